What follows belongs to an exercise in optimizing a design on an open flow for small area; a production flow would make more cautious choices. Only simulation tests tie the RTL to the original design; equivalence was not proved. Runs are listed by start time; runs that overlapped did not see each other's results, and the first one shown may already differ from the original design. Some runs may be left out. An edit can pass the tests and still lose a function that they never use. Power figures rest on the tool's default switching activity, not on a simulated workload.

===== run.sh =====
#!/bin/bash
# synth_recipe.tcl (not shown) runs the flow's synth.tcl, then flattens the netlist and writes it again
# the make line also repeats each setting of config.mk as NAME=value (left out here)
make -C /OpenROAD-flow-scripts/flow DESIGN_CONFIG=/design/flow/config.mk WORK_HOME=/design/flow/orfs CLKGATE_MAP_FILE= SYNTH_SCRIPT=/design/flow/synth_recipe.tcl finish

===== config.mk =====
export PLATFORM = sky130hd
export DESIGN_NAME = ES_top
export DESIGN_NICKNAME = ES_top
export VERILOG_FILES = /design/flow/design.v
export SDC_FILE = /design/flow/constraint.sdc
export NUM_CORES = 8
export LEC_CHECK = 0
export ABC_AREA = 1
export CAP_MARGIN = 20
export CORE_MARGIN = 2
export CORE_UTILIZATION = 40
export SLEW_MARGIN = 20

===== constraint.sdc =====
create_clock -name core_clock -period 300.0 [get_ports {clk_t}]
set_input_delay 60.0000 -clock core_clock [delete_from_list [all_inputs] [get_ports {clk_t}]]
set_output_delay 60.0000 -clock core_clock [all_outputs]
set_load 0.01 [all_outputs]

===== design.v =====
`timescale 1ns / 1ps
module ES_top(
    input wire clk_t,
    input wire clr_t,
    input wire [7:0] sw_t,
    input wire [1:0] dip_t,
    input wire [9:0] ad_data_t,
    output wire clk_1kHz_t,
    output wire [7:0] seg_left_t,
    output wire [7:0] seg_right_t,
    output wire [3:0] an_left_t,
    output wire [3:0] an_right_t,
    output wire [13:0] dac_sum_t,
    input wire btn_up_t,
    input wire btn_down_t,
    input wire [1:0] waveform_sel_t,
    input wire mode_sel_t
    );
    wire clk_1hz_t;
    wire en_1k_t;
    wire [31:0] frequency_t;
    wire freq_valid_t;
    wire [15:0] duty_cycle_t;
    wire duty_valid_t;
    wire [2:0] fine_step_t;
    wire [31:0] current_freq_t;
    wire [3:0] waveform_type_t;
    wire [13:0] dac_waveform_t;
    wire [13:0] dac_dds_t;
    freq_division u_freq_division(
        .clk(clk_t),
        .clr(clr_t),
        .clk_1kHz(clk_1kHz_t),
        .en_1k(en_1k_t),
        .clk_1hz(clk_1hz_t)
    );
    number u_number(
        .clk(clk_t),
        .en_1k(en_1k_t),
        .rst(clr_t),
        .sw(sw_t),
        .dip(dip_t),
        .seg_left(seg_left_t),
        .seg_right(seg_right_t),
        .an_left(an_left_t),
        .an_right(an_right_t),
        .freq_data(frequency_t),
        .freq_valid(freq_valid_t),
        .duty_data(duty_cycle_t),
        .duty_valid(duty_valid_t),
        .high_res_freq(current_freq_t),
        .fine_step(fine_step_t),
        .waveform_type(waveform_type_t),
        .mode_sel(mode_sel_t)
    );
    freq_meter u_freq_meter(
        .clk_10m(clk_t),
        .rst(clr_t),
        .adc_data(ad_data_t),
        .gate_clk(clk_1hz_t),
        .frequency(frequency_t),
        .freq_valid(freq_valid_t)
    );
    duty_cycle_meter u_duty_cycle_meter(
        .clk_10m(clk_t),
        .rst(clr_t),
        .adc_data(ad_data_t),
        .duty_cycle(duty_cycle_t),
        .duty_valid(duty_valid_t)
    );
    dds_high_res u_dds_high_res(
    .clk(clk_t),
    .rst_n(clr_t),
    .freq_word(sw_t),
    .btn_up(btn_up_t),
    .btn_down(btn_down_t),
    .dac_sum(dac_dds_t),
    .fine_step(fine_step_t),
    .current_freq(current_freq_t)
    );
    waveform_generator u_waveform_gen(
    .clk(clk_t),
    .rst_n(clr_t),
    .freq_word(sw_t),
    .waveform_sel(waveform_sel_t),
    .dac_out(dac_waveform_t),
    .waveform_type(waveform_type_t)
    );
    assign dac_sum_t = mode_sel_t ? dac_waveform_t : dac_dds_t;
endmodule
`timescale 1ns / 1ps
module freq_division(
    input wire clk,
    input wire clr,
    output reg clk_1kHz,
    output wire en_1k,
    output reg clk_1hz
    );
    parameter CNT_1kHz=8;
    parameter CNT_1Hz=2048;
    reg [16:0] cnt_1khz;
    always @(posedge clk or posedge clr) begin
        if (clr) begin
            cnt_1khz <= 17'd0;
            clk_1kHz <= 1'b0;
        end
        else begin
            if(cnt_1khz == CNT_1kHz-1) begin
                cnt_1khz <=17'd0;
                clk_1kHz <= ~clk_1kHz;
            end
            else begin
                cnt_1khz <= cnt_1khz + 1'b1;
            end
        end
    end
    assign en_1k = (cnt_1khz == CNT_1kHz-1) && !clk_1kHz;
    reg [26:0] cnt_1hz;
    always @(posedge clk or posedge clr) begin
        if (clr) begin
            cnt_1hz <= 27'd0;
            clk_1hz <= 1'b0;
        end else begin
            if (cnt_1hz == CNT_1Hz-1) begin
                cnt_1hz <= 27'd0;
                clk_1hz <= ~clk_1hz;
            end else begin
                cnt_1hz <= cnt_1hz + 1'b1;
            end
        end
    end
endmodule
`timescale 1ns / 1ps
module number(
    input clk,                  
    input en_1k,                
    input rst,
    input wire [7:0] sw,
    input wire [1:0] dip,
    input wire [31:0] freq_data,
    input wire freq_valid,
    input wire [15:0] duty_data,
    input wire duty_valid,
    input wire [31:0] high_res_freq,
    input wire [2:0] fine_step,
    input wire [3:0] waveform_type,
    input wire mode_sel,
    output reg [7:0] seg_left,
    output reg [7:0] seg_right,
    output reg [3:0] an_left,
    output reg [3:0] an_right
    );
    reg [1:0] scan_counter;
    reg [3:0] current_digit;
    reg current_dp;
    reg [6:0] seg_pattern;
    reg group_sel;
    always @(posedge clk or posedge rst) begin
        if (rst) begin
            scan_counter <= 2'd0;
            group_sel <=1'b0;
        end else if (en_1k) begin
            if (scan_counter == 2'd3)begin
                scan_counter <= 2'd0;
                group_sel <= ~group_sel;
            end
            else
                scan_counter <= scan_counter + 1'b1;
        end
    end
    reg [31:0] high_res_freq_hz;
    reg [3:0] high_res_digits[7:0];
    always @(*) begin
        high_res_freq_hz = high_res_freq;    
    end
    integer i;
    reg [31:0] temp_high_res;
    always @(*) begin
        temp_high_res = high_res_freq_hz;
        for (i = 0; i < 8; i = i + 1) begin
            high_res_digits[i] = temp_high_res % 10;
            temp_high_res = temp_high_res / 10;
        end
    end
    reg [3:0] bcd[7:0];
    reg [31:0] freq_display;
    always @(posedge clk or posedge rst) begin
        if (rst) begin
            freq_display <= 32'd0;
        end else if (en_1k && freq_valid) begin
            freq_display <= freq_data;
        end
    end
    integer j;
    reg [31:0] temp_meter;
    always @(*) begin
        temp_meter = freq_display;
        for (j = 0; j < 8; j = j + 1) begin
            bcd[j] = temp_meter % 10;
            temp_meter = temp_meter / 10;
        end
    end
    reg [3:0] duty_bcd[3:0];
    reg [15:0] duty_display;
    always @(posedge clk or posedge rst) begin
        if (rst) begin
            duty_display <= 16'd0;
        end else if (en_1k && duty_valid) begin
            duty_display <= duty_data;
        end
    end
    integer k;
    reg [15:0] temp_duty;
    always @(*) begin
        temp_duty = duty_display;
        for (k = 0; k < 4; k = k + 1) begin
            duty_bcd[k] = temp_duty % 10;
            temp_duty = temp_duty / 10;
        end
    end
    always @(*) begin
        case (current_digit)
            4'd0: seg_pattern = 7'b0111111;   
            4'd1: seg_pattern = 7'b0000110;   
            4'd2: seg_pattern = 7'b1011011;   
            4'd3: seg_pattern = 7'b1001111;   
            4'd4: seg_pattern = 7'b1100110;   
            4'd5: seg_pattern = 7'b1101101;   
            4'd6: seg_pattern = 7'b1111101;   
            4'd7: seg_pattern = 7'b0000111;   
            4'd8: seg_pattern = 7'b1111111;   
            4'd9: seg_pattern = 7'b1101111;   
            default: seg_pattern = 7'b0000000;
        endcase
    end
    always @(*) begin
        if (group_sel == 1'b0) begin
            case (scan_counter)
                2'd0: an_left = 4'b0001;
                2'd1: an_left = 4'b0010;
                2'd2: an_left = 4'b0100;
                2'd3: an_left = 4'b1000;
                default: an_left = 4'b0000;
            endcase
            an_right = 4'b0000;
        end else begin
            an_left = 4'b0000;
            case (scan_counter)
                2'd0: an_right = 4'b0001;
                2'd1: an_right = 4'b0010;
                2'd2: an_right = 4'b0100;
                2'd3: an_right = 4'b1000;
                default: an_right = 4'b0000;
            endcase
        end
    end
    reg [3:0] display_left [3:0];
    reg [3:0] display_right [3:0];
    reg [3:0] dp_left;
    reg [3:0] dp_right;
    always @(*) begin
        if (dip == 2'b00) begin
            display_left[3] = 4'd2;
            display_left[2] = 4'd0;   
            display_left[1] = 4'd2;   
            display_left[0] = 4'd5;
            display_right[3] = 4'd0;
            display_right[2] = 4'd2;  
            display_right[1] = 4'd1;  
            display_right[0] = 4'd1;
            dp_left = 4'b0001;
            dp_right = 4'b0000;
        end else if (dip == 2'b01) begin
            display_left[3] = high_res_digits[7];
            display_left[2] = high_res_digits[6];
            display_left[1] = high_res_digits[5];
            display_left[0] = high_res_digits[4];
            display_right[3] = high_res_digits[3];
            display_right[2] = high_res_digits[2];
            display_right[1] = high_res_digits[1];
            display_right[0] = high_res_digits[0];
            dp_left = 4'b0000;
            dp_right = 4'b1000;
        end else if (dip == 2'b10) begin
            display_left[3] = bcd[7];
            display_left[2] = bcd[6];
            display_left[1] = bcd[5];
            display_left[0] = bcd[4];
            display_right[3] = bcd[3];
            display_right[2] = bcd[2];
            display_right[1] = bcd[1];
            display_right[0] = bcd[0];
            dp_left = 4'b0000;
            dp_right = 4'b1000;
        end else begin  
            if (mode_sel == 1'b0) begin
                display_left[3] = 4'd0;
                display_left[2] = 4'd0;
                display_left[1] = 4'd0;
                display_left[0] = 4'd0;
                display_right[3] = 4'd0;
                display_right[2] = 4'd0;
                display_right[1] = duty_bcd[3];
                display_right[0] = duty_bcd[2];
                dp_left = 4'b0000;
                dp_right = 4'b0100;
            end else begin
                display_left[3] = 4'd0;
                display_left[2] = 4'd0;
                display_left[1] = 4'd0;
                display_left[0] = 4'd0;
                display_right[3] = waveform_type;
                display_right[2] = 4'd0;
                display_right[1] = 4'd0;
                display_right[0] = 4'd0;
                dp_left = 4'b0001;
                dp_right = 4'b0000;
            end
        end
    end
    always @(*) begin
        if (group_sel == 1'b0) begin
            current_digit = display_left[scan_counter];
            current_dp = dp_left[scan_counter];
        end else begin
            current_digit = display_right[scan_counter];
            current_dp = dp_right[scan_counter];
        end
    end
    always @(*) begin
        if (group_sel == 1'b0) begin
            seg_left = {current_dp, seg_pattern};   
            seg_right = 8'b00000000;
        end
        else begin
            seg_right = {current_dp, seg_pattern};
            seg_left = 8'b00000000;
        end
    end
endmodule
`timescale 1ns/1ps
module freq_meter(
    input wire clk_10m,            
    input wire rst,                
    input wire [9:0] adc_data,     
    input wire gate_clk,           
    output reg [31:0] frequency,   
    output reg freq_valid          
);
    parameter THRESHOLD_HIGH = 10'd522;
    parameter THRESHOLD_LOW = 10'd502;
    parameter VALID_WIDTH = 16'd32;       
    localparam IDLE = 2'd0;
    localparam COUNTING = 2'd1;
    localparam DONE = 2'd2;
    reg [9:0] adc_data_d1;
    reg signal_level;
    reg signal_level_d1;
    wire rising_edge;
    reg gate_clk_d1, gate_clk_d2;
    wire gate_posedge;
    reg [31:0] pulse_counter;
    reg [1:0] state;
    reg counting_enable;
    reg [31:0] frequency_internal;
    reg freq_valid_pulse;
    reg [15:0] valid_counter;
    reg data_locked;
    always @(posedge clk_10m or posedge rst) begin
        if (rst) begin
            adc_data_d1 <= 10'd512;
            signal_level <= 1'b0;
            signal_level_d1 <= 1'b0;
        end else begin
            adc_data_d1 <= adc_data;
            signal_level_d1 <= signal_level;
            if (adc_data_d1 >= THRESHOLD_HIGH) begin
                signal_level <= 1'b1;
            end else if (adc_data_d1 <= THRESHOLD_LOW) begin
                signal_level <= 1'b0;
            end
        end
    end
    assign rising_edge = signal_level && !signal_level_d1;
    always @(posedge clk_10m or posedge rst) begin
        if (rst) begin
            gate_clk_d1 <= 1'b0;
            gate_clk_d2 <= 1'b0;
        end else begin
            gate_clk_d1 <= gate_clk;
            gate_clk_d2 <= gate_clk_d1;
        end
    end
    assign gate_posedge = gate_clk_d1 && !gate_clk_d2;
    always @(posedge clk_10m or posedge rst) begin
        if (rst) begin
            state <= IDLE;
            pulse_counter <= 32'd0;
            frequency_internal <= 32'd0;
            freq_valid_pulse <= 1'b0;
            counting_enable <= 1'b0;
        end else begin
            freq_valid_pulse <= 1'b0;
            case (state)
                IDLE: begin
                    if (gate_posedge && !data_locked) begin
                        pulse_counter <= 32'd0;
                        counting_enable <= 1'b1;
                        state <= COUNTING;
                    end
                end
                COUNTING: begin
                    if (rising_edge && counting_enable) begin
                        pulse_counter <= pulse_counter + 1'b1;
                    end
                    if (gate_posedge) begin
                        frequency_internal <= pulse_counter;
                        freq_valid_pulse <= 1'b1;
                        counting_enable <= 1'b0;
                        state <= DONE;
                    end
                end
                DONE: begin
                    if (!data_locked) begin
                        state <= IDLE;
                    end
                end
                default: begin
                    state <= IDLE;
                end
            endcase
        end
    end
    always @(posedge clk_10m or posedge rst) begin
        if (rst) begin
            freq_valid <= 1'b0;
            frequency <= 32'd0;
            valid_counter <= 16'd0;
            data_locked <= 1'b0;
        end else begin
            if (freq_valid_pulse) begin
                freq_valid <= 1'b1;
                frequency <= frequency_internal;
                valid_counter <= VALID_WIDTH;
                data_locked <= 1'b1;
            end else if (valid_counter > 16'd0) begin
                valid_counter <= valid_counter - 1'b1;
                freq_valid <= 1'b1;
                data_locked <= 1'b1;
            end else begin
                freq_valid <= 1'b0;
                data_locked <= 1'b0;
            end
        end
    end
endmodule
`timescale 1ns / 1ps
module duty_cycle_meter(
    input wire clk_10m,
    input wire rst,
    input wire [9:0] adc_data,
    output reg [15:0] duty_cycle,
    output reg duty_valid
);
    parameter THRESHOLD_HIGH = 10'd520;
    parameter THRESHOLD_LOW  = 10'd504;
    localparam IDLE         = 3'd0;
    localparam WAIT_LOW     = 3'd1;
    localparam WAIT_RISING  = 3'd2;
    localparam COUNT_HIGH   = 3'd3;
    localparam COUNT_LOW    = 3'd4;
    localparam CALCULATE    = 3'd5;
    localparam DATA_LOCKED  = 3'd6;
    reg [2:0] state;
    reg [31:0] high_counter;
    reg [31:0] period_counter;
    reg [15:0] duty_cycle_internal;
    reg duty_valid_pulse;
    reg [15:0] valid_counter;
    parameter VALID_WIDTH = 16'd32;      
    reg data_locked;
    reg [9:0] adc_d1;
    wire is_high, is_low;
    assign is_high = (adc_d1 >= THRESHOLD_HIGH);
    assign is_low  = (adc_d1 <= THRESHOLD_LOW);
    reg prev_is_high;
    wire rising_edge, falling_edge;
    always @(posedge clk_10m or posedge rst) begin
        if (rst) begin
            adc_d1 <= 10'd512;
            prev_is_high <= 1'b0;
        end else begin
            adc_d1 <= adc_data;
            prev_is_high <= is_high;
        end
    end
    assign rising_edge  = is_high && !prev_is_high;
    assign falling_edge = !is_high && prev_is_high;
    reg [27:0] timeout_counter;
    parameter TIMEOUT_MAX = 28'd4000;    
    always @(posedge clk_10m or posedge rst) begin
        if (rst) begin
            state <= IDLE;
            high_counter <= 32'd0;
            period_counter <= 32'd0;
            duty_cycle_internal <= 16'd0;
            duty_valid_pulse <= 1'b0;
            timeout_counter <= 28'd0;
        end else begin
            duty_valid_pulse <= 1'b0;
            case (state)
                IDLE: begin
                    if (!data_locked) begin
                        high_counter <= 32'd0;
                        period_counter <= 32'd0;
                        timeout_counter <= 28'd0;
                        state <= WAIT_LOW;
                    end
                end
                WAIT_LOW: begin
                    timeout_counter <= timeout_counter + 1'b1;
                    if (is_low) begin
                        state <= WAIT_RISING;
                        timeout_counter <= 28'd0;
                    end else if (timeout_counter >= TIMEOUT_MAX) begin
                        state <= IDLE;
                    end
                end
                WAIT_RISING: begin
                    timeout_counter <= timeout_counter + 1'b1;
                    if (rising_edge) begin
                        high_counter <= 32'd0;
                        period_counter <= 32'd0;
                        state <= COUNT_HIGH;
                        timeout_counter <= 28'd0;
                    end else if (timeout_counter >= TIMEOUT_MAX) begin
                        state <= IDLE;
                    end
                end
                COUNT_HIGH: begin
                    timeout_counter <= timeout_counter + 1'b1;
                    high_counter <= high_counter + 1'b1;
                    period_counter <= period_counter + 1'b1;
                    if (falling_edge) begin
                        state <= COUNT_LOW;
                        timeout_counter <= 28'd0;
                    end else if (timeout_counter >= TIMEOUT_MAX) begin
                        state <= IDLE;
                    end
                end
                COUNT_LOW: begin
                    timeout_counter <= timeout_counter + 1'b1;
                    period_counter <= period_counter + 1'b1;
                    if (rising_edge) begin
                        state <= CALCULATE;
                        timeout_counter <= 28'd0;
                    end else if (timeout_counter >= TIMEOUT_MAX) begin
                        state <= IDLE;
                    end
                end
                CALCULATE: begin
                    if (period_counter > 32'd100) begin
                        duty_cycle_internal <= (high_counter * 64'd10000) / period_counter;
                        duty_valid_pulse <= 1'b1;
                    end else begin
                        duty_cycle_internal <= 16'd0;
                    end
                    state <= DATA_LOCKED;
                end
                DATA_LOCKED: begin
                    if (!data_locked) begin
                        state <= IDLE;
                    end
                end
                default: begin
                    state <= IDLE;
                end
            endcase
        end
    end
    always @(posedge clk_10m or posedge rst) begin
        if (rst) begin
            duty_valid <= 1'b0;
            duty_cycle <= 16'd0;
            valid_counter <= 16'd0;
            data_locked <= 1'b0;
        end else begin
            if (duty_valid_pulse) begin
                duty_valid <= 1'b1;
                duty_cycle <= duty_cycle_internal;
                valid_counter <= VALID_WIDTH;
                data_locked <= 1'b1;
            end else if (valid_counter > 16'd0) begin
                valid_counter <= valid_counter - 1'b1;
                duty_valid <= 1'b1;
                data_locked <= 1'b1;
            end else begin
                duty_valid <= 1'b0;
                data_locked <= 1'b0;
            end
        end
    end
endmodule
`timescale 1ns / 1ps
module dds_high_res(
    input wire clk,
    input wire rst_n,
    input wire [7:0] freq_word,
    input wire btn_up,
    input wire btn_down,
    output reg [13:0] dac_sum,
    output reg [2:0] fine_step,
    output reg [31:0] current_freq
    );
    reg [10:0] phase_acc;
    wire [10:0] freq_word_full;
    assign freq_word_full = {freq_word, fine_step};
    function [7:0] sine_rom;
        input [7:0] addr;
        begin
          case (addr)
            8'd0: sine_rom = 8'd128;
            8'd1: sine_rom = 8'd131;
            8'd2: sine_rom = 8'd134;
            8'd3: sine_rom = 8'd137;
            8'd4: sine_rom = 8'd140;
            8'd5: sine_rom = 8'd144;
            8'd6: sine_rom = 8'd147;
            8'd7: sine_rom = 8'd150;
            8'd8: sine_rom = 8'd153;
            8'd9: sine_rom = 8'd156;
            8'd10: sine_rom = 8'd159;
            8'd11: sine_rom = 8'd162;
            8'd12: sine_rom = 8'd165;
            8'd13: sine_rom = 8'd168;
            8'd14: sine_rom = 8'd171;
            8'd15: sine_rom = 8'd174;
            8'd16: sine_rom = 8'd177;
            8'd17: sine_rom = 8'd179;
            8'd18: sine_rom = 8'd182;
            8'd19: sine_rom = 8'd185;
            8'd20: sine_rom = 8'd188;
            8'd21: sine_rom = 8'd191;
            8'd22: sine_rom = 8'd193;
            8'd23: sine_rom = 8'd196;
            8'd24: sine_rom = 8'd199;
            8'd25: sine_rom = 8'd201;
            8'd26: sine_rom = 8'd204;
            8'd27: sine_rom = 8'd206;
            8'd28: sine_rom = 8'd209;
            8'd29: sine_rom = 8'd211;
            8'd30: sine_rom = 8'd213;
            8'd31: sine_rom = 8'd216;
            8'd32: sine_rom = 8'd218;
            8'd33: sine_rom = 8'd220;
            8'd34: sine_rom = 8'd222;
            8'd35: sine_rom = 8'd224;
            8'd36: sine_rom = 8'd226;
            8'd37: sine_rom = 8'd228;
            8'd38: sine_rom = 8'd230;
            8'd39: sine_rom = 8'd232;
            8'd40: sine_rom = 8'd234;
            8'd41: sine_rom = 8'd235;
            8'd42: sine_rom = 8'd237;
            8'd43: sine_rom = 8'd239;
            8'd44: sine_rom = 8'd240;
            8'd45: sine_rom = 8'd241;
            8'd46: sine_rom = 8'd243;
            8'd47: sine_rom = 8'd244;
            8'd48: sine_rom = 8'd245;
            8'd49: sine_rom = 8'd246;
            8'd50: sine_rom = 8'd248;
            8'd51: sine_rom = 8'd249;
            8'd52: sine_rom = 8'd250;
            8'd53: sine_rom = 8'd250;
            8'd54: sine_rom = 8'd251;
            8'd55: sine_rom = 8'd252;
            8'd56: sine_rom = 8'd253;
            8'd57: sine_rom = 8'd253;
            8'd58: sine_rom = 8'd254;
            8'd59: sine_rom = 8'd254;
            8'd60: sine_rom = 8'd254;
            8'd61: sine_rom = 8'd255;
            8'd62: sine_rom = 8'd255;
            8'd63: sine_rom = 8'd255;
            8'd64: sine_rom = 8'd255;
            8'd65: sine_rom = 8'd255;
            8'd66: sine_rom = 8'd255;
            8'd67: sine_rom = 8'd255;
            8'd68: sine_rom = 8'd254;
            8'd69: sine_rom = 8'd254;
            8'd70: sine_rom = 8'd254;
            8'd71: sine_rom = 8'd253;
            8'd72: sine_rom = 8'd253;
            8'd73: sine_rom = 8'd252;
            8'd74: sine_rom = 8'd251;
            8'd75: sine_rom = 8'd250;
            8'd76: sine_rom = 8'd250;
            8'd77: sine_rom = 8'd249;
            8'd78: sine_rom = 8'd248;
            8'd79: sine_rom = 8'd246;
            8'd80: sine_rom = 8'd245;
            8'd81: sine_rom = 8'd244;
            8'd82: sine_rom = 8'd243;
            8'd83: sine_rom = 8'd241;
            8'd84: sine_rom = 8'd240;
            8'd85: sine_rom = 8'd239;
            8'd86: sine_rom = 8'd237;
            8'd87: sine_rom = 8'd235;
            8'd88: sine_rom = 8'd234;
            8'd89: sine_rom = 8'd232;
            8'd90: sine_rom = 8'd230;
            8'd91: sine_rom = 8'd228;
            8'd92: sine_rom = 8'd226;
            8'd93: sine_rom = 8'd224;
            8'd94: sine_rom = 8'd222;
            8'd95: sine_rom = 8'd220;
            8'd96: sine_rom = 8'd218;
            8'd97: sine_rom = 8'd216;
            8'd98: sine_rom = 8'd213;
            8'd99: sine_rom = 8'd211;
            8'd100: sine_rom = 8'd209;
            8'd101: sine_rom = 8'd206;
            8'd102: sine_rom = 8'd204;
            8'd103: sine_rom = 8'd201;
            8'd104: sine_rom = 8'd199;
            8'd105: sine_rom = 8'd196;
            8'd106: sine_rom = 8'd193;
            8'd107: sine_rom = 8'd191;
            8'd108: sine_rom = 8'd188;
            8'd109: sine_rom = 8'd185;
            8'd110: sine_rom = 8'd182;
            8'd111: sine_rom = 8'd179;
            8'd112: sine_rom = 8'd177;
            8'd113: sine_rom = 8'd174;
            8'd114: sine_rom = 8'd171;
            8'd115: sine_rom = 8'd168;
            8'd116: sine_rom = 8'd165;
            8'd117: sine_rom = 8'd162;
            8'd118: sine_rom = 8'd159;
            8'd119: sine_rom = 8'd156;
            8'd120: sine_rom = 8'd153;
            8'd121: sine_rom = 8'd150;
            8'd122: sine_rom = 8'd147;
            8'd123: sine_rom = 8'd144;
            8'd124: sine_rom = 8'd140;
            8'd125: sine_rom = 8'd137;
            8'd126: sine_rom = 8'd134;
            8'd127: sine_rom = 8'd131;
            8'd128: sine_rom = 8'd128;
            8'd129: sine_rom = 8'd125;
            8'd130: sine_rom = 8'd122;
            8'd131: sine_rom = 8'd119;
            8'd132: sine_rom = 8'd116;
            8'd133: sine_rom = 8'd112;
            8'd134: sine_rom = 8'd109;
            8'd135: sine_rom = 8'd106;
            8'd136: sine_rom = 8'd103;
            8'd137: sine_rom = 8'd100;
            8'd138: sine_rom = 8'd97;
            8'd139: sine_rom = 8'd94;
            8'd140: sine_rom = 8'd91;
            8'd141: sine_rom = 8'd88;
            8'd142: sine_rom = 8'd85;
            8'd143: sine_rom = 8'd82;
            8'd144: sine_rom = 8'd79;
            8'd145: sine_rom = 8'd77;
            8'd146: sine_rom = 8'd74;
            8'd147: sine_rom = 8'd71;
            8'd148: sine_rom = 8'd68;
            8'd149: sine_rom = 8'd65;
            8'd150: sine_rom = 8'd63;
            8'd151: sine_rom = 8'd60;
            8'd152: sine_rom = 8'd57;
            8'd153: sine_rom = 8'd55;
            8'd154: sine_rom = 8'd52;
            8'd155: sine_rom = 8'd50;
            8'd156: sine_rom = 8'd47;
            8'd157: sine_rom = 8'd45;
            8'd158: sine_rom = 8'd43;
            8'd159: sine_rom = 8'd40;
            8'd160: sine_rom = 8'd38;
            8'd161: sine_rom = 8'd36;
            8'd162: sine_rom = 8'd34;
            8'd163: sine_rom = 8'd32;
            8'd164: sine_rom = 8'd30;
            8'd165: sine_rom = 8'd28;
            8'd166: sine_rom = 8'd26;
            8'd167: sine_rom = 8'd24;
            8'd168: sine_rom = 8'd22;
            8'd169: sine_rom = 8'd21;
            8'd170: sine_rom = 8'd19;
            8'd171: sine_rom = 8'd17;
            8'd172: sine_rom = 8'd16;
            8'd173: sine_rom = 8'd15;
            8'd174: sine_rom = 8'd13;
            8'd175: sine_rom = 8'd12;
            8'd176: sine_rom = 8'd11;
            8'd177: sine_rom = 8'd10;
            8'd178: sine_rom = 8'd8;
            8'd179: sine_rom = 8'd7;
            8'd180: sine_rom = 8'd6;
            8'd181: sine_rom = 8'd6;
            8'd182: sine_rom = 8'd5;
            8'd183: sine_rom = 8'd4;
            8'd184: sine_rom = 8'd3;
            8'd185: sine_rom = 8'd3;
            8'd186: sine_rom = 8'd2;
            8'd187: sine_rom = 8'd2;
            8'd188: sine_rom = 8'd2;
            8'd189: sine_rom = 8'd1;
            8'd190: sine_rom = 8'd1;
            8'd191: sine_rom = 8'd1;
            8'd192: sine_rom = 8'd1;
            8'd193: sine_rom = 8'd1;
            8'd194: sine_rom = 8'd1;
            8'd195: sine_rom = 8'd1;
            8'd196: sine_rom = 8'd2;
            8'd197: sine_rom = 8'd2;
            8'd198: sine_rom = 8'd2;
            8'd199: sine_rom = 8'd3;
            8'd200: sine_rom = 8'd3;
            8'd201: sine_rom = 8'd4;
            8'd202: sine_rom = 8'd5;
            8'd203: sine_rom = 8'd6;
            8'd204: sine_rom = 8'd6;
            8'd205: sine_rom = 8'd7;
            8'd206: sine_rom = 8'd8;
            8'd207: sine_rom = 8'd10;
            8'd208: sine_rom = 8'd11;
            8'd209: sine_rom = 8'd12;
            8'd210: sine_rom = 8'd13;
            8'd211: sine_rom = 8'd15;
            8'd212: sine_rom = 8'd16;
            8'd213: sine_rom = 8'd17;
            8'd214: sine_rom = 8'd19;
            8'd215: sine_rom = 8'd21;
            8'd216: sine_rom = 8'd22;
            8'd217: sine_rom = 8'd24;
            8'd218: sine_rom = 8'd26;
            8'd219: sine_rom = 8'd28;
            8'd220: sine_rom = 8'd30;
            8'd221: sine_rom = 8'd32;
            8'd222: sine_rom = 8'd34;
            8'd223: sine_rom = 8'd36;
            8'd224: sine_rom = 8'd38;
            8'd225: sine_rom = 8'd40;
            8'd226: sine_rom = 8'd43;
            8'd227: sine_rom = 8'd45;
            8'd228: sine_rom = 8'd47;
            8'd229: sine_rom = 8'd50;
            8'd230: sine_rom = 8'd52;
            8'd231: sine_rom = 8'd55;
            8'd232: sine_rom = 8'd57;
            8'd233: sine_rom = 8'd60;
            8'd234: sine_rom = 8'd63;
            8'd235: sine_rom = 8'd65;
            8'd236: sine_rom = 8'd68;
            8'd237: sine_rom = 8'd71;
            8'd238: sine_rom = 8'd74;
            8'd239: sine_rom = 8'd77;
            8'd240: sine_rom = 8'd79;
            8'd241: sine_rom = 8'd82;
            8'd242: sine_rom = 8'd85;
            8'd243: sine_rom = 8'd88;
            8'd244: sine_rom = 8'd91;
            8'd245: sine_rom = 8'd94;
            8'd246: sine_rom = 8'd97;
            8'd247: sine_rom = 8'd100;
            8'd248: sine_rom = 8'd103;
            8'd249: sine_rom = 8'd106;
            8'd250: sine_rom = 8'd109;
            8'd251: sine_rom = 8'd112;
            8'd252: sine_rom = 8'd116;
            8'd253: sine_rom = 8'd119;
            8'd254: sine_rom = 8'd122;
            8'd255: sine_rom = 8'd125;
            default: sine_rom = 8'd0;
          endcase
        end
    endfunction
    reg [7:0] dac_data;
    reg [19:0] btn_up_cnt;
    reg [19:0] btn_down_cnt;
    reg btn_up_stable;
    reg btn_down_stable;
    reg btn_up_prev;
    reg btn_down_prev;
    wire btn_up_posedge;
    wire btn_down_posedge;
    parameter DEBOUNCE_TIME = 20'd50;    
    always @(posedge clk or posedge rst_n) begin
        if (rst_n) begin
            btn_up_cnt <= 20'd0;
            btn_up_stable <= 1'b0;
        end else begin
            if (btn_up == btn_up_stable) begin
                btn_up_cnt <= 20'd0;
            end else begin
                btn_up_cnt <= btn_up_cnt + 1'b1;
                if (btn_up_cnt >= DEBOUNCE_TIME) begin
                    btn_up_stable <= btn_up;
                    btn_up_cnt <= 20'd0;
                end
            end
        end
    end
    always @(posedge clk or posedge rst_n) begin
        if (rst_n) begin
            btn_down_cnt <= 20'd0;
            btn_down_stable <= 1'b0;
        end else begin
            if (btn_down == btn_down_stable) begin
                btn_down_cnt <= 20'd0;
            end else begin
                btn_down_cnt <= btn_down_cnt + 1'b1;
                if (btn_down_cnt >= DEBOUNCE_TIME) begin
                    btn_down_stable <= btn_down;
                    btn_down_cnt <= 20'd0;
                end
            end
        end
    end
    always @(posedge clk or posedge rst_n) begin
        if (rst_n) begin
            btn_up_prev <= 1'b0;
            btn_down_prev <= 1'b0;
        end else begin
            btn_up_prev <= btn_up_stable;
            btn_down_prev <= btn_down_stable;
        end
    end
    assign btn_up_posedge = btn_up_stable && !btn_up_prev;
    assign btn_down_posedge = btn_down_stable && !btn_down_prev;
    always @(posedge clk or posedge rst_n) begin
        if (rst_n) begin
            fine_step <= 3'd0;
        end else begin
            if (btn_up_posedge) begin
                if (fine_step == 3'd7)
                    fine_step <= 3'd0;
                else
                    fine_step <= fine_step + 1'b1;
            end else if (btn_down_posedge) begin
                if (fine_step == 3'd0)
                    fine_step <= 3'd7;
                else
                    fine_step <= fine_step - 1'b1;
            end
        end
    end
    always @(*) begin
        current_freq = ({freq_word, fine_step} * 32'd4882813) / 32'd1000;
    end
    always @(posedge clk or posedge rst_n) begin
        if (rst_n) begin
            phase_acc <= 11'd0;
        end else begin
            phase_acc <= phase_acc + freq_word_full;
        end
    end
    always @(posedge clk or posedge rst_n) begin
        if (rst_n) begin
            dac_data <= 8'd128;
        end else begin
            dac_data <= sine_rom(phase_acc[10:3]);
        end
    end
    always @(posedge clk or posedge rst_n) begin
        if (rst_n) begin
            dac_sum <= 14'd0;
        end else begin
            dac_sum <= {dac_data, 6'b0};
        end
    end
endmodule
`timescale 1ns / 1ps
module waveform_generator(
    input wire clk,
    input wire rst_n,
    input wire [7:0] freq_word,
    input wire [1:0] waveform_sel,
    output reg [13:0] dac_out,
    output reg [3:0] waveform_type
    );
    reg [7:0] phase_acc;
    reg [7:0] waveform_data;
    parameter SQUARE_HIGH = 8'd255;
    parameter SQUARE_LOW = 8'd0;
    always @(posedge clk or posedge rst_n) begin
        if (rst_n) begin
            phase_acc <= 8'd0;
        end else begin
            phase_acc <= phase_acc + freq_word;
        end
    end
    always @(posedge clk or posedge rst_n) begin
        if (rst_n) begin
            waveform_data <= 8'd128;
            waveform_type <= 4'd0;
        end else begin
            case (waveform_sel)
                2'b00: begin
                    waveform_type <= 4'd0;
                    if (phase_acc < 8'd128)
                        waveform_data <= SQUARE_HIGH;
                    else
                        waveform_data <= SQUARE_LOW;
                end
                2'b01: begin
                    waveform_type <= 4'd1;
                    if (phase_acc < 8'd128)
                        waveform_data <= {phase_acc[6:0], 1'b0};
                    else
                        waveform_data <= {~phase_acc[6:0], 1'b0};
                end
                2'b10: begin
                    waveform_type <= 4'd2;
                    waveform_data <= phase_acc;
                end
                2'b11: begin
                    waveform_type <= 4'd3;
                    waveform_data <= ~phase_acc;
                end
                default: begin
                    waveform_type <= 4'd0;
                    waveform_data <= 8'd128;
                end
            endcase
        end
    end
    always @(posedge clk or posedge rst_n) begin
        if (rst_n) begin
            dac_out <= 14'd8192;
        end else begin
            dac_out <= {waveform_data, 6'b0};
        end
    end
endmodule

==> impl_metrics.sql, run 1 <==
INSERT INTO impl_metrics (metric_group, metric, value, unit) VALUES
('status', 'outcome', 'finished clean', ''),
('worst_hold_path', 'worst_hold_startpoint', 'u_waveform_gen.waveform_data[0]', ''),
('critical_path', 'worstSetupPathType', 'reg2reg', ''),
('synthesis', 'synthMuxAreaShare', '0.121', '%'),
('critical_path', 'slowest_stage_cell_cp', 'sky130_fd_sc_hd__clkinv_1', ''),
('critical_path', 'critical-path-top-cell-by-count', 'sky130_fd_sc_hd__nand2_1', ''),
('critical_path', 'endpoint', 'u_duty_cycle_meter.duty_cycle_internal[0]', ''),
('sta', 'worst-slew-pin-transition', '1.16', 'ns'),
('critical_path', 'timing.rr.end', 'u_duty_cycle_meter.duty_cycle_internal[0]', ''),
('sta', 'layout_min_cycle_time', '260.89', 'ns'),
('sta', 'final_hold_viol_count', '0', ''),
('synthesis', 'synth-seq-cells', '474', ''),
('worst_hold_path', 'whs_endpoint', 'u_waveform_gen.dac_out[6]', ''),
('cells_and_area', 'layout-area-overhead-vs-synth', '4.43', '%'),
('critical_path', 'worst_r2r_startpoint', 'u_duty_cycle_meter.high_counter[4]', ''),
('die', 'std_cell_rows', '242', ''),
('die', 'io-pin-count', '66', ''),
('sta', 'fmaxAchievable', '0.00383', 'GHz'),
('synthesis', 'synth_enable_flop_cells', '0', ''),
('detailed_routing', 'dr.pass1.iters', '6', ''),
('synthesis', 'syn-instance-count', '29000', ''),
('worst_hold_path', 'class_of_the_most_critical_hold_timing_path', 'reg2reg', ''),
('detailed_routing', 'drc_errors', '0', ''),
('sta', 'setup_total_negative_slack', '0', 'ns'),
('die', 'coreArea', '435000', 'um2'),
('sta', 'setup_failing_eps_final', '0', ''),
('synthesis', 'postSynthAreaPerCell', '6.01', 'um2'),
('synthesis', 'area_contributors_post_synth', 'sky130_fd_sc_hd__nand2_1 14%, sky130_fd_sc_hd__ha_1 14%, sky130_fd_sc_hd__inv_1 9.6%', ''),
('grt', 'grtUsageTotal', '25.5', '%'),
('grt', 'globalRouteOverflowTotal', '0', ''),
('detailed_routing', 'wl', '588000', 'um'),
('grt', 'vias_in_the_first_global_route', '169000', ''),
('cells_and_area', 'final_nets', '31000', ''),
('synthesis', 'synth.top_cells.by_count', '6622 x sky130_fd_sc_hd__nand2_1, 4479 x sky130_fd_sc_hd__inv_1, 2960 x sky130_fd_sc_hd__nor2_1, 2238 x sky130_fd_sc_hd__a21oi_1, 1916 x sky130_fd_sc_hd__ha_1', ''),
('sta', 'setup_repair_after_global_routing_missed_its_margin', 'no', ''),
('synthesis', 'post_synthesis_share_of_cell_area_spent_on_full_adders_half_adders_and_majority_gates', '15.3', '%'),
('critical_path', 'critical_path_required', '300.58', 'ns'),
('cells_and_area', 'finish.utilization', '41.9', '%'),
('critical_path', 'maximum_net_fanout_on_the_critical_path', '46', ''),
('critical_path', 'crit_family', 'compound AO/OA/AOI/OAI gates', ''),
('detailed_routing', 'detail-route-antenna-nets', '0', ''),
('grt', 'grt_pass1_wl', '924000', 'um'),
('placed_design', 'gp_congestion', '0.996', ''),
('critical_path', 'r2r_depth', '1590', ''),
('cts', 'postCtsResizedCells', '0', ''),
('cts', 'clock_tree.htree_level_count', '2', ''),
('die', 'overall_die_area', '442000', 'um2'),
('cells_and_area', 'total_area_of_multi_input_combinational_cells', '140000', 'um2'),
('synthesis', 'synth_flop_cell', 'sky130_fd_sc_hd__dfrtp_1', ''),
('cells_and_area', 'sequential_cell_area', '11900', 'um2'),
('grt', 'grt_start_max_net_pins', '141', ''),
('synthesis', 'synth_warnings', '11', ''),
('job', 'max_cap_violations', '0', ''),
('synthesis', 'most_used_standard_cell_by_instance_count_after_synthesis', 'sky130_fd_sc_hd__nand2_1', ''),
('cts', 'post_cts_hold_buffers', '0', ''),
('critical_path', 'setup.worst_path.start', 'u_duty_cycle_meter.high_counter[4]', ''),
('sta', 'slew-limit-headroom', '22.1', '%'),
('cts', 'cts_tree', 'yes', ''),
('synthesis', 'synth_xor_area_share', '9.26', '%'),
('sta', 'fin_crit_sh', '87.0', '%'),
('worst_hold_path', 'min_path_cells', '0', ''),
('cts', 'cts_made_buffers', '60', ''),
('synthesis', 'synth_top_area_share', '14.2', '%'),
('critical_path', 'worstSetupEndpointType', 'register', ''),
('cts', 'clk_path_buf_depth', '3', ''),
('detailed_routing', 'vias_per_cell', '5.30', ''),
('placed_design', 'hpwlAfterDp', '489000', 'um'),
('cts', 'clock_sinks', '474', ''),
('die', 'overall_die_height', '664', 'um'),
('cts', 'clk-insertion-delay-late', '0.73', 'ns'),
('synthesis', 'synth_compound_area_share', '17.3', '%');
-- flip-flops by register name, summed over array words and instances, names as in the netlist, 10 cells and up --
name,cells
u_duty_cycle_meter.duty_cycle_internal,16
u_freq_division.cnt_1khz,17
u_freq_meter.valid_counter,16
u_dds_high_res.phase_acc,11
u_duty_cycle_meter.valid_counter,16
u_duty_cycle_meter.period_counter,32
u_number.freq_display,32
u_number.duty_display,16
u_duty_cycle_meter.duty_cycle,16
u_freq_meter.frequency,32
u_freq_meter.pulse_counter,32
u_freq_meter.frequency_internal,32
u_duty_cycle_meter.timeout_counter,28
u_duty_cycle_meter.adc_d1,10
u_dds_high_res.btn_up_cnt,20
u_duty_cycle_meter.high_counter,32
u_dds_high_res.btn_down_cnt,20
u_freq_division.cnt_1hz,27
-- metrics by stage --
step                hold WS (ns)  cell area, um2  worst slack, ns  instances
global placement           0.334          180000            49.05      34500
detailed placement         0.335          180000            42.96      34500
global route               0.351          182000             7.93      34700
finish                     0.347          182000            39.11      34700
floorplan                  0.331          175000            72.38      29100
CTS                        0.349          182000            42.20      34700
-- routing by layer --
metal  up-vias  track usage [%]  routed length, um
li1      94400                -                  -
met1     83800             35.6             279000
met2      4738             42.1             262000
met3       740             2.34              31800
met4         4             6.42              15700
met5         -                0                 26
-- cell type report --
cell class,instances,area share [%]
Tap cell,5734,3.94
Multi-Input combinational cell,23300,76.9
Clock inverter,35,0.279
Clock buffer,79,0.913
Sequential cell,474,6.51
Antenna cell,4,0.00549
Inverter,4854,10.5
Timing Repair Buffer,202,0.946
-- kinds of logic (layout without fill, tap and decap cells) --
group           Yosys count  after routing
flops                   474            474
mux                      20             20
simple gates          14000          14000
xor+xnor               1830           1830
compound gates         5366           5366
buf+inv                5330           5170
other cells               1             47
fa+ha+maj              2055           2055
-- placed cells by master, fill, tap and decap left out, types with 363 or more instances in the layout --
master,count
sky130_fd_sc_hd__a21oi_1,2237
sky130_fd_sc_hd__inv_1,4449
sky130_fd_sc_hd__nand2_2,455
sky130_fd_sc_hd__ha_1,1916
sky130_fd_sc_hd__nor3_1,363
sky130_fd_sc_hd__xnor2_1,705
sky130_fd_sc_hd__nand4_1,542
sky130_fd_sc_hd__xor2_1,1109
sky130_fd_sc_hd__nor2_1,2956
sky130_fd_sc_hd__nand3_1,1334
sky130_fd_sc_hd__nand2_1,6621
sky130_fd_sc_hd__dfrtp_1,469
sky130_fd_sc_hd__o21ai_0,1904
Power of run 1 is not shown: the default activity estimate is doubtful for this run.
==> run 2: changes to the inputs <==
==> design.v (replaced) <==
module ES_top(
    input wire clk_t,
    input wire clr_t,
    input wire [7:0] sw_t,
    input wire [1:0] dip_t,
    input wire [9:0] ad_data_t,
    output wire clk_1kHz_t,
    output wire [7:0] seg_left_t,
    output wire [7:0] seg_right_t,
    output wire [3:0] an_left_t,
    output wire [3:0] an_right_t,
    output wire [13:0] dac_sum_t,
    input wire btn_up_t,
    input wire btn_down_t,
    input wire [1:0] waveform_sel_t,
    input wire mode_sel_t
    );
    wire [12:0] e;
    wire [13:0] freq_bcd;
    wire [6:0] qn;
    wire duty_valid;
    wire [2:0] fine_step;
    wire [1:0] waveform_type;
    wire [7:0] dac_dds, dac_wave;
    freq_division u_freq_division(.clk(clk_t), .clr(clr_t), .e(e));
    assign clk_1kHz_t = ~e[3];
    freq_meter u_freq_meter(.clk(clk_t), .rst(clr_t), .adc_data(ad_data_t),
        .e(e), .freq_bcd(freq_bcd));
    duty_cycle_meter u_duty_cycle_meter(.clk(clk_t), .rst(clr_t),
        .adc_data(ad_data_t), .qn(qn), .duty_valid(duty_valid));
    dds_high_res u_dds_high_res(.clk(clk_t), .rst(clr_t), .freq_word(sw_t),
        .btn_up(btn_up_t), .btn_down(btn_down_t), .dac_hi(dac_dds),
        .fine_step(fine_step));
    waveform_generator u_waveform_gen(.clk(clk_t), .rst(clr_t),
        .freq_word(sw_t), .waveform_sel(waveform_sel_t), .dac_hi(dac_wave),
        .waveform_type(waveform_type));
    number u_number(.clk(clk_t), .rst(clr_t), .e(e), .sw(sw_t), .dip(dip_t),
        .fine_step(fine_step), .freq_bcd(freq_bcd), .qn(qn),
        .duty_valid(duty_valid), .waveform_type(waveform_type),
        .mode_sel(mode_sel_t), .seg_left(seg_left_t), .seg_right(seg_right_t),
        .an_left(an_left_t), .an_right(an_right_t));
    assign dac_sum_t = {mode_sel_t ? dac_wave : dac_dds, 6'b000000};
endmodule
module freq_division(
    input wire clk,
    input wire clr,
    output reg [12:0] e
    );
    always @(posedge clk or posedge clr) begin
        if (clr) e <= 13'd8;
        else     e <= e + 1'b1;
    end
endmodule
module hr_digits(
    input wire [10:0] x,
    output wire [27:0] dig           
    );
    wire k1 = (x >= 11'd880) && (x < 11'd1760);
    wire k2 = (x >= 11'd1760);
    wire [10:0] m = x - (k2 ? 11'd1760 : k1 ? 11'd880 : 11'd0);
    wire [13:0] t1 = m * 3'd5;
    wire [9:0]  f1 = t1[9:0];
    wire [12:0] t2 = f1 * 3'd5;
    wire [8:0]  f2 = t2[8:0];
    wire [11:0] t3 = f2 * 3'd5;
    wire [7:0]  f3 = t3[7:0];
    wire [10:0] t4 = f3 * 3'd5;
    wire [6:0]  f4 = t4[6:0];
    wire [9:0]  t5 = f4 * 3'd5;
    wire [5:0]  f5 = t5[5:0];
    wire [8:0]  t6 = f5 * 3'd5;
    wire [4:0]  f6 = t6[4:0];
    wire [7:0]  t7 = f6 * 3'd5;
    wire [3:0]  f7 = t7[3:0];
    wire [3:0] i6 = t1[13:10], i5 = t2[12:9], i4 = t3[11:8], i3 = t4[10:7],
               i2 = t5[9:6], i1 = t6[8:5], i0 = t7[7:4];
    wire [14:0] fsum = f7 * 10'd1000 + {x, 3'b000};
    wire c = k2 ? (fsum >= 15'd25472) : k1 ? (fsum >= 15'd20736) : (fsum >= 15'd16000);
    wire [3:0] a0 = k2 ? 4'd6 : k1 ? 4'd8 : 4'd0;
    wire [3:0] a1 = k2 ? 4'd1 : 4'd0;
    wire [3:0] a2 = k2 ? 4'd8 : k1 ? 4'd9 : 4'd0;
    wire [3:0] a3 = k2 ? 4'd3 : k1 ? 4'd1 : 4'd0;
    wire [4:0] s0 = i0 + a0 + c;
    wire c0 = (s0 >= 5'd10);
    wire [3:0] o0 = c0 ? s0 - 5'd10 : s0[3:0];
    wire [4:0] s1 = i1 + a1 + c0;
    wire c1 = (s1 >= 5'd10);
    wire [3:0] o1 = c1 ? s1 - 5'd10 : s1[3:0];
    wire [4:0] s2 = i2 + a2 + c1;
    wire c2 = (s2 >= 5'd10);
    wire [3:0] o2 = c2 ? s2 - 5'd10 : s2[3:0];
    wire [4:0] s3 = i3 + a3 + c2;
    wire c3 = (s3 >= 5'd10);
    wire [3:0] o3 = c3 ? s3 - 5'd10 : s3[3:0];
    wire [4:0] s4 = i4 + c3;
    wire c4 = (s4 >= 5'd10);
    wire [3:0] o4 = c4 ? s4 - 5'd10 : s4[3:0];
    wire [4:0] s5 = i5 + c4;
    wire c5 = (s5 >= 5'd10);
    wire [3:0] o5 = c5 ? s5 - 5'd10 : s5[3:0];
    wire [3:0] o6 = i6 + c5;
    assign dig = {o6, o5, o4, o3, o2, o1, o0};
endmodule
module number(
    input wire clk,
    input wire rst,
    input wire [12:0] e,
    input wire [7:0] sw,
    input wire [1:0] dip,
    input wire [2:0] fine_step,
    input wire [13:0] freq_bcd,
    input wire [6:0] qn,                
    input wire duty_valid,
    input wire [1:0] waveform_type,
    input wire mode_sel,
    output wire [7:0] seg_left,
    output wire [7:0] seg_right,
    output wire [3:0] an_left,
    output wire [3:0] an_right
    );
    wire en_1k = (e[3:0] == 4'hf);
    wire [1:0] scan = e[5:4];
    wire group_sel = e[6];
    wire [2:0] j = {~e[6], e[5:4]};    
    reg [6:0] duty_display;            
    always @(posedge clk or posedge rst) begin
        if (rst) duty_display <= 7'd99;
        else if (en_1k && duty_valid) duty_display <= qn;
    end
    wire [3:0] duty_tens = 4'd9 - duty_display / 7'd10;
    wire [3:0] duty_ones = 4'd9 - duty_display % 7'd10;
    wire [27:0] hr;
    hr_digits u_hr(.x({sw, fine_step}), .dig(hr));
    reg [3:0] digit;
    reg dp;
    always @(*) begin
        digit = 4'd0;
        dp = 1'b0;
        case (dip)
            2'b00: begin
                case (j)
                    3'd7: digit = 4'd2;
                    3'd5: digit = 4'd2;
                    3'd4: digit = 4'd5;
                    3'd2: digit = 4'd2;
                    3'd1: digit = 4'd1;
                    3'd0: digit = 4'd1;
                    default: digit = 4'd0;
                endcase
                dp = (j == 3'd4);
            end
            2'b01: begin
                case (j)
                    3'd0: digit = hr[3:0];
                    3'd1: digit = hr[7:4];
                    3'd2: digit = hr[11:8];
                    3'd3: digit = hr[15:12];
                    3'd4: digit = hr[19:16];
                    3'd5: digit = hr[23:20];
                    3'd6: digit = hr[27:24];
                    default: digit = 4'd0;
                endcase
                dp = (j == 3'd3);
            end
            2'b10: begin
                case (j)
                    3'd0: digit = freq_bcd[3:0];
                    3'd1: digit = freq_bcd[7:4];
                    3'd2: digit = freq_bcd[11:8];
                    3'd3: digit = {2'b00, freq_bcd[13:12]};
                    default: digit = 4'd0;
                endcase
                dp = (j == 3'd3);
            end
            default: begin
                if (!mode_sel) begin
                    case (j)
                        3'd0: digit = duty_ones;
                        3'd1: digit = duty_tens;
                        default: digit = 4'd0;
                    endcase
                    dp = (j == 3'd2);
                end else begin
                    digit = (j == 3'd3) ? {2'b00, waveform_type} : 4'd0;
                    dp = (j == 3'd4);
                end
            end
        endcase
    end
    reg [6:0] seg;
    always @(*) begin
        case (digit)
            4'd0: seg = 7'b0111111;
            4'd1: seg = 7'b0000110;
            4'd2: seg = 7'b1011011;
            4'd3: seg = 7'b1001111;
            4'd4: seg = 7'b1100110;
            4'd5: seg = 7'b1101101;
            4'd6: seg = 7'b1111101;
            4'd7: seg = 7'b0000111;
            4'd8: seg = 7'b1111111;
            4'd9: seg = 7'b1101111;
            default: seg = 7'b0000000;
        endcase
    end
    wire [3:0] an = 4'b0001 << scan;
    assign seg_left  = group_sel ? 8'd0 : {dp, seg};
    assign seg_right = group_sel ? {dp, seg} : 8'd0;
    assign an_left   = group_sel ? 4'd0 : an;
    assign an_right  = group_sel ? an : 4'd0;
endmodule
module freq_meter(
    input wire clk,
    input wire rst,
    input wire [9:0] adc_data,
    input wire [12:0] e,
    output reg [13:0] freq_bcd      
);
    reg sl_n;     
    reg sl, sl_d1;
    always @(posedge clk or posedge rst) begin
        if (rst) sl_n <= 1'b0;
        else if (adc_data >= 10'd522) sl_n <= 1'b1;
        else if (adc_data <= 10'd502) sl_n <= 1'b0;
    end
    always @(posedge clk) begin
        sl <= sl_n;
        sl_d1 <= sl;
    end
    wire rising = sl & ~sl_d1;
    wire win = (e >= 13'd2058) && (e <= 13'd6152);
    wire clear = (e[12:11] == 2'b00);
    wire load = (e == 13'd6159);
    reg [3:0] d0, d1, d2;
    reg [1:0] d3;
    always @(posedge clk) begin
        if (clear) begin
            d0 <= 4'd0; d1 <= 4'd0; d2 <= 4'd0; d3 <= 2'd0;
        end else if (win && rising) begin
            if (d0 == 4'd9) begin
                d0 <= 4'd0;
                if (d1 == 4'd9) begin
                    d1 <= 4'd0;
                    if (d2 == 4'd9) begin
                        d2 <= 4'd0;
                        d3 <= d3 + 1'b1;
                    end else d2 <= d2 + 1'b1;
                end else d1 <= d1 + 1'b1;
            end else d0 <= d0 + 1'b1;
        end
    end
    always @(posedge clk or posedge rst) begin
        if (rst) freq_bcd <= 14'd0;
        else if (load) freq_bcd <= {d3, d2, d1, d0};
    end
endmodule
module duty_cycle_meter(
    input wire clk,
    input wire rst,
    input wire [9:0] adc_data,
    output wire [6:0] qn,           
    output wire duty_valid
);
    localparam IDLE = 3'd0, WAIT_LOW = 3'd1, WAIT_RISING = 3'd2,
               COUNT_HIGH = 3'd3, COUNT_LOW = 3'd4, DIV1 = 3'd5,
               DIV2 = 3'd6, WIN = 3'd7;
    reg is_high, is_low, prev_is_high;
    always @(posedge clk) begin
        is_high <= (adc_data >= 10'd520);
        is_low  <= (adc_data <= 10'd504);
        prev_is_high <= is_high;
    end
    wire rising_edge  = is_high & ~prev_is_high;
    wire falling_edge = ~is_high & prev_is_high;
    reg [2:0] state;
    reg [19:0] x;        
    reg [12:0] p;        
    wire [16:0] tq = x[18:2];
    wire tmo = (tq >= 17'd100024);             
    function [20:0] dstep;       
        input [19:0] xi;
        input [12:0] d;
        reg [13:0] r2, diff;
        reg ge, c;
        integer i;
        begin
            r2 = {xi[19:7], xi[6]};
            c = 1'b1;                        
            for (i = 0; i < 14; i = i + 1) begin
                diff[i] = r2[i] ^ ~(i < 13 ? d[i] : 1'b0) ^ c;
                c = (r2[i] & ~(i < 13 ? d[i] : 1'b0)) | (r2[i] & c) | (~(i < 13 ? d[i] : 1'b0) & c);
            end
            ge = ~diff[13];
            dstep = {ge, (ge ? diff[12:0] : r2[12:0]), xi[5:0], ge};
        end
    endfunction
    function [16:0] add25;       
        input [16:0] v;
        reg [16:0] k;
        reg c;
        integer i;
        begin
            k = 17'd25;
            c = 1'b0;
            for (i = 0; i < 17; i = i + 1) begin
                add25[i] = v[i] ^ k[i] ^ c;
                c = (v[i] & k[i]) | (v[i] & c) | (k[i] & c);
            end
        end
    endfunction
    function [12:0] inc13;
        input [12:0] v;
        reg c;
        integer i;
        begin
            c = 1'b1;
            for (i = 0; i < 13; i = i + 1) begin
                inc13[i] = v[i] ^ c;
                c = c & v[i];
            end
        end
    endfunction
    wire in_div = (state == COUNT_LOW) || (state == DIV1) || (state == DIV2);
    wire [19:0] xsrc = (state == COUNT_LOW) ? {1'b0, tq, 2'b11} : x;
    wire [20:0] s1 = dstep(xsrc, p);
    wire [20:0] s2 = dstep(s1[19:0], p);
    wire ge_last = s1[20];
    wire first = (p[12:6] != 7'd0);
    assign duty_valid = (state == WIN);
    assign qn = {x[5:0], first ? ge_last : x[6]};
    always @(posedge clk or posedge rst) begin
        if (rst) state <= IDLE;
        else case (state)
            IDLE: state <= WAIT_LOW;
            WAIT_LOW: begin
                if (is_low) state <= WAIT_RISING;
                else if (tmo) state <= IDLE;
            end
            WAIT_RISING: begin
                if (rising_edge) state <= COUNT_HIGH;
                else if (tmo) state <= IDLE;
            end
            COUNT_HIGH: begin
                if (falling_edge) state <= COUNT_LOW;
                else if (tmo) state <= IDLE;
            end
            COUNT_LOW: begin
                if (rising_edge) state <= DIV1;
                else if (tmo) state <= IDLE;
            end
            DIV1: state <= DIV2;
            DIV2: state <= (p > 13'd100) ? WIN : IDLE;
            default: if (!first && p[5]) state <= IDLE;
        endcase
    end
    wire restart = (state == IDLE) ||
                   (state == WAIT_LOW && is_low) ||
                   (state == WAIT_RISING && rising_edge) ||
                   (state == COUNT_HIGH && falling_edge);
    wire div_now = (state == DIV1) || (state == DIV2) ||
                   (state == COUNT_LOW && rising_edge);
    always @(posedge clk) begin
        if (div_now) x <= s2[19:0];
        else if (state == WIN) begin
            if (first) x[6] <= ge_last;
        end else if (restart) x[18:2] <= 17'd24;
        else x[18:2] <= add25(tq);
    end
    always @(posedge clk) begin
        if (state == WAIT_RISING || (state == WIN && first)) p <= 13'd1;
        else if (!div_now) p <= inc13(p);
    end
endmodule
module dds_high_res(
    input wire clk,
    input wire rst,
    input wire [7:0] freq_word,
    input wire btn_up,
    input wire btn_down,
    output wire [7:0] dac_hi,        
    output reg [2:0] fine_step
    );
    function [6:0] half_sine;
        input [6:0] a;
        reg [6:0] q;
        begin
          case (a)
            7'd0: q = 7'd0;
            7'd1: q = 7'd3;
            7'd2: q = 7'd6;
            7'd3: q = 7'd9;
            7'd4: q = 7'd12;
            7'd5: q = 7'd16;
            7'd6: q = 7'd19;
            7'd7: q = 7'd22;
            7'd8: q = 7'd25;
            7'd9: q = 7'd28;
            7'd10: q = 7'd31;
            7'd11: q = 7'd34;
            7'd12: q = 7'd37;
            7'd13: q = 7'd40;
            7'd14: q = 7'd43;
            7'd15: q = 7'd46;
            7'd16: q = 7'd49;
            7'd17: q = 7'd51;
            7'd18: q = 7'd54;
            7'd19: q = 7'd57;
            7'd20: q = 7'd60;
            7'd21: q = 7'd63;
            7'd22: q = 7'd65;
            7'd23: q = 7'd68;
            7'd24: q = 7'd71;
            7'd25: q = 7'd73;
            7'd26: q = 7'd76;
            7'd27: q = 7'd78;
            7'd28: q = 7'd81;
            7'd29: q = 7'd83;
            7'd30: q = 7'd85;
            7'd31: q = 7'd88;
            7'd32: q = 7'd90;
            7'd33: q = 7'd92;
            7'd34: q = 7'd94;
            7'd35: q = 7'd96;
            7'd36: q = 7'd98;
            7'd37: q = 7'd100;
            7'd38: q = 7'd102;
            7'd39: q = 7'd104;
            7'd40: q = 7'd106;
            7'd41: q = 7'd107;
            7'd42: q = 7'd109;
            7'd43: q = 7'd111;
            7'd44: q = 7'd112;
            7'd45: q = 7'd113;
            7'd46: q = 7'd115;
            7'd47: q = 7'd116;
            7'd48: q = 7'd117;
            7'd49: q = 7'd118;
            7'd50: q = 7'd120;
            7'd51: q = 7'd121;
            7'd52: q = 7'd122;
            7'd53: q = 7'd122;
            7'd54: q = 7'd123;
            7'd55: q = 7'd124;
            7'd56: q = 7'd125;
            7'd57: q = 7'd125;
            7'd58: q = 7'd126;
            7'd59: q = 7'd126;
            7'd60: q = 7'd126;
            7'd61: q = 7'd127;
            7'd62: q = 7'd127;
            7'd63: q = 7'd127;
            7'd64: q = 7'd127;
            7'd65: q = 7'd127;
            7'd66: q = 7'd127;
            7'd67: q = 7'd127;
            7'd68: q = 7'd126;
            7'd69: q = 7'd126;
            7'd70: q = 7'd126;
            7'd71: q = 7'd125;
            7'd72: q = 7'd125;
            7'd73: q = 7'd124;
            7'd74: q = 7'd123;
            7'd75: q = 7'd122;
            7'd76: q = 7'd122;
            7'd77: q = 7'd121;
            7'd78: q = 7'd120;
            7'd79: q = 7'd118;
            7'd80: q = 7'd117;
            7'd81: q = 7'd116;
            7'd82: q = 7'd115;
            7'd83: q = 7'd113;
            7'd84: q = 7'd112;
            7'd85: q = 7'd111;
            7'd86: q = 7'd109;
            7'd87: q = 7'd107;
            7'd88: q = 7'd106;
            7'd89: q = 7'd104;
            7'd90: q = 7'd102;
            7'd91: q = 7'd100;
            7'd92: q = 7'd98;
            7'd93: q = 7'd96;
            7'd94: q = 7'd94;
            7'd95: q = 7'd92;
            7'd96: q = 7'd90;
            7'd97: q = 7'd88;
            7'd98: q = 7'd85;
            7'd99: q = 7'd83;
            7'd100: q = 7'd81;
            7'd101: q = 7'd78;
            7'd102: q = 7'd76;
            7'd103: q = 7'd73;
            7'd104: q = 7'd71;
            7'd105: q = 7'd68;
            7'd106: q = 7'd65;
            7'd107: q = 7'd63;
            7'd108: q = 7'd60;
            7'd109: q = 7'd57;
            7'd110: q = 7'd54;
            7'd111: q = 7'd51;
            7'd112: q = 7'd49;
            7'd113: q = 7'd46;
            7'd114: q = 7'd43;
            7'd115: q = 7'd40;
            7'd116: q = 7'd37;
            7'd117: q = 7'd34;
            7'd118: q = 7'd31;
            7'd119: q = 7'd28;
            7'd120: q = 7'd25;
            7'd121: q = 7'd22;
            7'd122: q = 7'd19;
            7'd123: q = 7'd16;
            7'd124: q = 7'd12;
            7'd125: q = 7'd9;
            7'd126: q = 7'd6;
            7'd127: q = 7'd3;
            default: q = 7'd0;
          endcase
          half_sine = q;
        end
    endfunction
    reg [10:0] phase_acc;
    reg [7:0] dac_data;
    reg [7:0] dac_sum;
    assign dac_hi = dac_sum;
    reg [5:0] up_cnt, dn_cnt;
    reg up_stable, dn_stable, up_prev, dn_prev;
    always @(posedge clk or posedge rst) begin
        if (rst) begin
            up_cnt <= 6'd0;
            up_stable <= 1'b0;
        end else if (btn_up == up_stable) begin
            up_cnt <= 6'd0;
        end else if (up_cnt >= 6'd50) begin
            up_stable <= btn_up;
            up_cnt <= 6'd0;
        end else begin
            up_cnt <= up_cnt + 1'b1;
        end
    end
    always @(posedge clk or posedge rst) begin
        if (rst) begin
            dn_cnt <= 6'd0;
            dn_stable <= 1'b0;
        end else if (btn_down == dn_stable) begin
            dn_cnt <= 6'd0;
        end else if (dn_cnt >= 6'd50) begin
            dn_stable <= btn_down;
            dn_cnt <= 6'd0;
        end else begin
            dn_cnt <= dn_cnt + 1'b1;
        end
    end
    always @(posedge clk or posedge rst) begin
        if (rst) begin
            up_prev <= 1'b0;
            dn_prev <= 1'b0;
        end else begin
            up_prev <= up_stable;
            dn_prev <= dn_stable;
        end
    end
    always @(posedge clk or posedge rst) begin
        if (rst) fine_step <= 3'd0;
        else if (up_stable && !up_prev) fine_step <= fine_step + 1'b1;
        else if (dn_stable && !dn_prev) fine_step <= fine_step - 1'b1;
    end
    wire [6:0] hq = half_sine(phase_acc[9:3]);
    wire [7:0] sine = phase_acc[10] ? (8'd128 - {1'b0, hq}) : {1'b1, hq};
    always @(posedge clk or posedge rst) begin
        if (rst) begin
            phase_acc <= 11'd0;
            dac_data <= 8'd128;
            dac_sum <= 8'd0;
        end else begin
            phase_acc <= phase_acc + {freq_word, fine_step};
            dac_data <= sine;
            dac_sum <= dac_data;
        end
    end
endmodule
module waveform_generator(
    input wire clk,
    input wire rst,
    input wire [7:0] freq_word,
    input wire [1:0] waveform_sel,
    output reg [7:0] dac_hi,         
    output reg [1:0] waveform_type
    );
    reg [7:0] phase_acc;
    reg [7:0] wdata;
    always @(posedge clk or posedge rst) begin
        if (rst) begin
            phase_acc <= 8'd0;
            wdata <= 8'd128;
            waveform_type <= 2'd0;
            dac_hi <= 8'd128;
        end else begin
            phase_acc <= phase_acc + freq_word;
            waveform_type <= waveform_sel;
            case (waveform_sel)
                2'b00: wdata <= phase_acc[7] ? 8'd0 : 8'd255;
                2'b01: wdata <= phase_acc[7] ? {~phase_acc[6:0], 1'b0} : {phase_acc[6:0], 1'b0};
                2'b10: wdata <= phase_acc;
                default: wdata <= ~phase_acc;
            endcase
            dac_hi <= wdata;
        end
    end
endmodule
==> run 2 against run 1 <==
Net effect:
- synthesized cell count is 93% lower
- first-iteration DRC count down 96%
- via count fell by 93%
- clock-buffer cell count shrank 53
- largest cell class unchanged
- maximum frequency rose by 87%
- clock skew fell by 0.035 ns
- global-route usage fell by 6.4 points
- non-clock buffer count down 140
- highest routed layer unchanged
- hold slack lost 0.0086 ns
- sequential share of layout area increased by 17 points
- wire length shrank 94%
- register-to-register slack gained 250 ns
==> impl_metrics.sql, run 2 <==
INSERT INTO impl_metrics (metric_group, metric, value, unit) VALUES
('cells_and_area', 'largest_register_ffs', '20', ''),
('grt', 'globalRouteOverflowTotal', '0', ''),
('detailed_routing', 'routed_wire_length_per_instance', '13.8', 'um'),
('placed_design', 'detailedPlace.worstSlack', '160.70', 'ns'),
('cells_and_area', 'final_common_cell', 'sky130_fd_sc_hd__nand2_1', ''),
('cts', 'cts_made_buffers', '17', ''),
('synthesis', 'synth-seq-area-share', '26.4', '%'),
('sta', 'worst-slew-pin-transition', '1.05', 'ns'),
('critical_path', 'maximum_net_fanout_on_the_critical_path', '6', ''),
('cts', 'clock_sinks', '162', ''),
('status', 'outcome', 'finished clean', ''),
('grt', 'grt_antenna_before_repair', '1', ''),
('synthesis', 'synth_xor_area_share', '4.97', '%'),
('critical_path', 'worstSetupEndpointType', 'output pin', ''),
('worst_hold_path', 'class_of_the_most_critical_hold_timing_path', 'reg2reg', ''),
('critical_path', 'worst_setup_path_start_kind', 'input port', ''),
('detailed_routing', 'vias_per_cell', '5.03', ''),
('cts', 'postCtsSetupBuffers', '0', ''),
('critical_path', 'critical_path.n_buffers_inverters', '21', ''),
('synthesis', 'synth-simple-area-share', '24.0', '%'),
('sta', 'layout_min_cycle_time', '139.28', 'ns'),
('synthesis', 'synthMuxAreaShare', '0.149', '%'),
('synthesis', 'mappedNetlistArea', '15100', 'um2'),
('detailed_routing', 'wl', '36000', 'um'),
('cts', 'clk_path_buf_depth', '2', ''),
('critical_path', 'r2r_slack', '287.38', 'ns'),
('critical_path', 'critical_path_required', '240.00', 'ns'),
('synthesis', 'synth.distinct_cells', '60', ''),
('synthesis', 'synth_compound_area_share', '12.6', '%'),
('critical_path', 'cpPeakStageDelay', '0.65', 'ns'),
('grt', 'grt_busiest_layer', 'met2', ''),
('grt', 'met1_routing_resource_usage_after_global_routing', '25.6', '%'),
('cts', 'post_cts_hold_buffers', '0', ''),
('detailed_routing', 'detail_route.iter0.violations', '663', ''),
('synthesis', 'syn-instance-count', '2040', ''),
('cells_and_area', 'register_with_the_highest_flop_count', 'u_duty_cycle_meter.x', ''),
('critical_path', 'timing.rr.end', 'u_duty_cycle_meter.x[18]', ''),
('critical_path', 'critical-path-top-cell-by-count', 'sky130_fd_sc_hd__ha_1', ''),
('die', 'io-pin-count', '66', ''),
('grt', 'grt_use_met2', '32.0', '%'),
('die', 'overall_die_height', '199', 'um'),
('critical_path', 'crit_family', 'adder cells', ''),
('die', 'start_util', '40.4', '%'),
('cells_and_area', 'ratio_of_cells_with_drive_above_1_in_the_final_layout', '4.24', '%'),
('die', 'overall_die_area', '39400', 'um2'),
('cts', 'clkSlewWorstSetupHoldPaths', '0.07', 'ns'),
('critical_path', 'worst_r2r_startpoint', 'u_duty_cycle_meter.x[6]', ''),
('synthesis', 'post_synthesis_share_of_cell_area_spent_on_full_adders_half_adders_and_majority_gates', '22.6', '%'),
('critical_path', 'arrival_time_worst_endpoint', '79.28', 'ns'),
('job', 'max_cap_violations', '0', ''),
('cells_and_area', 'layout-area-overhead-vs-synth', '11.5', '%'),
('synthesis', 'synth-seq-cells', '162', ''),
('worst_hold_path', 'worst_hold_startpoint', 'u_waveform_gen.wdata[3]', ''),
('sta', 'setup_failing_eps_final', '0', ''),
('sta', 'fmaxAchievable', '0.00718', 'GHz'),
('cells_and_area', 'top_regs', 'u_duty_cycle_meter.x (20), u_freq_meter.freq_bcd (14)', ''),
('critical_path', 'slowest_stage_cell_cp', 'sky130_fd_sc_hd__clkdlybuf4s50_1', ''),
('detailed_routing', 'dr.pass1.iters', '5', ''),
('sta', 'fin_crit_sh', '46.4', '%'),
('grt', 'groute.layer.met3.usage', '2.88', '%'),
('cts', 'clock_tree.htree_level_count', '4', ''),
('sta', 'setup_repair_after_global_routing_missed_its_margin', 'no', ''),
('synthesis', 'synth_top_area_share', '16.8', '%'),
('die', 'coreArea', '37500', 'um2'),
('die', 'std_cell_rows', '71', ''),
('critical_path', 'r2r_depth', '38', ''),
('placed_design', 'hpwlAfterDp', '28600', 'um'),
('sta', 'slew_violations', '0', ''),
('cells_and_area', 'num_antenna_cells', '0', ''),
('grt', 'grt_start_max_net_pins', '63', ''),
('synthesis', 'yosysTopAreaCell', 'sky130_fd_sc_hd__dfrtp_1', ''),
('synthesis', 'area_contributors_post_synth', 'sky130_fd_sc_hd__dfrtp_1 17%, sky130_fd_sc_hd__ha_1 17%, sky130_fd_sc_hd__nand2_1 11%', ''),
('cts', 'cts_tree', 'yes', ''),
('placed_design', 'numPortBuffers', '59', ''),
('worst_hold_path', 'whs_endpoint', 'u_waveform_gen.dac_hi[3]', ''),
('sta', 'slew-limit-headroom', '29.5', '%'),
('cells_and_area', 'final_nets', '2361', ''),
('die', 'die_x', '199', 'um'),
('synthesis', 'synth.top_cells.by_count', '444 x sky130_fd_sc_hd__nand2_1, 322 x sky130_fd_sc_hd__inv_1, 200 x sky130_fd_sc_hd__ha_1, 156 x sky130_fd_sc_hd__nor2_1, 126 x sky130_fd_sc_hd__nand3_1', ''),
('synthesis', 'most_used_standard_cell_by_instance_count_after_synthesis', 'sky130_fd_sc_hd__nand2_1', ''),
('synthesis', 'synth-async-reset-ratio', '67.9', '%'),
('grt', 'vias_in_the_first_global_route', '12900', ''),
('placed_design', 'gp_congestion', '0.881', ''),
('synthesis', 'postSynthAreaPerCell', '7.43', 'um2'),
('cts', 'root_buffer_master', 'sky130_fd_sc_hd__clkbuf_16', ''),
('grt', 'grt_pass1_wl', '61500', 'um'),
('cts', 'clk-insertion-delay-late', '0.44', 'ns'),
('sta', 'least_setup_slack_across_all_paths_after_layout', '160.72', 'ns'),
('synthesis', 'synth_flop_cell', 'sky130_fd_sc_hd__dfrtp_1', ''),
('sta', 'setup_total_negative_slack', '0', 'ns'),
('cts', 'postCtsResizedCells', '0', ''),
('detailed_routing', 'vias', '13100', ''),
('critical_path', 'worstSetupPathType', 'in2out', ''),
('synthesis', 'synth_warnings', '6', ''),
('sta', 'final_hold_viol_count', '0', ''),
('synthesis', 'combinational_family_with_the_most_area_after_synthesis', 'simple AND/OR/NAND/NOR gates', ''),
('detailed_routing', 'drc_errors', '0', ''),
('sta', 'clock_skew', '0.0102', 'ns'),
('cells_and_area', 'layout.cells.most_common_list', '444 x sky130_fd_sc_hd__nand2_1, 321 x sky130_fd_sc_hd__inv_1, 200 x sky130_fd_sc_hd__ha_1', ''),
('detailed_routing', 'detail-route-antenna-nets', '0', ''),
('synthesis', 'synth_enable_flop_cells', '19', ''),
('worst_hold_path', 'min_path_cells', '0', ''),
('grt', 'grtUsageTotal', '19.2', '%');
-- run 2: changes by cell type after synthesis, moves of 327 or more --
| cell | delta |
|---|---|
| sky130_fd_sc_hd__ha_1 | -1716 |
| sky130_fd_sc_hd__o21ai_0 | -1787 |
| sky130_fd_sc_hd__nor3_1 | -327 |
| sky130_fd_sc_hd__nand3_1 | -1208 |
| sky130_fd_sc_hd__xor2_1 | -1059 |
| sky130_fd_sc_hd__nand2_1 | -6178 |
| sky130_fd_sc_hd__nand2_2 | -441 |
| sky130_fd_sc_hd__nor2_1 | -2804 |
| sky130_fd_sc_hd__inv_1 | -4157 |
| sky130_fd_sc_hd__dfrtp_1 | -368 |
| sky130_fd_sc_hd__xnor2_1 | -670 |
| sky130_fd_sc_hd__nand4_1 | -517 |
| sky130_fd_sc_hd__a21oi_1 | -2116 |
-- run 2: through the flow --
stage               std cells  hold WS (ns)  area [um2]  util, %
finish                   2612         0.339       16900     45.1
global placement         2580         0.333       16300     43.4
CTS                      2612         0.343       16900     45.0
floorplan                2045         0.331       15200        -
detailed placement       2580         0.335       16300     43.4
global route             2612         0.345       16900     45.1
-- run 2: cell type report --
class	count	area (um2)
clock buffer	26	574
clock inverter	6	50.0
fill	3779	20600
inverter	332	1250
multi-input combinational	1513	9770
sequential	162	3990
tap	511	639
timing repair buffer	62	613
-- run 2: per-layer routing --
layer	vias up	wire length (um)
met4	2	744
met2	225	16600
li1	6783	-
met3	46	1180
met1	6089	17500
met5	-	11
-- run 2: logic make-up (layout without fill, tap and decap cells) --
family                   Yosys count  after routing
AO/OA/AOI/OAI                    332            332
XOR/XNOR                          86             86
adder cells (fa/ha/maj)          246            246
buffers and inverters            370            426
flip-flops                       162            162
multiplexers                       2              2
other                              1              6
AND/OR/NAND/NOR                  841            841
-- run 2: worst max-delay path by stage --
stage / from / cells past startpoint / end / slack [ns]
after floorplan: sw_t[0] / 108 / seg_left_t[3] / 163.45
after global placement: sw_t[2] / 111 / seg_right_t[3] / 161.36
after detailed placement: sw_t[0] / 109 / seg_right_t[3] / 160.70
after CTS: sw_t[0] / 109 / seg_right_t[3] / 160.70
after global routing: sw_t[2] / 111 / seg_right_t[2] / 159.07
final: sw_t[0] / 109 / seg_right_t[3] / 160.72
Power of run 2 is not shown: default switching activity piles up to over one toggle a cycle in this logic, so the estimate is an artifact.
==> run 3: changes to the inputs <==
--- a/design.v
+++ b/design.v
@@ -44,63 +44,27 @@
 module freq_division(
     input wire clk,
     input wire clr,
-    output reg [12:0] e
+    output wire [12:0] e
     );
+    reg [12:0] r;
+    assign e = r ^ 13'h0008;
+    function [12:0] inc13;
+        input [12:0] v;
+        reg c;
+        integer i;
+        begin
+            c = 1'b1;
+            for (i = 0; i < 13; i = i + 1) begin
+                inc13[i] = v[i] ^ c;
+                c = c & v[i];
+            end
+        end
+    endfunction
     always @(posedge clk or posedge clr) begin
-        if (clr) e <= 13'd8;
-        else     e <= e + 1'b1;
+        if (clr) r <= 13'd0;
+        else     r <= inc13(e) ^ 13'h0008;
     end
 endmodule
-module hr_digits(
-    input wire [10:0] x,
-    output wire [27:0] dig           
-    );
-    wire k1 = (x >= 11'd880) && (x < 11'd1760);
-    wire k2 = (x >= 11'd1760);
-    wire [10:0] m = x - (k2 ? 11'd1760 : k1 ? 11'd880 : 11'd0);
-    wire [13:0] t1 = m * 3'd5;
-    wire [9:0]  f1 = t1[9:0];
-    wire [12:0] t2 = f1 * 3'd5;
-    wire [8:0]  f2 = t2[8:0];
-    wire [11:0] t3 = f2 * 3'd5;
-    wire [7:0]  f3 = t3[7:0];
-    wire [10:0] t4 = f3 * 3'd5;
-    wire [6:0]  f4 = t4[6:0];
-    wire [9:0]  t5 = f4 * 3'd5;
-    wire [5:0]  f5 = t5[5:0];
-    wire [8:0]  t6 = f5 * 3'd5;
-    wire [4:0]  f6 = t6[4:0];
-    wire [7:0]  t7 = f6 * 3'd5;
-    wire [3:0]  f7 = t7[3:0];
-    wire [3:0] i6 = t1[13:10], i5 = t2[12:9], i4 = t3[11:8], i3 = t4[10:7],
-               i2 = t5[9:6], i1 = t6[8:5], i0 = t7[7:4];
-    wire [14:0] fsum = f7 * 10'd1000 + {x, 3'b000};
-    wire c = k2 ? (fsum >= 15'd25472) : k1 ? (fsum >= 15'd20736) : (fsum >= 15'd16000);
-    wire [3:0] a0 = k2 ? 4'd6 : k1 ? 4'd8 : 4'd0;
-    wire [3:0] a1 = k2 ? 4'd1 : 4'd0;
-    wire [3:0] a2 = k2 ? 4'd8 : k1 ? 4'd9 : 4'd0;
-    wire [3:0] a3 = k2 ? 4'd3 : k1 ? 4'd1 : 4'd0;
-    wire [4:0] s0 = i0 + a0 + c;
-    wire c0 = (s0 >= 5'd10);
-    wire [3:0] o0 = c0 ? s0 - 5'd10 : s0[3:0];
-    wire [4:0] s1 = i1 + a1 + c0;
-    wire c1 = (s1 >= 5'd10);
-    wire [3:0] o1 = c1 ? s1 - 5'd10 : s1[3:0];
-    wire [4:0] s2 = i2 + a2 + c1;
-    wire c2 = (s2 >= 5'd10);
-    wire [3:0] o2 = c2 ? s2 - 5'd10 : s2[3:0];
-    wire [4:0] s3 = i3 + a3 + c2;
-    wire c3 = (s3 >= 5'd10);
-    wire [3:0] o3 = c3 ? s3 - 5'd10 : s3[3:0];
-    wire [4:0] s4 = i4 + c3;
-    wire c4 = (s4 >= 5'd10);
-    wire [3:0] o4 = c4 ? s4 - 5'd10 : s4[3:0];
-    wire [4:0] s5 = i5 + c4;
-    wire c5 = (s5 >= 5'd10);
-    wire [3:0] o5 = c5 ? s5 - 5'd10 : s5[3:0];
-    wire [3:0] o6 = i6 + c5;
-    assign dig = {o6, o5, o4, o3, o2, o1, o0};
-endmodule
 module number(
     input wire clk,
     input wire rst,
@@ -118,10 +82,63 @@
     output wire [3:0] an_left,
     output wire [3:0] an_right
     );
+    function [12:0] x5;          
+        input [9:0] f;
+        reg [12:0] a, b;
+        reg c;
+        integer i;
+        begin
+            a = {3'b000, f};
+            b = {1'b0, f, 2'b00};
+            c = 1'b0;
+            for (i = 0; i < 13; i = i + 1) begin
+                x5[i] = a[i] ^ b[i] ^ c;
+                c = (a[i] & b[i]) | (a[i] & c) | (b[i] & c);
+            end
+        end
+    endfunction
+    function [6:0] add7;
+        input [6:0] a;
+        input [6:0] b;
+        reg c;
+        integer i;
+        begin
+            c = 1'b0;
+            for (i = 0; i < 7; i = i + 1) begin
+                add7[i] = a[i] ^ b[i] ^ c;
+                c = (a[i] & b[i]) | (a[i] & c) | (b[i] & c);
+            end
+        end
+    endfunction
+    function [4:0] add4;         
+        input [3:0] a;
+        input [3:0] b;
+        input ci;
+        reg c;
+        integer i;
+        begin
+            c = ci;
+            for (i = 0; i < 4; i = i + 1) begin
+                add4[i] = a[i] ^ b[i] ^ c;
+                c = (a[i] & b[i]) | (a[i] & c) | (b[i] & c);
+            end
+            add4[4] = c;
+        end
+    endfunction
+    function bcdc;               
+        input [3:0] d;
+        input [3:0] a;
+        input ci;
+        reg [4:0] s;
+        begin
+            s = add4(d, a, ci);
+            bcdc = s[4] | (s[3] & (s[2] | s[1]));
+        end
+    endfunction
     wire en_1k = (e[3:0] == 4'hf);
     wire [1:0] scan = e[5:4];
     wire group_sel = e[6];
-    wire [2:0] j = {~e[6], e[5:4]};    
+    wire [2:0] j = {~e[6], e[5:4]};
     reg [6:0] duty_display;            
     always @(posedge clk or posedge rst) begin
         if (rst) duty_display <= 7'd99;
@@ -129,8 +146,64 @@
     end
     wire [3:0] duty_tens = 4'd9 - duty_display / 7'd10;
     wire [3:0] duty_ones = 4'd9 - duty_display % 7'd10;
-    wire [27:0] hr;
-    hr_digits u_hr(.x({sw, fine_step}), .dig(hr));
+    wire [6:0] xh = sw[7:1];
+    wire [3:0] ml = {sw[0], fine_step};
+    wire k2 = (xh >= 7'd110);
+    wire k1 = (xh >= 7'd55) & ~k2;
+    wire [6:0] msum = add7(xh, {k1, 1'b0, k2, k1, 1'b0, k2, k1});    
+    wire [5:0] mh = msum[5:0];
+    wire [12:0] t1 = x5({mh, ml});
+    wire [12:0] t2 = x5(t1[9:0]);
+    wire [12:0] t3 = x5({1'b0, t2[8:0]});
+    wire [12:0] t4 = x5({2'b0, t3[7:0]});
+    wire [12:0] t5 = x5({3'b0, t4[6:0]});
+    wire [12:0] t6 = x5({4'b0, t5[5:0]});
+    wire [12:0] t7 = x5({5'b0, t6[4:0]});
+    wire [3:0] i6 = {1'b0, t1[12:10]}, i5 = t2[12:9], i4 = t3[11:8],
+               i3 = t4[10:7], i2 = t5[9:6], i1 = t6[8:5], i0 = t7[7:4];
+    reg b;
+    always @(*) begin
+        case (ml)
+            4'd1:  b = (xh >= 7'd24 && xh < 7'd55) || xh >= 7'd61;
+            4'd2:  b = (xh >= 7'd47 && xh < 7'd55) || (xh >= 7'd84 && xh < 7'd110) || xh >= 7'd121;
+            4'd3:  b = (xh >= 7'd108 && xh < 7'd110);
+            4'd6:  b = xh >= 7'd16;
+            4'd7:  b = (xh >= 7'd39 && xh < 7'd55) || (xh >= 7'd76 && xh < 7'd110) || xh >= 7'd113;
+            4'd8:  b = (xh >= 7'd99 && xh < 7'd110);
+            4'd11: b = xh >= 7'd8;
+            4'd12: b = (xh >= 7'd31 && xh < 7'd55) || xh >= 7'd68;
+            4'd13: b = (xh == 7'd54) || (xh >= 7'd91 && xh < 7'd110);
+            default: b = 1'b0;
+        endcase
+    end
+    wire [3:0] a0 = k2 ? 4'd6 : k1 ? 4'd8 : 4'd0;
+    wire [3:0] a1 = k2 ? 4'd1 : 4'd0;
+    wire [3:0] a2 = k2 ? 4'd8 : k1 ? 4'd9 : 4'd0;
+    wire [3:0] a3 = k2 ? 4'd3 : k1 ? 4'd1 : 4'd0;
+    wire c1 = bcdc(i0, a0, b);
+    wire c2 = bcdc(i1, a1, c1);
+    wire c3 = bcdc(i2, a2, c2);
+    wire c4 = bcdc(i3, a3, c3);
+    wire c5 = c4 & i4[3] & i4[0];
+    wire c6 = c5 & i5[3] & i5[0];
+    reg [3:0] hi, ha;
+    reg hc;
+    always @(*) begin
+        case (j)
+            3'd0: begin hi = i0; ha = a0; hc = b;  end
+            3'd1: begin hi = i1; ha = a1; hc = c1; end
+            3'd2: begin hi = i2; ha = a2; hc = c2; end
+            3'd3: begin hi = i3; ha = a3; hc = c3; end
+            3'd4: begin hi = i4; ha = 4'd0; hc = c4; end
+            3'd5: begin hi = i5; ha = 4'd0; hc = c5; end
+            3'd6: begin hi = i6; ha = 4'd0; hc = c6; end
+            default: begin hi = 4'd0; ha = 4'd0; hc = 1'b0; end
+        endcase
+    end
+    wire [4:0] hs = add4(hi, ha, hc);
+    wire hco = hs[4] | (hs[3] & (hs[2] | hs[1]));
+    wire [4:0] hs6 = add4(hs[3:0], 4'd6, 1'b0);
+    wire [3:0] hr_digit = hco ? hs6[3:0] : hs[3:0];
     reg [3:0] digit;
     reg dp;
     always @(*) begin
@@ -150,16 +223,7 @@
                 dp = (j == 3'd4);
             end
             2'b01: begin
-                case (j)
-                    3'd0: digit = hr[3:0];
-                    3'd1: digit = hr[7:4];
-                    3'd2: digit = hr[11:8];
-                    3'd3: digit = hr[15:12];
-                    3'd4: digit = hr[19:16];
-                    3'd5: digit = hr[23:20];
-                    3'd6: digit = hr[27:24];
-                    default: digit = 4'd0;
-                endcase
+                digit = hr_digit;
                 dp = (j == 3'd3);
             end
             2'b10: begin
@@ -203,7 +267,7 @@
             default: seg = 7'b0000000;
         endcase
     end
-    wire [3:0] an = 4'b0001 << scan;
+    wire [3:0] an = {scan == 2'd3, scan == 2'd2, scan == 2'd1, scan == 2'd0};
     assign seg_left  = group_sel ? 8'd0 : {dp, seg};
     assign seg_right = group_sel ? {dp, seg} : 8'd0;
     assign an_left   = group_sel ? 4'd0 : an;
@@ -227,26 +291,34 @@
         sl <= sl_n;
         sl_d1 <= sl;
     end
-    wire rising = sl & ~sl_d1;
     wire win = (e >= 13'd2058) && (e <= 13'd6152);
     wire clear = (e[12:11] == 2'b00);
     wire load = (e == 13'd6159);
+    wire cnt = win & sl & ~sl_d1;
+    function [4:0] dinc;         
+        input [3:0] d;
+        input c;
+        reg co;
+        begin
+            co = c & d[3] & d[0];
+            dinc[0] = d[0] ^ c;
+            dinc[1] = (d[1] ^ (c & d[0])) & ~co;
+            dinc[2] = d[2] ^ (c & d[0] & d[1]);
+            dinc[3] = (d[3] ^ (c & d[0] & d[1] & d[2])) & ~co;
+            dinc[4] = co;
+        end
+    endfunction
     reg [3:0] d0, d1, d2;
     reg [1:0] d3;
+    wire [4:0] n0 = dinc(d0, cnt);
+    wire [4:0] n1 = dinc(d1, n0[4]);
+    wire [4:0] n2 = dinc(d2, n1[4]);
+    wire [1:0] n3 = {d3[1] ^ (n2[4] & d3[0]), d3[0] ^ n2[4]};
     always @(posedge clk) begin
         if (clear) begin
             d0 <= 4'd0; d1 <= 4'd0; d2 <= 4'd0; d3 <= 2'd0;
-        end else if (win && rising) begin
-            if (d0 == 4'd9) begin
-                d0 <= 4'd0;
-                if (d1 == 4'd9) begin
-                    d1 <= 4'd0;
-                    if (d2 == 4'd9) begin
-                        d2 <= 4'd0;
-                        d3 <= d3 + 1'b1;
-                    end else d2 <= d2 + 1'b1;
-                end else d1 <= d1 + 1'b1;
-            end else d0 <= d0 + 1'b1;
+        end else begin
+            d0 <= n0[3:0]; d1 <= n1[3:0]; d2 <= n2[3:0]; d3 <= n3;
         end
     end
     always @(posedge clk or posedge rst) begin
@@ -380,7 +452,7 @@
     output wire [7:0] dac_hi,        
     output reg [2:0] fine_step
     );
-    function [6:0] half_sine;
+    function [6:0] qsine;
         input [6:0] a;
         reg [6:0] q;
         begin
@@ -450,72 +522,46 @@
             7'd62: q = 7'd127;
             7'd63: q = 7'd127;
             7'd64: q = 7'd127;
-            7'd65: q = 7'd127;
-            7'd66: q = 7'd127;
-            7'd67: q = 7'd127;
-            7'd68: q = 7'd126;
-            7'd69: q = 7'd126;
-            7'd70: q = 7'd126;
-            7'd71: q = 7'd125;
-            7'd72: q = 7'd125;
-            7'd73: q = 7'd124;
-            7'd74: q = 7'd123;
-            7'd75: q = 7'd122;
-            7'd76: q = 7'd122;
-            7'd77: q = 7'd121;
-            7'd78: q = 7'd120;
-            7'd79: q = 7'd118;
-            7'd80: q = 7'd117;
-            7'd81: q = 7'd116;
-            7'd82: q = 7'd115;
-            7'd83: q = 7'd113;
-            7'd84: q = 7'd112;
-            7'd85: q = 7'd111;
-            7'd86: q = 7'd109;
-            7'd87: q = 7'd107;
-            7'd88: q = 7'd106;
-            7'd89: q = 7'd104;
-            7'd90: q = 7'd102;
-            7'd91: q = 7'd100;
-            7'd92: q = 7'd98;
-            7'd93: q = 7'd96;
-            7'd94: q = 7'd94;
-            7'd95: q = 7'd92;
-            7'd96: q = 7'd90;
-            7'd97: q = 7'd88;
-            7'd98: q = 7'd85;
-            7'd99: q = 7'd83;
-            7'd100: q = 7'd81;
-            7'd101: q = 7'd78;
-            7'd102: q = 7'd76;
-            7'd103: q = 7'd73;
-            7'd104: q = 7'd71;
-            7'd105: q = 7'd68;
-            7'd106: q = 7'd65;
-            7'd107: q = 7'd63;
-            7'd108: q = 7'd60;
-            7'd109: q = 7'd57;
-            7'd110: q = 7'd54;
-            7'd111: q = 7'd51;
-            7'd112: q = 7'd49;
-            7'd113: q = 7'd46;
-            7'd114: q = 7'd43;
-            7'd115: q = 7'd40;
-            7'd116: q = 7'd37;
-            7'd117: q = 7'd34;
-            7'd118: q = 7'd31;
-            7'd119: q = 7'd28;
-            7'd120: q = 7'd25;
-            7'd121: q = 7'd22;
-            7'd122: q = 7'd19;
-            7'd123: q = 7'd16;
-            7'd124: q = 7'd12;
-            7'd125: q = 7'd9;
-            7'd126: q = 7'd6;
-            7'd127: q = 7'd3;
             default: q = 7'd0;
           endcase
-          half_sine = q;
+          qsine = q;
+        end
+    endfunction
+    function [10:0] add11;
+        input [10:0] a;
+        input [10:0] b;
+        reg c;
+        integer i;
+        begin
+            c = 1'b0;
+            for (i = 0; i < 11; i = i + 1) begin
+                add11[i] = a[i] ^ b[i] ^ c;
+                c = (a[i] & b[i]) | (a[i] & c) | (b[i] & c);
+            end
+        end
+    endfunction
+    function [6:0] neg7;         
+        input [6:0] v;
+        reg c;
+        integer i;
+        begin
+            c = 1'b1;
+            for (i = 0; i < 7; i = i + 1) begin
+                neg7[i] = ~v[i] ^ c;
+                c = c & ~v[i];
+            end
+        end
+    endfunction
+    function [5:0] inc6;
+        input [5:0] v;
+        reg c;
+        integer i;
+        begin
+            c = 1'b1;
+            for (i = 0; i < 6; i = i + 1) begin
+                inc6[i] = v[i] ^ c;
+                c = c & v[i];
+            end
         end
     endfunction
     reg [10:0] phase_acc;
@@ -524,17 +570,19 @@
     assign dac_hi = dac_sum;
     reg [5:0] up_cnt, dn_cnt;
     reg up_stable, dn_stable, up_prev, dn_prev;
+    wire up_full = up_cnt[5] & up_cnt[4] & up_cnt[1];
+    wire dn_full = dn_cnt[5] & dn_cnt[4] & dn_cnt[1];
     always @(posedge clk or posedge rst) begin
         if (rst) begin
             up_cnt <= 6'd0;
             up_stable <= 1'b0;
         end else if (btn_up == up_stable) begin
             up_cnt <= 6'd0;
-        end else if (up_cnt >= 6'd50) begin
+        end else if (up_full) begin
             up_stable <= btn_up;
             up_cnt <= 6'd0;
         end else begin
-            up_cnt <= up_cnt + 1'b1;
+            up_cnt <= inc6(up_cnt);
         end
     end
     always @(posedge clk or posedge rst) begin
@@ -543,11 +591,11 @@
             dn_stable <= 1'b0;
         end else if (btn_down == dn_stable) begin
             dn_cnt <= 6'd0;
-        end else if (dn_cnt >= 6'd50) begin
+        end else if (dn_full) begin
             dn_stable <= btn_down;
             dn_cnt <= 6'd0;
         end else begin
-            dn_cnt <= dn_cnt + 1'b1;
+            dn_cnt <= inc6(dn_cnt);
         end
     end
     always @(posedge clk or posedge rst) begin
@@ -559,20 +607,24 @@
             dn_prev <= dn_stable;
         end
     end
+    wire up_ev = up_stable & ~up_prev;
+    wire dn_ev = dn_stable & ~dn_prev;
     always @(posedge clk or posedge rst) begin
         if (rst) fine_step <= 3'd0;
-        else if (up_stable && !up_prev) fine_step <= fine_step + 1'b1;
-        else if (dn_stable && !dn_prev) fine_step <= fine_step - 1'b1;
+        else if (up_ev) fine_step <= fine_step + 1'b1;
+        else if (dn_ev) fine_step <= fine_step - 1'b1;
     end
-    wire [6:0] hq = half_sine(phase_acc[9:3]);
-    wire [7:0] sine = phase_acc[10] ? (8'd128 - {1'b0, hq}) : {1'b1, hq};
+    wire [7:0] a = phase_acc[10:3];
+    wire [6:0] idx = a[6] ? (neg7({1'b0, a[5:0]}) ^ 7'h40) : {1'b0, a[5:0]};    
+    wire [6:0] hq = qsine(idx);
+    wire [7:0] sine = a[7] ? {hq == 7'd0, neg7(hq)} : {1'b1, hq};
     always @(posedge clk or posedge rst) begin
         if (rst) begin
             phase_acc <= 11'd0;
             dac_data <= 8'd128;
             dac_sum <= 8'd0;
         end else begin
-            phase_acc <= phase_acc + {freq_word, fine_step};
+            phase_acc <= add11(phase_acc, {freq_word, fine_step});
             dac_data <= sine;
             dac_sum <= dac_data;
         end
@@ -586,6 +638,19 @@
     output reg [7:0] dac_hi,         
     output reg [1:0] waveform_type
     );
+    function [7:0] add8;
+        input [7:0] a;
+        input [7:0] b;
+        reg c;
+        integer i;
+        begin
+            c = 1'b0;
+            for (i = 0; i < 8; i = i + 1) begin
+                add8[i] = a[i] ^ b[i] ^ c;
+                c = (a[i] & b[i]) | (a[i] & c) | (b[i] & c);
+            end
+        end
+    endfunction
     reg [7:0] phase_acc;
     reg [7:0] wdata;
     always @(posedge clk or posedge rst) begin
@@ -595,11 +660,11 @@
             waveform_type <= 2'd0;
             dac_hi <= 8'd128;
         end else begin
-            phase_acc <= phase_acc + freq_word;
+            phase_acc <= add8(phase_acc, freq_word);
             waveform_type <= waveform_sel;
             case (waveform_sel)
                 2'b00: wdata <= phase_acc[7] ? 8'd0 : 8'd255;
-                2'b01: wdata <= phase_acc[7] ? {~phase_acc[6:0], 1'b0} : {phase_acc[6:0], 1'b0};
+                2'b01: wdata <= {phase_acc[6:0] ^ {7{phase_acc[7]}}, 1'b0};
                 2'b10: wdata <= phase_acc;
                 default: wdata <= ~phase_acc;
             endcase
==> run 3 against run 2 <==
Net effect:
- sequential share of layout area increased by 5.6 points
- hold slack improved by 0.0020 ns
- clock skew increased by 0.0021 ns
- die area decreased by 20%
- final cell count decreased by 30%
- area after synthesis decreased by 20%
- via count decreased by 31%
- setup slack improved by 3.6 ns
- critical path depth decreased by 43
- maximum frequency increased by 2.6%
- global-route usage decreased by 2.0 points
- highest routed layer is now met4
==> impl_metrics.sql, run 3 <==
INSERT INTO impl_metrics (metric_group, metric, value, unit) VALUES
('placed_design', 'hpwlAfterDp', '19900', 'um'),
('critical_path', 'worstSetupEndpointType', 'output pin', ''),
('critical_path', 'maximum_net_fanout_on_the_critical_path', '11', ''),
('detailed_routing', 'dr.pass1.iters', '5', ''),
('cts', 'clk-insertion-delay-late', '0.43', 'ns'),
('critical_path', 'r2r_depth', '37', ''),
('synthesis', 'synth_flop_cell', 'sky130_fd_sc_hd__dfrtp_1', ''),
('grt', 'vias_in_the_first_global_route', '8891', ''),
('critical_path', 'critical_path_required', '240.00', 'ns'),
('cells_and_area', 'final_common_cell', 'sky130_fd_sc_hd__inv_1', ''),
('worst_hold_path', 'worst_hold_startpoint', 'u_waveform_gen.wdata[3]', ''),
('die', 'coreArea', '29700', 'um2'),
('synthesis', 'synth-seq-cells', '162', ''),
('critical_path', 'worstSetupPathType', 'in2out', ''),
('critical_path', 'critical_path.n_buffers_inverters', '16', ''),
('cells_and_area', 'ratio_of_cells_with_drive_above_1_in_the_final_layout', '7.36', '%'),
('synthesis', 'synth.distinct_cells', '59', ''),
('synthesis', 'synth_warnings', '6', ''),
('sta', 'fmaxAchievable', '0.00737', 'GHz'),
('sta', 'fin_crit_sh', '45.2', '%'),
('sta', 'setup_failing_eps_final', '0', ''),
('synthesis', 'synth-async-reset-ratio', '67.9', '%'),
('die', 'io-pin-count', '66', ''),
('critical_path', 'crit_family', 'adder cells', ''),
('detailed_routing', 'drc_errors', '0', ''),
('synthesis', 'yosysTopAreaCell', 'sky130_fd_sc_hd__dfrtp_1', ''),
('cells_and_area', 'register_with_the_highest_flop_count', 'u_duty_cycle_meter.x', ''),
('synthesis', 'postSynthAreaPerCell', '8.78', 'um2'),
('synthesis', 'mappedNetlistArea', '12100', 'um2'),
('synthesis', 'most_used_standard_cell_by_instance_count_after_synthesis', 'sky130_fd_sc_hd__inv_1', ''),
('die', 'overall_die_area', '31600', 'um2'),
('die', 'std_cell_rows', '63', ''),
('critical_path', 'arrival_time_worst_endpoint', '75.70', 'ns'),
('cts', 'postCtsResizedCells', '0', ''),
('critical_path', 'critical-path-top-cell-by-count', 'sky130_fd_sc_hd__fa_1', ''),
('grt', 'grt_antenna_before_repair', '0', ''),
('sta', 'slew-limit-headroom', '30.5', '%'),
('detailed_routing', 'detail-route-antenna-nets', '0', ''),
('sta', 'layout_min_cycle_time', '135.70', 'ns'),
('synthesis', 'synth-seq-area-share', '33.0', '%'),
('cells_and_area', 'layout-area-overhead-vs-synth', '12.9', '%'),
('detailed_routing', 'wl', '25400', 'um'),
('worst_hold_path', 'whs_endpoint', 'u_waveform_gen.dac_hi[3]', ''),
('placed_design', 'gp_congestion', '0.920', ''),
('synthesis', 'synth_enable_flop_cells', '19', ''),
('cts', 'clock_sinks', '162', ''),
('sta', 'setup_repair_after_global_routing_missed_its_margin', 'no', ''),
('grt', 'grt_start_max_net_pins', '71', ''),
('cts', 'post_cts_hold_buffers', '0', ''),
('cts', 'postCtsSetupBuffers', '0', ''),
('cts', 'clk_path_buf_depth', '2', ''),
('grt', 'grt_pass1_wl', '43300', 'um'),
('critical_path', 'worst_setup_path_start_kind', 'input port', ''),
('cells_and_area', 'finish.utilization', '46.0', '%'),
('worst_hold_path', 'min_path_cells', '0', ''),
('die', 'overall_die_height', '178', 'um'),
('cells_and_area', 'top_regs', 'u_duty_cycle_meter.x (20), u_freq_meter.freq_bcd (14)', ''),
('sta', 'slew_violations', '0', ''),
('critical_path', 'worst_r2r_startpoint', 'u_duty_cycle_meter.x[6]', ''),
('die', 'die_x', '178', 'um'),
('grt', 'grtUsageTotal', '17.1', '%'),
('critical_path', 'cpPeakStageDelay', '0.72', 'ns'),
('cts', 'cts_tree', 'yes', ''),
('worst_hold_path', 'class_of_the_most_critical_hold_timing_path', 'reg2reg', ''),
('job', 'max_cap_violations', '0', ''),
('cts', 'clkSlewWorstSetupHoldPaths', '0.07', 'ns'),
('detailed_routing', 'vias_per_cell', '4.97', ''),
('cells_and_area', 'largest_register_ffs', '20', ''),
('sta', 'clock_skew', '0.0122', 'ns'),
('cts', 'clock_tree.htree_level_count', '4', ''),
('synthesis', 'syn-instance-count', '1378', ''),
('synthesis', 'synth.top_cells.by_count', '231 x sky130_fd_sc_hd__inv_1, 219 x sky130_fd_sc_hd__nand2_1, 124 x sky130_fd_sc_hd__nor2_1, 117 x sky130_fd_sc_hd__ha_1, 103 x sky130_fd_sc_hd__dfrtp_1', ''),
('placed_design', 'numPortBuffers', '59', ''),
('sta', 'setup_total_negative_slack', '0', 'ns'),
('synthesis', 'synth_top_area_share', '21.3', '%'),
('critical_path', 'timing.rr.end', 'u_duty_cycle_meter.x[7]', ''),
('detailed_routing', 'detail_route.iter0.violations', '746', ''),
('cts', 'root_buffer_master', 'sky130_fd_sc_hd__clkbuf_16', ''),
('cts', 'cts_made_buffers', '17', ''),
('sta', 'worst-slew-pin-transition', '1.04', 'ns'),
('synthesis', 'area_contributors_post_synth', 'sky130_fd_sc_hd__dfrtp_1 21%, sky130_fd_sc_hd__fa_1 14%, sky130_fd_sc_hd__ha_1 12%', ''),
('status', 'outcome', 'finished clean', ''),
('detailed_routing', 'routed_wire_length_per_instance', '13.9', 'um'),
('detailed_routing', 'vias', '9100', ''),
('cells_and_area', 'num_antenna_cells', '0', ''),
('critical_path', 'r2r_slack', '288.16', 'ns'),
('critical_path', 'slowest_stage_cell_cp', 'sky130_fd_sc_hd__clkdlybuf4s50_1', ''),
('sta', 'final_hold_viol_count', '0', ''),
('grt', 'globalRouteOverflowTotal', '0', ''),
('die', 'start_util', '40.7', '%'),
('cells_and_area', 'layout.cells.most_common_list', '230 x sky130_fd_sc_hd__inv_1, 219 x sky130_fd_sc_hd__nand2_1, 124 x sky130_fd_sc_hd__nor2_1', ''),
('cells_and_area', 'final_nets', '1659', '');
## run 3: worst max-delay path by stage
stage            start        endpoint  slack, ns  cells past startpoint
2_1_floorplan  sw_t[4]   seg_left_t[3]     166.49                     67
3_5_place_dp   sw_t[4]   seg_left_t[1]     164.43                     66
5_1_grt        sw_t[4]  seg_right_t[3]     163.19                     69
4_1_cts        sw_t[4]   seg_left_t[1]     164.40                     66
3_3_place_gp   sw_t[4]   seg_left_t[3]     164.77                     68
6_report       sw_t[4]   seg_left_t[2]     164.30                     66
## run 3: logic make-up (layout without fill, tap and decap cells)
group,Yosys count,count (layout),synth area share (%)
AOI/OAI and AO/OA,228,228,11.1
xor gates and xnor gates,21,21,1.58
adders and majority gates,207,207,26.8
buffers and inverters,274,332,8.78
DFF,162,162,33.0
muxes,19,19,1.76
other,1,6,0.0310
and+or+nand+nor,466,466,17.0
## run 3: metrics by stage
stage	area, um2	hold slack (ns)	setup WS, ns	instances
2_1_floorplan	12100	0.331	166.49	1383
3_3_place_gp	13100	0.332	164.77	1799
3_5_place_dp	13100	0.336	164.43	1799
4_1_cts	13700	0.347	164.40	1831
5_1_grt	13700	0.346	163.19	1831
6_report	13700	0.341	164.30	1831
## run 3: area by class of cell
class / count / area (um2)
clock buffers: 21 / 493
repair buffers: 64 / 628
multi-input cells: 947 / 7060
flip-flops and latches: 162 / 3990
inverters: 236 / 888
fillers: 2864 / 16100
well taps: 390 / 488
clock inverters: 11 / 109
## run 3: layer usage
metal / vias to the layer above / GRT usage (%) / part of all wire, %
met4: 0 / 4.47 / 1.2
li1: 4571 / - / -
met2: 204 / 26.2 / 44
met5: - / 0 / 0
met3: 22 / 3.28 / 4.4
met1: 4303 / 24.9 / 50
Power of run 3 is left out for the same reason.
==> run 4: changes to the inputs <==
--- a/config.mk
+++ b/config.mk
@@ -8,5 +8,6 @@
 export ABC_AREA = 1
 export CAP_MARGIN = 20
 export CORE_MARGIN = 2
-export CORE_UTILIZATION = 40
+export CORE_UTILIZATION = 60
+export CTS_BUF_LIST = sky130_fd_sc_hd__clkbuf_8
 export SLEW_MARGIN = 20
==> run 4 against run 3 <==
Net effect:
- still clean
- final area fell by 2.8%
- die area fell by 33%
- setup slack got worse by 0.18 ns
- critical path depth unchanged
- first-iteration DRC count down 3.9%
- maximum frequency decreased by 0.13%
- sequential share of layout area is 0.83 points higher
- area after synthesis did not move
- via count is 1.7% higher
- non-clock buffer count is the same
- flip-flop and latch count is the same
- critical endpoint is now seg_left_t[1]
==> impl_metrics.sql, run 4 <==
INSERT INTO impl_metrics (metric_group, metric, value, unit) VALUES
('status', 'outcome', 'finished clean', ''),
('grt', 'grt_pass1_wl', '44800', 'um'),
('synthesis', 'synth_top_area_share', '21.3', '%'),
('cells_and_area', 'layout-area-overhead-vs-synth', '9.80', '%'),
('die', 'std_cell_rows', '51', ''),
('critical_path', 'slowest_stage_cell_cp', 'sky130_fd_sc_hd__clkdlybuf4s50_1', ''),
('detailed_routing', 'dr.pass1.iters', '5', ''),
('cells_and_area', 'final_nets', '1659', ''),
('detailed_routing', 'detail-route-antenna-nets', '0', ''),
('detailed_routing', 'wl', '25900', 'um'),
('cells_and_area', 'fill_cells', '1626', ''),
('cts', 'clk-insertion-delay-late', '0.48', 'ns'),
('sta', 'clock_skew', '0.0166', 'ns'),
('placed_design', 'hpwlAfterDp', '19900', 'um'),
('grt', 'globalRouteOverflowTotal', '0', ''),
('grt', 'grt_start_max_net_pins', '66', ''),
('grt', 'vias_in_the_first_global_route', '9086', ''),
('critical_path', 'worstSetupEndpointType', 'output pin', ''),
('cts', 'cts_made_buffers', '17', ''),
('cts', 'postCtsResizedCells', '0', ''),
('placed_design', 'numPortBuffers', '59', ''),
('sta', 'setup_failing_eps_final', '0', ''),
('cells_and_area', 'num_antenna_cells', '0', ''),
('sta', 'final_hold_viol_count', '0', ''),
('critical_path', 'arrival_time_worst_endpoint', '75.88', 'ns'),
('synthesis', 'area_contributors_post_synth', 'sky130_fd_sc_hd__dfrtp_1 21%, sky130_fd_sc_hd__fa_1 14%, sky130_fd_sc_hd__ha_1 12%', ''),
('cts', 'root_buffer_master', 'sky130_fd_sc_hd__clkbuf_8', ''),
('sta', 'slew_violations', '0', ''),
('synthesis', 'postSynthAreaPerCell', '8.78', 'um2'),
('cells_and_area', 'finish.utilization', '67.8', '%'),
('synthesis', 'mappedNetlistArea', '12100', 'um2'),
('placed_design', 'gp_congestion', '0.929', ''),
('cells_and_area', 'largest_register_ffs', '20', ''),
('cts', 'clk_path_buf_depth', '2', ''),
('synthesis', 'synth-seq-cells', '162', ''),
('synthesis', 'synth.distinct_cells', '59', ''),
('cts', 'clock_tree.htree_level_count', '4', ''),
('die', 'start_util', '61.7', '%'),
('detailed_routing', 'routed_wire_length_per_instance', '15.2', 'um'),
('critical_path', 'worst_setup_path_start_kind', 'input port', ''),
('sta', 'layout_min_cycle_time', '135.88', 'ns'),
('sta', 'setup_repair_after_global_routing_missed_its_margin', 'no', ''),
('die', 'coreArea', '19600', 'um2'),
('grt', 'grtUsageTotal', '25.9', '%'),
('critical_path', 'critical_path_required', '240.00', 'ns'),
('sta', 'fin_crit_sh', '45.3', '%'),
('synthesis', 'synth-seq-area-share', '33.0', '%'),
('sta', 'slew-limit-headroom', '23.0', '%'),
('detailed_routing', 'detail_route.iter0.violations', '717', ''),
('synthesis', 'synth.top_cells.by_count', '231 x sky130_fd_sc_hd__inv_1, 219 x sky130_fd_sc_hd__nand2_1, 124 x sky130_fd_sc_hd__nor2_1, 117 x sky130_fd_sc_hd__ha_1, 103 x sky130_fd_sc_hd__dfrtp_1', ''),
('detailed_routing', 'drc_errors', '0', ''),
('synthesis', 'syn-instance-count', '1378', ''),
('cells_and_area', 'final_cell_count_no_fill', '1706', ''),
('cells_and_area', 'top_regs', 'u_duty_cycle_meter.x (20), u_freq_meter.freq_bcd (14)', ''),
('synthesis', 'synth_flop_cell', 'sky130_fd_sc_hd__dfrtp_1', ''),
('critical_path', 'cpPeakStageDelay', '0.75', 'ns'),
('cts', 'post_cts_hold_buffers', '0', ''),
('cells_and_area', 'layout.cells.most_common_list', '230 x sky130_fd_sc_hd__inv_1, 219 x sky130_fd_sc_hd__nand2_1, 124 x sky130_fd_sc_hd__nor2_1', ''),
('synthesis', 'yosysTopAreaCell', 'sky130_fd_sc_hd__dfrtp_1', ''),
('synthesis', 'synth_enable_flop_cells', '19', ''),
('synthesis', 'most_used_standard_cell_by_instance_count_after_synthesis', 'sky130_fd_sc_hd__inv_1', ''),
('sta', 'fmaxAchievable', '0.00736', 'GHz'),
('die', 'overall_die_area', '21300', 'um2'),
('critical_path', 'maximum_net_fanout_on_the_critical_path', '8', ''),
('cells_and_area', 'total_area_of_multi_input_combinational_cells', '7060', 'um2'),
('cells_and_area', 'register_with_the_highest_flop_count', 'u_duty_cycle_meter.x', ''),
('cells_and_area', 'sequential_cell_area', '3990', 'um2'),
('job', 'max_cap_violations', '0', ''),
('sta', 'setup_total_negative_slack', '0', 'ns'),
('detailed_routing', 'vias_per_cell', '5.42', ''),
('synthesis', 'synth-async-reset-ratio', '67.9', '%'),
('cts', 'cts_tree', 'yes', ''),
('cells_and_area', 'ratio_of_cells_with_drive_above_1_in_the_final_layout', '7.43', '%'),
('grt', 'grt_antenna_before_repair', '0', ''),
('cells_and_area', 'final_common_cell', 'sky130_fd_sc_hd__inv_1', ''),
('critical_path', 'worstSetupPathType', 'in2out', ''),
('critical_path', 'critical-path-top-cell-by-count', 'sky130_fd_sc_hd__fa_1', ''),
('cts', 'clkSlewWorstSetupHoldPaths', '0.09', 'ns'),
('detailed_routing', 'vias', '9255', ''),
('placed_design', 'placed_cells_incl_taps', '1673', ''),
('cts', 'clock_sinks', '162', ''),
('sta', 'worst-slew-pin-transition', '1.15', 'ns'),
('cts', 'postCtsSetupBuffers', '0', ''),
('synthesis', 'synth_warnings', '6', ''),
('die', 'die_x', '146', 'um'),
('die', 'io-pin-count', '66', ''),
('worst_hold_path', 'class_of_the_most_critical_hold_timing_path', 'reg2reg', ''),
('die', 'overall_die_height', '146', 'um');
[run 4: cell families (layout without fill, tap and decap cells)]
family | count (synthesis) | count (layout) | share of synthesized area, %
multiplexers | 19 | 19 | 1.76
flip-flops | 162 | 162 | 33.0
AND/OR/NAND/NOR | 466 | 466 | 17.0
other | 1 | 6 | 0.0310
XOR/XNOR | 21 | 21 | 1.58
adder cells (fa/ha/maj) | 207 | 207 | 26.8
AO/OA/AOI/OAI | 228 | 228 | 11.1
buffers and inverters | 274 | 332 | 8.78
[run 4: metrics by stage]
step | cell area, um2 | hold WS [ns] | setup slack, ns
after floorplan | 12100 | 0.331 | 166.49
after global placement | 12900 | 0.332 | 164.68
after detailed placement | 12900 | 0.335 | 164.22
after CTS | 13300 | 0.357 | 164.23
after global routing | 13300 | 0.371 | 163.14
final | 13300 | 0.357 | 164.12
[run 4: cell type report]
class	count	share of cell area (%)
sequential	162	30.1
inverter	236	6.69
clock buffer	17	1.76
clock inverter	15	1.10
tap	265	2.50
multi-input combinational	947	53.1
timing repair buffer	64	4.73
[run 4: per-layer routing]
| layer | track usage [%] | routed length [um] | vias up | part of all wire, % |
|---|---|---|---|---|
| li1 | - | - | 4563 | - |
| met1 | 38.0 | 12600 | 4403 | 49 |
| met2 | 40.1 | 11600 | 250 | 45 |
| met3 | 4.48 | 1270 | 39 | 4.9 |
| met4 | 6.72 | 467 | 0 | 1.8 |
| met5 | 0 | 0 | - | 0 |
[run 4: worst paths after layout]
check	from	end	slack, ns	cells past startpoint
min in group asynchronous	clr_t	u_dds_high_res.dn_cnt[3]	59.94	2
max in group asynchronous	clr_t	u_dds_high_res.dac_data[6]	238.82	3
worst max register to register	u_duty_cycle_meter.p[0]	u_duty_cycle_meter.x[8]	287.85	36
worst min-delay path	u_waveform_gen.wdata[3]	u_waveform_gen.dac_hi[3]	0.36	0
worst max-delay path	sw_t[3]	seg_left_t[1]	164.12	66
worst min register to register	u_waveform_gen.wdata[3]	u_waveform_gen.dac_hi[3]	0.36	0
[run 4: worst max-delay path, delay by kind of cell]
family	cells	cell delay, ns
AOI/OAI and AO/OA	9	1.69
buffers and inverters	16	2.37
and+or+nand+nor	15	2.14
adders and majority gates	26	9.68
Power of run 4 is left out for the same reason.
==> run 5: changes to the inputs <==
--- a/design.v
+++ b/design.v
@@ -82,196 +82,957 @@
     output wire [3:0] an_left,
     output wire [3:0] an_right
     );
+    reg [6:0] duty_display;            
+    always @(posedge clk or posedge rst) begin
+        if (rst) duty_display <= 7'd99;
+        else if ((e[3:0] == 4'hf) && duty_valid) duty_display <= qn;
+    end
+    wire k1, k2, b;
+    wire [5:0] mh;
+    hr_wrap u_wrap(.xh(sw[7:1]), .ml({sw[0], fine_step}), .k1(k1), .k2(k2), .b(b), .mh(mh));
+    wire [27:0] i;
+    hr_chain u_chain(.m({mh, sw[0], fine_step}), .i(i));
+    display u_display(.e(e[6:4]), .dip(dip), .mode_sel(mode_sel), .i(i), .k1(k1), .k2(k2),
+        .b(b), .freq_bcd(freq_bcd), .duty_display(duty_display),
+        .waveform_type(waveform_type), .seg_left(seg_left), .seg_right(seg_right),
+        .an_left(an_left), .an_right(an_right));
+endmodule
+module hr_wrap(xh, ml, k1, k2, b, mh);
+  input [6:0] xh;
+  wire [6:0] xh;
+  input [3:0] ml;
+  wire [3:0] ml;
+  output k1;
+  wire k1;
+  output k2;
+  wire k2;
+  output b;
+  wire b;
+  output [5:0] mh;
+  wire [5:0] mh;
+  wire _000_;
+  wire _001_;
+  wire _002_;
+  wire _003_;
+  wire _004_;
+  wire _005_;
+  wire _006_;
+  wire _007_;
+  wire _008_;
+  wire _009_;
+  wire _010_;
+  wire _011_;
+  wire _012_;
+  wire _013_;
+  wire _014_;
+  wire _015_;
+  wire _016_;
+  wire _017_;
+  wire _018_;
+  wire _019_;
+  wire _020_;
+  wire _021_;
+  wire _022_;
+  wire _023_;
+  wire _024_;
+  wire _025_;
+  wire _026_;
+  wire _027_;
+  wire _028_;
+  wire _029_;
+  wire _030_;
+  wire _031_;
+  wire _032_;
+  wire _033_;
+  wire _034_;
+  wire _035_;
+  wire _036_;
+  wire _037_;
+  wire _038_;
+  wire _039_;
+  wire _040_;
+  wire _041_;
+  wire _042_;
+  wire _043_;
+  wire _044_;
+  wire _045_;
+  wire _046_;
+  wire _047_;
+  wire _048_;
+  wire _049_;
+  wire _050_;
+  wire _051_;
+  wire _052_;
+  wire _053_;
+  wire _054_;
+  wire _055_;
+  wire _056_;
+  wire _057_;
+  wire _058_;
+  wire _059_;
+  wire _060_;
+  wire _061_;
+  wire _062_;
+  wire _063_;
+  wire _064_;
+  wire _065_;
+  wire _066_;
+  wire _067_;
+  wire _068_;
+  wire _069_;
+  wire _070_;
+  wire _071_;
+  wire _072_;
+  wire _073_;
+  wire _074_;
+  wire _075_;
+  wire _076_;
+  wire _077_;
+  wire _078_;
+  wire _079_;
+  wire _080_;
+  wire _081_;
+  wire _082_;
+  wire _083_;
+  wire _084_;
+  wire _085_;
+  wire _086_;
+  wire _087_;
+  wire _088_;
+  wire _089_;
+  wire _090_;
+  wire _091_;
+  wire _092_;
+  wire _093_;
+  wire _094_;
+  wire _095_;
+  assign _023_ = 4'h8 >> { xh[5], xh[6] };
+  assign _024_ = 4'h8 >> xh[2:1];
+  assign _025_ = 4'h8 >> { _024_, xh[3] };
+  assign _026_ = 4'h2 >> { _025_, _023_ };
+  assign _027_ = 4'h4 >> { _026_, xh[4] };
+  assign k2 = 4'h2 >> { _027_, _023_ };
+  assign _028_ = 4'h8 >> { _024_, xh[0] };
+  assign _029_ = 4'h1 >> { _028_, xh[3] };
+  assign _030_ = 4'h1 >> { xh[5], xh[6] };
+  assign _031_ = 4'h1 >> { _030_, _023_ };
+  assign _032_ = 4'h4 >> { _031_, _029_ };
+  assign _033_ = 4'h1 >> { _032_, _026_ };
+  assign _034_ = 4'h2 >> { _033_, xh[4] };
+  assign _035_ = 4'h1 >> { _034_, xh[6] };
+  assign k1 = 4'h1 >> { _035_, k2 };
+  assign _036_ = 4'h8 >> { k1, xh[0] };
+  assign _037_ = 4'h1 >> { _036_, k2 };
+  assign _038_ = 4'h2 >> { _037_, xh[1] };
+  assign _039_ = 4'h2 >> { _038_, xh[2] };
+  assign _040_ = 4'h4 >> { _038_, xh[2] };
+  assign mh[2] = 4'he >> { _040_, _039_ };
+  assign _041_ = 4'h1 >> { k1, xh[0] };
+  assign mh[0] = 4'h1 >> { _041_, _036_ };
+  assign _042_ = 4'h1 >> { _034_, xh[5] };
+  assign _043_ = 4'h8 >> { _034_, xh[5] };
+  assign _044_ = 4'h1 >> { _043_, _042_ };
+  assign mh[5] = 4'h4 >> { _044_, k2 };
+  assign _045_ = 4'h4 >> { _037_, xh[1] };
+  assign mh[1] = 4'h1 >> { _045_, _038_ };
+  assign _046_ = 4'h2 >> { _023_, xh[4] };
+  assign _047_ = 4'h1 >> { _044_, xh[6] };
+  assign _048_ = 4'h1 >> { ml[2], xh[3] };
+  assign _049_ = 4'h1 >> { xh[2], xh[3] };
+  assign _050_ = 4'h8 >> { xh[4], xh[6] };
+  assign _051_ = 4'h4 >> { _050_, _049_ };
+  assign _052_ = 4'h1 >> { _051_, ml[2] };
+  assign _053_ = 4'h8 >> { xh[2], xh[3] };
+  assign _054_ = 4'h1 >> xh[5:4];
+  assign _055_ = 4'h8 >> { _054_, _053_ };
+  assign _056_ = 4'h2 >> { _050_, ml[0] };
+  assign _057_ = 4'h4 >> { _056_, _055_ };
+  assign _058_ = 4'h1 >> { _057_, _052_ };
+  assign _059_ = 4'h1 >> { xh[0], xh[1] };
+  assign _060_ = 4'h2 >> { xh[2], xh[5] };
+  assign _061_ = 4'h8 >> { _060_, _059_ };
+  assign _062_ = 4'h2 >> { _061_, _058_ };
+  assign _063_ = 4'h8 >> { ml[2], xh[3] };
+  assign _064_ = 4'h1 >> { _063_, _028_ };
+  assign _065_ = 4'h4 >> { _064_, _062_ };
+  assign _066_ = 4'h1 >> { _065_, _048_ };
+  assign _067_ = 4'h4 >> { _066_, _047_ };
+  assign _068_ = 4'h1 >> { _067_, _046_ };
+  assign _069_ = 4'h1 >> { _058_, mh[5] };
+  assign _070_ = 4'h1 >> { _069_, ml[3] };
+  assign _071_ = 4'h4 >> { _070_, _068_ };
+  assign _072_ = 4'h1 >> { _071_, _027_ };
+  assign _073_ = 4'h8 >> { ml[3], xh[3] };
+  assign _074_ = 4'h2 >> { _059_, xh[2] };
+  assign _075_ = 4'h2 >> { _074_, xh[5] };
+  assign _076_ = 4'h1 >> { ml[3], xh[3] };
+  assign _077_ = 4'h2 >> { _076_, xh[4] };
+  assign _078_ = 4'h4 >> { _077_, _075_ };
+  assign _079_ = 4'h1 >> { _078_, _073_ };
+  assign _080_ = 4'h8 >> { _079_, _047_ };
+  assign _081_ = 4'h2 >> { ml[2], ml[0] };
+  assign _082_ = 4'h4 >> { _081_, _080_ };
+  assign _083_ = 4'h1 >> { ml[3], ml[1] };
+  assign _084_ = 4'h8 >> { ml[3], ml[1] };
+  assign _085_ = 4'h1 >> { _084_, _083_ };
+  assign _086_ = 4'h8 >> { xh[0], xh[1] };
+  assign _087_ = 4'h1 >> { _086_, xh[2] };
+  assign _088_ = 4'h4 >> { _048_, ml[1] };
+  assign _089_ = 4'h8 >> { _088_, _087_ };
+  assign _090_ = 4'h2 >> { _089_, _085_ };
+  assign _091_ = 4'h4 >> { _090_, _082_ };
+  assign _092_ = 4'h4 >> { _091_, _072_ };
+  assign _093_ = 4'h4 >> { _053_, ml[3] };
+  assign _094_ = 4'h8 >> { _093_, _027_ };
+  assign _095_ = 4'h2 >> { _094_, _085_ };
+  assign _000_ = 4'h2 >> { _095_, _082_ };
+  assign _001_ = 4'h1 >> { _047_, ml[0] };
+  assign _002_ = 4'h2 >> { _087_, mh[5] };
+  assign _003_ = 4'h1 >> { ml[0], xh[5] };
+  assign _004_ = 4'h8 >> { _003_, _028_ };
+  assign _005_ = 4'h1 >> { _004_, _002_ };
+  assign _006_ = 4'h2 >> { xh[0], xh[1] };
+  assign _007_ = 4'h1 >> { _006_, xh[3] };
+  assign _008_ = 4'h2 >> { _007_, xh[4] };
+  assign _009_ = 4'h4 >> { _008_, _005_ };
+  assign _010_ = 4'h1 >> { _009_, _001_ };
+  assign _011_ = 4'h8 >> { _054_, _049_ };
+  assign _012_ = 4'h8 >> { _085_, ml[2] };
+  assign _013_ = 4'h4 >> { _012_, _011_ };
+  assign _014_ = 4'h4 >> { _013_, _010_ };
+  assign _015_ = 4'h1 >> { _014_, _000_ };
+  assign b = 4'hb >> { _015_, _092_ };
+  assign _016_ = 4'h4 >> { k1, _029_ };
+  assign _017_ = 4'h1 >> { _016_, xh[4] };
+  assign mh[4] = 4'h1 >> { _017_, _034_ };
+  assign _018_ = 4'h8 >> { k2, _024_ };
+  assign _019_ = 4'h4 >> { k1, _028_ };
+  assign _020_ = 4'h1 >> { _019_, _018_ };
+  assign _021_ = 4'h2 >> { _020_, xh[3] };
+  assign _022_ = 4'h4 >> { _020_, xh[3] };
+  assign mh[3] = 4'h1 >> { _022_, _021_ };
+endmodule
+module hr_chain(
+    input wire [9:0] m,
+    output wire [27:0] i
+    );
     function [12:0] x5;          
         input [9:0] f;
         reg [12:0] a, b;
         reg c;
-        integer i;
+        integer n;
         begin
             a = {3'b000, f};
             b = {1'b0, f, 2'b00};
             c = 1'b0;
-            for (i = 0; i < 13; i = i + 1) begin
-                x5[i] = a[i] ^ b[i] ^ c;
-                c = (a[i] & b[i]) | (a[i] & c) | (b[i] & c);
+            for (n = 0; n < 13; n = n + 1) begin
+                x5[n] = a[n] ^ b[n] ^ c;
+                c = (a[n] & b[n]) | (a[n] & c) | (b[n] & c);
             end
         end
     endfunction
-    function [6:0] add7;
-        input [6:0] a;
-        input [6:0] b;
-        reg c;
-        integer i;
-        begin
-            c = 1'b0;
-            for (i = 0; i < 7; i = i + 1) begin
-                add7[i] = a[i] ^ b[i] ^ c;
-                c = (a[i] & b[i]) | (a[i] & c) | (b[i] & c);
-            end
-        end
-    endfunction
-    function [4:0] add4;         
-        input [3:0] a;
-        input [3:0] b;
-        input ci;
-        reg c;
-        integer i;
-        begin
-            c = ci;
-            for (i = 0; i < 4; i = i + 1) begin
-                add4[i] = a[i] ^ b[i] ^ c;
-                c = (a[i] & b[i]) | (a[i] & c) | (b[i] & c);
-            end
-            add4[4] = c;
-        end
-    endfunction
-    function bcdc;               
-        input [3:0] d;
-        input [3:0] a;
-        input ci;
-        reg [4:0] s;
-        begin
-            s = add4(d, a, ci);
-            bcdc = s[4] | (s[3] & (s[2] | s[1]));
-        end
-    endfunction
-    wire en_1k = (e[3:0] == 4'hf);
-    wire [1:0] scan = e[5:4];
-    wire group_sel = e[6];
-    wire [2:0] j = {~e[6], e[5:4]};
-    reg [6:0] duty_display;            
-    always @(posedge clk or posedge rst) begin
-        if (rst) duty_display <= 7'd99;
-        else if (en_1k && duty_valid) duty_display <= qn;
-    end
-    wire [3:0] duty_tens = 4'd9 - duty_display / 7'd10;
-    wire [3:0] duty_ones = 4'd9 - duty_display % 7'd10;
-    wire [6:0] xh = sw[7:1];
-    wire [3:0] ml = {sw[0], fine_step};
-    wire k2 = (xh >= 7'd110);
-    wire k1 = (xh >= 7'd55) & ~k2;
-    wire [6:0] msum = add7(xh, {k1, 1'b0, k2, k1, 1'b0, k2, k1});    
-    wire [5:0] mh = msum[5:0];
-    wire [12:0] t1 = x5({mh, ml});
+    wire [12:0] t1 = x5(m);
     wire [12:0] t2 = x5(t1[9:0]);
     wire [12:0] t3 = x5({1'b0, t2[8:0]});
     wire [12:0] t4 = x5({2'b0, t3[7:0]});
     wire [12:0] t5 = x5({3'b0, t4[6:0]});
     wire [12:0] t6 = x5({4'b0, t5[5:0]});
     wire [12:0] t7 = x5({5'b0, t6[4:0]});
-    wire [3:0] i6 = {1'b0, t1[12:10]}, i5 = t2[12:9], i4 = t3[11:8],
-               i3 = t4[10:7], i2 = t5[9:6], i1 = t6[8:5], i0 = t7[7:4];
-    reg b;
-    always @(*) begin
-        case (ml)
-            4'd1:  b = (xh >= 7'd24 && xh < 7'd55) || xh >= 7'd61;
-            4'd2:  b = (xh >= 7'd47 && xh < 7'd55) || (xh >= 7'd84 && xh < 7'd110) || xh >= 7'd121;
-            4'd3:  b = (xh >= 7'd108 && xh < 7'd110);
-            4'd6:  b = xh >= 7'd16;
-            4'd7:  b = (xh >= 7'd39 && xh < 7'd55) || (xh >= 7'd76 && xh < 7'd110) || xh >= 7'd113;
-            4'd8:  b = (xh >= 7'd99 && xh < 7'd110);
-            4'd11: b = xh >= 7'd8;
-            4'd12: b = (xh >= 7'd31 && xh < 7'd55) || xh >= 7'd68;
-            4'd13: b = (xh == 7'd54) || (xh >= 7'd91 && xh < 7'd110);
-            default: b = 1'b0;
-        endcase
-    end
-    wire [3:0] a0 = k2 ? 4'd6 : k1 ? 4'd8 : 4'd0;
-    wire [3:0] a1 = k2 ? 4'd1 : 4'd0;
-    wire [3:0] a2 = k2 ? 4'd8 : k1 ? 4'd9 : 4'd0;
-    wire [3:0] a3 = k2 ? 4'd3 : k1 ? 4'd1 : 4'd0;
-    wire c1 = bcdc(i0, a0, b);
-    wire c2 = bcdc(i1, a1, c1);
-    wire c3 = bcdc(i2, a2, c2);
-    wire c4 = bcdc(i3, a3, c3);
-    wire c5 = c4 & i4[3] & i4[0];
-    wire c6 = c5 & i5[3] & i5[0];
-    reg [3:0] hi, ha;
-    reg hc;
-    always @(*) begin
-        case (j)
-            3'd0: begin hi = i0; ha = a0; hc = b;  end
-            3'd1: begin hi = i1; ha = a1; hc = c1; end
-            3'd2: begin hi = i2; ha = a2; hc = c2; end
-            3'd3: begin hi = i3; ha = a3; hc = c3; end
-            3'd4: begin hi = i4; ha = 4'd0; hc = c4; end
-            3'd5: begin hi = i5; ha = 4'd0; hc = c5; end
-            3'd6: begin hi = i6; ha = 4'd0; hc = c6; end
-            default: begin hi = 4'd0; ha = 4'd0; hc = 1'b0; end
-        endcase
-    end
-    wire [4:0] hs = add4(hi, ha, hc);
-    wire hco = hs[4] | (hs[3] & (hs[2] | hs[1]));
-    wire [4:0] hs6 = add4(hs[3:0], 4'd6, 1'b0);
-    wire [3:0] hr_digit = hco ? hs6[3:0] : hs[3:0];
-    reg [3:0] digit;
-    reg dp;
-    always @(*) begin
-        digit = 4'd0;
-        dp = 1'b0;
-        case (dip)
-            2'b00: begin
-                case (j)
-                    3'd7: digit = 4'd2;
-                    3'd5: digit = 4'd2;
-                    3'd4: digit = 4'd5;
-                    3'd2: digit = 4'd2;
-                    3'd1: digit = 4'd1;
-                    3'd0: digit = 4'd1;
-                    default: digit = 4'd0;
-                endcase
-                dp = (j == 3'd4);
-            end
-            2'b01: begin
-                digit = hr_digit;
-                dp = (j == 3'd3);
-            end
-            2'b10: begin
-                case (j)
-                    3'd0: digit = freq_bcd[3:0];
-                    3'd1: digit = freq_bcd[7:4];
-                    3'd2: digit = freq_bcd[11:8];
-                    3'd3: digit = {2'b00, freq_bcd[13:12]};
-                    default: digit = 4'd0;
-                endcase
-                dp = (j == 3'd3);
-            end
-            default: begin
-                if (!mode_sel) begin
-                    case (j)
-                        3'd0: digit = duty_ones;
-                        3'd1: digit = duty_tens;
-                        default: digit = 4'd0;
-                    endcase
-                    dp = (j == 3'd2);
-                end else begin
-                    digit = (j == 3'd3) ? {2'b00, waveform_type} : 4'd0;
-                    dp = (j == 3'd4);
-                end
-            end
-        endcase
-    end
-    reg [6:0] seg;
-    always @(*) begin
-        case (digit)
-            4'd0: seg = 7'b0111111;
-            4'd1: seg = 7'b0000110;
-            4'd2: seg = 7'b1011011;
-            4'd3: seg = 7'b1001111;
-            4'd4: seg = 7'b1100110;
-            4'd5: seg = 7'b1101101;
-            4'd6: seg = 7'b1111101;
-            4'd7: seg = 7'b0000111;
-            4'd8: seg = 7'b1111111;
-            4'd9: seg = 7'b1101111;
-            default: seg = 7'b0000000;
-        endcase
-    end
-    wire [3:0] an = {scan == 2'd3, scan == 2'd2, scan == 2'd1, scan == 2'd0};
-    assign seg_left  = group_sel ? 8'd0 : {dp, seg};
-    assign seg_right = group_sel ? {dp, seg} : 8'd0;
-    assign an_left   = group_sel ? 4'd0 : an;
-    assign an_right  = group_sel ? an : 4'd0;
+    assign i = {1'b0, t1[12:10], t2[12:9], t3[11:8], t4[10:7], t5[9:6], t6[8:5], t7[7:4]};
+endmodule
+module display(e, dip, mode_sel, i, k1, k2, b, freq_bcd, duty_display, waveform_type, seg_left, seg_right, an_left, an_right);
+  input [2:0] e;
+  wire [2:0] e;
+  input [1:0] dip;
+  wire [1:0] dip;
+  input mode_sel;
+  wire mode_sel;
+  input [27:0] i;
+  wire [27:0] i;
+  input k1;
+  wire k1;
+  input k2;
+  wire k2;
+  input b;
+  wire b;
+  input [13:0] freq_bcd;
+  wire [13:0] freq_bcd;
+  input [6:0] duty_display;
+  wire [6:0] duty_display;
+  input [1:0] waveform_type;
+  wire [1:0] waveform_type;
+  output [7:0] seg_left;
+  wire [7:0] seg_left;
+  output [7:0] seg_right;
+  wire [7:0] seg_right;
+  output [3:0] an_left;
+  wire [3:0] an_left;
+  output [3:0] an_right;
+  wire [3:0] an_right;
+  wire _000_;
+  wire _001_;
+  wire _002_;
+  wire _003_;
+  wire _004_;
+  wire _005_;
+  wire _006_;
+  wire _007_;
+  wire _008_;
+  wire _009_;
+  wire _010_;
+  wire _011_;
+  wire _012_;
+  wire _013_;
+  wire _014_;
+  wire _015_;
+  wire _016_;
+  wire _017_;
+  wire _018_;
+  wire _019_;
+  wire _020_;
+  wire _021_;
+  wire _022_;
+  wire _023_;
+  wire _024_;
+  wire _025_;
+  wire _026_;
+  wire _027_;
+  wire _028_;
+  wire _029_;
+  wire _030_;
+  wire _031_;
+  wire _032_;
+  wire _033_;
+  wire _034_;
+  wire _035_;
+  wire _036_;
+  wire _037_;
+  wire _038_;
+  wire _039_;
+  wire _040_;
+  wire _041_;
+  wire _042_;
+  wire _043_;
+  wire _044_;
+  wire _045_;
+  wire _046_;
+  wire _047_;
+  wire _048_;
+  wire _049_;
+  wire _050_;
+  wire _051_;
+  wire _052_;
+  wire _053_;
+  wire _054_;
+  wire _055_;
+  wire _056_;
+  wire _057_;
+  wire _058_;
+  wire _059_;
+  wire _060_;
+  wire _061_;
+  wire _062_;
+  wire _063_;
+  wire _064_;
+  wire _065_;
+  wire _066_;
+  wire _067_;
+  wire _068_;
+  wire _069_;
+  wire _070_;
+  wire _071_;
+  wire _072_;
+  wire _073_;
+  wire _074_;
+  wire _075_;
+  wire _076_;
+  wire _077_;
+  wire _078_;
+  wire _079_;
+  wire _080_;
+  wire _081_;
+  wire _082_;
+  wire _083_;
+  wire _084_;
+  wire _085_;
+  wire _086_;
+  wire _087_;
+  wire _088_;
+  wire _089_;
+  wire _090_;
+  wire _091_;
+  wire _092_;
+  wire _093_;
+  wire _094_;
+  wire _095_;
+  wire _096_;
+  wire _097_;
+  wire _098_;
+  wire _099_;
+  wire _100_;
+  wire _101_;
+  wire _102_;
+  wire _103_;
+  wire _104_;
+  wire _105_;
+  wire _106_;
+  wire _107_;
+  wire _108_;
+  wire _109_;
+  wire _110_;
+  wire _111_;
+  wire _112_;
+  wire _113_;
+  wire _114_;
+  wire _115_;
+  wire _116_;
+  wire _117_;
+  wire _118_;
+  wire _119_;
+  wire _120_;
+  wire _121_;
+  wire _122_;
+  wire _123_;
+  wire _124_;
+  wire _125_;
+  wire _126_;
+  wire _127_;
+  wire _128_;
+  wire _129_;
+  wire _130_;
+  wire _131_;
+  wire _132_;
+  wire _133_;
+  wire _134_;
+  wire _135_;
+  wire _136_;
+  wire _137_;
+  wire _138_;
+  wire _139_;
+  wire _140_;
+  wire _141_;
+  wire _142_;
+  wire _143_;
+  wire _144_;
+  wire _145_;
+  wire _146_;
+  wire _147_;
+  wire _148_;
+  wire _149_;
+  wire _150_;
+  wire _151_;
+  wire _152_;
+  wire _153_;
+  wire _154_;
+  wire _155_;
+  wire _156_;
+  wire _157_;
+  wire _158_;
+  wire _159_;
+  wire _160_;
+  wire _161_;
+  wire _162_;
+  wire _163_;
+  wire _164_;
+  wire _165_;
+  wire _166_;
+  wire _167_;
+  wire _168_;
+  wire _169_;
+  wire _170_;
+  wire _171_;
+  wire _172_;
+  wire _173_;
+  wire _174_;
+  wire _175_;
+  wire _176_;
+  wire _177_;
+  wire _178_;
+  wire _179_;
+  wire _180_;
+  wire _181_;
+  wire _182_;
+  wire _183_;
+  wire _184_;
+  wire _185_;
+  wire _186_;
+  wire _187_;
+  wire _188_;
+  wire _189_;
+  wire _190_;
+  wire _191_;
+  wire _192_;
+  wire _193_;
+  wire _194_;
+  wire _195_;
+  wire _196_;
+  wire _197_;
+  wire _198_;
+  wire _199_;
+  wire _200_;
+  wire _201_;
+  wire _202_;
+  wire _203_;
+  wire _204_;
+  wire _205_;
+  wire _206_;
+  wire _207_;
+  wire _208_;
+  wire _209_;
+  wire _210_;
+  wire _211_;
+  wire _212_;
+  wire _213_;
+  wire _214_;
+  wire _215_;
+  wire _216_;
+  wire _217_;
+  wire _218_;
+  wire _219_;
+  wire _220_;
+  wire _221_;
+  wire _222_;
+  wire _223_;
+  wire _224_;
+  wire _225_;
+  wire _226_;
+  wire _227_;
+  wire _228_;
+  wire _229_;
+  wire _230_;
+  wire _231_;
+  wire _232_;
+  wire _233_;
+  wire _234_;
+  wire _235_;
+  wire _236_;
+  wire _237_;
+  wire _238_;
+  wire _239_;
+  wire _240_;
+  wire _241_;
+  wire _242_;
+  wire _243_;
+  wire _244_;
+  wire _245_;
+  wire _246_;
+  wire _247_;
+  wire _248_;
+  wire _249_;
+  wire _250_;
+  wire _251_;
+  wire _252_;
+  wire _253_;
+  wire _254_;
+  wire _255_;
+  wire _256_;
+  wire _257_;
+  wire _258_;
+  wire _259_;
+  wire _260_;
+  wire _261_;
+  wire _262_;
+  wire _263_;
+  wire _264_;
+  wire _265_;
+  wire _266_;
+  wire _267_;
+  wire _268_;
+  wire _269_;
+  wire _270_;
+  wire _271_;
+  wire _272_;
+  wire _273_;
+  wire _274_;
+  wire _275_;
+  wire _276_;
+  wire _277_;
+  wire _278_;
+  wire _279_;
+  wire _280_;
+  wire _281_;
+  wire _282_;
+  wire _283_;
+  wire _284_;
+  wire _285_;
+  wire _286_;
+  wire _287_;
+  wire _288_;
+  wire _289_;
+  wire _290_;
+  wire _291_;
+  wire _292_;
+  wire _293_;
+  wire _294_;
+  wire _295_;
+  wire _296_;
+  wire _297_;
+  wire _298_;
+  wire _299_;
+  wire _300_;
+  wire _301_;
+  wire _302_;
+  wire _303_;
+  wire _304_;
+  wire _305_;
+  wire _306_;
+  wire _307_;
+  wire _308_;
+  wire _309_;
+  wire _310_;
+  wire _311_;
+  wire _312_;
+  wire _313_;
+  wire _314_;
+  wire _315_;
+  wire _316_;
+  wire _317_;
+  wire _318_;
+  wire _319_;
+  assign _313_ = 4'h2 >> { e[1], e[2] };
+  assign an_right[0] = 4'h4 >> { _313_, e[0] };
+  assign _314_ = 4'h4 >> e[1:0];
+  assign an_left[2] = 4'h4 >> { _314_, e[2] };
+  assign _315_ = 4'h4 >> { e[0], e[2] };
+  assign an_left[1] = 4'h4 >> { _315_, e[1] };
+  assign _316_ = 4'h1 >> { _315_, e[1] };
+  assign an_left[0] = 4'h4 >> { _316_, e[2] };
+  assign an_right[1] = 4'h8 >> { _313_, e[0] };
+  assign _317_ = 4'h8 >> { e[0], e[2] };
+  assign an_right[3] = 4'h8 >> { _317_, e[1] };
+  assign an_right[2] = 4'h8 >> { _314_, e[2] };
+  assign an_left[3] = 4'h8 >> { _315_, e[1] };
+  assign _318_ = 4'h4 >> { dip[0], dip[1] };
+  assign _319_ = 4'h1 >> { an_right[3], an_right[0] };
+  assign _000_ = 4'h2 >> { _319_, k2 };
+  assign _001_ = 4'h8 >> { an_right[3], i[13] };
+  assign _002_ = 4'h8 >> { an_left[2], i[25] };
+  assign _003_ = 4'h1 >> { _002_, _001_ };
+  assign _004_ = 4'h8 >> { an_left[1], i[21] };
+  assign _005_ = 4'h8 >> { an_right[1], i[5] };
+  assign _006_ = 4'h1 >> { _005_, _004_ };
+  assign _007_ = 4'h8 >> { _006_, _003_ };
+  assign _008_ = 4'h8 >> { an_left[0], i[17] };
+  assign _009_ = 4'h8 >> { an_right[0], i[1] };
+  assign _010_ = 4'h8 >> { an_right[2], i[9] };
+  assign _011_ = 4'h1 >> { _010_, _009_ };
+  assign _012_ = 4'h4 >> { _011_, _008_ };
+  assign _013_ = 4'h8 >> { _012_, _007_ };
+  assign _014_ = 4'h4 >> { _013_, _000_ };
+  assign _015_ = 4'h2 >> { _013_, _000_ };
+  assign _016_ = 4'h1 >> { _015_, _014_ };
+  assign _017_ = 4'h8 >> { _317_, k2 };
+  assign _018_ = 4'h4 >> { k1, k2 };
+  assign _019_ = 4'h8 >> { e[1], e[2] };
+  assign _020_ = 4'h8 >> { _019_, _018_ };
+  assign _021_ = 4'h1 >> { _020_, _017_ };
+  assign _022_ = 4'h8 >> { an_right[2], i[8] };
+  assign _023_ = 4'h8 >> { an_right[1], i[4] };
+  assign _024_ = 4'h1 >> { _023_, _022_ };
+  assign _025_ = 4'h8 >> { an_left[2], i[24] };
+  assign _026_ = 4'h8 >> { an_right[3], i[12] };
+  assign _027_ = 4'h1 >> { _026_, _025_ };
+  assign _028_ = 4'h8 >> { _027_, _024_ };
+  assign _029_ = 4'h8 >> { an_left[0], i[16] };
+  assign _030_ = 4'h8 >> { an_left[1], i[20] };
+  assign _031_ = 4'h8 >> { an_right[0], i[0] };
+  assign _032_ = 4'h1 >> { _031_, _030_ };
+  assign _033_ = 4'h4 >> { _032_, _029_ };
+  assign _034_ = 4'h8 >> { _033_, _028_ };
+  assign _035_ = 4'h1 >> { _034_, _021_ };
+  assign _036_ = 4'h8 >> { _034_, _021_ };
+  assign _037_ = 4'h1 >> { k1, k2 };
+  assign _038_ = 4'h4 >> { _037_, i[11] };
+  assign _039_ = 4'h1 >> { _018_, i[8] };
+  assign _040_ = 4'h4 >> { _037_, i[3] };
+  assign _041_ = 4'h2 >> { _037_, i[3] };
+  assign _042_ = 4'h4 >> { k2, i[1] };
+  assign _043_ = 4'h8 >> { b, i[0] };
+  assign _044_ = 4'h4 >> { _043_, _042_ };
+  assign _045_ = 4'h2 >> { k2, i[1] };
+  assign _046_ = 4'h1 >> { _045_, i[2] };
+  assign _047_ = 4'h4 >> { _046_, _044_ };
+  assign _048_ = 4'h4 >> { _047_, _041_ };
+  assign _049_ = 4'h1 >> { _048_, _040_ };
+  assign _050_ = 4'h1 >> { i[4], k2 };
+  assign _051_ = 4'h2 >> { _050_, _049_ };
+  assign _052_ = 4'h8 >> { i[4], k2 };
+  assign _053_ = 4'h1 >> i[6:5];
+  assign _054_ = 4'h4 >> { _053_, _052_ };
+  assign _055_ = 4'h4 >> { _054_, _051_ };
+  assign _056_ = 4'h2 >> { _055_, i[7] };
+  assign _057_ = 4'h4 >> { _056_, _039_ };
+  assign _058_ = 4'h4 >> { i[8], k2 };
+  assign _059_ = 4'h1 >> { _058_, i[11] };
+  assign _060_ = 4'h1 >> { _059_, _037_ };
+  assign _061_ = 4'h1 >> i[10:9];
+  assign _062_ = 4'h4 >> { _061_, _060_ };
+  assign _063_ = 4'h4 >> { _062_, _057_ };
+  assign _064_ = 4'h1 >> { _063_, _038_ };
+  assign _065_ = 4'h2 >> { _037_, i[12] };
+  assign _066_ = 4'h1 >> { _065_, _064_ };
+  assign _067_ = 4'h4 >> { _037_, i[12] };
+  assign _068_ = 4'h8 >> { k2, i[13] };
+  assign _069_ = 4'h8 >> { _068_, i[14] };
+  assign _070_ = 4'h1 >> { _069_, i[15] };
+  assign _071_ = 4'h1 >> { _070_, _067_ };
+  assign _072_ = 4'h4 >> { _071_, _066_ };
+  assign _073_ = 4'h1 >> { k2, i[13] };
+  assign _074_ = 4'h4 >> { _073_, i[14] };
+  assign _075_ = 4'h2 >> { _074_, i[15] };
+  assign _076_ = 4'h1 >> { _075_, _072_ };
+  assign _077_ = 4'h8 >> { i[23], i[20] };
+  assign _078_ = 4'h8 >> { _077_, an_left[2] };
+  assign _079_ = 4'h1 >> { _078_, an_left[1] };
+  assign _080_ = 4'h8 >> { i[19], i[16] };
+  assign _081_ = 4'h4 >> { _080_, _079_ };
+  assign _082_ = 4'h1 >> { _081_, an_left[0] };
+  assign _083_ = 4'h1 >> { _082_, _076_ };
+  assign _084_ = 4'h8 >> { _064_, an_right[3] };
+  assign _085_ = 4'h8 >> { _056_, an_right[2] };
+  assign _086_ = 4'h8 >> { _049_, an_right[1] };
+  assign _087_ = 4'h8 >> { an_right[0], b };
+  assign _088_ = 4'h1 >> { _087_, _086_ };
+  assign _089_ = 4'h4 >> { _088_, _085_ };
+  assign _090_ = 4'h4 >> { _089_, _084_ };
+  assign _091_ = 4'h4 >> { _090_, _083_ };
+  assign _092_ = 4'h1 >> { _091_, _036_ };
+  assign _093_ = 4'h1 >> { _092_, _035_ };
+  assign _094_ = 4'h8 >> { _093_, _016_ };
+  assign _095_ = 4'h1 >> { _093_, _016_ };
+  assign _096_ = 4'h1 >> { _095_, _094_ };
+  assign _097_ = 4'h1 >> { _094_, _014_ };
+  assign _098_ = 4'h8 >> { an_right[0], k2 };
+  assign _099_ = 4'h8 >> { an_right[3], i[14] };
+  assign _100_ = 4'h8 >> { an_right[1], i[6] };
+  assign _101_ = 4'h1 >> { _100_, _099_ };
+  assign _102_ = 4'h8 >> { an_left[1], i[22] };
+  assign _103_ = 4'h8 >> { an_right[0], i[2] };
+  assign _104_ = 4'h1 >> { _103_, _102_ };
+  assign _105_ = 4'h8 >> { _104_, _101_ };
+  assign _106_ = 4'h8 >> { an_left[0], i[18] };
+  assign _107_ = 4'h8 >> { an_right[2], i[10] };
+  assign _108_ = 4'h8 >> { an_left[2], i[26] };
+  assign _109_ = 4'h1 >> { _108_, _107_ };
+  assign _110_ = 4'h4 >> { _109_, _106_ };
+  assign _111_ = 4'h8 >> { _110_, _105_ };
+  assign _112_ = 4'h4 >> { _111_, _098_ };
+  assign _113_ = 4'h2 >> { _111_, _098_ };
+  assign _114_ = 4'h1 >> { _113_, _112_ };
+  assign _115_ = 4'h4 >> { _114_, _097_ };
+  assign _116_ = 4'h2 >> { _114_, _097_ };
+  assign _117_ = 4'h1 >> { _116_, _115_ };
+  assign _118_ = 4'h8 >> { _117_, _096_ };
+  assign _119_ = 4'h1 >> { _115_, _112_ };
+  assign _120_ = 4'h4 >> { an_right[0], k2 };
+  assign _121_ = 4'h1 >> { _120_, an_right[2] };
+  assign _122_ = 4'h1 >> { _121_, _037_ };
+  assign _123_ = 4'h8 >> { an_left[1], i[23] };
+  assign _124_ = 4'h8 >> { an_right[2], i[11] };
+  assign _125_ = 4'h1 >> { _124_, _123_ };
+  assign _126_ = 4'h8 >> { an_left[2], i[27] };
+  assign _127_ = 4'h8 >> { an_right[3], i[15] };
+  assign _128_ = 4'h1 >> { _127_, _126_ };
+  assign _129_ = 4'h8 >> { _128_, _125_ };
+  assign _130_ = 4'h8 >> { an_left[0], i[19] };
+  assign _131_ = 4'h8 >> { an_right[0], i[3] };
+  assign _132_ = 4'h8 >> { an_right[1], i[7] };
+  assign _133_ = 4'h1 >> { _132_, _131_ };
+  assign _134_ = 4'h4 >> { _133_, _130_ };
+  assign _135_ = 4'h8 >> { _134_, _129_ };
+  assign _136_ = 4'h4 >> { _135_, _122_ };
+  assign _137_ = 4'h2 >> { _135_, _122_ };
+  assign _138_ = 4'h1 >> { _137_, _136_ };
+  assign _139_ = 4'h8 >> { _138_, _119_ };
+  assign _140_ = 4'h1 >> { _138_, _119_ };
+  assign _141_ = 4'h1 >> { _140_, _139_ };
+  assign _142_ = 4'h4 >> { _141_, _118_ };
+  assign _143_ = 4'h2 >> { _136_, _119_ };
+  assign _144_ = 4'h1 >> { _143_, _137_ };
+  assign _145_ = 4'h4 >> { _144_, _142_ };
+  assign _146_ = 4'h2 >> { _145_, _096_ };
+  assign _147_ = 4'h4 >> { _145_, _096_ };
+  assign _148_ = 4'h1 >> { _147_, _146_ };
+  assign _149_ = 4'h2 >> { _148_, _318_ };
+  assign _150_ = 4'h8 >> { an_right[1], freq_bcd[5] };
+  assign _151_ = 4'h8 >> { an_right[0], freq_bcd[1] };
+  assign _152_ = 4'h1 >> { _151_, _150_ };
+  assign _153_ = 4'h8 >> { an_right[2], freq_bcd[9] };
+  assign _154_ = 4'h8 >> { an_right[3], freq_bcd[13] };
+  assign _155_ = 4'h1 >> { _154_, _153_ };
+  assign _156_ = 4'h8 >> { _155_, _152_ };
+  assign _157_ = 4'h2 >> { _156_, dip[1] };
+  assign _158_ = 4'h1 >> { dip[0], dip[1] };
+  assign _159_ = 4'h1 >> { an_right[2], _315_ };
+  assign _160_ = 4'h2 >> { _159_, _158_ };
+  assign _161_ = 4'h8 >> { dip[0], dip[1] };
+  assign _162_ = 4'h1 >> { _161_, _160_ };
+  assign _163_ = 4'h4 >> { _162_, _157_ };
+  assign _164_ = 4'h4 >> { _163_, _149_ };
+  assign _165_ = 4'h4 >> { _313_, mode_sel };
+  assign _166_ = 4'h2 >> { duty_display[4], duty_display[6] };
+  assign _167_ = 4'h4 >> { _166_, duty_display[5] };
+  assign _168_ = 4'h4 >> { duty_display[4], duty_display[6] };
+  assign _169_ = 4'h8 >> { _166_, duty_display[5] };
+  assign _170_ = 4'h1 >> { _169_, _168_ };
+  assign _171_ = 4'h4 >> { _170_, duty_display[3] };
+  assign _172_ = 4'h2 >> { _166_, duty_display[5] };
+  assign _173_ = 4'h4 >> { _172_, _171_ };
+  assign _174_ = 4'h1 >> { _173_, _167_ };
+  assign _175_ = 4'h1 >> { _174_, duty_display[3] };
+  assign _176_ = 4'h8 >> { _174_, duty_display[3] };
+  assign _177_ = 4'h1 >> { _176_, _175_ };
+  assign _178_ = 4'h4 >> { _177_, duty_display[2] };
+  assign _179_ = 4'h1 >> { _175_, _170_ };
+  assign _180_ = 4'h8 >> { _171_, _167_ };
+  assign _181_ = 4'h1 >> { _180_, _179_ };
+  assign _182_ = 4'h1 >> { _181_, _178_ };
+  assign _183_ = 4'h1 >> { _171_, _167_ };
+  assign _184_ = 4'h1 >> { _172_, duty_display[3] };
+  assign _185_ = 4'h1 >> { _184_, _183_ };
+  assign _186_ = 4'h1 >> { _185_, _182_ };
+  assign _187_ = 4'h1 >> { _186_, duty_display[2] };
+  assign _188_ = 4'h2 >> { _185_, _181_ };
+  assign _189_ = 4'h8 >> { _188_, duty_display[2] };
+  assign _190_ = 4'h1 >> { _189_, _187_ };
+  assign _191_ = 4'h4 >> { _190_, duty_display[1] };
+  assign _192_ = 4'h1 >> { _187_, _177_ };
+  assign _193_ = 4'h8 >> { _185_, _178_ };
+  assign _194_ = 4'h1 >> { _193_, _192_ };
+  assign _195_ = 4'h1 >> { _194_, _191_ };
+  assign _196_ = 4'h1 >> { _188_, _182_ };
+  assign _197_ = 4'h1 >> { _196_, _195_ };
+  assign _198_ = 4'h8 >> { _197_, duty_display[1] };
+  assign _199_ = 4'h1 >> { _197_, duty_display[1] };
+  assign _200_ = 4'h1 >> { _199_, an_right[1] };
+  assign _201_ = 4'h4 >> { _200_, _198_ };
+  assign _202_ = 4'h8 >> { _186_, an_right[1] };
+  assign _203_ = 4'h1 >> { _202_, _201_ };
+  assign _204_ = 4'h8 >> { _203_, _165_ };
+  assign _205_ = 4'h8 >> { waveform_type[1], mode_sel };
+  assign _206_ = 4'h8 >> { _205_, an_right[3] };
+  assign _207_ = 4'h2 >> { _206_, _161_ };
+  assign _208_ = 4'h4 >> { _207_, _204_ };
+  assign _209_ = 4'h1 >> { _208_, _164_ };
+  assign _210_ = 4'h1 >> { _036_, _035_ };
+  assign _211_ = 4'h4 >> { _210_, _091_ };
+  assign _212_ = 4'h2 >> { _210_, _091_ };
+  assign _213_ = 4'h2 >> { _212_, dip[0] };
+  assign _214_ = 4'h4 >> { _213_, _211_ };
+  assign _215_ = 4'h8 >> { an_right[0], freq_bcd[0] };
+  assign _216_ = 4'h8 >> { an_right[1], freq_bcd[4] };
+  assign _217_ = 4'h1 >> { _216_, _215_ };
+  assign _218_ = 4'h8 >> { an_right[2], freq_bcd[8] };
+  assign _219_ = 4'h8 >> { an_right[3], freq_bcd[12] };
+  assign _220_ = 4'h1 >> { _219_, _218_ };
+  assign _221_ = 4'h8 >> { _220_, _217_ };
+  assign _222_ = 4'h2 >> { _221_, dip[1] };
+  assign _223_ = 4'h8 >> { _158_, _316_ };
+  assign _224_ = 4'h1 >> { _223_, _161_ };
+  assign _225_ = 4'h4 >> { _224_, _222_ };
+  assign _226_ = 4'h4 >> { _225_, _214_ };
+  assign _227_ = 4'h8 >> { _197_, an_right[1] };
+  assign _228_ = 4'h4 >> { an_right[0], duty_display[0] };
+  assign _229_ = 4'h1 >> { _228_, _227_ };
+  assign _230_ = 4'h1 >> { _229_, mode_sel };
+  assign _231_ = 4'h8 >> { waveform_type[0], mode_sel };
+  assign _232_ = 4'h8 >> { _231_, an_right[3] };
+  assign _233_ = 4'h2 >> { _232_, _161_ };
+  assign _234_ = 4'h4 >> { _233_, _230_ };
+  assign _235_ = 4'h1 >> { _234_, _226_ };
+  assign _236_ = 4'h8 >> { _235_, _209_ };
+  assign _237_ = 4'h4 >> { _146_, _117_ };
+  assign _238_ = 4'h2 >> { _146_, _117_ };
+  assign _239_ = 4'h2 >> { _238_, _318_ };
+  assign _240_ = 4'h4 >> { _239_, _237_ };
+  assign _241_ = 4'h1 >> { _199_, _190_ };
+  assign _242_ = 4'h8 >> { _199_, _190_ };
+  assign _243_ = 4'h1 >> { _242_, _241_ };
+  assign _244_ = 4'h1 >> { _243_, an_right[1] };
+  assign _245_ = 4'h2 >> { _174_, an_right[1] };
+  assign _246_ = 4'h1 >> { _245_, _244_ };
+  assign _247_ = 4'h2 >> { _246_, _203_ };
+  assign _248_ = 4'h4 >> { _246_, _203_ };
+  assign _249_ = 4'h8 >> { _165_, _161_ };
+  assign _250_ = 4'h4 >> { _249_, _248_ };
+  assign _251_ = 4'h4 >> { _250_, _247_ };
+  assign _252_ = 4'h2 >> { dip[0], dip[1] };
+  assign _253_ = 4'h8 >> { an_right[2], freq_bcd[10] };
+  assign _254_ = 4'h8 >> { an_right[1], freq_bcd[6] };
+  assign _255_ = 4'h8 >> { an_right[0], freq_bcd[2] };
+  assign _256_ = 4'h1 >> { _255_, _254_ };
+  assign _257_ = 4'h4 >> { _256_, _253_ };
+  assign _258_ = 4'h2 >> { _257_, _252_ };
+  assign _259_ = 4'h8 >> { _158_, an_left[0] };
+  assign _260_ = 4'h1 >> { _259_, _258_ };
+  assign _261_ = 4'h4 >> { _260_, _251_ };
+  assign _262_ = 4'h4 >> { _261_, _240_ };
+  assign _263_ = 4'h2 >> { _262_, _236_ };
+  assign _264_ = 4'h4 >> { _262_, _209_ };
+  assign _265_ = 4'h1 >> { _145_, _118_ };
+  assign _266_ = 4'h1 >> { _265_, _141_ };
+  assign _267_ = 4'h2 >> { _142_, _318_ };
+  assign _268_ = 4'h4 >> { _267_, _266_ };
+  assign _269_ = 4'h8 >> { an_right[1], freq_bcd[7] };
+  assign _270_ = 4'h8 >> { an_right[2], freq_bcd[11] };
+  assign _271_ = 4'h8 >> { an_right[0], freq_bcd[3] };
+  assign _272_ = 4'h1 >> { _271_, _270_ };
+  assign _273_ = 4'h4 >> { _272_, _269_ };
+  assign _274_ = 4'h2 >> { _273_, _252_ };
+  assign _275_ = 4'h4 >> { _196_, _191_ };
+  assign _276_ = 4'h2 >> { _275_, _194_ };
+  assign _277_ = 4'h1 >> { _195_, an_right[1] };
+  assign _278_ = 4'h4 >> { _277_, _276_ };
+  assign _279_ = 4'h8 >> { an_right[1], duty_display[6] };
+  assign _280_ = 4'h4 >> { _279_, _167_ };
+  assign _281_ = 4'h1 >> { _280_, _278_ };
+  assign _282_ = 4'h4 >> { _281_, _248_ };
+  assign _283_ = 4'h2 >> { _281_, _248_ };
+  assign _284_ = 4'h2 >> { _283_, _249_ };
+  assign _285_ = 4'h4 >> { _284_, _282_ };
+  assign _286_ = 4'h1 >> { _285_, _274_ };
+  assign _287_ = 4'h4 >> { _286_, _268_ };
+  assign _288_ = 4'h1 >> { _287_, _264_ };
+  assign _289_ = 4'h8 >> { _287_, _264_ };
+  assign _290_ = 4'h1 >> { _289_, _288_ };
+  assign _291_ = 4'h4 >> { _290_, _263_ };
+  assign seg_right[6] = 4'h8 >> { _291_, e[2] };
+  assign _292_ = 4'h1 >> { _262_, _236_ };
+  assign _293_ = 4'h1 >> { _235_, _209_ };
+  assign _294_ = 4'h2 >> { _293_, _287_ };
+  assign _295_ = 4'h4 >> { _294_, _292_ };
+  assign _296_ = 4'h2 >> { _288_, e[2] };
+  assign seg_right[5] = 4'h4 >> { _296_, _295_ };
+  assign _297_ = 4'h4 >> { _294_, _235_ };
+  assign _298_ = 4'h4 >> { _264_, _235_ };
+  assign _299_ = 4'h1 >> { _298_, _297_ };
+  assign seg_right[4] = 4'h2 >> { _299_, e[2] };
+  assign _300_ = 4'h2 >> { _293_, _290_ };
+  assign _301_ = 4'h1 >> { _300_, _298_ };
+  assign seg_right[0] = 4'h2 >> { _301_, e[2] };
+  assign seg_right[3] = 4'h4 >> { seg_right[0], _263_ };
+  assign _302_ = 4'h8 >> { _297_, _262_ };
+  assign seg_right[2] = 4'h2 >> { _302_, _296_ };
+  assign _303_ = 4'h2 >> { _293_, _292_ };
+  assign seg_right[1] = 4'h2 >> { _303_, _296_ };
+  assign seg_left[6] = 4'h4 >> { _291_, e[2] };
+  assign _304_ = 4'h1 >> { _288_, e[2] };
+  assign seg_left[5] = 4'h4 >> { _304_, _295_ };
+  assign seg_left[4] = 4'h1 >> { _299_, e[2] };
+  assign seg_left[0] = 4'h1 >> { _301_, e[2] };
+  assign seg_left[3] = 4'h4 >> { seg_left[0], _263_ };
+  assign seg_left[2] = 4'h4 >> { _304_, _302_ };
+  assign seg_left[1] = 4'h1 >> { _303_, e[2] };
+  assign _305_ = 4'h2 >> { _158_, an_right[3] };
+  assign _306_ = 4'h1 >> { _305_, _259_ };
+  assign _307_ = 4'h1 >> { _306_, _161_ };
+  assign _308_ = 4'h2 >> { an_left[0], mode_sel };
+  assign _309_ = 4'h1 >> { an_right[2], mode_sel };
+  assign _310_ = 4'h2 >> { _309_, _161_ };
+  assign _311_ = 4'h4 >> { _310_, _308_ };
+  assign _312_ = 4'h1 >> { _311_, _307_ };
+  assign seg_right[7] = 4'h2 >> { _312_, e[2] };
+  assign seg_left[7] = 4'h1 >> { _312_, e[2] };
 endmodule
 module freq_meter(
     input wire clk,
@@ -452,81 +1213,6 @@
     output wire [7:0] dac_hi,        
     output reg [2:0] fine_step
     );
-    function [6:0] qsine;
-        input [6:0] a;
-        reg [6:0] q;
-        begin
-          case (a)
-            7'd0: q = 7'd0;
-            7'd1: q = 7'd3;
-            7'd2: q = 7'd6;
-            7'd3: q = 7'd9;
-            7'd4: q = 7'd12;
-            7'd5: q = 7'd16;
-            7'd6: q = 7'd19;
-            7'd7: q = 7'd22;
-            7'd8: q = 7'd25;
-            7'd9: q = 7'd28;
-            7'd10: q = 7'd31;
-            7'd11: q = 7'd34;
-            7'd12: q = 7'd37;
-            7'd13: q = 7'd40;
-            7'd14: q = 7'd43;
-            7'd15: q = 7'd46;
-            7'd16: q = 7'd49;
-            7'd17: q = 7'd51;
-            7'd18: q = 7'd54;
-            7'd19: q = 7'd57;
-            7'd20: q = 7'd60;
-            7'd21: q = 7'd63;
-            7'd22: q = 7'd65;
-            7'd23: q = 7'd68;
-            7'd24: q = 7'd71;
-            7'd25: q = 7'd73;
-            7'd26: q = 7'd76;
-            7'd27: q = 7'd78;
-            7'd28: q = 7'd81;
-            7'd29: q = 7'd83;
-            7'd30: q = 7'd85;
-            7'd31: q = 7'd88;
-            7'd32: q = 7'd90;
-            7'd33: q = 7'd92;
-            7'd34: q = 7'd94;
-            7'd35: q = 7'd96;
-            7'd36: q = 7'd98;
-            7'd37: q = 7'd100;
-            7'd38: q = 7'd102;
-            7'd39: q = 7'd104;
-            7'd40: q = 7'd106;
-            7'd41: q = 7'd107;
-            7'd42: q = 7'd109;
-            7'd43: q = 7'd111;
-            7'd44: q = 7'd112;
-            7'd45: q = 7'd113;
-            7'd46: q = 7'd115;
-            7'd47: q = 7'd116;
-            7'd48: q = 7'd117;
-            7'd49: q = 7'd118;
-            7'd50: q = 7'd120;
-            7'd51: q = 7'd121;
-            7'd52: q = 7'd122;
-            7'd53: q = 7'd122;
-            7'd54: q = 7'd123;
-            7'd55: q = 7'd124;
-            7'd56: q = 7'd125;
-            7'd57: q = 7'd125;
-            7'd58: q = 7'd126;
-            7'd59: q = 7'd126;
-            7'd60: q = 7'd126;
-            7'd61: q = 7'd127;
-            7'd62: q = 7'd127;
-            7'd63: q = 7'd127;
-            7'd64: q = 7'd127;
-            default: q = 7'd0;
-          endcase
-          qsine = q;
-        end
-    endfunction
     function [10:0] add11;
         input [10:0] a;
         input [10:0] b;
@@ -540,18 +1226,6 @@
             end
         end
     endfunction
-    function [6:0] neg7;         
-        input [6:0] v;
-        reg c;
-        integer i;
-        begin
-            c = 1'b1;
-            for (i = 0; i < 7; i = i + 1) begin
-                neg7[i] = ~v[i] ^ c;
-                c = c & ~v[i];
-            end
-        end
-    endfunction
     function [5:0] inc6;
         input [5:0] v;
         reg c;
@@ -614,10 +1288,8 @@
         else if (up_ev) fine_step <= fine_step + 1'b1;
         else if (dn_ev) fine_step <= fine_step - 1'b1;
     end
-    wire [7:0] a = phase_acc[10:3];
-    wire [6:0] idx = a[6] ? (neg7({1'b0, a[5:0]}) ^ 7'h40) : {1'b0, a[5:0]};    
-    wire [6:0] hq = qsine(idx);
-    wire [7:0] sine = a[7] ? {hq == 7'd0, neg7(hq)} : {1'b1, hq};
+    wire [7:0] sine;
+    sine_rom u_sine(.a(phase_acc[10:3]), .s(sine));
     always @(posedge clk or posedge rst) begin
         if (rst) begin
             phase_acc <= 11'd0;
@@ -630,6 +1302,338 @@
         end
     end
 endmodule
+module sine_rom(a, s);
+  input [7:0] a;
+  wire [7:0] a;
+  output [7:0] s;
+  wire [7:0] s;
+  wire _000_;
+  wire _001_;
+  wire _002_;
+  wire _003_;
+  wire _004_;
+  wire _005_;
+  wire _006_;
+  wire _007_;
+  wire _008_;
+  wire _009_;
+  wire _010_;
+  wire _011_;
+  wire _012_;
+  wire _013_;
+  wire _014_;
+  wire _015_;
+  wire _016_;
+  wire _017_;
+  wire _018_;
+  wire _019_;
+  wire _020_;
+  wire _021_;
+  wire _022_;
+  wire _023_;
+  wire _024_;
+  wire _025_;
+  wire _026_;
+  wire _027_;
+  wire _028_;
+  wire _029_;
+  wire _030_;
+  wire _031_;
+  wire _032_;
+  wire _033_;
+  wire _034_;
+  wire _035_;
+  wire _036_;
+  wire _037_;
+  wire _038_;
+  wire _039_;
+  wire _040_;
+  wire _041_;
+  wire _042_;
+  wire _043_;
+  wire _044_;
+  wire _045_;
+  wire _046_;
+  wire _047_;
+  wire _048_;
+  wire _049_;
+  wire _050_;
+  wire _051_;
+  wire _052_;
+  wire _053_;
+  wire _054_;
+  wire _055_;
+  wire _056_;
+  wire _057_;
+  wire _058_;
+  wire _059_;
+  wire _060_;
+  wire _061_;
+  wire _062_;
+  wire _063_;
+  wire _064_;
+  wire _065_;
+  wire _066_;
+  wire _067_;
+  wire _068_;
+  wire _069_;
+  wire _070_;
+  wire _071_;
+  wire _072_;
+  wire _073_;
+  wire _074_;
+  wire _075_;
+  wire _076_;
+  wire _077_;
+  wire _078_;
+  wire _079_;
+  wire _080_;
+  wire _081_;
+  wire _082_;
+  wire _083_;
+  wire _084_;
+  wire _085_;
+  wire _086_;
+  wire _087_;
+  wire _088_;
+  wire _089_;
+  wire _090_;
+  wire _091_;
+  wire _092_;
+  wire _093_;
+  wire _094_;
+  wire _095_;
+  wire _096_;
+  wire _097_;
+  wire _098_;
+  wire _099_;
+  wire _100_;
+  wire _101_;
+  wire _102_;
+  wire _103_;
+  wire _104_;
+  wire _105_;
+  wire _106_;
+  wire _107_;
+  wire _108_;
+  wire _109_;
+  wire _110_;
+  wire _111_;
+  wire _112_;
+  wire _113_;
+  wire _114_;
+  wire _115_;
+  wire _116_;
+  wire _117_;
+  wire _118_;
+  wire _119_;
+  wire _120_;
+  wire _121_;
+  wire _122_;
+  wire _123_;
+  wire _124_;
+  wire _125_;
+  wire _126_;
+  wire _127_;
+  wire _128_;
+  wire _129_;
+  wire _130_;
+  wire _131_;
+  wire _132_;
+  wire _133_;
+  wire _134_;
+  wire _135_;
+  wire _136_;
+  wire _137_;
+  wire _138_;
+  wire _139_;
+  wire _140_;
+  wire _141_;
+  wire _142_;
+  wire _143_;
+  wire _144_;
+  wire _145_;
+  wire _146_;
+  wire _147_;
+  wire _148_;
+  wire _149_;
+  wire _150_;
+  wire _151_;
+  wire _152_;
+  wire _153_;
+  wire _154_;
+  wire _155_;
+  wire _156_;
+  wire _157_;
+  wire _158_;
+  assign _069_ = 4'h1 >> { a[0], a[1] };
+  assign _075_ = 4'h4 >> { _069_, a[2] };
+  assign _078_ = 4'h4 >> { _075_, a[3] };
+  assign _079_ = 4'h2 >> { _078_, a[6] };
+  assign _080_ = 4'h1 >> { _079_, a[4] };
+  assign _081_ = 4'h2 >> { _080_, a[6] };
+  assign _082_ = 4'h1 >> { _081_, a[5] };
+  assign _083_ = 4'h8 >> { _081_, a[5] };
+  assign _084_ = 4'h1 >> { _083_, _082_ };
+  assign _085_ = 4'h8 >> { _079_, a[4] };
+  assign _086_ = 4'h1 >> { _085_, _080_ };
+  assign _087_ = 4'h2 >> { _075_, a[6] };
+  assign _088_ = 4'h8 >> { _087_, a[3] };
+  assign _089_ = 4'h1 >> { _087_, a[3] };
+  assign _090_ = 4'h1 >> { _089_, _088_ };
+  assign _091_ = 4'h8 >> { a[0], a[6] };
+  assign _092_ = 4'h1 >> { _091_, a[1] };
+  assign _093_ = 4'h8 >> { _091_, a[1] };
+  assign _094_ = 4'h1 >> { _093_, _092_ };
+  assign _095_ = 4'h2 >> { _069_, a[6] };
+  assign _096_ = 4'h2 >> { _095_, a[2] };
+  assign _097_ = 4'h4 >> { _095_, a[2] };
+  assign _098_ = 4'h1 >> { _097_, _096_ };
+  assign _099_ = 4'h4 >> { _098_, _090_ };
+  assign _100_ = 4'h2 >> { _099_, _094_ };
+  assign _101_ = 4'h1 >> { _100_, _090_ };
+  assign _102_ = 4'h2 >> { _101_, _086_ };
+  assign _103_ = 4'h1 >> { _102_, _084_ };
+  assign _104_ = 4'h8 >> { _082_, a[6] };
+  assign _105_ = 4'h2 >> { _104_, _103_ };
+  assign _106_ = 4'h2 >> { _098_, _090_ };
+  assign _107_ = 4'h1 >> { _106_, _099_ };
+  assign _108_ = 4'h8 >> { _094_, a[0] };
+  assign _109_ = 4'h2 >> { _108_, _098_ };
+  assign _110_ = 4'h1 >> { _108_, _069_ };
+  assign _111_ = 4'h4 >> { _108_, _098_ };
+  assign _112_ = 4'h1 >> { _111_, _110_ };
+  assign _113_ = 4'h4 >> { _112_, _109_ };
+  assign _114_ = 4'h2 >> { _113_, _107_ };
+  assign _115_ = 4'h1 >> { _114_, _086_ };
+  assign _116_ = 4'h2 >> { _106_, _102_ };
+  assign _117_ = 4'h1 >> { _116_, _115_ };
+  assign _118_ = 4'h1 >> { _117_, _084_ };
+  assign _119_ = 4'h1 >> { _106_, _086_ };
+  assign _120_ = 4'h8 >> { _115_, _109_ };
+  assign _121_ = 4'h2 >> { _120_, _084_ };
+  assign _122_ = 4'h8 >> { _121_, _119_ };
+  assign _123_ = 4'h1 >> { _122_, _118_ };
+  assign _124_ = 4'h1 >> { _123_, _104_ };
+  assign _125_ = 4'h4 >> { _098_, _094_ };
+  assign _126_ = 4'h2 >> { _125_, _090_ };
+  assign _127_ = 4'h4 >> { _098_, a[0] };
+  assign _128_ = 4'h1 >> { _127_, _108_ };
+  assign _129_ = 4'h2 >> { _128_, _126_ };
+  assign _130_ = 4'h4 >> { _090_, _086_ };
+  assign _131_ = 4'h1 >> { _110_, _086_ };
+  assign _132_ = 4'h1 >> { _131_, _130_ };
+  assign _133_ = 4'h1 >> { _132_, _129_ };
+  assign _134_ = 4'h1 >> { _125_, _090_ };
+  assign _135_ = 4'h2 >> { _111_, _086_ };
+  assign _136_ = 4'h8 >> { _135_, _134_ };
+  assign _137_ = 4'h1 >> { _136_, _133_ };
+  assign _138_ = 4'h2 >> { _137_, _084_ };
+  assign _139_ = 4'h8 >> { _110_, _098_ };
+  assign _140_ = 4'h2 >> { a[0], a[1] };
+  assign _141_ = 4'h1 >> { _140_, _098_ };
+  assign _142_ = 4'h1 >> { _141_, _139_ };
+  assign _143_ = 4'h1 >> { _142_, _125_ };
+  assign _144_ = 4'h2 >> { _139_, _090_ };
+  assign _145_ = 4'h8 >> { _144_, _143_ };
+  assign _146_ = 4'h1 >> { _144_, _143_ };
+  assign _147_ = 4'h2 >> { _146_, _086_ };
+  assign _148_ = 4'h4 >> { _147_, _145_ };
+  assign _149_ = 4'h1 >> { _110_, _098_ };
+  assign _150_ = 4'h1 >> { _149_, _139_ };
+  assign _151_ = 4'h4 >> { _125_, _090_ };
+  assign _152_ = 4'h1 >> { _151_, _086_ };
+  assign _153_ = 4'h4 >> { _152_, _150_ };
+  assign _154_ = 4'h1 >> { _153_, _084_ };
+  assign _155_ = 4'h4 >> { _154_, _148_ };
+  assign _156_ = 4'h1 >> { _155_, _138_ };
+  assign _157_ = 4'h1 >> { _156_, _104_ };
+  assign _158_ = 4'h1 >> { _111_, _069_ };
+  assign _000_ = 4'h8 >> { _158_, _130_ };
+  assign _001_ = 4'h2 >> { _140_, _090_ };
+  assign _002_ = 4'h1 >> { _001_, _142_ };
+  assign _003_ = 4'h8 >> { _113_, _090_ };
+  assign _004_ = 4'h2 >> { _003_, _086_ };
+  assign _005_ = 4'h4 >> { _004_, _002_ };
+  assign _006_ = 4'h1 >> { _005_, _000_ };
+  assign _007_ = 4'h2 >> { _006_, _084_ };
+  assign _008_ = 4'h4 >> { _101_, a[0] };
+  assign _009_ = 4'h2 >> { _099_, a[0] };
+  assign _010_ = 4'h1 >> { _009_, _086_ };
+  assign _011_ = 4'h4 >> { _010_, _008_ };
+  assign _012_ = 4'h2 >> { _150_, _134_ };
+  assign _013_ = 4'h2 >> { _129_, _086_ };
+  assign _014_ = 4'h4 >> { _013_, _012_ };
+  assign _015_ = 4'h1 >> { _014_, _011_ };
+  assign _016_ = 4'h1 >> { _015_, _084_ };
+  assign _017_ = 4'h1 >> { _016_, _104_ };
+  assign s[0] = 4'hb >> { _017_, _007_ };
+  assign _018_ = 4'h8 >> { s[0], a[7] };
+  assign _019_ = 4'h8 >> { _110_, _101_ };
+  assign _020_ = 4'h8 >> { _001_, _150_ };
+  assign _021_ = 4'h2 >> { _020_, _086_ };
+  assign _022_ = 4'h4 >> { _021_, _019_ };
+  assign _023_ = 4'h1 >> { _109_, _086_ };
+  assign _024_ = 4'h2 >> { _023_, _132_ };
+  assign _025_ = 4'h1 >> { _024_, _100_ };
+  assign _026_ = 4'h1 >> { _025_, _084_ };
+  assign _027_ = 4'h4 >> { _026_, _022_ };
+  assign _028_ = 4'h2 >> { _143_, _090_ };
+  assign _029_ = 4'h1 >> { _090_, a[0] };
+  assign _030_ = 4'h1 >> { _029_, _086_ };
+  assign _031_ = 4'h4 >> { _030_, _028_ };
+  assign _032_ = 4'h4 >> { _128_, _090_ };
+  assign _033_ = 4'h2 >> { _126_, _086_ };
+  assign _034_ = 4'h4 >> { _033_, _032_ };
+  assign _035_ = 4'h2 >> { _034_, _084_ };
+  assign _036_ = 4'h4 >> { _035_, _031_ };
+  assign _037_ = 4'h1 >> { _036_, _104_ };
+  assign _038_ = 4'h4 >> { _037_, _027_ };
+  assign _039_ = 4'h4 >> { _038_, _018_ };
+  assign _040_ = 4'h2 >> { _039_, a[7] };
+  assign _041_ = 4'h2 >> { _040_, _157_ };
+  assign _042_ = 4'h2 >> { _041_, a[7] };
+  assign _043_ = 4'h2 >> { _109_, _101_ };
+  assign _044_ = 4'h1 >> { _139_, _108_ };
+  assign _045_ = 4'h2 >> { _044_, _090_ };
+  assign _046_ = 4'h2 >> { _045_, _086_ };
+  assign _047_ = 4'h4 >> { _046_, _043_ };
+  assign _048_ = 4'h1 >> { _113_, _090_ };
+  assign _049_ = 4'h1 >> { _048_, _003_ };
+  assign _050_ = 4'h1 >> { _049_, _086_ };
+  assign _051_ = 4'h1 >> { _050_, _084_ };
+  assign _052_ = 4'h4 >> { _051_, _047_ };
+  assign _053_ = 4'h8 >> { _108_, _107_ };
+  assign _054_ = 4'h2 >> { _053_, _023_ };
+  assign _055_ = 4'h8 >> { _151_, _086_ };
+  assign _056_ = 4'h2 >> { _055_, _084_ };
+  assign _057_ = 4'h4 >> { _056_, _054_ };
+  assign _058_ = 4'h1 >> { _057_, _104_ };
+  assign _059_ = 4'h4 >> { _058_, _052_ };
+  assign _060_ = 4'h4 >> { _059_, _042_ };
+  assign _061_ = 4'h2 >> { _060_, a[7] };
+  assign _062_ = 4'h2 >> { _061_, _124_ };
+  assign _063_ = 4'h2 >> { _062_, a[7] };
+  assign _064_ = 4'h2 >> { _003_, _119_ };
+  assign _065_ = 4'h2 >> { _064_, _103_ };
+  assign _066_ = 4'h1 >> { _121_, _104_ };
+  assign _067_ = 4'h4 >> { _066_, _065_ };
+  assign _068_ = 4'h4 >> { _067_, _063_ };
+  assign s[7] = 4'hd >> { _068_, a[7] };
+  assign _070_ = 4'h8 >> { s[7], _105_ };
+  assign _071_ = 4'h1 >> { s[7], _105_ };
+  assign s[6] = 4'h1 >> { _071_, _070_ };
+  assign _072_ = 4'h2 >> { _067_, _063_ };
+  assign s[5] = 4'h1 >> { _072_, _068_ };
+  assign _073_ = 4'h4 >> { _061_, _124_ };
+  assign s[4] = 4'h1 >> { _073_, _062_ };
+  assign _074_ = 4'h2 >> { _059_, _042_ };
+  assign s[3] = 4'h1 >> { _074_, _060_ };
+  assign _076_ = 4'h4 >> { _040_, _157_ };
+  assign s[2] = 4'h1 >> { _076_, _041_ };
+  assign _077_ = 4'h2 >> { _038_, _018_ };
+  assign s[1] = 4'h1 >> { _077_, _039_ };
+endmodule
 module waveform_generator(
     input wire clk,
     input wire rst,
==> run 5 against run 4 <==
Net effect:
- clock skew hardly changed
- area after synthesis decreased by 6.5%
- final cell count decreased by 7.0%
- largest cell class unchanged
- critical path depth fell by 15
- maximum frequency grew 4.0%
==> impl_metrics.sql, run 5 <==
INSERT INTO impl_metrics (metric_group, metric, value, unit) VALUES
('critical_path', 'r2r_slack', '286.29', 'ns'),
('grt', 'grt_pass1_wl', '41600', 'um'),
('sta', 'worst-slew-pin-transition', '0.875', 'ns'),
('synthesis', 'area_contributors_post_synth', 'sky130_fd_sc_hd__dfrtp_1 23%, sky130_fd_sc_hd__fa_1 13%, sky130_fd_sc_hd__ha_1 11%', ''),
('critical_path', 'worstSetupPathType', 'in2out', ''),
('cts', 'cts_tree', 'yes', ''),
('cells_and_area', 'final_cell_area', '12500', 'um2'),
('cells_and_area', 'layout.cells.most_common_list', '209 x sky130_fd_sc_hd__nand2_1, 204 x sky130_fd_sc_hd__inv_1, 109 x sky130_fd_sc_hd__nor2_1', ''),
('cts', 'postCtsResizedCells', '0', ''),
('cells_and_area', 'top_regs', 'u_duty_cycle_meter.x (20), u_freq_meter.freq_bcd (14)', ''),
('grt', 'globalRouteOverflowTotal', '0', ''),
('cts', 'post_cts_hold_buffers', '0', ''),
('sta', 'fin_crit_sh', '43.6', '%'),
('detailed_routing', 'vias', '8704', ''),
('critical_path', 'timing.rr.end', 'u_duty_cycle_meter.x[10]', ''),
('cts', 'clock_sinks', '162', ''),
('detailed_routing', 'routed_wire_length_per_instance', '15.1', 'um'),
('sta', 'setup_repair_after_global_routing_missed_its_margin', 'no', ''),
('synthesis', 'most_used_standard_cell_by_instance_count_after_synthesis', 'sky130_fd_sc_hd__nand2_1', ''),
('die', 'overall_die_area', '20000', 'um2'),
('synthesis', 'yosysTopAreaCell', 'sky130_fd_sc_hd__dfrtp_1', ''),
('synthesis', 'postSynthAreaPerCell', '8.84', 'um2'),
('critical_path', 'critical_path_required', '240.00', 'ns'),
('critical_path', 'cpPeakStageDelay', '0.70', 'ns'),
('cells_and_area', 'fill_cells', '1510', ''),
('grt', 'grt_start_max_net_pins', '83', ''),
('cells_and_area', 'num_antenna_cells', '0', ''),
('worst_hold_path', 'min_path_cells', '0', ''),
('grt', 'grt_antenna_before_repair', '0', ''),
('critical_path', 'worst_setup_path_start_kind', 'input port', ''),
('synthesis', 'syn-instance-count', '1280', ''),
('synthesis', 'synth.top_cells.by_count', '209 x sky130_fd_sc_hd__nand2_1, 205 x sky130_fd_sc_hd__inv_1, 109 x sky130_fd_sc_hd__nor2_1, 103 x sky130_fd_sc_hd__dfrtp_1, 102 x sky130_fd_sc_hd__ha_1', ''),
('die', 'start_util', '60.9', '%'),
('critical_path', 'critical-path-top-cell-by-count', 'sky130_fd_sc_hd__nand2_1', ''),
('cells_and_area', 'final_nets', '1542', ''),
('detailed_routing', 'route.layer.met1.wl', '10700', 'um'),
('die', 'die_x', '141', 'um'),
('status', 'outcome', 'finished clean', ''),
('detailed_routing', 'detail-route-antenna-nets', '0', ''),
('cts', 'postCtsSetupBuffers', '0', ''),
('sta', 'clock_skew', '0.0171', 'ns'),
('detailed_routing', 'routed-wl-met2', '12100', 'um'),
('worst_hold_path', 'whs_endpoint', 'u_dds_high_res.dac_sum[5]', ''),
('critical_path', 'worstSetupEndpointType', 'output pin', ''),
('synthesis', 'synth-seq-area-share', '35.3', '%'),
('critical_path', 'maximum_net_fanout_on_the_critical_path', '11', ''),
('cells_and_area', 'final_common_cell', 'sky130_fd_sc_hd__nand2_1', ''),
('synthesis', 'synth.distinct_cells', '62', ''),
('placed_design', 'numPortBuffers', '59', ''),
('placed_design', 'post_dp_cell_area', '12100', 'um2'),
('sta', 'fmaxAchievable', '0.00765', 'GHz'),
('cts', 'clk-insertion-delay-late', '0.46', 'ns'),
('detailed_routing', 'met3RoutedLength', '882', 'um'),
('grt', 'vias_in_the_first_global_route', '8826', ''),
('sta', 'final_hold_viol_count', '0', ''),
('job', 'max_cap_violations', '0', ''),
('cts', 'clk_path_buf_depth', '2', ''),
('die', 'std_cell_rows', '50', ''),
('synthesis', 'synth_warnings', '7', ''),
('synthesis', 'mappedNetlistArea', '11300', 'um2'),
('cts', 'clkSlewWorstSetupHoldPaths', '0.09', 'ns'),
('cts', 'root_buffer_master', 'sky130_fd_sc_hd__clkbuf_8', ''),
('critical_path', 'arrival_time_worst_endpoint', '70.71', 'ns'),
('synthesis', 'synth-async-reset-ratio', '67.9', '%'),
('critical_path', 'slowest_stage_cell_cp', 'sky130_fd_sc_hd__clkdlybuf4s50_1', ''),
('die', 'io-pin-count', '66', ''),
('worst_hold_path', 'worst_hold_startpoint', 'u_dds_high_res.dac_data[5]', ''),
('worst_hold_path', 'class_of_the_most_critical_hold_timing_path', 'reg2reg', ''),
('cells_and_area', 'final_cell_count_no_fill', '1587', ''),
('cells_and_area', 'ratio_of_cells_with_drive_above_1_in_the_final_layout', '7.69', '%'),
('placed_design', 'gp_congestion', '0.902', ''),
('detailed_routing', 'drc_errors', '0', ''),
('synthesis', 'synth_enable_flop_cells', '19', ''),
('detailed_routing', 'vias_per_cell', '5.48', ''),
('placed_design', 'hpwlAfterDp', '18500', 'um'),
('cells_and_area', 'layout-area-overhead-vs-synth', '10.7', '%'),
('grt', 'grtUsageTotal', '25.9', '%'),
('sta', 'layout_min_cycle_time', '130.71', 'ns'),
('cells_and_area', 'total_area_of_multi_input_combinational_cells', '6390', 'um2'),
('detailed_routing', 'dr.pass1.iters', '5', ''),
('detailed_routing', 'wl', '23900', 'um'),
('die', 'overall_die_height', '141', 'um'),
('sta', 'setup_failing_eps_final', '0', ''),
('synthesis', 'synth_flop_cell', 'sky130_fd_sc_hd__dfrtp_1', ''),
('cells_and_area', 'register_with_the_highest_flop_count', 'u_duty_cycle_meter.x', ''),
('synthesis', 'synth-seq-cells', '162', ''),
('detailed_routing', 'route.top_layer_used', 'met4', ''),
('sta', 'slew_violations', '0', ''),
('die', 'coreArea', '18600', 'um2'),
('critical_path', 'worst_r2r_startpoint', 'u_duty_cycle_meter.p[0]', ''),
('cts', 'clock_tree.htree_level_count', '4', ''),
('detailed_routing', 'detail_route.iter0.violations', '443', ''),
('placed_design', 'placed_cells_incl_taps', '1555', ''),
('cells_and_area', 'sequential_cell_area', '3990', 'um2'),
('cts', 'cts_made_buffers', '17', ''),
('sta', 'setup_total_negative_slack', '0', 'ns'),
('sta', 'slew-limit-headroom', '41.2', '%'),
('critical_path', 'r2r_depth', '37', ''),
('cells_and_area', 'largest_register_ffs', '20', ''),
('synthesis', 'synth_top_area_share', '22.8', '%');
run 5: cell types whose count changed after synthesis, sizes merged, moves of 11 or more:
| cell | change |
|---|---|
| inv | -25 |
| nand2 | -24 |
| ha | -15 |
| fa | -14 |
| nor2 | -14 |
| o21ai | -12 |
| or2 | +11 |
run 5: cell families after synthesis:
family | after synthesis | share of synthesized area (%)
and+or+nand+nor | 439 | 16.8
buffers and inverters | 242 | 8.36
AOI/OAI and AO/OA | 216 | 11.4
adders and majority gates | 175 | 24.2
DFF | 162 | 35.3
xor gates and xnor gates | 26 | 2.01
muxes | 19 | 1.89
other | 1 | 0.0332
run 5: layer usage:
metal / vias to the layer above / track usage [%]
met5: - / 0
met4: 0 / 5.68
met3: 27 / 4.32
met2: 185 / 45.6
met1: 4188 / 33.8
li1: 4304 / -
run 5: critical path, delay by kind of cell:
kind	cells	cell delay (ns)
fa+ha+maj	16	6.00
compound gates	4	0.42
buf+inv	9	1.79
simple gates	22	2.48
run 5: per-stage QoR:
| stage | setup WS (ns) | hold WS (ns) | utilization, % |
|---|---|---|---|
| 6_report | 169.29 | 0.349 | 67.4 |
| 5_1_grt | 168.54 | 0.363 | 67.4 |
| 4_1_cts | 169.35 | 0.353 | 67.4 |
| 3_5_place_dp | 169.39 | 0.335 | 65.2 |
| 3_3_place_gp | 169.62 | 0.333 | 65.2 |
| 2_1_floorplan | 171.19 | 0.323 | - |
run 5: layout make-up:
| type | count | area share [%] |
|---|---|---|
| sequential | 162 | 31.9 |
| clock inverter | 15 | 1.32 |
| timing repair buffer | 65 | 5.11 |
| inverter | 213 | 6.43 |
| clock buffer | 17 | 1.87 |
| multi-input combinational | 881 | 51.1 |
| tap | 234 | 2.34 |
run 5: worst max-delay path by stage:
stage / start / end / cells past startpoint
2_1_floorplan: sw_t[6] / seg_left_t[3] / 50
3_3_place_gp: sw_t[6] / seg_right_t[3] / 51
3_5_place_dp: sw_t[6] / seg_right_t[3] / 51
4_1_cts: sw_t[6] / seg_right_t[3] / 51
5_1_grt: sw_t[6] / seg_right_t[3] / 48
6_report: sw_t[6] / seg_right_t[3] / 51
Power of run 5 is left out for the same reason.
==> run 6: changes to the inputs <==
==> flow/run.sh (new file) <==
#!/bin/bash
# Own layout flow: the standard layout (standard.sh) with these changes:
#  - synthesis: the standard flow's synthesis script with an area-oriented ABC script
#    (flow/synth.tcl, flow/abc.script) and no full-adder extraction;
#  - every input and output port is buffered with buf_1.
# Each tool writes its log under orfs/logs/; make's own output goes to
# flow_make.log in the work folder.
set -euo pipefail
W=$(pwd)
bash "$W/standard.sh" \
  "SYNTH_SCRIPT=$W/flow/synth.tcl" \
  "ADDER_MAP_FILE=" \
  "BUFFER_PORTS_ARGS=-buffer_cell sky130_fd_sc_hd__buf_1" \
  finish > "$W/flow_make.log" 2>&1
==> flow/abc.script (new file) <==
strash
&get -n
&deepsyn -S 1 -T 120
&put
dch
map -a
topo
==> flow/synth.tcl (new file) <==
# The standard flow's synthesis script (synth_recipe.tcl) with one change: ABC runs the
# area script abc.script (beside this file) and gets no delay target.
proc synth {args} { yosys synth -nofsm -noshare {*}$args }
proc abc {args} {
  set i [lsearch -exact $args -script]
  if {$i >= 0} { set args [lreplace $args $i [expr {$i + 1}] -script $::own_abc_script] }
  set j [lsearch -exact $args -D]
  if {$j >= 0} { set args [lreplace $args $j [expr {$j + 1}]] }
  yosys abc {*}$args
}
set ::own_abc_script [file join [file dirname [file normalize [info script]]] abc.script]
source $::env(SCRIPTS_DIR)/synth.tcl
# left out here: clear keep_hierarchy, flatten, clean up, hide names made inside functions, write 1_2_yosys.v
==> standard.sh (new file) <==
#!/bin/bash
# synth_recipe.tcl (not shown) runs the flow's synth.tcl, then flattens the netlist and writes it again
# the make line also repeats each setting of config.mk as NAME=value (left out here)
make -C /OpenROAD-flow-scripts/flow DESIGN_CONFIG=/design/flow/config.mk WORK_HOME=/design/flow/orfs CLKGATE_MAP_FILE= SYNTH_SCRIPT=/design/flow/synth_recipe.tcl "${@:-finish}"
removed: run.sh
==> run 6 against run 5 <==
Net effect:
- die area down 3.6%
- maximum frequency up 1.2%
- sequential share of layout area up 1.9 points
- core utilization down 1.4 points
- synthesized cell count up 23%
- wire length up 8.2%
- first-iteration DRC count up 63%
- critical path type unchanged
- highest routed layer unchanged
==> impl_metrics.sql, run 6 <==
INSERT INTO impl_metrics (metric_group, metric, value, unit) VALUES
('grt', 'globalRouteOverflowTotal', '0', ''),
('cts', 'root_buffer_master', 'sky130_fd_sc_hd__clkbuf_8', ''),
('cells_and_area', 'layout.cells.most_common_list', '283 x sky130_fd_sc_hd__nor2_1, 273 x sky130_fd_sc_hd__nand2_1, 244 x sky130_fd_sc_hd__clkinv_1', ''),
('die', 'overall_die_height', '139', 'um'),
('sta', 'fin_crit_sh', '43.1', '%'),
('grt', 'grt_busiest_layer', 'met2', ''),
('critical_path', 'critical_path_required', '240.00', 'ns'),
('cts', 'clk_path_buf_depth', '2', ''),
('placed_design', 'gp_congestion', '0.976', ''),
('detailed_routing', 'drc_errors', '0', ''),
('grt', 'grt_start_max_net_pins', '60', ''),
('critical_path', 'critical-path-top-cell-by-count', 'sky130_fd_sc_hd__nor2_1', ''),
('detailed_routing', 'vias_per_cell', '5.48', ''),
('placed_design', 'detailedPlace.worstSlack', '170.97', 'ns'),
('placed_design', 'hpwlAfterDp', '19900', 'um'),
('synthesis', 'synth-seq-cells', '162', ''),
('cts', 'cts_made_buffers', '17', ''),
('worst_hold_path', 'class_of_the_most_critical_hold_timing_path', 'reg2reg', ''),
('sta', 'setup_repair_after_global_routing_missed_its_margin', 'no', ''),
('synthesis', 'synth.distinct_cells', '48', ''),
('cells_and_area', 'top_regs', 'u_duty_cycle_meter.x (20), u_freq_meter.freq_bcd (14)', ''),
('cts', 'clkSlewWorstSetupHoldPaths', '0.08', 'ns'),
('cells_and_area', 'final_nets', '1679', ''),
('synthesis', 'yosysTopAreaCell', 'sky130_fd_sc_hd__dfrtp_1', ''),
('detailed_routing', 'dr.pass1.iters', '6', ''),
('grt', 'met1_routing_resource_usage_after_global_routing', '39.4', '%'),
('cells_and_area', 'layout-area-overhead-vs-synth', '8.43', '%'),
('synthesis', 'synth_flop_cell', 'sky130_fd_sc_hd__dfrtp_1', ''),
('detailed_routing', 'vias', '10400', ''),
('synthesis', 'synth_enable_flop_cells', '19', ''),
('cts', 'clock_tree.htree_level_count', '4', ''),
('synthesis', 'synth-async-reset-ratio', '67.9', '%'),
('cells_and_area', 'num_antenna_cells', '0', ''),
('synthesis', 'mappedNetlistArea', '10900', 'um2'),
('sta', 'slew_violations', '0', ''),
('detailed_routing', 'detail_route.iter0.violations', '721', ''),
('synthesis', 'synth_warnings', '7', ''),
('cells_and_area', 'largest_register_ffs', '20', ''),
('grt', 'grt_antenna_before_repair', '0', ''),
('cells_and_area', 'final_common_cell', 'sky130_fd_sc_hd__nor2_1', ''),
('critical_path', 'arrival_time_worst_endpoint', '69.18', 'ns'),
('sta', 'slew-limit-headroom', '47.2', '%'),
('grt', 'grt_pass1_wl', '43700', 'um'),
('critical_path', 'worst_setup_path_start_kind', 'input port', ''),
('grt', 'groute.layer.met3.usage', '4.21', '%'),
('sta', 'fmaxAchievable', '0.00774', 'GHz'),
('synthesis', 'area_contributors_post_synth', 'sky130_fd_sc_hd__dfrtp_1 24%, sky130_fd_sc_hd__nor2_1 9.7%, sky130_fd_sc_hd__nand2_1 9.4%', ''),
('critical_path', 'setup.worst_path.start', 'sw_t[2]', ''),
('die', 'io-pin-count', '66', ''),
('synthesis', 'most_used_standard_cell_by_instance_count_after_synthesis', 'sky130_fd_sc_hd__nor2_1', ''),
('critical_path', 'maximum_net_fanout_on_the_critical_path', '9', ''),
('critical_path', 'cpPeakStageDelay', '0.51', 'ns'),
('die', 'overall_die_area', '19300', 'um2'),
('cts', 'postCtsSetupBuffers', '0', ''),
('sta', 'clock_skew', '0.0141', 'ns'),
('die', 'std_cell_rows', '49', ''),
('critical_path', 'worstSetupEndpointType', 'output pin', ''),
('worst_hold_path', 'worst_hold_startpoint', 'u_waveform_gen.wdata[1]', ''),
('cts', 'postCtsResizedCells', '0', ''),
('cts', 'post_cts_hold_buffers', '0', ''),
('sta', 'least_setup_slack_across_all_paths_after_layout', '170.82', 'ns'),
('job', 'max_cap_violations', '0', ''),
('grt', 'grt_use_met2', '42.1', '%'),
('sta', 'final_hold_viol_count', '0', ''),
('status', 'outcome', 'finished clean', ''),
('synthesis', 'synth.top_cells.by_count', '283 x sky130_fd_sc_hd__nor2_1, 273 x sky130_fd_sc_hd__nand2_1, 245 x sky130_fd_sc_hd__clkinv_1, 140 x sky130_fd_sc_hd__o21ai_0, 103 x sky130_fd_sc_hd__dfrtp_1', ''),
('cells_and_area', 'register_with_the_highest_flop_count', 'u_duty_cycle_meter.x', ''),
('critical_path', 'worst_r2r_startpoint', 'u_duty_cycle_meter.p[1]', ''),
('cts', 'clk-insertion-delay-late', '0.47', 'ns'),
('detailed_routing', 'routed_wire_length_per_instance', '13.7', 'um'),
('critical_path', 'worstSetupPathType', 'in2out', ''),
('grt', 'vias_in_the_first_global_route', '9396', ''),
('synthesis', 'syn-instance-count', '1569', ''),
('detailed_routing', 'wl', '25900', 'um'),
('synthesis', 'synth_top_area_share', '23.7', '%'),
('die', 'start_util', '60.9', '%'),
('critical_path', 'slowest_stage_cell_cp', 'sky130_fd_sc_hd__or3_2', ''),
('synthesis', 'synth-seq-area-share', '36.6', '%'),
('cells_and_area', 'ratio_of_cells_with_drive_above_1_in_the_final_layout', '5.35', '%'),
('detailed_routing', 'detail-route-antenna-nets', '0', ''),
('cts', 'clock_sinks', '162', ''),
('synthesis', 'postSynthAreaPerCell', '6.94', 'um2'),
('sta', 'setup_failing_eps_final', '0', ''),
('cts', 'cts_tree', 'yes', ''),
('die', 'die_x', '139', 'um'),
('sta', 'setup_total_negative_slack', '0', 'ns'),
('grt', 'grtUsageTotal', '27.1', '%'),
('die', 'coreArea', '17900', 'um2'),
('sta', 'worst-slew-pin-transition', '0.793', 'ns'),
('sta', 'layout_min_cycle_time', '129.18', 'ns'),
('sta', 'final.hold.worst_slack', '0.353', 'ns'),
('placed_design', 'numPortBuffers', '59', '');
## run 6: cell types whose count changed after synthesis, moves of 11 or more
cell and delta:
sky130_fd_sc_hd__nand2_1 +64, sky130_fd_sc_hd__fa_1 -73, sky130_fd_sc_hd__a21oi_1 +46, sky130_fd_sc_hd__nor3_1 +19
sky130_fd_sc_hd__clkinv_1 +240, sky130_fd_sc_hd__nor2_1 +174, sky130_fd_sc_hd__clkbuf_1 -20, sky130_fd_sc_hd__xnor2_1 +28
sky130_fd_sc_hd__o21ai_0 +48, sky130_fd_sc_hd__ha_1 -102, sky130_fd_sc_hd__xor2_1 +48, sky130_fd_sc_hd__inv_1 -205
sky130_fd_sc_hd__a31oi_1 +11
## run 6: final cells by class
| type | count | area, um2 |
|---|---|---|
| Sequential cell | 162 | 3990 |
| Tap cell | 229 | 287 |
| Clock buffer | 17 | 234 |
| Multi-Input combinational cell | 1161 | 5960 |
| Clock inverter | 15 | 149 |
| Inverter | 245 | 922 |
| Fill cell | 1653 | 6090 |
| Timing Repair Buffer | 65 | 267 |
## run 6: cell families after synthesis
| family | share of synthesized area (%) |
|---|---|
| AO/OA/AOI/OAI | 18.5 |
| XOR/XNOR | 8.20 |
| AND/OR/NAND/NOR | 26.0 |
| flip-flops | 36.6 |
| adder cells (fa/ha/maj) | 0.551 |
| multiplexers | 1.24 |
| other | 0.0344 |
| buffers and inverters | 8.85 |
## run 6: worst paths after layout
kind                                               to  slack, ns  cells after the start
max reg2reg                   u_duty_cycle_meter.x[8]     289.89                     50
min reg2reg                  u_waveform_gen.dac_hi[1]       0.35                      0
max in group asynchronous    u_number.duty_display[2]     239.23                      3
min in group asynchronous  u_dds_high_res.dac_data[5]      59.60                      2
min                          u_waveform_gen.dac_hi[1]       0.35                      0
max                                     seg_left_t[3]     170.82                     54
## run 6: stage by stage
step / utilization [%] / cells / area (um2)
floorplan: - / 1574 / 10900
global placement: 63.9 / 1862 / 11400
detailed placement: 63.9 / 1862 / 11400
CTS: 66.0 / 1894 / 11800
global route: 66.0 / 1894 / 11800
finish: 66.0 / 1894 / 11800
## run 6: layer usage
metal  vias to the layer above  share of wire, %
li1                       5385                 -
met1                      4657                48
met2                       296                44
met3                        34               5.6
met4                         0               1.6
met5                         -                 0
## run 6: critical path: cells and delay by family
kind / cells / cell delay, ns
simple gates: 28 / 4.78
xor+xnor: 7 / 1.56
compound gates: 10 / 1.45
buf+inv: 9 / 1.38
Power of run 6 is not shown: the default activity estimate is doubtful for this run.
==> run 7: changes to the inputs <==
--- a/flow/run.sh
+++ b/flow/run.sh
@@ -11,4 +11,5 @@
   "SYNTH_SCRIPT=$W/flow/synth.tcl" \
   "ADDER_MAP_FILE=" \
   "BUFFER_PORTS_ARGS=-buffer_cell sky130_fd_sc_hd__buf_1" \
+  "CTS_ARGS=-sink_clustering_enable -repair_clock_nets -buf_list sky130_fd_sc_hd__clkbuf_8 -dont_use_dummy_load" \
   finish > "$W/flow_make.log" 2>&1
==> flow/abc.script (replaced) <==
strash
dch
amap -F 4 -A 8
topo
==> run 7 against run 6 <==
Net effect:
- critical path depth grew 10
- flip-flop and latch count unchanged
- critical endpoint unchanged
- clock skew increased by 0.030 ns
- hold slack got worse by 0.0047 ns
- final cell count decreased by 5.8%
- synthesized cell count shrank 6.2%
- clock-buffer cell count did not move
- wire length increased by 6.5%
- core utilization shrank 0.21 points
==> impl_metrics.sql, run 7 <==
INSERT INTO impl_metrics (metric_group, metric, value, unit) VALUES
('placed_design', 'numPortBuffers', '59', ''),
('synthesis', 'synth.top_cells.by_count', '288 x sky130_fd_sc_hd__nor2_1, 223 x sky130_fd_sc_hd__o21ai_0, 183 x sky130_fd_sc_hd__clkinv_1, 140 x sky130_fd_sc_hd__nand2_1, 128 x sky130_fd_sc_hd__a21oi_1', ''),
('sta', 'final_hold_viol_count', '0', ''),
('synthesis', 'yosysTopAreaCell', 'sky130_fd_sc_hd__dfrtp_1', ''),
('die', 'overall_die_area', '18500', 'um2'),
('critical_path', 'worstSetupEndpointType', 'output pin', ''),
('worst_hold_path', 'whs_endpoint', 'u_waveform_gen.dac_hi[1]', ''),
('grt', 'grtUsageTotal', '29.7', '%'),
('synthesis', 'synth-async-reset-ratio', '67.9', '%'),
('critical_path', 'crit_family', 'compound AO/OA/AOI/OAI gates', ''),
('sta', 'least_setup_slack_across_all_paths_after_layout', '167.95', 'ns'),
('cells_and_area', 'layout.cells.most_common_list', '288 x sky130_fd_sc_hd__nor2_1, 223 x sky130_fd_sc_hd__o21ai_0, 182 x sky130_fd_sc_hd__clkinv_1', ''),
('detailed_routing', 'dr.pass1.iters', '9', ''),
('cells_and_area', 'final_common_cell', 'sky130_fd_sc_hd__nor2_1', ''),
('synthesis', 'synth_enable_flop_cells', '19', ''),
('die', 'start_util', '61.0', '%'),
('cts', 'clock_sinks', '162', ''),
('worst_hold_path', 'min_path_cells', '0', ''),
('critical_path', 'timing.rr.end', 'u_duty_cycle_meter.x[7]', ''),
('synthesis', 'synth_warnings', '7', ''),
('synthesis', 'synth-seq-area-share', '38.1', '%'),
('worst_hold_path', 'class_of_the_most_critical_hold_timing_path', 'reg2reg', ''),
('cts', 'postCtsResizedCells', '0', ''),
('detailed_routing', 'drc_errors', '0', ''),
('grt', 'globalRouteOverflowTotal', '0', ''),
('detailed_routing', 'vias', '10900', ''),
('critical_path', 'critical-path-top-cell-by-count', 'sky130_fd_sc_hd__o21ai_0', ''),
('synthesis', 'mappedNetlistArea', '10500', 'um2'),
('detailed_routing', 'wl', '27500', 'um'),
('cells_and_area', 'final_nets', '1588', ''),
('sta', 'slew-limit-headroom', '37.9', '%'),
('grt', 'grt_antenna_before_repair', '1', ''),
('critical_path', 'worst_setup_path_start_kind', 'input port', ''),
('cells_and_area', 'num_antenna_cells', '0', ''),
('cells_and_area', 'ratio_of_cells_with_drive_above_1_in_the_final_layout', '2.44', '%'),
('grt', 'grt_start_max_net_pins', '60', ''),
('cts', 'clock_tree.htree_level_count', '4', ''),
('worst_hold_path', 'worst_hold_startpoint', 'u_waveform_gen.wdata[1]', ''),
('grt', 'grt_pass1_wl', '44400', 'um'),
('cts', 'clk_path_buf_depth', '2', ''),
('critical_path', 'cpPeakStageDelay', '0.55', 'ns'),
('sta', 'fmaxAchievable', '0.00757', 'GHz'),
('critical_path', 'arrival_time_worst_endpoint', '72.05', 'ns'),
('job', 'max_cap_violations', '0', ''),
('sta', 'layout_min_cycle_time', '132.05', 'ns'),
('die', 'coreArea', '17200', 'um2'),
('sta', 'fin_crit_sh', '44.0', '%'),
('sta', 'worst-slew-pin-transition', '0.908', 'ns'),
('critical_path', 'maximum_net_fanout_on_the_critical_path', '11', ''),
('synthesis', 'area_contributors_post_synth', 'sky130_fd_sc_hd__dfrtp_1 25%, sky130_fd_sc_hd__o21ai_0 11%, sky130_fd_sc_hd__nor2_1 10%', ''),
('synthesis', 'synth_flop_cell', 'sky130_fd_sc_hd__dfrtp_1', ''),
('critical_path', 'worst_r2r_startpoint', 'u_duty_cycle_meter.p[0]', ''),
('cells_and_area', 'largest_register_ffs', '20', ''),
('die', 'overall_die_height', '136', 'um'),
('placed_design', 'hpwlAfterDp', '20600', 'um'),
('sta', 'clock_skew', '0.0437', 'ns'),
('critical_path', 'worstSetupPathType', 'in2out', ''),
('placed_design', 'detailedPlace.worstSlack', '168.20', 'ns'),
('status', 'outcome', 'finished clean', ''),
('synthesis', 'syn-instance-count', '1472', ''),
('synthesis', 'synth_top_area_share', '24.6', '%'),
('cts', 'cts_tree', 'yes', ''),
('cts', 'post_cts_hold_buffers', '0', ''),
('synthesis', 'most_used_standard_cell_by_instance_count_after_synthesis', 'sky130_fd_sc_hd__nor2_1', ''),
('synthesis', 'synth.distinct_cells', '52', ''),
('critical_path', 'critical_path.n_buffers_inverters', '9', ''),
('die', 'io-pin-count', '66', ''),
('synthesis', 'synth-seq-cells', '162', ''),
('critical_path', 'slowest_stage_cell_cp', 'sky130_fd_sc_hd__o21ai_0', ''),
('cts', 'clkSlewWorstSetupHoldPaths', '0.06', 'ns'),
('cts', 'postCtsSetupBuffers', '0', ''),
('critical_path', 'r2r_depth', '50', ''),
('critical_path', 'critical_path_required', '240.00', 'ns'),
('sta', 'setup_failing_eps_final', '0', ''),
('detailed_routing', 'detail-route-antenna-nets', '0', ''),
('critical_path', 'r2r_slack', '290.31', 'ns'),
('detailed_routing', 'routed_wire_length_per_instance', '15.4', 'um'),
('cells_and_area', 'layout-area-overhead-vs-synth', '7.78', '%'),
('sta', 'final.hold.worst_slack', '0.348', 'ns'),
('sta', 'setup_total_negative_slack', '0', 'ns'),
('synthesis', 'postSynthAreaPerCell', '7.12', 'um2'),
('cells_and_area', 'register_with_the_highest_flop_count', 'u_duty_cycle_meter.x', ''),
('detailed_routing', 'detail_route.iter0.violations', '915', ''),
('cells_and_area', 'top_regs', 'u_duty_cycle_meter.x (20), u_freq_meter.freq_bcd (14)', ''),
('sta', 'setup_repair_after_global_routing_missed_its_margin', 'no', ''),
('cts', 'clk-insertion-delay-late', '0.45', 'ns'),
('detailed_routing', 'vias_per_cell', '6.10', ''),
('grt', 'vias_in_the_first_global_route', '9378', ''),
('die', 'die_x', '136', 'um'),
('cts', 'cts_made_buffers', '17', ''),
('sta', 'slew_violations', '0', ''),
('die', 'std_cell_rows', '48', ''),
('placed_design', 'gp_congestion', '0.975', ''),
('cts', 'root_buffer_master', 'sky130_fd_sc_hd__clkbuf_8', '');
## run 7: changes by cell type after synthesis, sizes merged, moves of 15 or more
cell | before | now
o21ai | 140 | 223
clkinv | 245 | 183
xor2 | 66 | 2
a22o | 0 | 18
or2 | 18 | 3
o22ai | 21 | 78
a21oi | 96 | 128
nand2 | 273 | 140
o221ai | 1 | 22
nand3 | 44 | 17
xnor2 | 36 | 0
## run 7: cells by family (layout without fill, tap and decap cells)
logic type	after synthesis	after routing	synth area share, %
buf+inv	189	271	6.98
flops	162	162	38.1
compound gates	582	582	33.6
xor+xnor	2	2	0.167
simple gates	536	536	21.1
other cells	1	6	0.0358
## run 7: final cells by class
type	instances	area [um2]
tap	225	282
timing repair buffer	71	319
clock buffer	17	234
inverter	183	689
sequential	162	3990
multi-input combinational	1126	5780
fill	1573	5880
## run 7: how the worst max path moves through the flow
stage                    endpoint    start  cells after the start
finish              seg_left_t[3]  sw_t[3]                     64
global route        seg_left_t[3]  sw_t[3]                     64
CTS                 seg_left_t[3]  sw_t[3]                     64
detailed placement  seg_left_t[3]  sw_t[3]                     64
global placement    seg_left_t[3]  sw_t[3]                     64
floorplan           seg_left_t[3]  sw_t[3]                     61
## run 7: metal layers
metal	global-route usage (%)	up-vias	routed length, um
li1	-	5515	-
met1	42.8	4932	13200
met2	46.4	390	12300
met3	4.18	45	1550
met4	9.09	2	502
met5	0	-	13
## run 7: through the flow
stage          cell area (um2)  util, %  instances
3_3_place_gp             11100     64.3       1766
4_1_cts                  11300     65.7       1783
3_5_place_dp             11100     64.3       1766
2_1_floorplan            10500        -       1477
5_1_grt                  11300     65.8       1784
6_report                 11300     65.8       1784
Power of run 7 is not shown: the default activity estimate is doubtful for this run.
==> run 8: changes to the inputs <==
--- a/flow/run.sh
+++ b/flow/run.sh
@@ -11,5 +11,5 @@
   "SYNTH_SCRIPT=$W/flow/synth.tcl" \
   "ADDER_MAP_FILE=" \
   "BUFFER_PORTS_ARGS=-buffer_cell sky130_fd_sc_hd__buf_1" \
-  "CTS_ARGS=-sink_clustering_enable -repair_clock_nets -buf_list sky130_fd_sc_hd__clkbuf_8 -dont_use_dummy_load" \
+  "CTS_ARGS=-sink_clustering_enable -repair_clock_nets -buf_list sky130_fd_sc_hd__clkbuf_16 -dont_use_dummy_load -sink_clustering_size 40 -sink_clustering_max_diameter 300" \
   finish > "$W/flow_make.log" 2>&1
==> run 8 against run 7 <==
Net effect:
- still clean on timing, DRC and antenna
- clock-buffer cell count did not move
- flip-flop and latch count did not move
- wire length rose by 2.0%
- sequential share of layout area fell by 0.58 points
- first-iteration DRC count rose by 3.6%
- critical path depth did not move
- core utilization rose by 1.1 points
- final cell count did not move
- global-route usage rose by 0.71 points
- critical endpoint unchanged
- largest cell class unchanged
==> impl_metrics.sql, run 8 <==
INSERT INTO impl_metrics (metric_group, metric, value, unit) VALUES
('synthesis', 'postSynthAreaPerCell', '7.12', 'um2'),
('synthesis', 'synthMuxAreaShare', '0', '%'),
('placed_design', 'hpwlAfterDp', '20600', 'um'),
('die', 'die_x', '136', 'um'),
('cells_and_area', 'sequential_cell_area', '3990', 'um2'),
('placed_design', 'gp_congestion', '0.975', ''),
('cells_and_area', 'final_common_cell', 'sky130_fd_sc_hd__nor2_1', ''),
('grt', 'grt_pass1_wl', '45400', 'um'),
('critical_path', 'setup.worst_path.start', 'sw_t[3]', ''),
('synthesis', 'synth-async-reset-ratio', '67.9', '%'),
('sta', 'final_hold_viol_count', '0', ''),
('status', 'outcome', 'finished clean', ''),
('sta', 'slew-limit-headroom', '37.5', '%'),
('sta', 'fin_crit_sh', '44.0', '%'),
('detailed_routing', 'detail_route.iter0.violations', '948', ''),
('critical_path', 'maximum_net_fanout_on_the_critical_path', '11', ''),
('grt', 'vias_in_the_first_global_route', '9581', ''),
('critical_path', 'arrival_time_worst_endpoint', '72.07', 'ns'),
('critical_path', 'r2r_slack', '290.23', 'ns'),
('synthesis', 'synth.top_cells.by_count', '288 x sky130_fd_sc_hd__nor2_1, 223 x sky130_fd_sc_hd__o21ai_0, 183 x sky130_fd_sc_hd__clkinv_1, 140 x sky130_fd_sc_hd__nand2_1, 128 x sky130_fd_sc_hd__a21oi_1', ''),
('cts', 'postCtsResizedCells', '0', ''),
('critical_path', 'worst_setup_path_start_kind', 'input port', ''),
('die', 'coreArea', '17200', 'um2'),
('critical_path', 'r2r_depth', '50', ''),
('cells_and_area', 'total_area_of_multi_input_combinational_cells', '5780', 'um2'),
('synthesis', 'synth-seq-cells', '162', ''),
('cells_and_area', 'register_with_the_highest_flop_count', 'u_duty_cycle_meter.x', ''),
('synthesis', 'synth_flop_cell', 'sky130_fd_sc_hd__dfrtp_1', ''),
('sta', 'worst-slew-pin-transition', '0.914', 'ns'),
('worst_hold_path', 'whs_endpoint', 'u_waveform_gen.dac_hi[1]', ''),
('synthesis', 'most_used_standard_cell_by_instance_count_after_synthesis', 'sky130_fd_sc_hd__nor2_1', ''),
('synthesis', 'mappedNetlistArea', '10500', 'um2'),
('critical_path', 'worstSetupEndpointType', 'output pin', ''),
('synthesis', 'post_synthesis_share_of_cell_area_spent_on_full_adders_half_adders_and_majority_gates', '0', '%'),
('grt', 'grt_antenna_before_repair', '1', ''),
('die', 'std_cell_rows', '48', ''),
('synthesis', 'combinational_family_with_the_most_area_after_synthesis', 'compound AO/OA/AOI/OAI gates', ''),
('job', 'max_cap_violations', '0', ''),
('die', 'overall_die_height', '136', 'um'),
('cells_and_area', 'layout-area-overhead-vs-synth', '9.57', '%'),
('synthesis', 'synth.distinct_cells', '52', ''),
('cells_and_area', 'final_nets', '1588', ''),
('worst_hold_path', 'class_of_the_most_critical_hold_timing_path', 'reg2reg', ''),
('sta', 'setup_total_negative_slack', '0', 'ns'),
('synthesis', 'synth_enable_flop_cells', '19', ''),
('synthesis', 'synth_xor_area_share', '0.167', '%'),
('synthesis', 'area_contributors_post_synth', 'sky130_fd_sc_hd__dfrtp_1 25%, sky130_fd_sc_hd__o21ai_0 11%, sky130_fd_sc_hd__nor2_1 10%', ''),
('critical_path', 'critical_path_required', '240.00', 'ns'),
('synthesis', 'yosysTopAreaCell', 'sky130_fd_sc_hd__dfrtp_1', ''),
('die', 'start_util', '61.0', '%'),
('grt', 'grtUsageTotal', '30.4', '%'),
('detailed_routing', 'vias', '10900', ''),
('synthesis', 'synth-seq-area-share', '38.1', '%'),
('die', 'io-pin-count', '66', ''),
('die', 'overall_die_area', '18500', 'um2'),
('critical_path', 'critical-path-top-cell-by-count', 'sky130_fd_sc_hd__o21ai_0', ''),
('cells_and_area', 'largest_register_ffs', '20', ''),
('cts', 'clkSlewWorstSetupHoldPaths', '0.05', 'ns'),
('detailed_routing', 'drc_errors', '0', ''),
('critical_path', 'crit_family', 'compound AO/OA/AOI/OAI gates', ''),
('critical_path', 'worst_r2r_startpoint', 'u_duty_cycle_meter.p[0]', ''),
('cts', 'root_buffer_master', 'sky130_fd_sc_hd__clkbuf_16', ''),
('detailed_routing', 'route.layer.met1.wl', '13100', 'um'),
('cts', 'clock_sinks', '162', ''),
('cts', 'post_cts_hold_buffers', '0', ''),
('detailed_routing', 'wl', '28100', 'um'),
('cts', 'clock_tree.htree_level_count', '4', ''),
('cts', 'cts_made_buffers', '17', ''),
('synthesis', 'synth_top_area_share', '24.6', '%'),
('cts', 'clk-insertion-delay-late', '0.42', 'ns'),
('detailed_routing', 'routed-wl-met2', '12600', 'um'),
('synthesis', 'syn-instance-count', '1472', ''),
('cts', 'postCtsSetupBuffers', '0', ''),
('critical_path', 'critical_path.n_buffers_inverters', '9', ''),
('detailed_routing', 'vias_per_cell', '6.12', ''),
('detailed_routing', 'routed_wire_length_per_instance', '15.7', 'um'),
('grt', 'globalRouteOverflowTotal', '0', ''),
('cells_and_area', 'num_antenna_cells', '0', ''),
('critical_path', 'cpPeakStageDelay', '0.56', 'ns'),
('grt', 'grt_start_max_net_pins', '60', ''),
('detailed_routing', 'route.top_layer_used', 'met5', ''),
('cells_and_area', 'ratio_of_cells_with_drive_above_1_in_the_final_layout', '2.44', '%'),
('cells_and_area', 'fill_cells', '1539', ''),
('cells_and_area', 'top_regs', 'u_duty_cycle_meter.x (20), u_freq_meter.freq_bcd (14)', ''),
('sta', 'fmaxAchievable', '0.00757', 'GHz'),
('synthesis', 'synth_warnings', '7', ''),
('synthesis', 'synth_compound_area_share', '33.6', '%'),
('sta', 'setup_failing_eps_final', '0', ''),
('worst_hold_path', 'worst_hold_startpoint', 'u_waveform_gen.wdata[1]', ''),
('cts', 'cts_tree', 'yes', ''),
('sta', 'setup_repair_after_global_routing_missed_its_margin', 'no', ''),
('worst_hold_path', 'min_path_cells', '0', ''),
('cells_and_area', 'layout.cells.most_common_list', '288 x sky130_fd_sc_hd__nor2_1, 223 x sky130_fd_sc_hd__o21ai_0, 182 x sky130_fd_sc_hd__clkinv_1', ''),
('sta', 'layout_min_cycle_time', '132.07', 'ns'),
('sta', 'clock_skew', '0.0372', 'ns'),
('synthesis', 'synth-simple-area-share', '21.1', '%'),
('sta', 'slew_violations', '0', ''),
('cts', 'clk_path_buf_depth', '2', ''),
('critical_path', 'timing.rr.end', 'u_duty_cycle_meter.x[7]', ''),
('placed_design', 'numPortBuffers', '59', ''),
('detailed_routing', 'detail-route-antenna-nets', '0', ''),
('critical_path', 'slowest_stage_cell_cp', 'sky130_fd_sc_hd__o21ai_0', ''),
('detailed_routing', 'dr.pass1.iters', '8', ''),
('critical_path', 'worstSetupPathType', 'in2out', ''),
('detailed_routing', 'met3RoutedLength', '1760', 'um');
-- run 8: cell counts after synthesis --
Identical to the previous run, type by type.
-- run 8: how the worst max path moves through the flow --
stage                          endpoint  slack, ns  cells after the start
after floorplan           seg_left_t[3]     170.40                     61
after global placement    seg_left_t[3]     168.64                     64
after detailed placement  seg_left_t[3]     168.20                     64
after CTS                 seg_left_t[3]     168.13                     64
after global routing      seg_left_t[3]     166.24                     64
final                     seg_left_t[3]     167.93                     64
-- run 8: cells by family (layout without fill, tap and decap cells) --
group / count (synthesis) / in the layout
other: 1 / 6
AOI/OAI and AO/OA: 582 / 582
buffers and inverters: 189 / 271
DFF: 162 / 162
xor gates and xnor gates: 2 / 2
and+or+nand+nor: 536 / 536
-- run 8: final cells by class --
class | count | share of cell area (%)
Timing Repair Buffer | 71 | 2.74
Sequential cell | 162 | 34.8
Inverter | 183 | 6.00
Tap cell | 225 | 2.45
Clock buffer | 17 | 3.70
Multi-Input combinational cell | 1126 | 50.3
-- run 8: stage by stage --
stage	hold WS (ns)	setup WS (ns)	std cells	cell area [um2]	utilization [%]
final	0.346	167.93	1784	11500	66.9
after global routing	0.357	166.24	1784	11500	66.9
after CTS	0.346	168.13	1783	11500	66.8
after detailed placement	0.335	168.20	1766	11100	64.3
after global placement	0.332	168.64	1766	11100	64.3
after floorplan	0.330	170.40	1477	10500	-
-- run 8: per-layer routing --
metal  up-vias  global-route usage [%]
met5         -                       0
met4         2                    8.68
met3        49                    3.91
met2       399                    48.8
met1      4956                    43.2
li1       5519                       -
Power of run 8 is not shown: the default activity estimate is doubtful for this run.
==> run 9: changes to the inputs <==
--- a/flow/run.sh
+++ b/flow/run.sh
@@ -11,5 +11,5 @@
   "SYNTH_SCRIPT=$W/flow/synth.tcl" \
   "ADDER_MAP_FILE=" \
   "BUFFER_PORTS_ARGS=-buffer_cell sky130_fd_sc_hd__buf_1" \
-  "CTS_ARGS=-sink_clustering_enable -repair_clock_nets -buf_list sky130_fd_sc_hd__clkbuf_16 -dont_use_dummy_load -sink_clustering_size 40 -sink_clustering_max_diameter 300" \
+  "CTS_ARGS=-sink_clustering_enable -repair_clock_nets -buf_list sky130_fd_sc_hd__clkbuf_8 -dont_use_dummy_load -sink_clustering_size 30 -sink_clustering_max_diameter 200" \
   finish > "$W/flow_make.log" 2>&1
==> run 9 against run 8 <==
Net effect:
- still clean
- hold slack improved by 0.0021 ns
- die area did not move
- flip-flop and latch count did not move
- via count fell by 0.38%
- clock skew rose by 0.0065 ns
- sequential share of layout area rose by 0.58 points
- first-iteration DRC count fell by 3.5%
- maximum frequency barely moved
- wire length fell by 1.9%
- non-clock buffer count did not move
- register-to-register slack improved by 0.08 ns
- final area fell by 1.6%
==> impl_metrics.sql, run 9 <==
INSERT INTO impl_metrics (metric_group, metric, value, unit) VALUES
('placed_design', 'hpwlAfterDp', '20600', 'um'),
('worst_hold_path', 'class_of_the_most_critical_hold_timing_path', 'reg2reg', ''),
('sta', 'slew-limit-headroom', '37.9', '%'),
('cts', 'cts_made_buffers', '17', ''),
('sta', 'setup_total_negative_slack', '0', 'ns'),
('synthesis', 'synth.top_cells.by_count', '288 x sky130_fd_sc_hd__nor2_1, 223 x sky130_fd_sc_hd__o21ai_0, 183 x sky130_fd_sc_hd__clkinv_1, 140 x sky130_fd_sc_hd__nand2_1, 128 x sky130_fd_sc_hd__a21oi_1', ''),
('detailed_routing', 'dr.pass1.iters', '9', ''),
('detailed_routing', 'wl', '27500', 'um'),
('cells_and_area', 'top_regs', 'u_duty_cycle_meter.x (20), u_freq_meter.freq_bcd (14)', ''),
('cells_and_area', 'layout-area-overhead-vs-synth', '7.78', '%'),
('critical_path', 'worst_setup_path_start_kind', 'input port', ''),
('synthesis', 'synth.distinct_cells', '52', ''),
('grt', 'globalRouteOverflowTotal', '0', ''),
('sta', 'clock_skew', '0.0437', 'ns'),
('synthesis', 'yosysTopAreaCell', 'sky130_fd_sc_hd__dfrtp_1', ''),
('cts', 'clock_tree.htree_level_count', '4', ''),
('critical_path', 'maximum_net_fanout_on_the_critical_path', '11', ''),
('die', 'die_x', '136', 'um'),
('critical_path', 'endpoint', 'seg_left_t[3]', ''),
('sta', 'slew_violations', '0', ''),
('cells_and_area', 'num_antenna_cells', '0', ''),
('placed_design', 'numPortBuffers', '59', ''),
('synthesis', 'syn-instance-count', '1472', ''),
('critical_path', 'r2r_slack', '290.31', 'ns'),
('cells_and_area', 'ratio_of_cells_with_drive_above_1_in_the_final_layout', '2.44', '%'),
('grt', 'grt_start_max_net_pins', '60', ''),
('synthesis', 'synth-async-reset-ratio', '67.9', '%'),
('cells_and_area', 'fill_cells', '1573', ''),
('cells_and_area', 'final_cell_count_no_fill', '1784', ''),
('cells_and_area', 'final_nets', '1588', ''),
('cts', 'postCtsResizedCells', '0', ''),
('synthesis', 'synth-seq-cells', '162', ''),
('critical_path', 'r2r_depth', '50', ''),
('synthesis', 'synth-seq-area-share', '38.1', '%'),
('sta', 'final_hold_viol_count', '0', ''),
('grt', 'grt_pass1_wl', '44400', 'um'),
('critical_path', 'arrival_time_worst_endpoint', '72.05', 'ns'),
('detailed_routing', 'detail_route.iter0.violations', '915', ''),
('cts', 'clk_path_buf_depth', '2', ''),
('synthesis', 'postSynthAreaPerCell', '7.12', 'um2'),
('detailed_routing', 'vias_per_cell', '6.10', ''),
('critical_path', 'worst_r2r_startpoint', 'u_duty_cycle_meter.p[0]', ''),
('cells_and_area', 'final_common_cell', 'sky130_fd_sc_hd__nor2_1', ''),
('detailed_routing', 'routed_wire_length_per_instance', '15.4', 'um'),
('synthesis', 'area_contributors_post_synth', 'sky130_fd_sc_hd__dfrtp_1 25%, sky130_fd_sc_hd__o21ai_0 11%, sky130_fd_sc_hd__nor2_1 10%', ''),
('die', 'overall_die_height', '136', 'um'),
('status', 'outcome', 'finished clean', ''),
('grt', 'grtUsageTotal', '29.7', '%'),
('sta', 'fmaxAchievable', '0.00757', 'GHz'),
('die', 'overall_die_area', '18500', 'um2'),
('cts', 'root_buffer_master', 'sky130_fd_sc_hd__clkbuf_8', ''),
('critical_path', 'slowest_stage_cell_cp', 'sky130_fd_sc_hd__o21ai_0', ''),
('detailed_routing', 'vias', '10900', ''),
('synthesis', 'synth_enable_flop_cells', '19', ''),
('grt', 'grt_antenna_before_repair', '1', ''),
('critical_path', 'critical-path-top-cell-by-count', 'sky130_fd_sc_hd__o21ai_0', ''),
('sta', 'setup_failing_eps_final', '0', ''),
('sta', 'layout_min_cycle_time', '132.05', 'ns'),
('job', 'max_cap_violations', '0', ''),
('synthesis', 'synth_flop_cell', 'sky130_fd_sc_hd__dfrtp_1', ''),
('critical_path', 'critical_path_required', '240.00', 'ns'),
('die', 'coreArea', '17200', 'um2'),
('die', 'start_util', '61.0', '%'),
('placed_design', 'placed_cells_incl_taps', '1766', ''),
('cts', 'clock_sinks', '162', ''),
('cts', 'cts_tree', 'yes', ''),
('die', 'io-pin-count', '66', ''),
('detailed_routing', 'drc_errors', '0', ''),
('critical_path', 'worstSetupEndpointType', 'output pin', ''),
('critical_path', 'setup.worst_path.start', 'sw_t[3]', ''),
('cells_and_area', 'largest_register_ffs', '20', ''),
('critical_path', 'timing.rr.end', 'u_duty_cycle_meter.x[7]', ''),
('cts', 'clk-insertion-delay-late', '0.45', 'ns'),
('cts', 'clkSlewWorstSetupHoldPaths', '0.06', 'ns'),
('critical_path', 'cpPeakStageDelay', '0.55', 'ns'),
('sta', 'final.hold.worst_slack', '0.348', 'ns'),
('cts', 'postCtsSetupBuffers', '0', ''),
('sta', 'setup_repair_after_global_routing_missed_its_margin', 'no', ''),
('cts', 'post_cts_hold_buffers', '0', ''),
('critical_path', 'worstSetupPathType', 'in2out', ''),
('cells_and_area', 'layout.cells.most_common_list', '288 x sky130_fd_sc_hd__nor2_1, 223 x sky130_fd_sc_hd__o21ai_0, 182 x sky130_fd_sc_hd__clkinv_1', ''),
('sta', 'worst-slew-pin-transition', '0.908', 'ns'),
('synthesis', 'synth_warnings', '7', ''),
('synthesis', 'synth_top_area_share', '24.6', '%'),
('cells_and_area', 'register_with_the_highest_flop_count', 'u_duty_cycle_meter.x', ''),
('synthesis', 'most_used_standard_cell_by_instance_count_after_synthesis', 'sky130_fd_sc_hd__nor2_1', ''),
('synthesis', 'mappedNetlistArea', '10500', 'um2'),
('placed_design', 'gp_congestion', '0.975', ''),
('sta', 'fin_crit_sh', '44.0', '%'),
('grt', 'vias_in_the_first_global_route', '9378', ''),
('die', 'std_cell_rows', '48', ''),
('detailed_routing', 'detail-route-antenna-nets', '0', '');
==> run 9: final cells by class <==
cell class | instances | area (um2) | share of cell area, %
multi-input cells | 1126 | 5780 | 51.2
flip-flops and latches | 162 | 3990 | 35.3
inverters | 183 | 689 | 6.10
repair buffers | 71 | 319 | 2.82
clock buffers | 17 | 234 | 2.07
well taps | 225 | 282 | 2.49
==> run 9: cell families (layout without fill, tap and decap cells) <==
kind of cell | Yosys count | in the layout | synth area share [%]
compound gates | 582 | 582 | 33.6
other cells | 1 | 6 | 0.0358
xor+xnor | 2 | 2 | 0.167
buf+inv | 189 | 271 | 6.98
flops | 162 | 162 | 38.1
simple gates | 536 | 536 | 21.1
==> run 9: stage by stage <==
step	cell area, um2	utilization (%)	setup slack (ns)
final	11300	65.8	167.95
after floorplan	10500	-	170.40
after detailed placement	11100	64.3	168.20
after global placement	11100	64.3	168.64
after CTS	11300	65.7	168.14
after global routing	11300	65.8	166.24
==> run 9: worst min path at each step <==
| stage | endpoint | from | cells after the start | slack (ns) |
|---|---|---|---|---|
| 2_1_floorplan | u_freq_meter.sl_d1 | u_freq_meter.sl | 0 | 0.33 |
| 3_3_place_gp | u_dds_high_res.dac_sum[1] | u_dds_high_res.dac_data[1] | 0 | 0.33 |
| 3_5_place_dp | u_dds_high_res.dac_sum[1] | u_dds_high_res.dac_data[1] | 0 | 0.33 |
| 4_1_cts | u_waveform_gen.dac_hi[1] | u_waveform_gen.wdata[1] | 0 | 0.35 |
| 5_1_grt | u_waveform_gen.dac_hi[7] | u_waveform_gen.wdata[7] | 0 | 0.36 |
| 6_report | u_waveform_gen.dac_hi[1] | u_waveform_gen.wdata[1] | 0 | 0.35 |
==> run 9: per-layer routing <==
layer | GRT usage (%) | vias to the layer above | routed length (um)
li1 | - | 5515 | -
met1 | 42.8 | 4932 | 13200
met2 | 46.4 | 390 | 12300
met3 | 4.18 | 45 | 1550
met4 | 9.09 | 2 | 502
met5 | 0 | - | 13
==> run 9: critical path: cells and delay by family <==
kind	cells	cell delay, ns
compound gates	34	7.42
buf+inv	9	1.88
simple gates	21	2.74
Power of run 9 is not shown: the default activity estimate is doubtful for this run.
==> run 10: changes to the inputs <==
==> design.v (replaced) <==
module ES_top(
    input wire clk_t,
    input wire clr_t,
    input wire [7:0] sw_t,
    input wire [1:0] dip_t,
    input wire [9:0] ad_data_t,
    output wire clk_1kHz_t,
    output wire [7:0] seg_left_t,
    output wire [7:0] seg_right_t,
    output wire [3:0] an_left_t,
    output wire [3:0] an_right_t,
    output wire [13:0] dac_sum_t,
    input wire btn_up_t,
    input wire btn_down_t,
    input wire [1:0] waveform_sel_t,
    input wire mode_sel_t
    );
    wire [12:0] e;
    wire [13:0] freq_bcd;
    wire [6:0] qn;
    wire duty_valid;
    wire [2:0] fine_step;
    wire [1:0] waveform_type;
    wire [7:0] dac_dds, dac_wave;
    wire [7:0] sw_d2;
    wire [1:0] start;
    freq_division u_freq_division(.clk(clk_t), .clr(clr_t), .e(e));
    assign clk_1kHz_t = ~e[3];
    freq_meter u_freq_meter(.clk(clk_t), .rst(clr_t), .adc_data(ad_data_t),
        .e(e), .freq_bcd(freq_bcd));
    duty_cycle_meter u_duty_cycle_meter(.clk(clk_t), .rst(clr_t),
        .adc_data(ad_data_t), .qn(qn), .duty_valid(duty_valid));
    dds_high_res u_dds_high_res(.clk(clk_t), .rst(clr_t), .freq_word(sw_t),
        .btn_up(btn_up_t), .btn_down(btn_down_t), .dac_hi(dac_dds),
        .fine_step(fine_step), .sw_d2(sw_d2), .start(start));
    waveform_generator u_waveform_gen(.clk(clk_t), .rst(clr_t),
        .sw_d2(sw_d2), .start(start), .waveform_sel(waveform_sel_t), .dac_hi(dac_wave),
        .waveform_type(waveform_type));
    number u_number(.clk(clk_t), .rst(clr_t), .e(e), .sw(sw_t), .dip(dip_t),
        .fine_step(fine_step), .freq_bcd(freq_bcd), .qn(qn),
        .duty_valid(duty_valid), .waveform_type(waveform_type),
        .mode_sel(mode_sel_t), .seg_left(seg_left_t), .seg_right(seg_right_t),
        .an_left(an_left_t), .an_right(an_right_t));
    assign dac_sum_t = {mode_sel_t ? dac_wave : dac_dds, 6'b000000};
endmodule
module freq_division(
    input wire clk,
    input wire clr,
    output wire [12:0] e
    );
    reg [12:0] r;
    assign e = r ^ 13'h0008;
    function [12:0] inc13;
        input [12:0] v;
        reg c;
        integer i;
        begin
            c = 1'b1;
            for (i = 0; i < 13; i = i + 1) begin
                inc13[i] = v[i] ^ c;
                c = c & v[i];
            end
        end
    endfunction
    always @(posedge clk or posedge clr) begin
        if (clr) r <= 13'd0;
        else     r <= inc13(e) ^ 13'h0008;
    end
endmodule
module number(
    input wire clk,
    input wire rst,
    input wire [12:0] e,
    input wire [7:0] sw,
    input wire [1:0] dip,
    input wire [2:0] fine_step,
    input wire [13:0] freq_bcd,
    input wire [6:0] qn,                
    input wire duty_valid,
    input wire [1:0] waveform_type,
    input wire mode_sel,
    output wire [7:0] seg_left,
    output wire [7:0] seg_right,
    output wire [3:0] an_left,
    output wire [3:0] an_right
    );
    reg [6:0] duty_display;            
    always @(posedge clk or posedge rst) begin
        if (rst) duty_display <= 7'd99;
        else if ((e[3:0] == 4'hf) && duty_valid) duty_display <= qn;
    end
    wire k1, k2, b;
    wire [5:0] mh;
    hr_wrap u_wrap(.xh(sw[7:1]), .ml({sw[0], fine_step}), .k1(k1), .k2(k2), .b(b), .mh(mh));
    wire [27:0] i;
    hr_chain u_chain(.m({mh, sw[0], fine_step}), .i(i));
    display u_display(.e(e[6:4]), .dip(dip), .mode_sel(mode_sel), .i(i), .k1(k1), .k2(k2),
        .b(b), .freq_bcd(freq_bcd), .duty_display(duty_display),
        .waveform_type(waveform_type), .seg_left(seg_left), .seg_right(seg_right),
        .an_left(an_left), .an_right(an_right));
endmodule
module hr_wrap(
    input wire [6:0] xh,
    input wire [3:0] ml,
    output wire k1,
    output wire k2,
    output reg b,
    output wire [5:0] mh
    );
    assign k2 = (xh >= 7'd110);
    assign k1 = (xh >= 7'd55) & ~k2;
    wire [6:0] d = xh - (k2 ? 7'd110 : k1 ? 7'd55 : 7'd0);
    assign mh = d[5:0];
    always @(*) begin
        case (ml)
            4'd1:  b = (xh >= 7'd24 && xh < 7'd55) || xh >= 7'd61;
            4'd2:  b = (xh >= 7'd47 && xh < 7'd55) || (xh >= 7'd84 && xh < 7'd110) || xh >= 7'd121;
            4'd3:  b = (xh >= 7'd108 && xh < 7'd110);
            4'd6:  b = xh >= 7'd16;
            4'd7:  b = (xh >= 7'd39 && xh < 7'd55) || (xh >= 7'd76 && xh < 7'd110) || xh >= 7'd113;
            4'd8:  b = (xh >= 7'd99 && xh < 7'd110);
            4'd11: b = xh >= 7'd8;
            4'd12: b = (xh >= 7'd31 && xh < 7'd55) || xh >= 7'd68;
            4'd13: b = (xh == 7'd54) || (xh >= 7'd91 && xh < 7'd110);
            default: b = 1'b0;
        endcase
    end
endmodule
module hr_chain(
    input wire [9:0] m,
    output wire [27:0] i
    );
    function [12:0] x5;          
        input [9:0] f;
        reg [12:0] a, b;
        reg c;
        integer n;
        begin
            a = {3'b000, f};
            b = {1'b0, f, 2'b00};
            c = 1'b0;
            for (n = 0; n < 13; n = n + 1) begin
                x5[n] = a[n] ^ b[n] ^ c;
                c = (a[n] & b[n]) | (a[n] & c) | (b[n] & c);
            end
        end
    endfunction
    wire [12:0] t1 = x5(m);
    wire [12:0] t2 = x5(t1[9:0]);
    wire [12:0] t3 = x5({1'b0, t2[8:0]});
    wire [12:0] t4 = x5({2'b0, t3[7:0]});
    wire [12:0] t5 = x5({3'b0, t4[6:0]});
    wire [12:0] t6 = x5({4'b0, t5[5:0]});
    wire [12:0] t7 = x5({5'b0, t6[4:0]});
    assign i = {1'b0, t1[12:10], t2[12:9], t3[11:8], t4[10:7], t5[9:6], t6[8:5], t7[7:4]};
endmodule
module display(
    input wire [2:0] e,                 
    input wire [1:0] dip,
    input wire mode_sel,
    input wire [27:0] i,                
    input wire k1,
    input wire k2,
    input wire b,
    input wire [13:0] freq_bcd,
    input wire [6:0] duty_display,
    input wire [1:0] waveform_type,
    output wire [7:0] seg_left,
    output wire [7:0] seg_right,
    output wire [3:0] an_left,
    output wire [3:0] an_right
    );
    function [4:0] add4;         
        input [3:0] a;
        input [3:0] b;
        input ci;
        reg c;
        integer n;
        begin
            c = ci;
            for (n = 0; n < 4; n = n + 1) begin
                add4[n] = a[n] ^ b[n] ^ c;
                c = (a[n] & b[n]) | (a[n] & c) | (b[n] & c);
            end
            add4[4] = c;
        end
    endfunction
    function bcdc;               
        input [3:0] d;
        input [3:0] a;
        input ci;
        reg [4:0] s;
        begin
            s = add4(d, a, ci);
            bcdc = s[4] | (s[3] & (s[2] | s[1]));
        end
    endfunction
    wire [1:0] scan = e[1:0];
    wire group_sel = e[2];
    wire [2:0] j = {~e[2], e[1:0]};
    wire [3:0] duty_tens = 4'd9 - duty_display / 7'd10;
    wire [3:0] duty_ones = 4'd9 - duty_display % 7'd10;
    wire [3:0] i6 = i[27:24], i5 = i[23:20], i4 = i[19:16], i3 = i[15:12],
               i2 = i[11:8], i1 = i[7:4], i0 = i[3:0];
    wire [3:0] a0 = k2 ? 4'd6 : k1 ? 4'd8 : 4'd0;
    wire [3:0] a1 = k2 ? 4'd1 : 4'd0;
    wire [3:0] a2 = k2 ? 4'd8 : k1 ? 4'd9 : 4'd0;
    wire [3:0] a3 = k2 ? 4'd3 : k1 ? 4'd1 : 4'd0;
    wire c1 = bcdc(i0, a0, b);
    wire c2 = bcdc(i1, a1, c1);
    wire c3 = bcdc(i2, a2, c2);
    wire c4 = bcdc(i3, a3, c3);
    wire c5 = c4 & i4[3] & i4[0];
    wire c6 = c5 & i5[3] & i5[0];
    reg [3:0] hi, ha;
    reg hc;
    always @(*) begin
        case (j)
            3'd0: begin hi = i0; ha = a0; hc = b;  end
            3'd1: begin hi = i1; ha = a1; hc = c1; end
            3'd2: begin hi = i2; ha = a2; hc = c2; end
            3'd3: begin hi = i3; ha = a3; hc = c3; end
            3'd4: begin hi = i4; ha = 4'd0; hc = c4; end
            3'd5: begin hi = i5; ha = 4'd0; hc = c5; end
            3'd6: begin hi = i6; ha = 4'd0; hc = c6; end
            default: begin hi = 4'd0; ha = 4'd0; hc = 1'b0; end
        endcase
    end
    wire [4:0] hs = add4(hi, ha, hc);
    wire hco = hs[4] | (hs[3] & (hs[2] | hs[1]));
    wire [4:0] hs6 = add4(hs[3:0], 4'd6, 1'b0);
    wire [3:0] hr_digit = hco ? hs6[3:0] : hs[3:0];
    reg [3:0] digit;
    reg dp;
    always @(*) begin
        digit = 4'd0;
        dp = 1'b0;
        case (dip)
            2'b00: begin
                case (j)
                    3'd7: digit = 4'd2;
                    3'd5: digit = 4'd2;
                    3'd4: digit = 4'd5;
                    3'd2: digit = 4'd2;
                    3'd1: digit = 4'd1;
                    3'd0: digit = 4'd1;
                    default: digit = 4'd0;
                endcase
                dp = (j == 3'd4);
            end
            2'b01: begin
                digit = hr_digit;
                dp = (j == 3'd3);
            end
            2'b10: begin
                case (j)
                    3'd0: digit = freq_bcd[3:0];
                    3'd1: digit = freq_bcd[7:4];
                    3'd2: digit = freq_bcd[11:8];
                    3'd3: digit = {2'b00, freq_bcd[13:12]};
                    default: digit = 4'd0;
                endcase
                dp = (j == 3'd3);
            end
            default: begin
                if (!mode_sel) begin
                    case (j)
                        3'd0: digit = duty_ones;
                        3'd1: digit = duty_tens;
                        default: digit = 4'd0;
                    endcase
                    dp = (j == 3'd2);
                end else begin
                    digit = (j == 3'd3) ? {2'b00, waveform_type} : 4'd0;
                    dp = (j == 3'd4);
                end
            end
        endcase
    end
    reg [6:0] seg;
    always @(*) begin
        case (digit)
            4'd0: seg = 7'b0111111;
            4'd1: seg = 7'b0000110;
            4'd2: seg = 7'b1011011;
            4'd3: seg = 7'b1001111;
            4'd4: seg = 7'b1100110;
            4'd5: seg = 7'b1101101;
            4'd6: seg = 7'b1111101;
            4'd7: seg = 7'b0000111;
            4'd8: seg = 7'b1111111;
            4'd9: seg = 7'b1101111;
            default: seg = 7'b0000000;
        endcase
    end
    wire [3:0] an = {scan == 2'd3, scan == 2'd2, scan == 2'd1, scan == 2'd0};
    assign seg_left  = group_sel ? 8'd0 : {dp, seg};
    assign seg_right = group_sel ? {dp, seg} : 8'd0;
    assign an_left   = group_sel ? 4'd0 : an;
    assign an_right  = group_sel ? an : 4'd0;
endmodule
module freq_meter(
    input wire clk,
    input wire rst,
    input wire [9:0] adc_data,
    input wire [12:0] e,
    output reg [13:0] freq_bcd      
);
    reg sl_n;     
    reg sl;
    always @(posedge clk or posedge rst) begin
        if (rst) sl_n <= 1'b0;
        else if (adc_data >= 10'd522) sl_n <= 1'b1;
        else if (adc_data <= 10'd502) sl_n <= 1'b0;
    end
    always @(posedge clk) sl <= sl_n;
    wire win = (e >= 13'd2057) && (e <= 13'd6151);
    wire clear = (e[12:11] == 2'b00);
    wire load = (e == 13'd6159);
    wire cnt = win & sl_n & ~sl;
    function [4:0] dinc;         
        input [3:0] d;
        input c;
        reg co;
        begin
            co = c & d[3] & d[0];
            dinc[0] = d[0] ^ c;
            dinc[1] = (d[1] ^ (c & d[0])) & ~co;
            dinc[2] = d[2] ^ (c & d[0] & d[1]);
            dinc[3] = (d[3] ^ (c & d[0] & d[1] & d[2])) & ~co;
            dinc[4] = co;
        end
    endfunction
    reg [3:0] d0, d1, d2;
    reg [1:0] d3;
    wire [4:0] n0 = dinc(d0, cnt);
    wire [4:0] n1 = dinc(d1, n0[4]);
    wire [4:0] n2 = dinc(d2, n1[4]);
    wire [1:0] n3 = {d3[1] ^ (n2[4] & d3[0]), d3[0] ^ n2[4]};
    always @(posedge clk) begin
        if (clear) begin
            d0 <= 4'd0; d1 <= 4'd0; d2 <= 4'd0; d3 <= 2'd0;
        end else begin
            d0 <= n0[3:0]; d1 <= n1[3:0]; d2 <= n2[3:0]; d3 <= n3;
        end
    end
    always @(posedge clk or posedge rst) begin
        if (rst) freq_bcd <= 14'd0;
        else if (load) freq_bcd <= {d3, d2, d1, d0};
    end
endmodule
module duty_cycle_meter(
    input wire clk,
    input wire rst,
    input wire [9:0] adc_data,
    output wire [6:0] qn,           
    output wire duty_valid
);
    localparam IDLE = 3'd0, WAIT_LOW = 3'd1, WAIT_RISING = 3'd2,
               COUNT_HIGH = 3'd3, COUNT_LOW = 3'd4, DIV1 = 3'd5,
               DIV2 = 3'd6, WIN = 3'd7;
    reg is_high, is_low, prev_is_high;
    always @(posedge clk) begin
        is_high <= (adc_data >= 10'd520);
        is_low  <= (adc_data <= 10'd504);
        prev_is_high <= is_high;
    end
    wire rising_edge  = is_high & ~prev_is_high;
    wire falling_edge = ~is_high & prev_is_high;
    reg [2:0] state;
    reg [19:0] x;        
    reg [12:0] p;        
    wire [16:0] tq = x[18:2];
    wire tmo = (tq >= 17'd100024);             
    function [20:0] dstep;       
        input [19:0] xi;
        input [12:0] d;
        reg [13:0] r2, diff;
        reg ge, c;
        integer i;
        begin
            r2 = {xi[19:7], xi[6]};
            c = 1'b1;                        
            for (i = 0; i < 14; i = i + 1) begin
                diff[i] = r2[i] ^ ~(i < 13 ? d[i] : 1'b0) ^ c;
                c = (r2[i] & ~(i < 13 ? d[i] : 1'b0)) | (r2[i] & c) | (~(i < 13 ? d[i] : 1'b0) & c);
            end
            ge = ~diff[13];
            dstep = {ge, (ge ? diff[12:0] : r2[12:0]), xi[5:0], ge};
        end
    endfunction
    function [16:0] add25;       
        input [16:0] v;
        reg [16:0] k;
        reg c;
        integer i;
        begin
            k = 17'd25;
            c = 1'b0;
            for (i = 0; i < 17; i = i + 1) begin
                add25[i] = v[i] ^ k[i] ^ c;
                c = (v[i] & k[i]) | (v[i] & c) | (k[i] & c);
            end
        end
    endfunction
    function [12:0] inc13;
        input [12:0] v;
        reg c;
        integer i;
        begin
            c = 1'b1;
            for (i = 0; i < 13; i = i + 1) begin
                inc13[i] = v[i] ^ c;
                c = c & v[i];
            end
        end
    endfunction
    wire in_div = (state == COUNT_LOW) || (state == DIV1) || (state == DIV2);
    wire [19:0] xsrc = (state == COUNT_LOW) ? {1'b0, tq, 2'b11} : x;
    wire [20:0] s1 = dstep(xsrc, p);
    wire [20:0] s2 = dstep(s1[19:0], p);
    wire ge_last = s1[20];
    wire first = (p[12:6] != 7'd0);
    assign duty_valid = (state == WIN);
    assign qn = {x[5:0], first ? ge_last : x[6]};
    always @(posedge clk or posedge rst) begin
        if (rst) state <= IDLE;
        else case (state)
            IDLE: state <= WAIT_LOW;
            WAIT_LOW: begin
                if (is_low) state <= WAIT_RISING;
                else if (tmo) state <= IDLE;
            end
            WAIT_RISING: begin
                if (rising_edge) state <= COUNT_HIGH;
                else if (tmo) state <= IDLE;
            end
            COUNT_HIGH: begin
                if (falling_edge) state <= COUNT_LOW;
                else if (tmo) state <= IDLE;
            end
            COUNT_LOW: begin
                if (rising_edge) state <= DIV1;
                else if (tmo) state <= IDLE;
            end
            DIV1: state <= DIV2;
            DIV2: state <= (p > 13'd100) ? WIN : IDLE;
            default: if (!first && p[5]) state <= IDLE;
        endcase
    end
    wire restart = (state == IDLE) ||
                   (state == WAIT_LOW && is_low) ||
                   (state == WAIT_RISING && rising_edge) ||
                   (state == COUNT_HIGH && falling_edge);
    wire div_now = (state == DIV1) || (state == DIV2) ||
                   (state == COUNT_LOW && rising_edge);
    always @(posedge clk) begin
        if (div_now) x <= s2[19:0];
        else if (state == WIN) begin
            if (first) x[6] <= ge_last;
        end else if (restart) x[18:2] <= 17'd24;
        else x[18:2] <= add25(tq);
    end
    always @(posedge clk) begin
        if (state == WAIT_RISING || (state == WIN && first)) p <= 13'd1;
        else if (!div_now) p <= inc13(p);
    end
endmodule
module dds_high_res(
    input wire clk,
    input wire rst,
    input wire [7:0] freq_word,
    input wire btn_up,
    input wire btn_down,
    output wire [7:0] dac_hi,        
    output reg [2:0] fine_step,
    output reg [7:0] sw_d2,          
    output reg [1:0] start           
    );
    function [10:0] add11;
        input [10:0] a;
        input [10:0] b;
        reg c;
        integer i;
        begin
            c = 1'b0;
            for (i = 0; i < 11; i = i + 1) begin
                add11[i] = a[i] ^ b[i] ^ c;
                c = (a[i] & b[i]) | (a[i] & c) | (b[i] & c);
            end
        end
    endfunction
    function [5:0] inc6;
        input [5:0] v;
        reg c;
        integer i;
        begin
            c = 1'b1;
            for (i = 0; i < 6; i = i + 1) begin
                inc6[i] = v[i] ^ c;
                c = c & v[i];
            end
        end
    endfunction
    reg [10:0] phase_acc;            
    reg [7:0] sw_d1;
    reg [2:0] fs_d1, fs_d2;
    reg [5:0] up_cnt, dn_cnt;
    reg up_stable, dn_stable;
    wire up_mark = &up_cnt;
    wire dn_mark = &dn_cnt;
    wire up_full = up_cnt[5] & up_cnt[4] & up_cnt[1] & ~up_cnt[0];      
    wire dn_full = dn_cnt[5] & dn_cnt[4] & dn_cnt[1] & ~dn_cnt[0];
    wire [5:0] up_inc = inc6(up_cnt) | {5'd0, up_mark};                
    wire [5:0] dn_inc = inc6(dn_cnt) | {5'd0, dn_mark};
    always @(posedge clk or posedge rst) begin
        if (rst) begin
            up_cnt <= 6'd0;
            up_stable <= 1'b0;
        end else if (btn_up == up_stable) begin
            up_cnt <= 6'd0;
        end else if (up_full) begin
            up_stable <= btn_up;
            up_cnt <= 6'd63;
        end else begin
            up_cnt <= up_inc;
        end
    end
    always @(posedge clk or posedge rst) begin
        if (rst) begin
            dn_cnt <= 6'd0;
            dn_stable <= 1'b0;
        end else if (btn_down == dn_stable) begin
            dn_cnt <= 6'd0;
        end else if (dn_full) begin
            dn_stable <= btn_down;
            dn_cnt <= 6'd63;
        end else begin
            dn_cnt <= dn_inc;
        end
    end
    wire up_ev = up_stable & up_mark;       
    wire dn_ev = dn_stable & dn_mark;
    always @(posedge clk or posedge rst) begin
        if (rst) fine_step <= 3'd0;
        else if (up_ev) fine_step <= fine_step + 1'b1;
        else if (dn_ev) fine_step <= fine_step - 1'b1;
    end
    wire [7:0] sine;
    sine_rom u_sine(.a(phase_acc[10:3]), .s(sine));
    assign dac_hi = sine & {8{start[0]}};
    always @(posedge clk or posedge rst) begin
        if (rst) begin
            phase_acc <= 11'd0;
            sw_d1 <= 8'd0;
            sw_d2 <= 8'd0;
            fs_d1 <= 3'd0;
            fs_d2 <= 3'd0;
            start <= 2'b00;
        end else begin
            phase_acc <= add11(phase_acc, {sw_d2, fs_d2});
            sw_d1 <= freq_word;
            sw_d2 <= sw_d1;
            fs_d1 <= fine_step;
            fs_d2 <= fs_d1;
            start <= {start[0], 1'b1};
        end
    end
endmodule
module sine_rom(
    input wire [7:0] a,
    output wire [7:0] s
    );
    function [6:0] neg7;         
        input [6:0] v;
        reg c;
        integer i;
        begin
            c = 1'b1;
            for (i = 0; i < 7; i = i + 1) begin
                neg7[i] = ~v[i] ^ c;
                c = c & ~v[i];
            end
        end
    endfunction
    wire [6:0] idx = a[6] ? (neg7({1'b0, a[5:0]}) ^ 7'h40) : {1'b0, a[5:0]};    
    reg [6:0] q;
    always @(*) begin
          case (idx)
            7'd0: q = 7'd0;
            7'd1: q = 7'd3;
            7'd2: q = 7'd6;
            7'd3: q = 7'd9;
            7'd4: q = 7'd12;
            7'd5: q = 7'd16;
            7'd6: q = 7'd19;
            7'd7: q = 7'd22;
            7'd8: q = 7'd25;
            7'd9: q = 7'd28;
            7'd10: q = 7'd31;
            7'd11: q = 7'd34;
            7'd12: q = 7'd37;
            7'd13: q = 7'd40;
            7'd14: q = 7'd43;
            7'd15: q = 7'd46;
            7'd16: q = 7'd49;
            7'd17: q = 7'd51;
            7'd18: q = 7'd54;
            7'd19: q = 7'd57;
            7'd20: q = 7'd60;
            7'd21: q = 7'd63;
            7'd22: q = 7'd65;
            7'd23: q = 7'd68;
            7'd24: q = 7'd71;
            7'd25: q = 7'd73;
            7'd26: q = 7'd76;
            7'd27: q = 7'd78;
            7'd28: q = 7'd81;
            7'd29: q = 7'd83;
            7'd30: q = 7'd85;
            7'd31: q = 7'd88;
            7'd32: q = 7'd90;
            7'd33: q = 7'd92;
            7'd34: q = 7'd94;
            7'd35: q = 7'd96;
            7'd36: q = 7'd98;
            7'd37: q = 7'd100;
            7'd38: q = 7'd102;
            7'd39: q = 7'd104;
            7'd40: q = 7'd106;
            7'd41: q = 7'd107;
            7'd42: q = 7'd109;
            7'd43: q = 7'd111;
            7'd44: q = 7'd112;
            7'd45: q = 7'd113;
            7'd46: q = 7'd115;
            7'd47: q = 7'd116;
            7'd48: q = 7'd117;
            7'd49: q = 7'd118;
            7'd50: q = 7'd120;
            7'd51: q = 7'd121;
            7'd52: q = 7'd122;
            7'd53: q = 7'd122;
            7'd54: q = 7'd123;
            7'd55: q = 7'd124;
            7'd56: q = 7'd125;
            7'd57: q = 7'd125;
            7'd58: q = 7'd126;
            7'd59: q = 7'd126;
            7'd60: q = 7'd126;
            7'd61: q = 7'd127;
            7'd62: q = 7'd127;
            7'd63: q = 7'd127;
            7'd64: q = 7'd127;
            default: q = 7'd0;
          endcase
    end
    assign s = a[7] ? {q == 7'd0, neg7(q)} : {1'b1, q};
endmodule
module waveform_generator(
    input wire clk,
    input wire rst,
    input wire [7:0] sw_d2,          
    input wire [1:0] start,          
    input wire [1:0] waveform_sel,
    output wire [7:0] dac_hi,        
    output reg [1:0] waveform_type
    );
    function [7:0] add8;
        input [7:0] a;
        input [7:0] b;
        reg c;
        integer i;
        begin
            c = 1'b0;
            for (i = 0; i < 8; i = i + 1) begin
                add8[i] = a[i] ^ b[i] ^ c;
                c = (a[i] & b[i]) | (a[i] & c) | (b[i] & c);
            end
        end
    endfunction
    reg [7:0] phase_acc;             
    reg [1:0] sel_d2;
    always @(posedge clk or posedge rst) begin
        if (rst) begin
            phase_acc <= 8'd0;
            waveform_type <= 2'd0;
        end else begin
            phase_acc <= add8(phase_acc, sw_d2);
            waveform_type <= waveform_sel;
        end
    end
    always @(posedge clk) sel_d2 <= waveform_type;
    reg [7:0] wdata;
    always @(*) begin
        case (sel_d2)
            2'b00: wdata = phase_acc[7] ? 8'd0 : 8'd255;
            2'b01: wdata = {phase_acc[6:0] ^ {7{phase_acc[7]}}, 1'b0};
            2'b10: wdata = phase_acc;
            default: wdata = ~phase_acc;
        endcase
    end
    assign dac_hi = start[1] ? wdata : 8'd128;
endmodule
==> flow/run.sh (replaced) <==
#!/bin/bash
# Own layout flow: the standard layout (standard.sh, all steps) with
# these changes:
#  - synthesis: the standard flow's synthesis script, but ABC runs an area-oriented
#    script (flow/synth.tcl, flow/abc.script: &deepsyn, then amap) with no
#    delay target, and Yosys's full-adder extraction is off (ADDER_MAP_FILE
#    empty); the registers are the same as the standard synthesis's;
#  - every input and output port is buffered with buf_1;
#  - clock tree: clkbuf_8 buffers, no dummy loads.
# Each tool writes its log under orfs/logs/; make's own output goes to
# flow_make.log in the work folder.
set -euo pipefail
W=$(pwd)
bash "$W/standard.sh" \
  "SYNTH_SCRIPT=$W/flow/synth.tcl" \
  "ADDER_MAP_FILE=" \
  "BUFFER_PORTS_ARGS=-buffer_cell sky130_fd_sc_hd__buf_1" \
  "CTS_ARGS=-sink_clustering_enable -repair_clock_nets -buf_list sky130_fd_sc_hd__clkbuf_8 -dont_use_dummy_load" \
  finish > "$W/flow_make.log" 2>&1
==> flow/abc.script (replaced) <==
strash
&get -n
&deepsyn -S 1 -T 120
&put
dch
amap -F 4 -A 8
strash
&get -n
&deepsyn -T 60 -S 3
&put
dch
amap -F 4 -A 8
topo
--- a/config.mk
+++ b/config.mk
@@ -9,5 +9,4 @@
 export CAP_MARGIN = 20
 export CORE_MARGIN = 2
 export CORE_UTILIZATION = 60
-export CTS_BUF_LIST = sky130_fd_sc_hd__clkbuf_8
 export SLEW_MARGIN = 20
==> run 10 against run 9 <==
Net effect:
- still clean
- wire length decreased by 7.2%
- core utilization decreased by 0.094 points
- synthesized cell count decreased by 3.7%
- hold slack got worse by 0.00055 ns
- via count decreased by 5.0%
- global-route usage decreased by 0.20 points
- die area decreased by 4.1%
- critical endpoint is now seg_left_t[4]
==> impl_metrics.sql, run 10 <==
INSERT INTO impl_metrics (metric_group, metric, value, unit) VALUES
('synthesis', 'synth_top_area_share', '23.9', '%'),
('cells_and_area', 'layout-area-overhead-vs-synth', '7.71', '%'),
('cts', 'root_buffer_master', 'sky130_fd_sc_hd__clkbuf_8', ''),
('placed_design', 'placed_cells_incl_taps', '1704', ''),
('cts', 'postCtsSetupBuffers', '0', ''),
('die', 'start_util', '61.0', '%'),
('cts', 'clock_sinks', '153', ''),
('synthesis', 'synth_warnings', '10', ''),
('placed_design', 'numPortBuffers', '59', ''),
('die', 'io-pin-count', '66', ''),
('die', 'std_cell_rows', '47', ''),
('sta', 'clock_skew', '0.0264', 'ns'),
('synthesis', 'synth_xor_area_share', '0', '%'),
('cells_and_area', 'num_antenna_cells', '0', ''),
('synthesis', 'most_used_standard_cell_by_instance_count_after_synthesis', 'sky130_fd_sc_hd__nor2_1', ''),
('critical_path', 'worst_setup_path_start_kind', 'input port', ''),
('cells_and_area', 'ratio_of_cells_with_drive_above_1_in_the_final_layout', '2.07', '%'),
('critical_path', 'arrival_time_worst_endpoint', '69.74', 'ns'),
('sta', 'setup_total_negative_slack', '0', 'ns'),
('synthesis', 'synth_enable_flop_cells', '19', ''),
('detailed_routing', 'vias', '10300', ''),
('cts', 'cts_tree', 'yes', ''),
('cts', 'postCtsResizedCells', '0', ''),
('sta', 'setup_repair_after_global_routing_missed_its_margin', 'no', ''),
('job', 'max_cap_violations', '0', ''),
('cells_and_area', 'largest_register_ffs', '20', ''),
('placed_design', 'post_dp_cell_area', '10600', 'um2'),
('critical_path', 'maximum_net_fanout_on_the_critical_path', '9', ''),
('cells_and_area', 'final_cell_area', '10800', 'um2'),
('power', 'static-leakage-power', '0.00398', 'uW'),
('synthesis', 'synth_compound_area_share', '33.2', '%'),
('synthesis', 'synth.top_cells.by_count', '285 x sky130_fd_sc_hd__nor2_1, 211 x sky130_fd_sc_hd__clkinv_1, 158 x sky130_fd_sc_hd__o21ai_0, 131 x sky130_fd_sc_hd__nand2_1, 125 x sky130_fd_sc_hd__a21oi_1', ''),
('synthesis', 'area_contributors_post_synth', 'sky130_fd_sc_hd__dfrtp_1 24%, sky130_fd_sc_hd__nor2_1 11%, sky130_fd_sc_hd__clkinv_1 7.9%', ''),
('cells_and_area', 'fill_cells', '1482', ''),
('placed_design', 'hpwlAfterDp', '19800', 'um'),
('grt', 'grtUsageTotal', '29.5', '%'),
('detailed_routing', 'vias_per_cell', '6.01', ''),
('synthesis', 'synth.distinct_cells', '52', ''),
('sta', 'final_hold_viol_count', '0', ''),
('cts', 'cts_made_buffers', '17', ''),
('cts', 'post_cts_hold_buffers', '0', ''),
('grt', 'globalRouteOverflowTotal', '0', ''),
('grt', 'vias_in_the_first_global_route', '9307', ''),
('sta', 'fin_crit_sh', '43.2', '%'),
('sta', 'layout_min_cycle_time', '129.74', 'ns'),
('die', 'coreArea', '16500', 'um2'),
('synthesis', 'syn-instance-count', '1417', ''),
('cts', 'clk-insertion-delay-late', '0.46', 'ns'),
('cts', 'clock_tree.htree_level_count', '4', ''),
('cells_and_area', 'top_regs', 'u_duty_cycle_meter.x (20), u_freq_meter.freq_bcd (14)', ''),
('die', 'overall_die_height', '133', 'um'),
('sta', 'setup_failing_eps_final', '0', ''),
('detailed_routing', 'routed_wire_length_per_instance', '14.8', 'um'),
('synthesis', 'mappedNetlistArea', '10000', 'um2'),
('status', 'outcome', 'finished clean', ''),
('critical_path', 'cpPeakStageDelay', '0.38', 'ns'),
('detailed_routing', 'drc_errors', '0', ''),
('cells_and_area', 'layout.cells.most_common_list', '285 x sky130_fd_sc_hd__nor2_1, 210 x sky130_fd_sc_hd__clkinv_1, 158 x sky130_fd_sc_hd__o21ai_0', ''),
('sta', 'slew-limit-headroom', '38.5', '%'),
('sta', 'final.hold.worst_slack', '0.347', 'ns'),
('synthesis', 'synth-seq-cells', '153', ''),
('die', 'die_x', '133', 'um'),
('detailed_routing', 'dr.pass1.iters', '6', ''),
('critical_path', 'worstSetupEndpointType', 'output pin', ''),
('synthesis', 'combinational_family_with_the_most_area_after_synthesis', 'compound AO/OA/AOI/OAI gates', ''),
('power', 'irDropWorstVdd', '0.00654', 'mV'),
('cells_and_area', 'register_with_the_highest_flop_count', 'u_duty_cycle_meter.x', ''),
('sta', 'slew_violations', '0', ''),
('critical_path', 'critical_path_required', '240.00', 'ns'),
('critical_path', 'slowest_stage_cell_cp', 'sky130_fd_sc_hd__or3b_1', ''),
('detailed_routing', 'wl', '25600', 'um'),
('grt', 'grt_start_max_net_pins', '72', ''),
('synthesis', 'postSynthAreaPerCell', '7.09', 'um2'),
('cells_and_area', 'final_cell_count_no_fill', '1721', ''),
('synthesis', 'synth_flop_cell', 'sky130_fd_sc_hd__dfrtp_1', ''),
('grt', 'grt_antenna_before_repair', '0', ''),
('synthesis', 'synth-async-reset-ratio', '65.4', '%'),
('critical_path', 'worstSetupPathType', 'in2out', ''),
('synthesis', 'post_synthesis_share_of_cell_area_spent_on_full_adders_half_adders_and_majority_gates', '0', '%'),
('sta', 'fmaxAchievable', '0.00771', 'GHz'),
('synthesis', 'yosysTopAreaCell', 'sky130_fd_sc_hd__dfrtp_1', ''),
('placed_design', 'gp_congestion', '0.946', ''),
('synthesis', 'synth-seq-area-share', '37.4', '%'),
('die', 'overall_die_area', '17800', 'um2'),
('detailed_routing', 'detail-route-antenna-nets', '0', ''),
('power', 'power_per_cell_area', '9.33', 'nW/um2'),
('cells_and_area', 'final_nets', '1530', ''),
('grt', 'grt_pass1_wl', '42900', 'um'),
('sta', 'worst-slew-pin-transition', '0.922', 'ns'),
('synthesis', 'synth-simple-area-share', '21.0', '%'),
('cells_and_area', 'final_common_cell', 'sky130_fd_sc_hd__nor2_1', ''),
('cts', 'clk_path_buf_depth', '2', ''),
('synthesis', 'synthMuxAreaShare', '0', '%'),
('detailed_routing', 'detail_route.iter0.violations', '769', ''),
('critical_path', 'critical-path-top-cell-by-count', 'sky130_fd_sc_hd__nor2_1', ''),
('cts', 'clkSlewWorstSetupHoldPaths', '0.08', 'ns'),
('worst_hold_path', 'class_of_the_most_critical_hold_timing_path', 'reg2reg', '');
-- run 10: logic make-up after synthesis --
kind of cell | after synthesis
AOI/OAI and AO/OA | 532
and+or+nand+nor | 513
buffers and inverters | 217
DFF | 153
other | 2
-- run 10: cell type report --
cell class | instances | area, um2 | share of cell area, %
multi-input combinational | 1052 | 5470 | 50.5
sequential | 153 | 3760 | 34.7
inverter | 211 | 795 | 7.35
timing repair buffer | 68 | 289 | 2.67
tap | 220 | 275 | 2.54
clock buffer | 17 | 234 | 2.16
-- run 10: routing by layer --
metal | vias to the layer above | part of all wire [%] | global-route usage [%]
met3 | 61 | 7.3 | 6.13
met2 | 350 | 45 | 47.4
met5 | - | 0 | 0
met1 | 4683 | 46 | 40.3
li1 | 5250 | - | -
met4 | 0 | 1.9 | 9.10
-- run 10: stage by stage --
stage          util (%)  power (uW)  setup slack (ns)
5_1_grt            65.7         110            168.90
4_1_cts            65.7        99.9            170.46
3_3_place_gp       64.3        87.3            170.90
2_1_floorplan         -        74.7            172.33
6_report           65.7         101            170.26
3_5_place_dp       64.3        88.1            170.48
-- run 10: power by group --
part,internal (uW),switching (uW),total [uW]
sequential,25.3,3.84,29.1
combinational,19.8,40.4,60.3
clock,4.99,6.54,11.5
-- run 10: worst paths after layout --
| kind | start | to | slack (ns) | cells after the start |
|---|---|---|---|---|
| min | u_dds_high_res.sw_d1[0] | u_dds_high_res.sw_d2[0] | 0.35 | 0 |
| max | sw_t[5] | seg_left_t[4] | 170.26 | 57 |
| min reg2reg | u_dds_high_res.sw_d1[0] | u_dds_high_res.sw_d2[0] | 0.35 | 0 |
| min in group asynchronous | clr_t | u_dds_high_res.up_cnt[0] | 59.51 | 2 |
| max in group asynchronous | clr_t | u_number.duty_display[4] | 239.22 | 3 |
| max reg2reg | u_duty_cycle_meter.p[0] | u_duty_cycle_meter.x[7] | 288.71 | 56 |
-- run 10: worst max-delay path, delay by kind of cell --
kind | cells | cell delay [ns]
buf+inv | 8 | 1.49
compound gates | 24 | 4.82
simple gates | 25 | 3.40
==> run 11: changes to the inputs <==
==> flow/abc.script (replaced) <==
strash
dch
amap -F 4 -A 8
topo
==> run 11 against run 10 <==
Net effect:
- still clean
- clock-buffer cell count unchanged
- setup slack got worse by 3.3 ns
- hold slack lost 0.032 ns
- register-to-register slack better by 0.91 ns
- die area increased by 5.0%
- global-route usage grew 0.36 points
- via count increased by 7.4%
- critical path type unchanged
- largest cell class unchanged
- highest routed layer unchanged
==> impl_metrics.sql, run 11 <==
INSERT INTO impl_metrics (metric_group, metric, value, unit) VALUES
('status', 'outcome', 'finished clean', ''),
('power', 'power_per_cell_area', '9.24', 'nW/um2'),
('grt', 'vias_in_the_first_global_route', '9743', ''),
('detailed_routing', 'drc_errors', '0', ''),
('synthesis', 'most_used_standard_cell_by_instance_count_after_synthesis', 'sky130_fd_sc_hd__nor2_1', ''),
('cells_and_area', 'register_with_the_highest_flop_count', 'u_duty_cycle_meter.x', ''),
('synthesis', 'synth.top_cells.by_count', '300 x sky130_fd_sc_hd__nor2_1, 216 x sky130_fd_sc_hd__clkinv_1, 215 x sky130_fd_sc_hd__o21ai_0, 151 x sky130_fd_sc_hd__nand2_1, 143 x sky130_fd_sc_hd__a21oi_1', ''),
('power', 'static-leakage-power', '0.00405', 'uW'),
('cts', 'cts_tree', 'yes', ''),
('cells_and_area', 'final_nets', '1645', ''),
('synthesis', 'combinational_family_with_the_most_area_after_synthesis', 'compound AO/OA/AOI/OAI gates', ''),
('grt', 'grtUsageTotal', '29.9', '%'),
('sta', 'clock_skew', '0.0338', 'ns'),
('cts', 'clkSlewWorstSetupHoldPaths', '0.08', 'ns'),
('detailed_routing', 'vias', '11100', ''),
('sta', 'setup_total_negative_slack', '0', 'ns'),
('placed_design', 'placed_cells_incl_taps', '1824', ''),
('cells_and_area', 'final_cell_count_no_fill', '1841', ''),
('cells_and_area', 'finish.utilization', '65.9', '%'),
('critical_path', 'critical_path.n_buffers_inverters', '12', ''),
('synthesis', 'postSynthAreaPerCell', '6.90', 'um2'),
('cells_and_area', 'ratio_of_cells_with_drive_above_1_in_the_final_layout', '2.04', '%'),
('die', 'die_x', '137', 'um'),
('sta', 'final_hold_viol_count', '0', ''),
('cts', 'postCtsResizedCells', '0', ''),
('detailed_routing', 'routed_wire_length_per_instance', '14.7', 'um'),
('cts', 'postCtsSetupBuffers', '0', ''),
('sta', 'worst-slew-pin-transition', '1.03', 'ns'),
('synthesis', 'synth_xor_area_share', '0.249', '%'),
('cts', 'clk-insertion-delay-late', '0.45', 'ns'),
('critical_path', 'worstSetupEndpointType', 'output pin', ''),
('synthesis', 'synth_enable_flop_cells', '19', ''),
('synthesis', 'synth.distinct_cells', '56', ''),
('sta', 'fin_crit_sh', '44.3', '%'),
('cts', 'clock_tree.htree_level_count', '4', ''),
('grt', 'grt_start_max_net_pins', '57', ''),
('synthesis', 'synthMuxAreaShare', '0', '%'),
('cts', 'clock_sinks', '153', ''),
('synthesis', 'synth-async-reset-ratio', '65.4', '%'),
('synthesis', 'mappedNetlistArea', '10600', 'um2'),
('cells_and_area', 'final_common_cell', 'sky130_fd_sc_hd__nor2_1', ''),
('grt', 'globalRouteOverflowTotal', '0', ''),
('placed_design', 'hpwlAfterDp', '20400', 'um'),
('synthesis', 'yosysTopAreaCell', 'sky130_fd_sc_hd__dfrtp_1', ''),
('die', 'io-pin-count', '66', ''),
('detailed_routing', 'vias_per_cell', '6.03', ''),
('grt', 'grt_pass1_wl', '45100', 'um'),
('detailed_routing', 'detail-route-antenna-nets', '0', ''),
('power', 'irDropWorstVdd', '0.00740', 'mV'),
('critical_path', 'cpPeakStageDelay', '0.45', 'ns'),
('die', 'coreArea', '17200', 'um2'),
('cells_and_area', 'num_antenna_cells', '0', ''),
('critical_path', 'critical_path_required', '240.00', 'ns'),
('synthesis', 'syn-instance-count', '1530', ''),
('synthesis', 'synth_top_area_share', '22.7', '%'),
('cts', 'cts_made_buffers', '17', ''),
('synthesis', 'synth-seq-cells', '153', ''),
('die', 'overall_die_height', '137', 'um'),
('cts', 'clk_path_buf_depth', '2', ''),
('job', 'max_cap_violations', '0', ''),
('critical_path', 'maximum_net_fanout_on_the_critical_path', '12', ''),
('detailed_routing', 'wl', '27000', 'um'),
('synthesis', 'synth_compound_area_share', '35.3', '%'),
('detailed_routing', 'detail_route.iter0.violations', '1096', ''),
('cells_and_area', 'top_regs', 'u_duty_cycle_meter.x (20), u_freq_meter.freq_bcd (14)', ''),
('critical_path', 'worstSetupPathType', 'in2out', ''),
('sta', 'slew-limit-headroom', '30.9', '%'),
('sta', 'final.hold.worst_slack', '0.315', 'ns'),
('synthesis', 'area_contributors_post_synth', 'sky130_fd_sc_hd__dfrtp_1 23%, sky130_fd_sc_hd__nor2_1 11%, sky130_fd_sc_hd__o21ai_0 10%', ''),
('sta', 'fmaxAchievable', '0.00752', 'GHz'),
('sta', 'setup_repair_after_global_routing_missed_its_margin', 'no', ''),
('cells_and_area', 'layout-area-overhead-vs-synth', '7.53', '%'),
('placed_design', 'post_dp_cell_area', '11100', 'um2'),
('detailed_routing', 'dr.pass1.iters', '10', ''),
('sta', 'slew_violations', '0', ''),
('cells_and_area', 'layout.cells.most_common_list', '300 x sky130_fd_sc_hd__nor2_1, 215 x sky130_fd_sc_hd__clkinv_1, 215 x sky130_fd_sc_hd__o21ai_0', ''),
('placed_design', 'gp_congestion', '0.965', ''),
('critical_path', 'arrival_time_worst_endpoint', '73.01', 'ns'),
('cts', 'root_buffer_master', 'sky130_fd_sc_hd__clkbuf_8', ''),
('grt', 'grt_antenna_before_repair', '0', ''),
('cells_and_area', 'fill_cells', '1559', ''),
('critical_path', 'worst_setup_path_start_kind', 'input port', ''),
('worst_hold_path', 'class_of_the_most_critical_hold_timing_path', 'reg2reg', ''),
('cts', 'post_cts_hold_buffers', '0', ''),
('die', 'overall_die_area', '18700', 'um2'),
('sta', 'setup_failing_eps_final', '0', ''),
('synthesis', 'synth_warnings', '10', ''),
('synthesis', 'synth-simple-area-share', '20.7', '%'),
('synthesis', 'synth-seq-area-share', '35.6', '%'),
('critical_path', 'critical-path-top-cell-by-count', 'sky130_fd_sc_hd__o21ai_0', ''),
('cells_and_area', 'largest_register_ffs', '20', ''),
('critical_path', 'crit_family', 'compound AO/OA/AOI/OAI gates', ''),
('cells_and_area', 'final_cell_area', '11400', 'um2'),
('synthesis', 'synth_flop_cell', 'sky130_fd_sc_hd__dfrtp_1', ''),
('critical_path', 'slowest_stage_cell_cp', 'sky130_fd_sc_hd__o41ai_1', ''),
('synthesis', 'post_synthesis_share_of_cell_area_spent_on_full_adders_half_adders_and_majority_gates', '0', '%'),
('sta', 'layout_min_cycle_time', '133.01', 'ns'),
('die', 'start_util', '61.3', '%'),
('placed_design', 'numPortBuffers', '59', ''),
('die', 'std_cell_rows', '48', '');
-- run 11: cell types whose count changed in the layout (fill, tap and decap cells not counted), sizes merged, moves of 5 or more --
cell and change:
clkinv +5, nor2 +15, a211oi -11, a221oi -6, a222oi +6, nand2 +20
o22ai +33, nor2b -6, nand3 -6, o32ai +5, a21oi +18, a21o -18
o21ai +57
-- run 11: final timing paths --
check | startpoint | to | slack, ns | depth (start not counted)
setup / recovery | sw_t[5] | seg_left_t[3] | 166.99 | 68
hold / removal | u_dds_high_res.sw_d1[4] | u_dds_high_res.sw_d2[4] | 0.32 | 0
setup reg to reg | u_duty_cycle_meter.p[0] | u_duty_cycle_meter.x[17] | 289.62 | 55
hold reg to reg | u_dds_high_res.sw_d1[4] | u_dds_high_res.sw_d2[4] | 0.32 | 0
max in group asynchronous | clr_t | u_dds_high_res.sw_d1[3] | 239.24 | 3
min in group asynchronous | clr_t | u_freq_meter.sl_n | 59.60 | 2
-- run 11: metal layers --
layer	vias to the layer above	GRT usage, %	routed length [um]
met1	4966	40.7	12300
li1	5704	-	-
met5	-	0	0
met2	386	48.3	12400
met3	51	6.44	1800
met4	0	7.81	508
-- run 11: per-stage QoR --
stage | setup WS, ns | total power (uW)
global route | 165.26 | 115
finish | 166.99 | 105
CTS | 167.34 | 104
global placement | 167.93 | 90.8
floorplan | 169.59 | 77.7
detailed placement | 167.36 | 92.1
-- run 11: cells by family (layout without fill, tap and decap cells) --
| logic type | count (synthesis) | count (layout) |
|---|---|---|
| AO/OA/AOI/OAI | 614 | 614 |
| XOR/XNOR | 3 | 3 |
| AND/OR/NAND/NOR | 536 | 536 |
| other | 2 | 7 |
| flip-flops | 153 | 153 |
| buffers and inverters | 222 | 303 |
-- run 11: layout make-up --
class,count,area (um2),share of cell area (%)
tap,225,282,2.48
clock buffer,17,234,2.06
sequential,153,3760,33.1
timing repair buffer,70,304,2.68
inverter,216,813,7.16
multi-input combinational,1160,5970,52.5
-- run 11: where the power goes --
part           switching (uW)  total, uW  leakage (uW)  internal (uW)
logic                    41.5       64.0       0.00218           22.5
registers                3.87       29.1       0.00175           25.2
clock network            6.80       11.8      0.000122           5.00
total                    52.2        105       0.00405           52.7
==> run 12: changes to the inputs <==
--- a/flow/run.sh
+++ b/flow/run.sh
@@ -14,6 +14,7 @@
 bash "$W/standard.sh" \
   "SYNTH_SCRIPT=$W/flow/synth.tcl" \
   "ADDER_MAP_FILE=" \
+  "SYNTH_INSBUF=0" \
   "BUFFER_PORTS_ARGS=-buffer_cell sky130_fd_sc_hd__buf_1" \
   "CTS_ARGS=-sink_clustering_enable -repair_clock_nets -buf_list sky130_fd_sc_hd__clkbuf_8 -dont_use_dummy_load" \
   finish > "$W/flow_make.log" 2>&1
--- a/config.mk
+++ b/config.mk
@@ -9,4 +9,5 @@
 export CAP_MARGIN = 20
 export CORE_MARGIN = 2
 export CORE_UTILIZATION = 60
+export GPL_TIMING_DRIVEN = 0
 export SLEW_MARGIN = 20
==> run 12 against run 11 <==
Net effect:
- still clean on timing, DRC and antenna
- register-to-register slack got worse by 0.97 ns
- maximum frequency fell by 0.61%
- final cell count fell by 0.43%
- global-route usage fell by 0.90 points
- final area barely moved
- die area fell by 0.42%
- sequential power barely moved
- setup slack got worse by 0.82 ns
- flip-flop and latch count did not move
- clock skew fell by 0.0010 ns
- first-iteration DRC count fell by 13%
- critical endpoint is now seg_right_t[3]
- largest power group unchanged
- highest routed layer unchanged
==> impl_metrics.sql, run 12 <==
INSERT INTO impl_metrics (metric_group, metric, value, unit) VALUES
('detailed_routing', 'vias', '11000', ''),
('cells_and_area', 'layout-area-overhead-vs-synth', '7.91', '%'),
('synthesis', 'synth-seq-area-share', '35.7', '%'),
('cts', 'cts_made_buffers', '17', ''),
('job', 'max_cap_violations', '0', ''),
('cts', 'postCtsResizedCells', '0', ''),
('detailed_routing', 'detail-route-antenna-nets', '0', ''),
('cells_and_area', 'fill_cells', '1547', ''),
('synthesis', 'yosysTopAreaCell', 'sky130_fd_sc_hd__dfrtp_1', ''),
('synthesis', 'synth-seq-cells', '153', ''),
('sta', 'setup_total_negative_slack', '0', 'ns'),
('cells_and_area', 'largest_register_ffs', '20', ''),
('synthesis', 'synth_top_area_share', '22.8', '%'),
('cts', 'cts_tree', 'yes', ''),
('die', 'std_cell_rows', '48', ''),
('synthesis', 'most_used_standard_cell_by_instance_count_after_synthesis', 'sky130_fd_sc_hd__nor2_1', ''),
('critical_path', 'slowest_stage_cell_cp', 'sky130_fd_sc_hd__nor2_1', ''),
('worst_hold_path', 'class_of_the_most_critical_hold_timing_path', 'reg2reg', ''),
('sta', 'slew_violations', '0', ''),
('critical_path', 'worstSetupPathType', 'in2out', ''),
('die', 'overall_die_height', '136', 'um'),
('cts', 'root_buffer_master', 'sky130_fd_sc_hd__clkbuf_8', ''),
('synthesis', 'synth-async-reset-ratio', '65.4', '%'),
('critical_path', 'worstSetupEndpointType', 'output pin', ''),
('sta', 'setup_failing_eps_final', '0', ''),
('sta', 'final.hold.worst_slack', '0.350', 'ns'),
('die', 'coreArea', '17200', 'um2'),
('die', 'io-pin-count', '66', ''),
('placed_design', 'hpwlAfterDp', '19800', 'um'),
('detailed_routing', 'detail_route.iter0.violations', '955', ''),
('grt', 'grtUsageTotal', '29.0', '%'),
('grt', 'globalRouteOverflowTotal', '0', ''),
('power', 'irDropWorstVdd', '0.00744', 'mV'),
('synthesis', 'synth.distinct_cells', '55', ''),
('cells_and_area', 'ratio_of_cells_with_drive_above_1_in_the_final_layout', '1.93', '%'),
('detailed_routing', 'routed_wire_length_per_instance', '14.5', 'um'),
('grt', 'grt_pass1_wl', '43800', 'um'),
('die', 'overall_die_area', '18600', 'um2'),
('sta', 'worst-slew-pin-transition', '1.03', 'ns'),
('die', 'start_util', '61.0', '%'),
('sta', 'fmaxAchievable', '0.00747', 'GHz'),
('cts', 'clk-insertion-delay-late', '0.46', 'ns'),
('sta', 'slew-limit-headroom', '29.7', '%'),
('detailed_routing', 'drc_errors', '0', ''),
('detailed_routing', 'dr.pass1.iters', '5', ''),
('sta', 'final_hold_viol_count', '0', ''),
('grt', 'vias_in_the_first_global_route', '9532', ''),
('power', 'power_per_cell_area', '9.19', 'nW/um2'),
('synthesis', 'synth_enable_flop_cells', '19', ''),
('placed_design', 'placed_cells_incl_taps', '1816', ''),
('cts', 'clkSlewWorstSetupHoldPaths', '0.07', 'ns'),
('sta', 'layout_min_cycle_time', '133.83', 'ns'),
('cells_and_area', 'final_cell_count_no_fill', '1833', ''),
('critical_path', 'maximum_net_fanout_on_the_critical_path', '12', ''),
('sta', 'setup_repair_after_global_routing_missed_its_margin', 'no', ''),
('synthesis', 'area_contributors_post_synth', 'sky130_fd_sc_hd__dfrtp_1 23%, sky130_fd_sc_hd__nor2_1 11%, sky130_fd_sc_hd__o21ai_0 10%', ''),
('synthesis', 'synth_warnings', '10', ''),
('critical_path', 'arrival_time_worst_endpoint', '73.83', 'ns'),
('critical_path', 'worst_setup_path_start_kind', 'input port', ''),
('synthesis', 'mappedNetlistArea', '10500', 'um2'),
('critical_path', 'critical-path-top-cell-by-count', 'sky130_fd_sc_hd__o21ai_0', ''),
('cts', 'clock_sinks', '153', ''),
('critical_path', 'cpPeakStageDelay', '0.60', 'ns'),
('power', 'static-leakage-power', '0.00402', 'uW'),
('grt', 'grt_start_max_net_pins', '81', ''),
('synthesis', 'synth_flop_cell', 'sky130_fd_sc_hd__dfrtp_1', ''),
('cells_and_area', 'num_antenna_cells', '0', ''),
('sta', 'clock_skew', '0.0327', 'ns'),
('cells_and_area', 'final_nets', '1637', ''),
('cells_and_area', 'register_with_the_highest_flop_count', 'u_duty_cycle_meter.x', ''),
('die', 'die_x', '136', 'um'),
('detailed_routing', 'vias_per_cell', '6.01', ''),
('synthesis', 'postSynthAreaPerCell', '6.90', 'um2'),
('cts', 'clock_tree.htree_level_count', '4', ''),
('cts', 'post_cts_hold_buffers', '0', ''),
('cts', 'postCtsSetupBuffers', '0', ''),
('synthesis', 'synth.top_cells.by_count', '300 x sky130_fd_sc_hd__nor2_1, 216 x sky130_fd_sc_hd__clkinv_1, 215 x sky130_fd_sc_hd__o21ai_0, 151 x sky130_fd_sc_hd__nand2_1, 143 x sky130_fd_sc_hd__a21oi_1', ''),
('cells_and_area', 'final_common_cell', 'sky130_fd_sc_hd__nor2_1', ''),
('sta', 'fin_crit_sh', '44.6', '%'),
('grt', 'grt_antenna_before_repair', '0', ''),
('cts', 'clk_path_buf_depth', '2', ''),
('placed_design', 'gp_congestion', '0.910', ''),
('placed_design', 'numPortBuffers', '59', ''),
('status', 'outcome', 'finished clean', ''),
('synthesis', 'syn-instance-count', '1524', ''),
('power', 'post-layout-total-power', '104', 'uW'),
('cells_and_area', 'layout.cells.most_common_list', '299 x sky130_fd_sc_hd__nor2_1, 215 x sky130_fd_sc_hd__clkinv_1, 213 x sky130_fd_sc_hd__o21ai_0', ''),
('cells_and_area', 'top_regs', 'u_duty_cycle_meter.x (20), u_freq_meter.freq_bcd (14)', ''),
('detailed_routing', 'wl', '26600', 'um'),
('critical_path', 'critical_path_required', '240.00', 'ns');
==> run 12: cell types whose count changed after synthesis <==
cell and change:
sky130_fd_sc_hd__buf_4 -6
==> run 12: final cells by class <==
type,instances,area (um2),area share (%)
inverters,216,816,7.19
well taps,225,282,2.48
repair buffers,62,264,2.33
clock buffers,17,234,2.06
multi-input cells,1160,5990,52.8
flip-flops and latches,153,3760,33.1
==> run 12: worst paths after layout <==
path | startpoint | to | slack [ns] | depth (start not counted)
worst min register to register | u_dds_high_res.sw_d1[5] | u_dds_high_res.sw_d2[5] | 0.35 | 0
worst min-delay path | u_dds_high_res.sw_d1[5] | u_dds_high_res.sw_d2[5] | 0.35 | 0
min in group asynchronous | clr_t | u_dds_high_res.phase_acc[10] | 59.47 | 2
worst max register to register | u_duty_cycle_meter.p[0] | u_duty_cycle_meter.x[12] | 288.65 | 53
max in group asynchronous | clr_t | u_number.duty_display[1] | 239.85 | 3
worst max-delay path | sw_t[5] | seg_right_t[3] | 166.17 | 67
==> run 12: critical path: cells and delay by family <==
kind            cells  cell delay [ns]
compound gates     35             8.03
simple gates       21             3.45
buf+inv            11             2.34
==> run 12: cells by family (layout without fill, tap and decap cells) <==
group                  after synthesis  after routing  synth area share (%)
AO/OA/AOI/OAI                      614            614                  35.4
XOR/XNOR                             3              3                 0.250
buffers and inverters              216            295                  7.71
flip-flops                         153            153                  35.7
other                                2              7                0.0714
AND/OR/NAND/NOR                    536            536                  20.8
==> run 12: metal layers <==
layer,GRT usage (%),share of wire (%),routed length (um)
met5,0,0,0
met4,7.81,1.6,425
met3,5.67,6.5,1720
met2,47.1,46,12100
met1,39.6,46,12300
==> run 12: report_power, final <==
part | switching [uW] | internal [uW] | leakage, uW
clock network | 7.02 | 5.01 | 0.000122
logic | 41.1 | 22.0 | 0.00215
registers | 4.04 | 25.2 | 0.00175
==> run 12: through the flow <==
step / area (um2) / util (%) / setup WS (ns)
global route: 11300 / 65.8 / 164.43
CTS: 11300 / 65.8 / 166.60
floorplan: 10500 / - / 169.59
detailed placement: 11100 / 64.5 / 166.65
global placement: 11000 / 64.0 / 166.82
finish: 11300 / 65.8 / 166.17
==> run 13: changes to the inputs <==
--- a/flow/run.sh
+++ b/flow/run.sh
@@ -14,7 +14,6 @@
 bash "$W/standard.sh" \
   "SYNTH_SCRIPT=$W/flow/synth.tcl" \
   "ADDER_MAP_FILE=" \
-  "SYNTH_INSBUF=0" \
   "BUFFER_PORTS_ARGS=-buffer_cell sky130_fd_sc_hd__buf_1" \
-  "CTS_ARGS=-sink_clustering_enable -repair_clock_nets -buf_list sky130_fd_sc_hd__clkbuf_8 -dont_use_dummy_load" \
+  "CTS_ARGS=-sink_clustering_enable -repair_clock_nets -root_buf sky130_fd_sc_hd__clkbuf_16 -buf_list sky130_fd_sc_hd__clkbuf_8 -dont_use_dummy_load -sink_buffer_max_cap_derate 2.0" \
   finish > "$W/flow_make.log" 2>&1
--- a/config.mk
+++ b/config.mk
@@ -9,5 +9,4 @@
 export CAP_MARGIN = 20
 export CORE_MARGIN = 2
 export CORE_UTILIZATION = 60
-export GPL_TIMING_DRIVEN = 0
 export SLEW_MARGIN = 20
==> run 13 against run 12 <==
Net effect:
- the run now fails in 4_1_cts
- synthesized cell count up 0.39%
- area after synthesis rose by 0.43%
==> impl_metrics.sql, run 13 <==
INSERT INTO impl_metrics (metric_group, metric, value, unit) VALUES
('placed_design', 'hpwlAfterDp', '20400', 'um'),
('status', 'lastStage', '4_1_cts', ''),
('synthesis', 'synth_flop_cell', 'sky130_fd_sc_hd__dfrtp_1', ''),
('synthesis', 'synth_enable_flop_cells', '19', ''),
('placed_design', 'post_dp_cell_area', '11100', 'um2'),
('synthesis', 'synth.top_cells.by_count', '300 x sky130_fd_sc_hd__nor2_1, 216 x sky130_fd_sc_hd__clkinv_1, 215 x sky130_fd_sc_hd__o21ai_0, 151 x sky130_fd_sc_hd__nand2_1, 143 x sky130_fd_sc_hd__a21oi_1', ''),
('synthesis', 'synth-seq-area-share', '35.6', '%'),
('placed_design', 'numPortBuffers', '59', ''),
('synthesis', 'synth-simple-area-share', '20.7', '%'),
('synthesis', 'most_used_standard_cell_by_instance_count_after_synthesis', 'sky130_fd_sc_hd__nor2_1', ''),
('die', 'io-pin-count', '66', ''),
('synthesis', 'post_synthesis_share_of_cell_area_spent_on_full_adders_half_adders_and_majority_gates', '0', '%'),
('status', 'error_line', '[ERROR CTS-0109] sink_buffer_max_cap_derate needs to be between 0 and 1.0.', ''),
('synthesis', 'combinational_family_with_the_most_area_after_synthesis', 'compound AO/OA/AOI/OAI gates', ''),
('synthesis', 'synth-seq-cells', '153', ''),
('synthesis', 'area_contributors_post_synth', 'sky130_fd_sc_hd__dfrtp_1 23%, sky130_fd_sc_hd__nor2_1 11%, sky130_fd_sc_hd__o21ai_0 10%', ''),
('synthesis', 'postSynthAreaPerCell', '6.90', 'um2'),
('synthesis', 'synth_warnings', '10', ''),
('die', 'die_x', '137', 'um'),
('synthesis', 'synth_compound_area_share', '35.3', '%'),
('synthesis', 'mappedNetlistArea', '10600', 'um2'),
('synthesis', 'synthMuxAreaShare', '0', '%'),
('placed_design', 'gp_congestion', '0.965', ''),
('synthesis', 'synth.distinct_cells', '56', ''),
('synthesis', 'synth-async-reset-ratio', '65.4', '%'),
('die', 'std_cell_rows', '48', ''),
('synthesis', 'synth_top_area_share', '22.7', '%'),
('synthesis', 'yosysTopAreaCell', 'sky130_fd_sc_hd__dfrtp_1', ''),
('synthesis', 'synth_xor_area_share', '0.249', '%'),
('die', 'start_util', '61.3', '%'),
('die', 'overall_die_height', '137', 'um'),
('status', 'outcome', 'aborted with a tool error', ''),
('synthesis', 'syn-instance-count', '1530', '');
==> run 13: changes by cell type after synthesis <==
| cell | before | now |
|---|---|---|
| sky130_fd_sc_hd__buf_4 | 0 | 6 |
==> run 13: worst max path at each step <==
| stage | startpoint | end | slack [ns] | cells after the start |
|---|---|---|---|---|
| after floorplan | sw_t[4] | seg_left_t[3] | 169.59 | 66 |
| after global placement | sw_t[5] | seg_right_t[3] | 167.93 | 68 |
| after detailed placement | sw_t[5] | seg_left_t[3] | 167.36 | 68 |
==> run 13: metrics by stage <==
step / hold WS, ns / setup WS (ns) / cells / util (%)
2_1_floorplan: 0.331 / 169.59 / 1535 / -
3_3_place_gp: 0.333 / 167.93 / 1824 / 64.5
3_5_place_dp: 0.335 / 167.36 / 1824 / 64.5
==> run 13: cells by family after synthesis <==
kind of cell | count (synthesis)
DFF | 153
other | 2
and+or+nand+nor | 536
buffers and inverters | 222
xor gates and xnor gates | 3
AOI/OAI and AO/OA | 614
==> run 14: changes to the inputs <==
--- a/flow/run.sh
+++ b/flow/run.sh
@@ -15,5 +15,5 @@
   "SYNTH_SCRIPT=$W/flow/synth.tcl" \
   "ADDER_MAP_FILE=" \
   "BUFFER_PORTS_ARGS=-buffer_cell sky130_fd_sc_hd__buf_1" \
-  "CTS_ARGS=-sink_clustering_enable -repair_clock_nets -root_buf sky130_fd_sc_hd__clkbuf_16 -buf_list sky130_fd_sc_hd__clkbuf_8 -dont_use_dummy_load -sink_buffer_max_cap_derate 2.0" \
+  "CTS_ARGS=-repair_clock_nets -buf_list sky130_fd_sc_hd__clkbuf_8 -dont_use_dummy_load" \
   finish > "$W/flow_make.log" 2>&1
==> run 14 against run 13 <==
Net effect:
- the run now finishes clean
- synthesized cell count unchanged
- area after synthesis unchanged
==> impl_metrics.sql, run 14 <==
INSERT INTO impl_metrics (metric_group, metric, value, unit) VALUES
('sta', 'worst-slew-pin-transition', '1.03', 'ns'),
('die', 'overall_die_height', '137', 'um'),
('sta', 'final_hold_viol_count', '0', ''),
('cells_and_area', 'ratio_of_cells_with_drive_above_1_in_the_final_layout', '2.04', '%'),
('cells_and_area', 'total_area_of_multi_input_combinational_cells', '5970', 'um2'),
('power', 'irDropWorstVdd', '0.00740', 'mV'),
('synthesis', 'synth_enable_flop_cells', '19', ''),
('synthesis', 'synth-async-reset-ratio', '65.4', '%'),
('grt', 'grtUsageTotal', '29.9', '%'),
('sta', 'fmaxAchievable', '0.00752', 'GHz'),
('cts', 'post_cts_hold_buffers', '0', ''),
('detailed_routing', 'drc_errors', '0', ''),
('critical_path', 'maximum_net_fanout_on_the_critical_path', '12', ''),
('cells_and_area', 'final_common_cell', 'sky130_fd_sc_hd__nor2_1', ''),
('critical_path', 'arrival_time_worst_endpoint', '73.01', 'ns'),
('die', 'coreArea', '17200', 'um2'),
('placed_design', 'hpwlAfterDp', '20400', 'um'),
('sta', 'setup_total_negative_slack', '0', 'ns'),
('die', 'die_x', '137', 'um'),
('detailed_routing', 'vias', '11100', ''),
('cells_and_area', 'layout-area-overhead-vs-synth', '7.53', '%'),
('cts', 'clkSlewWorstSetupHoldPaths', '0.08', 'ns'),
('critical_path', 'worstSetupEndpointType', 'output pin', ''),
('cts', 'postCtsSetupBuffers', '0', ''),
('cts', 'root_buffer_master', 'sky130_fd_sc_hd__clkbuf_8', ''),
('cells_and_area', 'largest_register_ffs', '20', ''),
('sta', 'slew_violations', '0', ''),
('synthesis', 'yosysTopAreaCell', 'sky130_fd_sc_hd__dfrtp_1', ''),
('grt', 'grt_start_max_net_pins', '57', ''),
('die', 'std_cell_rows', '48', ''),
('detailed_routing', 'wl', '27000', 'um'),
('critical_path', 'critical-path-top-cell-by-count', 'sky130_fd_sc_hd__o21ai_0', ''),
('synthesis', 'synth.distinct_cells', '56', ''),
('status', 'outcome', 'finished clean', ''),
('synthesis', 'most_used_standard_cell_by_instance_count_after_synthesis', 'sky130_fd_sc_hd__nor2_1', ''),
('placed_design', 'gp_congestion', '0.965', ''),
('cts', 'clk-insertion-delay-late', '0.45', 'ns'),
('sta', 'least_setup_slack_across_all_paths_after_layout', '166.99', 'ns'),
('grt', 'grt_pass1_wl', '45100', 'um'),
('sta', 'setup_repair_after_global_routing_missed_its_margin', 'no', ''),
('cells_and_area', 'num_antenna_cells', '0', ''),
('cts', 'cts_tree', 'yes', ''),
('power', 'static-leakage-power', '0.00405', 'uW'),
('cts', 'clk_path_buf_depth', '2', ''),
('cells_and_area', 'final_nets', '1645', ''),
('synthesis', 'synth.top_cells.by_count', '300 x sky130_fd_sc_hd__nor2_1, 216 x sky130_fd_sc_hd__clkinv_1, 215 x sky130_fd_sc_hd__o21ai_0, 151 x sky130_fd_sc_hd__nand2_1, 143 x sky130_fd_sc_hd__a21oi_1', ''),
('detailed_routing', 'dr.pass1.iters', '10', ''),
('synthesis', 'synth_flop_cell', 'sky130_fd_sc_hd__dfrtp_1', ''),
('cells_and_area', 'fill_cells', '1559', ''),
('cells_and_area', 'top_regs', 'u_duty_cycle_meter.x (20), u_freq_meter.freq_bcd (14)', ''),
('grt', 'grt_antenna_before_repair', '0', ''),
('critical_path', 'cpPeakStageDelay', '0.45', 'ns'),
('critical_path', 'critical_path_required', '240.00', 'ns'),
('job', 'max_cap_violations', '0', ''),
('placed_design', 'numPortBuffers', '59', ''),
('detailed_routing', 'detail-route-antenna-nets', '0', ''),
('sta', 'clock_skew', '0.0338', 'ns'),
('die', 'overall_die_area', '18700', 'um2'),
('cts', 'cts_made_buffers', '17', ''),
('critical_path', 'worst_setup_path_start_kind', 'input port', ''),
('cts', 'postCtsResizedCells', '0', ''),
('cells_and_area', 'finish.utilization', '65.9', '%'),
('die', 'start_util', '61.3', '%'),
('sta', 'slew-limit-headroom', '30.9', '%'),
('synthesis', 'synth_warnings', '10', ''),
('die', 'io-pin-count', '66', ''),
('detailed_routing', 'routed_wire_length_per_instance', '14.7', 'um'),
('synthesis', 'synth_top_area_share', '22.7', '%'),
('grt', 'globalRouteOverflowTotal', '0', ''),
('synthesis', 'postSynthAreaPerCell', '6.90', 'um2'),
('sta', 'fin_crit_sh', '44.3', '%'),
('sta', 'layout_min_cycle_time', '133.01', 'ns'),
('placed_design', 'detailedPlace.worstSlack', '167.36', 'ns'),
('synthesis', 'mappedNetlistArea', '10600', 'um2'),
('critical_path', 'worstSetupPathType', 'in2out', ''),
('worst_hold_path', 'class_of_the_most_critical_hold_timing_path', 'reg2reg', ''),
('synthesis', 'synth-seq-area-share', '35.6', '%'),
('detailed_routing', 'vias_per_cell', '6.03', ''),
('synthesis', 'syn-instance-count', '1530', ''),
('critical_path', 'slowest_stage_cell_cp', 'sky130_fd_sc_hd__o41ai_1', ''),
('cells_and_area', 'sequential_cell_area', '3760', 'um2'),
('cells_and_area', 'layout.cells.most_common_list', '300 x sky130_fd_sc_hd__nor2_1, 215 x sky130_fd_sc_hd__clkinv_1, 215 x sky130_fd_sc_hd__o21ai_0', ''),
('cts', 'clock_tree.htree_level_count', '4', ''),
('cts', 'clock_sinks', '153', ''),
('sta', 'setup_failing_eps_final', '0', ''),
('cells_and_area', 'register_with_the_highest_flop_count', 'u_duty_cycle_meter.x', ''),
('power', 'power_per_cell_area', '9.24', 'nW/um2'),
('synthesis', 'area_contributors_post_synth', 'sky130_fd_sc_hd__dfrtp_1 23%, sky130_fd_sc_hd__nor2_1 11%, sky130_fd_sc_hd__o21ai_0 10%', ''),
('detailed_routing', 'detail_route.iter0.violations', '1096', ''),
('grt', 'vias_in_the_first_global_route', '9743', ''),
('synthesis', 'synth-seq-cells', '153', '');
==> run 14: layer usage <==
metal  part of all wire, %  track usage, %  vias up
met3                   6.7            6.44       51
li1                      -               -     5704
met4                   1.9            7.81        0
met1                    46            40.7     4966
met2                    46            48.3      386
met5                     0               0        -
==> run 14: logic make-up (layout without fill, tap and decap cells) <==
family / Yosys count / in the layout / synth area share, %
simple gates: 536 / 536 / 20.7
buf+inv: 222 / 303 / 8.10
compound gates: 614 / 614 / 35.3
other cells: 2 / 7 / 0.0711
xor+xnor: 3 / 3 / 0.249
flops: 153 / 153 / 35.6
==> run 14: worst paths after layout <==
kind                                         startpoint                  endpoint  slack (ns)  depth (start not counted)
worst max-delay path                            sw_t[5]             seg_left_t[3]      166.99                         68
worst min-delay path            u_dds_high_res.sw_d1[4]   u_dds_high_res.sw_d2[4]        0.32                          0
worst max register to register  u_duty_cycle_meter.p[0]  u_duty_cycle_meter.x[17]      289.62                         55
worst min register to register  u_dds_high_res.sw_d1[4]   u_dds_high_res.sw_d2[4]        0.32                          0
max in group asynchronous                         clr_t   u_dds_high_res.sw_d1[3]      239.24                          3
min in group asynchronous                         clr_t         u_freq_meter.sl_n       59.60                          2
==> run 14: area by class of cell <==
cell class	instances	area share (%)
multi-input cells	1160	52.5
flip-flops and latches	153	33.1
inverters	216	7.16
repair buffers	70	2.68
well taps	225	2.48
clock buffers	17	2.06
==> run 14: critical path, delay by kind of cell <==
family                 cells  cell delay (ns)
AO/OA/AOI/OAI             35             7.51
buffers and inverters     12             2.42
AND/OR/NAND/NOR           21             3.07
==> run 14: power breakdown <==
group | internal [uW] | leakage (uW) | switching (uW) | total (uW)
registers | 25.2 | 0.00175 | 3.87 | 29.1
clock network | 5.00 | 0.000122 | 6.80 | 11.8
logic | 22.5 | 0.00218 | 41.5 | 64.0
total | 52.7 | 0.00405 | 52.2 | 105
==> run 14: metrics by stage <==
stage	cells	cell area [um2]	total power (uW)	hold slack, ns
floorplan	1535	10600	77.7	0.331
global placement	1824	11100	90.8	0.333
detailed placement	1824	11100	92.1	0.335
CTS	1841	11400	104	0.318
global route	1841	11400	115	0.319
finish	1841	11400	105	0.315
==> run 15: changes to the inputs <==
--- a/flow/run.sh
+++ b/flow/run.sh
@@ -15,5 +15,5 @@
   "SYNTH_SCRIPT=$W/flow/synth.tcl" \
   "ADDER_MAP_FILE=" \
   "BUFFER_PORTS_ARGS=-buffer_cell sky130_fd_sc_hd__buf_1" \
-  "CTS_ARGS=-repair_clock_nets -buf_list sky130_fd_sc_hd__clkbuf_8 -dont_use_dummy_load" \
+  "CTS_ARGS=-sink_clustering_enable -repair_clock_nets -buf_list sky130_fd_sc_hd__clkbuf_8 -sink_clustering_buffer sky130_fd_sc_hd__clkbuf_8 -sink_clustering_size 25 -sink_clustering_max_diameter 150 -dont_use_dummy_load" \
   finish > "$W/flow_make.log" 2>&1
==> run 15 against run 14 <==
Net effect:
- die area stayed put
- hold slack stayed put
- sequential share of layout area stayed put
- flip-flop and latch count stayed put
- clock power hardly changed
- area after synthesis stayed put
- final area stayed put
- via count stayed put
- total power stayed put
- wire length stayed put
- largest cell class unchanged
==> impl_metrics.sql, run 15 <==
INSERT INTO impl_metrics (metric_group, metric, value, unit) VALUES
('detailed_routing', 'wl', '27000', 'um'),
('cells_and_area', 'final_nets', '1645', ''),
('synthesis', 'post_synthesis_share_of_cell_area_spent_on_full_adders_half_adders_and_majority_gates', '0', '%'),
('power', 'p_sw_share', '49.8', '%'),
('worst_hold_path', 'whs_endpoint', 'u_dds_high_res.sw_d2[4]', ''),
('detailed_routing', 'dr.pass1.iters', '10', ''),
('detailed_routing', 'drc_errors', '0', ''),
('sta', 'fin_crit_sh', '44.3', '%'),
('synthesis', 'synth_warnings', '10', ''),
('detailed_routing', 'detail_route.iter0.violations', '1096', ''),
('critical_path', 'r2r_slack', '289.62', 'ns'),
('die', 'io-pin-count', '66', ''),
('cells_and_area', 'ratio_of_cells_with_drive_above_1_in_the_final_layout', '2.04', '%'),
('job', 'max_cap_violations', '0', ''),
('synthesis', 'syn-instance-count', '1530', ''),
('synthesis', 'yosysTopAreaCell', 'sky130_fd_sc_hd__dfrtp_1', ''),
('synthesis', 'synthMuxAreaShare', '0', '%'),
('detailed_routing', 'detail-route-antenna-nets', '0', ''),
('cts', 'post_cts_hold_buffers', '0', ''),
('placed_design', 'gp_congestion', '0.965', ''),
('cells_and_area', 'layout-area-overhead-vs-synth', '7.53', '%'),
('synthesis', 'synth_top_area_share', '22.7', '%'),
('placed_design', 'hpwlAfterDp', '20400', 'um'),
('synthesis', 'postSynthAreaPerCell', '6.90', 'um2'),
('synthesis', 'synth-async-reset-ratio', '65.4', '%'),
('cts', 'clock_tree.htree_level_count', '4', ''),
('sta', 'clock_skew', '0.0338', 'ns'),
('cts', 'cts_tree', 'yes', ''),
('cts', 'clkSlewWorstSetupHoldPaths', '0.08', 'ns'),
('synthesis', 'mappedNetlistArea', '10600', 'um2'),
('cts', 'clk-insertion-delay-late', '0.45', 'ns'),
('detailed_routing', 'routed_wire_length_per_instance', '14.7', 'um'),
('die', 'overall_die_height', '137', 'um'),
('worst_hold_path', 'class_of_the_most_critical_hold_timing_path', 'reg2reg', ''),
('cts', 'clock_sinks', '153', ''),
('status', 'outcome', 'finished clean', ''),
('critical_path', 'maximum_net_fanout_on_the_critical_path', '12', ''),
('critical_path', 'critical_path_required', '240.00', 'ns'),
('detailed_routing', 'vias_per_cell', '6.03', ''),
('sta', 'setup_total_negative_slack', '0', 'ns'),
('synthesis', 'synth-seq-cells', '153', ''),
('synthesis', 'synth-simple-area-share', '20.7', '%'),
('power', 'power.share.sequential', '27.7', '%'),
('grt', 'vias_in_the_first_global_route', '9743', ''),
('critical_path', 'worst_r2r_startpoint', 'u_duty_cycle_meter.p[0]', ''),
('critical_path', 'critical-path-top-cell-by-count', 'sky130_fd_sc_hd__o21ai_0', ''),
('cells_and_area', 'num_antenna_cells', '0', ''),
('critical_path', 'r2r_depth', '55', ''),
('worst_hold_path', 'worst_hold_startpoint', 'u_dds_high_res.sw_d1[4]', ''),
('synthesis', 'synth.top_cells.by_count', '300 x sky130_fd_sc_hd__nor2_1, 216 x sky130_fd_sc_hd__clkinv_1, 215 x sky130_fd_sc_hd__o21ai_0, 151 x sky130_fd_sc_hd__nand2_1, 143 x sky130_fd_sc_hd__a21oi_1', ''),
('critical_path', 'slowest_stage_cell_cp', 'sky130_fd_sc_hd__o41ai_1', ''),
('power', 'power_per_cell_area', '9.24', 'nW/um2'),
('sta', 'fmaxAchievable', '0.00752', 'GHz'),
('power', 'internal_cell_power', '52.7', 'uW'),
('cts', 'clk_path_buf_depth', '2', ''),
('cts', 'cts_made_buffers', '17', ''),
('cells_and_area', 'register_with_the_highest_flop_count', 'u_duty_cycle_meter.x', ''),
('cts', 'postCtsSetupBuffers', '0', ''),
('grt', 'grt_pass1_wl', '45100', 'um'),
('critical_path', 'worstSetupPathType', 'in2out', ''),
('grt', 'grtUsageTotal', '29.9', '%'),
('die', 'start_util', '61.3', '%'),
('die', 'coreArea', '17200', 'um2'),
('die', 'std_cell_rows', '48', ''),
('synthesis', 'synth_xor_area_share', '0.249', '%'),
('cells_and_area', 'layout.cells.most_common_list', '300 x sky130_fd_sc_hd__nor2_1, 215 x sky130_fd_sc_hd__clkinv_1, 215 x sky130_fd_sc_hd__o21ai_0', ''),
('detailed_routing', 'vias', '11100', ''),
('synthesis', 'synth-seq-area-share', '35.6', '%'),
('power', 'static-leakage-power', '0.00405', 'uW'),
('synthesis', 'combinational_family_with_the_most_area_after_synthesis', 'compound AO/OA/AOI/OAI gates', ''),
('synthesis', 'most_used_standard_cell_by_instance_count_after_synthesis', 'sky130_fd_sc_hd__nor2_1', ''),
('worst_hold_path', 'min_path_cells', '0', ''),
('critical_path', 'worstSetupEndpointType', 'output pin', ''),
('grt', 'grt_start_max_net_pins', '57', ''),
('cells_and_area', 'final_common_cell', 'sky130_fd_sc_hd__nor2_1', ''),
('die', 'overall_die_area', '18700', 'um2'),
('power', 'irDropWorstVdd', '0.00740', 'mV'),
('power', 'share_comb_of_total_power', '61.0', '%'),
('cts', 'postCtsResizedCells', '0', ''),
('power', 'power.switching', '52.2', 'uW'),
('sta', 'worst-slew-pin-transition', '1.03', 'ns'),
('critical_path', 'timing.rr.end', 'u_duty_cycle_meter.x[17]', ''),
('sta', 'final_hold_viol_count', '0', ''),
('synthesis', 'area_contributors_post_synth', 'sky130_fd_sc_hd__dfrtp_1 23%, sky130_fd_sc_hd__nor2_1 11%, sky130_fd_sc_hd__o21ai_0 10%', ''),
('die', 'die_x', '137', 'um'),
('sta', 'setup_repair_after_global_routing_missed_its_margin', 'no', ''),
('synthesis', 'synth_flop_cell', 'sky130_fd_sc_hd__dfrtp_1', ''),
('sta', 'setup_failing_eps_final', '0', ''),
('grt', 'grt_antenna_before_repair', '0', ''),
('cells_and_area', 'top_regs', 'u_duty_cycle_meter.x (20), u_freq_meter.freq_bcd (14)', ''),
('cts', 'root_buffer_master', 'sky130_fd_sc_hd__clkbuf_8', ''),
('synthesis', 'synth.distinct_cells', '56', ''),
('grt', 'globalRouteOverflowTotal', '0', ''),
('critical_path', 'worst_setup_path_start_kind', 'input port', ''),
('synthesis', 'synth_compound_area_share', '35.3', '%'),
('critical_path', 'cpPeakStageDelay', '0.45', 'ns'),
('sta', 'layout_min_cycle_time', '133.01', 'ns'),
('sta', 'slew-limit-headroom', '30.9', '%'),
('cells_and_area', 'largest_register_ffs', '20', ''),
('cells_and_area', 'finish.utilization', '65.9', '%'),
('placed_design', 'numPortBuffers', '59', ''),
('power', 'proportion_of_power_drawn_by_the_clock_network', '11.2', '%'),
('synthesis', 'synth_enable_flop_cells', '19', ''),
('sta', 'slew_violations', '0', ''),
('critical_path', 'arrival_time_worst_endpoint', '73.01', 'ns');
run 15: cell type report:
cell class,count,area [um2]
fillers,1559,5880
inverters,216,813
well taps,225,282
flip-flops and latches,153,3760
clock buffers,17,234
repair buffers,70,304
multi-input cells,1160,5970
run 15: critical path: cells and delay by family:
family	cells	cell delay, ns
AO/OA/AOI/OAI	35	7.51
buffers and inverters	12	2.42
AND/OR/NAND/NOR	21	3.07
run 15: per-layer routing:
metal | wire, um | vias up | share of wire (%) | track usage [%]
met5 | 0 | - | 0 | 0
met4 | 508 | 0 | 1.9 | 7.81
met3 | 1800 | 51 | 6.7 | 6.44
met2 | 12400 | 386 | 46 | 48.3
met1 | 12300 | 4966 | 46 | 40.7
li1 | - | 5704 | - | -
run 15: power by group through the flow:
stage                     sequential, uW  clock [uW]  combinational, uW
after floorplan                     28.4           0               49.4
after global placement              29.2           0               61.6
after detailed placement            29.3           0               62.8
after CTS                           29.0        12.1               63.1
after global routing                29.6        13.0               72.6
final                               29.1        11.8               64.0
run 15: worst max path at each step:
stage                 start        endpoint  cells after the start
floorplan           sw_t[4]   seg_left_t[3]                     66
global placement    sw_t[5]  seg_right_t[3]                     68
detailed placement  sw_t[5]   seg_left_t[3]                     68
CTS                 sw_t[5]   seg_left_t[3]                     68
global route        sw_t[5]  seg_right_t[3]                     68
finish              sw_t[5]   seg_left_t[3]                     68
run 15: cells by family (layout without fill, tap and decap cells):
logic type | after synthesis | after routing
AO/OA/AOI/OAI | 614 | 614
AND/OR/NAND/NOR | 536 | 536
buffers and inverters | 222 | 303
flip-flops | 153 | 153
XOR/XNOR | 3 | 3
other | 2 | 7
run 15: metrics by stage:
| stage | total power [uW] | cell area [um2] | worst slack [ns] | hold WS, ns | instances |
|---|---|---|---|---|---|
| 3_3_place_gp | 90.8 | 11100 | 167.93 | 0.333 | 1824 |
| 5_1_grt | 115 | 11400 | 165.26 | 0.319 | 1841 |
| 3_5_place_dp | 92.1 | 11100 | 167.36 | 0.335 | 1824 |
| 2_1_floorplan | 77.7 | 10600 | 169.59 | 0.331 | 1535 |
| 4_1_cts | 104 | 11400 | 167.34 | 0.318 | 1841 |
| 6_report | 105 | 11400 | 166.99 | 0.315 | 1841 |
==> run 16: changes to the inputs <==
==> run.sh (new file) <==
#!/bin/bash
# synth_recipe.tcl (not shown) runs the flow's synth.tcl, then flattens the netlist and writes it again
# the make line also repeats each setting of config.mk as NAME=value (left out here)
make -C /OpenROAD-flow-scripts/flow DESIGN_CONFIG=/design/flow/config.mk WORK_HOME=/design/flow/orfs CLKGATE_MAP_FILE= SYNTH_SCRIPT=/design/flow/synth_recipe.tcl finish
--- a/config.mk
+++ b/config.mk
@@ -9,4 +9,5 @@
 export CAP_MARGIN = 20
 export CORE_MARGIN = 2
 export CORE_UTILIZATION = 60
+export CTS_BUF_LIST = sky130_fd_sc_hd__clkbuf_8
 export SLEW_MARGIN = 20
removed: flow/run.sh
removed: flow/abc.script
removed: flow/synth.tcl
removed: standard.sh
==> run 16 against run 15 <==
Net effect:
- wire length decreased by 8.3%
- still clean on timing, DRC and antenna
- highest routed layer unchanged
- final cell count decreased by 7.2%
- clock-buffer cell count unchanged
- maximum frequency decreased by 1.8%
- core utilization increased by 1.5 points
- setup slack got worse by 2.4 ns
==> impl_metrics.sql, run 16 <==
INSERT INTO impl_metrics (metric_group, metric, value, unit) VALUES
('synthesis', 'syn-instance-count', '1378', ''),
('die', 'std_cell_rows', '51', ''),
('die', 'die_x', '144', 'um'),
('sta', 'slew_violations', '0', ''),
('placed_design', 'numPortBuffers', '59', ''),
('synthesis', 'yosysTopAreaCell', 'sky130_fd_sc_hd__dfrtp_1', ''),
('sta', 'worst-slew-pin-transition', '1.01', 'ns'),
('cts', 'clock_sinks', '153', ''),
('cells_and_area', 'layout-area-overhead-vs-synth', '10.4', '%'),
('grt', 'grt_pass1_wl', '41900', 'um'),
('synthesis', 'area_contributors_post_synth', 'sky130_fd_sc_hd__dfrtp_1 20%, sky130_fd_sc_hd__fa_1 14%, sky130_fd_sc_hd__ha_1 13%', ''),
('cells_and_area', 'top_regs', 'u_duty_cycle_meter.x (20), u_freq_meter.freq_bcd (14)', ''),
('cells_and_area', 'total_area_of_multi_input_combinational_cells', '7010', 'um2'),
('placed_design', 'gp_congestion', '0.892', ''),
('critical_path', 'crit_family', 'adder cells', ''),
('die', 'overall_die_area', '20900', 'um2'),
('grt', 'grt_antenna_before_repair', '0', ''),
('placed_design', 'hpwlAfterDp', '19400', 'um'),
('cts', 'clk-insertion-delay-late', '0.47', 'ns'),
('critical_path', 'maximum_net_fanout_on_the_critical_path', '9', ''),
('synthesis', 'combinational_family_with_the_most_area_after_synthesis', 'adder cells', ''),
('synthesis', 'synth_flop_cell', 'sky130_fd_sc_hd__dfrtp_1', ''),
('synthesis', 'post_synthesis_share_of_cell_area_spent_on_full_adders_half_adders_and_majority_gates', '27.2', '%'),
('sta', 'setup_total_negative_slack', '0', 'ns'),
('critical_path', 'cpPeakStageDelay', '0.66', 'ns'),
('cts', 'post_cts_hold_buffers', '0', ''),
('critical_path', 'critical_path.n_buffers_inverters', '18', ''),
('synthesis', 'synth_enable_flop_cells', '19', ''),
('detailed_routing', 'vias', '9230', ''),
('synthesis', 'synth.top_cells.by_count', '239 x sky130_fd_sc_hd__inv_1, 200 x sky130_fd_sc_hd__nand2_1, 119 x sky130_fd_sc_hd__ha_1, 110 x sky130_fd_sc_hd__o21ai_0, 106 x sky130_fd_sc_hd__nor2_1', ''),
('synthesis', 'synth_top_area_share', '20.3', '%'),
('detailed_routing', 'detail-route-antenna-nets', '0', ''),
('critical_path', 'worstSetupPathType', 'in2out', ''),
('critical_path', 'critical-path-top-cell-by-count', 'sky130_fd_sc_hd__fa_1', ''),
('sta', 'setup_failing_eps_final', '0', ''),
('die', 'io-pin-count', '66', ''),
('die', 'overall_die_height', '144', 'um'),
('cts', 'clock_tree.htree_level_count', '4', ''),
('sta', 'layout_min_cycle_time', '135.38', 'ns'),
('synthesis', 'synthMuxAreaShare', '1.70', '%'),
('sta', 'clock_skew', '0.0154', 'ns'),
('die', 'coreArea', '19400', 'um2'),
('sta', 'setup_repair_after_global_routing_missed_its_margin', 'no', ''),
('cts', 'cts_tree', 'yes', ''),
('sta', 'fin_crit_sh', '45.1', '%'),
('cells_and_area', 'ratio_of_cells_with_drive_above_1_in_the_final_layout', '5.89', '%'),
('sta', 'slew-limit-headroom', '32.6', '%'),
('cells_and_area', 'register_with_the_highest_flop_count', 'u_duty_cycle_meter.x', ''),
('grt', 'grtUsageTotal', '25.1', '%'),
('critical_path', 'arrival_time_worst_endpoint', '75.38', 'ns'),
('critical_path', 'worstSetupEndpointType', 'output pin', ''),
('cells_and_area', 'num_antenna_cells', '0', ''),
('worst_hold_path', 'class_of_the_most_critical_hold_timing_path', 'reg2reg', ''),
('detailed_routing', 'vias_per_cell', '5.40', ''),
('cts', 'clk_path_buf_depth', '2', ''),
('sta', 'final_hold_viol_count', '0', ''),
('cts', 'cts_made_buffers', '17', ''),
('synthesis', 'synth_warnings', '10', ''),
('synthesis', 'mappedNetlistArea', '11800', 'um2'),
('synthesis', 'synth-async-reset-ratio', '65.4', '%'),
('synthesis', 'synth.distinct_cells', '57', ''),
('cells_and_area', 'layout.cells.most_common_list', '238 x sky130_fd_sc_hd__inv_1, 200 x sky130_fd_sc_hd__nand2_1, 119 x sky130_fd_sc_hd__ha_1', ''),
('synthesis', 'synth-simple-area-share', '15.3', '%'),
('critical_path', 'slowest_stage_cell_cp', 'sky130_fd_sc_hd__clkdlybuf4s50_1', ''),
('cells_and_area', 'sequential_cell_area', '3760', 'um2'),
('job', 'max_cap_violations', '0', ''),
('detailed_routing', 'detail_route.iter0.violations', '551', ''),
('synthesis', 'synth_compound_area_share', '13.1', '%'),
('synthesis', 'synth_xor_area_share', '1.63', '%'),
('critical_path', 'worst_setup_path_start_kind', 'input port', ''),
('cts', 'root_buffer_master', 'sky130_fd_sc_hd__clkbuf_8', ''),
('status', 'outcome', 'finished clean', ''),
('cts', 'postCtsResizedCells', '0', ''),
('cts', 'clkSlewWorstSetupHoldPaths', '0.09', 'ns'),
('cells_and_area', 'fill_cells', '1694', ''),
('grt', 'grt_start_max_net_pins', '77', ''),
('cells_and_area', 'final_nets', '1662', ''),
('grt', 'vias_in_the_first_global_route', '8904', ''),
('detailed_routing', 'drc_errors', '0', ''),
('die', 'start_util', '61.0', '%'),
('grt', 'globalRouteOverflowTotal', '0', ''),
('synthesis', 'synth-seq-cells', '153', ''),
('detailed_routing', 'routed_wire_length_per_instance', '14.5', 'um'),
('sta', 'fmaxAchievable', '0.00739', 'GHz'),
('detailed_routing', 'wl', '24800', 'um'),
('synthesis', 'postSynthAreaPerCell', '8.59', 'um2'),
('cts', 'postCtsSetupBuffers', '0', ''),
('cells_and_area', 'final_common_cell', 'sky130_fd_sc_hd__inv_1', ''),
('critical_path', 'critical_path_required', '240.00', 'ns'),
('synthesis', 'synth-seq-area-share', '31.8', '%'),
('cells_and_area', 'largest_register_ffs', '20', ''),
('synthesis', 'most_used_standard_cell_by_instance_count_after_synthesis', 'sky130_fd_sc_hd__inv_1', ''),
('detailed_routing', 'dr.pass1.iters', '7', '');
==> run 16: changes by cell type in the layout (fill, tap and decap cells not counted), sizes merged, moves of 85 or more <==
cell / change
ha: +119
fa: +85
o22ai: -85
clkinv: -213
inv: +257
o21ai: -92
nor2: -193
==> run 16: path summary, 6_finish.rpt <==
check	from	to	slack (ns)	depth (start not counted)
worst min register to register	u_dds_high_res.sw_d1[6]	u_dds_high_res.sw_d2[6]	0.35	0
worst max register to register	u_duty_cycle_meter.x[6]	u_duty_cycle_meter.x[18]	286.87	36
worst max-delay path	sw_t[4]	seg_right_t[3]	164.62	69
min in group asynchronous	clr_t	u_dds_high_res.phase_acc[3]	59.85	2
max in group asynchronous	clr_t	u_dds_high_res.fine_step[0]	238.89	3
worst min-delay path	u_dds_high_res.sw_d1[6]	u_dds_high_res.sw_d2[6]	0.35	0
==> run 16: area by class of cell <==
type,instances,area share (%)
inverters,248,7.14
well taps,265,2.54
repair buffers,64,4.80
clock buffers,17,1.79
flip-flops and latches,153,28.7
multi-input cells,947,53.6
clock inverters,15,1.36
==> run 16: metrics by stage <==
step	area, um2	setup slack (ns)	utilization [%]	cells	hold WS (ns)
after detailed placement	12700	164.61	65.3	1677	0.335
after global routing	13100	163.41	67.4	1709	0.357
final	13100	164.62	67.4	1709	0.348
after global placement	12700	165.07	65.3	1677	0.332
after CTS	13100	164.59	67.4	1709	0.353
after floorplan	11900	166.82	-	1383	0.331
==> run 16: worst register-to-register path: cells and delay by family (launching register included) <==
family / cells / cell delay, ns
compound gates: 3 / 0.61
xor+xnor: 1 / 0.13
fa+ha+maj: 25 / 10.67
buf+inv: 5 / 0.66
flops: 1 / 0.31
simple gates: 2 / 0.50
==> run 16: cell families after synthesis <==
group,after synthesis
AND/OR/NAND/NOR,425
buffers and inverters,283
AO/OA/AOI/OAI,268
adder cells (fa/ha/maj),207
flip-flops,153
XOR/XNOR,22
multiplexers,18
other,2
==> run 16: layer usage <==
metal / GRT usage [%] / share of wire, % / vias to the layer above / wire [um]
met5: 0 / 0 / - / 0
met4: 6.13 / 1.1 / 0 / 277
met3: 4.11 / 3.2 / 30 / 789
met2: 42.9 / 49 / 167 / 12200
met1: 33.7 / 46 / 4393 / 11500
li1: - / - / 4640 / -
Power of run 16 is not shown: the default activity estimate is doubtful for this run.
==> run 17: changes to the inputs <==
==> flow/run.sh (new file) <==
#!/bin/bash
# Own layout flow: the standard layout (standard.sh, all steps) with
# these changes:
#  - synthesis: the standard flow's synthesis script, but ABC runs an area-oriented
#    script (flow/synth.tcl, flow/abc.script: &deepsyn, then amap) with no
#    delay target, and Yosys's full-adder extraction is off (ADDER_MAP_FILE
#    empty); the registers are the same as the standard synthesis's;
#  - every input and output port is buffered with buf_1;
#  - clock tree: clkbuf_8 buffers, no dummy loads.
# Each tool writes its log under orfs/logs/; make's own output goes to
# flow_make.log in the work folder.
set -euo pipefail
W=$(pwd)
bash "$W/standard.sh" \
  "SYNTH_SCRIPT=$W/flow/synth.tcl" \
  "ADDER_MAP_FILE=" \
  "BUFFER_PORTS_ARGS=-buffer_cell sky130_fd_sc_hd__buf_1" \
  "CTS_ARGS=-sink_clustering_enable -repair_clock_nets -buf_list sky130_fd_sc_hd__clkbuf_8 -dont_use_dummy_load" \
  finish > "$W/flow_make.log" 2>&1
==> flow/abc.script (new file) <==
strash
dch
amap -F 4 -A 8
topo
==> flow/synth.tcl (new file) <==
# The standard flow's synthesis script (synth_recipe.tcl) with one change: ABC runs the
# area script abc.script (beside this file) and gets no delay target.
proc synth {args} { yosys synth -nofsm -noshare {*}$args }
proc abc {args} {
  set i [lsearch -exact $args -script]
  if {$i >= 0} { set args [lreplace $args $i [expr {$i + 1}] -script $::own_abc_script] }
  set j [lsearch -exact $args -D]
  if {$j >= 0} { set args [lreplace $args $j [expr {$j + 1}]] }
  yosys abc {*}$args
}
set ::own_abc_script [file join [file dirname [file normalize [info script]]] abc.script]
source $::env(SCRIPTS_DIR)/synth.tcl
# left out here: clear keep_hierarchy, flatten, clean up, hide names made inside functions, write 1_2_yosys.v
==> standard.sh (new file) <==
#!/bin/bash
# synth_recipe.tcl (not shown) runs the flow's synth.tcl, then flattens the netlist and writes it again
# the make line also repeats each setting of config.mk as NAME=value (left out here)
make -C /OpenROAD-flow-scripts/flow DESIGN_CONFIG=/design/flow/config.mk WORK_HOME=/design/flow/orfs CLKGATE_MAP_FILE= SYNTH_SCRIPT=/design/flow/synth_recipe.tcl "${@:-finish}"
--- a/config.mk
+++ b/config.mk
@@ -8,6 +8,6 @@
 export ABC_AREA = 1
 export CAP_MARGIN = 20
 export CORE_MARGIN = 2
-export CORE_UTILIZATION = 60
-export CTS_BUF_LIST = sky130_fd_sc_hd__clkbuf_8
+export CORE_UTILIZATION = 75
+export PLACE_DENSITY = 0.8
 export SLEW_MARGIN = 20
removed: run.sh
==> run 17 against run 16 <==
Net effect:
- critical path depth is 1 higher
- global-route usage is 13 points higher
- non-clock buffer count is 5 higher
- maximum frequency is 1.7% higher
- sequential share of layout area is 4.5 points higher
- die area is 28% lower
- wire length is 15% higher
- clock-buffer cell count stayed put
- synthesized cell count is 11% higher
- hold slack worse by 0.0052 ns
- area after synthesis is 11% lower
- clock skew is 0.0095 ns higher
- still clean on timing, DRC and antenna
==> impl_metrics.sql, run 17 <==
INSERT INTO impl_metrics (metric_group, metric, value, unit) VALUES
('status', 'outcome', 'finished clean', ''),
('power', 'internal_cell_power', '52.7', 'uW'),
('synthesis', 'synthMuxAreaShare', '0', '%'),
('grt', 'grtUsageTotal', '38.2', '%'),
('synthesis', 'postSynthAreaPerCell', '6.90', 'um2'),
('critical_path', 'r2r_slack', '289.84', 'ns'),
('die', 'coreArea', '13800', 'um2'),
('worst_hold_path', 'worst_hold_startpoint', 'u_dds_high_res.sw_d1[7]', ''),
('worst_hold_path', 'min_path_cells', '0', ''),
('synthesis', 'yosysTopAreaCell', 'sky130_fd_sc_hd__dfrtp_1', ''),
('synthesis', 'synth_flop_cell', 'sky130_fd_sc_hd__dfrtp_1', ''),
('cts', 'clock_sinks', '153', ''),
('critical_path', 'slowest_stage_cell_cp', 'sky130_fd_sc_hd__o41ai_1', ''),
('cts', 'clk_path_buf_depth', '2', ''),
('critical_path', 'critical_path_required', '240.00', 'ns'),
('sta', 'fin_crit_sh', '44.4', '%'),
('cts', 'clk-insertion-delay-late', '0.47', 'ns'),
('synthesis', 'mappedNetlistArea', '10600', 'um2'),
('power', 'p_sw_share', '50.4', '%'),
('synthesis', 'synth-simple-area-share', '20.7', '%'),
('synthesis', 'synth_top_area_share', '22.7', '%'),
('power', 'power_per_cell_area', '9.40', 'nW/um2'),
('critical_path', 'worst_setup_path_start_kind', 'input port', ''),
('cells_and_area', 'layout-area-overhead-vs-synth', '6.98', '%'),
('synthesis', 'synth_enable_flop_cells', '19', ''),
('sta', 'clock_skew', '0.0249', 'ns'),
('detailed_routing', 'routed_wire_length_per_instance', '15.9', 'um'),
('grt', 'vias_in_the_first_global_route', '10400', ''),
('synthesis', 'combinational_family_with_the_most_area_after_synthesis', 'compound AO/OA/AOI/OAI gates', ''),
('job', 'max_cap_violations', '0', ''),
('sta', 'layout_min_cycle_time', '133.14', 'ns'),
('power', 'proportion_of_power_drawn_by_the_clock_network', '11.0', '%'),
('critical_path', 'arrival_time_worst_endpoint', '73.14', 'ns'),
('cells_and_area', 'final_nets', '1644', ''),
('die', 'overall_die_height', '123', 'um'),
('power', 'static-leakage-power', '0.00405', 'uW'),
('grt', 'grt_antenna_before_repair', '0', ''),
('cts', 'clock_tree.htree_level_count', '4', ''),
('synthesis', 'synth_warnings', '10', ''),
('critical_path', 'timing.rr.end', 'u_duty_cycle_meter.x[17]', ''),
('detailed_routing', 'detail_route.iter0.violations', '1387', ''),
('critical_path', 'cpPeakStageDelay', '0.55', 'ns'),
('placed_design', 'gp_congestion', '0.952', ''),
('sta', 'final.hold.worst_slack', '0.343', 'ns'),
('power', 'share_comb_of_total_power', '61.4', '%'),
('grt', 'grt_pass1_wl', '46600', 'um'),
('placed_design', 'hpwlAfterDp', '21000', 'um'),
('synthesis', 'synth-seq-cells', '153', ''),
('sta', 'final_hold_viol_count', '0', ''),
('cells_and_area', 'largest_register_ffs', '20', ''),
('power', 'power.switching', '53.6', 'uW'),
('cts', 'clkSlewWorstSetupHoldPaths', '0.08', 'ns'),
('placed_design', 'numPortBuffers', '59', ''),
('synthesis', 'synth-async-reset-ratio', '65.4', '%'),
('detailed_routing', 'vias_per_cell', '6.56', ''),
('worst_hold_path', 'class_of_the_most_critical_hold_timing_path', 'reg2reg', ''),
('die', 'die_x', '123', 'um'),
('grt', 'globalRouteOverflowTotal', '0', ''),
('synthesis', 'synth_xor_area_share', '0.249', '%'),
('detailed_routing', 'vias', '11800', ''),
('critical_path', 'worst_r2r_startpoint', 'u_duty_cycle_meter.p[0]', ''),
('grt', 'grt_start_max_net_pins', '58', ''),
('cells_and_area', 'top_regs', 'u_duty_cycle_meter.x (20), u_freq_meter.freq_bcd (14)', ''),
('critical_path', 'critical-path-top-cell-by-count', 'sky130_fd_sc_hd__o21ai_0', ''),
('sta', 'fmaxAchievable', '0.00751', 'GHz'),
('die', 'overall_die_area', '15000', 'um2'),
('sta', 'setup_total_negative_slack', '0', 'ns'),
('synthesis', 'area_contributors_post_synth', 'sky130_fd_sc_hd__dfrtp_1 23%, sky130_fd_sc_hd__nor2_1 11%, sky130_fd_sc_hd__o21ai_0 10%', ''),
('synthesis', 'syn-instance-count', '1530', ''),
('die', 'io-pin-count', '66', ''),
('sta', 'worst-slew-pin-transition', '1.03', 'ns'),
('critical_path', 'worstSetupEndpointType', 'output pin', ''),
('cells_and_area', 'layout.cells.most_common_list', '300 x sky130_fd_sc_hd__nor2_1, 215 x sky130_fd_sc_hd__clkinv_1, 215 x sky130_fd_sc_hd__o21ai_0', ''),
('cells_and_area', 'final_common_cell', 'sky130_fd_sc_hd__nor2_1', ''),
('sta', 'slew_violations', '0', ''),
('cts', 'postCtsSetupBuffers', '0', ''),
('cts', 'post_cts_hold_buffers', '0', ''),
('synthesis', 'synth.distinct_cells', '56', ''),
('synthesis', 'synth_compound_area_share', '35.3', '%'),
('synthesis', 'post_synthesis_share_of_cell_area_spent_on_full_adders_half_adders_and_majority_gates', '0', '%'),
('die', 'start_util', '76.4', '%'),
('detailed_routing', 'wl', '28600', 'um'),
('cells_and_area', 'num_antenna_cells', '0', ''),
('power', 'power.share.sequential', '27.6', '%'),
('detailed_routing', 'dr.pass1.iters', '9', ''),
('cts', 'cts_tree', 'yes', ''),
('sta', 'slew-limit-headroom', '30.7', '%'),
('worst_hold_path', 'whs_endpoint', 'u_dds_high_res.sw_d2[7]', ''),
('detailed_routing', 'detail-route-antenna-nets', '0', ''),
('cells_and_area', 'register_with_the_highest_flop_count', 'u_duty_cycle_meter.x', ''),
('synthesis', 'synth-seq-area-share', '35.6', '%'),
('sta', 'setup_failing_eps_final', '0', ''),
('synthesis', 'most_used_standard_cell_by_instance_count_after_synthesis', 'sky130_fd_sc_hd__nor2_1', ''),
('critical_path', 'worstSetupPathType', 'in2out', ''),
('sta', 'setup_repair_after_global_routing_missed_its_margin', 'no', ''),
('cts', 'root_buffer_master', 'sky130_fd_sc_hd__clkbuf_8', ''),
('die', 'std_cell_rows', '43', ''),
('cells_and_area', 'ratio_of_cells_with_drive_above_1_in_the_final_layout', '2.04', '%'),
('critical_path', 'maximum_net_fanout_on_the_critical_path', '12', ''),
('cts', 'postCtsResizedCells', '0', ''),
('detailed_routing', 'drc_errors', '0', ''),
('synthesis', 'synth.top_cells.by_count', '300 x sky130_fd_sc_hd__nor2_1, 216 x sky130_fd_sc_hd__clkinv_1, 215 x sky130_fd_sc_hd__o21ai_0, 151 x sky130_fd_sc_hd__nand2_1, 143 x sky130_fd_sc_hd__a21oi_1', ''),
('power', 'irDropWorstVdd', '0.00570', 'mV'),
('critical_path', 'r2r_depth', '54', ''),
('cts', 'cts_made_buffers', '17', '');
run 17: critical path, delay by kind of cell:
family | cells | cell delay, ns
compound gates | 34 | 7.06
buf+inv | 12 | 2.42
simple gates | 24 | 3.60
run 17: cell type report:
class | instances | area [um2]
timing repair buffer | 69 | 297
sequential | 153 | 3760
inverter | 216 | 813
tap | 180 | 225
multi-input combinational | 1160 | 5970
clock buffer | 17 | 234
fill | 947 | 2530
run 17: per-stage QoR:
step / total power, uW / cell area (um2) / instances / util (%) / setup WS (ns)
3_5_place_dp: 92.4 / 11100 / 1778 / 80.0 / 167.36
2_1_floorplan: 77.7 / 10600 / 1535 / - / 169.59
5_1_grt: 115 / 11300 / 1795 / 81.7 / 164.96
4_1_cts: 104 / 11300 / 1795 / 81.7 / 167.23
3_3_place_gp: 89.4 / 11100 / 1778 / 80.0 / 168.02
6_report: 106 / 11300 / 1795 / 81.7 / 166.86
run 17: how the worst max path moves through the flow:
stage / from / end / slack (ns) / cells past startpoint
after detailed placement: sw_t[5] / seg_right_t[3] / 167.36 / 72
after floorplan: sw_t[4] / seg_left_t[3] / 169.59 / 66
after CTS: sw_t[5] / seg_right_t[3] / 167.23 / 72
after global routing: sw_t[5] / seg_right_t[3] / 164.96 / 72
after global placement: sw_t[5] / seg_right_t[3] / 168.02 / 68
final: sw_t[5] / seg_right_t[3] / 166.86 / 70
run 17: kinds of logic after synthesis:
| kind of cell | Yosys count |
|---|---|
| AOI/OAI and AO/OA | 614 |
| and+or+nand+nor | 536 |
| buffers and inverters | 222 |
| DFF | 153 |
| other | 2 |
| xor gates and xnor gates | 3 |
run 17: per-layer routing:
| layer | up-vias | track usage (%) | wire length [um] |
|---|---|---|---|
| met4 | 0 | 13.9 | 760 |
| li1 | 5686 | - | - |
| met3 | 106 | 8.04 | 2540 |
| met5 | - | 0 | 0 |
| met1 | 5307 | 48.6 | 11800 |
| met2 | 672 | 64.4 | 13500 |
run 17: power by group through the flow:
stage | sequential [uW] | clock [uW] | combinational [uW]
5_1_grt | 29.7 | 12.5 | 72.8
3_5_place_dp | 29.4 | 0 | 62.9
4_1_cts | 29.1 | 11.6 | 63.5
2_1_floorplan | 28.4 | 0 | 49.4
3_3_place_gp | 29.2 | 0 | 60.2
6_report | 29.3 | 11.7 | 65.3
==> run 18: changes to the inputs <==
--- a/design.v
+++ b/design.v
@@ -17,6 +17,7 @@
     );
     wire [12:0] e;
     wire [13:0] freq_bcd;
+    wire fseen;
     wire [6:0] qn;
     wire duty_valid;
     wire [2:0] fine_step;
@@ -27,7 +28,7 @@
     freq_division u_freq_division(.clk(clk_t), .clr(clr_t), .e(e));
     assign clk_1kHz_t = ~e[3];
     freq_meter u_freq_meter(.clk(clk_t), .rst(clr_t), .adc_data(ad_data_t),
-        .e(e), .freq_bcd(freq_bcd));
+        .e(e), .freq_bcd(freq_bcd), .fseen(fseen));
     duty_cycle_meter u_duty_cycle_meter(.clk(clk_t), .rst(clr_t),
         .adc_data(ad_data_t), .qn(qn), .duty_valid(duty_valid));
     dds_high_res u_dds_high_res(.clk(clk_t), .rst(clr_t), .freq_word(sw_t),
@@ -37,7 +38,7 @@
         .sw_d2(sw_d2), .start(start), .waveform_sel(waveform_sel_t), .dac_hi(dac_wave),
         .waveform_type(waveform_type));
     number u_number(.clk(clk_t), .rst(clr_t), .e(e), .sw(sw_t), .dip(dip_t),
-        .fine_step(fine_step), .freq_bcd(freq_bcd), .qn(qn),
+        .fine_step(fine_step), .freq_bcd(freq_bcd), .fseen(fseen), .qn(qn),
         .duty_valid(duty_valid), .waveform_type(waveform_type),
         .mode_sel(mode_sel_t), .seg_left(seg_left_t), .seg_right(seg_right_t),
         .an_left(an_left_t), .an_right(an_right_t));
@@ -75,6 +76,7 @@
     input wire [1:0] dip,
     input wire [2:0] fine_step,
     input wire [13:0] freq_bcd,
+    input wire fseen,
     input wire [6:0] qn,                
     input wire duty_valid,
     input wire [1:0] waveform_type,
@@ -95,7 +97,7 @@
     wire [27:0] i;
     hr_chain u_chain(.m({mh, sw[0], fine_step}), .i(i));
     display u_display(.e(e[6:4]), .dip(dip), .mode_sel(mode_sel), .i(i), .k1(k1), .k2(k2),
-        .b(b), .freq_bcd(freq_bcd), .duty_display(duty_display),
+        .b(b), .freq_bcd(freq_bcd & {14{fseen}}), .duty_display(duty_display),
         .waveform_type(waveform_type), .seg_left(seg_left), .seg_right(seg_right),
         .an_left(an_left), .an_right(an_right));
 endmodule
@@ -304,7 +306,8 @@
     input wire rst,
     input wire [9:0] adc_data,
     input wire [12:0] e,
-    output reg [13:0] freq_bcd      
+    output reg [13:0] freq_bcd,     
+    output reg fseen                
 );
     reg sl_n;     
     reg sl;
@@ -344,9 +347,12 @@
             d0 <= n0[3:0]; d1 <= n1[3:0]; d2 <= n2[3:0]; d3 <= n3;
         end
     end
+    always @(posedge clk) begin
+        if (load) freq_bcd <= {d3, d2, d1, d0};
+    end
     always @(posedge clk or posedge rst) begin
-        if (rst) freq_bcd <= 14'd0;
-        else if (load) freq_bcd <= {d3, d2, d1, d0};
+        if (rst) fseen <= 1'b0;
+        else if (load) fseen <= 1'b1;
     end
 endmodule
 module duty_cycle_meter(
--- a/flow/run.sh
+++ b/flow/run.sh
@@ -5,6 +5,7 @@
 #    script (flow/synth.tcl, flow/abc.script: &deepsyn, then amap) with no
 #    delay target, and Yosys's full-adder extraction is off (ADDER_MAP_FILE
 #    empty); the registers are the same as the standard synthesis's;
+#  - no buffers inserted for pass-through wires in synthesis (SYNTH_INSBUF 0);
 #  - every input and output port is buffered with buf_1;
 #  - clock tree: clkbuf_8 buffers, no dummy loads.
 # Each tool writes its log under orfs/logs/; make's own output goes to
@@ -14,6 +15,7 @@
 bash "$W/standard.sh" \
   "SYNTH_SCRIPT=$W/flow/synth.tcl" \
   "ADDER_MAP_FILE=" \
+  "SYNTH_INSBUF=0" \
   "BUFFER_PORTS_ARGS=-buffer_cell sky130_fd_sc_hd__buf_1" \
   "CTS_ARGS=-sink_clustering_enable -repair_clock_nets -buf_list sky130_fd_sc_hd__clkbuf_8 -dont_use_dummy_load" \
   finish > "$W/flow_make.log" 2>&1
==> flow/abc.script (replaced) <==
strash
&get -n
&deepsyn -S 1 -T 120
&put
dch
amap -F 4 -A 8
strash
&get -n
&deepsyn -T 60 -S 3
&put
dch
amap -F 4 -A 8
topo
--- a/config.mk
+++ b/config.mk
@@ -8,6 +8,5 @@
 export ABC_AREA = 1
 export CAP_MARGIN = 20
 export CORE_MARGIN = 2
-export CORE_UTILIZATION = 75
-export PLACE_DENSITY = 0.8
+export CORE_UTILIZATION = 60
 export SLEW_MARGIN = 20
==> run 18 against run 17 <==
Net effect:
- maximum frequency is 2.5% higher
- clock-buffer cell count did not move
- die area increased by 17%
- combinational power fell by 3.4%
- sequential share of layout area grew 2.7 points
- final cell count is 5.8% lower
- wire length fell by 11%
- hold slack worse by 0.00099 ns
- total power decreased by 1.2%
- final area is 5.1% lower
- synthesized cell count is 9.3% lower
- largest cell class unchanged
==> impl_metrics.sql, run 18 <==
INSERT INTO impl_metrics (metric_group, metric, value, unit) VALUES
('cells_and_area', 'largest_register_ffs', '20', ''),
('cts', 'clkSlewWorstSetupHoldPaths', '0.06', 'ns'),
('die', 'io-pin-count', '66', ''),
('sta', 'slew-limit-headroom', '48.1', '%'),
('synthesis', 'area_contributors_post_synth', 'sky130_fd_sc_hd__dfrtp_1 21%, sky130_fd_sc_hd__nor2_1 10%, sky130_fd_sc_hd__edfxtp_1 10%', ''),
('critical_path', 'worstSetupEndpointType', 'output pin', ''),
('synthesis', 'postSynthAreaPerCell', '7.15', 'um2'),
('sta', 'setup_repair_after_global_routing_missed_its_margin', 'no', ''),
('worst_hold_path', 'class_of_the_most_critical_hold_timing_path', 'reg2reg', ''),
('sta', 'setup_total_negative_slack', '0', 'ns'),
('critical_path', 'worstSetupPathType', 'in2out', ''),
('critical_path', 'worst_setup_path_start_kind', 'input port', ''),
('power', 'static-leakage-power', '0.00394', 'uW'),
('sta', 'layout_min_cycle_time', '129.92', 'ns'),
('synthesis', 'synth.top_cells.by_count', '274 x sky130_fd_sc_hd__nor2_1, 183 x sky130_fd_sc_hd__clkinv_1, 164 x sky130_fd_sc_hd__o21ai_0, 160 x sky130_fd_sc_hd__nand2_1, 116 x sky130_fd_sc_hd__a21oi_1', ''),
('cts', 'clk_path_buf_depth', '2', ''),
('status', 'outcome', 'finished clean', ''),
('synthesis', 'mappedNetlistArea', '9910', 'um2'),
('detailed_routing', 'routed_wire_length_per_instance', '15.1', 'um'),
('die', 'std_cell_rows', '46', ''),
('synthesis', 'synth-seq-cells', '154', ''),
('cells_and_area', 'final_nets', '1504', ''),
('power', 'power_per_cell_area', '9.79', 'nW/um2'),
('sta', 'worst-slew-pin-transition', '0.776', 'ns'),
('critical_path', 'critical-path-top-cell-by-count', 'sky130_fd_sc_hd__nor2_1', ''),
('critical_path', 'crit_family', 'compound AO/OA/AOI/OAI gates', ''),
('grt', 'globalRouteOverflowTotal', '0', ''),
('cts', 'clock_tree.htree_level_count', '4', ''),
('cells_and_area', 'final_common_cell', 'sky130_fd_sc_hd__nor2_1', ''),
('synthesis', 'synth_enable_flop_cells', '33', ''),
('synthesis', 'synth.distinct_cells', '48', ''),
('cells_and_area', 'total_area_of_multi_input_combinational_cells', '5400', 'um2'),
('detailed_routing', 'vias', '10200', ''),
('synthesis', 'synth-async-reset-ratio', '56.5', '%'),
('detailed_routing', 'drc_errors', '0', ''),
('sta', 'fmaxAchievable', '0.00770', 'GHz'),
('grt', 'grt_pass1_wl', '41900', 'um'),
('cts', 'cts_made_buffers', '17', ''),
('cts', 'root_buffer_master', 'sky130_fd_sc_hd__clkbuf_8', ''),
('cells_and_area', 'fill_cells', '1436', ''),
('cts', 'postCtsResizedCells', '0', ''),
('detailed_routing', 'detail-route-antenna-nets', '0', ''),
('cells_and_area', 'ratio_of_cells_with_drive_above_1_in_the_final_layout', '2.03', '%'),
('synthesis', 'synth_top_area_share', '21.0', '%'),
('cts', 'clock_sinks', '154', ''),
('power', 'post-layout-total-power', '105', 'uW'),
('grt', 'grtUsageTotal', '29.1', '%'),
('cts', 'postCtsSetupBuffers', '0', ''),
('power', 'irDropWorstVdd', '0.00525', 'mV'),
('critical_path', 'critical_path_required', '240.00', 'ns'),
('cts', 'clk-insertion-delay-late', '0.46', 'ns'),
('cells_and_area', 'num_antenna_cells', '0', ''),
('cells_and_area', 'top_regs', 'u_duty_cycle_meter.x (20), u_freq_meter.freq_bcd (14)', ''),
('synthesis', 'most_used_standard_cell_by_instance_count_after_synthesis', 'sky130_fd_sc_hd__nor2_1', ''),
('job', 'max_cap_violations', '0', ''),
('cts', 'post_cts_hold_buffers', '0', ''),
('detailed_routing', 'dr.pass1.iters', '8', ''),
('die', 'coreArea', '16000', 'um2'),
('sta', 'clock_skew', '0.0406', 'ns'),
('critical_path', 'maximum_net_fanout_on_the_critical_path', '7', ''),
('synthesis', 'synth_flop_cell', 'sky130_fd_sc_hd__dfrtp_1', ''),
('critical_path', 'cpPeakStageDelay', '0.46', 'ns'),
('critical_path', 'slowest_stage_cell_cp', 'sky130_fd_sc_hd__a2111oi_0', ''),
('grt', 'grt_start_max_net_pins', '56', ''),
('placed_design', 'gp_congestion', '0.998', ''),
('cells_and_area', 'layout-area-overhead-vs-synth', '8.17', '%'),
('synthesis', 'syn-instance-count', '1387', ''),
('die', 'overall_die_area', '17600', 'um2'),
('synthesis', 'yosysTopAreaCell', 'sky130_fd_sc_hd__dfrtp_1', ''),
('cts', 'cts_tree', 'yes', ''),
('detailed_routing', 'detail_route.iter0.violations', '938', ''),
('placed_design', 'numPortBuffers', '59', ''),
('sta', 'slew_violations', '0', ''),
('cells_and_area', 'layout.cells.most_common_list', '274 x sky130_fd_sc_hd__nor2_1, 182 x sky130_fd_sc_hd__clkinv_1, 164 x sky130_fd_sc_hd__o21ai_0', ''),
('sta', 'setup_failing_eps_final', '0', ''),
('sta', 'fin_crit_sh', '43.3', '%'),
('critical_path', 'arrival_time_worst_endpoint', '69.92', 'ns'),
('placed_design', 'hpwlAfterDp', '19700', 'um'),
('grt', 'vias_in_the_first_global_route', '8883', ''),
('grt', 'grt_antenna_before_repair', '0', ''),
('sta', 'final_hold_viol_count', '0', ''),
('critical_path', 'critical_path.n_buffers_inverters', '7', ''),
('die', 'overall_die_height', '133', 'um'),
('cells_and_area', 'sequential_cell_area', '3850', 'um2'),
('cells_and_area', 'register_with_the_highest_flop_count', 'u_duty_cycle_meter.x', ''),
('detailed_routing', 'wl', '25500', 'um'),
('die', 'start_util', '62.0', '%'),
('synthesis', 'synth-seq-area-share', '38.9', '%'),
('detailed_routing', 'vias_per_cell', '6.04', ''),
('synthesis', 'synth_warnings', '10', ''),
('die', 'die_x', '133', 'um');
## run 18: changes by cell type in the layout (fill, tap and decap cells not counted), sizes merged, moves of 9 or more
cell	before	now
o21ai	215	164
dfrtp	96	83
a222oi	16	6
o22ai	91	56
nor2	300	274
a21oi	143	116
nand2	151	160
edfxtp	19	33
clkinv	215	183
## run 18: path summary, 6_finish.rpt
path	slack, ns	endpoint	cells past startpoint	from
worst min-delay path	0.34	u_dds_high_res.sw_d2[1]	0	u_dds_high_res.sw_d1[1]
worst max-delay path	170.08	seg_right_t[1]	51	sw_t[1]
min in group asynchronous	59.59	u_dds_high_res.phase_acc[9]	2	clr_t
worst max register to register	288.96	u_duty_cycle_meter.x[7]	55	u_duty_cycle_meter.p[0]
max in group asynchronous	239.31	u_dds_high_res.up_cnt[1]	3	clr_t
worst min register to register	0.34	u_dds_high_res.sw_d2[1]	0	u_dds_high_res.sw_d1[1]
## run 18: cell type report
type	instances	share of cell area (%)
Clock buffer	17	2.18
Inverter	183	6.42
Multi-Input combinational cell	1055	50.4
Tap cell	216	2.52
Sequential cell	154	35.9
Timing Repair Buffer	66	2.56
## run 18: cells by family after synthesis
kind of cell           synth area share, %
AO/OA/AOI/OAI                         32.1
XOR/XNOR                            0.0884
buffers and inverters                 6.93
flip-flops                            38.9
other                               0.0758
AND/OR/NAND/NOR                       21.9
## run 18: metal layers
metal | vias to the layer above | GRT usage [%] | wire (um)
met1 | 4594 | 40.0 | 11300
met3 | 60 | 5.29 | 1740
met5 | - | 0 | 0
met2 | 397 | 47.4 | 11900
li1 | 5156 | - | -
met4 | 0 | 8.06 | 539
## run 18: metrics by stage
| step | instance area, um2 | cells | utilization [%] | hold slack, ns | setup slack, ns |
|---|---|---|---|---|---|
| floorplan | 9930 | 1392 | - | 0.331 | 172.34 |
| global placement | 10500 | 1674 | 65.5 | 0.332 | 170.48 |
| detailed placement | 10500 | 1674 | 65.5 | 0.335 | 170.41 |
| CTS | 10700 | 1691 | 67.0 | 0.344 | 170.37 |
| global route | 10700 | 1691 | 67.0 | 0.345 | 169.05 |
| finish | 10700 | 1691 | 67.0 | 0.342 | 170.08 |
## run 18: power breakdown
group	total (uW)	switching, uW	internal, uW
logic	63.1	42.4	20.7
registers	30.5	4.28	26.2
clock network	11.4	6.44	5.00
total	105	53.1	51.9
## run 18: worst reg2reg max path, delay by kind of cell, from the launching register on
family                 cells  cell delay, ns
DFF                        1            0.40
AOI/OAI and AO/OA         31            7.23
buffers and inverters      5            1.27
and+or+nand+nor           19            2.01

==> port drivers added, routing unchanged <==
Ports are ideal in the flow. The routed layouts listed here were re-timed in OpenROAD. Step 1 sets driving cells, clkbuf_16 on the clock port and buf_2 on the other inputs (assumed; they add their load-dependent delay and slew). Step 2, shift: input delay + t, output delay - t, t = (earliest + latest rising clock arrival at the registers) / 2. This alone moves slack from input paths to output paths. Three values: ideal ports, drivers, drivers and shift; two values: the first two.
| run | t, ns | setup slack, ns | worst setup path at the end | worst slew at a driven data input, ns | pins driven straight from the clock port |
|---|---|---|---|---|---|
| run 1 | 0.792 | 39.112 / 39.112 / 39.112 | register to register | 0.09 | 1 |
| run 2 | 0.487 | 160.717 / 160.691 / 160.691 | input to output | 0.08 | 1 |
| run 3 | 0.479 | 164.300 / 164.268 / 164.268 | input to output | 0.05 | 1 |
| run 4 | 0.510 | 164.122 / 164.096 / 164.096 | input to output | 0.04 | 1 |
| run 5 | 0.496 | 169.294 / 169.271 / 169.271 | input to output | 0.05 | 1 |
| run 6 | 0.503 | 170.819 / 170.783 / 170.783 | input to output | 0.04 | 1 |
| run 7 | 0.473 | 167.952 / 167.909 / 167.909 | input to output | 0.06 | 1 |
| run 8 | 0.453 | 167.931 / 167.889 / 167.889 | input to output | 0.06 | 1 |
| run 9 | 0.473 | 167.952 / 167.909 / 167.909 | input to output | 0.06 | 1 |
| run 10 | 0.483 | 170.260 / 170.198 / 170.198 | input to output | 0.08 | 1 |
| run 11 | 0.476 | 166.994 / 166.971 / 166.971 | input to output | 0.04 | 1 |
| run 12 | 0.482 | 166.172 / 166.140 / 166.140 | input to output | 0.03 | 1 |
| run 14 | 0.476 | 166.994 / 166.971 / 166.971 | input to output | 0.04 | 1 |
| run 15 | 0.476 | 166.994 / 166.971 / 166.971 | input to output | 0.04 | 1 |
| run 16 | 0.500 | 164.623 / 164.601 / 164.601 | input to output | 0.05 | 1 |
| run 17 | 0.493 | 166.864 / 166.841 / 166.841 | input to output | 0.05 | 1 |
| run 18 | 0.477 | 170.078 / 170.056 / 170.056 | input to output | 0.04 | 1 |
After both steps setup and hold are still met in every run listed. The setup slack of run 10, which loses most, moves by -0.062 ns with the drivers and by -0.062 ns with both steps.
